Source: an optimization exercise on an open RTL-to-GDS flow (aim: small area and a short achievable clock period). Production flows keep margins and buffers that such runs may drop.
RTL that was checked went through simulation tests only; none was proved equivalent to the original.
Order is by start time. A run may have started before the one above it ended, and the first run may already hold edits.
The series may have gaps, and a smaller design here may also do less where the tests do not look.
Function not checked in runs 2 to 9, 23, 30 and 32: the RTL went through the layout flow alone.
Power is estimated from default activity; no workload was simulated.

<file path="flow/run.sh">
#!/bin/bash
# synth_recipe.tcl (not shown) runs the flow's synth.tcl, then flattens the netlist and writes it again
# the make line also repeats each setting of config.mk as NAME=value (left out here)
make -C /OpenROAD-flow-scripts/flow DESIGN_CONFIG=/design/flow/config.mk WORK_HOME=/design/flow/orfs CLKGATE_MAP_FILE= SYNTH_SCRIPT=/design/flow/synth_recipe.tcl finish
</file>
<file path="flow/config.mk">
export PLATFORM = sky130hd
export DESIGN_NAME = mac
export DESIGN_NICKNAME = mac
export VERILOG_FILES = /design/flow/design.v
export SDC_FILE = /design/flow/constraint.sdc
export NUM_CORES = 4
export LEC_CHECK = 0
export CAP_MARGIN = 20
export CORE_MARGIN = 2
export CORE_UTILIZATION = 40
export SLEW_MARGIN = 20
</file>
<file path="flow/constraint.sdc">
create_clock -name core_clock -period 18.0 [get_ports {clk}]
set_input_delay 3.6000 -clock core_clock [delete_from_list [all_inputs] [get_ports {clk}]]
set_output_delay 3.6000 -clock core_clock [all_outputs]
set_load 0.01 [all_outputs]
</file>
<file path="flow/design.v">
module vm16bit(a,b,z);
  input [15:0] a,b;
  output [31:0] z;
  wire [63:0] s;
  wire c1,c2,c3;
  wire [15:0] s1;
  wire [15:0]sp;
  vm8bit v1(a[7:0],b[7:0],s[15:0]);
  vm8bit v2(a[7:0],b[15:8],s[31:16]);
  vm8bit v3(a[15:8],b[7:0],s[47:32]);
  vm8bit v4(a[15:8],b[15:8],s[63:48]);
  rca16 a1(s[31:16], s[47:32], 1'b0, s1[15:0], c1);
  rca16 a2(s1[15:0], {8'd0,s[15:8]} ,1'b0, sp[15:0],c2);
  rca16 a3(s[63:48], {6'd0,(c1&c2),(c1^c2),sp[15:8]}, 1'b0, z[31:16],c3);
  assign z[7:0]=s[7:0];
  assign z[15:8]=sp[7:0];
endmodule
module vm8bit(a,b,z);
  input [7:0] a,b;
  output [15:0] z;
  wire [31:0] s;
  wire c1,c2,c3;
  wire [7:0] s1;
  wire [7:0]sp;
  vm4bit v1(a[3:0],b[3:0],s[7:0]);
  vm4bit v2(a[3:0],b[7:4],s[15:8]);
  vm4bit v3(a[7:4],b[3:0],s[23:16]);
  vm4bit v4(a[7:4],b[7:4],s[31:24]);
  rca8 a1(s[15:8], s[23:16], 1'b0, s1[7:0], c1);
  rca8 a2(s1[7:0], {1'b0,1'b0,1'b0,1'b0,s[7:4]} ,1'b0, sp[7:0],c2);
  rca8 a3(s[31:24], {2'b00,(c1&c2),(c1^c2),sp[7:4]}, 1'b0, z[15:8],c3);
  assign z[3:0]=s[3:0];
  assign z[7:4]=sp[3:0];
endmodule
module vm4bit(a,b,z);
  input [3:0] a,b;
  output [7:0] z;
  wire [15:0] s;
  wire c1,c2,c3;
  wire [3:0] s1;
  wire [3:0]sp;
  vm2bit v1(a[1:0],b[1:0],s[3:0]);
  vm2bit v2(a[1:0],b[3:2],s[7:4]);
  vm2bit v3(a[3:2],b[1:0],s[11:8]);
  vm2bit v4(a[3:2],b[3:2],s[15:12]);
  rca4 a1(s[11:8],s[7:4],1'b0,s1[3:0],c1);
  rca4 a2(s1[3:0],{1'b0,1'b0,s[3],s[2]},1'b0,sp[3:0],c2);
  rca4 a3(s[15:12],{(c1&c2),(c1^c2),sp[3:2]},1'b0,z[7:4],c3);
  assign z[1:0]=s[1:0];
  assign z[3:2]=sp[1:0];
endmodule
module vm2bit(a,b,z);
  input [1:0] a,b;
  output [3:0] z;
  reg p[1:0][1:0];
  wire [1:0] s,c;
  integer i,j;
  always @(a,b) begin
    for(i=0;i<2;i=i+1) 
      for(j=0;j<2;j=j+1)
        p[j][i] = a[j] & b[i];end 
  ha h1(p[0][1],p[1][0],s[0],c[0]);
  ha h2(c[0],p[1][1],s[1],c[1]);
  assign z[0]=p[0][0];
  assign z[1]=s[0];
  assign z[2]=s[1];
  assign z[3]=c[1];
endmodule 
module rca16(a,b,cin,s,cout);
  input [15:0] a,b;
  input cin;
  output [15:0] s;
  output cout;
  wire c1;
rca8 a1(a[7:0],b[7:0],cin,s[7:0],c1);
rca8 a2(a[15:8],b[15:8],c1,s[15:8],cout);
endmodule 
module rca8(a,b,cin,s,cout);
  input [7:0] a,b;
  input cin;
  output [7:0] s;
  output cout;
  wire c1;
  rca4 a1(a[3:0],b[3:0],cin,s[3:0],c1);
  rca4 a2(a[7:4],b[7:4],c1,s[7:4],cout);
endmodule 
module rca4(a,b,cin,s,cout);
  input [3:0] a,b;
  input cin;
  output [3:0] s;
  output cout;
  wire c1,c2,c3;
  fa f1(a[0],b[0],cin,s[0],c1);
  fa f2(a[1],b[1],c1,s[1],c2);
  fa f3(a[2],b[2],c2,s[2],c3);
  fa f4(a[3],b[3],c3,s[3],cout);
endmodule 
module fa(input a,b,cin,output sum,carry);
  assign sum = a ^ b ^ cin;
  assign carry = (a & b) | (b & cin) | (cin & a);
endmodule 
module ha(input a,b,output sum,carry);
  assign sum = a ^ b;
  assign carry = a & b;
endmodule
module pipo(input[31:0]rin,input clk,rst,output reg [31:0]rout);
always@(posedge clk )
 begin
  if(rst) rout<=31'd0;
  else rout<=rin;
 end
endmodule
module mac(input clk,rst,input [15:0] x,y,output [31:0]acc);
wire[31:0] w1,x1;
reg [15:0] in1,in2;
always@(posedge clk)
begin
in1<=x;in2<=y;
 if(rst)begin in1<=16'd0;in2<=16'd0;end
end
vm16bit v01(in1,in2,w1);
assign acc=w1+x1;
pipo p1(acc,clk,rst,x1);
endmodule
</file>
==> impl_results.md, run 1 <==
* Distinct cell type count after synthesis at 49
* Top post-synthesis cells by count: inv_1 (316), ha_1 (308), and2_1 (259), fa_1 (188), dfxtp_1 (64)
* WHS at between 0.5 and 0.6 ns
* Initial Util at between 40% and 50%
* Final nets at roughly 2100
* Dpl ws at ~0.21 ns
* Final Power at between 1 and 1.5 mW
* Bufs on Longest Clock Path at 2
* N_diodes at 0
* Worst Hold Class: reg2reg
* Yosys warnings at 5
* # DRC at 0
* Largest net degree at the start of global routing at 72
* Layout cells sized above 1 at under 10%
* Layout Area Growth over Synthesis at 11.4%
* Crit path kind: reg2out
* GRT Resource Usage Total at between 10% and 20%
* Ports at 66
* Crit-path max cell delay at about 0.52 ns
* Biggest area consumer among synthesized cells: ha_1
* Synth area leaders: ha_1 (27%), fa_1 (27%), and2_1 (11%), dfxtp_1 (9.1%), inv_1 (8.4%)
* Antenna violations before repair at 0
* CP Max Fanout at 15
* Vias in the first global route at approximately 11000
* Clk slew on worst S/H paths at about 0.06 ns
* First-pass GRT wire length at around 52000 µm
* Critical Path End Type: primary output
* Synthesized flop and latch total at 64
* Final ANT Viol Nets at 0
* Worst Path Required at about 14 ns
* Dpl hpwl at approximately 26000 µm
* Final period util at 96.9%
* CP dominant cell by count: fa_1
* DR iter-0 viols at 344
* Worst IR Drop VDD at around 120 µV
* Slew Limit Fails at 0
* Core Region at about 35000 µm²
* Via Count at slightly below 10000
* Routed len/inst at between 15 and 20 µm
* Delay-heaviest family, CP: adder cells
* Avg Inst Size Synth at between 9 and 10 µm²
* Syn Inst Count at ~1500
* # H-tree levels at 3
* EDFF count, synth at 0
* Row cnt at ~70
* Final Hold Viols at 0
* Buf/Inv on CP at 10
* CTS tree: done
* Total wire length at 31000 µm
* Top FF cell, synth: dfxtp_1
* Final setup violation count at 0
* Grt total ovfl at 0
* Rel. slew slack at a little under half
* Most frequent cell after synthesis: inv_1
* Clock latency on the worst-skew pair at 0.36 ns
* Final worst slack at 0.552 ns
* Clock buffer count from CTS at 9
* CP max-delay cell: fa_1
* Max Freq at approximately 0.057 GHz
* Final Instance Count excl. Fillers at 2032
* Status: finished clean
* Mapped Area at 14100 µm²
* LEAKAGE at ~8.5 nW
* Placed Cells at 2014
* Pwr per Cell Area at 90.3 nW/µm²
* Worst Path Arrival at roughly 14 ns
* Worst setup SP type: flop
* Final setup skew at between 0.007 and 0.008 ns
* Vias per cell at 4.83
* Synth top area share at 27.3%
* Tightest Pin Transition at 0.817 ns
* Max_cap viols at 0
* Synth async-reset ratio at 0%
* Die width at 192 µm
* Clock net sink count at 64
* Crit path time final at roughly 17 ns
* RD Place Congestion at around 0.85
* Sequential area share after synthesis at a little under a tenth
* Final Instance Area at 15700 µm²
* Root Buffer: clkbuf_16
* Fin util at roughly 45%
* DIE AREA at about 37000 µm²
* Setup TNS Final at 0 ns
* TritonRoute pass-1 iters at 5
* PortBufs at 65
* Fillers at between 3000 and 4000
* Die height at between 150 and 200 µm
* Placed inst area at 15300 µm²
==> metal layers <==
metal | up-vias | GRT usage [%] | part of all wire (%)
li1 | 4872 | - | -
met2 | 125 | 31.4 | 48
met4 | 0 | 4.35 | 1.2
met5 | - | 0 | 0
met1 | 4795 | 24.3 | 48
met3 | 23 | 2.03 | 2.7
==> worst reg2reg max path: cells and delay by family (launching register included) <==
family          cells  cell delay, ns
simple gates        2            0.42
mux                 1            0.32
fa+ha+maj          35           11.02
compound gates      3            0.80
flops               1            0.31
buf+inv            10            0.81
==> cell usage in the layout (no fill, tap or decap), drive strengths merged, types with 24 or more instances in the layout <==
| master | n |
|---|---|
| ha | 308 |
| buf | 28 |
| clkdlybuf4s50 | 60 |
| dfxtp | 64 |
| nand2 | 24 |
| nor2b | 57 |
| a21oi | 32 |
| xnor2 | 47 |
| fa | 188 |
| and2 | 259 |
| inv | 316 |
==> final cells by class <==
cell class	count	area, µm²	share of cell area (%)
multi-input cells	1089	11500	73.2
flip-flops and latches	64	1280	8.15
inverters	316	1190	7.54
repair buffers	92	851	5.41
well taps	455	569	3.62
clock buffers	11	253	1.61
clock inverters	5	78.8	0.501
==> where the power goes <==
part           total (mW)  switching (mW)  internal, mW
registers           0.189          0.0164         0.172
logic                1.03           0.563         0.464
clock network       0.205          0.0762         0.129
==> repair_timing <==
item	CTS	global route
hold buffers	0	0
setup endpoints to repair	2	6
gates resized for setup	3	21
pin swaps	0	3
buffers inserted	0	2
==> worst paths after layout <==
check / depth (start not counted) / end / slack [ns] / start
setup / recovery: 51 / acc[31] / 0.55 / in2[0]
hold / removal: 2 / p1.rout[0] / 0.58 / p1.rout[0]
setup reg to reg: 51 / p1.rout[31] / 4.24 / in2[0]
hold reg to reg: 2 / p1.rout[0] / 0.58 / p1.rout[0]
==> kinds of logic (layout without fill, tap and decap cells) <==
group	Yosys count	after routing	share of synthesized area (%)
adders and majority gates	496	496	54.0
and+or+nand+nor	415	415	17.7
buffers and inverters	368	424	9.84
AOI/OAI and AO/OA	113	113	5.23
DFF	64	64	9.08
xor gates and xnor gates	58	58	3.60
muxes	7	7	0.559
==> state kept, by name, summed over array words and instances (netlist names) <==
signal / cells
p1.rout: 32
in2: 16
in1: 16
==> run 2: changes to the inputs <==
==> flow/design.v (replaced) <==
module mac(input clk, input rst, input [15:0] x, input [15:0] y, output [31:0] acc);
reg r0_0;
reg r0_1;
reg r1_0;
reg r1_1;
reg r2_0;
reg r2_1;
reg r3_0;
reg r3_1;
reg r4_0;
reg r4_1;
reg r5_0;
reg r5_1;
reg r6_0;
reg r6_1;
reg r7_0;
reg r7_1;
reg r8_0;
reg r8_1;
reg r9_0;
reg r9_1;
reg r10_0;
reg r10_1;
reg r11_0;
reg r11_1;
reg r12_0;
reg r12_1;
reg r13_0;
reg r13_1;
reg r14_0;
reg r14_1;
reg r15_0;
reg r15_1;
reg r16_0;
reg r16_1;
reg r17_0;
reg r17_1;
reg r18_0;
reg r18_1;
reg r19_0;
reg r19_1;
reg r20_0;
reg r20_1;
reg r21_0;
reg r21_1;
reg r22_0;
reg r22_1;
reg r23_0;
reg r23_1;
reg r24_0;
reg r24_1;
reg r25_0;
reg r25_1;
reg r26_0;
reg r26_1;
reg r27_0;
reg r27_1;
reg r28_0;
reg r28_1;
reg r29_0;
reg r29_1;
reg r30_0;
reg r30_1;
reg r31_0;
wire p1;
wire p2;
wire p3;
wire p4;
wire p5;
wire p6;
wire p7;
wire p8;
wire p9;
wire p10;
wire p11;
wire p12;
wire p13;
wire p14;
wire p15;
wire p16;
wire p17;
wire p18;
wire p19;
wire p20;
wire p21;
wire p22;
wire p23;
wire p24;
wire p25;
wire p26;
wire p27;
wire p28;
wire p29;
wire p30;
wire p31;
wire p32;
wire p33;
wire p34;
wire p35;
wire p36;
wire p37;
wire p38;
wire p39;
wire p40;
wire p41;
wire p42;
wire p43;
wire p44;
wire p45;
wire p46;
wire p47;
wire p48;
wire p49;
wire p50;
wire p51;
wire p52;
wire p53;
wire p54;
wire p55;
wire p56;
wire p57;
wire p58;
wire p59;
wire p60;
wire p61;
wire p62;
wire p63;
wire p64;
wire p65;
wire p66;
wire p67;
wire p68;
wire p69;
wire p70;
wire p71;
wire p72;
wire p73;
wire p74;
wire p75;
wire p76;
wire p77;
wire p78;
wire p79;
wire p80;
wire p81;
wire p82;
wire p83;
wire p84;
wire p85;
wire p86;
wire p87;
wire p88;
wire p89;
wire p90;
wire p91;
wire p92;
wire p93;
wire p94;
wire p95;
wire p96;
wire p97;
wire p98;
wire p99;
wire p100;
wire p101;
wire p102;
wire p103;
wire p104;
wire p105;
wire p106;
wire p107;
wire p108;
wire p109;
wire p110;
wire p111;
wire p112;
wire p113;
wire p114;
wire p115;
wire p116;
wire p117;
wire p118;
wire p119;
wire p120;
wire p121;
wire p122;
wire p123;
wire p124;
wire p125;
wire p126;
wire p127;
wire p128;
wire p129;
wire p130;
wire p131;
wire p132;
wire p133;
wire p134;
wire p135;
wire p136;
wire p137;
wire p138;
wire p139;
wire p140;
wire p141;
wire p142;
wire p143;
wire p144;
wire p145;
wire p146;
wire p147;
wire p148;
wire p149;
wire p150;
wire p151;
wire p152;
wire p153;
wire p154;
wire p155;
wire p156;
wire p157;
wire p158;
wire p159;
wire p160;
wire p161;
wire p162;
wire p163;
wire p164;
wire p165;
wire p166;
wire p167;
wire p168;
wire p169;
wire p170;
wire p171;
wire p172;
wire p173;
wire p174;
wire p175;
wire p176;
wire p177;
wire p178;
wire p179;
wire p180;
wire p181;
wire p182;
wire p183;
wire p184;
wire p185;
wire p186;
wire p187;
wire p188;
wire p189;
wire p190;
wire p191;
wire p192;
wire p193;
wire p194;
wire p195;
wire p196;
wire p197;
wire p198;
wire p199;
wire p200;
wire p201;
wire p202;
wire p203;
wire p204;
wire p205;
wire p206;
wire p207;
wire p208;
wire p209;
wire p210;
wire p211;
wire p212;
wire p213;
wire p214;
wire p215;
wire p216;
wire p217;
wire p218;
wire p219;
wire p220;
wire p221;
wire p222;
wire p223;
wire p224;
wire p225;
wire p226;
wire p227;
wire p228;
wire p229;
wire p230;
wire p231;
wire p232;
wire p233;
wire p234;
wire p235;
wire p236;
wire p237;
wire p238;
wire p239;
wire p240;
wire p241;
wire p242;
wire p243;
wire p244;
wire p245;
wire p246;
wire p247;
wire p248;
wire p249;
wire p250;
wire p251;
wire p252;
wire p253;
wire p254;
wire p255;
wire p256;
wire s257;
wire c258;
wire s259;
wire c260;
wire s261;
wire c262;
wire s263;
wire c264;
wire s265;
wire c266;
wire s267;
wire c268;
wire s269;
wire c270;
wire s271;
wire c272;
wire s273;
wire c274;
wire s275;
wire c276;
wire s277;
wire c278;
wire s279;
wire c280;
wire s281;
wire c282;
wire s283;
wire c284;
wire s285;
wire c286;
wire s287;
wire c288;
wire s289;
wire c290;
wire s291;
wire c292;
wire s293;
wire c294;
wire s295;
wire c296;
wire s297;
wire c298;
wire s299;
wire c300;
wire s301;
wire c302;
wire s303;
wire c304;
wire s305;
wire c306;
wire s307;
wire c308;
wire s309;
wire c310;
wire s311;
wire c312;
wire s313;
wire c314;
wire s315;
wire c316;
wire s317;
wire c318;
wire s319;
wire c320;
wire s321;
wire c322;
wire s323;
wire c324;
wire s325;
wire c326;
wire s327;
wire c328;
wire s329;
wire c330;
wire s331;
wire c332;
wire s333;
wire c334;
wire s335;
wire c336;
wire s337;
wire c338;
wire s339;
wire c340;
wire s341;
wire c342;
wire s343;
wire c344;
wire s345;
wire c346;
wire s347;
wire c348;
wire s349;
wire c350;
wire s351;
wire c352;
wire s353;
wire c354;
wire s355;
wire c356;
wire s357;
wire c358;
wire s359;
wire c360;
wire s361;
wire c362;
wire s363;
wire c364;
wire s365;
wire c366;
wire s367;
wire c368;
wire s369;
wire c370;
wire s371;
wire c372;
wire s373;
wire c374;
wire s375;
wire c376;
wire s377;
wire c378;
wire s379;
wire c380;
wire s381;
wire c382;
wire s383;
wire c384;
wire s385;
wire c386;
wire s387;
wire c388;
wire s389;
wire c390;
wire s391;
wire c392;
wire s393;
wire c394;
wire s395;
wire c396;
wire s397;
wire c398;
wire s399;
wire c400;
wire s401;
wire c402;
wire s403;
wire c404;
wire s405;
wire c406;
wire s407;
wire c408;
wire s409;
wire c410;
wire s411;
wire c412;
wire s413;
wire c414;
wire s415;
wire c416;
wire s417;
wire c418;
wire s419;
wire c420;
wire s421;
wire c422;
wire s423;
wire c424;
wire s425;
wire c426;
wire s427;
wire c428;
wire s429;
wire c430;
wire s431;
wire c432;
wire s433;
wire c434;
wire s435;
wire c436;
wire s437;
wire c438;
wire s439;
wire c440;
wire s441;
wire c442;
wire s443;
wire c444;
wire s445;
wire c446;
wire s447;
wire c448;
wire s449;
wire c450;
wire s451;
wire c452;
wire s453;
wire c454;
wire s455;
wire c456;
wire s457;
wire c458;
wire s459;
wire c460;
wire s461;
wire c462;
wire s463;
wire c464;
wire s465;
wire c466;
wire s467;
wire c468;
wire s469;
wire c470;
wire s471;
wire c472;
wire s473;
wire c474;
wire s475;
wire c476;
wire s477;
wire c478;
wire s479;
wire c480;
wire s481;
wire c482;
wire s483;
wire c484;
wire s485;
wire c486;
wire s487;
wire c488;
wire s489;
wire c490;
wire s491;
wire c492;
wire s493;
wire c494;
wire s495;
wire c496;
wire s497;
wire c498;
wire s499;
wire c500;
wire s501;
wire c502;
wire s503;
wire c504;
wire s505;
wire c506;
wire s507;
wire c508;
wire s509;
wire c510;
wire s511;
wire c512;
wire s513;
wire c514;
wire s515;
wire c516;
wire s517;
wire c518;
wire s519;
wire c520;
wire s521;
wire c522;
wire s523;
wire c524;
wire s525;
wire c526;
wire s527;
wire c528;
wire s529;
wire c530;
wire s531;
wire c532;
wire s533;
wire c534;
wire s535;
wire c536;
wire s537;
wire c538;
wire s539;
wire c540;
wire s541;
wire c542;
wire s543;
wire c544;
wire s545;
wire c546;
wire s547;
wire c548;
wire s549;
wire c550;
wire s551;
wire c552;
wire s553;
wire c554;
wire s555;
wire c556;
wire s557;
wire c558;
wire s559;
wire c560;
wire s561;
wire c562;
wire s563;
wire c564;
wire s565;
wire c566;
wire s567;
wire c568;
wire s569;
wire c570;
wire s571;
wire c572;
wire s573;
wire c574;
wire s575;
wire c576;
wire s577;
wire c578;
wire s579;
wire c580;
wire s581;
wire c582;
wire s583;
wire c584;
wire s585;
wire c586;
wire s587;
wire c588;
wire s589;
wire c590;
wire s591;
wire c592;
wire s593;
wire c594;
wire s595;
wire c596;
wire s597;
wire c598;
wire s599;
wire c600;
wire s601;
wire c602;
wire s603;
wire c604;
wire s605;
wire c606;
wire s607;
wire c608;
wire s609;
wire c610;
wire s611;
wire c612;
wire s613;
wire c614;
wire s615;
wire c616;
wire s617;
wire c618;
wire s619;
wire c620;
wire s621;
wire c622;
wire s623;
wire c624;
wire s625;
wire c626;
wire s627;
wire c628;
wire s629;
wire c630;
wire s631;
wire c632;
wire s633;
wire c634;
wire s635;
wire c636;
wire s637;
wire c638;
wire s639;
wire c640;
wire s641;
wire c642;
wire s643;
wire c644;
wire s645;
wire c646;
wire s647;
wire c648;
wire s649;
wire c650;
wire s651;
wire c652;
wire s653;
wire c654;
wire s655;
wire c656;
wire s657;
wire c658;
wire s659;
wire c660;
wire s661;
wire c662;
wire s663;
wire c664;
wire s665;
wire c666;
wire s667;
wire c668;
wire s669;
wire c670;
wire s671;
wire c672;
wire s673;
wire c674;
wire s675;
wire c676;
wire s677;
wire c678;
wire s679;
wire c680;
wire s681;
wire c682;
wire s683;
wire c684;
wire s685;
wire c686;
wire s687;
wire c688;
wire s689;
wire c690;
wire s691;
wire c692;
wire s693;
wire c694;
wire s695;
wire c696;
wire s697;
wire c698;
wire s699;
wire c700;
wire s701;
wire c702;
wire s703;
wire c704;
wire s705;
wire c706;
wire s707;
wire c708;
wire s709;
wire c710;
wire s711;
wire c712;
wire s713;
wire c714;
wire s715;
wire c716;
wire s717;
wire c718;
wire s719;
wire c720;
wire s721;
wire c722;
wire s723;
wire c724;
wire s725;
wire c726;
wire s727;
wire c728;
wire s729;
wire c730;
wire s731;
wire c732;
wire s733;
wire c734;
wire s735;
wire c736;
wire s737;
wire c738;
wire s739;
wire c740;
wire s741;
wire c742;
wire s743;
wire c744;
wire s745;
wire c746;
wire s747;
wire c748;
wire s749;
wire c750;
wire s751;
wire c752;
wire s753;
wire c754;
wire s755;
wire c756;
wire s757;
wire c758;
wire s759;
wire c760;
wire s761;
wire c762;
wire s763;
wire c764;
wire s765;
wire c766;
wire s767;
wire c768;
wire s769;
wire c770;
wire s771;
wire c772;
wire s773;
wire c774;
wire s775;
wire c776;
wire s777;
wire c778;
wire s779;
wire c780;
wire s781;
wire c782;
wire s783;
wire c784;
wire s785;
wire c786;
wire s787;
wire c788;
wire s789;
wire c790;
wire s791;
wire c792;
wire s793;
wire c794;
wire s795;
wire c796;
wire s797;
wire c798;
wire x799;
wire x800;
assign p1 = ~(x[0] & y[0]);
assign p2 = ~(x[0] & y[1]);
assign p3 = ~(x[0] & y[2]);
assign p4 = ~(x[0] & y[3]);
assign p5 = ~(x[0] & y[4]);
assign p6 = ~(x[0] & y[5]);
assign p7 = ~(x[0] & y[6]);
assign p8 = ~(x[0] & y[7]);
assign p9 = ~(x[0] & y[8]);
assign p10 = ~(x[0] & y[9]);
assign p11 = ~(x[0] & y[10]);
assign p12 = ~(x[0] & y[11]);
assign p13 = ~(x[0] & y[12]);
assign p14 = ~(x[0] & y[13]);
assign p15 = ~(x[0] & y[14]);
assign p16 = ~(x[0] & y[15]);
assign p17 = ~(x[1] & y[0]);
assign p18 = ~(x[1] & y[1]);
assign p19 = ~(x[1] & y[2]);
assign p20 = ~(x[1] & y[3]);
assign p21 = ~(x[1] & y[4]);
assign p22 = ~(x[1] & y[5]);
assign p23 = ~(x[1] & y[6]);
assign p24 = ~(x[1] & y[7]);
assign p25 = ~(x[1] & y[8]);
assign p26 = ~(x[1] & y[9]);
assign p27 = ~(x[1] & y[10]);
assign p28 = ~(x[1] & y[11]);
assign p29 = ~(x[1] & y[12]);
assign p30 = ~(x[1] & y[13]);
assign p31 = ~(x[1] & y[14]);
assign p32 = ~(x[1] & y[15]);
assign p33 = ~(x[2] & y[0]);
assign p34 = ~(x[2] & y[1]);
assign p35 = ~(x[2] & y[2]);
assign p36 = ~(x[2] & y[3]);
assign p37 = ~(x[2] & y[4]);
assign p38 = ~(x[2] & y[5]);
assign p39 = ~(x[2] & y[6]);
assign p40 = ~(x[2] & y[7]);
assign p41 = ~(x[2] & y[8]);
assign p42 = ~(x[2] & y[9]);
assign p43 = ~(x[2] & y[10]);
assign p44 = ~(x[2] & y[11]);
assign p45 = ~(x[2] & y[12]);
assign p46 = ~(x[2] & y[13]);
assign p47 = ~(x[2] & y[14]);
assign p48 = ~(x[2] & y[15]);
assign p49 = ~(x[3] & y[0]);
assign p50 = ~(x[3] & y[1]);
assign p51 = ~(x[3] & y[2]);
assign p52 = ~(x[3] & y[3]);
assign p53 = ~(x[3] & y[4]);
assign p54 = ~(x[3] & y[5]);
assign p55 = ~(x[3] & y[6]);
assign p56 = ~(x[3] & y[7]);
assign p57 = ~(x[3] & y[8]);
assign p58 = ~(x[3] & y[9]);
assign p59 = ~(x[3] & y[10]);
assign p60 = ~(x[3] & y[11]);
assign p61 = ~(x[3] & y[12]);
assign p62 = ~(x[3] & y[13]);
assign p63 = ~(x[3] & y[14]);
assign p64 = ~(x[3] & y[15]);
assign p65 = ~(x[4] & y[0]);
assign p66 = ~(x[4] & y[1]);
assign p67 = ~(x[4] & y[2]);
assign p68 = ~(x[4] & y[3]);
assign p69 = ~(x[4] & y[4]);
assign p70 = ~(x[4] & y[5]);
assign p71 = ~(x[4] & y[6]);
assign p72 = ~(x[4] & y[7]);
assign p73 = ~(x[4] & y[8]);
assign p74 = ~(x[4] & y[9]);
assign p75 = ~(x[4] & y[10]);
assign p76 = ~(x[4] & y[11]);
assign p77 = ~(x[4] & y[12]);
assign p78 = ~(x[4] & y[13]);
assign p79 = ~(x[4] & y[14]);
assign p80 = ~(x[4] & y[15]);
assign p81 = ~(x[5] & y[0]);
assign p82 = ~(x[5] & y[1]);
assign p83 = ~(x[5] & y[2]);
assign p84 = ~(x[5] & y[3]);
assign p85 = ~(x[5] & y[4]);
assign p86 = ~(x[5] & y[5]);
assign p87 = ~(x[5] & y[6]);
assign p88 = ~(x[5] & y[7]);
assign p89 = ~(x[5] & y[8]);
assign p90 = ~(x[5] & y[9]);
assign p91 = ~(x[5] & y[10]);
assign p92 = ~(x[5] & y[11]);
assign p93 = ~(x[5] & y[12]);
assign p94 = ~(x[5] & y[13]);
assign p95 = ~(x[5] & y[14]);
assign p96 = ~(x[5] & y[15]);
assign p97 = ~(x[6] & y[0]);
assign p98 = ~(x[6] & y[1]);
assign p99 = ~(x[6] & y[2]);
assign p100 = ~(x[6] & y[3]);
assign p101 = ~(x[6] & y[4]);
assign p102 = ~(x[6] & y[5]);
assign p103 = ~(x[6] & y[6]);
assign p104 = ~(x[6] & y[7]);
assign p105 = ~(x[6] & y[8]);
assign p106 = ~(x[6] & y[9]);
assign p107 = ~(x[6] & y[10]);
assign p108 = ~(x[6] & y[11]);
assign p109 = ~(x[6] & y[12]);
assign p110 = ~(x[6] & y[13]);
assign p111 = ~(x[6] & y[14]);
assign p112 = ~(x[6] & y[15]);
assign p113 = ~(x[7] & y[0]);
assign p114 = ~(x[7] & y[1]);
assign p115 = ~(x[7] & y[2]);
assign p116 = ~(x[7] & y[3]);
assign p117 = ~(x[7] & y[4]);
assign p118 = ~(x[7] & y[5]);
assign p119 = ~(x[7] & y[6]);
assign p120 = ~(x[7] & y[7]);
assign p121 = ~(x[7] & y[8]);
assign p122 = ~(x[7] & y[9]);
assign p123 = ~(x[7] & y[10]);
assign p124 = ~(x[7] & y[11]);
assign p125 = ~(x[7] & y[12]);
assign p126 = ~(x[7] & y[13]);
assign p127 = ~(x[7] & y[14]);
assign p128 = ~(x[7] & y[15]);
assign p129 = ~(x[8] & y[0]);
assign p130 = ~(x[8] & y[1]);
assign p131 = ~(x[8] & y[2]);
assign p132 = ~(x[8] & y[3]);
assign p133 = ~(x[8] & y[4]);
assign p134 = ~(x[8] & y[5]);
assign p135 = ~(x[8] & y[6]);
assign p136 = ~(x[8] & y[7]);
assign p137 = ~(x[8] & y[8]);
assign p138 = ~(x[8] & y[9]);
assign p139 = ~(x[8] & y[10]);
assign p140 = ~(x[8] & y[11]);
assign p141 = ~(x[8] & y[12]);
assign p142 = ~(x[8] & y[13]);
assign p143 = ~(x[8] & y[14]);
assign p144 = ~(x[8] & y[15]);
assign p145 = ~(x[9] & y[0]);
assign p146 = ~(x[9] & y[1]);
assign p147 = ~(x[9] & y[2]);
assign p148 = ~(x[9] & y[3]);
assign p149 = ~(x[9] & y[4]);
assign p150 = ~(x[9] & y[5]);
assign p151 = ~(x[9] & y[6]);
assign p152 = ~(x[9] & y[7]);
assign p153 = ~(x[9] & y[8]);
assign p154 = ~(x[9] & y[9]);
assign p155 = ~(x[9] & y[10]);
assign p156 = ~(x[9] & y[11]);
assign p157 = ~(x[9] & y[12]);
assign p158 = ~(x[9] & y[13]);
assign p159 = ~(x[9] & y[14]);
assign p160 = ~(x[9] & y[15]);
assign p161 = ~(x[10] & y[0]);
assign p162 = ~(x[10] & y[1]);
assign p163 = ~(x[10] & y[2]);
assign p164 = ~(x[10] & y[3]);
assign p165 = ~(x[10] & y[4]);
assign p166 = ~(x[10] & y[5]);
assign p167 = ~(x[10] & y[6]);
assign p168 = ~(x[10] & y[7]);
assign p169 = ~(x[10] & y[8]);
assign p170 = ~(x[10] & y[9]);
assign p171 = ~(x[10] & y[10]);
assign p172 = ~(x[10] & y[11]);
assign p173 = ~(x[10] & y[12]);
assign p174 = ~(x[10] & y[13]);
assign p175 = ~(x[10] & y[14]);
assign p176 = ~(x[10] & y[15]);
assign p177 = ~(x[11] & y[0]);
assign p178 = ~(x[11] & y[1]);
assign p179 = ~(x[11] & y[2]);
assign p180 = ~(x[11] & y[3]);
assign p181 = ~(x[11] & y[4]);
assign p182 = ~(x[11] & y[5]);
assign p183 = ~(x[11] & y[6]);
assign p184 = ~(x[11] & y[7]);
assign p185 = ~(x[11] & y[8]);
assign p186 = ~(x[11] & y[9]);
assign p187 = ~(x[11] & y[10]);
assign p188 = ~(x[11] & y[11]);
assign p189 = ~(x[11] & y[12]);
assign p190 = ~(x[11] & y[13]);
assign p191 = ~(x[11] & y[14]);
assign p192 = ~(x[11] & y[15]);
assign p193 = ~(x[12] & y[0]);
assign p194 = ~(x[12] & y[1]);
assign p195 = ~(x[12] & y[2]);
assign p196 = ~(x[12] & y[3]);
assign p197 = ~(x[12] & y[4]);
assign p198 = ~(x[12] & y[5]);
assign p199 = ~(x[12] & y[6]);
assign p200 = ~(x[12] & y[7]);
assign p201 = ~(x[12] & y[8]);
assign p202 = ~(x[12] & y[9]);
assign p203 = ~(x[12] & y[10]);
assign p204 = ~(x[12] & y[11]);
assign p205 = ~(x[12] & y[12]);
assign p206 = ~(x[12] & y[13]);
assign p207 = ~(x[12] & y[14]);
assign p208 = ~(x[12] & y[15]);
assign p209 = ~(x[13] & y[0]);
assign p210 = ~(x[13] & y[1]);
assign p211 = ~(x[13] & y[2]);
assign p212 = ~(x[13] & y[3]);
assign p213 = ~(x[13] & y[4]);
assign p214 = ~(x[13] & y[5]);
assign p215 = ~(x[13] & y[6]);
assign p216 = ~(x[13] & y[7]);
assign p217 = ~(x[13] & y[8]);
assign p218 = ~(x[13] & y[9]);
assign p219 = ~(x[13] & y[10]);
assign p220 = ~(x[13] & y[11]);
assign p221 = ~(x[13] & y[12]);
assign p222 = ~(x[13] & y[13]);
assign p223 = ~(x[13] & y[14]);
assign p224 = ~(x[13] & y[15]);
assign p225 = ~(x[14] & y[0]);
assign p226 = ~(x[14] & y[1]);
assign p227 = ~(x[14] & y[2]);
assign p228 = ~(x[14] & y[3]);
assign p229 = ~(x[14] & y[4]);
assign p230 = ~(x[14] & y[5]);
assign p231 = ~(x[14] & y[6]);
assign p232 = ~(x[14] & y[7]);
assign p233 = ~(x[14] & y[8]);
assign p234 = ~(x[14] & y[9]);
assign p235 = ~(x[14] & y[10]);
assign p236 = ~(x[14] & y[11]);
assign p237 = ~(x[14] & y[12]);
assign p238 = ~(x[14] & y[13]);
assign p239 = ~(x[14] & y[14]);
assign p240 = ~(x[14] & y[15]);
assign p241 = ~(x[15] & y[0]);
assign p242 = ~(x[15] & y[1]);
assign p243 = ~(x[15] & y[2]);
assign p244 = ~(x[15] & y[3]);
assign p245 = ~(x[15] & y[4]);
assign p246 = ~(x[15] & y[5]);
assign p247 = ~(x[15] & y[6]);
assign p248 = ~(x[15] & y[7]);
assign p249 = ~(x[15] & y[8]);
assign p250 = ~(x[15] & y[9]);
assign p251 = ~(x[15] & y[10]);
assign p252 = ~(x[15] & y[11]);
assign p253 = ~(x[15] & y[12]);
assign p254 = ~(x[15] & y[13]);
assign p255 = ~(x[15] & y[14]);
assign p256 = ~(x[15] & y[15]);
han us257 (r0_0, r0_1, s257, c258);
fa us259 (r1_0, r1_1, c258, s259, c260);
han us261 (s259, p17, s261, c262);
fa us263 (r2_0, r2_1, c260, s263, c264);
fa us265 (s263, p18, p3, s265, c266);
han us267 (p33, c262, s267, c268);
fa us269 (r3_0, r3_1, c264, s269, c270);
fa us271 (s269, p19, p34, s271, c272);
fa us273 (p4, p49, c266, s273, c274);
han us275 (s271, c268, s275, c276);
fa us277 (r4_0, r4_1, c270, s277, c278);
fa us279 (s277, p20, p35, s279, c280);
fa us281 (p5, p50, p65, s281, c282);
fa us283 (c272, s279, s281, s283, c284);
han us285 (c276, c274, s285, c286);
fa us287 (r5_0, r5_1, c278, s287, c288);
fa us289 (s287, p21, p36, s289, c290);
fa us291 (p51, p6, p66, s291, c292);
fa us293 (p81, c280, c282, s293, c294);
fa us295 (s289, s291, c284, s295, c296);
han us297 (s293, c286, s297, c298);
fa us299 (r6_0, r6_1, c288, s299, c300);
fa us301 (s299, p22, p37, s301, c302);
fa us303 (p52, p67, p7, s303, c304);
fa us305 (p82, p97, c290, s305, c306);
fa us307 (c292, s301, s303, s307, c308);
fa us309 (c294, s305, s307, s309, c310);
han us311 (c296, c298, s311, c312);
fa us313 (r7_0, r7_1, c300, s313, c314);
fa us315 (s313, p113, p23, s315, c316);
fa us317 (p38, p53, p68, s317, c318);
fa us319 (p8, p83, p98, s319, c320);
fa us321 (c302, c304, s315, s321, c322);
fa us323 (s317, s319, c306, s323, c324);
fa us325 (c308, s321, s323, s325, c326);
han us327 (c310, c312, s327, c328);
fa us329 (r8_0, r8_1, c314, s329, c330);
fa us331 (s329, p114, p129, s331, c332);
fa us333 (p24, p39, p54, s333, c334);
fa us335 (p69, p84, p9, s335, c336);
fa us337 (p99, c316, c318, s337, c338);
fa us339 (c320, s331, s333, s339, c340);
fa us341 (s335, c322, s337, s341, c342);
fa us343 (s339, c324, s341, s343, c344);
han us345 (c326, s343, s345, c346);
fa us347 (r9_0, r9_1, c330, s347, c348);
fa us349 (p10, p100, p115, s349, c350);
fa us351 (p130, p145, p25, s351, c352);
fa us353 (p40, p55, p70, s353, c354);
fa us355 (p85, s347, c332, s355, c356);
fa us357 (c334, c336, s349, s357, c358);
fa us359 (s351, s353, c338, s359, c360);
fa us361 (c340, s355, s357, s361, c362);
fa us363 (c342, s359, s361, s363, c364);
han us365 (c344, s363, s365, c366);
fa us367 (r10_0, r10_1, p101, s367, c368);
fa us369 (p11, p116, p131, s369, c370);
fa us371 (p146, p161, p26, s371, c372);
fa us373 (p41, p56, p71, s373, c374);
fa us375 (p86, c348, c350, s375, c376);
fa us377 (c352, c354, s367, s377, c378);
fa us379 (s369, s371, s373, s379, c380);
fa us381 (c356, c358, s375, s381, c382);
fa us383 (s377, s379, c360, s383, c384);
fa us385 (c362, s381, s383, s385, c386);
han us387 (c364, c366, s387, c388);
fa us389 (r11_0, r11_1, p102, s389, c390);
fa us391 (p117, p12, p132, s391, c392);
fa us393 (p147, p162, p177, s393, c394);
fa us395 (p27, p42, p57, s395, c396);
fa us397 (p72, p87, c368, s397, c398);
fa us399 (c370, c372, c374, s399, c400);
fa us401 (s389, s391, s393, s401, c402);
fa us403 (s395, c376, c378, s403, c404);
fa us405 (c380, s397, s399, s405, c406);
fa us407 (s401, c382, s403, s407, c408);
fa us409 (s405, c384, s407, s409, c410);
han us411 (c386, s409, s411, c412);
fa us413 (r12_0, r12_1, p103, s413, c414);
fa us415 (p118, p13, p133, s415, c416);
fa us417 (p148, p163, p178, s417, c418);
fa us419 (p193, p28, p43, s419, c420);
fa us421 (p58, p73, p88, s421, c422);
fa us423 (c390, c392, c394, s423, c424);
fa us425 (c396, s413, s415, s425, c426);
fa us427 (s417, s419, s421, s427, c428);
fa us429 (c398, c400, c402, s429, c430);
fa us431 (s423, s425, s427, s431, c432);
fa us433 (c404, c406, s429, s433, c434);
fa us435 (s431, c408, s433, s435, c436);
han us437 (c410, s435, s437, c438);
fa us439 (r13_0, r13_1, p104, s439, c440);
fa us441 (p119, p134, p14, s441, c442);
fa us443 (p149, p164, p179, s443, c444);
fa us445 (p194, p209, p29, s445, c446);
fa us447 (p44, p59, p74, s447, c448);
fa us449 (p89, c414, c416, s449, c450);
fa us451 (c418, c420, c422, s451, c452);
fa us453 (s439, s441, s443, s453, c454);
fa us455 (s445, s447, c424, s455, c456);
fa us457 (c426, c428, s449, s457, c458);
fa us459 (s451, s453, c430, s459, c460);
fa us461 (s455, c432, s457, s461, c462);
fa us463 (c434, s459, s461, s463, c464);
han us465 (c436, s463, s465, c466);
fa us467 (r14_0, r14_1, p105, s467, c468);
fa us469 (p120, p135, p15, s469, c470);
fa us471 (p150, p165, p180, s471, c472);
fa us473 (p195, p210, p225, s473, c474);
fa us475 (p30, p45, p60, s475, c476);
fa us477 (p75, p90, c440, s477, c478);
fa us479 (c442, c444, c446, s479, c480);
fa us481 (c448, s467, s469, s481, c482);
fa us483 (s471, s473, s475, s483, c484);
fa us485 (c450, c452, c454, s485, c486);
fa us487 (s477, s479, s481, s487, c488);
fa us489 (s483, c456, c458, s489, c490);
fa us491 (s485, s487, c460, s491, c492);
fa us493 (c462, s489, s491, s493, c494);
han us495 (c464, c466, s495, c496);
fa us497 (r15_0, r15_1, p106, s497, c498);
fa us499 (p121, p136, p151, s499, c500);
fa us501 (p16, p166, p181, s501, c502);
fa us503 (p196, p211, p226, s503, c504);
fa us505 (p241, p31, p46, s505, c506);
fa us507 (p61, p76, p91, s507, c508);
fa us509 (c468, c470, c472, s509, c510);
fa us511 (c474, c476, s497, s511, c512);
fa us513 (s499, s501, s503, s513, c514);
fa us515 (s505, s507, c478, s515, c516);
fa us517 (c480, c482, c484, s517, c518);
fa us519 (s509, s511, s513, s519, c520);
fa us521 (c486, s515, c488, s521, c522);
fa us523 (s517, s519, c490, s523, c524);
fa us525 (s521, c492, s523, s525, c526);
han us527 (c494, s525, s527, c528);
fa us529 (r16_0, r16_1, p107, s529, c530);
fa us531 (p122, p137, p152, s531, c532);
fa us533 (p167, p182, p197, s533, c534);
fa us535 (p212, p227, p242, s535, c536);
fa us537 (p32, p47, p62, s537, c538);
fa us539 (p77, p92, c498, s539, c540);
fa us541 (c500, c502, c504, s541, c542);
fa us543 (c506, c508, s529, s543, c544);
fa us545 (s531, s533, s535, s545, c546);
fa us547 (s537, c510, c512, s547, c548);
fa us549 (c514, s539, s541, s549, c550);
fa us551 (s543, s545, c516, s551, c552);
fa us553 (c518, c520, s547, s553, c554);
fa us555 (s549, s551, c522, s555, c556);
fa us557 (s553, c524, s555, s557, c558);
han us559 (c526, s557, s559, c560);
fa us561 (r17_0, r17_1, p108, s561, c562);
fa us563 (p123, p138, p153, s563, c564);
fa us565 (p168, p183, p198, s565, c566);
fa us567 (p213, p228, p243, s567, c568);
fa us569 (p48, p63, p78, s569, c570);
fa us571 (p93, c530, c532, s571, c572);
fa us573 (c534, c536, c538, s573, c574);
fa us575 (s561, s563, s565, s575, c576);
fa us577 (s567, s569, c540, s577, c578);
fa us579 (c542, c544, c546, s579, c580);
fa us581 (s571, s573, s575, s581, c582);
fa us583 (c548, c550, s577, s583, c584);
fa us585 (s579, s581, c552, s585, c586);
fa us587 (c554, s583, s585, s587, c588);
fa us589 (c556, s587, c558, s589, c590);
fa us591 (r18_0, r18_1, p109, s591, c592);
fa us593 (p124, p139, p154, s593, c594);
fa us595 (p169, p184, p199, s595, c596);
fa us597 (p214, p229, p244, s597, c598);
fa us599 (p64, p79, p94, s599, c600);
fa us601 (c562, c564, c566, s601, c602);
fa us603 (c568, c570, s591, s603, c604);
fa us605 (s593, s595, s597, s605, c606);
fa us607 (s599, c572, c574, s607, c608);
fa us609 (c576, s601, s603, s609, c610);
fa us611 (s605, c578, c580, s611, c612);
fa us613 (s607, c582, s609, s613, c614);
fa us615 (c584, s611, s613, s615, c616);
fa us617 (c586, s615, c588, s617, c618);
fa us619 (r19_0, r19_1, p110, s619, c620);
fa us621 (p125, p140, p155, s621, c622);
fa us623 (p170, p185, p200, s623, c624);
fa us625 (p215, p230, p245, s625, c626);
fa us627 (p80, p95, c592, s627, c628);
fa us629 (c594, c596, c598, s629, c630);
fa us631 (c600, s619, s621, s631, c632);
fa us633 (s623, s625, c602, s633, c634);
fa us635 (c604, c606, s627, s635, c636);
fa us637 (s629, s631, c608, s637, c638);
fa us639 (s633, c610, s635, s639, c640);
fa us641 (c612, s637, c614, s641, c642);
fa us643 (s639, c616, s641, s643, c644);
fa us645 (r20_0, r20_1, p111, s645, c646);
fa us647 (p126, p141, p156, s647, c648);
fa us649 (p171, p186, p201, s649, c650);
fa us651 (p216, p231, p246, s651, c652);
fa us653 (p96, c620, c622, s653, c654);
fa us655 (c624, c626, s645, s655, c656);
fa us657 (s647, s649, s651, s657, c658);
fa us659 (c628, c630, c632, s659, c660);
fa us661 (s653, s655, s657, s661, c662);
fa us663 (c634, c636, s659, s663, c664);
fa us665 (s661, c638, c640, s665, c666);
fa us667 (s663, c642, s665, s667, c668);
fa us669 (r21_0, r21_1, p112, s669, c670);
fa us671 (p127, p142, p157, s671, c672);
fa us673 (p172, p187, p202, s673, c674);
fa us675 (p217, p232, p247, s675, c676);
fa us677 (c646, c648, c650, s677, c678);
fa us679 (c652, s669, s671, s679, c680);
fa us681 (s673, s675, c654, s681, c682);
fa us683 (c656, c658, s677, s683, c684);
fa us685 (s679, c660, s681, s685, c686);
fa us687 (c662, s683, c664, s687, c688);
fa us689 (s685, c666, s687, s689, c690);
fa us691 (r22_0, r22_1, p128, s691, c692);
fa us693 (p143, p158, p173, s693, c694);
fa us695 (p188, p203, p218, s695, c696);
fa us697 (p233, p248, c670, s697, c698);
fa us699 (c672, c674, c676, s699, c700);
fa us701 (s691, s693, s695, s701, c702);
fa us703 (c678, c680, s697, s703, c704);
fa us705 (s699, s701, c682, s705, c706);
fa us707 (c684, s703, c686, s707, c708);
fa us709 (s705, c688, s707, s709, c710);
fa us711 (r23_0, r23_1, p144, s711, c712);
fa us713 (p159, p174, p189, s713, c714);
fa us715 (p204, p219, p234, s715, c716);
fa us717 (p249, c692, c694, s717, c718);
fa us719 (c696, s711, s713, s719, c720);
fa us721 (s715, c698, c700, s721, c722);
fa us723 (c702, s717, s719, s723, c724);
fa us725 (c704, s721, s723, s725, c726);
fa us727 (c706, s725, c708, s727, c728);
fa us729 (r24_0, r24_1, p160, s729, c730);
fa us731 (p175, p190, p205, s731, c732);
fa us733 (p220, p235, p250, s733, c734);
fa us735 (c712, c714, c716, s735, c736);
fa us737 (s729, s731, s733, s737, c738);
fa us739 (c718, c720, s735, s739, c740);
fa us741 (s737, c722, c724, s741, c742);
fa us743 (s739, c726, s741, s743, c744);
fa us745 (r25_0, r25_1, p176, s745, c746);
fa us747 (p191, p206, p221, s747, c748);
fa us749 (p236, p251, c730, s749, c750);
fa us751 (c732, c734, s745, s751, c752);
fa us753 (s747, c736, c738, s753, c754);
fa us755 (s749, s751, c740, s755, c756);
fa us757 (s753, c742, s755, s757, c758);
fa us759 (r26_0, r26_1, p192, s759, c760);
fa us761 (p207, p222, p237, s761, c762);
fa us763 (p252, c746, c748, s763, c764);
fa us765 (s759, s761, c750, s765, c766);
fa us767 (c752, s763, c754, s767, c768);
fa us769 (s765, c756, s767, s769, c770);
fa us771 (r27_0, r27_1, p208, s771, c772);
fa us773 (p223, p238, p253, s773, c774);
fa us775 (c760, c762, s771, s775, c776);
fa us777 (s773, c764, s775, s777, c778);
fa us779 (c766, s777, c768, s779, c780);
fa us781 (r28_0, r28_1, p224, s781, c782);
fa us783 (p239, p254, c772, s783, c784);
fa us785 (c774, s781, c776, s785, c786);
fa us787 (s783, c778, s785, s787, c788);
fa us789 (r29_0, r29_1, p240, s789, c790);
fa us791 (p255, c782, s789, s791, c792);
fa us793 (c784, s791, c786, s793, c794);
fa us795 (r30_0, r30_1, p256, s795, c796);
fa us797 (c790, s795, c792, s797, c798);
assign x799 = ~(r31_0 ^ c796);
assign x800 = ~(x799 ^ c798);
always @(posedge clk) begin
  r0_0 <= rst | s257;
  r0_1 <= rst | p1;
  r1_0 <= rst | p2;
  r1_1 <= rst | s261;
  r2_0 <= rst | s265;
  r2_1 <= rst | s267;
  r3_0 <= rst | s275;
  r3_1 <= rst | s273;
  r4_0 <= rst | s283;
  r4_1 <= rst | s285;
  r5_0 <= rst | s295;
  r5_1 <= rst | s297;
  r6_0 <= rst | s309;
  r6_1 <= rst | s311;
  r7_0 <= rst | s325;
  r7_1 <= rst | s327;
  r8_0 <= rst | c328;
  r8_1 <= rst | s345;
  r9_0 <= rst | c346;
  r9_1 <= rst | s365;
  r10_0 <= rst | s385;
  r10_1 <= rst | s387;
  r11_0 <= rst | c388;
  r11_1 <= rst | s411;
  r12_0 <= rst | c412;
  r12_1 <= rst | s437;
  r13_0 <= rst | c438;
  r13_1 <= rst | s465;
  r14_0 <= rst | s493;
  r14_1 <= rst | s495;
  r15_0 <= rst | c496;
  r15_1 <= rst | s527;
  r16_0 <= rst | c528;
  r16_1 <= rst | s559;
  r17_0 <= rst | c560;
  r17_1 <= rst | s589;
  r18_0 <= rst | s617;
  r18_1 <= rst | c590;
  r19_0 <= rst | s643;
  r19_1 <= rst | c618;
  r20_0 <= rst | c644;
  r20_1 <= rst | s667;
  r21_0 <= rst | c668;
  r21_1 <= rst | s689;
  r22_0 <= rst | c690;
  r22_1 <= rst | s709;
  r23_0 <= rst | c710;
  r23_1 <= rst | s727;
  r24_0 <= rst | s743;
  r24_1 <= rst | c728;
  r25_0 <= rst | c744;
  r25_1 <= rst | s757;
  r26_0 <= rst | c758;
  r26_1 <= rst | s769;
  r27_0 <= rst | c770;
  r27_1 <= rst | s779;
  r28_0 <= rst | s787;
  r28_1 <= rst | c780;
  r29_0 <= rst | c788;
  r29_1 <= rst | s793;
  r30_0 <= rst | s797;
  r30_1 <= rst | c794;
  r31_0 <= rst | x800;
end
wire [31:0] sa = {r31_0, r30_0, r29_0, r28_0, r27_0, r26_0, r25_0, r24_0, r23_0, r22_0, r21_0, r20_0, r19_0, r18_0, r17_0, r16_0, r15_0, r14_0, r13_0, r12_0, r11_0, r10_0, r9_0, r8_0, r7_0, r6_0, r5_0, r4_0, r3_0, r2_0, r1_0, r0_0};
wire [31:0] sb = {1'b1, r30_1, r29_1, r28_1, r27_1, r26_1, r25_1, r24_1, r23_1, r22_1, r21_1, r20_1, r19_1, r18_1, r17_1, r16_1, r15_1, r14_1, r13_1, r12_1, r11_1, r10_1, r9_1, r8_1, r7_1, r6_1, r5_1, r4_1, r3_1, r2_1, r1_1, r0_1};
assign acc = ~(sa + sb + 32'd1);
endmodule
module fa(input a, input b, input c, output s, output co);
assign s = a ^ b ^ c;
assign co = (a & b) | (a & c) | (b & c);
endmodule
module ha(input a, input b, output s, output co);
assign s = a ^ b;
assign co = a & b;
endmodule
module han(input a, input b, output s, output co);
assign s = ~(a ^ b);
assign co = a | b;
endmodule
--- a/flow/config.mk
+++ b/flow/config.mk
@@ -11 +11,3 @@
 export SLEW_MARGIN = 20
+export SYNTH_HIERARCHICAL = 1
+export SYNTH_MINIMUM_KEEP_SIZE = 0
==> run 2 against run 1 <==
  * Via count shrank 26%
  * Total power grew 60%
  * Sequential cell count shrank 1
  * Wire length shrank 12%
  * Die area shrank 27%
  * Largest cell class unchanged
  * Still clean on timing, DRC and antenna
  * Register-to-register slack gained 6.9 ns
  * Synthesized cell count shrank 32%
==> impl_results.md, run 2 <==
* Crit path kind: in2reg
* Post-synthesis compound-gate area fraction at 7.04% (+1.8 points)
* Dpl ws at 9.59 ns (+9.38 ns)
* RD Place Congestion at 0.893 (+5.1%)
* Max_cap viols at 0 (unchanged)
* Top FF cell, synth: dfxtp_1
* Max Freq at 0.124 GHz (+120%)
* Setup TNS Final at 0 ns (unchanged)
* N_diodes at 0 (unchanged)
* Most frequent cell after synthesis: nand2_1
* WHS at 0.525 ns (-0.0556 ns)
* Hold path endpoint: r31_0
* Row cnt at 58 (-15%)
* Status: finished clean
* Final worst slack at 9.93 ns (+9.38 ns)
* Via Count at 7290 (-26%)
* Ports at 66 (unchanged)
* Bufs on Longest Clock Path at 2 (unchanged)
* LEAKAGE at 4.26 nW (-50%)
* Total wire length at 27200 µm (-12%)
* Worst flop-to-flop path endpoint: r14_1
* Synth Area in Simple Gates at 16.2% (-1.5 points)
* Top post-synthesis cells by count: nand2_1 (273), fa_1 (255), inv_1 (82), clkbuf_1 (69), dfxtp_1 (63)
* Met3 WL at 1510 µm (+81%)
* Tightest Pin Transition at 0.983 ns (+0.166 ns)
* Post-Synth Adder-Cell Area at 56.3% (+2.3 points)
* RSZ-0062 raised after global routing: false
* Placed inst area at 11000 µm² (-28%)
* Mux cell area share after synthesis at 0% (-0.56 points)
* Placed Cells at 1360 (-32%)
* Flop-to-flop setup slack at 11.10 ns (+6.86 ns)
* Distinct cell type count after synthesis at 53 (+8.2%)
* Final nets at 1379 (-34%)
* Vias in the first global route at 8379 (-20%)
* Largest family of logic cells by synthesized area: adder cells
* Synth area leaders: fa_1 (50%), dfxtp_1 (12%), nand2_1 (10%), ha_1 (6.0%), or2_2 (3.7%)
* Synthesized flop and latch total at 63 (-1.6%)
* Final setup skew at 0.0108 ns (+0.00337 ns)
* Biggest area consumer among synthesized cells: fa_1
* Critical Path End Type: flop
* Final Power at 2.27 mW (+60%)
* Slew Limit Fails at 0 (unchanged)
* Crit path time final at 8.07 ns (-9.38 ns)
* Layout cells sized above 1 at 9.37% (+4.6 points)
* Grt total ovfl at 0 (unchanged)
* Clk slew on worst S/H paths at 0.05 ns (about the same)
* Clock latency on the worst-skew pair at 0.34 ns (-0.02 ns)
* Avg Inst Size Synth at 9.88 µm² (+6.5%)
* Routed len/inst at 19.8 µm (+30%)
* EDFF count, synth at 0 (unchanged)
* Syn Inst Count at 1029 (-32%)
* Yosys warnings at 7 (+2)
* Root Buffer: clkbuf_16
* Beginning of the worst hold path: r31_0
* Dpl hpwl at 21200 µm (-18%)
* Mapped Area at 10200 µm² (-28%)
* Clock net sink count at 63 (-1.6%)
* Post CTS Setup Buffer Count at 0 (unchanged)
* Worst R2R Path Depth at 23 (-55%)
* Final ANT Viol Nets at 0 (unchanged)
* Final Hold Viols at 0 (unchanged)
* Layout Area Growth over Synthesis at 12.1%
* Most frequent cells in the layout: nand2_1 (273), fa_1 (255), inv_1 (82), clkdlybuf4s50_1 (65), dfxtp_1 (63)
* Vias per cell at 5.30 (+9.7%)
* PortBufs at 65 (unchanged)
* DR top layer: met4
* Rel. slew slack at 34.2% (-11 points)
* Pwr per Cell Area at 199 nW/µm² (+120%)
* Commonest non-fill, non-tap cell in the layout: nand2_1
* Final period util at 44.8% (-52 points)
* Worst setup SP type: primary input
* # H-tree levels at 3 (unchanged)
* Met2 wire length at 14100 µm (-6.0%)
* First-pass GRT wire length at 45000 µm (-14%)
* CP Max Fanout at 16 (+1)
* Core Region at 25000 µm² (-28%)
* Worst Path Required at 18.22 ns (+3.82 ns)
* DR iter-0 viols at 399 (+16%)
* # resized after CTS at 0 (-3)
* Xor and xnor area share after synthesis at 2.41% (-1.2 points)
* Die height at 163 µm (-15%)
* GRT Resource Usage Total at 22.4% (+4.3 points)
* TritonRoute pass-1 iters at 4 (-1)
* Largest net degree at the start of global routing at 63 (-13%)
* Initial Util at 40.6% (-0.16 points)
* Die width at 163 µm (-15%)
* CTS tree: done
* Worst r2r src: r0_0
* Synth async-reset ratio at 0% (unchanged)
* Post-CTS Hold Fix Bufs at 0 (unchanged)
* Clock buffer count from CTS at 9 (unchanged)
* Fin util at 45.5% (+0.096 points)
* Worst Hold Class: reg2reg
* Antenna violations before repair at 0 (unchanged)
* Hold path cells at 2 (unchanged)
* Final Instance Count excl. Fillers at 1376 (-32%)
* Worst IR Drop VDD at 104 µV (-15%)
* Final Instance Area at 11400 µm² (-28%)
* Sequential area share after synthesis at 12.4% (+3.3 points)
* DIE AREA at 26700 µm² (-27%)
* # DRC at 0 (unchanged)
* Worst Path Arrival at 8.29 ns (-5.56 ns)
* Final setup violation count at 0 (unchanged)
* Synth top area share at 50.2% (+23 points)
* Met1 WL at 10500 µm (-29%)
-- run 2: cell families after synthesis --
group,after synthesis
AOI/OAI and AO/OA,103
xor gates and xnor gates,28
adders and majority gates,304
buffers and inverters,153
DFF,63
and+or+nand+nor,378
-- run 2: critical path: stages --
cell             delay [ns]
clkdlybuf4s50_1        1.12
nand2_1                0.18
fa_1                   0.53
fa_1                   0.44
fa_1                   0.41
fa_1                   0.44
fa_1                   0.48
fa_1                   0.40
fa_1                   0.42
or2_2                  0.27
-- run 2: routing by layer --
metal,global-route usage (%),vias to the layer above
met2,39.9,269
met1,26.8,3766
met3,4.04,68
met4,9.05,0
li1,-,3187
met5,0,-
-- run 2: worst max-delay path by stage --
stage          start     to  slack, ns  cells past startpoint
6_report        x[8]  r17_1       9.93                     10
5_1_grt         x[8]  r17_1       9.74                     10
4_1_cts         x[8]  r17_1       9.94                     10
3_5_place_dp    x[8]  r17_1       9.59                     10
3_3_place_gp    x[8]  r17_1       9.63                     10
2_1_floorplan   x[9]  r17_1      10.42                     11
-- run 2: per-module statistics from Yosys (local to each module, per instance) --
module / flops+latches / copies in the design
fa: 0 / 254
mac: 63 / 1
han: 0 / 17
-- run 2: area by class of cell --
cell class | count | area (µm²)
fillers | 2409 | 13600
clock inverters | 5 | 128
inverters | 82 | 308
well taps | 330 | 413
flip-flops and latches | 63 | 1260
clock buffers | 11 | 253
repair buffers | 72 | 703
multi-input cells | 813 | 8330
-- run 2: power by group --
part	switching, mW	internal, mW	total (mW)
clock network	0.0658	0.157	0.223
logic	0.901	0.897	1.80
registers	0.0457	0.201	0.247
total	1.01	1.26	2.27
==> run 3: changes to the inputs <==
--- a/flow/config.mk
+++ b/flow/config.mk
@@ -11,3 +11 @@
 export SLEW_MARGIN = 20
-export SYNTH_HIERARCHICAL = 1
-export SYNTH_MINIMUM_KEEP_SIZE = 0
==> run 3 against run 2 <==
  * Via count grew 6.7%
  * Sequential cell count is the same
  * Clock skew decreased by 0.0016 ns
  * Synthesized cell count increased by 16%
  * Cell count up 18%
  * Synthesized area grew 10%
  * Utilization shrank 0.23 points
  * Die area is 9.9% higher
  * Still clean
  * Global-route usage decreased by 0.24 points
  * Fmax about the same
==> impl_results.md, run 3 <==
* PortBufs at 65 (unchanged)
* RSZ-0062 raised after global routing: false
* Hold path cells at 3 (+1)
* CTS tree: done
* Pwr per Cell Area at 178 nW/µm² (-10%)
* Rel. slew slack at 36.0% (+1.8 points)
* Post CTS Setup Buffer Count at 0 (unchanged)
* Max_cap viols at 0 (unchanged)
* Mapped Area at 11200 µm² (+10%)
* Slew Limit Fails at 0 (unchanged)
* RD Place Congestion at 0.854 (-4.3%)
* CP Max Fanout at 16 (unchanged)
* Synth top area share at 45.4% (-4.8 points)
* Worst setup SP type: primary input
* Antenna violations before repair at 0 (unchanged)
* Setup TNS Final at 0 ns (unchanged)
* Final Hold Viols at 0 (unchanged)
* Top FF cell, synth: dfxtp_1
* Final Power at 2.24 mW (-1.3%)
* Worst R2R Path Depth at 21 (-8.7%)
* Final nets at 1571 (+14%)
* Worst IR Drop VDD at 71.4 µV (-32%)
* Vias in the first global route at 8708 (+3.9%)
* Total wire length at 29800 µm (+9.6%)
* Via Count at 7781 (+6.7%)
* Clk slew on worst S/H paths at 0.06 ns (about the same)
* Dpl hpwl at 22800 µm (+7.4%)
* Avg Inst Size Synth at 9.35 µm² (-5.3%)
* Crit path time final at 8.08 ns (+0.00731 ns)
* N_diodes at 0 (unchanged)
* WHS at 0.575 ns (+0.0499 ns)
* Hold path endpoint: r0_0
* Tightest Pin Transition at 0.957 ns (-0.0267 ns)
* Final period util at 44.9% (about the same)
* Worst flop-to-flop path endpoint: r10_1
* Final setup violation count at 0 (unchanged)
* DR iter-0 viols at 390 (-2.3%)
* Die height at 171 µm (+4.9%)
* # DRC at 0 (unchanged)
* Setup crit start: x[11]
* Worst r2r src: r0_0
* Clock buffer count from CTS at 9 (unchanged)
* Vias per cell at 4.81 (-9.3%)
* Most frequent cell after synthesis: inv_1
* Row cnt at 61 (+5.2%)
* Status: finished clean
* Bufs on Longest Clock Path at 2 (unchanged)
* Core Region at 27700 µm² (+11%)
* Final ANT Viol Nets at 0 (unchanged)
* Final Instance Count excl. Fillers at 1619 (+18%)
* Syn Inst Count at 1198 (+16%)
* Initial Util at 40.4% (-0.17 points)
* Flop-to-flop setup slack at 11.42 ns (+0.32 ns)
* GRT Resource Usage Total at 22.2% (-0.24 points)
* Crit path kind: in2reg
* Max Freq at 0.124 GHz (about the same)
* Sequential area share after synthesis at 11.3% (-1.1 points)
* Synthesized flop and latch total at 63 (unchanged)
* Distinct cell type count after synthesis at 40 (-25%)
* Commonest non-fill, non-tap cell in the layout: inv_1
* TritonRoute pass-1 iters at 5 (+1)
* Most frequent cells in the layout: inv_1 (275), fa_1 (254), and2_1 (200), nand2_1 (80), clkdlybuf4s50_1 (65)
* Worst Path Required at 18.23 ns (about the same)
* Root Buffer: clkbuf_16
* Clock latency on the worst-skew pair at 0.34 ns (about the same)
* Ports at 66 (unchanged)
* Die width at 171 µm (+4.9%)
* # resized after CTS at 0 (unchanged)
* Layout cells sized above 1 at 4.75% (-4.6 points)
* Yosys warnings at 1 (-6)
* DIE AREA at 29400 µm² (+9.9%)
* Critical Path End Type: flop
* Worst Hold Class: reg2reg
* Largest net degree at the start of global routing at 63 (unchanged)
* Routed len/inst at 18.4 µm (-6.9%)
* Synth area leaders: fa_1 (45%), dfxtp_1 (11%), and2_1 (11%), inv_1 (9.2%), ha_1 (5.3%)
* Worst Path Arrival at 8.31 ns (+0.02 ns)
* Placed Cells at 1603 (+18%)
* First-pass GRT wire length at 48600 µm (+8.0%)
* Final setup skew at 0.00925 ns (-0.00156 ns)
* EDFF count, synth at 0 (unchanged)
* # H-tree levels at 3 (unchanged)
* Clock net sink count at 63 (unchanged)
* Post-CTS Hold Fix Bufs at 0 (unchanged)
* Final Instance Area at 12500 µm² (+10%)
* LEAKAGE at 6.08 nW (+43%)
* Biggest area consumer among synthesized cells: fa_1
* Beginning of the worst hold path: r0_1
* Top post-synthesis cells by count: inv_1 (275), fa_1 (254), and2_1 (200), nand2_1 (80), dfxtp_1 (63)
* Synth async-reset ratio at 0% (unchanged)
* Placed inst area at 12200 µm² (+11%)
* Grt total ovfl at 0 (unchanged)
* Layout Area Growth over Synthesis at 12.0%
-- run 3: cell types whose count changed after synthesis, moves of 25 or more --
cell and change:
or2_2 -25, and2_1 +200, nand2b_1 +26, nand2_1 -193, clkbuf_1 -27, inv_1 +193
-- run 3: power by group --
part / internal, mW / leakage (nW) / switching [mW]
Clock: 0.139 / 0.168 / 0.0690
Sequential: 0.201 / 0.523 / 0.0319
Combinational: 0.843 / 5.39 / 0.954
-- run 3: cell families after synthesis --
| logic type | share of synthesized area (%) |
|---|---|
| multiplexers | 0.190 |
| AND/OR/NAND/NOR | 19.6 |
| buffers and inverters | 10.6 |
| adder cells (fa/ha/maj) | 50.6 |
| XOR/XNOR | 2.27 |
| flip-flops | 11.3 |
| AO/OA/AOI/OAI | 5.37 |
-- run 3: metrics by stage --
step	util [%]	setup WS [ns]
2_1_floorplan	-	10.68
3_3_place_gp	44.0	9.60
3_5_place_dp	44.0	9.59
4_1_cts	45.3	9.94
5_1_grt	45.3	9.81
6_report	45.3	9.92
-- run 3: layer usage --
layer / track usage (%) / share of wire, % / vias to the layer above
met3: 2.76 / 4.8 / 31
met5: 0 / 0 / -
met4: 5.20 / 1.4 / 0
met1: 31.6 / 47 / 3987
li1: - / - / 3571
met2: 36.3 / 47 / 192
-- run 3: layout make-up --
type,count,area [µm²]
fill,2740,15200
timing repair buffer,69,681
sequential,63,1260
clock buffer,10,239
clock inverter,6,108
inverter,275,1030
tap,378,473
multi-input combinational,818,8750
-- run 3: critical path: stages --
cell and delay, ns:
clkdlybuf4s50_1 0.91, and2_1 0.44, fa_1 0.46, fa_1 0.47
fa_1 0.46, fa_1 0.42, fa_1 0.40, fa_1 0.39
inv_1 0.07, fa_1 0.40, or2_2 0.27
-- run 3: worst max path at each step --
stage / end / slack [ns]
detailed placement: r17_1 / 9.59
global route: r17_1 / 9.81
finish: r17_1 / 9.92
floorplan: r17_1 / 10.68
global placement: r17_1 / 9.60
CTS: r17_1 / 9.94
==> run 4: changes to the inputs <==
==> flow/flow/run.sh (new file) <==
#!/bin/bash
# Standard ORFS layout with timing repair aimed below the clock period,
# port buffers of a small cell, and a clock tree without dummy loads.
set -euo pipefail
cat >> config.mk <<'EOC'
export SETUP_SLACK_MARGIN = 10
export BUFFER_PORTS_ARGS = -buffer_cell sky130_fd_sc_hd__buf_2
export CTS_ARGS = -sink_clustering_enable -repair_clock_nets -dont_use_dummy_load
EOC
bash standard.sh > standard.log 2>&1
==> flow/standard.sh (new file) <==
#!/bin/bash
# synth_recipe.tcl (not shown) runs the flow's synth.tcl, then flattens the netlist and writes it again
# the make line also repeats each setting of config.mk as NAME=value (left out here)
make -C /OpenROAD-flow-scripts/flow DESIGN_CONFIG=/design/flow/config.mk WORK_HOME=/design/flow/orfs CLKGATE_MAP_FILE= SYNTH_SCRIPT=/design/flow/synth_recipe.tcl "${@:-finish}"
--- a/flow/config.mk
+++ b/flow/config.mk
@@ -11 +11,6 @@
 export SLEW_MARGIN = 20
+export SYNTH_HIERARCHICAL = 1
+export SYNTH_MINIMUM_KEEP_SIZE = 0
+export SETUP_SLACK_MARGIN = 10
+export BUFFER_PORTS_ARGS = -buffer_cell sky130_fd_sc_hd__buf_2
+export CTS_ARGS = -sink_clustering_enable -repair_clock_nets -dont_use_dummy_load
removed: flow/run.sh
==> run 4 against run 3 <==
  * Clock skew increased by 0.013 ns
  * First-iteration DRC count decreased by 6.4%
  * Synthesized area decreased by 9.3%
  * Setup slack improved by 0.78 ns
  * Clock-buffer cell count decreased by 1
  * Utilization decreased by 1.9 points
  * Sequential cell count unchanged
  * Die area decreased by 9.0%
  * Sequential share of layout area increased by 1.6 points
  * Total power decreased by 6.1%
  * Cell area decreased by 13%
  * Critical endpoint unchanged
==> impl_results.md, run 4 <==
* Grt total ovfl at 0 (unchanged)
* First-pass GRT wire length at 44500 µm (-8.5%)
* Worst Hold Class: reg2reg
* TritonRoute pass-1 iters at 5 (unchanged)
* Pwr per Cell Area at 194 nW/µm² (+8.5%)
* CP dominant cell by count: fa_1
* Beginning of the worst hold path: r31_0
* Row cnt at 58 (-4.9%)
* Final worst slack at 10.70 ns (+0.782 ns)
* Fin util at 43.4% (-1.9 points)
* CP cell instances: buf_2 > nand2_1 > fa_1 > fa_1 > fa_1 > fa_1 > fa_1 > fa_1 > fa_1 > or2_2
* DR top layer: met4
* Synthesized flop and latch total at 63 (unchanged)
* Final ANT Viol Nets at 0 (unchanged)
* Core Region at 25000 µm² (-9.6%)
* Dpl hpwl at 21200 µm (-7.1%)
* Top post-synthesis cells by count: nand2_1 (273), fa_1 (255), inv_1 (82), clkbuf_1 (69), dfxtp_1 (63)
* Commonest non-fill, non-tap cell in the layout: nand2_1
* Initial Util at 40.6% (+0.17 points)
* Layout Area Growth over Synthesis at 6.86%
* Slew Limit Fails at 0 (unchanged)
* Setup TNS Final at 0 ns (unchanged)
* Biggest area consumer among synthesized cells: fa_1
* Tightest Pin Transition at 0.955 ns (-0.00117 ns)
* PortBufs at 65 (unchanged)
* Vias in the first global route at 8295 (-4.7%)
* Layout cells sized above 1 at 14.4% (+9.7 points)
* Crit path time final at 7.30 ns (-0.782 ns)
* Combinational share of power at 81.4% (+1.1 points)
* RSZ-0062 raised after global routing: false
* Hold path endpoint: r31_0
* Die width at 163 µm (-4.6%)
* Avg Inst Size Synth at 9.88 µm² (+5.6%)
* Final nets at 1372 (-13%)
* Routed len/inst at 19.7 µm (+7.1%)
* LEAKAGE at 4.17 nW (-31%)
* Int Pwr at 1.10 mW (-7.0%)
* Root Buffer: clkbuf_16
* Most frequent cells in the layout: nand2_1 (273), fa_1 (255), inv_1 (82), buf_2 (65), dfxtp_1 (63)
* Delay-heaviest family, CP: adder cells
* Post CTS Setup Buffer Count at 0 (unchanged)
* Top FF cell, synth: dfxtp_1
* GRT Resource Usage Total at 22.0% (-0.15 points)
* Antenna violations before repair at 0 (unchanged)
* Final setup skew at 0.0221 ns (+0.0129 ns)
* Synth top area share at 50.2% (+4.8 points)
* Ports at 66 (unchanged)
* Buf/Inv on CP at 1 (-1)
* Critical Path End Type: flop
* Worst R2R Path Depth at 23 (+9.5%)
* Die height at 163 µm (-4.6%)
* Met3 WL at 1440 µm (unchanged)
* Total wire length at 26900 µm (-9.9%)
* Flop-to-flop setup slack at 10.99 ns (-0.43 ns)
* Clk slew on worst S/H paths at 0.05 ns (about the same)
* Crit path kind: in2reg
* Met2 wire length at 14100 µm (+1.2%)
* Clock latency on the worst-skew pair at 0.34 ns (about the same)
* Via Count at 7215 (-7.3%)
* Yosys warnings at 7 (+6)
* Status: finished clean
* Hold path cells at 2 (-1)
* Clock buffer count from CTS at 9 (unchanged)
* Final Power at 2.10 mW (-6.1%)
* Mapped Area at 10200 µm² (-9.3%)
* RD Place Congestion at 0.882 (+3.2%)
* CP max-delay cell: fa_1
* Post-CTS Hold Fix Bufs at 0 (unchanged)
* Synth async-reset ratio at 0% (unchanged)
* Worst IR Drop VDD at 126 µV (+77%)
* Sequential area share after synthesis at 12.4% (+1.1 points)
* Worst r2r src: r0_0
* DIE AREA at 26700 µm² (-9.0%)
* Worst Path Arrival at 7.50 ns (-0.81 ns)
* Clock net sink count at 63 (unchanged)
* Most frequent cell after synthesis: nand2_1
* Rel. slew slack at 36.3% (+0.28 points)
* Worst Path Required at 18.21 ns (-0.02 ns)
* Dpl ws at 10.39 ns (+0.800 ns)
* Worst setup SP type: primary input
* CP Max Fanout at 16 (unchanged)
* Vias per cell at 5.30 (+10%)
* Bufs on Longest Clock Path at 2 (unchanged)
* EDFF count, synth at 0 (unchanged)
* Final Instance Area at 10900 µm² (-13%)
* # resized after CTS at 0 (unchanged)
* Final period util at 40.5% (-4.3 points)
* Placed inst area at 10600 µm² (-13%)
* P_sw at 1.00 mW (-5.1%)
* Worst flop-to-flop path endpoint: r14_1
* Largest net degree at the start of global routing at 63 (unchanged)
* # DRC at 0 (unchanged)
* Final Hold Viols at 0 (unchanged)
* Sequential share of power at 11.7% (+1.3 points)
* Max_cap viols at 0 (unchanged)
* Crit-path max cell delay at 0.53 ns (-0.38 ns)
* Distinct cell type count after synthesis at 53 (+33%)
* CTS tree: done
* DR iter-0 viols at 365 (-6.4%)
* Synth area leaders: fa_1 (50%), dfxtp_1 (12%), nand2_1 (10%), ha_1 (6.0%), or2_2 (3.7%)
* Clock share of power at 6.9% (-2.4 points)
* Final setup violation count at 0 (unchanged)
* N_diodes at 0 (unchanged)
* # H-tree levels at 3 (unchanged)
* Sw frac at 47.7% (+0.51 points)
* Met1 WL at 10400 µm (-26%)
* Syn Inst Count at 1029 (-14%)
* Max Freq at 0.137 GHz (+11%)
-- run 4: cells by family after synthesis --
family / Yosys count / share of synthesized area, %
fa+ha+maj: 304 / 56.3
xor+xnor: 28 / 2.41
simple gates: 378 / 16.2
flops: 63 / 12.4
buf+inv: 153 / 5.65
compound gates: 103 / 7.04
-- run 4: final cells by class --
class | count | area, µm²
fill | 2436 | 14200
clock buffer | 9 | 225
timing repair buffer | 65 | 325
multi-input combinational | 813 | 8330
tap | 330 | 413
inverter | 82 | 308
sequential | 63 | 1260
-- run 4: power groups by stage --
stage | clock network (mW) | registers [mW] | logic, mW
floorplan | 0 | 0.236 | 1.26
detailed placement | 0 | 0.251 | 1.72
CTS | 0.149 | 0.249 | 1.74
global placement | 0 | 0.252 | 1.71
finish | 0.144 | 0.247 | 1.71
global route | 0.154 | 0.255 | 2.00
-- run 4: modules after synthesis (local to each module, per instance) --
module,cell area [µm²],copies in the design,cells,flops+latches
mac,4610,1,690,63
han,27.5,17,5,0
fa,20.0,254,1,0
-- run 4: per-stage QoR --
step,cells,hold slack (ns)
detailed placement,1353,0.518
finish,1362,0.522
CTS,1362,0.531
global placement,1353,0.504
floorplan,1029,0.490
global route,1362,0.573
-- run 4: per-layer routing --
metal | vias to the layer above | global-route usage [%]
li1 | 3170 | -
met4 | 0 | 7.88
met2 | 238 | 40.3
met5 | - | 0
met1 | 3748 | 25.9
met3 | 59 | 3.81
-- run 4: worst max-delay path by stage --
| stage | from | endpoint | depth (start not counted) |
|---|---|---|---|
| 2_1_floorplan | x[9] | r17_1 | 11 |
| 3_3_place_gp | y[6] | r16_1 | 12 |
| 3_5_place_dp | x[2] | r17_1 | 10 |
| 4_1_cts | x[2] | r17_1 | 10 |
| 5_1_grt | y[10] | r14_1 | 14 |
| 6_report | x[2] | r17_1 | 10 |
-- run 4: worst min-delay path: stages, from the launching register on --
cell,delay (ns)
dfxtp_1,0.36
xnor2_1,0.08
nand2b_1,0.05
==> run 5: changes to the inputs <==
--- a/flow/flow/run.sh
+++ b/flow/flow/run.sh
@@ -5,3 +5,3 @@
 cat >> config.mk <<'EOC'
-export SETUP_SLACK_MARGIN = 10
+export SETUP_SLACK_MARGIN = 11
 export BUFFER_PORTS_ARGS = -buffer_cell sky130_fd_sc_hd__buf_2
--- a/flow/config.mk
+++ b/flow/config.mk
@@ -13,3 +13,3 @@
 export SYNTH_MINIMUM_KEEP_SIZE = 0
-export SETUP_SLACK_MARGIN = 10
+export SETUP_SLACK_MARGIN = 11
 export BUFFER_PORTS_ARGS = -buffer_cell sky130_fd_sc_hd__buf_2
==> run 5 against run 4 <==
  * Synthesized area did not move
  * Global-route usage is 0.30 points higher
  * Clock skew fell by 0.0053 ns
  * Cell count stayed put
  * Critical path depth unchanged
  * Wire length grew 2.0%
  * Register-to-register slack gained 0.29 ns
  * Setup slack better by 0.36 ns
  * Non-clock buffer count is the same
  * Clock-buffer cell count is the same
  * Die area unchanged
  * First-iteration DRC count is 1.4% higher
  * Critical endpoint unchanged
  * Largest cell class unchanged
  * Largest power group unchanged
  * Highest routed layer unchanged
==> impl_results.md, run 5 <==
* Top FF cell, synth: dfxtp_1
* Clock buffer count from CTS at 9 (unchanged)
* Fin util at 44.9% (+1.5 points)
* Die width at 163 µm (unchanged)
* # DRC at 0 (unchanged)
* Vias in the first global route at 8149 (-1.8%)
* RSZ-0062 raised after global routing: true
* Buf/Inv on CP at 1 (unchanged)
* Vias per cell at 5.29 (about the same)
* Rel. slew slack at 38.5% (+2.2 points)
* Post CTS Setup Buffer Count at 0 (unchanged)
* LEAKAGE at 4.26 nW (+2.1%)
* Setup TNS Final at 0 ns (unchanged)
* Row cnt at 58 (unchanged)
* Synth area leaders: fa_1 (50%), dfxtp_1 (12%), nand2_1 (10%), ha_1 (6.0%), or2_2 (3.7%)
* Synthesized flop and latch total at 63 (unchanged)
* RD Place Congestion at 0.846 (-4.1%)
* Most frequent cells in the layout: nand2_1 (270), fa_1 (212), inv_1 (82), dfxtp_1 (63), or2_2 (57)
* Clk slew on worst S/H paths at 0.06 ns (about the same)
* Worst Path Required at 18.20 ns (about the same)
* Fillers at 2396 (-1.6%)
* Worst Path Arrival at 7.14 ns (-0.36 ns)
* Largest net degree at the start of global routing at 63 (unchanged)
* Via Count at 7211 (-0.055%)
* Critical Path End Type: flop
* Layout cells sized above 1 at 19.0% (+4.6 points)
* Slew Limit Fails at 0 (unchanged)
* Max_cap viols at 0 (unchanged)
* Grt total ovfl at 0 (unchanged)
* Synth top area share at 50.2% (unchanged)
* Biggest area consumer among synthesized cells: fa_1
* Crit path kind: in2reg
* Layout Area Growth over Synthesis at 10.6%
* CP cell instances: buf_8 > nand2_1 > fa_1 > fa_1 > fa_2 > fa_2 > fa_1 > fa_2 > fa_2 > or2_2
* Commonest non-fill, non-tap cell in the layout: nand2_1
* Final setup skew at 0.0168 ns (-0.00533 ns)
* Tightest Pin Transition at 0.922 ns (-0.0333 ns)
* Antenna violations before repair at 0 (unchanged)
* Sequential area share after synthesis at 12.4% (unchanged)
* Delay-heaviest family, CP: adder cells
* N_diodes at 0 (unchanged)
* Dpl hpwl at 21200 µm (about the same)
* Pwr per Cell Area at 191 nW/µm² (-1.4%)
* Avg Inst Size Synth at 9.88 µm² (unchanged)
* Initial Util at 40.6% (unchanged)
* Placed Cells at 1353 (unchanged)
* Distinct cell type count after synthesis at 53 (unchanged)
* Bufs on Longest Clock Path at 2 (unchanged)
* GRT Resource Usage Total at 22.3% (+0.30 points)
* Crit path time final at 6.94 ns (-0.358 ns)
* Final Hold Viols at 0 (unchanged)
* Worst setup SP type: primary input
* Core Region at 25000 µm² (unchanged)
* EDFF count, synth at 0 (unchanged)
* Status: finished clean
* Final ANT Viol Nets at 0 (unchanged)
* CP dominant cell by count: fa_2
* Die height at 163 µm (unchanged)
* Yosys warnings at 7 (unchanged)
* DR iter-0 viols at 370 (+1.4%)
* Worst IR Drop VDD at 90.8 µV (-28%)
* First-pass GRT wire length at 44800 µm (+0.64%)
* Final nets at 1372 (unchanged)
* Final Instance Count excl. Fillers at 1362 (unchanged)
* CP max-delay cell: fa_1
* Root Buffer: clkbuf_16
* Worst Hold Class: reg2reg
* Routed len/inst at 20.1 µm (+2.0%)
* Ports at 66 (unchanged)
* TritonRoute pass-1 iters at 4 (-1)
* DIE AREA at 26700 µm² (unchanged)
* Max Freq at 0.144 GHz (+5.2%)
* Synth async-reset ratio at 0% (unchanged)
* Crit-path max cell delay at 0.57 ns (+0.04 ns)
* Total wire length at 27400 µm (+2.0%)
* Most frequent cell after synthesis: nand2_1
* Syn Inst Count at 1029 (unchanged)
* Clock net sink count at 63 (unchanged)
* Final setup violation count at 0 (unchanged)
* Clock latency on the worst-skew pair at 0.34 ns (about the same)
* PortBufs at 65 (unchanged)
* Top post-synthesis cells by count: nand2_1 (273), fa_1 (255), inv_1 (82), clkbuf_1 (69), dfxtp_1 (63)
* Final period util at 38.5% (-2.0 points)
* CTS tree: done
* # H-tree levels at 3 (unchanged)
* CP Max Fanout at 16 (unchanged)
* Mapped Area at 10200 µm² (unchanged)
run 5: metrics by stage:
stage | total power, mW | hold WS [ns] | setup WS (ns) | cell area [µm²]
final | 2.15 | 0.534 | 11.06 | 11200
after global routing | 2.45 | 0.565 | 11.00 | 11200
after CTS | 2.18 | 0.538 | 11.00 | 11100
after detailed placement | 2.02 | 0.524 | 10.48 | 10800
after floorplan | 1.55 | 0.490 | 10.81 | 10800
after global placement | 2.00 | 0.515 | 10.51 | 10800
run 5: layer usage:
| metal | global-route usage [%] | vias up | wire (µm) |
|---|---|---|---|
| li1 | - | 3176 | - |
| met1 | 27.0 | 3722 | 10800 |
| met2 | 40.1 | 248 | 14400 |
| met3 | 2.92 | 65 | 1270 |
| met4 | 9.37 | 0 | 929 |
| met5 | 0 | - | 0 |
run 5: worst min-delay path: cells and delay by family (launching register included):
| kind | cells | cell delay [ns] |
|---|---|---|
| AND/OR/NAND/NOR | 1 | 0.06 |
| XOR/XNOR | 1 | 0.08 |
| flip-flops | 1 | 0.36 |
run 5: cell type report:
class                           instances  area, µm²  share of cell area [%]
Clock buffer                            9        225                    2.00
Multi-Input combinational cell        813       8470                    75.4
Sequential cell                        63       1260                    11.2
Tap cell                              330        413                    3.67
Timing Repair Buffer                   65        559                    4.98
Inverter                               82        308                    2.74
run 5: logic make-up (layout without fill, tap and decap cells):
logic type,after synthesis,after routing,synth area share (%)
AO/OA/AOI/OAI,103,103,7.04
XOR/XNOR,28,28,2.41
adder cells (fa/ha/maj),304,304,56.3
buffers and inverters,153,156,5.65
flip-flops,63,63,12.4
AND/OR/NAND/NOR,378,378,16.2
run 5: path summary, 6_finish.rpt:
kind	slack, ns	from	to	cells past startpoint
setup / recovery	11.06	y[7]	r17_1	10
hold / removal	0.53	r31_0	r31_0	2
setup reg to reg	11.28	r0_0	r12_1	20
hold reg to reg	0.53	r31_0	r31_0	2
run 5: report_power, final:
part	switching [mW]	internal (mW)	total, mW
Clock	0.0554	0.0871	0.142
Sequential	0.0507	0.201	0.252
Combinational	0.904	0.846	1.75
Total	1.01	1.13	2.15
run 5: per-module statistics from Yosys, one instance, submodules excluded:
module | area [µm²] | flops+latches | cells inside
mac | 4610 | 63 | 690
fa | 20.0 | 0 | 1
han | 27.5 | 0 | 5
run 5: repair_timing:
action | 4_1_cts | 5_1_grt
hold endpoints to repair | 0 | 0
hold buffers | 0 | 0
resized for setup | 38 | 44
endpoints found under the setup margin | 11 | 12
pin swaps | 0 | 2
==> run 6: changes to the inputs <==
--- a/flow/design.v
+++ b/flow/design.v
@@ -2,13 +2,7 @@
 reg r0_0;
-reg r0_1;
 reg r1_0;
-reg r1_1;
 reg r2_0;
-reg r2_1;
 reg r3_0;
-reg r3_1;
 reg r4_0;
-reg r4_1;
 reg r5_0;
-reg r5_1;
 reg r6_0;
@@ -64,2 +58,3 @@
 reg r31_0;
+reg rci;
 wire p1;
@@ -862,4 +857,8 @@
 wire c798;
-wire x799;
-wire x800;
+wire s799;
+wire c800;
+wire s801;
+wire c802;
+wire x803;
+wire x804;
 assign p1 = ~(x[0] & y[0]);
@@ -1120,343 +1119,448 @@
 assign p256 = ~(x[15] & y[15]);
-han us257 (r0_0, r0_1, s257, c258);
-fa us259 (r1_0, r1_1, c258, s259, c260);
-han us261 (s259, p17, s261, c262);
-fa us263 (r2_0, r2_1, c260, s263, c264);
-fa us265 (s263, p18, p3, s265, c266);
-han us267 (p33, c262, s267, c268);
-fa us269 (r3_0, r3_1, c264, s269, c270);
-fa us271 (s269, p19, p34, s271, c272);
-fa us273 (p4, p49, c266, s273, c274);
-han us275 (s271, c268, s275, c276);
-fa us277 (r4_0, r4_1, c270, s277, c278);
-fa us279 (s277, p20, p35, s279, c280);
-fa us281 (p5, p50, p65, s281, c282);
-fa us283 (c272, s279, s281, s283, c284);
-han us285 (c276, c274, s285, c286);
-fa us287 (r5_0, r5_1, c278, s287, c288);
-fa us289 (s287, p21, p36, s289, c290);
-fa us291 (p51, p6, p66, s291, c292);
-fa us293 (p81, c280, c282, s293, c294);
-fa us295 (s289, s291, c284, s295, c296);
-han us297 (s293, c286, s297, c298);
-fa us299 (r6_0, r6_1, c288, s299, c300);
-fa us301 (s299, p22, p37, s301, c302);
-fa us303 (p52, p67, p7, s303, c304);
-fa us305 (p82, p97, c290, s305, c306);
-fa us307 (c292, s301, s303, s307, c308);
-fa us309 (c294, s305, s307, s309, c310);
-han us311 (c296, c298, s311, c312);
-fa us313 (r7_0, r7_1, c300, s313, c314);
-fa us315 (s313, p113, p23, s315, c316);
-fa us317 (p38, p53, p68, s317, c318);
-fa us319 (p8, p83, p98, s319, c320);
-fa us321 (c302, c304, s315, s321, c322);
-fa us323 (s317, s319, c306, s323, c324);
-fa us325 (c308, s321, s323, s325, c326);
-han us327 (c310, c312, s327, c328);
-fa us329 (r8_0, r8_1, c314, s329, c330);
-fa us331 (s329, p114, p129, s331, c332);
-fa us333 (p24, p39, p54, s333, c334);
-fa us335 (p69, p84, p9, s335, c336);
-fa us337 (p99, c316, c318, s337, c338);
-fa us339 (c320, s331, s333, s339, c340);
-fa us341 (s335, c322, s337, s341, c342);
-fa us343 (s339, c324, s341, s343, c344);
-han us345 (c326, s343, s345, c346);
-fa us347 (r9_0, r9_1, c330, s347, c348);
-fa us349 (p10, p100, p115, s349, c350);
-fa us351 (p130, p145, p25, s351, c352);
-fa us353 (p40, p55, p70, s353, c354);
-fa us355 (p85, s347, c332, s355, c356);
-fa us357 (c334, c336, s349, s357, c358);
-fa us359 (s351, s353, c338, s359, c360);
-fa us361 (c340, s355, s357, s361, c362);
-fa us363 (c342, s359, s361, s363, c364);
-han us365 (c344, s363, s365, c366);
-fa us367 (r10_0, r10_1, p101, s367, c368);
-fa us369 (p11, p116, p131, s369, c370);
-fa us371 (p146, p161, p26, s371, c372);
-fa us373 (p41, p56, p71, s373, c374);
-fa us375 (p86, c348, c350, s375, c376);
-fa us377 (c352, c354, s367, s377, c378);
-fa us379 (s369, s371, s373, s379, c380);
-fa us381 (c356, c358, s375, s381, c382);
-fa us383 (s377, s379, c360, s383, c384);
-fa us385 (c362, s381, s383, s385, c386);
-han us387 (c364, c366, s387, c388);
-fa us389 (r11_0, r11_1, p102, s389, c390);
-fa us391 (p117, p12, p132, s391, c392);
-fa us393 (p147, p162, p177, s393, c394);
-fa us395 (p27, p42, p57, s395, c396);
-fa us397 (p72, p87, c368, s397, c398);
-fa us399 (c370, c372, c374, s399, c400);
-fa us401 (s389, s391, s393, s401, c402);
-fa us403 (s395, c376, c378, s403, c404);
-fa us405 (c380, s397, s399, s405, c406);
-fa us407 (s401, c382, s403, s407, c408);
-fa us409 (s405, c384, s407, s409, c410);
-han us411 (c386, s409, s411, c412);
-fa us413 (r12_0, r12_1, p103, s413, c414);
-fa us415 (p118, p13, p133, s415, c416);
-fa us417 (p148, p163, p178, s417, c418);
-fa us419 (p193, p28, p43, s419, c420);
-fa us421 (p58, p73, p88, s421, c422);
-fa us423 (c390, c392, c394, s423, c424);
-fa us425 (c396, s413, s415, s425, c426);
-fa us427 (s417, s419, s421, s427, c428);
-fa us429 (c398, c400, c402, s429, c430);
-fa us431 (s423, s425, s427, s431, c432);
-fa us433 (c404, c406, s429, s433, c434);
-fa us435 (s431, c408, s433, s435, c436);
-han us437 (c410, s435, s437, c438);
-fa us439 (r13_0, r13_1, p104, s439, c440);
-fa us441 (p119, p134, p14, s441, c442);
-fa us443 (p149, p164, p179, s443, c444);
-fa us445 (p194, p209, p29, s445, c446);
-fa us447 (p44, p59, p74, s447, c448);
-fa us449 (p89, c414, c416, s449, c450);
-fa us451 (c418, c420, c422, s451, c452);
-fa us453 (s439, s441, s443, s453, c454);
-fa us455 (s445, s447, c424, s455, c456);
-fa us457 (c426, c428, s449, s457, c458);
-fa us459 (s451, s453, c430, s459, c460);
-fa us461 (s455, c432, s457, s461, c462);
-fa us463 (c434, s459, s461, s463, c464);
-han us465 (c436, s463, s465, c466);
-fa us467 (r14_0, r14_1, p105, s467, c468);
-fa us469 (p120, p135, p15, s469, c470);
-fa us471 (p150, p165, p180, s471, c472);
-fa us473 (p195, p210, p225, s473, c474);
-fa us475 (p30, p45, p60, s475, c476);
-fa us477 (p75, p90, c440, s477, c478);
-fa us479 (c442, c444, c446, s479, c480);
-fa us481 (c448, s467, s469, s481, c482);
-fa us483 (s471, s473, s475, s483, c484);
-fa us485 (c450, c452, c454, s485, c486);
-fa us487 (s477, s479, s481, s487, c488);
-fa us489 (s483, c456, c458, s489, c490);
-fa us491 (s485, s487, c460, s491, c492);
-fa us493 (c462, s489, s491, s493, c494);
-han us495 (c464, c466, s495, c496);
-fa us497 (r15_0, r15_1, p106, s497, c498);
-fa us499 (p121, p136, p151, s499, c500);
-fa us501 (p16, p166, p181, s501, c502);
-fa us503 (p196, p211, p226, s503, c504);
-fa us505 (p241, p31, p46, s505, c506);
-fa us507 (p61, p76, p91, s507, c508);
-fa us509 (c468, c470, c472, s509, c510);
-fa us511 (c474, c476, s497, s511, c512);
-fa us513 (s499, s501, s503, s513, c514);
-fa us515 (s505, s507, c478, s515, c516);
-fa us517 (c480, c482, c484, s517, c518);
-fa us519 (s509, s511, s513, s519, c520);
-fa us521 (c486, s515, c488, s521, c522);
-fa us523 (s517, s519, c490, s523, c524);
-fa us525 (s521, c492, s523, s525, c526);
-han us527 (c494, s525, s527, c528);
-fa us529 (r16_0, r16_1, p107, s529, c530);
-fa us531 (p122, p137, p152, s531, c532);
-fa us533 (p167, p182, p197, s533, c534);
-fa us535 (p212, p227, p242, s535, c536);
-fa us537 (p32, p47, p62, s537, c538);
-fa us539 (p77, p92, c498, s539, c540);
-fa us541 (c500, c502, c504, s541, c542);
-fa us543 (c506, c508, s529, s543, c544);
-fa us545 (s531, s533, s535, s545, c546);
-fa us547 (s537, c510, c512, s547, c548);
-fa us549 (c514, s539, s541, s549, c550);
-fa us551 (s543, s545, c516, s551, c552);
-fa us553 (c518, c520, s547, s553, c554);
-fa us555 (s549, s551, c522, s555, c556);
-fa us557 (s553, c524, s555, s557, c558);
-han us559 (c526, s557, s559, c560);
-fa us561 (r17_0, r17_1, p108, s561, c562);
-fa us563 (p123, p138, p153, s563, c564);
-fa us565 (p168, p183, p198, s565, c566);
-fa us567 (p213, p228, p243, s567, c568);
-fa us569 (p48, p63, p78, s569, c570);
-fa us571 (p93, c530, c532, s571, c572);
-fa us573 (c534, c536, c538, s573, c574);
-fa us575 (s561, s563, s565, s575, c576);
-fa us577 (s567, s569, c540, s577, c578);
-fa us579 (c542, c544, c546, s579, c580);
-fa us581 (s571, s573, s575, s581, c582);
-fa us583 (c548, c550, s577, s583, c584);
-fa us585 (s579, s581, c552, s585, c586);
-fa us587 (c554, s583, s585, s587, c588);
-fa us589 (c556, s587, c558, s589, c590);
-fa us591 (r18_0, r18_1, p109, s591, c592);
-fa us593 (p124, p139, p154, s593, c594);
-fa us595 (p169, p184, p199, s595, c596);
-fa us597 (p214, p229, p244, s597, c598);
-fa us599 (p64, p79, p94, s599, c600);
-fa us601 (c562, c564, c566, s601, c602);
-fa us603 (c568, c570, s591, s603, c604);
-fa us605 (s593, s595, s597, s605, c606);
-fa us607 (s599, c572, c574, s607, c608);
-fa us609 (c576, s601, s603, s609, c610);
-fa us611 (s605, c578, c580, s611, c612);
-fa us613 (s607, c582, s609, s613, c614);
-fa us615 (c584, s611, s613, s615, c616);
-fa us617 (c586, s615, c588, s617, c618);
-fa us619 (r19_0, r19_1, p110, s619, c620);
-fa us621 (p125, p140, p155, s621, c622);
-fa us623 (p170, p185, p200, s623, c624);
-fa us625 (p215, p230, p245, s625, c626);
-fa us627 (p80, p95, c592, s627, c628);
-fa us629 (c594, c596, c598, s629, c630);
-fa us631 (c600, s619, s621, s631, c632);
-fa us633 (s623, s625, c602, s633, c634);
-fa us635 (c604, c606, s627, s635, c636);
-fa us637 (s629, s631, c608, s637, c638);
-fa us639 (s633, c610, s635, s639, c640);
-fa us641 (c612, s637, c614, s641, c642);
-fa us643 (s639, c616, s641, s643, c644);
-fa us645 (r20_0, r20_1, p111, s645, c646);
-fa us647 (p126, p141, p156, s647, c648);
-fa us649 (p171, p186, p201, s649, c650);
-fa us651 (p216, p231, p246, s651, c652);
-fa us653 (p96, c620, c622, s653, c654);
-fa us655 (c624, c626, s645, s655, c656);
-fa us657 (s647, s649, s651, s657, c658);
-fa us659 (c628, c630, c632, s659, c660);
-fa us661 (s653, s655, s657, s661, c662);
-fa us663 (c634, c636, s659, s663, c664);
-fa us665 (s661, c638, c640, s665, c666);
-fa us667 (s663, c642, s665, s667, c668);
-fa us669 (r21_0, r21_1, p112, s669, c670);
-fa us671 (p127, p142, p157, s671, c672);
-fa us673 (p172, p187, p202, s673, c674);
-fa us675 (p217, p232, p247, s675, c676);
-fa us677 (c646, c648, c650, s677, c678);
-fa us679 (c652, s669, s671, s679, c680);
-fa us681 (s673, s675, c654, s681, c682);
-fa us683 (c656, c658, s677, s683, c684);
-fa us685 (s679, c660, s681, s685, c686);
-fa us687 (c662, s683, c664, s687, c688);
-fa us689 (s685, c666, s687, s689, c690);
-fa us691 (r22_0, r22_1, p128, s691, c692);
-fa us693 (p143, p158, p173, s693, c694);
-fa us695 (p188, p203, p218, s695, c696);
-fa us697 (p233, p248, c670, s697, c698);
-fa us699 (c672, c674, c676, s699, c700);
-fa us701 (s691, s693, s695, s701, c702);
-fa us703 (c678, c680, s697, s703, c704);
-fa us705 (s699, s701, c682, s705, c706);
-fa us707 (c684, s703, c686, s707, c708);
-fa us709 (s705, c688, s707, s709, c710);
-fa us711 (r23_0, r23_1, p144, s711, c712);
-fa us713 (p159, p174, p189, s713, c714);
-fa us715 (p204, p219, p234, s715, c716);
-fa us717 (p249, c692, c694, s717, c718);
-fa us719 (c696, s711, s713, s719, c720);
-fa us721 (s715, c698, c700, s721, c722);
-fa us723 (c702, s717, s719, s723, c724);
-fa us725 (c704, s721, s723, s725, c726);
-fa us727 (c706, s725, c708, s727, c728);
-fa us729 (r24_0, r24_1, p160, s729, c730);
-fa us731 (p175, p190, p205, s731, c732);
-fa us733 (p220, p235, p250, s733, c734);
-fa us735 (c712, c714, c716, s735, c736);
-fa us737 (s729, s731, s733, s737, c738);
-fa us739 (c718, c720, s735, s739, c740);
-fa us741 (s737, c722, c724, s741, c742);
-fa us743 (s739, c726, s741, s743, c744);
-fa us745 (r25_0, r25_1, p176, s745, c746);
-fa us747 (p191, p206, p221, s747, c748);
-fa us749 (p236, p251, c730, s749, c750);
-fa us751 (c732, c734, s745, s751, c752);
-fa us753 (s747, c736, c738, s753, c754);
-fa us755 (s749, s751, c740, s755, c756);
-fa us757 (s753, c742, s755, s757, c758);
-fa us759 (r26_0, r26_1, p192, s759, c760);
-fa us761 (p207, p222, p237, s761, c762);
-fa us763 (p252, c746, c748, s763, c764);
-fa us765 (s759, s761, c750, s765, c766);
-fa us767 (c752, s763, c754, s767, c768);
-fa us769 (s765, c756, s767, s769, c770);
-fa us771 (r27_0, r27_1, p208, s771, c772);
-fa us773 (p223, p238, p253, s773, c774);
-fa us775 (c760, c762, s771, s775, c776);
-fa us777 (s773, c764, s775, s777, c778);
-fa us779 (c766, s777, c768, s779, c780);
-fa us781 (r28_0, r28_1, p224, s781, c782);
-fa us783 (p239, p254, c772, s783, c784);
-fa us785 (c774, s781, c776, s785, c786);
-fa us787 (s783, c778, s785, s787, c788);
-fa us789 (r29_0, r29_1, p240, s789, c790);
-fa us791 (p255, c782, s789, s791, c792);
-fa us793 (c784, s791, c786, s793, c794);
-fa us795 (r30_0, r30_1, p256, s795, c796);
-fa us797 (c790, s795, c792, s797, c798);
-assign x799 = ~(r31_0 ^ c796);
-assign x800 = ~(x799 ^ c798);
+fa us257 (r0_0, p1, 1'b1, s257, c258);
+fa us259 (r1_0, p17, p2, s259, c260);
+fa us261 (c258, s259, 1'b1, s261, c262);
+fa us263 (r2_0, p18, p3, s263, c264);
+fa us265 (p33, c260, s263, s265, c266);
+fa us267 (c262, s265, 1'b1, s267, c268);
+fa us269 (r3_0, p19, p34, s269, c270);
+fa us271 (p4, p49, c264, s271, c272);
+fa us273 (s269, c266, s271, s273, c274);
+fa us275 (c268, s273, 1'b1, s275, c276);
+fa us277 (r4_0, p20, p35, s277, c278);
+fa us279 (p5, p50, p65, s279, c280);
+fa us281 (c270, s277, s279, s281, c282);
+fa us283 (c272, s281, c274, s283, c284);
+fa us285 (c276, s283, 1'b1, s285, c286);
+fa us287 (r5_0, p21, p36, s287, c288);
+fa us289 (p51, p6, p66, s289, c290);
+fa us291 (p81, c278, c280, s291, c292);
+fa us293 (s287, s289, c282, s293, c294);
+fa us295 (s291, s293, c284, s295, c296);
+fa us297 (c286, s295, 1'b1, s297, c298);
+fa us299 (r6_0, r6_1, rci, s299, c300);
+fa us301 (r11_0, r11_1, 1'b1, s301, c302);
+fa us303 (r12_0, r12_1, p103, s303, c304);
+fa us305 (p118, p13, 1'b1, s305, c306);
+fa us307 (r13_0, r13_1, p104, s307, c308);
+fa us309 (p119, p134, p14, s309, c310);
+fa us311 (p149, p164, 1'b1, s311, c312);
+fa us313 (r14_0, r14_1, p105, s313, c314);
+fa us315 (p120, p135, p15, s315, c316);
+fa us317 (p150, p165, p180, s317, c318);
+fa us319 (p195, p210, 1'b1, s319, c320);
+fa us321 (r15_0, r15_1, p106, s321, c322);
+fa us323 (p121, p136, p151, s323, c324);
+fa us325 (p16, p166, p181, s325, c326);
+fa us327 (p196, p211, p226, s327, c328);
+fa us329 (p241, p31, 1'b1, s329, c330);
+fa us331 (r16_0, r16_1, p107, s331, c332);
+fa us333 (p122, p137, p152, s333, c334);
+fa us335 (p167, p182, p197, s335, c336);
+fa us337 (p212, p227, p242, s337, c338);
+fa us339 (p32, p47, 1'b1, s339, c340);
+fa us341 (r17_0, r17_1, p108, s341, c342);
+fa us343 (p123, p138, p153, s343, c344);
+fa us345 (p168, p183, p198, s345, c346);
+fa us347 (p213, p228, p243, s347, c348);
+fa us349 (r18_0, r18_1, p109, s349, c350);
+fa us351 (p124, p139, p154, s351, c352);
+fa us353 (p169, p184, p199, s353, c354);
+fa us355 (r19_0, r19_1, p110, s355, c356);
+fa us357 (p125, p140, p155, s357, c358);
+fa us359 (r20_0, r20_1, p111, s359, c360);
+fa us361 (s299, p22, p37, s361, c362);
+fa us363 (p52, p67, p7, s363, c364);
+fa us365 (r7_0, r7_1, c300, s365, c366);
+fa us367 (p113, p23, p38, s367, c368);
+fa us369 (r8_0, r8_1, p114, s369, c370);
+fa us371 (p129, p24, p39, s371, c372);
+fa us373 (r9_0, r9_1, p10, s373, c374);
+fa us375 (p100, p115, p130, s375, c376);
+fa us377 (p145, p25, 1'b1, s377, c378);
+fa us379 (r10_0, r10_1, p101, s379, c380);
+fa us381 (p11, p116, p131, s381, c382);
+fa us383 (p146, p161, p26, s383, c384);
+fa us385 (p41, p56, 1'b1, s385, c386);
+fa us387 (s301, p102, p117, s387, c388);
+fa us389 (p12, p132, p147, s389, c390);
+fa us391 (p162, p177, p27, s391, c392);
+fa us393 (p42, p57, p72, s393, c394);
+fa us395 (c302, p133, p148, s395, c396);
+fa us397 (p163, p178, p193, s397, c398);
+fa us399 (p28, p43, p58, s399, c400);
+fa us401 (p73, p88, s303, s401, c402);
+fa us403 (p179, p194, p209, s403, c404);
+fa us405 (p29, p44, p59, s405, c406);
+fa us407 (p74, p89, c304, s407, c408);
+fa us409 (c306, s307, s309, s409, c410);
+fa us411 (p225, p30, p45, s411, c412);
+fa us413 (p60, p75, p90, s413, c414);
+fa us415 (c308, c310, c312, s415, c416);
+fa us417 (s313, s315, s317, s417, c418);
+fa us419 (p46, p61, p76, s419, c420);
+fa us421 (p91, c314, c316, s421, c422);
+fa us423 (c318, c320, s321, s423, c424);
+fa us425 (s323, s325, s327, s425, c426);
+fa us427 (p62, p77, p92, s427, c428);
+fa us429 (c322, c324, c326, s429, c430);
+fa us431 (c328, c330, s331, s431, c432);
+fa us433 (s333, s335, s337, s433, c434);
+fa us435 (p48, p63, p78, s435, c436);
+fa us437 (p93, c332, c334, s437, c438);
+fa us439 (c336, c338, c340, s439, c440);
+fa us441 (s341, s343, s345, s441, c442);
+fa us443 (p214, p229, p244, s443, c444);
+fa us445 (p64, p79, p94, s445, c446);
+fa us447 (c342, c344, c346, s447, c448);
+fa us449 (c348, s349, s351, s449, c450);
+fa us451 (p170, p185, p200, s451, c452);
+fa us453 (p215, p230, p245, s453, c454);
+fa us455 (p80, p95, c350, s455, c456);
+fa us457 (c352, c354, s355, s457, c458);
+fa us459 (p126, p141, p156, s459, c460);
+fa us461 (p171, p186, p201, s461, c462);
+fa us463 (p216, p231, p246, s463, c464);
+fa us465 (p96, c356, c358, s465, c466);
+fa us467 (r21_0, r21_1, p112, s467, c468);
+fa us469 (p127, p142, p157, s469, c470);
+fa us471 (p172, p187, p202, s471, c472);
+fa us473 (p217, p232, p247, s473, c474);
+fa us475 (r22_0, r22_1, p128, s475, c476);
+fa us477 (p143, p158, p173, s477, c478);
+fa us479 (p188, p203, p218, s479, c480);
+fa us481 (r23_0, r23_1, p144, s481, c482);
+fa us483 (p159, p174, p189, s483, c484);
+fa us485 (r24_0, r24_1, p160, s485, c486);
+fa us487 (p82, p97, c288, s487, c488);
+fa us489 (c290, s361, 1'b1, s489, c490);
+fa us491 (s365, p53, p68, s491, c492);
+fa us493 (p8, p83, p98, s493, c494);
+fa us495 (c362, c364, 1'b1, s495, c496);
+fa us497 (c366, p54, p69, s497, c498);
+fa us499 (p84, p9, p99, s499, c500);
+fa us501 (c368, s369, s371, s501, c502);
+fa us503 (p40, p55, p70, s503, c504);
+fa us505 (p85, c370, c372, s505, c506);
+fa us507 (s373, s375, s377, s507, c508);
+fa us509 (p71, p86, c374, s509, c510);
+fa us511 (c376, c378, s379, s511, c512);
+fa us513 (s381, s383, s385, s513, c514);
+fa us515 (p87, c380, c382, s515, c516);
+fa us517 (c384, c386, s387, s517, c518);
+fa us519 (s389, s391, s393, s519, c520);
+fa us521 (c388, c390, c392, s521, c522);
+fa us523 (c394, s305, s395, s523, c524);
+fa us525 (s397, s399, s401, s525, c526);
+fa us527 (c396, c398, c400, s527, c528);
+fa us529 (s311, s403, s405, s529, c530);
+fa us531 (c402, s407, s409, s531, c532);
+fa us533 (c404, c406, s319, s533, c534);
+fa us535 (s411, s413, c408, s535, c536);
+fa us537 (c410, s415, s417, s537, c538);
+fa us539 (c412, c414, s329, s539, c540);
+fa us541 (s419, c416, c418, s541, c542);
+fa us543 (s421, s423, s425, s543, c544);
+fa us545 (c420, s339, s427, s545, c546);
+fa us547 (c422, c424, c426, s547, c548);
+fa us549 (s429, s431, s433, s549, c550);
+fa us551 (c428, s347, s435, s551, c552);
+fa us553 (c430, c432, c434, s553, c554);
+fa us555 (s437, s439, s441, s555, c556);
+fa us557 (c436, s353, s443, s557, c558);
+fa us559 (s445, c438, c440, s559, c560);
+fa us561 (c442, s447, s449, s561, c562);
+fa us563 (c444, c446, s357, s563, c564);
+fa us565 (s451, s453, c448, s565, c566);
+fa us567 (c450, s455, s457, s567, c568);
+fa us569 (c452, c454, s359, s569, c570);
+fa us571 (s459, s461, s463, s571, c572);
+fa us573 (c456, c458, s465, s573, c574);
+fa us575 (c360, c460, c462, s575, c576);
+fa us577 (c464, s467, s469, s577, c578);
+fa us579 (s471, s473, c466, s579, c580);
+fa us581 (p233, p248, c468, s581, c582);
+fa us583 (c470, c472, c474, s583, c584);
+fa us585 (s475, s477, s479, s585, c586);
+fa us587 (p204, p219, p234, s587, c588);
+fa us589 (p249, c476, c478, s589, c590);
+fa us591 (c480, s481, s483, s591, c592);
+fa us593 (p175, p190, p205, s593, c594);
+fa us595 (p220, p235, p250, s595, c596);
+fa us597 (c482, c484, s485, s597, c598);
+fa us599 (r25_0, r25_1, p176, s599, c600);
+fa us601 (p191, p206, p221, s601, c602);
+fa us603 (p236, p251, c486, s603, c604);
+fa us605 (r26_0, r26_1, p192, s605, c606);
+fa us607 (p207, p222, p237, s607, c608);
+fa us609 (r27_0, r27_1, p208, s609, c610);
+fa us611 (s363, c292, s487, s611, c612);
+fa us613 (s367, s491, s493, s613, c614);
+fa us615 (c488, c490, 1'b1, s615, c616);
+fa us617 (c492, c494, s497, s617, c618);
+fa us619 (s499, c496, s501, s619, c620);
+fa us621 (c498, c500, s503, s621, c622);
+fa us623 (c502, s505, s507, s623, c624);
+fa us625 (c504, c506, c508, s625, c626);
+fa us627 (s509, s511, s513, s627, c628);
+fa us629 (c510, c512, c514, s629, c630);
+fa us631 (s515, s517, s519, s631, c632);
+fa us633 (c516, c518, c520, s633, c634);
+fa us635 (s521, s523, s525, s635, c636);
+fa us637 (c522, c524, s527, s637, c638);
+fa us639 (s529, c526, s531, s639, c640);
+fa us641 (c528, c530, s533, s641, c642);
+fa us643 (s535, c532, s537, s643, c644);
+fa us645 (c534, s539, c536, s645, c646);
+fa us647 (c538, s541, s543, s647, c648);
+fa us649 (c540, s545, c542, s649, c650);
+fa us651 (c544, s547, s549, s651, c652);
+fa us653 (c546, s551, c548, s653, c654);
+fa us655 (c550, s553, s555, s655, c656);
+fa us657 (c552, s557, c554, s657, c658);
+fa us659 (s559, c556, s561, s659, c660);
+fa us661 (c558, s563, c560, s661, c662);
+fa us663 (s565, c562, s567, s663, c664);
+fa us665 (c564, s569, s571, s665, c666);
+fa us667 (c566, c568, s573, s667, c668);
+fa us669 (c570, c572, s575, s669, c670);
+fa us671 (s577, c574, s579, s671, c672);
+fa us673 (c576, c578, s581, s673, c674);
+fa us675 (s583, s585, c580, s675, c676);
+fa us677 (s587, c582, c584, s677, c678);
+fa us679 (c586, s589, s591, s679, c680);
+fa us681 (c588, s593, s595, s681, c682);
+fa us683 (c590, c592, s597, s683, c684);
+fa us685 (c594, c596, s599, s685, c686);
+fa us687 (s601, c598, s603, s687, c688);
+fa us689 (p252, c600, c602, s689, c690);
+fa us691 (s605, s607, c604, s691, c692);
+fa us693 (p223, p238, p253, s693, c694);
+fa us695 (c606, c608, s609, s695, c696);
+fa us697 (r28_0, r28_1, p224, s697, c698);
+fa us699 (p239, p254, c610, s699, c700);
+fa us701 (r29_0, r29_1, p240, s701, c702);
+fa us703 (s489, c294, 1'b1, s703, c704);
+fa us705 (s495, s613, c612, s705, c706);
+fa us707 (c614, s617, c616, s707, c708);
+fa us709 (c618, s621, c620, s709, c710);
+fa us711 (c622, c624, s625, s711, c712);
+fa us713 (c626, c628, s629, s713, c714);
+fa us715 (c630, c632, s633, s715, c716);
+fa us717 (c634, s637, c636, s717, c718);
+fa us719 (c638, s641, c640, s719, c720);
+fa us721 (c642, s645, c644, s721, c722);
+fa us723 (c646, s649, c648, s723, c724);
+fa us725 (c650, s653, c652, s725, c726);
+fa us727 (c654, s657, c656, s727, c728);
+fa us729 (c658, s661, c660, s729, c730);
+fa us731 (s665, c662, c664, s731, c732);
+fa us733 (c666, s669, c668, s733, c734);
+fa us735 (c670, s673, c672, s735, c736);
+fa us737 (c674, s677, s679, s737, c738);
+fa us739 (s681, c678, c680, s739, c740);
+fa us741 (c682, s685, c684, s741, c742);
+fa us743 (c686, s689, c688, s743, c744);
+fa us745 (s693, c690, s695, s745, c746);
+fa us747 (c694, s697, c696, s747, c748);
+fa us749 (p255, c698, s701, s749, c750);
+fa us751 (r30_0, r30_1, p256, s751, c752);
+fa us753 (s611, s703, 1'b1, s753, c754);
+fa us755 (s615, c704, s705, s755, c756);
+fa us757 (s619, c706, s707, s757, c758);
+fa us759 (s623, c708, s709, s759, c760);
+fa us761 (s627, c710, s711, s761, c762);
+fa us763 (s631, c712, s713, s763, c764);
+fa us765 (c714, s715, s635, s765, c766);
+fa us767 (c716, s639, s717, s767, c768);
+fa us769 (s643, c718, s719, s769, c770);
+fa us771 (s647, c720, s721, s771, c772);
+fa us773 (s651, c722, s723, s773, c774);
+fa us775 (s655, c724, s725, s775, c776);
+fa us777 (s659, c726, s727, s777, c778);
+fa us779 (s663, c728, s729, s779, c780);
+fa us781 (s667, c730, s731, s781, c782);
+fa us783 (s671, c732, s733, s783, c784);
+fa us785 (s675, c734, s735, s785, c786);
+fa us787 (c676, s737, c736, s787, c788);
+fa us789 (s683, c738, s739, s789, c790);
+fa us791 (s687, c740, s741, s791, c792);
+fa us793 (s691, c742, s743, s793, c794);
+fa us795 (c692, s745, c744, s795, c796);
+fa us797 (s699, c746, s747, s797, c798);
+fa us799 (c700, s749, c748, s799, c800);
+fa us801 (c702, s751, c750, s801, c802);
+assign x803 = ~(r31_0 ^ c752);
+assign x804 = ~(x803 ^ c802);
 always @(posedge clk) begin
   r0_0 <= rst | s257;
-  r0_1 <= rst | p1;
-  r1_0 <= rst | p2;
-  r1_1 <= rst | s261;
-  r2_0 <= rst | s265;
-  r2_1 <= rst | s267;
+  r1_0 <= rst | s261;
+  r2_0 <= rst | s267;
   r3_0 <= rst | s275;
-  r3_1 <= rst | s273;
-  r4_0 <= rst | s283;
-  r4_1 <= rst | s285;
-  r5_0 <= rst | s295;
-  r5_1 <= rst | s297;
-  r6_0 <= rst | s309;
-  r6_1 <= rst | s311;
-  r7_0 <= rst | s325;
-  r7_1 <= rst | s327;
-  r8_0 <= rst | c328;
-  r8_1 <= rst | s345;
-  r9_0 <= rst | c346;
-  r9_1 <= rst | s365;
-  r10_0 <= rst | s385;
-  r10_1 <= rst | s387;
-  r11_0 <= rst | c388;
-  r11_1 <= rst | s411;
-  r12_0 <= rst | c412;
-  r12_1 <= rst | s437;
-  r13_0 <= rst | c438;
-  r13_1 <= rst | s465;
-  r14_0 <= rst | s493;
-  r14_1 <= rst | s495;
-  r15_0 <= rst | c496;
-  r15_1 <= rst | s527;
-  r16_0 <= rst | c528;
-  r16_1 <= rst | s559;
-  r17_0 <= rst | c560;
-  r17_1 <= rst | s589;
-  r18_0 <= rst | s617;
-  r18_1 <= rst | c590;
-  r19_0 <= rst | s643;
-  r19_1 <= rst | c618;
-  r20_0 <= rst | c644;
-  r20_1 <= rst | s667;
-  r21_0 <= rst | c668;
-  r21_1 <= rst | s689;
-  r22_0 <= rst | c690;
-  r22_1 <= rst | s709;
-  r23_0 <= rst | c710;
-  r23_1 <= rst | s727;
-  r24_0 <= rst | s743;
-  r24_1 <= rst | c728;
-  r25_0 <= rst | c744;
-  r25_1 <= rst | s757;
-  r26_0 <= rst | c758;
-  r26_1 <= rst | s769;
-  r27_0 <= rst | c770;
-  r27_1 <= rst | s779;
-  r28_0 <= rst | s787;
-  r28_1 <= rst | c780;
-  r29_0 <= rst | c788;
-  r29_1 <= rst | s793;
-  r30_0 <= rst | s797;
-  r30_1 <= rst | c794;
-  r31_0 <= rst | x800;
+  r4_0 <= rst | s285;
+  r5_0 <= rst | s297;
+  r6_0 <= rst | c296;
+  r6_1 <= rst | s753;
+  r7_0 <= rst | c754;
+  r7_1 <= rst | s755;
+  r8_0 <= rst | c756;
+  r8_1 <= rst | s757;
+  r9_0 <= rst | c758;
+  r9_1 <= rst | s759;
+  r10_0 <= rst | c760;
+  r10_1 <= rst | s761;
+  r11_0 <= rst | c762;
+  r11_1 <= rst | s763;
+  r12_0 <= rst | c764;
+  r12_1 <= rst | s765;
+  r13_0 <= rst | c766;
+  r13_1 <= rst | s767;
+  r14_0 <= rst | c768;
+  r14_1 <= rst | s769;
+  r15_0 <= rst | c770;
+  r15_1 <= rst | s771;
+  r16_0 <= rst | c772;
+  r16_1 <= rst | s773;
+  r17_0 <= rst | c774;
+  r17_1 <= rst | s775;
+  r18_0 <= rst | c776;
+  r18_1 <= rst | s777;
+  r19_0 <= rst | c778;
+  r19_1 <= rst | s779;
+  r20_0 <= rst | c780;
+  r20_1 <= rst | s781;
+  r21_0 <= rst | c782;
+  r21_1 <= rst | s783;
+  r22_0 <= rst | c784;
+  r22_1 <= rst | s785;
+  r23_0 <= rst | c786;
+  r23_1 <= rst | s787;
+  r24_0 <= rst | s789;
+  r24_1 <= rst | c788;
+  r25_0 <= rst | c790;
+  r25_1 <= rst | s791;
+  r26_0 <= rst | c792;
+  r26_1 <= rst | s793;
+  r27_0 <= rst | c794;
+  r27_1 <= rst | s795;
+  r28_0 <= rst | s797;
+  r28_1 <= rst | c796;
+  r29_0 <= rst | c798;
+  r29_1 <= rst | s799;
+  r30_0 <= rst | s801;
+  r30_1 <= rst | c800;
+  r31_0 <= rst | x804;
+  rci <= rst | c298;
 end
-wire [31:0] sa = {r31_0, r30_0, r29_0, r28_0, r27_0, r26_0, r25_0, r24_0, r23_0, r22_0, r21_0, r20_0, r19_0, r18_0, r17_0, r16_0, r15_0, r14_0, r13_0, r12_0, r11_0, r10_0, r9_0, r8_0, r7_0, r6_0, r5_0, r4_0, r3_0, r2_0, r1_0, r0_0};
-wire [31:0] sb = {1'b1, r30_1, r29_1, r28_1, r27_1, r26_1, r25_1, r24_1, r23_1, r22_1, r21_1, r20_1, r19_1, r18_1, r17_1, r16_1, r15_1, r14_1, r13_1, r12_1, r11_1, r10_1, r9_1, r8_1, r7_1, r6_1, r5_1, r4_1, r3_1, r2_1, r1_1, r0_1};
-assign acc = ~(sa + sb + 32'd1);
+assign acc[0] = ~r0_0;
+assign acc[1] = ~r1_0;
+assign acc[2] = ~r2_0;
+assign acc[3] = ~r3_0;
+assign acc[4] = ~r4_0;
+assign acc[5] = ~r5_0;
+wire [25:0] ra = {r31_0, r30_0, r29_0, r28_0, r27_0, r26_0, r25_0, r24_0, r23_0, r22_0, r21_0, r20_0, r19_0, r18_0, r17_0, r16_0, r15_0, r14_0, r13_0, r12_0, r11_0, r10_0, r9_0, r8_0, r7_0, r6_0};
+wire [25:0] rb = {1'b1, r30_1, r29_1, r28_1, r27_1, r26_1, r25_1, r24_1, r23_1, r22_1, r21_1, r20_1, r19_1, r18_1, r17_1, r16_1, r15_1, r14_1, r13_1, r12_1, r11_1, r10_1, r9_1, r8_1, r7_1, r6_1};
+addn u_add (ra, rb, rci, acc[31:6]);
+endmodule
+module addn(input [25:0] a, input [25:0] b, input ci, output [25:0] s);
+wire [25:0] g, p, c;
+pgen u_pg (a, b, g, p);
+pfx u_pfx (g, p, ci, c);
+assign s = ~(p ^ c);
+endmodule
+module pgen(input [25:0] a, input [25:0] b, output [25:0] g, output [25:0] p);
+assign g = a & b;
+assign p = a ^ b;
+endmodule
+module pfx(input [25:0] g, input [25:0] p, input ci, output [25:0] c);
+wire gc0 = g[0] | (p[0] & ci);
+wire G1 = g[1] | (p[1] & gc0);
+wire G2 = g[3] | (p[3] & g[2]);
+wire P2 = p[3] & p[2];
+wire G3 = g[5] | (p[5] & g[4]);
+wire P3 = p[5] & p[4];
+wire G4 = g[7] | (p[7] & g[6]);
+wire P4 = p[7] & p[6];
+wire G5 = g[9] | (p[9] & g[8]);
+wire P5 = p[9] & p[8];
+wire G6 = g[11] | (p[11] & g[10]);
+wire P6 = p[11] & p[10];
+wire G7 = g[13] | (p[13] & g[12]);
+wire P7 = p[13] & p[12];
+wire G8 = g[15] | (p[15] & g[14]);
+wire P8 = p[15] & p[14];
+wire G9 = g[17] | (p[17] & g[16]);
+wire P9 = p[17] & p[16];
+wire G10 = g[19] | (p[19] & g[18]);
+wire P10 = p[19] & p[18];
+wire G11 = g[21] | (p[21] & g[20]);
+wire P11 = p[21] & p[20];
+wire G12 = g[23] | (p[23] & g[22]);
+wire P12 = p[23] & p[22];
+wire G13 = g[25] | (p[25] & g[24]);
+wire P13 = p[25] & p[24];
+wire G14 = G2 | (P2 & G1);
+wire G15 = G4 | (P4 & G3);
+wire P15 = P4 & P3;
+wire G16 = G6 | (P6 & G5);
+wire P16 = P6 & P5;
+wire G17 = G8 | (P8 & G7);
+wire P17 = P8 & P7;
+wire G18 = G10 | (P10 & G9);
+wire P18 = P10 & P9;
+wire G19 = G12 | (P12 & G11);
+wire P19 = P12 & P11;
+wire G20 = G15 | (P15 & G14);
+wire G21 = G17 | (P17 & G16);
+wire P21 = P17 & P16;
+wire G22 = G19 | (P19 & G18);
+wire P22 = P19 & P18;
+wire G23 = G21 | (P21 & G20);
+wire G24 = G22 | (P22 & G23);
+wire G25 = G16 | (P16 & G20);
+wire G26 = G18 | (P18 & G23);
+wire G27 = G3 | (P3 & G14);
+wire G28 = G5 | (P5 & G20);
+wire G29 = G7 | (P7 & G25);
+wire G30 = G9 | (P9 & G23);
+wire G31 = G11 | (P11 & G26);
+wire G32 = G13 | (P13 & G24);
+wire G33 = g[2] | (p[2] & G1);
+wire G34 = g[4] | (p[4] & G14);
+wire G35 = g[6] | (p[6] & G27);
+wire G36 = g[8] | (p[8] & G20);
+wire G37 = g[10] | (p[10] & G28);
+wire G38 = g[12] | (p[12] & G25);
+wire G39 = g[14] | (p[14] & G29);
+wire G40 = g[16] | (p[16] & G23);
+wire G41 = g[18] | (p[18] & G30);
+wire G42 = g[20] | (p[20] & G26);
+wire G43 = g[22] | (p[22] & G31);
+wire G44 = g[24] | (p[24] & G24);
+assign c[0] = ci;
+assign c[1] = gc0;
+assign c[2] = G1;
+assign c[3] = G33;
+assign c[4] = G14;
+assign c[5] = G34;
+assign c[6] = G27;
+assign c[7] = G35;
+assign c[8] = G20;
+assign c[9] = G36;
+assign c[10] = G28;
+assign c[11] = G37;
+assign c[12] = G25;
+assign c[13] = G38;
+assign c[14] = G29;
+assign c[15] = G39;
+assign c[16] = G23;
+assign c[17] = G40;
+assign c[18] = G30;
+assign c[19] = G41;
+assign c[20] = G26;
+assign c[21] = G42;
+assign c[22] = G31;
+assign c[23] = G43;
+assign c[24] = G24;
+assign c[25] = G44;
 endmodule
@@ -1466,9 +1570 @@
 endmodule
-module ha(input a, input b, output s, output co);
-assign s = a ^ b;
-assign co = a & b;
-endmodule
-module han(input a, input b, output s, output co);
-assign s = ~(a ^ b);
-assign co = a | b;
-endmodule
==> flow/flow/run.sh (replaced) <==
#!/bin/bash
# Layout: the standard ORFS flow (standard.sh, standard synthesis), with
#  - timing repair aimed at a setup slack of SETUP_MARGIN ns, so the resizer
#    works on the real critical paths even though the clock period is loose,
#  - port buffers of a small cell (every port still gets its own buffer),
#  - a clock tree without dummy balancing loads.
# Each tool's output goes to standard.log here and ORFS's own logs in orfs/logs.
set -euo pipefail
M=$(cat flow/margin)
cat >> config.mk <<EOC
export SETUP_SLACK_MARGIN = $M
export BUFFER_PORTS_ARGS = -buffer_cell sky130_fd_sc_hd__buf_2
export CTS_ARGS = -sink_clustering_enable -repair_clock_nets -dont_use_dummy_load
EOC
bash standard.sh > standard.log 2>&1
==> flow/flow/margin (new file) <==
11
==> run 6 against run 5 <==
  * Still clean on timing, DRC and antenna
  * Sequential power shrank 4%
  * Cell area shrank 9.8%
  * Sequential share of layout area grew 0.23 points
  * Non-clock buffer count is the same
  * Die area shrank 5.1%
  * Clock skew shrank 0.0020 ns
  * Via count shrank 16%
  * Register-to-register slack gained 3.1 ns
  * Synthesized area shrank 5.2%
  * Clock power is essentially flat
  * Critical path type unchanged
==> impl_results.md, run 6 <==
* Status: finished clean
* Commonest non-fill, non-tap cell in the layout: nand2_1
* Worst setup SP type: primary input
* Post CTS Setup Buffer Count at 0 (unchanged)
* CP cell instances: buf_2 > nand2_1 > fa_1 > fa_1 > fa_1 > fa_1 > fa_1 > fa_1 > or2_2
* Core Region at 23500 µm² (-6.0%)
* Mapped Area at 9640 µm² (-5.2%)
* Setup TNS Final at 0 ns (unchanged)
* Final Hold Viols at 0 (unchanged)
* Worst r2r src: r11_0
* Via Count at 6088 (-16%)
* CTS tree: done
* Final setup violation count at 0 (unchanged)
* Rel. slew slack at 38.9% (+0.35 points)
* Fillers at 2346 (-2.1%)
* Synthesized flop and latch total at 58 (-7.9%)
* Final period util at 38.3% (-0.20 points)
* CP Max Fanout at 16 (unchanged)
* Pwr per Cell Area at 192 nW/µm² (+0.84%)
* Layout cells sized above 1 at 14.7% (-4.3 points)
* Synth top area share at 56.7% (+6.5 points)
* Max_cap viols at 0 (unchanged)
* Beginning of the worst hold path: r31_0
* Syn Inst Count at 876 (-15%)
* Placed Cells at 1183 (-13%)
* Most frequent cells in the layout: nand2_1 (266), fa_1 (264), dfxtp_1 (58), buf_2 (54), or2_2 (38)
* Clk slew on worst S/H paths at 0.05 ns (about the same)
* Distinct cell type count after synthesis at 40 (-25%)
* Top post-synthesis cells by count: fa_1 (273), nand2_1 (266), dfxtp_1 (58), or2_2 (38), buf_4 (35)
* RSZ-0062 raised after global routing: true
* # DRC at 0 (unchanged)
* Hold path endpoint: r31_0
* Antenna violations before repair at 1 (+1)
* Routed len/inst at 19.4 µm (-3.3%)
* Slew Limit Fails at 0 (unchanged)
* Final setup skew at 0.0148 ns (-0.00203 ns)
* CP max-delay cell: fa_1
* Die height at 159 µm (-2.6%)
* Crit path time final at 6.90 ns (-0.0355 ns)
* Top FF cell, synth: dfxtp_1
* Total wire length at 23200 µm (-15%)
* Bufs on Longest Clock Path at 2 (unchanged)
* Max Freq at 0.145 GHz (+0.51%)
* Ports at 66 (unchanged)
* Vias in the first global route at 6740 (-17%)
* LEAKAGE at 3.63 nW (-15%)
* Clock net sink count at 58 (-7.9%)
* Clock buffer count from CTS at 9 (unchanged)
* Die width at 159 µm (-2.6%)
* Grt total ovfl at 0 (unchanged)
* Layout Area Growth over Synthesis at 5.18%
* Largest net degree at the start of global routing at 59 (-6.3%)
* Worst Hold Class: reg2reg
* EDFF count, synth at 0 (unchanged)
* Crit-path max cell delay at 0.55 ns (-0.02 ns)
* Hold path cells at 2 (unchanged)
* Worst Path Arrival at 7.13 ns (about the same)
* Worst Path Required at 18.22 ns (+0.02 ns)
* Root Buffer: clkbuf_16
* # H-tree levels at 3 (unchanged)
* DR iter-0 viols at 344 (-7.0%)
* Synth area leaders: fa_1 (57%), dfxtp_1 (12%), nand2_1 (10%), ha_1 (3.4%), buf_4 (2.7%)
* PortBufs at 65 (unchanged)
* First-pass GRT wire length at 38400 µm (-14%)
* N_diodes at 0 (unchanged)
* TritonRoute pass-1 iters at 5 (+1)
* RD Place Congestion at 0.812 (-4.0%)
* Tightest Pin Transition at 0.917 ns (-0.00531 ns)
* Worst IR Drop VDD at 104 µV (+14%)
* Critical Path End Type: flop
* Flop-to-flop setup slack at 14.39 ns (+3.11 ns)
* Avg Inst Size Synth at 11.0 µm² (+11%)
* Final nets at 1208 (-12%)
* Vias per cell at 5.11 (-3.5%)
* DIE AREA at 25300 µm² (-5.1%)
* Sequential area share after synthesis at 12.0% (-0.36 points)
* Worst R2R Path Depth at 7 (-65%)
* Final ANT Viol Nets at 0 (unchanged)
* Synth async-reset ratio at 0% (unchanged)
* Dpl hpwl at 18400 µm (-13%)
* Initial Util at 40.9% (+0.34 points)
* Most frequent cell after synthesis: fa_1
* CP dominant cell by count: fa_1
* Clock latency on the worst-skew pair at 0.34 ns (about the same)
* Crit path kind: in2reg
* Biggest area consumer among synthesized cells: fa_1
* Row cnt at 56 (-3.4%)
* Yosys warnings at 7 (unchanged)
* Final Instance Count excl. Fillers at 1192 (-12%)
* Worst flop-to-flop path endpoint: r12_1
* GRT Resource Usage Total at 19.8% (-2.5 points)
run 6: changes by cell type after synthesis, sizes merged, moves of 7 or more:
cell    change
fa         +18
clkbuf     -34
o21ai      -20
xnor2       +7
nor2       -10
buf        +59
a21oi      -14
inv        -74
ha         -23
nand2       -7
xor2        -9
run 6: worst max-delay path: cells and delay by family:
family                     cells  cell delay (ns)
adders and majority gates      6             2.76
and+or+nand+nor                2             0.41
buffers and inverters          1             0.34
run 6: logic make-up (layout without fill, tap and decap cells):
| kind of cell | Yosys count | in the layout | synth area share (%) |
|---|---|---|---|
| simple gates | 343 | 343 | 15.7 |
| fa+ha+maj | 299 | 299 | 60.1 |
| compound gates | 44 | 44 | 3.31 |
| buf+inv | 104 | 82 | 6.25 |
| flops | 58 | 58 | 12.0 |
| other cells | 1 | 20 | 0.0389 |
| xor+xnor | 27 | 27 | 2.60 |
run 6: worst max path at each step:
stage          startpoint  endpoint  slack [ns]  depth (start not counted)
6_report             y[8]     r20_1       11.10                          9
3_5_place_dp         x[6]     r18_1       10.65                          9
3_3_place_gp         x[6]     r17_1       10.68                          9
2_1_floorplan       x[11]     r17_1       10.99                         10
4_1_cts              x[6]     r18_1       11.02                          9
5_1_grt             x[11]     r18_1       11.00                          9
run 6: timing repair:
action,4_1_cts,5_1_grt
endpoints found under the hold margin,0,0
hold buffers,0,0
gates resized for setup,0,12
endpoints found under the setup margin,0,11
run 6: layout make-up:
type	count	area [µm²]	share of cell area, %
clock buffers	9	225	2.22
inverters	8	30.0	0.296
multi-input cells	733	7970	78.6
flip-flops and latches	58	1160	11.5
well taps	319	399	3.94
repair buffers	65	353	3.48
run 6: metal layers:
| layer | vias up | share of wire, % | wire [µm] | global-route usage, % |
|---|---|---|---|---|
| met5 | - | 0.047 | 11 | 0 |
| met4 | 2 | 2.5 | 572 | 5.95 |
| met3 | 32 | 5.1 | 1190 | 3.41 |
| met2 | 179 | 48 | 11200 | 31.7 |
| met1 | 3266 | 44 | 10200 | 27.9 |
| li1 | 2609 | - | - | - |
run 6: per-stage QoR:
step                total power [mW]  hold WS [ns]  area (µm²)  setup slack [ns]  util [%]
floorplan                       1.47         0.605        9860             10.99         -
global placement                1.80         0.624        9880             10.68      42.0
detailed placement              1.82         0.641        9880             10.65      42.0
CTS                             1.99         0.649       10100             11.02      42.9
global route                    2.24         0.698       10100             11.00      43.1
finish                          1.95         0.642       10100             11.10      43.1
run 6: Yosys stat by module, one instance, submodules excluded:
| module | cells inside | flip-flops and latches | area (µm²) |
|---|---|---|---|
| pgen | 26 | 0 | 325 |
| addn | 26 | 0 | 228 |
| mac | 450 | 58 | 2910 |
| fa | 1 | 0 | 20.0 |
| pfx | 101 | 0 | 708 |
run 6: report_power, final:
part / switching (mW) / internal (mW) / total (mW)
registers: 0.0473 / 0.195 / 0.243
clock network: 0.0579 / 0.0873 / 0.145
logic: 0.787 / 0.776 / 1.56
total: 0.892 / 1.06 / 1.95
==> run 7: changes to the inputs <==
--- a/flow/design.v
+++ b/flow/design.v
@@ -1465,102 +1465,3 @@
 module addn(input [25:0] a, input [25:0] b, input ci, output [25:0] s);
-wire [25:0] g, p, c;
-pgen u_pg (a, b, g, p);
-pfx u_pfx (g, p, ci, c);
-assign s = ~(p ^ c);
-endmodule
-module pgen(input [25:0] a, input [25:0] b, output [25:0] g, output [25:0] p);
-assign g = a & b;
-assign p = a ^ b;
-endmodule
-module pfx(input [25:0] g, input [25:0] p, input ci, output [25:0] c);
-wire gc0 = g[0] | (p[0] & ci);
-wire G1 = g[1] | (p[1] & gc0);
-wire G2 = g[3] | (p[3] & g[2]);
-wire P2 = p[3] & p[2];
-wire G3 = g[5] | (p[5] & g[4]);
-wire P3 = p[5] & p[4];
-wire G4 = g[7] | (p[7] & g[6]);
-wire P4 = p[7] & p[6];
-wire G5 = g[9] | (p[9] & g[8]);
-wire P5 = p[9] & p[8];
-wire G6 = g[11] | (p[11] & g[10]);
-wire P6 = p[11] & p[10];
-wire G7 = g[13] | (p[13] & g[12]);
-wire P7 = p[13] & p[12];
-wire G8 = g[15] | (p[15] & g[14]);
-wire P8 = p[15] & p[14];
-wire G9 = g[17] | (p[17] & g[16]);
-wire P9 = p[17] & p[16];
-wire G10 = g[19] | (p[19] & g[18]);
-wire P10 = p[19] & p[18];
-wire G11 = g[21] | (p[21] & g[20]);
-wire P11 = p[21] & p[20];
-wire G12 = g[23] | (p[23] & g[22]);
-wire P12 = p[23] & p[22];
-wire G13 = g[25] | (p[25] & g[24]);
-wire P13 = p[25] & p[24];
-wire G14 = G2 | (P2 & G1);
-wire G15 = G4 | (P4 & G3);
-wire P15 = P4 & P3;
-wire G16 = G6 | (P6 & G5);
-wire P16 = P6 & P5;
-wire G17 = G8 | (P8 & G7);
-wire P17 = P8 & P7;
-wire G18 = G10 | (P10 & G9);
-wire P18 = P10 & P9;
-wire G19 = G12 | (P12 & G11);
-wire P19 = P12 & P11;
-wire G20 = G15 | (P15 & G14);
-wire G21 = G17 | (P17 & G16);
-wire P21 = P17 & P16;
-wire G22 = G19 | (P19 & G18);
-wire P22 = P19 & P18;
-wire G23 = G21 | (P21 & G20);
-wire G24 = G22 | (P22 & G23);
-wire G25 = G16 | (P16 & G20);
-wire G26 = G18 | (P18 & G23);
-wire G27 = G3 | (P3 & G14);
-wire G28 = G5 | (P5 & G20);
-wire G29 = G7 | (P7 & G25);
-wire G30 = G9 | (P9 & G23);
-wire G31 = G11 | (P11 & G26);
-wire G32 = G13 | (P13 & G24);
-wire G33 = g[2] | (p[2] & G1);
-wire G34 = g[4] | (p[4] & G14);
-wire G35 = g[6] | (p[6] & G27);
-wire G36 = g[8] | (p[8] & G20);
-wire G37 = g[10] | (p[10] & G28);
-wire G38 = g[12] | (p[12] & G25);
-wire G39 = g[14] | (p[14] & G29);
-wire G40 = g[16] | (p[16] & G23);
-wire G41 = g[18] | (p[18] & G30);
-wire G42 = g[20] | (p[20] & G26);
-wire G43 = g[22] | (p[22] & G31);
-wire G44 = g[24] | (p[24] & G24);
-assign c[0] = ci;
-assign c[1] = gc0;
-assign c[2] = G1;
-assign c[3] = G33;
-assign c[4] = G14;
-assign c[5] = G34;
-assign c[6] = G27;
-assign c[7] = G35;
-assign c[8] = G20;
-assign c[9] = G36;
-assign c[10] = G28;
-assign c[11] = G37;
-assign c[12] = G25;
-assign c[13] = G38;
-assign c[14] = G29;
-assign c[15] = G39;
-assign c[16] = G23;
-assign c[17] = G40;
-assign c[18] = G30;
-assign c[19] = G41;
-assign c[20] = G26;
-assign c[21] = G42;
-assign c[22] = G31;
-assign c[23] = G43;
-assign c[24] = G24;
-assign c[25] = G44;
+assign s = ~(a + b + ci);
 endmodule
==> run 7 against run 6 <==
  * Still clean
  * Global-route usage up 1.2 points
  * Worst hold slack gained 0.0077 ns
  * Utilization rose by 0.45 points
  * Clock power hardly changed
  * Critical endpoint is now r17_1
  * Highest routed layer is now met4
==> impl_results.md, run 7 <==
* Distinct cell type count after synthesis at 55 (+38%)
* Worst IR Drop VDD at 94.8 µV (-8.4%)
* Final Hold Viols at 0 (unchanged)
* Synth async-reset ratio at 0% (unchanged)
* Layout Area Growth over Synthesis at 7.75%
* TritonRoute pass-1 iters at 5 (unchanged)
* Crit path kind: in2reg
* Tightest Pin Transition at 0.888 ns (-0.0287 ns)
* Biggest area consumer among synthesized cells: fa_1
* Final setup violation count at 0 (unchanged)
* Die width at 160 µm (+0.48%)
* CTS tree: done
* Most frequent cells in the layout: nand2_1 (272), fa_1 (264), dfxtp_1 (58), buf_2 (45), or2_2 (37)
* # H-tree levels at 3 (unchanged)
* Final nets at 1264 (+4.6%)
* Setup TNS Final at 0 ns (unchanged)
* # DRC at 0 (unchanged)
* Yosys warnings at 7 (unchanged)
* RD Place Congestion at 0.842 (+3.8%)
* Via Count at 6519 (+7.1%)
* Largest net degree at the start of global routing at 59 (unchanged)
* Fillers at 2358 (+0.51%)
* Most frequent cell after synthesis: fa_1
* Root Buffer: clkbuf_16
* Synthesized flop and latch total at 58 (unchanged)
* Worst r2r src: r17_1
* CP Max Fanout at 16 (unchanged)
* Placed inst area at 10100 µm² (+2.6%)
* Clock buffer count from CTS at 9 (unchanged)
* Worst Path Arrival at 7.14 ns (about the same)
* Clock net sink count at 58 (unchanged)
* Vias in the first global route at 7388 (+9.6%)
* Hold path endpoint: r0_0
* Worst R2R Path Depth at 7 (unchanged)
* Worst flop-to-flop path endpoint: r19_1
* Slew Limit Fails at 0 (unchanged)
* Placed Cells at 1238 (+4.6%)
* Clk slew on worst S/H paths at 0.05 ns (about the same)
* Die height at 160 µm (+0.48%)
* RSZ-0062 raised after global routing: false
* DIE AREA at 25600 µm² (+0.96%)
* CP max-delay cell: fa_1
* Synth top area share at 56.6% (-0.14 points)
* Avg Inst Size Synth at 10.7 µm² (-2.6%)
* Crit path time final at 6.92 ns (+0.0179 ns)
* Top post-synthesis cells by count: fa_1 (275), nand2_1 (272), dfxtp_1 (58), or2_2 (37)
* Final setup skew at 0.0146 ns (-0.000196 ns)
* Worst setup SP type: primary input
* Post-CTS Hold Fix Bufs at 0 (unchanged)
* Mapped Area at 9730 µm² (+0.99%)
* Vias per cell at 5.20 (+1.9%)
* Flop-to-flop setup slack at 14.39 ns (about the same)
* Ports at 66 (unchanged)
* Sequential area share after synthesis at 11.9% (-0.12 points)
* GRT Resource Usage Total at 21.1% (+1.2 points)
* First-pass GRT wire length at 40900 µm (+6.5%)
* Antenna violations before repair at 0 (-1)
* Grt total ovfl at 0 (unchanged)
* Core Region at 24100 µm² (+2.4%)
* Top FF cell, synth: dfxtp_1
* Max Freq at 0.145 GHz (-0.26%)
* Final Instance Count excl. Fillers at 1253 (+5.1%)
* Beginning of the worst hold path: r0_0
* Max_cap viols at 0 (unchanged)
* Final ANT Viol Nets at 0 (unchanged)
* Final Instance Area at 10500 µm² (+3.5%)
* Hold path cells at 2 (unchanged)
* Dpl hpwl at 19400 µm (+5.9%)
* Commonest non-fill, non-tap cell in the layout: nand2_1
* Worst Hold Class: reg2reg
* CP cell instances: buf_2 > nand2_1 > fa_1 > fa_1 > fa_2 > fa_2 > fa_1 > fa_1 > or2_2
* Clock latency on the worst-skew pair at 0.34 ns (about the same)
* Area of the multi-input gates at 8240 µm² (+3.4%)
* Pwr per Cell Area at 192 nW/µm² (-0.29%)
* LEAKAGE at 3.74 nW (+3.0%)
* Initial Util at 40.4% (-0.56 points)
* EDFF count, synth at 0 (unchanged)
* Critical Path End Type: flop
* Setup crit start: x[14]
* Final Power at 2.01 mW (+3.2%)
* DR iter-0 viols at 417 (+21%)
* N_diodes at 0 (unchanged)
* PortBufs at 65 (unchanged)
* CP dominant cell by count: fa_1
* Final period util at 38.4% (+0.099 points)
* Worst Path Required at 18.22 ns (about the same)
* Crit-path max cell delay at 0.54 ns (about the same)
* Rel. slew slack at 40.8% (+1.9 points)
* Synth area leaders: fa_1 (57%), dfxtp_1 (12%), nand2_1 (10%), ha_1 (3.1%), or2_2 (2.4%)
* Row cnt at 57 (+1.8%)
* Bufs on Longest Clock Path at 2 (unchanged)
* Layout cells sized above 1 at 15.0% (+0.30 points)
* Syn Inst Count at 908 (+3.7%)
* Routed len/inst at 19.9 µm (+2.4%)
* Total wire length at 24900 µm (+7.6%)
* Status: finished clean
* Reg area at 1160 µm² (unchanged)
run 7: report_power, final:
group	switching (mW)	leakage, nW	total, mW	internal, mW
clock network	0.0580	0.111	0.145	0.0872
registers	0.0509	0.483	0.246	0.195
logic	0.832	3.14	1.62	0.789
run 7: critical path: cells and delay by family:
kind,cells,cell delay (ns)
fa+ha+maj,6,2.75
simple gates,2,0.42
buf+inv,1,0.36
run 7: how the worst max path moves through the flow:
stage / depth (start not counted) / slack [ns] / endpoint
after global placement: 9 / 10.72 / r17_1
final: 9 / 11.08 / r17_1
after CTS: 9 / 11.00 / r17_1
after detailed placement: 9 / 10.66 / r17_1
after floorplan: 10 / 10.99 / r17_1
after global routing: 9 / 11.00 / r5_0
run 7: metal layers:
metal | vias to the layer above | GRT usage (%) | wire, µm
met2 | 211 | 35.7 | 12500
met1 | 3440 | 28.0 | 10500
met5 | - | 0 | 0
met3 | 45 | 3.09 | 1170
li1 | 2823 | - | -
met4 | 0 | 6.88 | 754
run 7: logic make-up after synthesis:
group,after synthesis,share of synthesized area [%]
AOI/OAI and AO/OA,70,4.99
xor gates and xnor gates,22,2.12
adders and majority gates,299,59.7
buffers and inverters,88,4.62
DFF,58,11.9
muxes,1,0.103
other,1,0.0385
and+or+nand+nor,369,16.5
run 7: layout make-up:
type / count / share of cell area, %
multi-input cells: 781 / 78.5
inverters: 10 / 0.358
clock buffers: 9 / 2.15
flip-flops and latches: 58 / 11.1
well taps: 324 / 3.87
repair buffers: 71 / 4.01
run 7: stage by stage:
stage	hold WS, ns	setup WS [ns]	util [%]
2_1_floorplan	0.605	10.99	-
3_3_place_gp	0.635	10.72	42.1
3_5_place_dp	0.634	10.66	42.1
4_1_cts	0.659	11.00	43.2
5_1_grt	0.675	11.00	43.5
6_report	0.650	11.08	43.5
run 7: per-module statistics from Yosys (local to each module, per instance):
module / flops+latches / times used / cells
fa: 0 / 273 / 1
addn: 0 / 1 / 185
mac: 58 / 1 / 450
run 7: repair_timing:
| item | in CTS | in global routing |
|---|---|---|
| gates resized for setup | 3 | 22 |
| pin swaps | 2 | 4 |
| endpoints found under the setup margin | 4 | 13 |
| buffers inserted | 3 | 3 |
==> run 8: changes to the inputs <==
--- a/flow/design.v
+++ b/flow/design.v
@@ -1465,3 +1465,128 @@
 module addn(input [25:0] a, input [25:0] b, input ci, output [25:0] s);
-assign s = ~(a + b + ci);
+wire [25:0] g, p, c;
+pgen u_pg (a, b, g, p);
+pfx u_pfx (g, p, ci, c);
+assign s = ~(p ^ c);
+endmodule
+module pgen(input [25:0] a, input [25:0] b, output [25:0] g, output [25:0] p);
+assign g = a & b;
+assign p = a ^ b;
+endmodule
+module pfx(input [25:0] g, input [25:0] p, input ci, output [25:0] c);
+wire gc0 = g[0] | (p[0] & ci);
+wire G1 = g[1] | (p[1] & gc0);
+wire G2 = g[3] | (p[3] & g[2]);
+wire P2 = p[3] & p[2];
+wire G3 = g[5] | (p[5] & g[4]);
+wire P3 = p[5] & p[4];
+wire G4 = g[7] | (p[7] & g[6]);
+wire P4 = p[7] & p[6];
+wire G5 = g[9] | (p[9] & g[8]);
+wire P5 = p[9] & p[8];
+wire G6 = g[11] | (p[11] & g[10]);
+wire P6 = p[11] & p[10];
+wire G7 = g[13] | (p[13] & g[12]);
+wire P7 = p[13] & p[12];
+wire G8 = g[15] | (p[15] & g[14]);
+wire P8 = p[15] & p[14];
+wire G9 = g[17] | (p[17] & g[16]);
+wire P9 = p[17] & p[16];
+wire G10 = g[19] | (p[19] & g[18]);
+wire P10 = p[19] & p[18];
+wire G11 = g[21] | (p[21] & g[20]);
+wire P11 = p[21] & p[20];
+wire G12 = g[23] | (p[23] & g[22]);
+wire P12 = p[23] & p[22];
+wire G13 = g[25] | (p[25] & g[24]);
+wire P13 = p[25] & p[24];
+wire G14 = g[2] | (p[2] & G1);
+wire G15 = G2 | (P2 & G1);
+wire G16 = g[6] | (p[6] & G3);
+wire P16 = p[6] & P3;
+wire G17 = G4 | (P4 & G3);
+wire P17 = P4 & P3;
+wire G18 = g[10] | (p[10] & G5);
+wire P18 = p[10] & P5;
+wire G19 = G6 | (P6 & G5);
+wire P19 = P6 & P5;
+wire G20 = g[14] | (p[14] & G7);
+wire P20 = p[14] & P7;
+wire G21 = G8 | (P8 & G7);
+wire P21 = P8 & P7;
+wire G22 = g[18] | (p[18] & G9);
+wire P22 = p[18] & P9;
+wire G23 = G10 | (P10 & G9);
+wire P23 = P10 & P9;
+wire G24 = g[22] | (p[22] & G11);
+wire P24 = p[22] & P11;
+wire G25 = G12 | (P12 & G11);
+wire P25 = P12 & P11;
+wire G26 = g[4] | (p[4] & G15);
+wire G27 = G3 | (P3 & G15);
+wire G28 = G16 | (P16 & G15);
+wire G29 = G17 | (P17 & G15);
+wire G30 = g[12] | (p[12] & G19);
+wire P30 = p[12] & P19;
+wire G31 = G7 | (P7 & G19);
+wire P31 = P7 & P19;
+wire G32 = G20 | (P20 & G19);
+wire P32 = P20 & P19;
+wire G33 = G21 | (P21 & G19);
+wire P33 = P21 & P19;
+wire G34 = g[20] | (p[20] & G23);
+wire P34 = p[20] & P23;
+wire G35 = G11 | (P11 & G23);
+wire P35 = P11 & P23;
+wire G36 = G24 | (P24 & G23);
+wire P36 = P24 & P23;
+wire G37 = G25 | (P25 & G23);
+wire P37 = P25 & P23;
+wire G38 = g[8] | (p[8] & G29);
+wire G39 = G5 | (P5 & G29);
+wire G40 = G18 | (P18 & G29);
+wire G41 = G19 | (P19 & G29);
+wire G42 = G30 | (P30 & G29);
+wire G43 = G31 | (P31 & G29);
+wire G44 = G32 | (P32 & G29);
+wire G45 = G33 | (P33 & G29);
+wire G46 = g[24] | (p[24] & G37);
+wire P46 = p[24] & P37;
+wire G47 = G13 | (P13 & G37);
+wire P47 = P13 & P37;
+wire G48 = g[16] | (p[16] & G45);
+wire G49 = G9 | (P9 & G45);
+wire G50 = G22 | (P22 & G45);
+wire G51 = G23 | (P23 & G45);
+wire G52 = G34 | (P34 & G45);
+wire G53 = G35 | (P35 & G45);
+wire G54 = G36 | (P36 & G45);
+wire G55 = G37 | (P37 & G45);
+wire G56 = G46 | (P46 & G45);
+wire G57 = G47 | (P47 & G45);
+assign c[0] = ci;
+assign c[1] = gc0;
+assign c[2] = G1;
+assign c[3] = G14;
+assign c[4] = G15;
+assign c[5] = G26;
+assign c[6] = G27;
+assign c[7] = G28;
+assign c[8] = G29;
+assign c[9] = G38;
+assign c[10] = G39;
+assign c[11] = G40;
+assign c[12] = G41;
+assign c[13] = G42;
+assign c[14] = G43;
+assign c[15] = G44;
+assign c[16] = G45;
+assign c[17] = G48;
+assign c[18] = G49;
+assign c[19] = G50;
+assign c[20] = G51;
+assign c[21] = G52;
+assign c[22] = G53;
+assign c[23] = G54;
+assign c[24] = G55;
+assign c[25] = G56;
 endmodule
==> run 8 against run 7 <==
  * Critical path depth unchanged
  * Clock skew decreased by 0.0039 ns
  * Synthesized cell count decreased by 4.7%
  * Critical path type is now reg2out
==> impl_results.md, run 8 <==
* Status: finished clean
* Most frequent cells in the layout: fa_1 (264), nand2_1 (261), buf_2 (58), dfxtp_1 (58), or2_2 (37)
* Critical Path End Type: primary output
* RD Place Congestion at 0.832 (-1.2%)
* Sequential area share after synthesis at 12.2% (+0.23 points)
* Syn Inst Count at 865 (-4.7%)
* Placed inst area at 9790 µm² (-3.5%)
* Root Buffer: clkbuf_16
* Setup TNS Final at 0 ns (unchanged)
* Largest net degree at the start of global routing at 59 (unchanged)
* Final setup violation count at 0 (unchanged)
* Synth async-reset ratio at 0% (unchanged)
* Bufs on Longest Clock Path at 2 (unchanged)
* Commonest non-fill, non-tap cell in the layout: fa_1
* # DRC at 0 (unchanged)
* CP Max Fanout at 4 (-12)
* Worst Hold Class: reg2reg
* Most frequent cell after synthesis: fa_1
* Core Region at 23500 µm² (-2.6%)
* Delay-heaviest family, CP: compound AO/OA/AOI/OAI gates
* Biggest area consumer among synthesized cells: fa_1
* LEAKAGE at 3.60 nW (-3.7%)
* Slew Limit Fails at 0 (unchanged)
* EDFF count, synth at 0 (unchanged)
* Antenna violations before repair at 0 (unchanged)
* Post-CTS Hold Fix Bufs at 0 (unchanged)
* Dpl hpwl at 18500 µm (-4.8%)
* Worst IR Drop VDD at 104 µV (+9.8%)
* Vias per cell at 5.14 (-1.2%)
* First-pass GRT wire length at 38200 µm (-6.5%)
* RSZ-0062 raised after global routing: false
* Buf/Inv on CP at 1 (unchanged)
* TritonRoute pass-1 iters at 6 (+1)
* Layout cells sized above 1 at 14.4% (-0.58 points)
* Crit path time final at 6.94 ns (+0.0216 ns)
* Distinct cell type count after synthesis at 36 (-35%)
* Initial Util at 40.7% (+0.31 points)
* Via Count at 6073 (-6.8%)
* Final Instance Count excl. Fillers at 1181 (-5.7%)
* Final nets at 1197 (-5.3%)
* Tightest Pin Transition at 0.883 ns (-0.00557 ns)
* Clock latency on the worst-skew pair at 0.34 ns (about the same)
* Top post-synthesis cells by count: fa_1 (273), nand2_1 (261), dfxtp_1 (58), or2_2 (37), buf_4 (35)
* Synth top area share at 57.2% (+0.67 points)
* CP cell instances: ha_1 > nand4_1 > or2_1 > a211oi_1 > nor4_1 > o21ai_1 > o31a_1 > xnor2_1 > buf_2
* DR iter-0 viols at 426 (+2.2%)
* Placed Cells at 1172 (-5.3%)
* WHS at 0.648 ns (-0.00210 ns)
* Final period util at 38.6% (+0.12 points)
* Routed len/inst at 19.6 µm (-1.4%)
* # H-tree levels at 3 (unchanged)
* Layout Area Growth over Synthesis at 5.12%
* Top FF cell, synth: dfxtp_1
* Dpl ws at 10.69 ns (+0.0255 ns)
* Pwr per Cell Area at 191 nW/µm² (-0.45%)
* Crit-path max cell delay at 0.70 ns (+0.16 ns)
* Clock buffer count from CTS at 9 (unchanged)
* Total wire length at 23200 µm (-7.0%)
* Final ANT Viol Nets at 0 (unchanged)
* Ports at 66 (unchanged)
* Mapped Area at 9550 µm² (-1.9%)
* CP max-delay cell: a211oi_1
* Yosys warnings at 7 (unchanged)
* Die height at 159 µm (-0.93%)
* GRT Resource Usage Total at 20.7% (-0.32 points)
* Worst setup SP type: flop
* Avg Inst Size Synth at 11.0 µm² (+3.0%)
* Grt total ovfl at 0 (unchanged)
* Die width at 159 µm (-0.93%)
* Final setup skew at 0.0107 ns (-0.00391 ns)
* Vias in the first global route at 6799 (-8.0%)
* Max_cap viols at 0 (unchanged)
* Final Hold Viols at 0 (unchanged)
* Worst Path Required at 14.40 ns (-3.82 ns)
* Clk slew on worst S/H paths at 0.05 ns (about the same)
* CTS tree: done
* N_diodes at 0 (unchanged)
* Synth area leaders: fa_1 (57%), dfxtp_1 (12%), nand2_1 (10%), ha_1 (3.4%), buf_4 (2.8%)
* Crit path kind: reg2out
* Worst Path Arrival at 3.34 ns (-3.80 ns)
* Synthesized flop and latch total at 58 (unchanged)
* Row cnt at 56 (-1.8%)
* Final worst slack at 11.06 ns (-0.0216 ns)
* Max Freq at 0.144 GHz (-0.31%)
* PortBufs at 65 (unchanged)
* Rel. slew slack at 41.2% (+0.37 points)
* Final Power at 1.92 mW (-4.7%)
* Final Instance Area at 10000 µm² (-4.3%)
* DIE AREA at 25100 µm² (-1.8%)
* Fin util at 42.8% (-0.74 points)
* Clock net sink count at 58 (unchanged)
==> run 8: cell types whose count changed after synthesis, moves of 5 or more <==
cell / change
xnor2_1: +14
buf_4: +25
o211ai_1: -5
a21oi_1: -10
nand3_1: -7
a21o_1: +10
o21ai_0: -7
nor2_1: -9
xor2_1: -9
nand2_1: -11
==> run 8: final timing paths <==
| check | startpoint | to | slack, ns | cells past startpoint |
|---|---|---|---|---|
| worst min register to register | r31_0 | r31_0 | 0.65 | 2 |
| worst max-delay path | r18_0 | acc[31] | 11.06 | 9 |
| worst min-delay path | r31_0 | r31_0 | 0.65 | 2 |
| worst max register to register | r11_0 | r13_1 | 14.38 | 7 |
==> run 8: layout make-up <==
type	count	area [µm²]
Clock buffer	9	225
Fill cell	2269	13400
Inverter	8	30.0
Multi-Input combinational cell	722	7880
Sequential cell	58	1160
Tap cell	319	399
Timing Repair Buffer	65	343
==> run 8: timing repair <==
item                                    4_1_cts  5_1_grt
buffers inserted                              0        0
gates resized for setup                       0        7
endpoints found under the setup margin        0        6
==> run 8: power breakdown <==
part           internal, mW  total (mW)  switching (mW)
Sequential            0.195       0.240          0.0451
Combinational         0.769        1.53           0.766
Clock                0.0870       0.142          0.0554
==> run 8: cells by family (layout without fill, tap and decap cells) <==
logic type                 after synthesis  in the layout  share of synthesized area (%)
AOI/OAI and AO/OA                       46             46                           3.42
buffers and inverters                  104             82                           6.30
other                                    1             20                         0.0393
DFF                                     58             58                           12.2
xor gates and xnor gates                27             27                           2.62
and+or+nand+nor                        330            330                           14.8
adders and majority gates              299            299                           60.6
==> run 8: layer usage <==
layer / global-route usage (%) / routed length, µm / vias to the layer above
met2: 33.5 / 11300 / 195
li1: - / - / 2576
met1: 29.5 / 10400 / 3278
met3: 3.29 / 1110 / 24
met5: 0 / 0 / -
met4: 5.28 / 365 / 0
==> run 8: worst reg2reg max path, delay by kind of cell (launching register included) <==
kind	cells	cell delay [ns]
and+or+nand+nor	1	0.21
DFF	1	0.33
adders and majority gates	6	2.96
==> run 8: Yosys stat by module, one instance, submodules excluded <==
module	cells	flops+latches	area, µm²
mac	450	58	2910
fa	1	0	20.0
addn	26	0	228
pfx	90	0	619
pgen	26	0	325
==> run 9: changes to the inputs <==
==> flow/flow/margin (replaced) <==
11.5
--- a/flow/config.mk
+++ b/flow/config.mk
@@ -13,3 +13,3 @@
 export SYNTH_MINIMUM_KEEP_SIZE = 0
-export SETUP_SLACK_MARGIN = 11
+export SETUP_SLACK_MARGIN = 11.5
 export BUFFER_PORTS_ARGS = -buffer_cell sky130_fd_sc_hd__buf_2
==> run 9 against run 8 <==
  * Largest power group unchanged
  * Utilization increased by 6.3 points
  * Wire length increased by 11%
  * Clock skew increased by 0.0042 ns
  * Setup slack improved by 0.25 ns
==> impl_results.md, run 9 <==
* Row cnt at 56 (unchanged)
* Worst path depth at 9 (unchanged)
* Pwr per Cell Area at 183 nW/µm² (-4.1%)
* N_diodes at 0 (unchanged)
* RSZ-0062 raised after global routing: true
* LEAKAGE at 4.18 nW (+16%)
* Placed inst area at 9950 µm² (+1.6%)
* Avg Inst Size Synth at 11.0 µm² (unchanged)
* Die height at 159 µm (unchanged)
* TritonRoute pass-1 iters at 5 (-1)
* Distinct cell type count after synthesis at 36 (unchanged)
* CP dominant cell by count: fa_2
* GRT Resource Usage Total at 22.0% (+1.3 points)
* Max Freq at 0.149 GHz (+3.8%)
* Crit path time final at 6.69 ns (-0.251 ns)
* Yosys warnings at 7 (unchanged)
* Worst setup SP type: primary input
* Vias in the first global route at 7262 (+6.8%)
* Max_cap viols at 0 (unchanged)
* RD Place Congestion at 0.814 (-2.2%)
* Synthesized flop and latch total at 58 (unchanged)
* Top post-synthesis cells by count: fa_1 (273), nand2_1 (261), dfxtp_1 (58), or2_2 (37), buf_4 (35)
* Clock latency on the worst-skew pair at 0.35 ns (about the same)
* Layout cells sized above 1 at 33.3% (+19 points)
* EDFF count, synth at 0 (unchanged)
* Clk slew on worst S/H paths at 0.06 ns (about the same)
* Rel. slew slack at 39.0% (-2.1 points)
* Sequential area share after synthesis at 12.2% (unchanged)
* Die width at 159 µm (unchanged)
* Final ANT Viol Nets at 0 (unchanged)
* Worst Path Required at 18.22 ns (+3.82 ns)
* Ports at 66 (unchanged)
* Bufs on Longest Clock Path at 2 (unchanged)
* Mapped Area at 9550 µm² (unchanged)
* Commonest non-fill, non-tap cell in the layout: nand2_1
* Tightest Pin Transition at 0.914 ns (+0.0317 ns)
* Grt total ovfl at 0 (unchanged)
* Most frequent cells in the layout: nand2_1 (232), fa_1 (186), fa_2 (87), buf_4 (58), dfxtp_1 (57)
* Clock buffer count from CTS at 9 (unchanged)
* Hold path cells at 2 (unchanged)
* Clock net sink count at 58 (unchanged)
* Most frequent cell after synthesis: fa_1
* Synth async-reset ratio at 0% (unchanged)
* First-pass GRT wire length at 40500 µm (+6.1%)
* Via Count at 6417 (+5.7%)
* Worst IR Drop VDD at 117 µV (+13%)
* Total wire length at 25700 µm (+11%)
* Critical Path End Type: flop
* Antenna violations before repair at 0 (unchanged)
* Vias per cell at 5.13 (-0.17%)
* Final nets at 1266 (+5.8%)
* Synth area leaders: fa_1 (57%), dfxtp_1 (12%), nand2_1 (10%), ha_1 (3.4%), buf_4 (2.8%)
* PortBufs at 65 (unchanged)
* CTS tree: done
* Worst Path Arrival at 6.91 ns (+3.57 ns)
* Routed len/inst at 20.6 µm (+4.9%)
* CP Max Fanout at 8 (+4)
* Biggest area consumer among synthesized cells: fa_1
* Core Region at 23500 µm² (unchanged)
* Dpl hpwl at 18600 µm (+0.40%)
* Syn Inst Count at 865 (unchanged)
* CP cell instances: buf_12 > nand2_1 > fa_2 > fa_1 > fa_2 > fa_2 > fa_2 > fa_2 > or2_2
* Status: finished clean
* # H-tree levels at 3 (unchanged)
* CP max-delay cell: fa_1
* Delay-heaviest family, CP: adder cells
* Final Hold Viols at 0 (unchanged)
* Setup TNS Final at 0 ns (unchanged)
* Final period util at 37.2% (-1.4 points)
* Worst Hold Class: reg2reg
* Final setup skew at 0.0149 ns (+0.00424 ns)
* Final Instance Area at 11500 µm² (+15%)
* Top FF cell, synth: dfxtp_1
* Buf/Inv on CP at 1 (unchanged)
* # DRC at 0 (unchanged)
* Synth top area share at 57.2% (unchanged)
* Crit-path max cell delay at 0.59 ns (-0.11 ns)
* Crit path kind: in2reg
* DR iter-0 viols at 462 (+8.5%)
* DIE AREA at 25100 µm² (unchanged)
* Root Buffer: clkbuf_16
* Initial Util at 40.7% (unchanged)
* Largest net degree at the start of global routing at 59 (unchanged)
* Layout Area Growth over Synthesis at 20.7%
* Worst R2R Path Depth at 7 (unchanged)
* Slew Limit Fails at 0 (unchanged)
* Final setup violation count at 0 (unchanged)
[run 9: final timing paths]
kind              start    end  slack, ns
setup / recovery  x[11]  r18_1      11.31
hold / removal    r31_0  r31_0       0.64
setup reg to reg  r17_1  r18_1      14.39
hold reg to reg   r31_0  r31_0       0.64
[run 9: where the power goes]
part | switching (mW) | internal, mW
Sequential | 0.0473 | 0.195
Combinational | 0.832 | 0.890
Clock | 0.0589 | 0.0873
Total | 0.938 | 1.17
[run 9: repair_timing]
| item | in CTS | in global routing |
|---|---|---|
| pin swaps | 27 | 41 |
| buffers inserted | 44 | 24 |
| hold buffers | 0 | 0 |
| gates cloned | 0 | 1 |
| gates resized for setup | 157 | 55 |
| setup endpoints to repair | 33 | 32 |
[run 9: metrics by stage]
step           instances  setup slack, ns  total power [mW]  hold WS [ns]  util [%]
6_report            1250            11.31              2.11         0.643      49.1
5_1_grt             1250            11.27              2.39         0.674      49.1
4_1_cts             1225            11.36              2.09         0.649      47.3
3_5_place_dp        1172            10.68              1.86         0.638      42.4
3_3_place_gp        1172            10.75              1.84         0.638      42.4
2_1_floorplan        884            11.02              1.50         0.619         -
[run 9: cell type report]
cell class	instances	area, µm²
well taps	319	399
repair buffers	134	1420
clock buffers	9	225
fillers	2083	12000
inverters	8	30.0
multi-input cells	722	8290
flip-flops and latches	58	1160
[run 9: kinds of logic after synthesis]
kind of cell	after synthesis	synth area share, %
flops	58	12.2
other cells	1	0.0393
fa+ha+maj	299	60.6
compound gates	46	3.42
simple gates	330	14.8
xor+xnor	27	2.62
buf+inv	104	6.30
[run 9: metal layers]
metal | global-route usage, % | wire length (µm) | vias up
met3 | 4.14 | 1970 | 30
met4 | 6.52 | 398 | 0
met5 | 0 | 0 | -
li1 | - | - | 2717
met2 | 36.1 | 12700 | 263
met1 | 30.1 | 10600 | 3407
[run 9: modules after synthesis, one instance, submodules excluded]
module  cells  times used  cell area, µm²
pgen       26           1             325
addn       26           1             228
mac       450           1            2910
fa          1         273            20.0
pfx        90           1             619
[run 9: tightest hold or removal path, stage by stage, from the launching register on]
cell	delay [ns]
dfxtp_1	0.35
xnor3_1	0.20
nand2b_1	0.05
==> run 10: changes to the inputs <==
--- a/flow/design.v
+++ b/flow/design.v
@@ -863,265 +863,324 @@
 wire x804;
-assign p1 = ~(x[0] & y[0]);
-assign p2 = ~(x[0] & y[1]);
-assign p3 = ~(x[0] & y[2]);
-assign p4 = ~(x[0] & y[3]);
-assign p5 = ~(x[0] & y[4]);
-assign p6 = ~(x[0] & y[5]);
-assign p7 = ~(x[0] & y[6]);
-assign p8 = ~(x[0] & y[7]);
-assign p9 = ~(x[0] & y[8]);
-assign p10 = ~(x[0] & y[9]);
-assign p11 = ~(x[0] & y[10]);
-assign p12 = ~(x[0] & y[11]);
-assign p13 = ~(x[0] & y[12]);
-assign p14 = ~(x[0] & y[13]);
-assign p15 = ~(x[0] & y[14]);
-assign p16 = ~(x[0] & y[15]);
-assign p17 = ~(x[1] & y[0]);
-assign p18 = ~(x[1] & y[1]);
-assign p19 = ~(x[1] & y[2]);
-assign p20 = ~(x[1] & y[3]);
-assign p21 = ~(x[1] & y[4]);
-assign p22 = ~(x[1] & y[5]);
-assign p23 = ~(x[1] & y[6]);
-assign p24 = ~(x[1] & y[7]);
-assign p25 = ~(x[1] & y[8]);
-assign p26 = ~(x[1] & y[9]);
-assign p27 = ~(x[1] & y[10]);
-assign p28 = ~(x[1] & y[11]);
-assign p29 = ~(x[1] & y[12]);
-assign p30 = ~(x[1] & y[13]);
-assign p31 = ~(x[1] & y[14]);
-assign p32 = ~(x[1] & y[15]);
-assign p33 = ~(x[2] & y[0]);
-assign p34 = ~(x[2] & y[1]);
-assign p35 = ~(x[2] & y[2]);
-assign p36 = ~(x[2] & y[3]);
-assign p37 = ~(x[2] & y[4]);
-assign p38 = ~(x[2] & y[5]);
-assign p39 = ~(x[2] & y[6]);
-assign p40 = ~(x[2] & y[7]);
-assign p41 = ~(x[2] & y[8]);
-assign p42 = ~(x[2] & y[9]);
-assign p43 = ~(x[2] & y[10]);
-assign p44 = ~(x[2] & y[11]);
-assign p45 = ~(x[2] & y[12]);
-assign p46 = ~(x[2] & y[13]);
-assign p47 = ~(x[2] & y[14]);
-assign p48 = ~(x[2] & y[15]);
-assign p49 = ~(x[3] & y[0]);
-assign p50 = ~(x[3] & y[1]);
-assign p51 = ~(x[3] & y[2]);
-assign p52 = ~(x[3] & y[3]);
-assign p53 = ~(x[3] & y[4]);
-assign p54 = ~(x[3] & y[5]);
-assign p55 = ~(x[3] & y[6]);
-assign p56 = ~(x[3] & y[7]);
-assign p57 = ~(x[3] & y[8]);
-assign p58 = ~(x[3] & y[9]);
-assign p59 = ~(x[3] & y[10]);
-assign p60 = ~(x[3] & y[11]);
-assign p61 = ~(x[3] & y[12]);
-assign p62 = ~(x[3] & y[13]);
-assign p63 = ~(x[3] & y[14]);
-assign p64 = ~(x[3] & y[15]);
-assign p65 = ~(x[4] & y[0]);
-assign p66 = ~(x[4] & y[1]);
-assign p67 = ~(x[4] & y[2]);
-assign p68 = ~(x[4] & y[3]);
-assign p69 = ~(x[4] & y[4]);
-assign p70 = ~(x[4] & y[5]);
-assign p71 = ~(x[4] & y[6]);
-assign p72 = ~(x[4] & y[7]);
-assign p73 = ~(x[4] & y[8]);
-assign p74 = ~(x[4] & y[9]);
-assign p75 = ~(x[4] & y[10]);
-assign p76 = ~(x[4] & y[11]);
-assign p77 = ~(x[4] & y[12]);
-assign p78 = ~(x[4] & y[13]);
-assign p79 = ~(x[4] & y[14]);
-assign p80 = ~(x[4] & y[15]);
-assign p81 = ~(x[5] & y[0]);
-assign p82 = ~(x[5] & y[1]);
-assign p83 = ~(x[5] & y[2]);
-assign p84 = ~(x[5] & y[3]);
-assign p85 = ~(x[5] & y[4]);
-assign p86 = ~(x[5] & y[5]);
-assign p87 = ~(x[5] & y[6]);
-assign p88 = ~(x[5] & y[7]);
-assign p89 = ~(x[5] & y[8]);
-assign p90 = ~(x[5] & y[9]);
-assign p91 = ~(x[5] & y[10]);
-assign p92 = ~(x[5] & y[11]);
-assign p93 = ~(x[5] & y[12]);
-assign p94 = ~(x[5] & y[13]);
-assign p95 = ~(x[5] & y[14]);
-assign p96 = ~(x[5] & y[15]);
-assign p97 = ~(x[6] & y[0]);
-assign p98 = ~(x[6] & y[1]);
-assign p99 = ~(x[6] & y[2]);
-assign p100 = ~(x[6] & y[3]);
-assign p101 = ~(x[6] & y[4]);
-assign p102 = ~(x[6] & y[5]);
-assign p103 = ~(x[6] & y[6]);
-assign p104 = ~(x[6] & y[7]);
-assign p105 = ~(x[6] & y[8]);
-assign p106 = ~(x[6] & y[9]);
-assign p107 = ~(x[6] & y[10]);
-assign p108 = ~(x[6] & y[11]);
-assign p109 = ~(x[6] & y[12]);
-assign p110 = ~(x[6] & y[13]);
-assign p111 = ~(x[6] & y[14]);
-assign p112 = ~(x[6] & y[15]);
-assign p113 = ~(x[7] & y[0]);
-assign p114 = ~(x[7] & y[1]);
-assign p115 = ~(x[7] & y[2]);
-assign p116 = ~(x[7] & y[3]);
-assign p117 = ~(x[7] & y[4]);
-assign p118 = ~(x[7] & y[5]);
-assign p119 = ~(x[7] & y[6]);
-assign p120 = ~(x[7] & y[7]);
-assign p121 = ~(x[7] & y[8]);
-assign p122 = ~(x[7] & y[9]);
-assign p123 = ~(x[7] & y[10]);
-assign p124 = ~(x[7] & y[11]);
-assign p125 = ~(x[7] & y[12]);
-assign p126 = ~(x[7] & y[13]);
-assign p127 = ~(x[7] & y[14]);
-assign p128 = ~(x[7] & y[15]);
-assign p129 = ~(x[8] & y[0]);
-assign p130 = ~(x[8] & y[1]);
-assign p131 = ~(x[8] & y[2]);
-assign p132 = ~(x[8] & y[3]);
-assign p133 = ~(x[8] & y[4]);
-assign p134 = ~(x[8] & y[5]);
-assign p135 = ~(x[8] & y[6]);
-assign p136 = ~(x[8] & y[7]);
-assign p137 = ~(x[8] & y[8]);
-assign p138 = ~(x[8] & y[9]);
-assign p139 = ~(x[8] & y[10]);
-assign p140 = ~(x[8] & y[11]);
-assign p141 = ~(x[8] & y[12]);
-assign p142 = ~(x[8] & y[13]);
-assign p143 = ~(x[8] & y[14]);
-assign p144 = ~(x[8] & y[15]);
-assign p145 = ~(x[9] & y[0]);
-assign p146 = ~(x[9] & y[1]);
-assign p147 = ~(x[9] & y[2]);
-assign p148 = ~(x[9] & y[3]);
-assign p149 = ~(x[9] & y[4]);
-assign p150 = ~(x[9] & y[5]);
-assign p151 = ~(x[9] & y[6]);
-assign p152 = ~(x[9] & y[7]);
-assign p153 = ~(x[9] & y[8]);
-assign p154 = ~(x[9] & y[9]);
-assign p155 = ~(x[9] & y[10]);
-assign p156 = ~(x[9] & y[11]);
-assign p157 = ~(x[9] & y[12]);
-assign p158 = ~(x[9] & y[13]);
-assign p159 = ~(x[9] & y[14]);
-assign p160 = ~(x[9] & y[15]);
-assign p161 = ~(x[10] & y[0]);
-assign p162 = ~(x[10] & y[1]);
-assign p163 = ~(x[10] & y[2]);
-assign p164 = ~(x[10] & y[3]);
-assign p165 = ~(x[10] & y[4]);
-assign p166 = ~(x[10] & y[5]);
-assign p167 = ~(x[10] & y[6]);
-assign p168 = ~(x[10] & y[7]);
-assign p169 = ~(x[10] & y[8]);
-assign p170 = ~(x[10] & y[9]);
-assign p171 = ~(x[10] & y[10]);
-assign p172 = ~(x[10] & y[11]);
-assign p173 = ~(x[10] & y[12]);
-assign p174 = ~(x[10] & y[13]);
-assign p175 = ~(x[10] & y[14]);
-assign p176 = ~(x[10] & y[15]);
-assign p177 = ~(x[11] & y[0]);
-assign p178 = ~(x[11] & y[1]);
-assign p179 = ~(x[11] & y[2]);
-assign p180 = ~(x[11] & y[3]);
-assign p181 = ~(x[11] & y[4]);
-assign p182 = ~(x[11] & y[5]);
-assign p183 = ~(x[11] & y[6]);
-assign p184 = ~(x[11] & y[7]);
-assign p185 = ~(x[11] & y[8]);
-assign p186 = ~(x[11] & y[9]);
-assign p187 = ~(x[11] & y[10]);
-assign p188 = ~(x[11] & y[11]);
-assign p189 = ~(x[11] & y[12]);
-assign p190 = ~(x[11] & y[13]);
-assign p191 = ~(x[11] & y[14]);
-assign p192 = ~(x[11] & y[15]);
-assign p193 = ~(x[12] & y[0]);
-assign p194 = ~(x[12] & y[1]);
-assign p195 = ~(x[12] & y[2]);
-assign p196 = ~(x[12] & y[3]);
-assign p197 = ~(x[12] & y[4]);
-assign p198 = ~(x[12] & y[5]);
-assign p199 = ~(x[12] & y[6]);
-assign p200 = ~(x[12] & y[7]);
-assign p201 = ~(x[12] & y[8]);
-assign p202 = ~(x[12] & y[9]);
-assign p203 = ~(x[12] & y[10]);
-assign p204 = ~(x[12] & y[11]);
-assign p205 = ~(x[12] & y[12]);
-assign p206 = ~(x[12] & y[13]);
-assign p207 = ~(x[12] & y[14]);
-assign p208 = ~(x[12] & y[15]);
-assign p209 = ~(x[13] & y[0]);
-assign p210 = ~(x[13] & y[1]);
-assign p211 = ~(x[13] & y[2]);
-assign p212 = ~(x[13] & y[3]);
-assign p213 = ~(x[13] & y[4]);
-assign p214 = ~(x[13] & y[5]);
-assign p215 = ~(x[13] & y[6]);
-assign p216 = ~(x[13] & y[7]);
-assign p217 = ~(x[13] & y[8]);
-assign p218 = ~(x[13] & y[9]);
-assign p219 = ~(x[13] & y[10]);
-assign p220 = ~(x[13] & y[11]);
-assign p221 = ~(x[13] & y[12]);
-assign p222 = ~(x[13] & y[13]);
-assign p223 = ~(x[13] & y[14]);
-assign p224 = ~(x[13] & y[15]);
-assign p225 = ~(x[14] & y[0]);
-assign p226 = ~(x[14] & y[1]);
-assign p227 = ~(x[14] & y[2]);
-assign p228 = ~(x[14] & y[3]);
-assign p229 = ~(x[14] & y[4]);
-assign p230 = ~(x[14] & y[5]);
-assign p231 = ~(x[14] & y[6]);
-assign p232 = ~(x[14] & y[7]);
-assign p233 = ~(x[14] & y[8]);
-assign p234 = ~(x[14] & y[9]);
-assign p235 = ~(x[14] & y[10]);
-assign p236 = ~(x[14] & y[11]);
-assign p237 = ~(x[14] & y[12]);
-assign p238 = ~(x[14] & y[13]);
-assign p239 = ~(x[14] & y[14]);
-assign p240 = ~(x[14] & y[15]);
-assign p241 = ~(x[15] & y[0]);
-assign p242 = ~(x[15] & y[1]);
-assign p243 = ~(x[15] & y[2]);
-assign p244 = ~(x[15] & y[3]);
-assign p245 = ~(x[15] & y[4]);
-assign p246 = ~(x[15] & y[5]);
-assign p247 = ~(x[15] & y[6]);
-assign p248 = ~(x[15] & y[7]);
-assign p249 = ~(x[15] & y[8]);
-assign p250 = ~(x[15] & y[9]);
-assign p251 = ~(x[15] & y[10]);
-assign p252 = ~(x[15] & y[11]);
-assign p253 = ~(x[15] & y[12]);
-assign p254 = ~(x[15] & y[13]);
-assign p255 = ~(x[15] & y[14]);
-assign p256 = ~(x[15] & y[15]);
-fa us257 (r0_0, p1, 1'b1, s257, c258);
-fa us259 (r1_0, p17, p2, s259, c260);
+wire [15:0] xg = x;
+wire r0_0_f = ~r0_0;
+wire r1_0_f = ~r1_0;
+wire r2_0_f = ~r2_0;
+wire r3_0_f = ~r3_0;
+wire r4_0_f = ~r4_0;
+wire r5_0_f = ~r5_0;
+wire r6_0_f = ~r6_0;
+wire r6_1_f = ~r6_1;
+wire r7_0_f = ~r7_0;
+wire r7_1_f = ~r7_1;
+wire r8_0_f = ~r8_0;
+wire r8_1_f = ~r8_1;
+wire r9_0_f = ~r9_0;
+wire r9_1_f = ~r9_1;
+wire r10_0_f = ~r10_0;
+wire r10_1_f = ~r10_1;
+wire r11_0_f = ~r11_0;
+wire r11_1_f = ~r11_1;
+wire r12_0_f = ~r12_0;
+wire r12_1_f = ~r12_1;
+wire r13_0_f = ~r13_0;
+wire r13_1_f = ~r13_1;
+wire r14_0_f = ~r14_0;
+wire r14_1_f = ~r14_1;
+wire r15_0_f = ~r15_0;
+wire r15_1_f = ~r15_1;
+wire r16_0_f = ~r16_0;
+wire r16_1_f = ~r16_1;
+wire r17_0_f = ~r17_0;
+wire r17_1_f = ~r17_1;
+wire r18_0_f = ~r18_0;
+wire r18_1_f = ~r18_1;
+wire r19_0_f = ~r19_0;
+wire r19_1_f = ~r19_1;
+wire r20_0_f = ~r20_0;
+wire r20_1_f = ~r20_1;
+wire r21_0_f = ~r21_0;
+wire r21_1_f = ~r21_1;
+wire r22_0_f = ~r22_0;
+wire r22_1_f = ~r22_1;
+wire r23_0_f = ~r23_0;
+wire r23_1_f = ~r23_1;
+wire r24_0_f = ~r24_0;
+wire r24_1_f = ~r24_1;
+wire r25_0_f = ~r25_0;
+wire r25_1_f = ~r25_1;
+wire r26_0_f = ~r26_0;
+wire r26_1_f = ~r26_1;
+wire r27_0_f = ~r27_0;
+wire r27_1_f = ~r27_1;
+wire r28_0_f = ~r28_0;
+wire r28_1_f = ~r28_1;
+wire r29_0_f = ~r29_0;
+wire r29_1_f = ~r29_1;
+wire r30_0_f = ~r30_0;
+wire r30_1_f = ~r30_1;
+wire r31_0_f = ~r31_0;
+wire rci_f = ~rci;
+assign p1 = ~(xg[0] & y[0]);
+assign p2 = ~(xg[0] & y[1]);
+assign p3 = ~(xg[0] & y[2]);
+assign p4 = ~(xg[0] & y[3]);
+assign p5 = ~(xg[0] & y[4]);
+assign p6 = ~(xg[0] & y[5]);
+assign p7 = ~(xg[0] & y[6]);
+assign p8 = ~(xg[0] & y[7]);
+assign p9 = ~(xg[0] & y[8]);
+assign p10 = ~(xg[0] & y[9]);
+assign p11 = ~(xg[0] & y[10]);
+assign p12 = ~(xg[0] & y[11]);
+assign p13 = ~(xg[0] & y[12]);
+assign p14 = ~(xg[0] & y[13]);
+assign p15 = ~(xg[0] & y[14]);
+assign p16 = ~(xg[0] & y[15]);
+assign p17 = ~(xg[1] & y[0]);
+assign p18 = ~(xg[1] & y[1]);
+assign p19 = ~(xg[1] & y[2]);
+assign p20 = ~(xg[1] & y[3]);
+assign p21 = ~(xg[1] & y[4]);
+assign p22 = ~(xg[1] & y[5]);
+assign p23 = ~(xg[1] & y[6]);
+assign p24 = ~(xg[1] & y[7]);
+assign p25 = ~(xg[1] & y[8]);
+assign p26 = ~(xg[1] & y[9]);
+assign p27 = ~(xg[1] & y[10]);
+assign p28 = ~(xg[1] & y[11]);
+assign p29 = ~(xg[1] & y[12]);
+assign p30 = ~(xg[1] & y[13]);
+assign p31 = ~(xg[1] & y[14]);
+assign p32 = ~(xg[1] & y[15]);
+assign p33 = ~(xg[2] & y[0]);
+assign p34 = ~(xg[2] & y[1]);
+assign p35 = ~(xg[2] & y[2]);
+assign p36 = ~(xg[2] & y[3]);
+assign p37 = ~(xg[2] & y[4]);
+assign p38 = ~(xg[2] & y[5]);
+assign p39 = ~(xg[2] & y[6]);
+assign p40 = ~(xg[2] & y[7]);
+assign p41 = ~(xg[2] & y[8]);
+assign p42 = ~(xg[2] & y[9]);
+assign p43 = ~(xg[2] & y[10]);
+assign p44 = ~(xg[2] & y[11]);
+assign p45 = ~(xg[2] & y[12]);
+assign p46 = ~(xg[2] & y[13]);
+assign p47 = ~(xg[2] & y[14]);
+assign p48 = ~(xg[2] & y[15]);
+assign p49 = ~(xg[3] & y[0]);
+assign p50 = ~(xg[3] & y[1]);
+assign p51 = ~(xg[3] & y[2]);
+assign p52 = ~(xg[3] & y[3]);
+assign p53 = ~(xg[3] & y[4]);
+assign p54 = ~(xg[3] & y[5]);
+assign p55 = ~(xg[3] & y[6]);
+assign p56 = ~(xg[3] & y[7]);
+assign p57 = ~(xg[3] & y[8]);
+assign p58 = ~(xg[3] & y[9]);
+assign p59 = ~(xg[3] & y[10]);
+assign p60 = ~(xg[3] & y[11]);
+assign p61 = ~(xg[3] & y[12]);
+assign p62 = ~(xg[3] & y[13]);
+assign p63 = ~(xg[3] & y[14]);
+assign p64 = ~(xg[3] & y[15]);
+assign p65 = ~(xg[4] & y[0]);
+assign p66 = ~(xg[4] & y[1]);
+assign p67 = ~(xg[4] & y[2]);
+assign p68 = ~(xg[4] & y[3]);
+assign p69 = ~(xg[4] & y[4]);
+assign p70 = ~(xg[4] & y[5]);
+assign p71 = ~(xg[4] & y[6]);
+assign p72 = ~(xg[4] & y[7]);
+assign p73 = ~(xg[4] & y[8]);
+assign p74 = ~(xg[4] & y[9]);
+assign p75 = ~(xg[4] & y[10]);
+assign p76 = ~(xg[4] & y[11]);
+assign p77 = ~(xg[4] & y[12]);
+assign p78 = ~(xg[4] & y[13]);
+assign p79 = ~(xg[4] & y[14]);
+assign p80 = ~(xg[4] & y[15]);
+assign p81 = ~(xg[5] & y[0]);
+assign p82 = ~(xg[5] & y[1]);
+assign p83 = ~(xg[5] & y[2]);
+assign p84 = ~(xg[5] & y[3]);
+assign p85 = ~(xg[5] & y[4]);
+assign p86 = ~(xg[5] & y[5]);
+assign p87 = ~(xg[5] & y[6]);
+assign p88 = ~(xg[5] & y[7]);
+assign p89 = ~(xg[5] & y[8]);
+assign p90 = ~(xg[5] & y[9]);
+assign p91 = ~(xg[5] & y[10]);
+assign p92 = ~(xg[5] & y[11]);
+assign p93 = ~(xg[5] & y[12]);
+assign p94 = ~(xg[5] & y[13]);
+assign p95 = ~(xg[5] & y[14]);
+assign p96 = ~(xg[5] & y[15]);
+assign p97 = ~(xg[6] & y[0]);
+assign p98 = ~(xg[6] & y[1]);
+assign p99 = ~(xg[6] & y[2]);
+assign p100 = ~(xg[6] & y[3]);
+assign p101 = ~(xg[6] & y[4]);
+assign p102 = ~(xg[6] & y[5]);
+assign p103 = ~(xg[6] & y[6]);
+assign p104 = ~(xg[6] & y[7]);
+assign p105 = ~(xg[6] & y[8]);
+assign p106 = ~(xg[6] & y[9]);
+assign p107 = ~(xg[6] & y[10]);
+assign p108 = ~(xg[6] & y[11]);
+assign p109 = ~(xg[6] & y[12]);
+assign p110 = ~(xg[6] & y[13]);
+assign p111 = ~(xg[6] & y[14]);
+assign p112 = ~(xg[6] & y[15]);
+assign p113 = ~(xg[7] & y[0]);
+assign p114 = ~(xg[7] & y[1]);
+assign p115 = ~(xg[7] & y[2]);
+assign p116 = ~(xg[7] & y[3]);
+assign p117 = ~(xg[7] & y[4]);
+assign p118 = ~(xg[7] & y[5]);
+assign p119 = ~(xg[7] & y[6]);
+assign p120 = ~(xg[7] & y[7]);
+assign p121 = ~(xg[7] & y[8]);
+assign p122 = ~(xg[7] & y[9]);
+assign p123 = ~(xg[7] & y[10]);
+assign p124 = ~(xg[7] & y[11]);
+assign p125 = ~(xg[7] & y[12]);
+assign p126 = ~(xg[7] & y[13]);
+assign p127 = ~(xg[7] & y[14]);
+assign p128 = ~(xg[7] & y[15]);
+assign p129 = ~(xg[8] & y[0]);
+assign p130 = ~(xg[8] & y[1]);
+assign p131 = ~(xg[8] & y[2]);
+assign p132 = ~(xg[8] & y[3]);
+assign p133 = ~(xg[8] & y[4]);
+assign p134 = ~(xg[8] & y[5]);
+assign p135 = ~(xg[8] & y[6]);
+assign p136 = ~(xg[8] & y[7]);
+assign p137 = ~(xg[8] & y[8]);
+assign p138 = ~(xg[8] & y[9]);
+assign p139 = ~(xg[8] & y[10]);
+assign p140 = ~(xg[8] & y[11]);
+assign p141 = ~(xg[8] & y[12]);
+assign p142 = ~(xg[8] & y[13]);
+assign p143 = ~(xg[8] & y[14]);
+assign p144 = ~(xg[8] & y[15]);
+assign p145 = ~(xg[9] & y[0]);
+assign p146 = ~(xg[9] & y[1]);
+assign p147 = ~(xg[9] & y[2]);
+assign p148 = ~(xg[9] & y[3]);
+assign p149 = ~(xg[9] & y[4]);
+assign p150 = ~(xg[9] & y[5]);
+assign p151 = ~(xg[9] & y[6]);
+assign p152 = ~(xg[9] & y[7]);
+assign p153 = ~(xg[9] & y[8]);
+assign p154 = ~(xg[9] & y[9]);
+assign p155 = ~(xg[9] & y[10]);
+assign p156 = ~(xg[9] & y[11]);
+assign p157 = ~(xg[9] & y[12]);
+assign p158 = ~(xg[9] & y[13]);
+assign p159 = ~(xg[9] & y[14]);
+assign p160 = ~(xg[9] & y[15]);
+assign p161 = ~(xg[10] & y[0]);
+assign p162 = ~(xg[10] & y[1]);
+assign p163 = ~(xg[10] & y[2]);
+assign p164 = ~(xg[10] & y[3]);
+assign p165 = ~(xg[10] & y[4]);
+assign p166 = ~(xg[10] & y[5]);
+assign p167 = ~(xg[10] & y[6]);
+assign p168 = ~(xg[10] & y[7]);
+assign p169 = ~(xg[10] & y[8]);
+assign p170 = ~(xg[10] & y[9]);
+assign p171 = ~(xg[10] & y[10]);
+assign p172 = ~(xg[10] & y[11]);
+assign p173 = ~(xg[10] & y[12]);
+assign p174 = ~(xg[10] & y[13]);
+assign p175 = ~(xg[10] & y[14]);
+assign p176 = ~(xg[10] & y[15]);
+assign p177 = ~(xg[11] & y[0]);
+assign p178 = ~(xg[11] & y[1]);
+assign p179 = ~(xg[11] & y[2]);
+assign p180 = ~(xg[11] & y[3]);
+assign p181 = ~(xg[11] & y[4]);
+assign p182 = ~(xg[11] & y[5]);
+assign p183 = ~(xg[11] & y[6]);
+assign p184 = ~(xg[11] & y[7]);
+assign p185 = ~(xg[11] & y[8]);
+assign p186 = ~(xg[11] & y[9]);
+assign p187 = ~(xg[11] & y[10]);
+assign p188 = ~(xg[11] & y[11]);
+assign p189 = ~(xg[11] & y[12]);
+assign p190 = ~(xg[11] & y[13]);
+assign p191 = ~(xg[11] & y[14]);
+assign p192 = ~(xg[11] & y[15]);
+assign p193 = ~(xg[12] & y[0]);
+assign p194 = ~(xg[12] & y[1]);
+assign p195 = ~(xg[12] & y[2]);
+assign p196 = ~(xg[12] & y[3]);
+assign p197 = ~(xg[12] & y[4]);
+assign p198 = ~(xg[12] & y[5]);
+assign p199 = ~(xg[12] & y[6]);
+assign p200 = ~(xg[12] & y[7]);
+assign p201 = ~(xg[12] & y[8]);
+assign p202 = ~(xg[12] & y[9]);
+assign p203 = ~(xg[12] & y[10]);
+assign p204 = ~(xg[12] & y[11]);
+assign p205 = ~(xg[12] & y[12]);
+assign p206 = ~(xg[12] & y[13]);
+assign p207 = ~(xg[12] & y[14]);
+assign p208 = ~(xg[12] & y[15]);
+assign p209 = ~(xg[13] & y[0]);
+assign p210 = ~(xg[13] & y[1]);
+assign p211 = ~(xg[13] & y[2]);
+assign p212 = ~(xg[13] & y[3]);
+assign p213 = ~(xg[13] & y[4]);
+assign p214 = ~(xg[13] & y[5]);
+assign p215 = ~(xg[13] & y[6]);
+assign p216 = ~(xg[13] & y[7]);
+assign p217 = ~(xg[13] & y[8]);
+assign p218 = ~(xg[13] & y[9]);
+assign p219 = ~(xg[13] & y[10]);
+assign p220 = ~(xg[13] & y[11]);
+assign p221 = ~(xg[13] & y[12]);
+assign p222 = ~(xg[13] & y[13]);
+assign p223 = ~(xg[13] & y[14]);
+assign p224 = ~(xg[13] & y[15]);
+assign p225 = ~(xg[14] & y[0]);
+assign p226 = ~(xg[14] & y[1]);
+assign p227 = ~(xg[14] & y[2]);
+assign p228 = ~(xg[14] & y[3]);
+assign p229 = ~(xg[14] & y[4]);
+assign p230 = ~(xg[14] & y[5]);
+assign p231 = ~(xg[14] & y[6]);
+assign p232 = ~(xg[14] & y[7]);
+assign p233 = ~(xg[14] & y[8]);
+assign p234 = ~(xg[14] & y[9]);
+assign p235 = ~(xg[14] & y[10]);
+assign p236 = ~(xg[14] & y[11]);
+assign p237 = ~(xg[14] & y[12]);
+assign p238 = ~(xg[14] & y[13]);
+assign p239 = ~(xg[14] & y[14]);
+assign p240 = ~(xg[14] & y[15]);
+assign p241 = ~(xg[15] & y[0]);
+assign p242 = ~(xg[15] & y[1]);
+assign p243 = ~(xg[15] & y[2]);
+assign p244 = ~(xg[15] & y[3]);
+assign p245 = ~(xg[15] & y[4]);
+assign p246 = ~(xg[15] & y[5]);
+assign p247 = ~(xg[15] & y[6]);
+assign p248 = ~(xg[15] & y[7]);
+assign p249 = ~(xg[15] & y[8]);
+assign p250 = ~(xg[15] & y[9]);
+assign p251 = ~(xg[15] & y[10]);
+assign p252 = ~(xg[15] & y[11]);
+assign p253 = ~(xg[15] & y[12]);
+assign p254 = ~(xg[15] & y[13]);
+assign p255 = ~(xg[15] & y[14]);
+assign p256 = ~(xg[15] & y[15]);
+fa us257 (r0_0_f, p1, 1'b1, s257, c258);
+fa us259 (r1_0_f, p17, p2, s259, c260);
 fa us261 (c258, s259, 1'b1, s261, c262);
-fa us263 (r2_0, p18, p3, s263, c264);
+fa us263 (r2_0_f, p18, p3, s263, c264);
 fa us265 (p33, c260, s263, s265, c266);
 fa us267 (c262, s265, 1'b1, s267, c268);
-fa us269 (r3_0, p19, p34, s269, c270);
+fa us269 (r3_0_f, p19, p34, s269, c270);
 fa us271 (p4, p49, c264, s271, c272);
@@ -1129,3 +1188,3 @@
 fa us275 (c268, s273, 1'b1, s275, c276);
-fa us277 (r4_0, p20, p35, s277, c278);
+fa us277 (r4_0_f, p20, p35, s277, c278);
 fa us279 (p5, p50, p65, s279, c280);
@@ -1134,3 +1193,3 @@
 fa us285 (c276, s283, 1'b1, s285, c286);
-fa us287 (r5_0, p21, p36, s287, c288);
+fa us287 (r5_0_f, p21, p36, s287, c288);
 fa us289 (p51, p6, p66, s289, c290);
@@ -1140,10 +1199,10 @@
 fa us297 (c286, s295, 1'b1, s297, c298);
-fa us299 (r6_0, r6_1, rci, s299, c300);
-fa us301 (r11_0, r11_1, 1'b1, s301, c302);
-fa us303 (r12_0, r12_1, p103, s303, c304);
+fa us299 (r6_0_f, r6_1_f, rci_f, s299, c300);
+fa us301 (r11_0_f, r11_1_f, 1'b1, s301, c302);
+fa us303 (r12_0_f, r12_1_f, p103, s303, c304);
 fa us305 (p118, p13, 1'b1, s305, c306);
-fa us307 (r13_0, r13_1, p104, s307, c308);
+fa us307 (r13_0_f, r13_1_f, p104, s307, c308);
 fa us309 (p119, p134, p14, s309, c310);
 fa us311 (p149, p164, 1'b1, s311, c312);
-fa us313 (r14_0, r14_1, p105, s313, c314);
+fa us313 (r14_0_f, r14_1_f, p105, s313, c314);
 fa us315 (p120, p135, p15, s315, c316);
@@ -1151,3 +1210,3 @@
 fa us319 (p195, p210, 1'b1, s319, c320);
-fa us321 (r15_0, r15_1, p106, s321, c322);
+fa us321 (r15_0_f, r15_1_f, p106, s321, c322);
 fa us323 (p121, p136, p151, s323, c324);
@@ -1156,3 +1215,3 @@
 fa us329 (p241, p31, 1'b1, s329, c330);
-fa us331 (r16_0, r16_1, p107, s331, c332);
+fa us331 (r16_0_f, r16_1_f, p107, s331, c332);
 fa us333 (p122, p137, p152, s333, c334);
@@ -1161,3 +1220,3 @@
 fa us339 (p32, p47, 1'b1, s339, c340);
-fa us341 (r17_0, r17_1, p108, s341, c342);
+fa us341 (r17_0_f, r17_1_f, p108, s341, c342);
 fa us343 (p123, p138, p153, s343, c344);
@@ -1165,18 +1224,18 @@
 fa us347 (p213, p228, p243, s347, c348);
-fa us349 (r18_0, r18_1, p109, s349, c350);
+fa us349 (r18_0_f, r18_1_f, p109, s349, c350);
 fa us351 (p124, p139, p154, s351, c352);
 fa us353 (p169, p184, p199, s353, c354);
-fa us355 (r19_0, r19_1, p110, s355, c356);
+fa us355 (r19_0_f, r19_1_f, p110, s355, c356);
 fa us357 (p125, p140, p155, s357, c358);
-fa us359 (r20_0, r20_1, p111, s359, c360);
+fa us359 (r20_0_f, r20_1_f, p111, s359, c360);
 fa us361 (s299, p22, p37, s361, c362);
 fa us363 (p52, p67, p7, s363, c364);
-fa us365 (r7_0, r7_1, c300, s365, c366);
+fa us365 (r7_0_f, r7_1_f, c300, s365, c366);
 fa us367 (p113, p23, p38, s367, c368);
-fa us369 (r8_0, r8_1, p114, s369, c370);
+fa us369 (r8_0_f, r8_1_f, p114, s369, c370);
 fa us371 (p129, p24, p39, s371, c372);
-fa us373 (r9_0, r9_1, p10, s373, c374);
+fa us373 (r9_0_f, r9_1_f, p10, s373, c374);
 fa us375 (p100, p115, p130, s375, c376);
 fa us377 (p145, p25, 1'b1, s377, c378);
-fa us379 (r10_0, r10_1, p101, s379, c380);
+fa us379 (r10_0_f, r10_1_f, p101, s379, c380);
 fa us381 (p11, p116, p131, s381, c382);
@@ -1224,3 +1283,3 @@
 fa us465 (p96, c356, c358, s465, c466);
-fa us467 (r21_0, r21_1, p112, s467, c468);
+fa us467 (r21_0_f, r21_1_f, p112, s467, c468);
 fa us469 (p127, p142, p157, s469, c470);
@@ -1228,8 +1287,8 @@
 fa us473 (p217, p232, p247, s473, c474);
-fa us475 (r22_0, r22_1, p128, s475, c476);
+fa us475 (r22_0_f, r22_1_f, p128, s475, c476);
 fa us477 (p143, p158, p173, s477, c478);
 fa us479 (p188, p203, p218, s479, c480);
-fa us481 (r23_0, r23_1, p144, s481, c482);
+fa us481 (r23_0_f, r23_1_f, p144, s481, c482);
 fa us483 (p159, p174, p189, s483, c484);
-fa us485 (r24_0, r24_1, p160, s485, c486);
+fa us485 (r24_0_f, r24_1_f, p160, s485, c486);
 fa us487 (p82, p97, c288, s487, c488);
@@ -1290,8 +1349,8 @@
 fa us597 (c482, c484, s485, s597, c598);
-fa us599 (r25_0, r25_1, p176, s599, c600);
+fa us599 (r25_0_f, r25_1_f, p176, s599, c600);
 fa us601 (p191, p206, p221, s601, c602);
 fa us603 (p236, p251, c486, s603, c604);
-fa us605 (r26_0, r26_1, p192, s605, c606);
+fa us605 (r26_0_f, r26_1_f, p192, s605, c606);
 fa us607 (p207, p222, p237, s607, c608);
-fa us609 (r27_0, r27_1, p208, s609, c610);
+fa us609 (r27_0_f, r27_1_f, p208, s609, c610);
 fa us611 (s363, c292, s487, s611, c612);
@@ -1339,5 +1398,5 @@
 fa us695 (c606, c608, s609, s695, c696);
-fa us697 (r28_0, r28_1, p224, s697, c698);
+fa us697 (r28_0_f, r28_1_f, p224, s697, c698);
 fa us699 (p239, p254, c610, s699, c700);
-fa us701 (r29_0, r29_1, p240, s701, c702);
+fa us701 (r29_0_f, r29_1_f, p240, s701, c702);
 fa us703 (s489, c294, 1'b1, s703, c704);
@@ -1366,3 +1425,3 @@
 fa us749 (p255, c698, s701, s749, c750);
-fa us751 (r30_0, r30_1, p256, s751, c752);
+fa us751 (r30_0_f, r30_1_f, p256, s751, c752);
 fa us753 (s611, s703, 1'b1, s753, c754);
@@ -1392,72 +1451,72 @@
 fa us801 (c702, s751, c750, s801, c802);
-assign x803 = ~(r31_0 ^ c752);
+assign x803 = ~(r31_0_f ^ c752);
 assign x804 = ~(x803 ^ c802);
 always @(posedge clk) begin
-  r0_0 <= rst | s257;
-  r1_0 <= rst | s261;
-  r2_0 <= rst | s267;
-  r3_0 <= rst | s275;
-  r4_0 <= rst | s285;
-  r5_0 <= rst | s297;
-  r6_0 <= rst | c296;
-  r6_1 <= rst | s753;
-  r7_0 <= rst | c754;
-  r7_1 <= rst | s755;
-  r8_0 <= rst | c756;
-  r8_1 <= rst | s757;
-  r9_0 <= rst | c758;
-  r9_1 <= rst | s759;
-  r10_0 <= rst | c760;
-  r10_1 <= rst | s761;
-  r11_0 <= rst | c762;
-  r11_1 <= rst | s763;
-  r12_0 <= rst | c764;
-  r12_1 <= rst | s765;
-  r13_0 <= rst | c766;
-  r13_1 <= rst | s767;
-  r14_0 <= rst | c768;
-  r14_1 <= rst | s769;
-  r15_0 <= rst | c770;
-  r15_1 <= rst | s771;
-  r16_0 <= rst | c772;
-  r16_1 <= rst | s773;
-  r17_0 <= rst | c774;
-  r17_1 <= rst | s775;
-  r18_0 <= rst | c776;
-  r18_1 <= rst | s777;
-  r19_0 <= rst | c778;
-  r19_1 <= rst | s779;
-  r20_0 <= rst | c780;
-  r20_1 <= rst | s781;
-  r21_0 <= rst | c782;
-  r21_1 <= rst | s783;
-  r22_0 <= rst | c784;
-  r22_1 <= rst | s785;
-  r23_0 <= rst | c786;
-  r23_1 <= rst | s787;
-  r24_0 <= rst | s789;
-  r24_1 <= rst | c788;
-  r25_0 <= rst | c790;
-  r25_1 <= rst | s791;
-  r26_0 <= rst | c792;
-  r26_1 <= rst | s793;
-  r27_0 <= rst | c794;
-  r27_1 <= rst | s795;
-  r28_0 <= rst | s797;
-  r28_1 <= rst | c796;
-  r29_0 <= rst | c798;
-  r29_1 <= rst | s799;
-  r30_0 <= rst | s801;
-  r30_1 <= rst | c800;
-  r31_0 <= rst | x804;
-  rci <= rst | c298;
+  r0_0 <= ~(rst | s257);
+  r1_0 <= ~(rst | s261);
+  r2_0 <= ~(rst | s267);
+  r3_0 <= ~(rst | s275);
+  r4_0 <= ~(rst | s285);
+  r5_0 <= ~(rst | s297);
+  r6_0 <= ~(rst | c296);
+  r6_1 <= ~(rst | s753);
+  r7_0 <= ~(rst | c754);
+  r7_1 <= ~(rst | s755);
+  r8_0 <= ~(rst | c756);
+  r8_1 <= ~(rst | s757);
+  r9_0 <= ~(rst | c758);
+  r9_1 <= ~(rst | s759);
+  r10_0 <= ~(rst | c760);
+  r10_1 <= ~(rst | s761);
+  r11_0 <= ~(rst | c762);
+  r11_1 <= ~(rst | s763);
+  r12_0 <= ~(rst | c764);
+  r12_1 <= ~(rst | s765);
+  r13_0 <= ~(rst | c766);
+  r13_1 <= ~(rst | s767);
+  r14_0 <= ~(rst | c768);
+  r14_1 <= ~(rst | s769);
+  r15_0 <= ~(rst | c770);
+  r15_1 <= ~(rst | s771);
+  r16_0 <= ~(rst | c772);
+  r16_1 <= ~(rst | s773);
+  r17_0 <= ~(rst | c774);
+  r17_1 <= ~(rst | s775);
+  r18_0 <= ~(rst | c776);
+  r18_1 <= ~(rst | s777);
+  r19_0 <= ~(rst | c778);
+  r19_1 <= ~(rst | s779);
+  r20_0 <= ~(rst | c780);
+  r20_1 <= ~(rst | s781);
+  r21_0 <= ~(rst | c782);
+  r21_1 <= ~(rst | s783);
+  r22_0 <= ~(rst | c784);
+  r22_1 <= ~(rst | s785);
+  r23_0 <= ~(rst | c786);
+  r23_1 <= ~(rst | s787);
+  r24_0 <= ~(rst | s789);
+  r24_1 <= ~(rst | c788);
+  r25_0 <= ~(rst | c790);
+  r25_1 <= ~(rst | s791);
+  r26_0 <= ~(rst | c792);
+  r26_1 <= ~(rst | s793);
+  r27_0 <= ~(rst | c794);
+  r27_1 <= ~(rst | s795);
+  r28_0 <= ~(rst | s797);
+  r28_1 <= ~(rst | c796);
+  r29_0 <= ~(rst | c798);
+  r29_1 <= ~(rst | s799);
+  r30_0 <= ~(rst | s801);
+  r30_1 <= ~(rst | c800);
+  r31_0 <= ~(rst | x804);
+  rci <= ~(rst | c298);
 end
-assign acc[0] = ~r0_0;
-assign acc[1] = ~r1_0;
-assign acc[2] = ~r2_0;
-assign acc[3] = ~r3_0;
-assign acc[4] = ~r4_0;
-assign acc[5] = ~r5_0;
+assign acc[0] = r0_0;
+assign acc[1] = r1_0;
+assign acc[2] = r2_0;
+assign acc[3] = r3_0;
+assign acc[4] = r4_0;
+assign acc[5] = r5_0;
 wire [25:0] ra = {r31_0, r30_0, r29_0, r28_0, r27_0, r26_0, r25_0, r24_0, r23_0, r22_0, r21_0, r20_0, r19_0, r18_0, r17_0, r16_0, r15_0, r14_0, r13_0, r12_0, r11_0, r10_0, r9_0, r8_0, r7_0, r6_0};
-wire [25:0] rb = {1'b1, r30_1, r29_1, r28_1, r27_1, r26_1, r25_1, r24_1, r23_1, r22_1, r21_1, r20_1, r19_1, r18_1, r17_1, r16_1, r15_1, r14_1, r13_1, r12_1, r11_1, r10_1, r9_1, r8_1, r7_1, r6_1};
+wire [25:0] rb = {1'b0, r30_1, r29_1, r28_1, r27_1, r26_1, r25_1, r24_1, r23_1, r22_1, r21_1, r20_1, r19_1, r18_1, r17_1, r16_1, r15_1, r14_1, r13_1, r12_1, r11_1, r10_1, r9_1, r8_1, r7_1, r6_1};
 addn u_add (ra, rb, rci, acc[31:6]);
@@ -1468,3 +1527,3 @@
 pfx u_pfx (g, p, ci, c);
-assign s = ~(p ^ c);
+assign s = p ^ c;
 endmodule
--- a/flow/flow/run.sh
+++ b/flow/flow/run.sh
@@ -9,2 +9,3 @@
 M=$(cat flow/margin)
+CTS_EXTRA=$(cat flow/cts 2>/dev/null || true)
 cat >> config.mk <<EOC
@@ -12,3 +13,3 @@
 export BUFFER_PORTS_ARGS = -buffer_cell sky130_fd_sc_hd__buf_2
-export CTS_ARGS = -sink_clustering_enable -repair_clock_nets -dont_use_dummy_load
+export CTS_ARGS = -sink_clustering_enable -repair_clock_nets -dont_use_dummy_load $CTS_EXTRA
 EOC
==> flow/flow/cts (new file) <==
-buf_list sky130_fd_sc_hd__clkbuf_4 -root_buf sky130_fd_sc_hd__clkbuf_4 -sink_clustering_size 30
==> flow/flow/margin (replaced) <==
11
--- a/flow/config.mk
+++ b/flow/config.mk
@@ -13,4 +13,4 @@
 export SYNTH_MINIMUM_KEEP_SIZE = 0
-export SETUP_SLACK_MARGIN = 11.5
+export SETUP_SLACK_MARGIN = 11
 export BUFFER_PORTS_ARGS = -buffer_cell sky130_fd_sc_hd__buf_2
-export CTS_ARGS = -sink_clustering_enable -repair_clock_nets -dont_use_dummy_load
+export CTS_ARGS = -sink_clustering_enable -repair_clock_nets -dont_use_dummy_load -buf_list sky130_fd_sc_hd__clkbuf_4 -root_buf sky130_fd_sc_hd__clkbuf_4 -sink_clustering_size 30
==> run 10 against run 9 <==
  * Synthesized area grew 0.88%
  * Cell count is 1.4% lower
  * Worst hold slack worse by 0.0097 ns
  * Critical path depth stayed put
  * Register-to-register slack better by 0.07 ns
  * First-iteration DRC count shrank 22%
  * Sequential power shrank 8.2%
  * Wire length is 11% lower
  * Clock skew increased by 0.014 ns
==> impl_results.md, run 10 <==
* Final Instance Area at 9900 µm² (-14%)
* Setup TNS Final at 0 ns (unchanged)
* Die height at 159 µm (+0.43%)
* Top FF cell, synth: dfxtp_1
* Initial Util at 40.9% (+0.24 points)
* Syn Inst Count at 923 (+6.7%)
* Biggest area consumer among synthesized cells: fa_1
* Synth area leaders: fa_1 (57%), dfxtp_1 (12%), nand2_1 (10%), ha_1 (3.4%), buf_4 (2.6%)
* Grt total ovfl at 0 (unchanged)
* Crit-path max cell delay at 0.60 ns (about the same)
* Worst path depth at 9 (unchanged)
* Final ANT Viol Nets at 0 (unchanged)
* Clk slew on worst S/H paths at 0.10 ns (+0.04 ns)
* Ports at 66 (unchanged)
* Clock buffer count from CTS at 9 (unchanged)
* Total wire length at 23000 µm (-11%)
* Largest net degree at the start of global routing at 59 (unchanged)
* Rel. slew slack at 57.8% (+19 points)
* Area of the multi-input gates at 7720 µm² (-6.8%)
* Sequential area share after synthesis at 12.1% (-0.11 points)
* CP Max Fanout at 16 (+8)
* Post-CTS Hold Fix Bufs at 0 (unchanged)
* Met1 WL at 10100 µm (-5.2%)
* Met2 wire length at 11200 µm (-12%)
* CP max-delay cell: fa_1
* LEAKAGE at 3.95 nW (-5.6%)
* Bufs on Longest Clock Path at 2 (unchanged)
* Post CTS Setup Buffer Count at 0 (-100%)
* Via Count at 6172 (-3.8%)
* Worst Path Arrival at 7.06 ns (+0.15 ns)
* TritonRoute pass-1 iters at 5 (unchanged)
* Worst Path Required at 18.33 ns (+0.11 ns)
* RSZ-0062 raised after global routing: false
* Crit path kind: in2reg
* Synth async-reset ratio at 0% (unchanged)
* DR iter-0 viols at 361 (-22%)
* RD Place Congestion at 0.857 (+5.3%)
* First-pass GRT wire length at 38500 µm (-5.0%)
* Critical Path End Type: flop
* Synthesized flop and latch total at 58 (unchanged)
* Mapped Area at 9630 µm² (+0.88%)
* Max Freq at 0.149 GHz (-0.56%)
* Worst setup SP type: primary input
* Met3 WL at 1060 µm (-46%)
* Die width at 159 µm (+0.43%)
* DIE AREA at 25300 µm² (+0.85%)
* CTS tree: done
* Synth top area share at 56.7% (-0.50 points)
* Row cnt at 56 (unchanged)
* Distinct cell type count after synthesis at 34 (-5.6%)
* Slew Limit Fails at 0 (unchanged)
* CP cell instances: buf_2 > nand2_1 > fa_1 > fa_1 > fa_1 > fa_1 > fa_1 > fa_1 > nor2_1
* Worst R2R Path Depth at 8 (+1)
* # H-tree levels at 3 (unchanged)
* Final nets at 1248 (-1.4%)
* PortBufs at 65 (unchanged)
* Layout cells sized above 1 at 8.76% (-25 points)
* Crit path time final at 6.73 ns (+0.0377 ns)
* Yosys warnings at 7 (unchanged)
* Reg area at 1160 µm² (-0.11%)
* Root Buffer: clkbuf_4
* Final Hold Viols at 0 (unchanged)
* Status: finished clean
* Commonest non-fill, non-tap cell in the layout: fa_1
* Dpl hpwl at 18200 µm (-2.2%)
* WHS at 0.633 ns (-0.00973 ns)
* Vias in the first global route at 7075 (-2.6%)
* Final setup violation count at 0 (unchanged)
* Avg Inst Size Synth at 10.4 µm² (-5.5%)
* Most frequent cells in the layout: fa_1 (273), nand2_1 (261), buf_2 (64), nor2_1 (59), inv_1 (59)
* # DRC at 0 (unchanged)
* Buf/Inv on CP at 1 (unchanged)
* Antenna violations before repair at 2 (+2)
* Worst IR Drop VDD at 99.1 µV (-15%)
* Delay-heaviest family, CP: adder cells
* Tightest Pin Transition at 0.633 ns (-0.281 ns)
* Worst Hold Class: reg2reg
* GRT Resource Usage Total at 19.8% (-2.2 points)
* EDFF count, synth at 0 (unchanged)
* Placed inst area at 9820 µm² (-1.3%)
* Hold path cells at 2 (unchanged)
* Final setup skew at 0.0284 ns (+0.0135 ns)
* Final period util at 37.4% (+0.21 points)
* Routed len/inst at 18.6 µm (-9.6%)
* Pwr per Cell Area at 170 nW/µm² (-7.2%)
* Clock net sink count at 58 (unchanged)
* Vias per cell at 5.01 (-2.5%)
* Clock latency on the worst-skew pair at 0.46 ns (+0.11 ns)
* Fillers at 2334 (+12%)
* Max_cap viols at 0 (unchanged)
* Final Power at 1.68 mW (-20%)
* Layout Area Growth over Synthesis at 2.81%
* Core Region at 23500 µm² (+0.30%)
* DR top layer: met5
* CP dominant cell by count: fa_1
* Most frequent cell after synthesis: fa_1
* Top post-synthesis cells by count: fa_1 (273), nand2_1 (261), inv_1 (59), nor2_1 (59), dfxtp_1 (58)
run 10: cell count changes in the layout (fill, tap and decap cells not counted), sizes merged, moves of 26 or more:
cell   previous run  this run
buf             129        65
inv               8        59
nor2              1        59
or2              58         1
xnor2            26         0
xor2              0        26
run 10: worst paths after layout:
check        startpoint    end  slack (ns)
max                y[9]  r17_1       11.27
min               r31_0  r31_0        0.63
max reg2reg       r11_0  r13_1       14.46
min reg2reg       r31_0  r31_0        0.63
run 10: final cells by class:
type                            count  area share (%)
Inverter                           59            2.24
Sequential cell                    58            11.7
Clock buffer                        9           0.682
Antenna cell                        1          0.0253
Tap cell                          319            4.03
Multi-Input combinational cell    722            78.0
Timing Repair Buffer               65            3.31
run 10: repair_timing:
item                                    CTS  global route
endpoints found under the setup margin    2             2
hold endpoints to repair                  0             0
pin swaps                                 0             0
gates resized for setup                   1             1
run 10: cells by family (layout without fill, tap and decap cells):
kind of cell | Yosys count | in the layout | synth area share, %
AO/OA/AOI/OAI | 46 | 46 | 3.39
buffers and inverters | 161 | 133 | 8.59
flip-flops | 58 | 58 | 12.1
AND/OR/NAND/NOR | 330 | 330 | 13.2
adder cells (fa/ha/maj) | 299 | 299 | 60.1
XOR/XNOR | 27 | 27 | 2.60
other | 2 | 21 | 0.0780
run 10: stage by stage:
stage	cells	utilization (%)	setup WS, ns
floorplan	941	-	11.04
global placement	1223	41.7	10.84
detailed placement	1223	41.7	10.80
CTS	1232	42.0	11.01
global route	1233	42.1	11.09
finish	1233	42.1	11.27
run 10: power breakdown:
| part | internal (mW) | switching, mW |
|---|---|---|
| Sequential | 0.195 | 0.0284 |
| Combinational | 0.644 | 0.745 |
| Clock | 0.0231 | 0.0484 |
| Total | 0.862 | 0.822 |
run 10: tightest hold or removal path, stage by stage, from the launching register on:
cell and delay, ns:
dfxtp_1 0.36, xnor3_1 0.20, nor2_1 0.03
run 10: modules after synthesis, one instance, submodules excluded:
| module | cells inside | flip-flops and latches | cell area [µm²] |
|---|---|---|---|
| addn | 26 | 0 | 228 |
| fa | 1 | 0 | 20.0 |
| mac | 508 | 58 | 2990 |
| pfx | 90 | 0 | 619 |
| pgen | 26 | 0 | 325 |
run 10: layer usage:
metal / vias to the layer above / GRT usage, %
li1: 2669 / -
met1: 3282 / 26.7
met2: 181 / 32.5
met3: 38 / 3.23
met4: 2 / 7.23
met5: - / 0
==> run 11: changes to the inputs <==
==> flow/flow/cts (replaced) <==
-buf_list sky130_fd_sc_hd__clkbuf_8 -root_buf sky130_fd_sc_hd__clkbuf_16 -sink_clustering_size 30
--- a/flow/config.mk
+++ b/flow/config.mk
@@ -9,3 +9,3 @@
 export CORE_MARGIN = 2
-export CORE_UTILIZATION = 40
+export CORE_UTILIZATION = 60
 export SLEW_MARGIN = 20
@@ -15,2 +15,2 @@
 export BUFFER_PORTS_ARGS = -buffer_cell sky130_fd_sc_hd__buf_2
-export CTS_ARGS = -sink_clustering_enable -repair_clock_nets -dont_use_dummy_load -buf_list sky130_fd_sc_hd__clkbuf_4 -root_buf sky130_fd_sc_hd__clkbuf_4 -sink_clustering_size 30
+export CTS_ARGS = -sink_clustering_enable -repair_clock_nets -dont_use_dummy_load -buf_list sky130_fd_sc_hd__clkbuf_8 -root_buf sky130_fd_sc_hd__clkbuf_16 -sink_clustering_size 30
==> run 11 against run 10 <==
  * Sequential share of layout area about the same
  * Utilization increased by 21 points
  * Setup slack got worse by 0.16 ns
  * Synthesized cell count unchanged
  * Non-clock buffer count unchanged
  * Die area decreased by 33%
  * Global-route usage increased by 11 points
  * Clock power increased by 100%
  * Largest cell class unchanged
==> impl_results.md, run 11 <==
* DR iter-0 viols at 365 (+1.1%)
* Crit path time final at 6.89 ns (+0.157 ns)
* Placed Cells at 1120 (-8.4%)
* PortBufs at 65 (unchanged)
* Clock share of power at 8.2% (+4.0 points)
* Synth Area in Simple Gates at 13.2% (unchanged)
* Worst setup SP type: primary input
* Slew Limit Fails at 0 (unchanged)
* Mux cell area share after synthesis at 0% (unchanged)
* CTS tree: done
* Distinct cell type count after synthesis at 34 (unchanged)
* Buf/Inv on CP at 1 (unchanged)
* Yosys warnings at 7 (unchanged)
* Clock latency on the worst-skew pair at 0.35 ns (-0.11 ns)
* LEAKAGE at 4.02 nW (+1.8%)
* Top FF cell, synth: dfxtp_1
* Layout Area Growth over Synthesis at 3.08%
* Grt total ovfl at 0 (unchanged)
* Synth top area share at 56.7% (unchanged)
* Flop-to-flop setup slack at 14.41 ns (-0.05 ns)
* Post-synthesis compound-gate area fraction at 3.39% (unchanged)
* Core Region at 15800 µm² (-33%)
* Ports at 66 (unchanged)
* Clock buffer count from CTS at 9 (unchanged)
* Synthesized flop and latch total at 58 (unchanged)
* Worst r2r src: r6_0
* Dpl ws at 10.77 ns (-0.0295 ns)
* Max Freq at 0.145 GHz (-2.3%)
* Setup TNS Final at 0 ns (unchanged)
* Xor and xnor area share after synthesis at 2.60% (unchanged)
* Synth area leaders: fa_1 (57%), dfxtp_1 (12%), nand2_1 (10%), ha_1 (3.4%), buf_4 (2.6%)
* Crit path kind: in2reg
* Final setup skew at 0.0172 ns (-0.0112 ns)
* Die width at 131 µm (-18%)
* Tightest Pin Transition at 0.677 ns (+0.0440 ns)
* Routed len/inst at 20.9 µm (+12%)
* Post-Synth Adder-Cell Area at 60.1% (unchanged)
* Critical Path End Type: flop
* Dpl hpwl at 18500 µm (+1.7%)
* Worst Path Arrival at 7.09 ns (+0.03 ns)
* Crit-path max cell delay at 0.60 ns (about the same)
* Final Hold Viols at 0 (unchanged)
* Pwr per Cell Area at 180 nW/µm² (+5.9%)
* Sequential area share after synthesis at 12.1% (unchanged)
* P_sw at 0.853 mW (+3.7%)
* CP cell instances: buf_2 > nand2_1 > fa_1 > fa_1 > fa_1 > fa_1 > fa_1 > fa_1 > nor2_1
* Final period util at 38.3% (+0.87 points)
* Int Pwr at 0.936 mW (+8.6%)
* Bufs on Longest Clock Path at 2 (unchanged)
* Largest family of logic cells by synthesized area: adder cells
* Worst R2R Path Depth at 8 (unchanged)
* Antenna violations before repair at 1 (-1)
* EDFF count, synth at 0 (unchanged)
* Final setup violation count at 0 (unchanged)
* Final worst slack at 11.11 ns (-0.157 ns)
* RSZ-0062 raised after global routing: false
* Synth async-reset ratio at 0% (unchanged)
* Sequential share of power at 12.7% (-0.5 points)
* First-pass GRT wire length at 38400 µm (-0.30%)
* Beginning of the worst hold path: r31_0
* Top post-synthesis cells by count: fa_1 (273), nand2_1 (261), inv_1 (59), nor2_1 (59), dfxtp_1 (58)
* Die height at 131 µm (-18%)
* Hold path endpoint: r31_0
* CP max-delay cell: fa_1
* CP dominant cell by count: fa_1
* Total wire length at 23600 µm (+2.8%)
* Sw frac at 47.7% (-1.2 points)
* RD Place Congestion at 0.849 (-0.93%)
* Avg Inst Size Synth at 10.4 µm² (unchanged)
* Most frequent cells in the layout: fa_1 (273), nand2_1 (261), buf_2 (64), nor2_1 (59), inv_1 (59)
* Final Instance Area at 9930 µm² (+0.27%)
* Final Instance Count excl. Fillers at 1129 (-8.4%)
* CP Max Fanout at 16 (unchanged)
* GRT Resource Usage Total at 31.1% (+11 points)
* Worst Path Required at 18.20 ns (-0.13 ns)
* Via Count at 6351 (+2.9%)
* Vias per cell at 5.63 (+12%)
* # DRC at 0 (unchanged)
* Initial Util at 61.1% (+20 points)
* Worst Hold Class: reg2reg
* Final nets at 1248 (unchanged)
* Biggest area consumer among synthesized cells: fa_1
* Max_cap viols at 0 (unchanged)
* Combinational share of power at 79.2% (-3.3 points)
* Worst IR Drop VDD at 115 µV (+16%)
* Layout cells sized above 1 at 8.76% (unchanged)
* Commonest non-fill, non-tap cell in the layout: fa_1
* Worst flop-to-flop path endpoint: r7_1
* Most frequent cell after synthesis: fa_1
* Clock net sink count at 58 (unchanged)
* Clk slew on worst S/H paths at 0.06 ns (-0.04 ns)
* N_diodes at 0 (-1)
* Rel. slew slack at 54.9% (-2.9 points)
* Final ANT Viol Nets at 0 (unchanged)
* Status: finished clean
* Row cnt at 46 (-18%)
* # H-tree levels at 3 (unchanged)
* DIE AREA at 17100 µm² (-33%)
* Syn Inst Count at 923 (unchanged)
* Placed inst area at 9690 µm² (-1.3%)
* Hold path cells at 2 (unchanged)
* TritonRoute pass-1 iters at 4 (-1)
* Post CTS Setup Buffer Count at 0 (unchanged)
* Mapped Area at 9630 µm² (unchanged)
* Largest net degree at the start of global routing at 59 (unchanged)
* Root Buffer: clkbuf_16
* Delay-heaviest family, CP: adder cells
* Vias in the first global route at 7208 (+1.9%)
-- run 11: cell counts after synthesis --
No cell type changed its count.
-- run 11: final cells by class --
class                           instances  area [µm²]
Sequential cell                        58        1160
Clock buffer                            9         225
Tap cell                              216         270
Multi-Input combinational cell        722        7720
Timing Repair Buffer                   65         328
Inverter                               59         221
Fill cell                            1378        5840
-- run 11: what timing repair did --
action | CTS | global route
hold buffers | 0 | 0
resized for setup | 1 | 1
setup endpoints to repair | 1 | 1
-- run 11: power groups by stage --
stage / clock, mW / combinational (mW) / sequential (mW)
after global placement: 0 / 1.38 / 0.227
after CTS: 0.150 / 1.44 / 0.227
after detailed placement: 0 / 1.42 / 0.228
after global routing: 0.154 / 1.65 / 0.231
final: 0.146 / 1.42 / 0.226
after floorplan: 0 / 1.09 / 0.217
-- run 11: cell families after synthesis --
logic type	after synthesis
AND/OR/NAND/NOR	330
adder cells (fa/ha/maj)	299
buffers and inverters	161
flip-flops	58
AO/OA/AOI/OAI	46
XOR/XNOR	27
other	2
-- run 11: worst max-delay path by stage --
stage,startpoint,to,depth (start not counted)
floorplan,x[1],r5_0,10
global placement,y[9],r17_1,9
detailed placement,y[9],r17_1,9
CTS,r19_0,acc[31],9
global route,x[7],r17_1,9
finish,y[9],r17_1,9
-- run 11: routing by layer --
metal	vias up	GRT usage, %	part of all wire, %
li1	2673	-	-
met1	3360	43.4	42
met3	50	5.66	6.8
met5	-	0	0
met2	268	49.6	48
met4	0	11.6	3.2
-- run 11: stage by stage --
step | hold WS, ns | power (mW) | util [%]
final | 0.625 | 1.79 | 63.0
after global routing | 0.679 | 2.03 | 63.0
after CTS | 0.633 | 1.81 | 62.9
after detailed placement | 0.623 | 1.65 | 61.4
after global placement | 0.608 | 1.61 | 61.4
after floorplan | 0.598 | 1.31 | -
-- run 11: per-module statistics from Yosys (local to each module, per instance) --
module | flops+latches | cell area, µm² | times used | cells inside
fa | 0 | 20.0 | 273 | 1
pgen | 0 | 325 | 1 | 26
addn | 0 | 228 | 1 | 26
mac | 58 | 2990 | 1 | 508
pfx | 0 | 619 | 1 | 90
-- run 11: tightest hold or removal path, stage by stage, from the launching register on --
cell and delay (ns):
dfxtp_1 0.35, xnor3_1 0.20, nor2_1 0.04
==> run 12: changes to the inputs <==
--- a/flow/config.mk
+++ b/flow/config.mk
@@ -9,3 +9,3 @@
 export CORE_MARGIN = 2
-export CORE_UTILIZATION = 60
+export CORE_UTILIZATION = 40
 export SLEW_MARGIN = 20
==> run 12 against run 11 <==
  * Synthesized cell count unchanged
  * Cell area increased by 1.2%
  * Non-clock buffer count unchanged
  * Synthesized area unchanged
  * Critical path type unchanged
  * Sequential cell count unchanged
  * Largest power group unchanged
  * Die area increased by 48%
  * Clock skew decreased by 0.0036 ns
  * Fmax increased by 0.63%
  * Utilization decreased by 20 points
==> impl_results.md, run 12 <==
* Status: finished clean
* Worst r2r src: r11_0
* Crit path kind: in2reg
* Crit path time final at 6.84 ns (-0.0433 ns)
* N_diodes at 0 (unchanged)
* Worst setup SP type: primary input
* Dpl hpwl at 18200 µm (-1.7%)
* Setup TNS Final at 0 ns (unchanged)
* Grt total ovfl at 0 (unchanged)
* Worst Path Arrival at 7.04 ns (-0.05 ns)
* Sw frac at 47.3% (-0.41 points)
* Final setup violation count at 0 (unchanged)
* Final setup skew at 0.0136 ns (-0.00358 ns)
* Row cnt at 56 (+22%)
* Clock share of power at 8.2% (about the same)
* Post-Synth Adder-Cell Area at 60.1% (unchanged)
* Most frequent cells in the layout: fa_1 (273), nand2_1 (261), buf_2 (64), nor2_1 (59), inv_1 (59)
* Synth top area share at 56.7% (unchanged)
* Layout cells sized above 1 at 8.65% (-0.11 points)
* Flop-to-flop setup slack at 14.47 ns (+0.06 ns)
* Vias per cell at 5.02 (-11%)
* Synth Area in Simple Gates at 13.2% (unchanged)
* # resized after CTS at 0 (-1)
* Final nets at 1248 (unchanged)
* Core Region at 23500 µm² (+49%)
* Critical Path End Type: flop
* Routed len/inst at 18.7 µm (-11%)
* Clock latency on the worst-skew pair at 0.34 ns (about the same)
* LEAKAGE at 4.01 nW (about the same)
* DR iter-0 viols at 316 (-13%)
* GRT Resource Usage Total at 19.8% (-11 points)
* Final Instance Area at 10100 µm² (+1.2%)
* Largest family of logic cells by synthesized area: adder cells
* Distinct cell type count after synthesis at 34 (unchanged)
* EDFF count, synth at 0 (unchanged)
* Die height at 159 µm (+22%)
* RD Place Congestion at 0.857 (+0.94%)
* Pwr per Cell Area at 174 nW/µm² (-3.2%)
* Area of the multi-input gates at 7720 µm² (about the same)
* Syn Inst Count at 923 (unchanged)
* PortBufs at 65 (unchanged)
* Worst Path Required at 18.20 ns (about the same)
* Sequential area share after synthesis at 12.1% (unchanged)
* Met1 WL at 10100 µm (+2.0%)
* Worst Hold Class: reg2reg
* Commonest non-fill, non-tap cell in the layout: fa_1
* Yosys warnings at 7 (unchanged)
* Xor and xnor area share after synthesis at 2.60% (unchanged)
* Post-CTS Hold Fix Bufs at 0 (unchanged)
* Vias in the first global route at 7102 (-1.5%)
* RSZ-0062 raised after global routing: false
* Bufs on Longest Clock Path at 2 (unchanged)
* Mapped Area at 9630 µm² (unchanged)
* Tightest Pin Transition at 0.761 ns (+0.0843 ns)
* CP Max Fanout at 16 (unchanged)
* Fillers at 2312 (+68%)
* Avg Inst Size Synth at 10.4 µm² (unchanged)
* Top post-synthesis cells by count: fa_1 (273), nand2_1 (261), inv_1 (59), nor2_1 (59), dfxtp_1 (58)
* Synth async-reset ratio at 0% (unchanged)
* Layout Area Growth over Synthesis at 4.35%
* TritonRoute pass-1 iters at 5 (+1)
* First-pass GRT wire length at 38500 µm (+0.30%)
* Combinational share of power at 79.0% (-0.2 points)
* Rel. slew slack at 48.8% (-6.1 points)
* Largest net degree at the start of global routing at 59 (unchanged)
* Met2 wire length at 11100 µm (-2.1%)
* Max Freq at 0.146 GHz (+0.63%)
* DR top layer: met5
* Total wire length at 23000 µm (-2.7%)
* Sequential share of power at 12.8% (about the same)
* DIE AREA at 25300 µm² (+48%)
* Root Buffer: clkbuf_16
* # H-tree levels at 3 (unchanged)
* # DRC at 0 (unchanged)
* Antenna violations before repair at 1 (unchanged)
* Post-synthesis compound-gate area fraction at 3.39% (unchanged)
* Synth area leaders: fa_1 (57%), dfxtp_1 (12%), nand2_1 (10%), ha_1 (3.4%), buf_4 (2.6%)
* Dpl ws at 10.80 ns (+0.0295 ns)
* Most frequent cell after synthesis: fa_1
* Hold path cells at 2 (unchanged)
* Via Count at 6189 (-2.6%)
* Die width at 159 µm (+22%)
* CTS tree: done
* Met3 WL at 1050 µm (-35%)
* Initial Util at 40.9% (-20 points)
* Biggest area consumer among synthesized cells: fa_1
* Worst flop-to-flop path endpoint: r13_1
* Final Hold Viols at 0 (unchanged)
* Clock net sink count at 58 (unchanged)
* Top FF cell, synth: dfxtp_1
* Clock buffer count from CTS at 9 (unchanged)
* Reg area at 1160 µm² (unchanged)
* Max_cap viols at 0 (unchanged)
* Final ANT Viol Nets at 0 (unchanged)
* Slew Limit Fails at 0 (unchanged)
* Post CTS Setup Buffer Count at 0 (unchanged)
* Worst R2R Path Depth at 8 (unchanged)
* Worst IR Drop VDD at 102 µV (-11%)
* Final period util at 38.0% (-0.24 points)
* Placed inst area at 9820 µm² (+1.3%)
* Int Pwr at 0.925 mW (-1.2%)
* Beginning of the worst hold path: r31_0
* Mux cell area share after synthesis at 0% (unchanged)
* Hold path endpoint: r31_0
* Final worst slack at 11.16 ns (+0.0433 ns)
* Clk slew on worst S/H paths at 0.05 ns (about the same)
* Synthesized flop and latch total at 58 (unchanged)
* Ports at 66 (unchanged)
* P_sw at 0.829 mW (-2.8%)
[run 12: critical path, stage by stage]
cell	delay, ns
buf_2	0.34
nand2_1	0.14
fa_1	0.53
fa_1	0.59
fa_1	0.45
fa_1	0.40
fa_1	0.45
fa_1	0.49
nor2_1	0.04
[run 12: worst max-delay path by stage]
stage | startpoint | to | depth (start not counted)
2_1_floorplan | x[1] | r5_0 | 10
6_report | y[9] | r17_1 | 9
5_1_grt | y[8] | r17_1 | 9
4_1_cts | r6_0 | acc[30] | 9
3_5_place_dp | y[9] | r17_1 | 9
3_3_place_gp | y[9] | r17_1 | 9
[run 12: cell families (layout without fill, tap and decap cells)]
family / Yosys count / count (layout)
xor gates and xnor gates: 27 / 27
DFF: 58 / 58
adders and majority gates: 299 / 299
AOI/OAI and AO/OA: 46 / 46
other: 2 / 20
and+or+nand+nor: 330 / 330
buffers and inverters: 161 / 133
[run 12: metal layers]
layer / vias to the layer above / track usage (%)
met5: - / 0
li1: 2670 / -
met1: 3297 / 26.7
met3: 43 / 3.02
met2: 177 / 32.6
met4: 2 / 7.02
[run 12: power by group through the flow]
stage                     sequential, mW  combinational, mW  clock (mW)
after global routing               0.230               1.63       0.151
final                              0.224               1.39       0.144
after CTS                          0.225               1.42       0.147
after detailed placement           0.226               1.41           0
after global placement             0.226               1.40           0
after floorplan                    0.217               1.09           0
[run 12: area by class of cell]
cell class                      count  share of cell area, %
Multi-Input combinational cell    722                   76.8
Sequential cell                    58                   11.6
Tap cell                          319                   3.97
Timing Repair Buffer               65                   3.26
Clock buffer                        9                   2.24
Inverter                           59                   2.20
[run 12: stage by stage]
| stage | util (%) | power, mW | instances | hold slack [ns] |
|---|---|---|---|---|
| final | 42.7 | 1.75 | 1232 | 0.627 |
| after global placement | 41.7 | 1.62 | 1223 | 0.614 |
| after floorplan | - | 1.31 | 941 | 0.598 |
| after detailed placement | 41.7 | 1.64 | 1223 | 0.621 |
| after CTS | 42.7 | 1.80 | 1232 | 0.633 |
| after global routing | 42.7 | 2.02 | 1232 | 0.668 |
[run 12: Yosys stat by module, one instance, submodules excluded]
module / flip-flops and latches / cells inside
pfx: 0 / 90
fa: 0 / 1
mac: 58 / 508
pgen: 0 / 26
addn: 0 / 26
==> run 13: changes to the inputs <==
==> flow/flow/run.sh (replaced) <==
#!/bin/bash
# Layout: the standard ORFS flow (standard.sh, standard synthesis), with
#  - timing repair aimed at a setup slack of flow/margin ns, so the resizer
#    works on the real critical paths even though the clock period is loose,
#  - port buffers placed by flow/ports.tcl (every port gets its own buffer,
#    a stronger one on the inputs, which each drive 16 gates),
#  - a clock tree without dummy balancing loads and with the buffers in flow/cts.
# standard.log here holds make's output; ORFS's own logs are in orfs/logs.
set -euo pipefail
M=$(cat flow/margin)
CTS_EXTRA=$(cat flow/cts 2>/dev/null || true)
cat >> config.mk <<EOC
export SETUP_SLACK_MARGIN = $M
export DONT_BUFFER_PORTS = 1
export PRE_GLOBAL_PLACE_TCL = $PWD/flow/ports.tcl
export CTS_ARGS = -sink_clustering_enable -repair_clock_nets -dont_use_dummy_load $CTS_EXTRA
EOC
bash standard.sh > standard.log 2>&1
==> flow/flow/cts (replaced) <==

==> flow/flow/ports.tcl (new file) <==
# Buffer every input and output port (run before global placement).
puts "Perform port buffering (flow/ports.tcl)..."
buffer_ports -inputs -buffer_cell sky130_fd_sc_hd__buf_4
buffer_ports -outputs -buffer_cell sky130_fd_sc_hd__buf_1
--- a/flow/config.mk
+++ b/flow/config.mk
@@ -14,3 +14,4 @@
 export SETUP_SLACK_MARGIN = 11
-export BUFFER_PORTS_ARGS = -buffer_cell sky130_fd_sc_hd__buf_2
-export CTS_ARGS = -sink_clustering_enable -repair_clock_nets -dont_use_dummy_load -buf_list sky130_fd_sc_hd__clkbuf_8 -root_buf sky130_fd_sc_hd__clkbuf_16 -sink_clustering_size 30
+export DONT_BUFFER_PORTS = 1
+export PRE_GLOBAL_PLACE_TCL = /design/flow/flow/ports.tcl
+export CTS_ARGS = -sink_clustering_enable -repair_clock_nets -dont_use_dummy_load 
==> run 13 against run 12 <==
  * Still clean
  * Sequential power hardly changed
  * Clock power about the same
  * Wire length is 0.97% lower
  * Cell area down 3.3%
  * First-iteration DRC count fell by 1.6%
  * Total power fell by 4.4%
  * Utilization is 1.4 points lower
  * Critical endpoint is now acc[31]
  * Largest power group unchanged
  * Highest routed layer is now met4
==> impl_results.md, run 13 <==
* Clock net sink count at 58 (unchanged)
* Setup TNS Final at 0 ns (unchanged)
* Worst flop-to-flop path endpoint: r12_1
* Top post-synthesis cells by count: fa_1 (273), nand2_1 (261), inv_1 (59), nor2_1 (59), dfxtp_1 (58)
* Final setup skew at 0.0111 ns (-0.00248 ns)
* Clock buffer count from CTS at 9 (unchanged)
* RD Place Congestion at 0.840 (-2.0%)
* Largest net degree at the start of global routing at 59 (unchanged)
* Core Region at 23500 µm² (unchanged)
* Vias per cell at 5.11 (+1.7%)
* Tightest Pin Transition at 0.621 ns (-0.141 ns)
* Worst Path Required at 14.40 ns (-3.80 ns)
* Final ANT Viol Nets at 0 (unchanged)
* LEAKAGE at 3.74 nW (-6.8%)
* Crit path time final at 6.67 ns (-0.174 ns)
* Antenna violations before repair at 0 (-1)
* Worst R2R Path Depth at 8 (unchanged)
* Die height at 159 µm (unchanged)
* RSZ-0062 raised after global routing: false
* Hold path endpoint: r31_0
* TritonRoute pass-1 iters at 5 (unchanged)
* Layout Area Growth over Synthesis at 0.948%
* GRT Resource Usage Total at 19.9% (+0.16 points)
* Clk slew on worst S/H paths at 0.05 ns (about the same)
* CTS tree: done
* Yosys warnings at 7 (unchanged)
* Crit path kind: reg2out
* Vias in the first global route at 6972 (-1.8%)
* Dpl hpwl at 18000 µm (-1.0%)
* # resized after CTS at 0 (unchanged)
* Sequential area share after synthesis at 12.1% (unchanged)
* Pwr per Cell Area at 172 nW/µm² (-1.2%)
* Row cnt at 56 (unchanged)
* Worst setup SP type: flop
* Final Hold Viols at 0 (unchanged)
* Final period util at 37.0% (-0.97 points)
* Synth area leaders: fa_1 (57%), dfxtp_1 (12%), nand2_1 (10%), ha_1 (3.4%), buf_4 (2.6%)
* Root Buffer: clkbuf_16
* Worst IR Drop VDD at 98.7 µV (-3.5%)
* Beginning of the worst hold path: r31_0
* Via Count at 5962 (-3.7%)
* Avg Inst Size Synth at 10.4 µm² (unchanged)
* Synth async-reset ratio at 0% (unchanged)
* Fillers at 2349 (+1.6%)
* CP Max Fanout at 4 (-12)
* Clock latency on the worst-skew pair at 0.35 ns (about the same)
* Rel. slew slack at 58.2% (+9.5 points)
* Layout cells sized above 1 at 1.65% (-7.0 points)
* Distinct cell type count after synthesis at 34 (unchanged)
* Flop-to-flop setup slack at 14.46 ns (about the same)
* Max_cap viols at 0 (unchanged)
* Synthesized flop and latch total at 58 (unchanged)
* Slew Limit Fails at 0 (unchanged)
* DR iter-0 viols at 311 (-1.6%)
* Post-CTS Hold Fix Bufs at 0 (unchanged)
* Ports at 66 (unchanged)
* Most frequent cells in the layout: fa_1 (273), nand2_1 (261), nor2_1 (59), inv_1 (59), dfxtp_1 (58)
* Hold path cells at 2 (unchanged)
* Max Freq at 0.150 GHz (+2.6%)
* Mapped Area at 9630 µm² (unchanged)
* Final setup violation count at 0 (unchanged)
* Grt total ovfl at 0 (unchanged)
* Synth top area share at 56.7% (unchanged)
* N_diodes at 0 (unchanged)
* Top FF cell, synth: dfxtp_1
* DIE AREA at 25300 µm² (unchanged)
* Routed len/inst at 19.5 µm (+4.5%)
* Total wire length at 22800 µm (-0.97%)
* PortBufs at 32 (-51%)
* Worst Hold Class: reg2reg
* Initial Util at 40.9% (unchanged)
* Final nets at 1183 (-5.2%)
* First-pass GRT wire length at 38700 µm (+0.59%)
* Syn Inst Count at 923 (unchanged)
* Critical Path End Type: primary output
* Commonest non-fill, non-tap cell in the layout: fa_1
* Bufs on Longest Clock Path at 2 (unchanged)
* # DRC at 0 (unchanged)
* WHS at 0.639 ns (+0.0118 ns)
* Die width at 159 µm (unchanged)
* Post CTS Setup Buffer Count at 0 (unchanged)
* Most frequent cell after synthesis: fa_1
* EDFF count, synth at 0 (unchanged)
* Status: finished clean
* # H-tree levels at 3 (unchanged)
* Biggest area consumer among synthesized cells: fa_1
* Worst r2r src: r11_0
* Worst Path Arrival at 3.07 ns (-3.97 ns)
==> run 13: cell counts after synthesis <==
No cell type changed its count.
==> run 13: kinds of logic (layout without fill, tap and decap cells) <==
family	count (synthesis)	after routing	share of synthesized area (%)
other	2	20	0.0780
buffers and inverters	161	68	8.59
DFF	58	58	12.1
xor gates and xnor gates	27	27	2.60
adders and majority gates	299	299	60.1
AOI/OAI and AO/OA	46	46	3.39
and+or+nand+nor	330	330	13.2
==> run 13: worst max-delay path by stage <==
stage                     startpoint      end  slack, ns  depth (start not counted)
after floorplan                 x[1]     r5_0      11.04                         10
after global placement          x[7]    r17_1      11.33                          8
after detailed placement        x[1]     r5_0      11.31                          8
after CTS                       r6_1  acc[30]      11.08                          8
after global routing            r8_0  acc[31]      11.20                          8
final                          r20_0  acc[31]      11.33                          8
==> run 13: critical path: stages, from the launching register on <==
cell     delay (ns)
dfxtp_1        0.31
ha_1           0.35
nand4_1        0.19
or2_1          0.22
o22ai_1        0.20
nor4_1         0.62
o21ai_1        0.29
o31a_1         0.30
xor2_1         0.26
==> run 13: metrics by stage <==
step	util, %	power (mW)	std cells	worst slack [ns]	instance area (µm²)
2_1_floorplan	-	1.31	941	11.04	9700
3_3_place_gp	40.3	1.55	1158	11.33	9490
3_5_place_dp	40.3	1.56	1158	11.31	9490
4_1_cts	41.3	1.72	1167	11.08	9720
5_1_grt	41.3	1.95	1167	11.20	9720
6_report	41.3	1.68	1167	11.33	9720
==> run 13: metal layers <==
metal / up-vias / global-route usage (%) / part of all wire, % / routed length, µm
li1: 2542 / - / - / -
met3: 34 / 3.65 / 5.7 / 1290
met4: 0 / 6.98 / 2.4 / 550
met5: - / 0 / 0 / 0
met2: 178 / 33.4 / 50 / 11400
met1: 3208 / 26.1 / 42 / 9540
==> run 13: area by class of cell <==
cell class              instances  area (µm²)  area share [%]
clock buffers                   9         225            2.32
inverters                      59         221            2.28
multi-input cells             722        7720            79.4
flip-flops and latches         58        1160            11.9
well taps                     319         399            4.11
==> run 13: Yosys stat by module (local to each module, per instance) <==
module | flip-flops and latches | cells | cell area [µm²] | copies in the design
mac | 58 | 508 | 2990 | 1
addn | 0 | 26 | 228 | 1
pgen | 0 | 26 | 325 | 1
fa | 0 | 1 | 20.0 | 273
pfx | 0 | 90 | 619 | 1
==> run 13: power breakdown <==
part           internal (mW)  switching [mW]  leakage, nW
registers              0.196          0.0315        0.482
clock network         0.0872          0.0587        0.111
logic                  0.599           0.703         3.15
total                  0.882           0.794         3.74
==> run 14: changes to the inputs <==
==> flow/flow/cts (replaced) <==
-buf_list sky130_fd_sc_hd__clkbuf_4 -root_buf sky130_fd_sc_hd__clkbuf_4 -sink_clustering_size 30
--- a/flow/config.mk
+++ b/flow/config.mk
@@ -16,2 +16,2 @@
 export PRE_GLOBAL_PLACE_TCL = /design/flow/flow/ports.tcl
-export CTS_ARGS = -sink_clustering_enable -repair_clock_nets -dont_use_dummy_load 
+export CTS_ARGS = -sink_clustering_enable -repair_clock_nets -dont_use_dummy_load -buf_list sky130_fd_sc_hd__clkbuf_4 -root_buf sky130_fd_sc_hd__clkbuf_4 -sink_clustering_size 30
==> run 14 against run 13 <==
  * Clock skew is 0.023 ns higher
  * Sequential power barely moved
  * Via count fell by 0.57%
  * Cell area shrank 1.6%
  * Combinational power about the same
  * Clock power decreased by about 50%
  * Largest cell class unchanged
==> impl_results.md, run 14 <==
* Status: finished clean
* Most frequent cells in the layout: fa_1 (273), nand2_1 (261), nor2_1 (59), inv_1 (59), dfxtp_1 (58)
* Top post-synthesis cells by count: fa_1 (273), nand2_1 (261), inv_1 (59), nor2_1 (59), dfxtp_1 (58)
* Most frequent cell after synthesis: fa_1
* Top FF cell, synth: dfxtp_1
* Largest net degree at the start of global routing at 59 (unchanged)
* Commonest non-fill, non-tap cell in the layout: fa_1
* TritonRoute pass-1 iters at 5 (unchanged)
* Final Hold Viols at 0 (unchanged)
* Rel. slew slack at 57.2% (-1.0 points)
* Dpl hpwl at 18000 µm (unchanged)
* Mapped Area at 9630 µm² (unchanged)
* DR iter-0 viols at 351 (+13%)
* Final nets at 1183 (unchanged)
* Synth async-reset ratio at 0% (unchanged)
* Worst Path Arrival at 3.22 ns (+0.15 ns)
* Antenna violations before repair at 1 (+1)
* Bufs on Longest Clock Path at 2 (unchanged)
* Final setup violation count at 0 (unchanged)
* Placed inst area at 9490 µm² (unchanged)
* Routed len/inst at 19.3 µm (-0.78%)
* Setup TNS Final at 0 ns (unchanged)
* Placed Cells at 1158 (unchanged)
* Worst Path Required at 14.40 ns (about the same)
* Die height at 159 µm (unchanged)
* Tightest Pin Transition at 0.636 ns (+0.0149 ns)
* Worst Hold Class: reg2reg
* Hold path cells at 2 (unchanged)
* Sequential area share after synthesis at 12.1% (unchanged)
* Worst R2R Path Depth at 8 (unchanged)
* Worst r2r src: r11_0
* Layout Area Growth over Synthesis at -0.637%
* Pwr per Cell Area at 167 nW/µm² (-3.2%)
* Clock latency on the worst-skew pair at 0.46 ns (+0.11 ns)
* Syn Inst Count at 923 (unchanged)
* Slew Limit Fails at 0 (unchanged)
* Final Instance Area at 9570 µm² (-1.6%)
* Max Freq at 0.147 GHz (-2.2%)
* Vias in the first global route at 6979 (+0.10%)
* LEAKAGE at 3.67 nW (-1.9%)
* Worst setup SP type: flop
* Fillers at 2367 (+0.77%)
* Final Instance Count excl. Fillers at 1169 (+0.17%)
* CTS tree: done
* Synthesized flop and latch total at 58 (unchanged)
* Root Buffer: clkbuf_4
* Worst IR Drop VDD at 96.7 µV (-2.0%)
* Crit path time final at 6.82 ns (+0.151 ns)
* Flop-to-flop setup slack at 14.43 ns (-0.03 ns)
* Clock buffer count from CTS at 9 (unchanged)
* Synth top area share at 56.7% (unchanged)
* Crit path kind: reg2out
* Grt total ovfl at 0 (unchanged)
* DIE AREA at 25300 µm² (unchanged)
* Biggest area consumer among synthesized cells: fa_1
* Final period util at 37.9% (+0.84 points)
* Final ANT Viol Nets at 0 (unchanged)
* RSZ-0062 raised after global routing: false
* Final setup skew at 0.0342 ns (+0.0230 ns)
* # DRC at 0 (unchanged)
* Via Count at 5928 (-0.57%)
* # H-tree levels at 3 (unchanged)
* Worst flop-to-flop path endpoint: r12_1
* First-pass GRT wire length at 38600 µm (-0.36%)
* Clock net sink count at 58 (unchanged)
* RD Place Congestion at 0.840 (unchanged)
* Layout cells sized above 1 at 1.65% (unchanged)
* Avg Inst Size Synth at 10.4 µm² (unchanged)
* Reg area at 1160 µm² (unchanged)
* Synth area leaders: fa_1 (57%), dfxtp_1 (12%), nand2_1 (10%), ha_1 (3.4%), buf_4 (2.6%)
* Total wire length at 22600 µm (-0.61%)
* Ports at 66 (unchanged)
* Beginning of the worst hold path: r31_0
* EDFF count, synth at 0 (unchanged)
* CP Max Fanout at 4 (unchanged)
* Hold path endpoint: r31_0
* Critical Path End Type: primary output
* Area of the multi-input gates at 7720 µm² (unchanged)
* Yosys warnings at 7 (unchanged)
* Vias per cell at 5.07 (-0.74%)
* Distinct cell type count after synthesis at 34 (unchanged)
* Fin util at 40.7% (-0.65 points)
* Clk slew on worst S/H paths at 0.12 ns (+0.07 ns)
* GRT Resource Usage Total at 19.8% (-0.10 points)
* Max_cap viols at 0 (unchanged)
* Core Region at 23500 µm² (unchanged)
* Post CTS Setup Buffer Count at 0 (unchanged)
* Die width at 159 µm (unchanged)
* PortBufs at 32 (unchanged)
* Row cnt at 56 (unchanged)
* Initial Util at 40.9% (unchanged)
==> run 14: cell count changes in the layout (fill, tap and decap cells not counted) <==
cell and change:
clkbuf_4 +9, clkbuf_16 -9, diode_2 +2
==> run 14: power breakdown <==
| group | leakage (nW) | internal [mW] | total (mW) | switching [mW] |
|---|---|---|---|---|
| logic | 3.15 | 0.597 | 1.30 | 0.700 |
| clock network | 0.0414 | 0.0231 | 0.0730 | 0.0499 |
| registers | 0.482 | 0.195 | 0.226 | 0.0314 |
| total | 3.67 | 0.815 | 1.60 | 0.781 |
==> run 14: how the worst max path moves through the flow <==
stage               endpoint   from  cells after the start
global route         acc[31]  r11_0                      8
floorplan               r5_0   x[1]                     10
detailed placement      r5_0   x[1]                      8
global placement       r17_1   x[7]                      8
finish               acc[31]  r11_0                      8
CTS                  acc[31]   r8_0                      8
==> run 14: layout make-up <==
type | count | area share (%)
diodes | 2 | 0.0523
clock buffers | 9 | 0.706
inverters | 59 | 2.31
multi-input cells | 722 | 80.6
flip-flops and latches | 58 | 12.1
well taps | 319 | 4.17
==> run 14: per-layer routing <==
| metal | vias up | GRT usage (%) | part of all wire [%] |
|---|---|---|---|
| li1 | 2541 | - | - |
| met1 | 3193 | 26.0 | 42 |
| met2 | 161 | 33.3 | 50 |
| met3 | 33 | 3.86 | 5.2 |
| met4 | 0 | 6.45 | 2.6 |
| met5 | - | 0 | 0 |
==> run 14: kinds of logic (layout without fill, tap and decap cells) <==
kind of cell             after synthesis  after routing  synth area share, %
AO/OA/AOI/OAI                         46             46                 3.39
flip-flops                            58             58                 12.1
buffers and inverters                161             68                 8.59
AND/OR/NAND/NOR                      330            330                 13.2
adder cells (fa/ha/maj)              299            299                 60.1
XOR/XNOR                              27             27                 2.60
other                                  2             22               0.0780
==> run 14: critical path, stage by stage, from the launching register on <==
cell and delay (ns):
dfxtp_1 0.34, ha_1 0.35, a21oi_1 0.18, o21a_1 0.21, o22ai_1 0.18, nor4_1 0.63
o21ai_1 0.30, o31a_1 0.31, xor2_1 0.25
==> run 14: stage by stage <==
step                      power [mW]  hold slack [ns]  worst slack (ns)
after floorplan                 1.31            0.598             11.04
after global placement          1.55            0.627             11.33
after detailed placement        1.56            0.641             11.31
after CTS                       1.64            0.659             11.07
after global routing            1.87            0.684             11.03
final                           1.60            0.645             11.18
==> run 14: timing repair <==
action | in CTS | in global routing
endpoints found under the setup margin | 2 | 0
hold buffers | 0 | 0
resized for setup | 1 | 0
==> run 14: modules after synthesis, one instance, submodules excluded <==
module	flops+latches	copies in the design	cells inside	area (µm²)
addn	0	1	26	228
fa	0	273	1	20.0
mac	58	1	508	2990
pfx	0	1	90	619
pgen	0	1	26	325
==> run 15: changes to the inputs <==
==> flow/flow/run.sh (replaced) <==
#!/bin/bash
# Layout: the standard ORFS flow (standard.sh, standard synthesis), with
#  - timing repair aimed at a setup slack of SETUP_MARGIN ns, so the resizer
#    works on the real critical paths even though the clock period is loose,
#  - port buffers of a small cell (every port still gets its own buffer),
#  - a clock tree without dummy balancing loads.
# Each tool's output goes to standard.log here and ORFS's own logs in orfs/logs.
set -euo pipefail
M=$(cat flow/margin)
cat >> config.mk <<EOC
export SETUP_SLACK_MARGIN = $M
export BUFFER_PORTS_ARGS = -buffer_cell sky130_fd_sc_hd__buf_2
export CTS_ARGS = -sink_clustering_enable -repair_clock_nets -dont_use_dummy_load
EOC
bash standard.sh > standard.log 2>&1
--- a/flow/config.mk
+++ b/flow/config.mk
@@ -14,4 +14,3 @@
 export SETUP_SLACK_MARGIN = 11
-export DONT_BUFFER_PORTS = 1
-export PRE_GLOBAL_PLACE_TCL = /design/flow/flow/ports.tcl
-export CTS_ARGS = -sink_clustering_enable -repair_clock_nets -dont_use_dummy_load -buf_list sky130_fd_sc_hd__clkbuf_4 -root_buf sky130_fd_sc_hd__clkbuf_4 -sink_clustering_size 30
+export BUFFER_PORTS_ARGS = -buffer_cell sky130_fd_sc_hd__buf_2
+export CTS_ARGS = -sink_clustering_enable -repair_clock_nets -dont_use_dummy_load
removed: flow/flow/cts
removed: flow/flow/ports.tcl
==> run 15 against run 14 <==
  * Utilization rose by 2.0 points
  * Synthesized cell count did not move
  * Critical path type is now in2reg
  * Setup slack got worse by 0.024 ns
==> impl_results.md, run 15 <==
* DIE AREA at 25300 µm² (unchanged)
* Final setup violation count at 0 (unchanged)
* Row cnt at 56 (unchanged)
* RSZ-0062 raised after global routing: false
* Final Hold Viols at 0 (unchanged)
* Initial Util at 40.9% (unchanged)
* Avg Inst Size Synth at 10.4 µm² (unchanged)
* Via Count at 6189 (+4.4%)
* CTS tree: done
* Crit path time final at 6.84 ns (+0.0236 ns)
* Beginning of the worst hold path: r31_0
* Routed len/inst at 18.7 µm (-3.6%)
* # resized after CTS at 0 (-1)
* Root Buffer: clkbuf_16
* LEAKAGE at 4.01 nW (+9.3%)
* RD Place Congestion at 0.857 (+2.0%)
* CP Max Fanout at 16 (+12)
* GRT Resource Usage Total at 19.8% (-0.057 points)
* Distinct cell type count after synthesis at 34 (unchanged)
* Dpl hpwl at 18200 µm (+1.0%)
* Clock net sink count at 58 (unchanged)
* Antenna violations before repair at 1 (unchanged)
* Layout cells sized above 1 at 8.65% (+7.0 points)
* Crit path kind: in2reg
* Biggest area consumer among synthesized cells: fa_1
* Top FF cell, synth: dfxtp_1
* Most frequent cell after synthesis: fa_1
* Worst Path Arrival at 7.04 ns (+3.82 ns)
* # DRC at 0 (unchanged)
* Int Pwr at 0.925 mW (+13%)
* Yosys warnings at 7 (unchanged)
* Clk slew on worst S/H paths at 0.05 ns (-0.07 ns)
* Clock buffer count from CTS at 9 (unchanged)
* Worst IR Drop VDD at 102 µV (+5.8%)
* Total wire length at 23000 µm (+1.6%)
* Final Instance Count excl. Fillers at 1232 (+5.4%)
* Mapped Area at 9630 µm² (unchanged)
* # H-tree levels at 3 (unchanged)
* Grt total ovfl at 0 (unchanged)
* Commonest non-fill, non-tap cell in the layout: fa_1
* Tightest Pin Transition at 0.761 ns (+0.126 ns)
* Reg area at 1160 µm² (unchanged)
* Final nets at 1248 (+5.5%)
* Status: finished clean
* Post CTS Setup Buffer Count at 0 (unchanged)
* Post-CTS Hold Fix Bufs at 0 (unchanged)
* Core Region at 23500 µm² (unchanged)
* Most frequent cells in the layout: fa_1 (273), nand2_1 (261), buf_2 (64), nor2_1 (59), inv_1 (59)
* TritonRoute pass-1 iters at 5 (unchanged)
* First-pass GRT wire length at 38500 µm (-0.23%)
* Worst Path Required at 18.20 ns (+3.80 ns)
* Largest net degree at the start of global routing at 59 (unchanged)
* Clock share of power at 8.2% (+3.6 points)
* Final ANT Viol Nets at 0 (unchanged)
* Critical Path End Type: flop
* Sequential share of power at 12.8% (-1.4 points)
* Worst Hold Class: reg2reg
* Pwr per Cell Area at 174 nW/µm² (+4.6%)
* Sequential area share after synthesis at 12.1% (unchanged)
* Sw frac at 47.3% (-1.7 points)
* Vias in the first global route at 7102 (+1.8%)
* Top post-synthesis cells by count: fa_1 (273), nand2_1 (261), inv_1 (59), nor2_1 (59), dfxtp_1 (58)
* Layout Area Growth over Synthesis at 4.35%
* Final setup skew at 0.0136 ns (-0.0205 ns)
* Synthesized flop and latch total at 58 (unchanged)
* EDFF count, synth at 0 (unchanged)
* PortBufs at 65 (+100%)
* Placed Cells at 1223 (+5.6%)
* Setup crit start: y[9]
* Synth area leaders: fa_1 (57%), dfxtp_1 (12%), nand2_1 (10%), ha_1 (3.4%), buf_4 (2.6%)
* Slew Limit Fails at 0 (unchanged)
* Ports at 66 (unchanged)
* Synth top area share at 56.7% (unchanged)
* Synth async-reset ratio at 0% (unchanged)
* Die width at 159 µm (unchanged)
* Rel. slew slack at 48.8% (-8.5 points)
* Final period util at 38.0% (+0.13 points)
* Max_cap viols at 0 (unchanged)
* Syn Inst Count at 923 (unchanged)
* Die height at 159 µm (unchanged)
* Combinational share of power at 79.0% (-2.3 points)
* DR iter-0 viols at 316 (-10%)
* Clock latency on the worst-skew pair at 0.34 ns (-0.12 ns)
* N_diodes at 0 (-2)
* Bufs on Longest Clock Path at 2 (unchanged)
* Worst setup SP type: primary input
* Setup TNS Final at 0 ns (unchanged)
* Vias per cell at 5.02 (-0.94%)
* P_sw at 0.829 mW (+6.1%)
* Max Freq at 0.146 GHz (-0.35%)
* Worst r2r src: r11_0
* Fillers at 2312 (-2.3%)
* Area of the multi-input gates at 7720 µm² (unchanged)
run 15: changes by cell type in the layout (fill, tap and decap cells not counted), sizes merged:
cell,before,now
diode,2,0
buf,0,65
run 15: power by group through the flow:
stage | Combinational (mW) | Clock (mW) | Sequential [mW]
6_report | 1.39 | 0.144 | 0.224
5_1_grt | 1.63 | 0.151 | 0.230
4_1_cts | 1.42 | 0.147 | 0.225
2_1_floorplan | 1.09 | 0 | 0.217
3_3_place_gp | 1.40 | 0 | 0.226
3_5_place_dp | 1.41 | 0 | 0.226
run 15: per-module statistics from Yosys (local to each module, per instance):
| module | cell area [µm²] | times used |
|---|---|---|
| mac | 2990 | 1 |
| pfx | 619 | 1 |
| pgen | 325 | 1 |
| addn | 228 | 1 |
| fa | 20.0 | 273 |
run 15: final cells by class:
cell class                      count  area share (%)
Multi-Input combinational cell    722            76.8
Sequential cell                    58            11.6
Tap cell                          319            3.97
Timing Repair Buffer               65            3.26
Clock buffer                        9            2.24
Inverter                           59            2.20
run 15: worst paths after layout:
path	end	slack, ns	cells after the start
max reg2reg	r13_1	14.47	8
min	r31_0	0.63	2
min reg2reg	r31_0	0.63	2
max	r17_1	11.16	9
run 15: cells by family (layout without fill, tap and decap cells):
kind of cell | Yosys count | count (layout) | share of synthesized area [%]
compound gates | 46 | 46 | 3.39
buf+inv | 161 | 133 | 8.59
flops | 58 | 58 | 12.1
xor+xnor | 27 | 27 | 2.60
fa+ha+maj | 299 | 299 | 60.1
simple gates | 330 | 330 | 13.2
other cells | 2 | 20 | 0.0780
run 15: metrics by stage:
step	hold slack (ns)	utilization (%)	setup slack [ns]	instance area [µm²]	total power, mW
after floorplan	0.598	-	11.04	9700	1.31
after global placement	0.614	41.7	10.84	9820	1.62
after detailed placement	0.621	41.7	10.80	9820	1.64
after CTS	0.633	42.7	11.11	10000	1.80
after global routing	0.668	42.7	11.03	10100	2.02
final	0.627	42.7	11.16	10100	1.75
run 15: layer usage:
| metal | global-route usage (%) | routed length [µm] |
|---|---|---|
| met1 | 26.7 | 10100 |
| met5 | 0 | 7 |
| met4 | 7.02 | 716 |
| met3 | 3.02 | 1050 |
| met2 | 32.6 | 11100 |
run 15: critical path, stage by stage:
cell     delay [ns]
buf_2          0.34
nand2_1        0.14
fa_1           0.53
fa_1           0.59
fa_1           0.45
fa_1           0.40
fa_1           0.45
fa_1           0.49
nor2_1         0.04
==> run 16: changes to the inputs <==
==> flow/flow/run.sh (replaced) <==
#!/bin/bash
# Layout: the standard ORFS flow (standard.sh, standard synthesis), with
#  - timing repair aimed at a setup slack of flow/margin ns, so the resizer
#    works on the real critical paths even though the clock period is loose,
#  - port buffers placed by flow/ports.tcl (every port gets its own buffer,
#    a stronger one on the inputs, which each drive 16 gates),
#  - a clock tree without dummy balancing loads and with the buffers in flow/cts.
# standard.log here holds make's output; ORFS's own logs are in orfs/logs.
set -euo pipefail
M=$(cat flow/margin)
CTS_EXTRA=$(cat flow/cts 2>/dev/null || true)
cat >> config.mk <<EOC
export SETUP_SLACK_MARGIN = $M
export DONT_BUFFER_PORTS = 1
export PRE_GLOBAL_PLACE_TCL = $PWD/flow/ports.tcl
export CTS_ARGS = -sink_clustering_enable -repair_clock_nets -dont_use_dummy_load $CTS_EXTRA
EOC
bash standard.sh > standard.log 2>&1
==> flow/flow/cts (new file) <==

==> flow/flow/margin (replaced) <==
11.5
==> flow/flow/ports.tcl (new file) <==
# Buffer every input and output port (run before global placement).
puts "Perform port buffering (flow/ports.tcl)..."
buffer_ports -inputs -buffer_cell sky130_fd_sc_hd__buf_4
buffer_ports -outputs -buffer_cell sky130_fd_sc_hd__buf_1
--- a/flow/config.mk
+++ b/flow/config.mk
@@ -13,4 +13,5 @@
 export SYNTH_MINIMUM_KEEP_SIZE = 0
-export SETUP_SLACK_MARGIN = 11
-export BUFFER_PORTS_ARGS = -buffer_cell sky130_fd_sc_hd__buf_2
-export CTS_ARGS = -sink_clustering_enable -repair_clock_nets -dont_use_dummy_load
+export SETUP_SLACK_MARGIN = 11.5
+export DONT_BUFFER_PORTS = 1
+export PRE_GLOBAL_PLACE_TCL = /design/flow/flow/ports.tcl
+export CTS_ARGS = -sink_clustering_enable -repair_clock_nets -dont_use_dummy_load 
==> run 16 against run 15 <==
  * Total power down 1.2%
  * Critical endpoint is now acc[27]
  * Worst hold slack got worse by 0.0027 ns
  * Non-clock buffer count shrank 63
  * Clock skew rose by 0.0012 ns
  * Critical path depth decreased by 1
  * Global-route usage rose by 0.22 points
  * Synthesized cell count unchanged
  * Critical path type is now reg2out
==> impl_results.md, run 16 <==
* Status: finished clean
* TritonRoute pass-1 iters at 5 (unchanged)
* DIE AREA at 25300 µm² (unchanged)
* Max Freq at 0.156 GHz (+7.0%)
* Die width at 159 µm (unchanged)
* CTS tree: done
* Initial Util at 40.9% (unchanged)
* Layout Area Growth over Synthesis at 3.20%
* Synth top area share at 56.7% (unchanged)
* Synth area leaders: fa_1 (57%), dfxtp_1 (12%), nand2_1 (10%), ha_1 (3.4%), buf_4 (2.6%)
* Max_cap viols at 0 (unchanged)
* Vias per cell at 5.16 (+2.7%)
* Final setup skew at 0.0148 ns (+0.00118 ns)
* Via Count at 6030 (-2.6%)
* DR iter-0 viols at 355 (+12%)
* GRT Resource Usage Total at 20.0% (+0.22 points)
* Final Instance Count excl. Fillers at 1169 (-5.1%)
* Area of the multi-input gates at 7920 µm² (+2.6%)
* Top post-synthesis cells by count: fa_1 (273), nand2_1 (261), inv_1 (59), nor2_1 (59), dfxtp_1 (58)
* Sequential area share after synthesis at 12.1% (unchanged)
* Worst Path Arrival at 2.79 ns (-4.25 ns)
* Clock net sink count at 58 (unchanged)
* Avg Inst Size Synth at 10.4 µm² (unchanged)
* EDFF count, synth at 0 (unchanged)
* RSZ-0062 raised after global routing: true
* RD Place Congestion at 0.869 (+1.5%)
* Placed Cells at 1158 (-5.3%)
* CP Max Fanout at 4 (-12)
* Routed len/inst at 19.8 µm (+6.4%)
* Clock latency on the worst-skew pair at 0.35 ns (about the same)
* Total wire length at 23200 µm (+0.96%)
* Slew Limit Fails at 0 (unchanged)
* Row cnt at 56 (unchanged)
* Crit path kind: reg2out
* Largest net degree at the start of global routing at 59 (unchanged)
* Final ANT Viol Nets at 0 (unchanged)
* Layout cells sized above 1 at 9.41% (+0.76 points)
* Root Buffer: clkbuf_16
* Crit path time final at 6.39 ns (-0.448 ns)
* First-pass GRT wire length at 38900 µm (+0.91%)
* Top FF cell, synth: dfxtp_1
* Final Hold Viols at 0 (unchanged)
* Synthesized flop and latch total at 58 (unchanged)
* Reg area at 1160 µm² (unchanged)
* Vias in the first global route at 6921 (-2.5%)
* Core Region at 23500 µm² (unchanged)
* Pwr per Cell Area at 174 nW/µm² (about the same)
* Most frequent cell after synthesis: fa_1
* Syn Inst Count at 923 (unchanged)
* # H-tree levels at 3 (unchanged)
* Ports at 66 (unchanged)
* Antenna violations before repair at 0 (-1)
* Worst Path Required at 14.40 ns (-3.80 ns)
* Clk slew on worst S/H paths at 0.05 ns (about the same)
* Worst setup SP type: flop
* Mapped Area at 9630 µm² (unchanged)
* # DRC at 0 (unchanged)
* Yosys warnings at 7 (unchanged)
* Fillers at 2317 (+0.22%)
* Final setup violation count at 0 (unchanged)
* Bufs on Longest Clock Path at 2 (unchanged)
* Final worst slack at 11.61 ns (+0.448 ns)
* Final nets at 1185 (-5.0%)
* Synth async-reset ratio at 0% (unchanged)
* Most frequent cells in the layout: nand2_1 (254), fa_1 (222), nor2_1 (59), inv_1 (59), dfxtp_1 (58)
* Final period util at 35.5% (-2.5 points)
* Worst IR Drop VDD at 82.9 µV (-19%)
* Setup TNS Final at 0 ns (unchanged)
* Critical Path End Type: primary output
* LEAKAGE at 3.75 nW (-6.5%)
* Worst Hold Class: reg2reg
* Final Power at 1.73 mW (-1.2%)
* PortBufs at 32 (-51%)
* Clock buffer count from CTS at 9 (unchanged)
* Commonest non-fill, non-tap cell in the layout: nand2_1
* Biggest area consumer among synthesized cells: fa_1
* Distinct cell type count after synthesis at 34 (unchanged)
* Dpl ws at 11.33 ns (+0.529 ns)
* N_diodes at 0 (unchanged)
* Grt total ovfl at 0 (unchanged)
* Dpl hpwl at 18400 µm (+1.5%)
* Die height at 159 µm (unchanged)
run 16: cell types whose count changed in the layout (fill, tap and decap cells not counted), sizes merged:
cell / change
buf: -63
run 16: critical path, cell delays in order (launching register included):
cell and delay (ns):
dfxtp_1 0.32, ha_1 0.35, nand4_1 0.23, or2_4 0.34
o22ai_2 0.30, or3_4 0.24, o21a_1 0.24, a21o_1 0.16
xor2_1 0.27
run 16: stage by stage:
stage	util [%]	hold WS, ns	cell area (µm²)
after detailed placement	41.0	0.619	9640
after global routing	42.2	0.675	9940
after floorplan	-	0.598	10200
final	42.2	0.624	9940
after global placement	41.0	0.613	9640
after CTS	42.0	0.627	9890
run 16: layout make-up:
type	count	share of cell area, %
clock buffers	9	2.27
well taps	319	4.02
flip-flops and latches	58	11.7
repair buffers	2	0.151
inverters	59	2.23
multi-input cells	722	79.7
run 16: Yosys stat by module (local to each module, per instance):
module / times used / flip-flops and latches
addn: 1 / 0
fa: 273 / 0
mac: 1 / 58
pfx: 1 / 0
pgen: 1 / 0
run 16: power by group:
part	internal (mW)	total [mW]	leakage, nW	switching [mW]
Sequential	0.195	0.227	0.482	0.0311
Clock	0.0872	0.145	0.111	0.0575
Combinational	0.639	1.36	3.16	0.722
run 16: final timing paths:
path	start	end	slack, ns	depth (start not counted)
min	r31_0	r31_0	0.62	2
max reg2reg	r11_0	r13_1	14.43	8
min reg2reg	r31_0	r31_0	0.62	2
max	r18_0	acc[27]	11.61	8
run 16: kinds of logic (layout without fill, tap and decap cells):
family / Yosys count / in the layout / share of synthesized area [%]
other cells: 2 / 20 / 0.0780
buf+inv: 161 / 70 / 8.59
xor+xnor: 27 / 27 / 2.60
compound gates: 46 / 46 / 3.39
fa+ha+maj: 299 / 299 / 60.1
flops: 58 / 58 / 12.1
simple gates: 330 / 330 / 13.2
run 16: timing repair:
item | CTS | global route
cloned | 0 | 0
pin swaps | 1 | 2
setup endpoints to repair | 7 | 5
buffers inserted | 0 | 2
hold buffers | 0 | 0
gates resized for setup | 4 | 6
run 16: routing by layer:
layer,global-route usage [%],routed length [µm]
met3,3.78,1280
met5,0,0
met4,6.28,618
met2,33.3,11600
met1,26.6,9740
==> run 17: changes to the inputs <==
==> flow/flow/margin (replaced) <==
11.7
--- a/flow/config.mk
+++ b/flow/config.mk
@@ -13,3 +13,3 @@
 export SYNTH_MINIMUM_KEEP_SIZE = 0
-export SETUP_SLACK_MARGIN = 11.5
+export SETUP_SLACK_MARGIN = 11.7
 export DONT_BUFFER_PORTS = 1
==> run 17 against run 16 <==
  * Combinational power grew 4%
  * Critical path depth unchanged
  * Clock power hardly changed
  * Clock skew up 0.0033 ns
  * Critical path type is now in2reg
  * Worst hold slack gained 0.012 ns
  * Global-route usage rose by 0.31 points
  * Largest cell class unchanged
  * Total power rose by 3.5%
  * Still clean
  * Clock-buffer cell count stayed put
  * Setup slack gained 0.096 ns
  * Sequential share of layout area decreased by 0.19 points
  * Cell count rose by 0.34%
  * Die area is the same
==> impl_results.md, run 17 <==
* Clock latency on the worst-skew pair at 0.35 ns (about the same)
* DR iter-0 viols at 399 (+12%)
* Yosys warnings at 7 (unchanged)
* First-pass GRT wire length at 39000 µm (+0.48%)
* Antenna violations before repair at 0 (unchanged)
* Via Count at 5981 (-0.81%)
* Routed len/inst at 20.1 µm (+1.2%)
* Initial Util at 40.9% (unchanged)
* Largest net degree at the start of global routing at 59 (unchanged)
* Final worst slack at 11.70 ns (+0.0960 ns)
* Synth area leaders: fa_1 (57%), dfxtp_1 (12%), nand2_1 (10%), ha_1 (3.4%), buf_4 (2.6%)
* Synth top area share at 56.7% (unchanged)
* Vias per cell at 5.10 (-1.2%)
* Pwr per Cell Area at 176 nW/µm² (+0.95%)
* Crit path kind: in2reg
* Most frequent cell after synthesis: fa_1
* Worst IR Drop VDD at 90.5 µV (+9.1%)
* Clk slew on worst S/H paths at 0.06 ns (about the same)
* Mux cell area share after synthesis at 0% (unchanged)
* Worst Path Arrival at 6.57 ns (+3.78 ns)
* Clock net sink count at 58 (unchanged)
* Dpl hpwl at 18500 µm (+0.59%)
* PortBufs at 32 (unchanged)
* Row cnt at 56 (unchanged)
* Synth async-reset ratio at 0% (unchanged)
* Worst Hold Class: reg2reg
* Sequential share of power at 13.0% (about the same)
* Post-Synth Adder-Cell Area at 60.1% (unchanged)
* Final setup skew at 0.0181 ns (+0.00326 ns)
* Final Power at 1.79 mW (+3.5%)
* Clock buffer count from CTS at 9 (unchanged)
* Combinational share of power at 78.9% (+0.3 points)
* Core Region at 23500 µm² (unchanged)
* Setup TNS Final at 0 ns (unchanged)
* Biggest area consumer among synthesized cells: fa_1
* Slew Limit Fails at 0 (unchanged)
* EDFF count, synth at 0 (unchanged)
* Top FF cell, synth: dfxtp_1
* Grt total ovfl at 0 (unchanged)
* Final period util at 35.0% (-0.53 points)
* Total wire length at 23600 µm (+1.5%)
* Most frequent cells in the layout: nand2_1 (252), fa_1 (196), fa_2 (77), nor2_1 (59), inv_1 (59)
* LEAKAGE at 3.76 nW (+0.30%)
* GRT Resource Usage Total at 20.3% (+0.31 points)
* Post-synthesis compound-gate area fraction at 3.39% (unchanged)
* CP Max Fanout at 16 (+12)
* Tightest Pin Transition at about 0.49 ns
* Die height at 159 µm (unchanged)
* Final nets at 1189 (+0.34%)
* Sw frac at 46.5% (-0.27 points)
* Synthesized flop and latch total at 58 (unchanged)
* Largest family of logic cells by synthesized area: adder cells
* N_diodes at 0 (unchanged)
* Syn Inst Count at 923 (unchanged)
* RSZ-0062 raised after global routing: true
* # DRC at 0 (unchanged)
* Worst setup SP type: primary input
* Top post-synthesis cells by count: fa_1 (273), nand2_1 (261), inv_1 (59), nor2_1 (59), dfxtp_1 (58)
* TritonRoute pass-1 iters at 6 (+1)
* Dpl ws at 11.34 ns (+0.00670 ns)
* Xor and xnor area share after synthesis at 2.60% (unchanged)
* Max_cap viols at 0 (unchanged)
* Sequential area share after synthesis at 12.1% (unchanged)
* Layout cells sized above 1 at 15.2% (+5.8 points)
* Bufs on Longest Clock Path at 2 (unchanged)
* Avg Inst Size Synth at 10.4 µm² (unchanged)
* Final ANT Viol Nets at 0 (unchanged)
* Mapped Area at 9630 µm² (unchanged)
* Synth Area in Simple Gates at 13.2% (unchanged)
* Critical Path End Type: flop
* Layout Area Growth over Synthesis at 5.79%
* CTS tree: done
* Status: finished clean
* Distinct cell type count after synthesis at 34 (unchanged)
* Root Buffer: clkbuf_16
* # H-tree levels at 3 (unchanged)
* Final Hold Viols at 0 (unchanged)
* Clock share of power at 8.1% (-0.3 points)
* DIE AREA at 25300 µm² (unchanged)
* Vias in the first global route at 7000 (+1.1%)
* Die width at 159 µm (unchanged)
* P_sw at 0.834 mW (+2.9%)
* Final setup violation count at 0 (unchanged)
* Ports at 66 (unchanged)
* Int Pwr at 0.959 mW (+4.0%)
* Max Freq at 0.159 GHz (+1.5%)
* Rel. slew slack at about two thirds
* Crit path time final at 6.30 ns (-0.0960 ns)
* RD Place Congestion at 0.836 (-3.8%)
* Worst Path Required at 18.27 ns (+3.87 ns)
* Commonest non-fill, non-tap cell in the layout: nand2_1
[run 17: cell count changes in the layout (fill, tap and decap cells not counted), sizes merged]
cell  before  now
buf        2    6
[run 17: path summary, 6_finish.rpt]
| kind | from | to | slack [ns] | cells past startpoint |
|---|---|---|---|---|
| worst max-delay path | y[11] | r18_1 | 11.70 | 8 |
| worst min register to register | r31_0 | r31_0 | 0.64 | 2 |
| worst max register to register | r11_0 | r13_1 | 14.43 | 8 |
| worst min-delay path | r31_0 | r31_0 | 0.64 | 2 |
[run 17: modules after synthesis, one instance, submodules excluded]
module	copies in the design	area [µm²]
mac	1	2990
pgen	1	325
fa	273	20.0
pfx	1	619
addn	1	228
[run 17: repair_timing]
action / 4_1_cts / 5_1_grt
buffers inserted: 3 / 3
setup endpoints to repair: 12 / 14
pin swaps: 10 / 24
hold buffers: 0 / 0
resized for setup: 24 / 18
[run 17: metrics by stage]
| step | instance area, µm² | hold WS (ns) | util (%) | cells |
|---|---|---|---|---|
| floorplan | 10300 | 0.598 | - | 941 |
| global placement | 9690 | 0.618 | 41.2 | 1158 |
| detailed placement | 9690 | 0.635 | 41.2 | 1158 |
| CTS | 10100 | 0.648 | 42.9 | 1170 |
| global route | 10200 | 0.664 | 43.3 | 1173 |
| finish | 10200 | 0.636 | 43.3 | 1173 |
[run 17: area by class of cell]
cell class / count / area, µm²
repair buffers: 6 / 52.6
well taps: 319 / 399
fillers: 2296 / 13400
clock buffers: 9 / 225
multi-input cells: 722 / 8120
inverters: 59 / 221
flip-flops and latches: 58 / 1170
[run 17: cells by family (layout without fill, tap and decap cells)]
group / Yosys count / after routing
AND/OR/NAND/NOR: 330 / 330
buffers and inverters: 161 / 74
XOR/XNOR: 27 / 27
flip-flops: 58 / 58
AO/OA/AOI/OAI: 46 / 46
other: 2 / 20
adder cells (fa/ha/maj): 299 / 299
[run 17: critical path, stage by stage]
cell     delay, ns
nand2_8       0.04
fa_1          0.48
fa_2          0.59
fa_2          0.46
fa_2          0.35
fa_2          0.54
fa_1          0.41
nor2_1        0.09
[run 17: power by group through the flow]
stage | clock network [mW] | logic, mW | registers (mW)
6_report | 0.145 | 1.41 | 0.233
4_1_cts | 0.149 | 1.45 | 0.231
3_5_place_dp | 0 | 1.42 | 0.228
2_1_floorplan | 0 | 1.16 | 0.217
5_1_grt | 0.155 | 1.66 | 0.239
3_3_place_gp | 0 | 1.38 | 0.229
[run 17: layer usage]
| metal | vias up | routed length (µm) | global-route usage, % |
|---|---|---|---|
| li1 | 2552 | - | - |
| met1 | 3184 | 9510 | 26.2 |
| met2 | 203 | 11700 | 33.6 |
| met3 | 42 | 1520 | 4.40 |
| met4 | 0 | 801 | 7.98 |
| met5 | - | 0 | 0 |
==> run 18: changes to the inputs <==
==> flow/flow/run.sh (replaced) <==
#!/bin/bash
# Layout: the standard ORFS flow (standard.sh, standard synthesis), with
#  - timing repair aimed at a setup slack of flow/margin ns, so the resizer
#    works on the real critical paths even though the clock period is loose
#    (no gate cloning, so each port keeps exactly one buffer),
#  - the standard port buffering (every port gets its own buffer), with the
#    buffer cell in flow/portbuf,
#  - a clock tree without dummy balancing loads, extra CTS options in flow/cts.
# standard.log here holds make's output; ORFS's own logs are in orfs/logs.
set -euo pipefail
M=$(cat flow/margin)
PB=$(cat flow/portbuf)
CTS_EXTRA=$(cat flow/cts 2>/dev/null || true)
cat >> config.mk <<EOC
export SETUP_SLACK_MARGIN = $M
export SKIP_GATE_CLONING = 1
export BUFFER_PORTS_ARGS = -buffer_cell $PB
export CTS_ARGS = -sink_clustering_enable -repair_clock_nets -dont_use_dummy_load $CTS_EXTRA
EOC
bash standard.sh > standard.log 2>&1
==> flow/flow/margin (replaced) <==
11.5
==> flow/flow/portbuf (new file) <==
sky130_fd_sc_hd__buf_2
--- a/flow/config.mk
+++ b/flow/config.mk
@@ -13,5 +13,5 @@
 export SYNTH_MINIMUM_KEEP_SIZE = 0
-export SETUP_SLACK_MARGIN = 11.7
-export DONT_BUFFER_PORTS = 1
-export PRE_GLOBAL_PLACE_TCL = /design/flow/flow/ports.tcl
+export SETUP_SLACK_MARGIN = 11.5
+export SKIP_GATE_CLONING = 1
+export BUFFER_PORTS_ARGS = -buffer_cell sky130_fd_sc_hd__buf_2
 export CTS_ARGS = -sink_clustering_enable -repair_clock_nets -dont_use_dummy_load 
removed: flow/flow/ports.tcl
==> run 18 against run 17 <==
  * Still clean
  * Combinational power increased by 7%
  * Setup slack worse by 0.24 ns
  * Clock-buffer cell count unchanged
  * Global-route usage increased by 0.41 points
==> impl_results.md, run 18 <==
* Synth area leaders: fa_1 (57%), dfxtp_1 (12%), nand2_1 (10%), ha_1 (3.4%), buf_4 (2.6%)
* Delay-heaviest family, CP: adder cells
* Grt total ovfl at 0 (unchanged)
* TritonRoute pass-1 iters at 7 (+1)
* Clock buffer count from CTS at 9 (unchanged)
* Distinct cell type count after synthesis at 34 (unchanged)
* Top post-synthesis cells by count: fa_1 (273), nand2_1 (261), inv_1 (59), nor2_1 (59), dfxtp_1 (58)
* Most frequent cells in the layout: nand2_1 (242), fa_1 (212), fa_2 (61), nor2_1 (59), inv_1 (59)
* Mapped Area at 9630 µm² (unchanged)
* Worst path depth at 9 (+1)
* Crit path kind: in2reg
* LEAKAGE at 4.35 nW (+16%)
* Layout Area Growth over Synthesis at 15.3%
* PortBufs at 65 (+100%)
* Synthesized flop and latch total at 58 (unchanged)
* Worst Path Arrival at 6.74 ns (+0.17 ns)
* Core Region at 23500 µm² (unchanged)
* Biggest area consumer among synthesized cells: fa_1
* Rel. slew slack at 56.6% (-11 points)
* Synth async-reset ratio at 0% (unchanged)
* Layout cells sized above 1 at 21.5% (+6.3 points)
* Clock net sink count at 58 (unchanged)
* Worst setup SP type: primary input
* # H-tree levels at 3 (unchanged)
* CP Max Fanout at 16 (unchanged)
* Worst Path Required at 18.20 ns (-0.07 ns)
* Ports at 66 (unchanged)
* RD Place Congestion at 0.860 (+2.8%)
* Worst flop-to-flop path endpoint: r13_1
* Tightest Pin Transition at 0.651 ns (+0.163 ns)
* Final period util at 36.3% (+1.3 points)
* Routed len/inst at 19.4 µm (-3.2%)
* Critical Path End Type: flop
* Final setup skew at 0.00971 ns (-0.00835 ns)
* Clock latency on the worst-skew pair at 0.35 ns (about the same)
* CP max-delay cell: fa_2
* Worst Hold Class: reg2reg
* GRT Resource Usage Total at 20.7% (+0.41 points)
* Final setup violation count at 0 (unchanged)
* Clk slew on worst S/H paths at 0.04 ns (-0.02 ns)
* DIE AREA at 25300 µm² (unchanged)
* Pwr per Cell Area at 169 nW/µm² (-3.8%)
* Antenna violations before repair at 1 (+1)
* Die width at 159 µm (unchanged)
* Syn Inst Count at 923 (unchanged)
* Root Buffer: clkbuf_16
* # DRC at 0 (unchanged)
* Worst IR Drop VDD at 81.2 µV (-10%)
* Worst Setup EP: r17_1
* Final Hold Viols at 0 (unchanged)
* EDFF count, synth at 0 (unchanged)
* Vias per cell at 5.04 (-1.1%)
* Yosys warnings at 7 (unchanged)
* DR iter-0 viols at 351 (-12%)
* First-pass GRT wire length at 39600 µm (+1.4%)
* Synth top area share at 56.7% (unchanged)
* Dpl hpwl at 18600 µm (+0.54%)
* Setup crit start: x[13]
* Die height at 159 µm (unchanged)
* Initial Util at 40.9% (unchanged)
* Sequential area share after synthesis at 12.1% (unchanged)
* Flop-to-flop setup slack at 14.38 ns (-0.05 ns)
* Vias in the first global route at 7211 (+3.0%)
* WHS at 0.631 ns (-0.00485 ns)
* Final Power at 1.88 mW (+4.9%)
* Worst R2R Path Depth at 8 (unchanged)
* Worst r2r src: r11_0
* CTS tree: done
* RSZ-0062 raised after global routing: true
* Final ANT Viol Nets at 0 (unchanged)
* Crit-path max cell delay at 0.58 ns (about the same)
* Fillers at 2192 (-4.5%)
* Slew Limit Fails at 0 (unchanged)
* Final nets at 1282 (+7.8%)
* Top FF cell, synth: dfxtp_1
* Setup TNS Final at 0 ns (unchanged)
* Total wire length at 24600 µm (+4.5%)
* Via Count at 6391 (+6.9%)
* Row cnt at 56 (unchanged)
* CP cell instances: buf_12 > nand2_2 > fa_1 > fa_2 > fa_2 > fa_2 > fa_1 > fa_1 > nor2_1
* Post-CTS Hold Fix Bufs at 0 (unchanged)
* Bufs on Longest Clock Path at 2 (unchanged)
* Avg Inst Size Synth at 10.4 µm² (unchanged)
* Max Freq at 0.153 GHz (-3.7%)
* Largest net degree at the start of global routing at 59 (unchanged)
* Commonest non-fill, non-tap cell in the layout: nand2_1
* Crit path time final at 6.54 ns (+0.240 ns)
* Buf/Inv on CP at 1 (+1)
* Most frequent cell after synthesis: fa_1
* Max_cap viols at 0 (unchanged)
* Status: finished clean
## run 18: cell count changes in the layout (fill, tap and decap cells not counted), sizes merged
cell | previous run | this run
diode | 0 | 1
buf | 6 | 97
clkbuf | 9 | 11
## run 18: worst min path at each step
stage          start     to  slack [ns]  cells after the start
3_3_place_gp    r0_0   r0_0        0.61                      3
2_1_floorplan   r0_0   r0_0        0.60                      3
5_1_grt        r31_0  r31_0        0.67                      2
4_1_cts         r0_0   r0_0        0.63                      3
6_report        r0_0   r0_0        0.63                      3
3_5_place_dp    r0_0   r0_0        0.62                      3
## run 18: through the flow
stage / setup WS [ns] / utilization [%] / instances / area, µm²
finish: 11.46 / 47.2 / 1267 / 11100
global route: 11.46 / 47.2 / 1266 / 11100
CTS: 11.49 / 46.3 / 1262 / 10900
detailed placement: 10.81 / 42.3 / 1223 / 9970
global placement: 10.89 / 42.3 / 1223 / 9970
floorplan: 11.20 / - / 941 / 10200
## run 18: per-module statistics from Yosys, one instance, submodules excluded
| module | cells | area [µm²] |
|---|---|---|
| mac | 508 | 2990 |
| fa | 1 | 20.0 |
| pgen | 26 | 325 |
| pfx | 90 | 619 |
| addn | 26 | 228 |
## run 18: logic make-up after synthesis
logic type               share of synthesized area, %
flip-flops                                       12.1
other                                          0.0780
buffers and inverters                            8.59
XOR/XNOR                                         2.60
AO/OA/AOI/OAI                                    3.39
adder cells (fa/ha/maj)                          60.1
AND/OR/NAND/NOR                                  13.2
## run 18: tightest hold or removal path, cell delays in order (launching register included)
cell and delay, ns:
dfxtp_1 0.30, inv_1 0.07, fa_1 0.17, nor2_1 0.04
## run 18: power breakdown
group	switching (mW)	internal [mW]	leakage, nW	total [mW]
clock network	0.0583	0.0872	0.111	0.146
registers	0.0318	0.195	0.482	0.227
logic	0.784	0.724	3.76	1.51
## run 18: final cells by class
type	count	area, µm²	area share (%)
multi-input combinational	722	8050	72.5
sequential	58	1160	10.5
timing repair buffer	99	1050	9.43
tap	319	399	3.59
clock buffer	9	225	2.03
inverter	59	221	1.99
antenna	1	2.50	0.0225
## run 18: layer usage
| metal | GRT usage, % | vias up | part of all wire (%) |
|---|---|---|---|
| met2 | 35.2 | 211 | 51 |
| met3 | 4.01 | 49 | 5.1 |
| met4 | 7.60 | 0 | 3.2 |
| met1 | 26.4 | 3384 | 41 |
| met5 | 0 | - | 0 |
| li1 | - | 2747 | - |
## run 18: repair_timing
item                                    in CTS  in global routing
pin swaps                                    7                 12
gates resized for setup                    121                 36
endpoints found under the setup margin      27                 12
buffers inserted                            30                  4
hold endpoints to repair                     0                  0
==> run 19: changes to the inputs <==
==> flow/flow/portbuf (replaced) <==
sky130_fd_sc_hd__buf_1
--- a/flow/config.mk
+++ b/flow/config.mk
@@ -15,3 +15,3 @@
 export SKIP_GATE_CLONING = 1
-export BUFFER_PORTS_ARGS = -buffer_cell sky130_fd_sc_hd__buf_2
+export BUFFER_PORTS_ARGS = -buffer_cell sky130_fd_sc_hd__buf_1
 export CTS_ARGS = -sink_clustering_enable -repair_clock_nets -dont_use_dummy_load 
==> run 19 against run 18 <==
  * Register-to-register slack better by 0.05 ns
  * Critical path depth is 2 higher
  * Global-route usage is 0.15 points higher
  * Fmax is 0.55% lower
  * Cell count is 1.2% higher
  * Synthesized cell count stayed put
  * Clock power hardly changed
  * Sequential share of layout area is 0.18 points higher
  * Setup slack worse by 0.036 ns
  * Worst hold slack better by 0.0017 ns
  * Clock skew is 0.00097 ns higher
  * Non-clock buffer count is 15 higher
==> impl_results.md, run 19 <==
* Status: finished clean
* Die width at 159 µm (unchanged)
* PortBufs at 65 (unchanged)
* Biggest area consumer among synthesized cells: fa_1
* Antenna violations before repair at 2 (+1)
* Worst Path Arrival at 6.78 ns (+0.04 ns)
* Clock share of power at 7.8% (about the same)
* Distinct cell type count after synthesis at 34 (unchanged)
* Grt total ovfl at 0 (unchanged)
* Syn Inst Count at 923 (unchanged)
* CTS tree: done
* EDFF count, synth at 0 (unchanged)
* RSZ-0062 raised after global routing: true
* Sw frac at 46.9% (+0.45 points)
* Core Region at 23500 µm² (unchanged)
* Sequential area share after synthesis at 12.1% (unchanged)
* Rel. slew slack at 55.7% (-0.87 points)
* Total wire length at 25000 µm (+1.5%)
* First-pass GRT wire length at 40100 µm (+1.3%)
* Tightest Pin Transition at 0.664 ns (+0.0131 ns)
* Setup TNS Final at 0 ns (unchanged)
* Layout Area Growth over Synthesis at 13.4%
* Synthesized flop and latch total at 58 (unchanged)
* Clock net sink count at 58 (unchanged)
* Buf/Inv on CP at 3 (+2)
* Top FF cell, synth: dfxtp_1
* Synth top area share at 56.7% (unchanged)
* # DRC at 0 (unchanged)
* Worst Hold Class: reg2reg
* Max_cap viols at 0 (unchanged)
* Clock latency on the worst-skew pair at 0.35 ns (about the same)
* Final ANT Viol Nets at 0 (unchanged)
* Mapped Area at 9630 µm² (unchanged)
* Delay-heaviest family, CP: adder cells
* Int Pwr at 0.980 mW (-2.6%)
* Fin util at 46.4% (-0.78 points)
* Crit path kind: in2reg
* Row cnt at 56 (unchanged)
* Most frequent cell after synthesis: fa_1
* CP Max Fanout at 6 (-10)
* TritonRoute pass-1 iters at 5 (-2)
* P_sw at 0.867 mW (-0.86%)
* Final Hold Viols at 0 (unchanged)
* LEAKAGE at 4.21 nW (-3.3%)
* Largest net degree at the start of global routing at 59 (unchanged)
* Final nets at 1297 (+1.2%)
* Clock buffer count from CTS at 9 (unchanged)
* Critical Path End Type: flop
* Combinational share of power at 80.0% (-0.2 points)
* Via Count at 6488 (+1.5%)
* Most frequent cells in the layout: nand2_1 (250), fa_1 (203), fa_2 (70), nor2_1 (59), inv_1 (59)
* Layout cells sized above 1 at 18.5% (-3.0 points)
* RD Place Congestion at 0.859 (about the same)
* Dpl hpwl at 18700 µm (+0.44%)
* Worst setup SP type: primary input
* GRT Resource Usage Total at 20.8% (+0.15 points)
* Max Freq at 0.152 GHz (-0.55%)
* Final setup violation count at 0 (unchanged)
* Final period util at 36.5% (+0.20 points)
* Initial Util at 40.9% (unchanged)
* Ports at 66 (unchanged)
* Final setup skew at 0.0107 ns (+0.000970 ns)
* Fillers at 2251 (+2.7%)
* Crit-path max cell delay at 0.58 ns (about the same)
* Commonest non-fill, non-tap cell in the layout: nand2_1
* Vias in the first global route at 7271 (+0.83%)
* Post-CTS Hold Fix Bufs at 0 (unchanged)
* Root Buffer: clkbuf_16
* Vias per cell at 5.06 (+0.33%)
* Yosys warnings at 7 (unchanged)
* Pwr per Cell Area at 169 nW/µm² (-0.14%)
* Synth area leaders: fa_1 (57%), dfxtp_1 (12%), nand2_1 (10%), ha_1 (3.4%), buf_4 (2.6%)
* CP cell instances: buf_2 > buf_12 > buf_4 > nand2_1 > fa_2 > fa_2 > fa_1 > fa_2 > fa_1 > fa_2 > nor2_1
* Die height at 159 µm (unchanged)
* Final Instance Count excl. Fillers at 1282 (+1.2%)
* Routed len/inst at 19.5 µm (+0.33%)
* # H-tree levels at 3 (unchanged)
* Avg Inst Size Synth at 10.4 µm² (unchanged)
* Slew Limit Fails at 0 (unchanged)
* Crit path time final at 6.57 ns (+0.0359 ns)
* Clk slew on worst S/H paths at 0.05 ns (about the same)
* Synth async-reset ratio at 0% (unchanged)
* Sequential share of power at 12.2% (about the same)
* Top post-synthesis cells by count: fa_1 (273), nand2_1 (261), inv_1 (59), nor2_1 (59), dfxtp_1 (58)
* CP max-delay cell: fa_2
* Worst IR Drop VDD at 79.1 µV (-2.6%)
* DR iter-0 viols at 414 (+18%)
* Bufs on Longest Clock Path at 2 (unchanged)
* CP dominant cell by count: fa_2
* Placed Cells at 1234 (+0.90%)
* DIE AREA at 25300 µm² (unchanged)
* Worst Path Required at 18.21 ns (about the same)
[run 19: cell counts after synthesis]
Identical to the previous run, type by type.
[run 19: worst register-to-register path, cell delays in order (launching register included)]
cell and delay [ns]:
dfxtp_1 0.33, inv_1 0.06, fa_1 0.52, fa_1 0.59, fa_2 0.45, fa_1 0.42
fa_1 0.46, fa_2 0.58, nor2_1 0.04
[run 19: per-module statistics from Yosys, one instance, submodules excluded]
module,copies in the design,area [µm²],cells
mac,1,2990,508
pfx,1,619,90
pgen,1,325,26
addn,1,228,26
fa,273,20.0,1
[run 19: final timing paths]
kind | start | endpoint | slack, ns | cells after the start
max | y[12] | r14_1 | 11.43 | 11
min | r31_0 | r31_0 | 0.63 | 2
max reg2reg | r11_0 | r13_1 | 14.43 | 8
min reg2reg | r31_0 | r31_0 | 0.63 | 2
[run 19: per-stage QoR]
step	instance area [µm²]	total power, mW	hold WS, ns	setup slack (ns)
2_1_floorplan	10200	1.36	0.598	11.20
3_3_place_gp	9970	1.66	0.612	10.38
3_5_place_dp	9970	1.68	0.627	10.36
4_1_cts	10700	1.86	0.637	11.42
5_1_grt	10900	2.09	0.681	11.34
6_report	10900	1.85	0.633	11.43
[run 19: layout make-up]
class	count	area [µm²]	share of cell area (%)
Multi-Input combinational cell	722	8020	73.4
Tap cell	319	399	3.65
Inverter	59	221	2.03
Timing Repair Buffer	114	893	8.18
Clock buffer	9	225	2.06
Antenna cell	1	2.50	0.0229
Sequential cell	58	1160	10.6
[run 19: repair_timing]
| item | 4_1_cts | 5_1_grt |
|---|---|---|
| buffers inserted | 26 | 12 |
| pin swaps | 11 | 19 |
| gates resized for setup | 133 | 42 |
| endpoints found under the setup margin | 54 | 23 |
[run 19: kinds of logic (layout without fill, tap and decap cells)]
kind of cell	Yosys count	in the layout	synth area share (%)
fa+ha+maj	299	299	60.1
simple gates	330	330	13.2
xor+xnor	27	27	2.60
flops	58	58	12.1
other cells	2	21	0.0780
compound gates	46	46	3.39
buf+inv	161	182	8.59
[run 19: power by group through the flow]
stage / clock [mW] / sequential [mW] / combinational, mW
6_report: 0.145 / 0.225 / 1.48
4_1_cts: 0.149 / 0.224 / 1.49
3_3_place_gp: 0 / 0.226 / 1.44
3_5_place_dp: 0 / 0.226 / 1.46
5_1_grt: 0.153 / 0.231 / 1.71
2_1_floorplan: 0 / 0.217 / 1.14
[run 19: routing by layer]
| layer | up-vias | track usage [%] | routed length [µm] |
|---|---|---|---|
| li1 | 2774 | - | - |
| met1 | 3421 | 27.3 | 10100 |
| met4 | 2 | 7.02 | 716 |
| met3 | 43 | 4.51 | 1780 |
| met2 | 248 | 34.6 | 12400 |
| met5 | - | 0 | 16 |
==> run 20: changes to the inputs <==
==> flow/flow/margin (replaced) <==
11.0
--- a/flow/config.mk
+++ b/flow/config.mk
@@ -13,3 +13,3 @@
 export SYNTH_MINIMUM_KEEP_SIZE = 0
-export SETUP_SLACK_MARGIN = 11.5
+export SETUP_SLACK_MARGIN = 11.0
 export SKIP_GATE_CLONING = 1
==> run 20 against run 19 <==
  * Non-clock buffer count is 42 lower
  * Register-to-register slack improved by 0.02 ns
  * Utilization shrank 3.5 points
  * Largest power group unchanged
  * Critical path depth down 2
  * Synthesized cell count did not move
  * Combinational power is 7% lower
  * Synthesized area is the same
  * Largest cell class unchanged
  * Worst hold slack better by 0.0038 ns
  * Wire length decreased by 5.9%
  * Via count fell by 2.8%
  * Sequential share of layout area up 0.86 points
  * Sequential cell count did not move
  * Still clean on timing, DRC and antenna
==> impl_results.md, run 20 <==
* Status: finished clean
* Most frequent cells in the layout: fa_1 (273), nand2_1 (261), nor2_1 (59), inv_1 (59), dfxtp_1 (58)
* DIE AREA at 25300 µm² (unchanged)
* Synth async-reset ratio at 0% (unchanged)
* Layout cells sized above 1 at 4.89% (-14 points)
* DR iter-0 viols at 372 (-10%)
* Crit path kind: in2reg
* Commonest non-fill, non-tap cell in the layout: fa_1
* Placed inst area at 9790 µm² (-1.8%)
* Post-synthesis compound-gate area fraction at 3.39% (unchanged)
* Tightest Pin Transition at 1.07 ns (+0.402 ns)
* Beginning of the worst hold path: r31_0
* Bufs on Longest Clock Path at 2 (unchanged)
* Worst Path Arrival at 7.11 ns (+0.33 ns)
* TritonRoute pass-1 iters at 4 (-1)
* Final worst slack at 11.10 ns (-0.330 ns)
* Worst IR Drop VDD at 101 µV (+27%)
* Final setup skew at 0.0116 ns (+0.000901 ns)
* Vias per cell at 5.09 (+0.50%)
* Hold path cells at 2 (unchanged)
* CTS tree: done
* CP Max Fanout at 16 (+10)
* Final setup violation count at 0 (unchanged)
* Hold path endpoint: r31_0
* Fillers at 2322 (+3.2%)
* Antenna violations before repair at 1 (-1)
* Pwr per Cell Area at 172 nW/µm² (+1.5%)
* Final Hold Viols at 0 (unchanged)
* Largest net degree at the start of global routing at 59 (unchanged)
* Flop-to-flop setup slack at 14.45 ns (+0.02 ns)
* First-pass GRT wire length at 39400 µm (-1.8%)
* Core Region at 23500 µm² (unchanged)
* Row cnt at 56 (unchanged)
* Biggest area consumer among synthesized cells: fa_1
* Top FF cell, synth: dfxtp_1
* Top post-synthesis cells by count: fa_1 (273), nand2_1 (261), inv_1 (59), nor2_1 (59), dfxtp_1 (58)
* Worst Path Required at 18.20 ns (about the same)
* Sequential area share after synthesis at 12.1% (unchanged)
* Fin util at 42.9% (-3.5 points)
* Worst r2r src: r11_0
* Final Instance Count excl. Fillers at 1240 (-3.3%)
* # H-tree levels at 3 (unchanged)
* Final ANT Viol Nets at 0 (unchanged)
* Worst Hold Class: reg2reg
* Mapped Area at 9630 µm² (unchanged)
* Initial Util at 40.9% (unchanged)
* Max Freq at 0.145 GHz (-4.8%)
* Clock net sink count at 58 (unchanged)
* Post-CTS Hold Fix Bufs at 0 (unchanged)
* Worst flop-to-flop path endpoint: r12_1
* Distinct cell type count after synthesis at 34 (unchanged)
* Routed len/inst at 19.0 µm (-2.8%)
* Avg Inst Size Synth at 10.4 µm² (unchanged)
* Yosys warnings at 7 (unchanged)
* Vias in the first global route at 7208 (-0.87%)
* Grt total ovfl at 0 (unchanged)
* Setup TNS Final at 0 ns (unchanged)
* Worst setup SP type: primary input
* GRT Resource Usage Total at 20.4% (-0.46 points)
* Largest family of logic cells by synthesized area: adder cells
* Die height at 159 µm (unchanged)
* # DRC at 0 (unchanged)
* RD Place Congestion at 0.860 (about the same)
* Syn Inst Count at 923 (unchanged)
* Synthesized flop and latch total at 58 (unchanged)
* Most frequent cell after synthesis: fa_1
* Dpl ws at 10.36 ns (+0.00190 ns)
* Crit path time final at 6.90 ns (+0.330 ns)
* Root Buffer: clkbuf_16
* Max_cap viols at 0 (unchanged)
* EDFF count, synth at 0 (unchanged)
* Slew Limit Fails at 0 (unchanged)
* Clk slew on worst S/H paths at 0.05 ns (about the same)
* RSZ-0062 raised after global routing: false
* Clock buffer count from CTS at 9 (unchanged)
* PortBufs at 65 (unchanged)
* Final period util at 38.4% (+1.8 points)
* LEAKAGE at 3.93 nW (-6.7%)
* Critical Path End Type: flop
* Placed Cells at 1230 (-0.32%)
* Xor and xnor area share after synthesis at 2.60% (unchanged)
* Layout Area Growth over Synthesis at 4.88%
* Die width at 159 µm (unchanged)
* Via Count at 6307 (-2.8%)
* Synth area leaders: fa_1 (57%), dfxtp_1 (12%), nand2_1 (10%), ha_1 (3.4%), buf_4 (2.6%)
* Synth top area share at 56.7% (unchanged)
* Clock latency on the worst-skew pair at 0.34 ns (about the same)
* Rel. slew slack at 29.0% (-27 points)
* Post-Synth Adder-Cell Area at 60.1% (unchanged)
* Synth Area in Simple Gates at 13.2% (unchanged)
* Final Instance Area at 10100 µm² (-7.5%)
* Ports at 66 (unchanged)
* Mux cell area share after synthesis at 0% (unchanged)
* Total wire length at 23500 µm (-5.9%)
* Worst R2R Path Depth at 8 (unchanged)
* Dpl hpwl at 18100 µm (-3.1%)
* Final nets at 1255 (-3.2%)
run 20: repair_timing:
action	4_1_cts	5_1_grt
endpoints found under the setup margin	23	12
setup buffers	0	0
gates resized for setup	39	20
run 20: layer usage:
layer	wire [µm]	track usage, %	share of wire [%]
met4	586	6.40	2.5
met5	0	0	0
met1	9880	27.1	42
met3	1310	4.25	5.6
met2	11700	33.8	50
run 20: layout make-up:
cell class | count | area, µm² | area share, %
inverter | 59 | 221 | 2.19
antenna | 1 | 2.50 | 0.0248
timing repair buffer | 72 | 377 | 3.73
tap | 319 | 399 | 3.95
clock buffer | 9 | 225 | 2.23
sequential | 58 | 1160 | 11.5
multi-input combinational | 722 | 7720 | 76.4
run 20: through the flow:
step / total power [mW] / hold slack [ns]
floorplan: 1.31 / 0.598
global placement: 1.60 / 0.622
detailed placement: 1.61 / 0.633
CTS: 1.77 / 0.642
global route: 2.00 / 0.648
finish: 1.73 / 0.636
run 20: power by group:
part	switching [mW]	total, mW	internal (mW)
Clock	0.0548	0.142	0.0869
Sequential	0.0286	0.224	0.195
Combinational	0.744	1.37	0.624
run 20: modules after synthesis, one instance, submodules excluded:
module | cells inside | flip-flops and latches | times used
mac | 508 | 58 | 1
pfx | 90 | 0 | 1
pgen | 26 | 0 | 1
addn | 26 | 0 | 1
fa | 1 | 0 | 273
run 20: worst max path at each step:
| stage | startpoint | end | slack [ns] | depth (start not counted) |
|---|---|---|---|---|
| after floorplan | x[1] | r5_0 | 11.04 | 10 |
| after global placement | y[8] | r16_1 | 10.39 | 9 |
| after detailed placement | y[8] | r17_1 | 10.36 | 9 |
| after CTS | y[8] | r17_1 | 11.03 | 9 |
| after global routing | y[15] | r18_1 | 11.00 | 9 |
| final | x[9] | r17_1 | 11.10 | 9 |
run 20: worst max-delay path, cell delays in order:
cell and delay [ns]:
clkdlybuf4s18_2 0.46, nand2_1 0.14, fa_1 0.48, fa_1 0.58, fa_1 0.44, fa_1 0.40
fa_1 0.45, fa_1 0.49, nor2_1 0.05
run 20: kinds of logic after synthesis:
kind of cell / after synthesis
AND/OR/NAND/NOR: 330
adder cells (fa/ha/maj): 299
buffers and inverters: 161
flip-flops: 58
AO/OA/AOI/OAI: 46
XOR/XNOR: 27
other: 2
==> run 21: changes to the inputs <==
==> flow/flow/margin (replaced) <==
11.2
--- a/flow/config.mk
+++ b/flow/config.mk
@@ -13,3 +13,3 @@
 export SYNTH_MINIMUM_KEEP_SIZE = 0
-export SETUP_SLACK_MARGIN = 11.0
+export SETUP_SLACK_MARGIN = 11.2
 export SKIP_GATE_CLONING = 1
==> run 21 against run 20 <==
  * Still clean
  * Sequential cell count unchanged
  * Worst hold slack got worse by 0.0093 ns
  * Cell count grew 0.56%
  * Critical path depth increased by 1
  * Utilization grew 0.35 points
  * Register-to-register slack is essentially flat
  * First-iteration DRC count decreased by 3.8%
  * Non-clock buffer count rose by 7
  * Total power rose by 2.4%
  * Fmax increased by 2.5%
  * Sequential power about the same
  * Wire length decreased by 0.29%
==> impl_results.md, run 21 <==
* Commonest non-fill, non-tap cell in the layout: nand2_1
* Worst IR Drop VDD at 79.0 µV (-21%)
* First-pass GRT wire length at 38800 µm (-1.3%)
* GRT Resource Usage Total at 20.1% (-0.30 points)
* Max Freq at 0.148 GHz (+2.5%)
* RD Place Congestion at 0.831 (-3.3%)
* Dpl hpwl at 18300 µm (+0.91%)
* Slew Limit Fails at 0 (unchanged)
* Final setup skew at 0.0127 ns (+0.00109 ns)
* Antenna violations before repair at 1 (unchanged)
* Vias in the first global route at 7144 (-0.89%)
* Largest family of logic cells by synthesized area: adder cells
* Row cnt at 56 (unchanged)
* Worst Path Required at 18.18 ns (-0.02 ns)
* Ports at 66 (unchanged)
* Syn Inst Count at 923 (unchanged)
* Synth top area share at 56.7% (unchanged)
* TritonRoute pass-1 iters at 5 (+1)
* # DRC at 0 (unchanged)
* LEAKAGE at 3.95 nW (+0.53%)
* Layout Area Growth over Synthesis at 5.73%
* DIE AREA at 25300 µm² (unchanged)
* Clock latency on the worst-skew pair at 0.34 ns (about the same)
* Biggest area consumer among synthesized cells: fa_1
* EDFF count, synth at 0 (unchanged)
* Vias per cell at 5.02 (-1.4%)
* Sequential area share after synthesis at 12.1% (unchanged)
* Yosys warnings at 7 (unchanged)
* Setup TNS Final at 0 ns (unchanged)
* Die height at 159 µm (unchanged)
* Synth area leaders: fa_1 (57%), dfxtp_1 (12%), nand2_1 (10%), ha_1 (3.4%), buf_4 (2.6%)
* Post-Synth Adder-Cell Area at 60.1% (unchanged)
* Clk slew on worst S/H paths at 0.04 ns (about the same)
* Final ANT Viol Nets at 0 (unchanged)
* Core Region at 23500 µm² (unchanged)
* Clock net sink count at 58 (unchanged)
* Mapped Area at 9630 µm² (unchanged)
* CTS tree: done
* Final Instance Count excl. Fillers at 1247 (+0.56%)
* Status: finished clean
* Final Hold Viols at 0 (unchanged)
* Via Count at 6256 (-0.81%)
* Synth async-reset ratio at 0% (unchanged)
* Final setup violation count at 0 (unchanged)
* Xor and xnor area share after synthesis at 2.60% (unchanged)
* Synth Area in Simple Gates at 13.2% (unchanged)
* Root Buffer: clkbuf_16
* Placed Cells at 1237 (+0.57%)
* Rel. slew slack at 55.6% (+27 points)
* DR iter-0 viols at 358 (-3.8%)
* Synthesized flop and latch total at 58 (unchanged)
* Most frequent cell after synthesis: fa_1
* Final period util at 37.4% (-0.95 points)
* Fillers at 2315 (-0.30%)
* Distinct cell type count after synthesis at 34 (unchanged)
* PortBufs at 65 (unchanged)
* Worst Hold Class: reg2reg
* Top post-synthesis cells by count: fa_1 (273), nand2_1 (261), inv_1 (59), nor2_1 (59), dfxtp_1 (58)
* Grt total ovfl at 0 (unchanged)
* Initial Util at 40.9% (unchanged)
* Tightest Pin Transition at 0.666 ns (-0.400 ns)
* CP Max Fanout at 16 (unchanged)
* Most frequent cells in the layout: nand2_1 (261), fa_1 (259), nor2_1 (59), inv_1 (59), dfxtp_1 (58)
* Crit path kind: in2reg
* Worst Path Arrival at 6.92 ns (-0.19 ns)
* Final nets at 1262 (+0.56%)
* Routed len/inst at 18.8 µm (-0.84%)
* Total wire length at 23400 µm (-0.29%)
* Die width at 159 µm (unchanged)
* Post-synthesis compound-gate area fraction at 3.39% (unchanged)
* Post CTS Setup Buffer Count at 0 (unchanged)
* Max_cap viols at 0 (unchanged)
* Pwr per Cell Area at 174 nW/µm² (+1.6%)
* Critical Path End Type: flop
* Layout cells sized above 1 at 6.80% (+1.9 points)
* RSZ-0062 raised after global routing: true
* Crit path time final at 6.73 ns (-0.171 ns)
* Mux cell area share after synthesis at 0% (unchanged)
* Top FF cell, synth: dfxtp_1
* Bufs on Longest Clock Path at 2 (unchanged)
* Clock buffer count from CTS at 9 (unchanged)
* Avg Inst Size Synth at 10.4 µm² (unchanged)
* # H-tree levels at 3 (unchanged)
* Worst setup SP type: primary input
* Largest net degree at the start of global routing at 59 (unchanged)
==> run 21: cell counts after synthesis <==
No cell type changed its count.
==> run 21: final timing paths <==
| kind | from | endpoint | slack, ns | cells after the start |
|---|---|---|---|---|
| max | x[7] | r20_1 | 11.27 | 10 |
| min | r0_0 | r0_0 | 0.63 | 3 |
| max reg2reg | r11_0 | r13_1 | 14.45 | 8 |
| min reg2reg | r0_0 | r0_0 | 0.63 | 3 |
==> run 21: repair_timing <==
action,in CTS,in global routing
endpoints found under the hold margin,0,0
setup endpoints to repair,32,17
hold buffers,0,0
resized for setup,48,19
==> run 21: critical path, stage by stage <==
cell and delay (ns):
buf_1 0.06, buf_4 0.26, nand2_1 0.13, fa_2 0.49
fa_1 0.41, fa_1 0.53, fa_1 0.42, fa_1 0.46
fa_1 0.50, nor2_1 0.05
==> run 21: logic make-up (layout without fill, tap and decap cells) <==
family	after synthesis	in the layout
AND/OR/NAND/NOR	330	330
XOR/XNOR	27	27
AO/OA/AOI/OAI	46	46
buffers and inverters	161	147
flip-flops	58	58
adder cells (fa/ha/maj)	299	299
other	2	21
==> run 21: final cells by class <==
cell class / instances / area [µm²] / share of cell area (%)
timing repair buffer: 79 / 417 / 4.09
sequential: 58 / 1160 / 11.4
tap: 319 / 399 / 3.92
antenna: 1 / 2.50 / 0.0246
multi-input combinational: 722 / 7760 / 76.2
inverter: 59 / 221 / 2.17
clock buffer: 9 / 225 / 2.21
==> run 21: per-layer routing <==
metal,wire [µm],track usage (%),part of all wire [%],vias up
met2,11900,34.4,51,194
li1,-,-,-,2707
met1,9850,26.0,42,3321
met4,551,6.45,2.4,0
met5,0,0,0,-
met3,1120,3.62,4.8,34
==> run 21: per-stage QoR <==
step	cell area (µm²)	hold slack (ns)	utilization, %	power [mW]	setup WS [ns]
finish	10200	0.627	43.3	1.78	11.27
global route	10200	0.658	43.3	2.04	11.16
detailed placement	9880	0.624	42.0	1.65	10.44
global placement	9880	0.617	42.0	1.63	10.47
floorplan	9930	0.598	-	1.33	11.18
CTS	10100	0.636	43.1	1.82	11.18
==> run 21: report_power, final <==
| group | total (mW) | switching, mW | leakage (nW) | internal [mW] |
|---|---|---|---|---|
| clock network | 0.146 | 0.0585 | 0.111 | 0.0873 |
| registers | 0.224 | 0.0285 | 0.482 | 0.195 |
| logic | 1.41 | 0.758 | 3.35 | 0.648 |
==> run 21: per-module statistics from Yosys, one instance, submodules excluded <==
module / times used / flops+latches
addn: 1 / 0
fa: 273 / 0
mac: 1 / 58
pfx: 1 / 0
pgen: 1 / 0
==> run 22: changes to the inputs <==
==> flow/flow/margin (replaced) <==
11.3
--- a/flow/config.mk
+++ b/flow/config.mk
@@ -13,3 +13,3 @@
 export SYNTH_MINIMUM_KEEP_SIZE = 0
-export SETUP_SLACK_MARGIN = 11.2
+export SETUP_SLACK_MARGIN = 11.3
 export SKIP_GATE_CLONING = 1
==> run 22 against run 21 <==
  * Clock-buffer cell count is the same
  * Highest routed layer unchanged
  * Critical path depth shrank 1
  * Still clean
  * Wire length grew 2.5%
  * Synthesized cell count unchanged
  * Critical endpoint is now r17_1
==> impl_results.md, run 22 <==
* Status: finished clean
* Final period util at 37.1% (-0.32 points)
* Final Hold Viols at 0 (unchanged)
* Synth top area share at 56.7% (unchanged)
* Most frequent cell after synthesis: fa_1
* CP max-delay cell: fa_1
* Beginning of the worst hold path: r31_0
* Final ANT Viol Nets at 0 (unchanged)
* Final Power at 1.79 mW (+0.54%)
* Worst Setup EP: r17_1
* Setup crit start: x[11]
* Routed len/inst at 19.0 µm (+1.3%)
* LEAKAGE at 4.06 nW (+2.8%)
* Clock buffer count from CTS at 9 (unchanged)
* Synthesized flop and latch total at 58 (unchanged)
* Max_cap viols at 0 (unchanged)
* DIE AREA at 25300 µm² (unchanged)
* Ports at 66 (unchanged)
* Most frequent cells in the layout: nand2_1 (261), fa_1 (250), nor2_1 (59), inv_1 (59), dfxtp_1 (58)
* Root Buffer: clkbuf_16
* DR iter-0 viols at 324 (-9.5%)
* Worst Hold Class: reg2reg
* First-pass GRT wire length at 39400 µm (+1.3%)
* Top FF cell, synth: dfxtp_1
* Layout Area Growth over Synthesis at 8.16%
* Fin util at 44.2% (+0.99 points)
* Distinct cell type count after synthesis at 34 (unchanged)
* Worst IR Drop VDD at 99.9 µV (+26%)
* Critical Path End Type: flop
* Initial Util at 40.9% (unchanged)
* Post-CTS Hold Fix Bufs at 0 (unchanged)
* # H-tree levels at 3 (unchanged)
* EDFF count, synth at 0 (unchanged)
* Synth async-reset ratio at 0% (unchanged)
* CP cell instances: clkbuf_4 > nand2_1 > fa_2 > fa_1 > fa_2 > fa_2 > fa_1 > fa_1 > nor2_1
* Clk slew on worst S/H paths at 0.05 ns (about the same)
* Fillers at 2266 (-2.1%)
* Crit-path max cell delay at 0.58 ns (+0.05 ns)
* Vias in the first global route at 7119 (-0.35%)
* Yosys warnings at 7 (unchanged)
* Worst Path Arrival at 6.88 ns (-0.04 ns)
* Crit path kind: in2reg
* TritonRoute pass-1 iters at 4 (-1)
* Total wire length at 24000 µm (+2.5%)
* Setup TNS Final at 0 ns (unchanged)
* Row cnt at 56 (unchanged)
* Die height at 159 µm (unchanged)
* Final setup violation count at 0 (unchanged)
* Crit path time final at 6.68 ns (-0.0582 ns)
* Grt total ovfl at 0 (unchanged)
* Top post-synthesis cells by count: fa_1 (273), nand2_1 (261), inv_1 (59), nor2_1 (59), dfxtp_1 (58)
* Final setup skew at 0.00743 ns (-0.00524 ns)
* Syn Inst Count at 923 (unchanged)
* Core Region at 23500 µm² (unchanged)
* CP Max Fanout at 16 (unchanged)
* Worst R2R Path Depth at 8 (unchanged)
* Avg Inst Size Synth at 10.4 µm² (unchanged)
* Rel. slew slack at 56.3% (+0.65 points)
* Pwr per Cell Area at 171 nW/µm² (-1.7%)
* # DRC at 0 (unchanged)
* Dpl hpwl at 18400 µm (+0.33%)
* PortBufs at 65 (unchanged)
* Worst flop-to-flop path endpoint: r13_1
* Largest net degree at the start of global routing at 59 (unchanged)
* Die width at 159 µm (unchanged)
* Via Count at 6363 (+1.7%)
* Slew Limit Fails at 0 (unchanged)
* Max Freq at 0.150 GHz (+0.87%)
* Worst r2r src: r11_0
* Worst setup SP type: primary input
* Commonest non-fill, non-tap cell in the layout: nand2_1
* CTS tree: done
* Mapped Area at 9630 µm² (unchanged)
* Worst Path Required at 18.20 ns (+0.02 ns)
* Tightest Pin Transition at 0.656 ns (-0.00970 ns)
* GRT Resource Usage Total at 20.4% (+0.29 points)
* RD Place Congestion at 0.835 (+0.45%)
* Clock net sink count at 58 (unchanged)
* Bufs on Longest Clock Path at 2 (unchanged)
* Antenna violations before repair at 0 (-1)
* RSZ-0062 raised after global routing: true
* Sequential area share after synthesis at 12.1% (unchanged)
* Synth area leaders: fa_1 (57%), dfxtp_1 (12%), nand2_1 (10%), ha_1 (3.4%), buf_4 (2.6%)
* Layout cells sized above 1 at 10.1% (+3.3 points)
* Biggest area consumer among synthesized cells: fa_1
* N_diodes at 0 (-1)
* Flop-to-flop setup slack at 14.44 ns (about the same)
* Clock latency on the worst-skew pair at 0.34 ns (about the same)
* Final nets at 1278 (+1.3%)
* Vias per cell at 5.04 (+0.50%)
[run 22: routing by layer]
metal / share of wire [%] / GRT usage [%] / up-vias
met4: 2.8 / 6.65 / 0
met1: 42 / 26.6 / 3380
li1: - / - / 2734
met3: 4.5 / 3.23 / 47
met5: 0 / 0 / -
met2: 51 / 34.9 / 202
[run 22: worst min-delay path by stage]
stage            end  slack, ns  cells after the start
6_report       r31_0       0.63                      2
5_1_grt         r0_0       0.67                      3
4_1_cts        r31_0       0.64                      2
3_5_place_dp   r31_0       0.63                      2
3_3_place_gp   r31_0       0.61                      2
2_1_floorplan   r0_0       0.60                      3
[run 22: what timing repair did]
item,CTS,global route
setup endpoints to repair,38,16
pin swaps,0,1
gates resized for setup,79,27
buffers inserted,0,21
[run 22: Yosys stat by module (local to each module, per instance)]
| module | cells inside | area [µm²] |
|---|---|---|
| mac | 508 | 2990 |
| pgen | 26 | 325 |
| pfx | 90 | 619 |
| fa | 1 | 20.0 |
| addn | 26 | 228 |
[run 22: kinds of logic (layout without fill, tap and decap cells)]
kind of cell | Yosys count | in the layout | share of synthesized area, %
fa+ha+maj | 299 | 299 | 60.1
other cells | 2 | 20 | 0.0780
xor+xnor | 27 | 27 | 2.60
compound gates | 46 | 46 | 3.39
simple gates | 330 | 330 | 13.2
flops | 58 | 58 | 12.1
buf+inv | 161 | 163 | 8.59
[run 22: worst max-delay path, delay by kind of cell]
family	cells	cell delay (ns)
adder cells (fa/ha/maj)	6	2.82
buffers and inverters	1	0.26
AND/OR/NAND/NOR	2	0.18
[run 22: where the power goes]
group | switching [mW] | internal [mW]
registers | 0.0288 | 0.195
logic | 0.760 | 0.654
clock network | 0.0592 | 0.0873
total | 0.848 | 0.937
[run 22: area by class of cell]
type	instances	area, µm²	area share, %
multi-input cells	722	7800	74.8
inverters	59	221	2.13
well taps	319	399	3.83
clock buffers	9	225	2.16
flip-flops and latches	58	1160	11.1
repair buffers	95	613	5.89
[run 22: stage by stage]
step	hold slack [ns]	setup slack [ns]	instance area, µm²	instances
final	0.630	11.32	10400	1262
after global routing	0.675	11.27	10400	1262
after CTS	0.636	11.25	10200	1241
after detailed placement	0.627	10.41	9860	1232
after global placement	0.614	10.46	9860	1232
after floorplan	0.598	11.19	10000	941
==> run 23: changes to the inputs <==
--- a/flow/design.v
+++ b/flow/design.v
@@ -8,3 +8,3 @@
 reg r6_0;
-reg r6_1;
+wire r6_1 = 1'b0;
 reg r7_0;
@@ -857,8 +857,4 @@
 wire c798;
-wire s799;
-wire c800;
-wire s801;
-wire c802;
-wire x803;
-wire x804;
+wire x799;
+wire x800;
 wire [15:0] xg = x;
@@ -871,3 +867,2 @@
 wire r6_0_f = ~r6_0;
-wire r6_1_f = ~r6_1;
 wire r7_0_f = ~r7_0;
@@ -922,2 +917,3 @@
 wire rci_f = ~rci;
+wire r6_1_f = 1'b1;
 assign p1 = ~(xg[0] & y[0]);
@@ -1200,8 +1196,8 @@
 fa us299 (r6_0_f, r6_1_f, rci_f, s299, c300);
-fa us301 (r11_0_f, r11_1_f, 1'b1, s301, c302);
+fa us301 (r11_0_f, r11_1_f, p102, s301, c302);
 fa us303 (r12_0_f, r12_1_f, p103, s303, c304);
-fa us305 (p118, p13, 1'b1, s305, c306);
+fa us305 (p118, p13, p133, s305, c306);
 fa us307 (r13_0_f, r13_1_f, p104, s307, c308);
 fa us309 (p119, p134, p14, s309, c310);
-fa us311 (p149, p164, 1'b1, s311, c312);
+fa us311 (p149, p164, p179, s311, c312);
 fa us313 (r14_0_f, r14_1_f, p105, s313, c314);
@@ -1209,3 +1205,3 @@
 fa us317 (p150, p165, p180, s317, c318);
-fa us319 (p195, p210, 1'b1, s319, c320);
+fa us319 (p195, p210, p225, s319, c320);
 fa us321 (r15_0_f, r15_1_f, p106, s321, c322);
@@ -1214,3 +1210,3 @@
 fa us327 (p196, p211, p226, s327, c328);
-fa us329 (p241, p31, 1'b1, s329, c330);
+fa us329 (p241, p31, p46, s329, c330);
 fa us331 (r16_0_f, r16_1_f, p107, s331, c332);
@@ -1219,3 +1215,3 @@
 fa us337 (p212, p227, p242, s337, c338);
-fa us339 (p32, p47, 1'b1, s339, c340);
+fa us339 (p32, p47, p62, s339, c340);
 fa us341 (r17_0_f, r17_1_f, p108, s341, c342);
@@ -1238,3 +1234,3 @@
 fa us375 (p100, p115, p130, s375, c376);
-fa us377 (p145, p25, 1'b1, s377, c378);
+fa us377 (p145, p25, p40, s377, c378);
 fa us379 (r10_0_f, r10_1_f, p101, s379, c380);
@@ -1242,27 +1238,27 @@
 fa us383 (p146, p161, p26, s383, c384);
-fa us385 (p41, p56, 1'b1, s385, c386);
-fa us387 (s301, p102, p117, s387, c388);
-fa us389 (p12, p132, p147, s389, c390);
-fa us391 (p162, p177, p27, s391, c392);
-fa us393 (p42, p57, p72, s393, c394);
-fa us395 (c302, p133, p148, s395, c396);
-fa us397 (p163, p178, p193, s397, c398);
-fa us399 (p28, p43, p58, s399, c400);
-fa us401 (p73, p88, s303, s401, c402);
-fa us403 (p179, p194, p209, s403, c404);
-fa us405 (p29, p44, p59, s405, c406);
-fa us407 (p74, p89, c304, s407, c408);
-fa us409 (c306, s307, s309, s409, c410);
-fa us411 (p225, p30, p45, s411, c412);
-fa us413 (p60, p75, p90, s413, c414);
-fa us415 (c308, c310, c312, s415, c416);
-fa us417 (s313, s315, s317, s417, c418);
-fa us419 (p46, p61, p76, s419, c420);
-fa us421 (p91, c314, c316, s421, c422);
-fa us423 (c318, c320, s321, s423, c424);
-fa us425 (s323, s325, s327, s425, c426);
-fa us427 (p62, p77, p92, s427, c428);
-fa us429 (c322, c324, c326, s429, c430);
-fa us431 (c328, c330, s331, s431, c432);
-fa us433 (s333, s335, s337, s433, c434);
+fa us385 (p41, p56, p71, s385, c386);
+fa us387 (p117, p12, p132, s387, c388);
+fa us389 (p147, p162, p177, s389, c390);
+fa us391 (p27, p42, p57, s391, c392);
+fa us393 (p72, p87, s301, s393, c394);
+fa us395 (p148, p163, p178, s395, c396);
+fa us397 (p193, p28, p43, s397, c398);
+fa us399 (p58, p73, p88, s399, c400);
+fa us401 (c302, s303, s305, s401, c402);
+fa us403 (p194, p209, p29, s403, c404);
+fa us405 (p44, p59, p74, s405, c406);
+fa us407 (p89, c304, c306, s407, c408);
+fa us409 (s307, s309, s311, s409, c410);
+fa us411 (p30, p45, p60, s411, c412);
+fa us413 (p75, p90, c308, s413, c414);
+fa us415 (c310, c312, s313, s415, c416);
+fa us417 (s315, s317, s319, s417, c418);
+fa us419 (p61, p76, p91, s419, c420);
+fa us421 (c314, c316, c318, s421, c422);
+fa us423 (c320, s321, s323, s423, c424);
+fa us425 (s325, s327, s329, s425, c426);
+fa us427 (p77, p92, c322, s427, c428);
+fa us429 (c324, c326, c328, s429, c430);
+fa us431 (c330, s331, s333, s431, c432);
+fa us433 (s335, s337, s339, s433, c434);
 fa us435 (p48, p63, p78, s435, c436);
@@ -1294,6 +1290,6 @@
 fa us487 (p82, p97, c288, s487, c488);
-fa us489 (c290, s361, 1'b1, s489, c490);
+fa us489 (c290, s361, s363, s489, c490);
 fa us491 (s365, p53, p68, s491, c492);
 fa us493 (p8, p83, p98, s493, c494);
-fa us495 (c362, c364, 1'b1, s495, c496);
+fa us495 (c362, c364, s367, s495, c496);
 fa us497 (c366, p54, p69, s497, c498);
@@ -1301,27 +1297,27 @@
 fa us501 (c368, s369, s371, s501, c502);
-fa us503 (p40, p55, p70, s503, c504);
-fa us505 (p85, c370, c372, s505, c506);
-fa us507 (s373, s375, s377, s507, c508);
-fa us509 (p71, p86, c374, s509, c510);
-fa us511 (c376, c378, s379, s511, c512);
-fa us513 (s381, s383, s385, s513, c514);
-fa us515 (p87, c380, c382, s515, c516);
-fa us517 (c384, c386, s387, s517, c518);
-fa us519 (s389, s391, s393, s519, c520);
+fa us503 (p55, p70, p85, s503, c504);
+fa us505 (c370, c372, s373, s505, c506);
+fa us507 (s375, s377, 1'b1, s507, c508);
+fa us509 (p86, c374, c376, s509, c510);
+fa us511 (c378, s379, s381, s511, c512);
+fa us513 (s383, s385, 1'b1, s513, c514);
+fa us515 (c380, c382, c384, s515, c516);
+fa us517 (c386, s387, s389, s517, c518);
+fa us519 (s391, s393, 1'b1, s519, c520);
 fa us521 (c388, c390, c392, s521, c522);
-fa us523 (c394, s305, s395, s523, c524);
-fa us525 (s397, s399, s401, s525, c526);
+fa us523 (s395, s397, s399, s523, c524);
+fa us525 (c394, s401, 1'b1, s525, c526);
 fa us527 (c396, c398, c400, s527, c528);
-fa us529 (s311, s403, s405, s529, c530);
-fa us531 (c402, s407, s409, s531, c532);
-fa us533 (c404, c406, s319, s533, c534);
-fa us535 (s411, s413, c408, s535, c536);
-fa us537 (c410, s415, s417, s537, c538);
-fa us539 (c412, c414, s329, s539, c540);
-fa us541 (s419, c416, c418, s541, c542);
-fa us543 (s421, s423, s425, s543, c544);
-fa us545 (c420, s339, s427, s545, c546);
-fa us547 (c422, c424, c426, s547, c548);
-fa us549 (s429, s431, s433, s549, c550);
-fa us551 (c428, s347, s435, s551, c552);
+fa us529 (s403, s405, c402, s529, c530);
+fa us531 (s407, s409, 1'b1, s531, c532);
+fa us533 (c404, c406, s411, s533, c534);
+fa us535 (c408, c410, s413, s535, c536);
+fa us537 (s415, s417, 1'b1, s537, c538);
+fa us539 (c412, s419, c414, s539, c540);
+fa us541 (c416, c418, s421, s541, c542);
+fa us543 (s423, s425, 1'b1, s543, c544);
+fa us545 (c420, c422, c424, s545, c546);
+fa us547 (c426, s427, s429, s547, c548);
+fa us549 (s431, s433, 1'b1, s549, c550);
+fa us551 (s347, s435, c428, s551, c552);
 fa us553 (c430, c432, c434, s553, c554);
@@ -1355,100 +1351,98 @@
 fa us609 (r27_0_f, r27_1_f, p208, s609, c610);
-fa us611 (s363, c292, s487, s611, c612);
-fa us613 (s367, s491, s493, s613, c614);
-fa us615 (c488, c490, 1'b1, s615, c616);
-fa us617 (c492, c494, s497, s617, c618);
-fa us619 (s499, c496, s501, s619, c620);
-fa us621 (c498, c500, s503, s621, c622);
-fa us623 (c502, s505, s507, s623, c624);
-fa us625 (c504, c506, c508, s625, c626);
-fa us627 (s509, s511, s513, s627, c628);
-fa us629 (c510, c512, c514, s629, c630);
-fa us631 (s515, s517, s519, s631, c632);
-fa us633 (c516, c518, c520, s633, c634);
-fa us635 (s521, s523, s525, s635, c636);
-fa us637 (c522, c524, s527, s637, c638);
-fa us639 (s529, c526, s531, s639, c640);
-fa us641 (c528, c530, s533, s641, c642);
-fa us643 (s535, c532, s537, s643, c644);
-fa us645 (c534, s539, c536, s645, c646);
-fa us647 (c538, s541, s543, s647, c648);
-fa us649 (c540, s545, c542, s649, c650);
-fa us651 (c544, s547, s549, s651, c652);
-fa us653 (c546, s551, c548, s653, c654);
-fa us655 (c550, s553, s555, s655, c656);
-fa us657 (c552, s557, c554, s657, c658);
-fa us659 (s559, c556, s561, s659, c660);
-fa us661 (c558, s563, c560, s661, c662);
-fa us663 (s565, c562, s567, s663, c664);
-fa us665 (c564, s569, s571, s665, c666);
-fa us667 (c566, c568, s573, s667, c668);
-fa us669 (c570, c572, s575, s669, c670);
-fa us671 (s577, c574, s579, s671, c672);
-fa us673 (c576, c578, s581, s673, c674);
-fa us675 (s583, s585, c580, s675, c676);
-fa us677 (s587, c582, c584, s677, c678);
-fa us679 (c586, s589, s591, s679, c680);
-fa us681 (c588, s593, s595, s681, c682);
-fa us683 (c590, c592, s597, s683, c684);
-fa us685 (c594, c596, s599, s685, c686);
-fa us687 (s601, c598, s603, s687, c688);
-fa us689 (p252, c600, c602, s689, c690);
-fa us691 (s605, s607, c604, s691, c692);
-fa us693 (p223, p238, p253, s693, c694);
-fa us695 (c606, c608, s609, s695, c696);
-fa us697 (r28_0_f, r28_1_f, p224, s697, c698);
-fa us699 (p239, p254, c610, s699, c700);
-fa us701 (r29_0_f, r29_1_f, p240, s701, c702);
-fa us703 (s489, c294, 1'b1, s703, c704);
-fa us705 (s495, s613, c612, s705, c706);
-fa us707 (c614, s617, c616, s707, c708);
-fa us709 (c618, s621, c620, s709, c710);
-fa us711 (c622, c624, s625, s711, c712);
-fa us713 (c626, c628, s629, s713, c714);
-fa us715 (c630, c632, s633, s715, c716);
-fa us717 (c634, s637, c636, s717, c718);
-fa us719 (c638, s641, c640, s719, c720);
-fa us721 (c642, s645, c644, s721, c722);
-fa us723 (c646, s649, c648, s723, c724);
-fa us725 (c650, s653, c652, s725, c726);
-fa us727 (c654, s657, c656, s727, c728);
-fa us729 (c658, s661, c660, s729, c730);
-fa us731 (s665, c662, c664, s731, c732);
-fa us733 (c666, s669, c668, s733, c734);
-fa us735 (c670, s673, c672, s735, c736);
-fa us737 (c674, s677, s679, s737, c738);
-fa us739 (s681, c678, c680, s739, c740);
-fa us741 (c682, s685, c684, s741, c742);
-fa us743 (c686, s689, c688, s743, c744);
-fa us745 (s693, c690, s695, s745, c746);
-fa us747 (c694, s697, c696, s747, c748);
-fa us749 (p255, c698, s701, s749, c750);
-fa us751 (r30_0_f, r30_1_f, p256, s751, c752);
-fa us753 (s611, s703, 1'b1, s753, c754);
-fa us755 (s615, c704, s705, s755, c756);
-fa us757 (s619, c706, s707, s757, c758);
-fa us759 (s623, c708, s709, s759, c760);
-fa us761 (s627, c710, s711, s761, c762);
-fa us763 (s631, c712, s713, s763, c764);
-fa us765 (c714, s715, s635, s765, c766);
-fa us767 (c716, s639, s717, s767, c768);
-fa us769 (s643, c718, s719, s769, c770);
-fa us771 (s647, c720, s721, s771, c772);
-fa us773 (s651, c722, s723, s773, c774);
-fa us775 (s655, c724, s725, s775, c776);
-fa us777 (s659, c726, s727, s777, c778);
-fa us779 (s663, c728, s729, s779, c780);
-fa us781 (s667, c730, s731, s781, c782);
-fa us783 (s671, c732, s733, s783, c784);
-fa us785 (s675, c734, s735, s785, c786);
-fa us787 (c676, s737, c736, s787, c788);
-fa us789 (s683, c738, s739, s789, c790);
-fa us791 (s687, c740, s741, s791, c792);
-fa us793 (s691, c742, s743, s793, c794);
-fa us795 (c692, s745, c744, s795, c796);
-fa us797 (s699, c746, s747, s797, c798);
-fa us799 (c700, s749, c748, s799, c800);
-fa us801 (c702, s751, c750, s801, c802);
-assign x803 = ~(r31_0_f ^ c752);
-assign x804 = ~(x803 ^ c802);
+fa us611 (c292, s487, s489, s611, c612);
+fa us613 (s491, s493, c488, s613, c614);
+fa us615 (c492, c494, s497, s615, c616);
+fa us617 (s499, c496, s501, s617, c618);
+fa us619 (c498, c500, s503, s619, c620);
+fa us621 (c502, s505, s507, s621, c622);
+fa us623 (c504, c506, c508, s623, c624);
+fa us625 (s509, s511, s513, s625, c626);
+fa us627 (c510, c512, c514, s627, c628);
+fa us629 (s515, s517, s519, s629, c630);
+fa us631 (c516, c518, s521, s631, c632);
+fa us633 (s523, c520, s525, s633, c634);
+fa us635 (c522, c524, s527, s635, c636);
+fa us637 (c526, s529, s531, s637, c638);
+fa us639 (c528, s533, c530, s639, c640);
+fa us641 (c532, s535, s537, s641, c642);
+fa us643 (c534, c536, s539, s643, c644);
+fa us645 (c538, s541, s543, s645, c646);
+fa us647 (c540, c542, c544, s647, c648);
+fa us649 (s545, s547, s549, s649, c650);
+fa us651 (c546, c548, s551, s651, c652);
+fa us653 (c550, s553, s555, s653, c654);
+fa us655 (s557, c552, c554, s655, c656);
+fa us657 (s559, c556, s561, s657, c658);
+fa us659 (c558, s563, c560, s659, c660);
+fa us661 (s565, c562, s567, s661, c662);
+fa us663 (c564, s569, s571, s663, c664);
+fa us665 (c566, c568, s573, s665, c666);
+fa us667 (c570, c572, s575, s667, c668);
+fa us669 (s577, c574, s579, s669, c670);
+fa us671 (c576, c578, s581, s671, c672);
+fa us673 (s583, s585, c580, s673, c674);
+fa us675 (s587, c582, c584, s675, c676);
+fa us677 (c586, s589, s591, s677, c678);
+fa us679 (c588, s593, s595, s679, c680);
+fa us681 (c590, c592, s597, s681, c682);
+fa us683 (c594, c596, s599, s683, c684);
+fa us685 (s601, c598, s603, s685, c686);
+fa us687 (p252, c600, c602, s687, c688);
+fa us689 (s605, s607, c604, s689, c690);
+fa us691 (p223, p238, p253, s691, c692);
+fa us693 (c606, c608, s609, s693, c694);
+fa us695 (r28_0_f, r28_1_f, p224, s695, c696);
+fa us697 (p239, p254, c610, s697, c698);
+fa us699 (r29_0_f, r29_1_f, p240, s699, c700);
+fa us701 (c490, s495, s613, s701, c702);
+fa us703 (s615, c614, s617, s703, c704);
+fa us705 (c616, s619, c618, s705, c706);
+fa us707 (c620, c622, s623, s707, c708);
+fa us709 (c624, c626, s627, s709, c710);
+fa us711 (c628, s631, c630, s711, c712);
+fa us713 (c632, s635, c634, s713, c714);
+fa us715 (c636, s639, c638, s715, c716);
+fa us717 (c640, s643, c642, s717, c718);
+fa us719 (c644, c646, s647, s719, c720);
+fa us721 (c648, s651, c650, s721, c722);
+fa us723 (c652, s655, c654, s723, c724);
+fa us725 (c656, s659, c658, s725, c726);
+fa us727 (s663, c660, c662, s727, c728);
+fa us729 (c664, s667, c666, s729, c730);
+fa us731 (c668, s671, c670, s731, c732);
+fa us733 (c672, s675, s677, s733, c734);
+fa us735 (s679, c676, c678, s735, c736);
+fa us737 (c680, s683, c682, s737, c738);
+fa us739 (c684, s687, c686, s739, c740);
+fa us741 (s691, c688, s693, s741, c742);
+fa us743 (c692, s695, c694, s743, c744);
+fa us745 (p255, c696, s699, s745, c746);
+fa us747 (r30_0_f, r30_1_f, p256, s747, c748);
+fa us749 (c294, s611, c296, s749, c750);
+fa us751 (c612, s701, 1'b1, s751, c752);
+fa us753 (c702, s703, 1'b1, s753, c754);
+fa us755 (s621, c704, s705, s755, c756);
+fa us757 (s625, c706, s707, s757, c758);
+fa us759 (c708, s709, s629, s759, c760);
+fa us761 (c710, s633, s711, s761, c762);
+fa us763 (s637, c712, s713, s763, c764);
+fa us765 (s641, c714, s715, s765, c766);
+fa us767 (s645, c716, s717, s767, c768);
+fa us769 (s649, c718, s719, s769, c770);
+fa us771 (s653, c720, s721, s771, c772);
+fa us773 (s657, c722, s723, s773, c774);
+fa us775 (s661, c724, s725, s775, c776);
+fa us777 (s665, c726, s727, s777, c778);
+fa us779 (s669, c728, s729, s779, c780);
+fa us781 (s673, c730, s731, s781, c782);
+fa us783 (c674, s733, c732, s783, c784);
+fa us785 (s681, c734, s735, s785, c786);
+fa us787 (s685, c736, s737, s787, c788);
+fa us789 (s689, c738, s739, s789, c790);
+fa us791 (c690, s741, c740, s791, c792);
+fa us793 (s697, c742, s743, s793, c794);
+fa us795 (c698, s745, c744, s795, c796);
+fa us797 (c700, s747, c746, s797, c798);
+assign x799 = ~(r31_0_f ^ c748);
+assign x800 = ~(x799 ^ c798);
 always @(posedge clk) begin
@@ -1460,53 +1454,52 @@
   r5_0 <= ~(rst | s297);
-  r6_0 <= ~(rst | c296);
-  r6_1 <= ~(rst | s753);
-  r7_0 <= ~(rst | c754);
-  r7_1 <= ~(rst | s755);
-  r8_0 <= ~(rst | c756);
-  r8_1 <= ~(rst | s757);
-  r9_0 <= ~(rst | c758);
-  r9_1 <= ~(rst | s759);
-  r10_0 <= ~(rst | c760);
-  r10_1 <= ~(rst | s761);
-  r11_0 <= ~(rst | c762);
-  r11_1 <= ~(rst | s763);
-  r12_0 <= ~(rst | c764);
-  r12_1 <= ~(rst | s765);
-  r13_0 <= ~(rst | c766);
-  r13_1 <= ~(rst | s767);
-  r14_0 <= ~(rst | c768);
-  r14_1 <= ~(rst | s769);
-  r15_0 <= ~(rst | c770);
-  r15_1 <= ~(rst | s771);
-  r16_0 <= ~(rst | c772);
-  r16_1 <= ~(rst | s773);
-  r17_0 <= ~(rst | c774);
-  r17_1 <= ~(rst | s775);
-  r18_0 <= ~(rst | c776);
-  r18_1 <= ~(rst | s777);
-  r19_0 <= ~(rst | c778);
-  r19_1 <= ~(rst | s779);
-  r20_0 <= ~(rst | c780);
-  r20_1 <= ~(rst | s781);
-  r21_0 <= ~(rst | c782);
-  r21_1 <= ~(rst | s783);
-  r22_0 <= ~(rst | c784);
-  r22_1 <= ~(rst | s785);
-  r23_0 <= ~(rst | c786);
-  r23_1 <= ~(rst | s787);
-  r24_0 <= ~(rst | s789);
-  r24_1 <= ~(rst | c788);
-  r25_0 <= ~(rst | c790);
-  r25_1 <= ~(rst | s791);
-  r26_0 <= ~(rst | c792);
-  r26_1 <= ~(rst | s793);
-  r27_0 <= ~(rst | c794);
-  r27_1 <= ~(rst | s795);
-  r28_0 <= ~(rst | s797);
-  r28_1 <= ~(rst | c796);
-  r29_0 <= ~(rst | c798);
-  r29_1 <= ~(rst | s799);
-  r30_0 <= ~(rst | s801);
-  r30_1 <= ~(rst | c800);
-  r31_0 <= ~(rst | x804);
+  r6_0 <= ~(rst | s749);
+  r7_0 <= ~(rst | s751);
+  r7_1 <= ~(rst | c750);
+  r8_0 <= ~(rst | c752);
+  r8_1 <= ~(rst | s753);
+  r9_0 <= ~(rst | c754);
+  r9_1 <= ~(rst | s755);
+  r10_0 <= ~(rst | c756);
+  r10_1 <= ~(rst | s757);
+  r11_0 <= ~(rst | c758);
+  r11_1 <= ~(rst | s759);
+  r12_0 <= ~(rst | c760);
+  r12_1 <= ~(rst | s761);
+  r13_0 <= ~(rst | c762);
+  r13_1 <= ~(rst | s763);
+  r14_0 <= ~(rst | c764);
+  r14_1 <= ~(rst | s765);
+  r15_0 <= ~(rst | c766);
+  r15_1 <= ~(rst | s767);
+  r16_0 <= ~(rst | c768);
+  r16_1 <= ~(rst | s769);
+  r17_0 <= ~(rst | c770);
+  r17_1 <= ~(rst | s771);
+  r18_0 <= ~(rst | c772);
+  r18_1 <= ~(rst | s773);
+  r19_0 <= ~(rst | c774);
+  r19_1 <= ~(rst | s775);
+  r20_0 <= ~(rst | c776);
+  r20_1 <= ~(rst | s777);
+  r21_0 <= ~(rst | c778);
+  r21_1 <= ~(rst | s779);
+  r22_0 <= ~(rst | c780);
+  r22_1 <= ~(rst | s781);
+  r23_0 <= ~(rst | c782);
+  r23_1 <= ~(rst | s783);
+  r24_0 <= ~(rst | s785);
+  r24_1 <= ~(rst | c784);
+  r25_0 <= ~(rst | c786);
+  r25_1 <= ~(rst | s787);
+  r26_0 <= ~(rst | c788);
+  r26_1 <= ~(rst | s789);
+  r27_0 <= ~(rst | c790);
+  r27_1 <= ~(rst | s791);
+  r28_0 <= ~(rst | s793);
+  r28_1 <= ~(rst | c792);
+  r29_0 <= ~(rst | c794);
+  r29_1 <= ~(rst | s795);
+  r30_0 <= ~(rst | s797);
+  r30_1 <= ~(rst | c796);
+  r31_0 <= ~(rst | x800);
   rci <= ~(rst | c298);
==> flow/flow/cts (replaced) <==
-buf_list sky130_fd_sc_hd__clkbuf_4 -root_buf sky130_fd_sc_hd__clkbuf_8
==> flow/flow/margin (replaced) <==
11.2
--- a/flow/config.mk
+++ b/flow/config.mk
@@ -13,5 +13,5 @@
 export SYNTH_MINIMUM_KEEP_SIZE = 0
-export SETUP_SLACK_MARGIN = 11.3
+export SETUP_SLACK_MARGIN = 11.2
 export SKIP_GATE_CLONING = 1
 export BUFFER_PORTS_ARGS = -buffer_cell sky130_fd_sc_hd__buf_1
-export CTS_ARGS = -sink_clustering_enable -repair_clock_nets -dont_use_dummy_load 
+export CTS_ARGS = -sink_clustering_enable -repair_clock_nets -dont_use_dummy_load -buf_list sky130_fd_sc_hd__clkbuf_4 -root_buf sky130_fd_sc_hd__clkbuf_8
==> run 23 against run 22 <==
  * Clock skew rose by 0.0064 ns
  * Die area down 0.62%
  * Wire length is 4.6% lower
  * Critical path depth is the same
  * Setup slack worse by 0.062 ns
  * Clock-buffer cell count unchanged
  * Clock power fell by 33%
  * Largest power group unchanged
==> impl_results.md, run 23 <==
* Total wire length at 22900 µm (-4.6%)
* EDFF count, synth at 0 (unchanged)
* Bufs on Longest Clock Path at 2 (unchanged)
* PortBufs at 65 (unchanged)
* Sequential area share after synthesis at 11.9% (-0.13 points)
* Final period util at 37.4% (+0.34 points)
* Rel. slew slack at 57.6% (+1.4 points)
* Top FF cell, synth: dfxtp_1
* Most frequent cell after synthesis: fa_1
* Syn Inst Count at 918 (-0.54%)
* Distinct cell type count after synthesis at 34 (unchanged)
* Final setup skew at 0.0138 ns (+0.00637 ns)
* N_diodes at 0 (unchanged)
* # H-tree levels at 3 (unchanged)
* Vias per cell at 5.01 (-0.64%)
* Layout cells sized above 1 at 8.27% (-1.8 points)
* Root Buffer: clkbuf_8
* Final Instance Area at 10000 µm² (-3.6%)
* CP Max Fanout at 16 (unchanged)
* Pwr per Cell Area at 170 nW/µm² (-0.73%)
* Ports at 66 (unchanged)
* Setup TNS Final at 0 ns (unchanged)
* LEAKAGE at 3.86 nW (-4.8%)
* Clock latency on the worst-skew pair at 0.38 ns (+0.04 ns)
* Buf/Inv on CP at 1 (unchanged)
* Most frequent cells in the layout: nand2_1 (261), fa_1 (247), nor2_1 (58), inv_1 (58), dfxtp_1 (57)
* Crit-path max cell delay at 0.64 ns (+0.06 ns)
* Crit path time final at 6.74 ns (+0.0621 ns)
* Die height at 159 µm (-0.31%)
* Busiest grt layer: met2
* Tightest Pin Transition at 0.635 ns (-0.0206 ns)
* Max Freq at 0.148 GHz (-0.92%)
* Die width at 159 µm (-0.31%)
* Core Region at 23500 µm² (-0.30%)
* Clock net sink count at 57 (-1.7%)
* DR iter-0 viols at 248 (-23%)
* Synth top area share at 56.7% (about the same)
* Worst IR Drop VDD at 85.0 µV (-15%)
* TritonRoute pass-1 iters at 5 (+1)
* Grt total ovfl at 0 (unchanged)
* Worst Hold Class: reg2reg
* Final ANT Viol Nets at 0 (unchanged)
* RD Place Congestion at 0.849 (+1.7%)
* Synthesized flop and latch total at 57 (-1.7%)
* Final Hold Viols at 0 (unchanged)
* Status: finished clean
* Delay-heaviest family, CP: adder cells
* Routed len/inst at 18.5 µm (-2.8%)
* Synth area leaders: fa_1 (57%), dfxtp_1 (12%), nand2_1 (10%), ha_1 (3.4%), buf_4 (2.6%)
* CP max-delay cell: fa_2
* Avg Inst Size Synth at 10.4 µm² (about the same)
* # DRC at 0 (unchanged)
* CTS tree: done
* DIE AREA at 25200 µm² (-0.62%)
* GRT met2 Usage at 34.3% (-0.66 points)
* Placed Cells at 1227 (-0.41%)
* Fin util at 42.8% (-1.5 points)
* Worst Path Arrival at 6.97 ns (+0.09 ns)
* Vias in the first global route at 7085 (-0.48%)
* Final Power at 1.71 mW (-4.3%)
* Crit path kind: in2reg
* Largest net degree at the start of global routing at 58 (-1.7%)
* Yosys warnings at 7 (unchanged)
* Biggest area consumer among synthesized cells: fa_1
* Max_cap viols at 0 (unchanged)
* Synth async-reset ratio at 0% (unchanged)
* Final setup violation count at 0 (unchanged)
* Via Count at 6202 (-2.5%)
* Post-CTS Hold Fix Bufs at 0 (unchanged)
* Worst setup SP type: primary input
* RSZ-0062 raised after global routing: false
* Final nets at 1252 (-2.0%)
* Commonest non-fill, non-tap cell in the layout: nand2_1
* CP cell instances: buf_2 > nand2_1 > fa_1 > fa_2 > fa_2 > fa_2 > fa_1 > fa_1 > nor2_1
* Initial Util at 40.8% (-0.14 points)
* Mapped Area at 9570 µm² (-0.64%)
* Final Instance Count excl. Fillers at 1238 (-1.9%)
* Critical Path End Type: flop
* Placed inst area at 9800 µm² (-0.65%)
* Clk slew on worst S/H paths at 0.07 ns (+0.02 ns)
* Row cnt at 56 (unchanged)
* GRT Resource Usage Total at 20.4% (+0.046 points)
* Layout Area Growth over Synthesis at 4.95%
* First-pass GRT wire length at 38000 µm (-3.6%)
* Worst path depth at 9 (unchanged)
* Hold path cells at 3 (+1)
* Worst R2R Path Depth at 8 (unchanged)
* Worst Path Required at 18.23 ns (+0.03 ns)
* Top post-synthesis cells by count: fa_1 (271), nand2_1 (261), inv_1 (58), nor2_1 (58), dfxtp_1 (57)
* Met1 usage at 26.9% (+0.29 points)
* Clock buffer count from CTS at 9 (unchanged)
* Dpl hpwl at 18000 µm (-1.8%)
* Antenna violations before repair at 1 (+1)
* Slew Limit Fails at 0 (unchanged)
* Met3 usage at 4.16% (+0.93 points)
run 23: report_power, final:
part / total [mW] / switching (mW) / internal, mW
clock network: 0.0980 / 0.0535 / 0.0445
registers: 0.219 / 0.0277 / 0.191
logic: 1.39 / 0.748 / 0.644
run 23: metrics by stage:
step                worst slack, ns  hold slack, ns
floorplan                     11.15           0.598
global placement              10.43           0.618
detailed placement            10.39           0.625
CTS                           11.18           0.637
global route                  11.20           0.667
finish                        11.26           0.631
run 23: path summary, 6_finish.rpt:
check | start | endpoint | slack [ns]
min | r0_0 | r0_0 | 0.63
max reg2reg | r6_0 | r7_0 | 14.47
min reg2reg | r0_0 | r0_0 | 0.63
max | x[3] | r17_1 | 11.26
run 23: kinds of logic after synthesis:
family | synth area share, %
XOR/XNOR | 2.61
flip-flops | 11.9
AO/OA/AOI/OAI | 3.41
adder cells (fa/ha/maj) | 60.1
buffers and inverters | 8.67
AND/OR/NAND/NOR | 13.2
other | 0.0785
run 23: final cells by class:
class | count | area, µm²
inverter | 58 | 218
timing repair buffer | 77 | 414
multi-input combinational | 718 | 7750
sequential | 57 | 1140
fill | 2294 | 13400
clock buffer | 9 | 124
tap | 319 | 399
run 23: what timing repair did:
item,4_1_cts,5_1_grt
gates resized for setup,51,27
endpoints found under the setup margin,34,21
buffers inserted,0,2
run 23: Yosys stat by module (local to each module, per instance):
module	area, µm²	cells inside	times used
mac	2970	505	1
pgen	325	26	1
fa	20.0	1	271
pfx	619	90	1
addn	228	26	1
run 23: worst register-to-register path: stages, from the launching register on:
cell and delay (ns):
dfxtp_1 0.34, inv_1 0.07, fa_1 0.43, fa_1 0.48, fa_1 0.52, fa_1 0.57
fa_1 0.45, fa_1 0.52, nor2_1 0.04
run 23: routing by layer:
layer,vias to the layer above,wire (µm)
met5,-,12
met4,2,399
met3,27,1530
met2,229,11500
met1,3266,9470
li1,2678,-
==> run 24: changes to the inputs <==
==> flow/design.v: back to that of run 10 <==
==> flow/flow/margin (replaced) <==
11.1
--- a/flow/config.mk
+++ b/flow/config.mk
@@ -13,3 +13,3 @@
 export SYNTH_MINIMUM_KEEP_SIZE = 0
-export SETUP_SLACK_MARGIN = 11.2
+export SETUP_SLACK_MARGIN = 11.1
 export SKIP_GATE_CLONING = 1
==> run 24 against run 23 <==
  * Highest routed layer is now met4
  * Die area grew 0.63%
  * Total power shrank 0.58%
  * Register-to-register slack lost 0.03 ns
  * Global-route usage grew 0.087 points
  * Critical endpoint is now r16_1
  * Cell count grew 0.16%
  * Critical path depth shrank 1
  * Worst hold slack lost 0.0073 ns
  * Clock skew shrank 0.0028 ns
==> impl_results.md, run 24 <==
* Top post-synthesis cells by count: fa_1 (273), nand2_1 (261), inv_1 (59), nor2_1 (59), dfxtp_1 (58)
* Final period util at 37.9% (+0.43 points)
* Setup TNS Final at 0 ns (unchanged)
* Worst IR Drop VDD at 72.9 µV (-14%)
* Die height at 159 µm (+0.31%)
* Final ANT Viol Nets at 0 (unchanged)
* Worst setup SP type: primary input
* Grt total ovfl at 0 (unchanged)
* Clock buffer count from CTS at 9 (unchanged)
* Sequential area share after synthesis at 12.1% (+0.13 points)
* Dpl hpwl at 18600 µm (+2.9%)
* RSZ-0062 raised after global routing: false
* Clk slew on worst S/H paths at 0.06 ns (about the same)
* Synth async-reset ratio at 0% (unchanged)
* Placed inst area at 9800 µm² (about the same)
* Crit-path max cell delay at 0.67 ns (+0.03 ns)
* First-pass GRT wire length at 39900 µm (+5.1%)
* CTS tree: done
* TritonRoute pass-1 iters at 4 (-1)
* Commonest non-fill, non-tap cell in the layout: fa_1
* Max_cap viols at 0 (unchanged)
* Crit path kind: in2reg
* Worst Path Required at 18.22 ns (about the same)
* Fillers at 2352 (+2.5%)
* CP Max Fanout at 16 (unchanged)
* Synth top area share at 56.7% (about the same)
* Distinct cell type count after synthesis at 34 (unchanged)
* Worst r2r src: r11_0
* Ports at 66 (unchanged)
* Initial Util at 40.9% (+0.14 points)
* Vias per cell at 5.07 (+1.3%)
* Final Hold Viols at 0 (unchanged)
* Core Region at 23500 µm² (+0.30%)
* Total wire length at 23900 µm (+4.3%)
* Biggest area consumer among synthesized cells: fa_1
* Clock latency on the worst-skew pair at 0.36 ns (-0.02 ns)
* Status: finished clean
* N_diodes at 0 (unchanged)
* Syn Inst Count at 923 (+0.54%)
* Tightest Pin Transition at 0.768 ns (+0.133 ns)
* Post CTS Setup Buffer Count at 0 (unchanged)
* Synth area leaders: fa_1 (57%), dfxtp_1 (12%), nand2_1 (10%), ha_1 (3.4%), buf_4 (2.6%)
* Final Power at 1.70 mW (-0.58%)
* Max Freq at 0.147 GHz (-1.1%)
* Reg area at 1160 µm² (+1.8%)
* Crit path time final at 6.82 ns (+0.0772 ns)
* Beginning of the worst hold path: r0_0
* # H-tree levels at 3 (unchanged)
* Rel. slew slack at 48.8% (-8.8 points)
* Die width at 159 µm (+0.31%)
* DIE AREA at 25300 µm² (+0.63%)
* WHS at 0.624 ns (-0.00726 ns)
* Via Count at 6292 (+1.5%)
* Worst Hold Class: reg2reg
* Buf/Inv on CP at 1 (unchanged)
* Delay-heaviest family, CP: adder cells
* Layout cells sized above 1 at 5.32% (-2.9 points)
* CP max-delay cell: clkdlybuf4s15_1
* Final setup skew at 0.0110 ns (-0.00277 ns)
* Synthesized flop and latch total at 58 (+1.8%)
* Final nets at 1256 (+0.32%)
* Critical Path End Type: flop
* PortBufs at 65 (unchanged)
* Top FF cell, synth: dfxtp_1
* Avg Inst Size Synth at 10.4 µm² (about the same)
* # DRC at 0 (unchanged)
* Yosys warnings at 7 (unchanged)
* Most frequent cells in the layout: fa_1 (272), nand2_1 (261), nor2_1 (59), inv_1 (59), dfxtp_1 (58)
* LEAKAGE at 3.89 nW (+0.65%)
* Layout Area Growth over Synthesis at 3.74%
* Clock net sink count at 58 (+1.8%)
* Vias in the first global route at 7322 (+3.3%)
* Mapped Area at 9630 µm² (+0.64%)
* Most frequent cell after synthesis: fa_1
* Largest net degree at the start of global routing at 59 (+1.7%)
* Row cnt at 56 (unchanged)
* GRT Resource Usage Total at 20.5% (+0.087 points)
* Area of the multi-input gates at 7730 µm² (-0.21%)
* Slew Limit Fails at 0 (unchanged)
* EDFF count, synth at 0 (unchanged)
* Bufs on Longest Clock Path at 2 (unchanged)
* Routed len/inst at 19.3 µm (+4.1%)
* Pwr per Cell Area at 170 nW/µm² (about the same)
* CP cell instances: clkdlybuf4s15_1 > nand2_1 > fa_1 > fa_1 > fa_1 > fa_1 > fa_1 > nor2_1
* Worst Path Arrival at 7.04 ns (+0.07 ns)
* CP dominant cell by count: fa_1
* Antenna violations before repair at 0 (-1)
* RD Place Congestion at 0.808 (-4.8%)
* Root Buffer: clkbuf_8
* Final setup violation count at 0 (unchanged)
* Setup crit start: x[3]
* DR iter-0 viols at 353 (+42%)
* Final Instance Area at 9990 µm² (-0.52%)
==> run 24: cell count changes in the layout (fill, tap and decap cells not counted), sizes merged <==
cell           delta
buf               +6
clkbuf           -11
clkdlybuf4s15     +1
conb              +1
dfxtp             +1
fa                +2
inv               +1
nor2              +1
==> run 24: layer usage <==
| metal | track usage, % | vias up | part of all wire [%] |
|---|---|---|---|
| li1 | - | 2686 | - |
| met1 | 26.8 | 3354 | 42 |
| met2 | 34.1 | 202 | 50 |
| met3 | 3.96 | 50 | 5.0 |
| met4 | 7.60 | 0 | 3.2 |
| met5 | 0 | - | 0 |
==> run 24: per-stage QoR <==
| step | std cells | setup WS (ns) | util [%] |
|---|---|---|---|
| floorplan | 941 | 11.10 | - |
| global placement | 1231 | 10.36 | 41.6 |
| detailed placement | 1231 | 10.37 | 41.6 |
| CTS | 1240 | 11.07 | 42.8 |
| global route | 1240 | 11.10 | 42.4 |
| finish | 1240 | 11.18 | 42.4 |
==> run 24: kinds of logic (layout without fill, tap and decap cells) <==
logic type	Yosys count	count (layout)	share of synthesized area (%)
DFF	58	58	12.1
other	2	20	0.0780
adders and majority gates	299	299	60.1
and+or+nand+nor	330	330	13.2
buffers and inverters	161	141	8.59
xor gates and xnor gates	27	27	2.60
AOI/OAI and AO/OA	46	46	3.39
==> run 24: layout make-up <==
type / instances / area share [%]
repair buffers: 73 / 3.54
inverters: 59 / 2.22
well taps: 319 / 3.99
flip-flops and latches: 58 / 11.6
clock buffers: 9 / 1.24
multi-input cells: 722 / 77.4
==> run 24: worst paths after layout <==
path	to	slack, ns	cells after the start
worst max-delay path	r16_1	11.18	8
worst min-delay path	r0_0	0.62	3
worst max register to register	r13_1	14.44	8
worst min register to register	r0_0	0.62	3
==> run 24: worst min-delay path: cells and delay by family (launching register included) <==
| kind | cells | cell delay (ns) |
|---|---|---|
| flops | 1 | 0.31 |
| buf+inv | 1 | 0.07 |
| simple gates | 1 | 0.04 |
| fa+ha+maj | 1 | 0.16 |
==> run 24: per-module statistics from Yosys, one instance, submodules excluded <==
| module | flip-flops and latches | cell area, µm² | copies in the design | cells inside |
|---|---|---|---|---|
| fa | 0 | 20.0 | 273 | 1 |
| pfx | 0 | 619 | 1 | 90 |
| mac | 58 | 2990 | 1 | 508 |
| pgen | 0 | 325 | 1 | 26 |
| addn | 0 | 228 | 1 | 26 |
==> run 24: timing repair <==
action,in CTS,in global routing
hold buffers,0,0
endpoints found under the setup margin,28,18
gates resized for setup,45,41
==> run 24: report_power, final <==
group	total [mW]	internal [mW]	switching [mW]
clock	0.0954	0.0444	0.0510
sequential	0.224	0.195	0.0290
combinational	1.38	0.629	0.750
==> run 25: changes to the inputs <==
==> flow/flow/margin (replaced) <==
11.2
--- a/flow/config.mk
+++ b/flow/config.mk
@@ -13,3 +13,3 @@
 export SYNTH_MINIMUM_KEEP_SIZE = 0
-export SETUP_SLACK_MARGIN = 11.1
+export SETUP_SLACK_MARGIN = 11.2
 export SKIP_GATE_CLONING = 1
==> run 25 against run 24 <==
  * Cell area increased by 1.1%
  * Global-route usage down 0.41 points
  * Utilization grew 0.46 points
  * Non-clock buffer count rose by 6
  * Via count is 0.76% lower
  * Clock power up 0.9%
  * Setup slack improved by 0.13 ns
  * Total power rose by 1.8%
  * Largest cell class unchanged
==> impl_results.md, run 25 <==
* Clock net sink count at 58 (unchanged)
* Initial Util at 40.9% (unchanged)
* Antenna violations before repair at 1 (+1)
* RD Place Congestion at 0.831 (+2.8%)
* Tightest Pin Transition at 0.654 ns (-0.114 ns)
* Status: finished clean
* DIE AREA at 25300 µm² (unchanged)
* CP Max Fanout at 16 (unchanged)
* Ports at 66 (unchanged)
* Vias in the first global route at 7128 (-2.6%)
* Final period util at 37.1% (-0.75 points)
* Layout Area Growth over Synthesis at 4.87%
* Root Buffer: clkbuf_8
* Top FF cell, synth: dfxtp_1
* Largest net degree at the start of global routing at 59 (unchanged)
* Post CTS Setup Buffer Count at 0 (unchanged)
* Final worst slack at 11.32 ns (+0.135 ns)
* Top post-synthesis cells by count: fa_1 (273), nand2_1 (261), inv_1 (59), nor2_1 (59), dfxtp_1 (58)
* Synthesized flop and latch total at 58 (unchanged)
* DR iter-0 viols at 346 (-2.0%)
* Worst Path Arrival at 6.89 ns (-0.15 ns)
* LEAKAGE at 3.90 nW (+0.38%)
* First-pass GRT wire length at 38800 µm (-2.8%)
* Most frequent cells in the layout: nand2_1 (261), fa_1 (259), nor2_1 (59), inv_1 (59), dfxtp_1 (58)
* Mapped Area at 9630 µm² (unchanged)
* Clk slew on worst S/H paths at 0.06 ns (about the same)
* Via Count at 6244 (-0.76%)
* Critical Path End Type: flop
* Dpl hpwl at 18300 µm (-1.4%)
* Hold path cells at 3 (unchanged)
* Final Instance Count excl. Fillers at 1248 (+0.65%)
* Routed len/inst at 18.7 µm (-2.8%)
* Synth Area in Simple Gates at 13.2% (unchanged)
* Final setup violation count at 0 (unchanged)
* TritonRoute pass-1 iters at 4 (unchanged)
* Pwr per Cell Area at 171 nW/µm² (+0.69%)
* Commonest non-fill, non-tap cell in the layout: nand2_1
* Dpl ws at 10.44 ns (+0.0760 ns)
* Largest family of logic cells by synthesized area: adder cells
* Crit path kind: in2reg
* Xor and xnor area share after synthesis at 2.60% (unchanged)
* Yosys warnings at 7 (unchanged)
* Placed inst area at 9880 µm² (+0.79%)
* Avg Inst Size Synth at 10.4 µm² (unchanged)
* Setup TNS Final at 0 ns (unchanged)
* Post-Synth Adder-Cell Area at 60.1% (unchanged)
* # H-tree levels at 3 (unchanged)
* Clock buffer count from CTS at 9 (unchanged)
* Rel. slew slack at 56.4% (+7.6 points)
* Final Hold Viols at 0 (unchanged)
* Bufs on Longest Clock Path at 2 (unchanged)
* Worst setup SP type: primary input
* PortBufs at 65 (unchanged)
* Placed Cells at 1237 (+0.49%)
* Worst R2R Path Depth at 8 (unchanged)
* Max Freq at 0.150 GHz (+2.0%)
* # DRC at 0 (unchanged)
* Worst IR Drop VDD at 79.9 µV (+9.7%)
* Most frequent cell after synthesis: fa_1
* Layout cells sized above 1 at 6.90% (+1.6 points)
* CTS tree: done
* Sequential area share after synthesis at 12.1% (unchanged)
* Worst Hold Class: reg2reg
* Grt total ovfl at 0 (unchanged)
* Vias per cell at 5.00 (-1.4%)
* Biggest area consumer among synthesized cells: fa_1
* Clock latency on the worst-skew pair at 0.37 ns (about the same)
* Synth async-reset ratio at 0% (unchanged)
* Syn Inst Count at 923 (unchanged)
* Total wire length at 23400 µm (-2.2%)
* Mux cell area share after synthesis at 0% (unchanged)
* Final nets at 1262 (+0.48%)
* RSZ-0062 raised after global routing: false
* GRT Resource Usage Total at 20.1% (-0.41 points)
* Synth top area share at 56.7% (unchanged)
* Synth area leaders: fa_1 (57%), dfxtp_1 (12%), nand2_1 (10%), ha_1 (3.4%), buf_4 (2.6%)
* Slew Limit Fails at 0 (unchanged)
* Post-synthesis compound-gate area fraction at 3.39% (unchanged)
* Row cnt at 56 (unchanged)
* Fillers at 2332 (-0.85%)
* Distinct cell type count after synthesis at 34 (unchanged)
* Die height at 159 µm (unchanged)
* Worst Path Required at 18.21 ns (about the same)
* Final Power at 1.73 mW (+1.8%)
* Final ANT Viol Nets at 0 (unchanged)
* Final Instance Area at 10100 µm² (+1.1%)
* WHS at 0.630 ns (+0.00564 ns)
* Max_cap viols at 0 (unchanged)
* Final setup skew at 0.0207 ns (+0.00962 ns)
* EDFF count, synth at 0 (unchanged)
* Die width at 159 µm (unchanged)
* Fin util at 42.9% (+0.46 points)
* Crit path time final at 6.68 ns (-0.135 ns)
* Core Region at 23500 µm² (unchanged)
* Flop-to-flop setup slack at 14.45 ns (about the same)
[run 25: worst max-delay path, cell delays in order]
cell and delay [ns]:
clkbuf_4 0.26, nand2_1 0.12, fa_1 0.48, fa_1 0.54
fa_1 0.45, fa_1 0.42, fa_1 0.46, fa_1 0.50
nor2_1 0.04
[run 25: routing by layer]
| metal | track usage (%) | up-vias | part of all wire, % |
|---|---|---|---|
| li1 | - | 2706 | - |
| met1 | 26.0 | 3300 | 41 |
| met2 | 34.6 | 200 | 51 |
| met3 | 3.07 | 38 | 5.4 |
| met4 | 6.90 | 0 | 2.5 |
| met5 | 0 | - | 0 |
[run 25: worst paths after layout]
kind	startpoint	to
max reg2reg	r11_0	r13_1
min reg2reg	r0_0	r0_0
min	r0_0	r0_0
max	y[8]	r20_1
[run 25: cell families after synthesis]
logic type / after synthesis
adders and majority gates: 299
other: 2
DFF: 58
AOI/OAI and AO/OA: 46
and+or+nand+nor: 330
buffers and inverters: 161
xor gates and xnor gates: 27
[run 25: where the power goes]
group,internal (mW),switching [mW]
logic,0.649,0.760
clock network,0.0444,0.0519
registers,0.195,0.0286
[run 25: cell type report]
class	instances	area, µm²	area share [%]
Sequential cell	58	1160	11.5
Tap cell	319	399	3.95
Clock buffer	9	124	1.23
Antenna cell	2	5.00	0.0495
Timing Repair Buffer	79	419	4.15
Multi-Input combinational cell	722	7770	76.9
Inverter	59	221	2.19
[run 25: timing repair]
item                       in CTS  in global routing
cloned                          0                  0
hold buffers                    0                  0
setup endpoints to repair      28                 12
gates resized for setup        45                 25
[run 25: per-module statistics from Yosys (local to each module, per instance)]
module,copies in the design,flip-flops and latches,cells inside,area (µm²)
addn,1,0,26,228
fa,273,0,1,20.0
mac,1,58,508,2990
pfx,1,0,90,619
pgen,1,0,26,325
==> run 26: changes to the inputs <==
==> flow/flow/cts (replaced) <==
-buf_list sky130_fd_sc_hd__clkbuf_4 -root_buf sky130_fd_sc_hd__clkbuf_8 -sink_clustering_size 30 -sink_clustering_max_diameter 300
--- a/flow/config.mk
+++ b/flow/config.mk
@@ -16,2 +16,2 @@
 export BUFFER_PORTS_ARGS = -buffer_cell sky130_fd_sc_hd__buf_1
-export CTS_ARGS = -sink_clustering_enable -repair_clock_nets -dont_use_dummy_load -buf_list sky130_fd_sc_hd__clkbuf_4 -root_buf sky130_fd_sc_hd__clkbuf_8
+export CTS_ARGS = -sink_clustering_enable -repair_clock_nets -dont_use_dummy_load -buf_list sky130_fd_sc_hd__clkbuf_4 -root_buf sky130_fd_sc_hd__clkbuf_8 -sink_clustering_size 30 -sink_clustering_max_diameter 300
==> run 26 against run 25 <==
  * Still clean
  * Combinational power is essentially flat
  * Die area unchanged
  * Critical path depth stayed put
  * Critical endpoint unchanged
  * Largest cell class unchanged
  * Largest power group unchanged
==> impl_results.md, run 26 <==
* Row cnt at 56 (unchanged)
* Die height at 159 µm (unchanged)
* Rel. slew slack at 56.4% (unchanged)
* DR iter-0 viols at 346 (unchanged)
* Crit path kind: in2reg
* Worst R2R Path Depth at 8 (unchanged)
* Hold path cells at 3 (unchanged)
* Worst Path Arrival at 6.89 ns (about the same)
* Max Freq at 0.150 GHz (unchanged)
* # DRC at 0 (unchanged)
* # H-tree levels at 3 (unchanged)
* Root Buffer: clkbuf_8
* Clk slew on worst S/H paths at 0.06 ns (about the same)
* Met3 WL at 1260 µm (unchanged)
* Max_cap viols at 0 (unchanged)
* Placed inst area at 9880 µm² (unchanged)
* Die width at 159 µm (unchanged)
* Fin util at 42.9% (unchanged)
* Final Hold Viols at 0 (unchanged)
* Clock buffer count from CTS at 9 (unchanged)
* GRT Resource Usage Total at 20.1% (unchanged)
* Vias in the first global route at 7128 (unchanged)
* CP Max Fanout at 16 (unchanged)
* Synthesized flop and latch total at 58 (unchanged)
* Beginning of the worst hold path: r0_0
* Flop-to-flop setup slack at 14.45 ns (about the same)
* Most frequent cell after synthesis: fa_1
* Met1 WL at 9570 µm (unchanged)
* Worst Path Required at 18.21 ns (about the same)
* Status: finished clean
* Clock latency on the worst-skew pair at 0.37 ns (about the same)
* Final Instance Area at 10100 µm² (unchanged)
* Syn Inst Count at 923 (unchanged)
* Antenna violations before repair at 1 (unchanged)
* Final period util at 37.1% (unchanged)
* Pwr per Cell Area at 171 nW/µm² (unchanged)
* EDFF count, synth at 0 (unchanged)
* DIE AREA at 25300 µm² (unchanged)
* Final ANT Viol Nets at 0 (unchanged)
* Largest net degree at the start of global routing at 59 (unchanged)
* Final setup violation count at 0 (unchanged)
* Fillers at 2332 (unchanged)
* PortBufs at 65 (unchanged)
* First-pass GRT wire length at 38800 µm (unchanged)
* CTS tree: done
* Hold path endpoint: r0_0
* WHS at 0.630 ns (unchanged)
* Worst IR Drop VDD at 79.9 µV (unchanged)
* Post CTS Setup Buffer Count at 0 (unchanged)
* Mapped Area at 9630 µm² (unchanged)
* Core Region at 23500 µm² (unchanged)
* Crit path time final at 6.68 ns (unchanged)
* Synth top area share at 56.7% (unchanged)
* Dpl hpwl at 18300 µm (unchanged)
* Layout cells sized above 1 at 6.90% (unchanged)
* Avg Inst Size Synth at 10.4 µm² (unchanged)
* Most frequent cells in the layout: nand2_1 (261), fa_1 (259), nor2_1 (59), inv_1 (59), dfxtp_1 (58)
* Synth area leaders: fa_1 (57%), dfxtp_1 (12%), nand2_1 (10%), ha_1 (3.4%), buf_4 (2.6%)
* Setup TNS Final at 0 ns (unchanged)
* Clock net sink count at 58 (unchanged)
* Biggest area consumer among synthesized cells: fa_1
* Final setup skew at 0.0207 ns (unchanged)
* Total wire length at 23400 µm (unchanged)
* Synth async-reset ratio at 0% (unchanged)
* RD Place Congestion at 0.831 (unchanged)
* Slew Limit Fails at 0 (unchanged)
* Worst flop-to-flop path endpoint: r13_1
* Placed Cells at 1237 (unchanged)
* Top post-synthesis cells by count: fa_1 (273), nand2_1 (261), inv_1 (59), nor2_1 (59), dfxtp_1 (58)
* Tightest Pin Transition at 0.654 ns (unchanged)
* Met2 wire length at 11900 µm (unchanged)
* TritonRoute pass-1 iters at 4 (unchanged)
* Routed len/inst at 18.7 µm (unchanged)
* Layout Area Growth over Synthesis at 4.87% (unchanged)
* Post-CTS Hold Fix Bufs at 0 (unchanged)
* RSZ-0062 raised after global routing: false
* Top FF cell, synth: dfxtp_1
* Final nets at 1262 (unchanged)
* Worst setup SP type: primary input
* Bufs on Longest Clock Path at 2 (unchanged)
* Critical Path End Type: flop
* Commonest non-fill, non-tap cell in the layout: nand2_1
* Final Instance Count excl. Fillers at 1248 (unchanged)
* Distinct cell type count after synthesis at 34 (unchanged)
* Via Count at 6244 (unchanged)
* Grt total ovfl at 0 (unchanged)
* LEAKAGE at 3.90 nW (unchanged)
* Sequential area share after synthesis at 12.1% (unchanged)
* Worst Hold Class: reg2reg
* Worst r2r src: r11_0
* DR top layer: met4
* Initial Util at 40.9% (unchanged)
* Yosys warnings at 7 (unchanged)
* Ports at 66 (unchanged)
* Vias per cell at 5.00 (unchanged)
==> run 26: cell counts after synthesis <==
No cell type changed its count.
==> run 26: critical path, stage by stage <==
cell and delay (ns):
clkbuf_4 0.26, nand2_1 0.12, fa_1 0.48, fa_1 0.54, fa_1 0.45, fa_1 0.42
fa_1 0.46, fa_1 0.50, nor2_1 0.04
==> run 26: how the worst max path moves through the flow <==
stage,startpoint,to,depth (start not counted)
after floorplan,x[1],r5_0,10
after global placement,x[6],r17_1,9
after detailed placement,x[6],r18_1,9
after CTS,x[9],r16_1,9
after global routing,r18_1,acc[30],9
final,y[8],r20_1,9
==> run 26: kinds of logic (layout without fill, tap and decap cells) <==
kind of cell | count (synthesis) | after routing | synth area share [%]
XOR/XNOR | 27 | 27 | 2.60
AND/OR/NAND/NOR | 330 | 330 | 13.2
other | 2 | 22 | 0.0780
buffers and inverters | 161 | 147 | 8.59
flip-flops | 58 | 58 | 12.1
adder cells (fa/ha/maj) | 299 | 299 | 60.1
AO/OA/AOI/OAI | 46 | 46 | 3.39
==> run 26: power by group <==
group	internal (mW)	switching, mW
logic	0.649	0.760
clock network	0.0444	0.0519
registers	0.195	0.0286
total	0.889	0.841
==> run 26: per-module statistics from Yosys, one instance, submodules excluded <==
| module | cell area [µm²] | flip-flops and latches | cells | copies in the design |
|---|---|---|---|---|
| pfx | 619 | 0 | 90 | 1 |
| fa | 20.0 | 0 | 1 | 273 |
| addn | 228 | 0 | 26 | 1 |
| pgen | 325 | 0 | 26 | 1 |
| mac | 2990 | 58 | 508 | 1 |
==> run 26: stage by stage <==
step,worst slack (ns),total power [mW]
final,11.32,1.73
after CTS,11.20,1.77
after global routing,11.18,2.00
after floorplan,11.18,1.33
after global placement,10.47,1.63
after detailed placement,10.44,1.65
==> run 26: timing repair <==
item                       4_1_cts  5_1_grt
setup endpoints to repair       28       12
resized for setup               45       25
gates cloned                     0        0
==> run 26: per-layer routing <==
metal | global-route usage [%] | vias up
met5 | 0 | -
met4 | 6.90 | 0
met3 | 3.07 | 38
met2 | 34.6 | 200
li1 | - | 2706
met1 | 26.0 | 3300
==> run 26: final cells by class <==
| type | instances | area [µm²] | share of cell area (%) |
|---|---|---|---|
| Tap cell | 319 | 399 | 3.95 |
| Multi-Input combinational cell | 722 | 7770 | 76.9 |
| Timing Repair Buffer | 79 | 419 | 4.15 |
| Antenna cell | 2 | 5.00 | 0.0495 |
| Inverter | 59 | 221 | 2.19 |
| Sequential cell | 58 | 1160 | 11.5 |
| Clock buffer | 9 | 124 | 1.23 |
==> run 27: changes to the inputs <==
==> flow/flow/cts (replaced) <==
-buf_list sky130_fd_sc_hd__clkbuf_4 -root_buf sky130_fd_sc_hd__clkbuf_8
--- a/flow/config.mk
+++ b/flow/config.mk
@@ -9,3 +9,4 @@
 export CORE_MARGIN = 2
-export CORE_UTILIZATION = 40
+export CORE_UTILIZATION = 70
+export PLACE_DENSITY = 0.8
 export SLEW_MARGIN = 20
@@ -16,2 +17,2 @@
 export BUFFER_PORTS_ARGS = -buffer_cell sky130_fd_sc_hd__buf_1
-export CTS_ARGS = -sink_clustering_enable -repair_clock_nets -dont_use_dummy_load -buf_list sky130_fd_sc_hd__clkbuf_4 -root_buf sky130_fd_sc_hd__clkbuf_8 -sink_clustering_size 30 -sink_clustering_max_diameter 300
+export CTS_ARGS = -sink_clustering_enable -repair_clock_nets -dont_use_dummy_load -buf_list sky130_fd_sc_hd__clkbuf_4 -root_buf sky130_fd_sc_hd__clkbuf_8
==> run 27 against run 26 <==
  * Synthesized cell count is the same
  * Clock power shrank 3.2%
  * Via count up 0.85%
  * Non-clock buffer count shrank 8
  * Critical path type unchanged
  * Largest power group unchanged
==> impl_results.md, run 27 <==
* Biggest area consumer among synthesized cells: fa_1
* LEAKAGE at 3.88 nW (-0.64%)
* Synth async-reset ratio at 0% (unchanged)
* Layout Area Growth over Synthesis at 2.14%
* Worst setup SP type: primary input
* Final Hold Viols at 0 (unchanged)
* Dpl hpwl at 17100 µm (-6.7%)
* EDFF count, synth at 0 (unchanged)
* Final Instance Area at 9840 µm² (-2.6%)
* Synth top area share at 56.7% (unchanged)
* Slew Limit Fails at 0 (unchanged)
* Sequential area share after synthesis at 12.1% (unchanged)
* RD Place Congestion at 0.922 (+11%)
* PortBufs at 65 (unchanged)
* Final ANT Viol Nets at 0 (unchanged)
* Commonest non-fill, non-tap cell in the layout: nand2_1
* Clock net sink count at 58 (unchanged)
* CTS tree: done
* Final setup skew at 0.0208 ns (+0.000194 ns)
* Worst Path Arrival at 6.93 ns (+0.04 ns)
* Yosys warnings at 7 (unchanged)
* Total wire length at 21500 µm (-7.9%)
* Clock buffer count from CTS at 9 (unchanged)
* Top FF cell, synth: dfxtp_1
* Layout cells sized above 1 at 6.86% (-0.049 points)
* Die width at 121 µm (-24%)
* Max Freq at 0.149 GHz (-0.51%)
* Max_cap viols at 0 (unchanged)
* Pwr per Cell Area at 174 nW/µm² (+1.8%)
* Synth area leaders: fa_1 (57%), dfxtp_1 (12%), nand2_1 (10%), ha_1 (3.4%), buf_4 (2.6%)
* Vias per cell at 5.75 (+15%)
* Synthesized flop and latch total at 58 (unchanged)
* Top post-synthesis cells by count: fa_1 (273), nand2_1 (261), inv_1 (59), nor2_1 (59), dfxtp_1 (58)
* Distinct cell type count after synthesis at 34 (unchanged)
* Setup TNS Final at 0 ns (unchanged)
* Grt total ovfl at 0 (unchanged)
* Crit path kind: in2reg
* Rel. slew slack at 58.2% (+1.8 points)
* Most frequent cell after synthesis: fa_1
* Final setup violation count at 0 (unchanged)
* Worst IR Drop VDD at 117 µV (+46%)
* Placed Cells at 1086 (-12%)
* CP Max Fanout at 16 (unchanged)
* Crit path time final at 6.71 ns (+0.0340 ns)
* Status: finished clean
* Area of the multi-input gates at 7760 µm² (about the same)
* DR iter-0 viols at 376 (+8.7%)
* Worst Hold Class: reg2reg
* Row cnt at 42 (-25%)
* Reg area at 1160 µm² (unchanged)
* Post CTS Setup Buffer Count at 0 (unchanged)
* Final period util at 37.3% (+0.19 points)
* Largest net degree at the start of global routing at 59 (unchanged)
* Post-CTS Hold Fix Bufs at 0 (unchanged)
* DIE AREA at 14700 µm² (-42%)
* Fillers at 931 (-60%)
* GRT Resource Usage Total at 33.5% (+13 points)
* Critical Path End Type: flop
* Flop-to-flop setup slack at 14.42 ns (-0.03 ns)
* Via Count at 6297 (+0.85%)
* Syn Inst Count at 923 (unchanged)
* Vias in the first global route at 6997 (-1.8%)
* Ports at 66 (unchanged)
* Bufs on Longest Clock Path at 2 (unchanged)
* # DRC at 0 (unchanged)
* Root Buffer: clkbuf_8
* Clock latency on the worst-skew pair at 0.37 ns (about the same)
* RSZ-0062 raised after global routing: false
* Worst Path Required at 18.21 ns (about the same)
* Placed inst area at 9640 µm² (-2.4%)
* Final Instance Count excl. Fillers at 1096 (-12%)
* Routed len/inst at 19.6 µm (+4.8%)
* TritonRoute pass-1 iters at 4 (unchanged)
* Core Region at 13300 µm² (-43%)
* Clk slew on worst S/H paths at 0.05 ns (about the same)
* Tightest Pin Transition at 0.620 ns (-0.0335 ns)
* Mapped Area at 9630 µm² (unchanged)
* Final nets at 1254 (-0.63%)
* Antenna violations before repair at 0 (-1)
* Die height at 121 µm (-24%)
* Most frequent cells in the layout: nand2_1 (261), fa_1 (259), nor2_1 (59), inv_1 (59), dfxtp_1 (58)
* Initial Util at 72.2% (+31 points)
* Avg Inst Size Synth at 10.4 µm² (unchanged)
* First-pass GRT wire length at 36100 µm (-7.0%)
* # H-tree levels at 3 (unchanged)
## run 27: logic make-up (layout without fill, tap and decap cells)
| group | Yosys count | count (layout) | synth area share [%] |
|---|---|---|---|
| AOI/OAI and AO/OA | 46 | 46 | 3.39 |
| adders and majority gates | 299 | 299 | 60.1 |
| buffers and inverters | 161 | 139 | 8.59 |
| DFF | 58 | 58 | 12.1 |
| other | 2 | 21 | 0.0780 |
| and+or+nand+nor | 330 | 330 | 13.2 |
| xor gates and xnor gates | 27 | 27 | 2.60 |
## run 27: metal layers
layer	vias up	global-route usage, %	wire length [µm]
li1	2683	-	-
met4	0	15.5	893
met5	-	0	0
met1	3225	42.6	8120
met3	61	12.0	2220
met2	328	52.2	10300
## run 27: worst paths after layout
kind | start | endpoint | cells past startpoint
hold / removal | r0_0 | r0_0 | 3
setup / recovery | x[11] | r18_1 | 9
setup reg to reg | r11_1 | r12_1 | 8
hold reg to reg | r0_0 | r0_0 | 3
## run 27: power breakdown
part / switching [mW] / internal [mW]
clock: 0.0490 / 0.0442
sequential: 0.0300 / 0.195
combinational: 0.753 / 0.643
## run 27: Yosys stat by module, one instance, submodules excluded
module | flip-flops and latches | copies in the design | cells inside | cell area [µm²]
addn | 0 | 1 | 26 | 228
pgen | 0 | 1 | 26 | 325
fa | 0 | 273 | 1 | 20.0
pfx | 0 | 1 | 90 | 619
mac | 58 | 1 | 508 | 2990
## run 27: critical path, cell delays in order
cell and delay, ns:
buf_2 0.33, nand2_1 0.14, fa_2 0.47, fa_1 0.59, fa_2 0.46, fa_2 0.35, fa_1 0.41, fa_1 0.52
nor2_1 0.04
## run 27: layout make-up
type                       count  area share (%)
sequential                    58            11.8
inverter                      59            2.25
clock buffer                   9            1.26
tap                          176            2.24
multi-input combinational    722            78.9
timing repair buffer          71            3.50
antenna                        1          0.0254
## run 27: stage by stage
step | hold slack (ns) | power, mW | util (%) | setup WS [ns]
2_1_floorplan | 0.598 | 1.33 | - | 11.18
3_3_place_gp | 0.617 | 1.57 | 72.2 | 10.49
3_5_place_dp | 0.620 | 1.62 | 72.2 | 10.48
4_1_cts | 0.633 | 1.73 | 73.8 | 11.17
5_1_grt | 0.687 | 1.96 | 73.7 | 11.21
6_report | 0.628 | 1.71 | 73.7 | 11.29
## run 27: timing repair
item,in CTS,in global routing
resized for setup,41,30
endpoints found under the hold margin,0,0
endpoints found under the setup margin,29,24
==> run 28: changes to the inputs <==
==> flow/flow/cts (replaced) <==
-buf_list sky130_fd_sc_hd__clkbuf_16 -root_buf sky130_fd_sc_hd__clkbuf_16 -sink_clustering_size 60 -sink_clustering_max_diameter 500
--- a/flow/config.mk
+++ b/flow/config.mk
@@ -9,4 +9,3 @@
 export CORE_MARGIN = 2
-export CORE_UTILIZATION = 70
-export PLACE_DENSITY = 0.8
+export CORE_UTILIZATION = 40
 export SLEW_MARGIN = 20
@@ -17,2 +16,2 @@
 export BUFFER_PORTS_ARGS = -buffer_cell sky130_fd_sc_hd__buf_1
-export CTS_ARGS = -sink_clustering_enable -repair_clock_nets -dont_use_dummy_load -buf_list sky130_fd_sc_hd__clkbuf_4 -root_buf sky130_fd_sc_hd__clkbuf_8
+export CTS_ARGS = -sink_clustering_enable -repair_clock_nets -dont_use_dummy_load -buf_list sky130_fd_sc_hd__clkbuf_16 -root_buf sky130_fd_sc_hd__clkbuf_16 -sink_clustering_size 60 -sink_clustering_max_diameter 500
==> run 28 against run 27 <==
  * Non-clock buffer count increased by 8
  * Combinational power about the same
  * Critical path type unchanged
  * Clock-buffer cell count unchanged
  * Sequential cell count unchanged
  * Clock power increased by 57%
  * Cell count increased by 14%
  * Worst hold slack got worse by 0.0013 ns
  * Register-to-register slack improved by 0.03 ns
==> impl_results.md, run 28 <==
* Final setup violation count at 0 (unchanged)
* Syn Inst Count at 923 (unchanged)
* Synth async-reset ratio at 0% (unchanged)
* Root Buffer: clkbuf_16
* Bufs on Longest Clock Path at 2 (unchanged)
* Crit-path max cell delay at 0.53 ns (-0.06 ns)
* RSZ-0062 raised after global routing: true
* Core Region at 23500 µm² (+76%)
* Distinct cell type count after synthesis at 34 (unchanged)
* Final nets at 1262 (+0.64%)
* Max_cap viols at 0 (unchanged)
* Mapped Area at 9630 µm² (unchanged)
* Hold path endpoint: r0_0
* EDFF count, synth at 0 (unchanged)
* Final setup skew at 0.0127 ns (-0.00817 ns)
* Dpl hpwl at 18300 µm (+7.2%)
* Commonest non-fill, non-tap cell in the layout: nand2_1
* Worst flop-to-flop path endpoint: r13_1
* Worst Path Arrival at 6.92 ns (about the same)
* Rel. slew slack at 55.6% (-2.6 points)
* First-pass GRT wire length at 38800 µm (+7.7%)
* Placed Cells at 1237 (+14%)
* Die width at 159 µm (+31%)
* Worst Hold Class: reg2reg
* Biggest area consumer among synthesized cells: fa_1
* CP dominant cell by count: fa_1
* PortBufs at 65 (unchanged)
* TritonRoute pass-1 iters at 5 (+1)
* LEAKAGE at 3.95 nW (+1.8%)
* Sequential area share after synthesis at 12.1% (unchanged)
* Vias in the first global route at 7144 (+2.1%)
* Setup TNS Final at 0 ns (unchanged)
* DR iter-0 viols at 358 (-4.8%)
* Worst Path Required at 18.18 ns (-0.03 ns)
* Hold path cells at 3 (unchanged)
* Area of the multi-input gates at 7760 µm² (about the same)
* Final period util at 37.4% (+0.11 points)
* Post-CTS Hold Fix Bufs at 0 (unchanged)
* Layout cells sized above 1 at 6.80% (-0.059 points)
* Worst setup SP type: primary input
* GRT Resource Usage Total at 20.1% (-13 points)
* Grt total ovfl at 0 (unchanged)
* Worst IR Drop VDD at 79.0 µV (-32%)
* Worst r2r src: r11_0
* Ports at 66 (unchanged)
* Max Freq at 0.148 GHz (-0.29%)
* DIE AREA at 25300 µm² (+72%)
* RD Place Congestion at 0.831 (-9.8%)
* Final Hold Viols at 0 (unchanged)
* Synth area leaders: fa_1 (57%), dfxtp_1 (12%), nand2_1 (10%), ha_1 (3.4%), buf_4 (2.6%)
* CP max-delay cell: fa_1
* Tightest Pin Transition at 0.666 ns (+0.0454 ns)
* Crit path time final at 6.73 ns (+0.0198 ns)
* Die height at 159 µm (+31%)
* Clock net sink count at 58 (unchanged)
* Clock latency on the worst-skew pair at 0.34 ns (-0.03 ns)
* Critical Path End Type: flop
* Final ANT Viol Nets at 0 (unchanged)
* Pwr per Cell Area at 174 nW/µm² (about the same)
* Row cnt at 56 (+33%)
* CP Max Fanout at 16 (unchanged)
* Most frequent cells in the layout: nand2_1 (261), fa_1 (259), nor2_1 (59), inv_1 (59), dfxtp_1 (58)
* Clk slew on worst S/H paths at 0.04 ns (about the same)
* Synthesized flop and latch total at 58 (unchanged)
* Top FF cell, synth: dfxtp_1
* Worst R2R Path Depth at 8 (unchanged)
* Final Instance Count excl. Fillers at 1247 (+14%)
* Reg area at 1160 µm² (unchanged)
* Slew Limit Fails at 0 (unchanged)
* # DRC at 0 (unchanged)
* Largest net degree at the start of global routing at 59 (unchanged)
* Crit path kind: in2reg
* Status: finished clean
* Via Count at 6256 (-0.65%)
* Initial Util at 40.9% (-31 points)
* Post CTS Setup Buffer Count at 0 (unchanged)
* Beginning of the worst hold path: r0_0
* Total wire length at 23400 µm (+9.0%)
* Most frequent cell after synthesis: fa_1
* Fin util at 43.3% (-30 points)
* Yosys warnings at 7 (unchanged)
* Flop-to-flop setup slack at 14.45 ns (+0.03 ns)
* Routed len/inst at 18.8 µm (-4.2%)
* # H-tree levels at 3 (unchanged)
* CTS tree: done
* Vias per cell at 5.02 (-13%)
* Clock buffer count from CTS at 9 (unchanged)
* Top post-synthesis cells by count: fa_1 (273), nand2_1 (261), inv_1 (59), nor2_1 (59), dfxtp_1 (58)
* Fillers at 2315 (+150%)
* Synth top area share at 56.7% (unchanged)
* Antenna violations before repair at 1 (+1)
* CP cell instances: buf_1 > buf_4 > nand2_1 > fa_2 > fa_1 > fa_1 > fa_1 > fa_1 > fa_1 > nor2_1
* Avg Inst Size Synth at 10.4 µm² (unchanged)
* Layout Area Growth over Synthesis at 5.73%
==> run 28: logic make-up (layout without fill, tap and decap cells) <==
| family | Yosys count | count (layout) | synth area share, % |
|---|---|---|---|
| xor+xnor | 27 | 27 | 2.60 |
| simple gates | 330 | 330 | 13.2 |
| other cells | 2 | 21 | 0.0780 |
| buf+inv | 161 | 147 | 8.59 |
| flops | 58 | 58 | 12.1 |
| fa+ha+maj | 299 | 299 | 60.1 |
| compound gates | 46 | 46 | 3.39 |
==> run 28: critical path, delay by kind of cell <==
kind	cells	cell delay, ns
fa+ha+maj	6	2.81
buf+inv	2	0.32
simple gates	2	0.18
==> run 28: worst max path at each step <==
stage	slack, ns	start	cells after the start	end
3_3_place_gp	10.47	x[6]	9	r17_1
2_1_floorplan	11.18	x[1]	10	r5_0
3_5_place_dp	10.44	x[6]	9	r18_1
4_1_cts	11.18	y[9]	9	r18_1
5_1_grt	11.16	y[3]	9	r20_1
6_report	11.27	x[7]	10	r20_1
==> run 28: routing by layer <==
layer,track usage (%),wire length [µm],part of all wire [%]
met2,34.4,11900,51
met1,26.0,9850,42
met5,0,0,0
met3,3.62,1120,4.8
met4,6.45,551,2.4
==> run 28: cell type report <==
class / count / area share, %
multi-input cells: 722 / 76.2
well taps: 319 / 3.92
diodes: 1 / 0.0246
inverters: 59 / 2.17
flip-flops and latches: 58 / 11.4
clock buffers: 9 / 2.21
repair buffers: 79 / 4.09
==> run 28: modules after synthesis (local to each module, per instance) <==
module / cell area, µm² / copies in the design / flip-flops and latches
addn: 228 / 1 / 0
pgen: 325 / 1 / 0
pfx: 619 / 1 / 0
fa: 20.0 / 273 / 0
mac: 2990 / 1 / 58
==> run 28: timing repair <==
action | in CTS | in global routing
cloned | 0 | 0
endpoints found under the hold margin | 0 | 0
gates resized for setup | 48 | 19
endpoints found under the setup margin | 32 | 17
==> run 28: power by group <==
part / switching [mW] / internal (mW) / total, mW
clock: 0.0585 / 0.0873 / 0.146
combinational: 0.758 / 0.648 / 1.41
sequential: 0.0285 / 0.195 / 0.224
total: 0.845 / 0.930 / 1.78
==> run 28: per-stage QoR <==
stage	worst slack [ns]	total power, mW	area, µm²	hold slack [ns]
3_5_place_dp	10.44	1.65	9880	0.624
5_1_grt	11.16	2.04	10200	0.658
6_report	11.27	1.78	10200	0.627
2_1_floorplan	11.18	1.33	9930	0.598
3_3_place_gp	10.47	1.63	9880	0.617
4_1_cts	11.18	1.82	10100	0.636
==> run 29: changes to the inputs <==
==> flow/flow/cts (replaced) <==
-buf_list sky130_fd_sc_hd__clkbuf_8 -root_buf sky130_fd_sc_hd__clkbuf_8 -sink_clustering_size 60 -sink_clustering_max_diameter 500
--- a/flow/config.mk
+++ b/flow/config.mk
@@ -16,2 +16,2 @@
 export BUFFER_PORTS_ARGS = -buffer_cell sky130_fd_sc_hd__buf_1
-export CTS_ARGS = -sink_clustering_enable -repair_clock_nets -dont_use_dummy_load -buf_list sky130_fd_sc_hd__clkbuf_16 -root_buf sky130_fd_sc_hd__clkbuf_16 -sink_clustering_size 60 -sink_clustering_max_diameter 500
+export CTS_ARGS = -sink_clustering_enable -repair_clock_nets -dont_use_dummy_load -buf_list sky130_fd_sc_hd__clkbuf_8 -root_buf sky130_fd_sc_hd__clkbuf_8 -sink_clustering_size 60 -sink_clustering_max_diameter 500
==> run 29 against run 28 <==
  * Critical endpoint unchanged
  * Cell area fell by 0.81%
  * Global-route usage barely moved
  * First-iteration DRC count fell by 3.4%
  * Still clean
==> impl_results.md, run 29 <==
* Final worst slack at 11.32 ns (+0.0538 ns)
* Buf/Inv on CP at 1 (-1)
* Worst Hold Class: reg2reg
* Biggest area consumer among synthesized cells: fa_1
* Syn Inst Count at 923 (unchanged)
* Worst IR Drop VDD at 79.9 µV (+1.1%)
* First-pass GRT wire length at 38800 µm (-0.18%)
* Distinct cell type count after synthesis at 34 (unchanged)
* Row cnt at 56 (unchanged)
* LEAKAGE at 3.90 nW (-1.1%)
* TritonRoute pass-1 iters at 4 (-1)
* Clk slew on worst S/H paths at 0.06 ns (+0.02 ns)
* Fillers at 2332 (+0.73%)
* Crit-path max cell delay at 0.54 ns (about the same)
* WHS at 0.630 ns (+0.00254 ns)
* Post-CTS Hold Fix Bufs at 0 (unchanged)
* DR top layer: met4
* Via Count at 6244 (-0.19%)
* Dpl hpwl at 18300 µm (unchanged)
* Initial Util at 40.9% (unchanged)
* Pwr per Cell Area at 171 nW/µm² (-1.8%)
* Bufs on Longest Clock Path at 2 (unchanged)
* DR iter-0 viols at 346 (-3.4%)
* GRT Resource Usage Total at 20.1% (about the same)
* Crit path time final at 6.68 ns (-0.0538 ns)
* Largest net degree at the start of global routing at 59 (unchanged)
* Most frequent cells in the layout: nand2_1 (261), fa_1 (259), nor2_1 (59), inv_1 (59), dfxtp_1 (58)
* Tightest Pin Transition at 0.654 ns (-0.0119 ns)
* Setup TNS Final at 0 ns (unchanged)
* # resized after CTS at 45 (-6.3%)
* Ports at 66 (unchanged)
* Worst setup SP type: primary input
* Rel. slew slack at 56.4% (+0.79 points)
* Total wire length at 23400 µm (-0.33%)
* Root Buffer: clkbuf_8
* Synth async-reset ratio at 0% (unchanged)
* Core Region at 23500 µm² (unchanged)
* Clock net sink count at 58 (unchanged)
* Clock latency on the worst-skew pair at 0.37 ns (+0.03 ns)
* Met1 WL at 9570 µm (-2.9%)
* Mapped Area at 9630 µm² (unchanged)
* Met3 WL at 1260 µm (+13%)
* RD Place Congestion at 0.831 (unchanged)
* Routed len/inst at 18.7 µm (-0.41%)
* Final setup skew at 0.0207 ns (+0.00798 ns)
* Final setup violation count at 0 (unchanged)
* # H-tree levels at 3 (unchanged)
* Slew Limit Fails at 0 (unchanged)
* Most frequent cell after synthesis: fa_1
* Yosys warnings at 7 (unchanged)
* Post CTS Setup Buffer Count at 0 (unchanged)
* CP dominant cell by count: fa_1
* Delay-heaviest family, CP: adder cells
* Vias per cell at 5.00 (-0.27%)
* Max_cap viols at 0 (unchanged)
* Vias in the first global route at 7128 (-0.22%)
* CTS tree: done
* Synth top area share at 56.7% (unchanged)
* Final ANT Viol Nets at 0 (unchanged)
* CP cell instances: clkbuf_4 > nand2_1 > fa_1 > fa_1 > fa_1 > fa_1 > fa_1 > fa_1 > nor2_1
* DIE AREA at 25300 µm² (unchanged)
* Worst Path Required at 18.21 ns (+0.03 ns)
* Avg Inst Size Synth at 10.4 µm² (unchanged)
* CP Max Fanout at 16 (unchanged)
* Grt total ovfl at 0 (unchanged)
* Final Hold Viols at 0 (unchanged)
* RSZ-0062 raised after global routing: false
* Commonest non-fill, non-tap cell in the layout: nand2_1
* EDFF count, synth at 0 (unchanged)
* Clock buffer count from CTS at 9 (unchanged)
* Status: finished clean
* Worst Path Arrival at 6.89 ns (-0.03 ns)
* Synthesized flop and latch total at 58 (unchanged)
* Die height at 159 µm (unchanged)
* Dpl ws at 10.44 ns (unchanged)
* Layout cells sized above 1 at 6.90% (+0.11 points)
* CP max-delay cell: fa_1
* Final period util at 37.1% (-0.30 points)
* # DRC at 0 (unchanged)
* PortBufs at 65 (unchanged)
* Synth area leaders: fa_1 (57%), dfxtp_1 (12%), nand2_1 (10%), ha_1 (3.4%), buf_4 (2.6%)
* Top post-synthesis cells by count: fa_1 (273), nand2_1 (261), inv_1 (59), nor2_1 (59), dfxtp_1 (58)
* Layout Area Growth over Synthesis at 4.87%
* Crit path kind: in2reg
* Met2 wire length at 11900 µm (+0.18%)
* Antenna violations before repair at 1 (unchanged)
* Critical Path End Type: flop
* Final nets at 1262 (unchanged)
* Die width at 159 µm (unchanged)
* Max Freq at 0.150 GHz (+0.81%)
* Sequential area share after synthesis at 12.1% (unchanged)
* Top FF cell, synth: dfxtp_1
## run 29: worst paths after layout
path	start	slack [ns]	cells past startpoint	endpoint
min reg2reg	r0_0	0.63	3	r0_0
max reg2reg	r11_0	14.45	8	r13_1
max	y[8]	11.32	9	r20_1
min	r0_0	0.63	3	r0_0
## run 29: cells by family after synthesis
group	count (synthesis)	synth area share, %
AO/OA/AOI/OAI	46	3.39
XOR/XNOR	27	2.60
adder cells (fa/ha/maj)	299	60.1
buffers and inverters	161	8.59
flip-flops	58	12.1
other	2	0.0780
AND/OR/NAND/NOR	330	13.2
## run 29: final cells by class
class,count,area (µm²),area share (%)
sequential,58,1160,11.5
antenna,2,5.00,0.0495
clock buffer,9,124,1.23
multi-input combinational,722,7770,76.9
tap,319,399,3.95
timing repair buffer,79,419,4.15
inverter,59,221,2.19
## run 29: stage by stage
stage	utilization (%)	std cells	power (mW)	cell area, µm²
after detailed placement	42.0	1237	1.65	9880
after global placement	42.0	1237	1.63	9880
after floorplan	-	941	1.33	9930
final	42.9	1248	1.73	10100
after CTS	42.7	1246	1.77	10100
after global routing	42.9	1247	2.00	10100
## run 29: modules after synthesis (local to each module, per instance)
module	flip-flops and latches	cells inside	times used	area [µm²]
mac	58	508	1	2990
addn	0	26	1	228
pfx	0	90	1	619
pgen	0	26	1	325
fa	0	1	273	20.0
## run 29: power by group
group          switching (mW)  leakage [nW]  internal [mW]
registers              0.0286         0.482          0.195
clock network          0.0519        0.0647         0.0444
logic                   0.760          3.36          0.649
## run 29: layer usage
metal	vias up	track usage [%]
met2	200	34.6
met5	-	0
li1	2706	-
met3	38	3.07
met4	0	6.90
met1	3300	26.0
## run 29: tightest hold or removal path: cells and delay by family (launching register included)
| kind | cells | cell delay [ns] |
|---|---|---|
| fa+ha+maj | 1 | 0.16 |
| simple gates | 1 | 0.04 |
| buf+inv | 1 | 0.07 |
| flops | 1 | 0.31 |
==> run 30: changes to the inputs <==
==> flow/design.v (replaced) <==
module mac(input clk, input rst, input [15:0] x, input [15:0] y, output [31:0] acc);
reg r0_0;
reg r1_0;
reg r2_0;
reg r3_0;
reg r4_0;
reg r4_1;
reg r5_0;
reg r5_1;
reg r6_0;
reg r6_1;
reg r7_0;
reg r7_1;
reg r8_0;
reg r8_1;
reg r9_0;
reg r9_1;
reg r10_0;
reg r10_1;
reg r11_0;
reg r11_1;
reg r12_0;
reg r12_1;
reg r13_0;
reg r13_1;
reg r14_0;
reg r14_1;
reg r15_0;
reg r15_1;
reg r16_0;
reg r16_1;
reg r17_0;
reg r17_1;
reg r18_0;
reg r18_1;
reg r19_0;
reg r19_1;
reg r20_0;
reg r20_1;
reg r21_0;
reg r21_1;
reg r22_0;
reg r22_1;
reg r23_0;
reg r23_1;
reg r24_0;
reg r24_1;
reg r25_0;
reg r25_1;
reg r26_0;
reg r26_1;
reg r27_0;
reg r27_1;
reg r28_0;
reg r28_1;
reg r29_0;
reg r29_1;
reg r30_0;
reg r30_1;
reg r31_0;
reg rci;
wire p1;
wire p2;
wire p3;
wire p4;
wire p5;
wire p6;
wire p7;
wire p8;
wire p9;
wire p10;
wire p11;
wire p12;
wire p13;
wire p14;
wire p15;
wire p16;
wire p17;
wire p18;
wire p19;
wire p20;
wire p21;
wire p22;
wire p23;
wire p24;
wire p25;
wire p26;
wire p27;
wire p28;
wire p29;
wire p30;
wire p31;
wire p32;
wire p33;
wire p34;
wire p35;
wire p36;
wire p37;
wire p38;
wire p39;
wire p40;
wire p41;
wire p42;
wire p43;
wire p44;
wire p45;
wire p46;
wire p47;
wire p48;
wire p49;
wire p50;
wire p51;
wire p52;
wire p53;
wire p54;
wire p55;
wire p56;
wire p57;
wire p58;
wire p59;
wire p60;
wire p61;
wire p62;
wire p63;
wire p64;
wire p65;
wire p66;
wire p67;
wire p68;
wire p69;
wire p70;
wire p71;
wire p72;
wire p73;
wire p74;
wire p75;
wire p76;
wire p77;
wire p78;
wire p79;
wire p80;
wire p81;
wire p82;
wire p83;
wire p84;
wire p85;
wire p86;
wire p87;
wire p88;
wire p89;
wire p90;
wire p91;
wire p92;
wire p93;
wire p94;
wire p95;
wire p96;
wire p97;
wire p98;
wire p99;
wire p100;
wire p101;
wire p102;
wire p103;
wire p104;
wire p105;
wire p106;
wire p107;
wire p108;
wire p109;
wire p110;
wire p111;
wire p112;
wire p113;
wire p114;
wire p115;
wire p116;
wire p117;
wire p118;
wire p119;
wire p120;
wire p121;
wire p122;
wire p123;
wire p124;
wire p125;
wire p126;
wire p127;
wire p128;
wire p129;
wire p130;
wire p131;
wire p132;
wire p133;
wire p134;
wire p135;
wire p136;
wire p137;
wire p138;
wire p139;
wire p140;
wire p141;
wire p142;
wire p143;
wire p144;
wire p145;
wire p146;
wire p147;
wire p148;
wire p149;
wire p150;
wire p151;
wire p152;
wire p153;
wire p154;
wire p155;
wire p156;
wire p157;
wire p158;
wire p159;
wire p160;
wire s161;
wire c162;
wire s163;
wire c164;
wire s165;
wire c166;
wire s167;
wire c168;
wire s169;
wire c170;
wire s171;
wire c172;
wire s173;
wire c174;
wire s175;
wire c176;
wire s177;
wire c178;
wire s179;
wire c180;
wire s181;
wire c182;
wire s183;
wire c184;
wire s185;
wire c186;
wire s187;
wire c188;
wire s189;
wire c190;
wire s191;
wire c192;
wire s193;
wire c194;
wire s195;
wire c196;
wire s197;
wire c198;
wire s199;
wire c200;
wire s201;
wire c202;
wire s203;
wire c204;
wire s205;
wire c206;
wire s207;
wire c208;
wire s209;
wire c210;
wire s211;
wire c212;
wire s213;
wire c214;
wire s215;
wire c216;
wire s217;
wire c218;
wire s219;
wire c220;
wire s221;
wire c222;
wire s223;
wire c224;
wire s225;
wire c226;
wire s227;
wire c228;
wire s229;
wire c230;
wire s231;
wire c232;
wire s233;
wire c234;
wire s235;
wire c236;
wire s237;
wire c238;
wire s239;
wire c240;
wire s241;
wire c242;
wire s243;
wire c244;
wire s245;
wire c246;
wire s247;
wire c248;
wire s249;
wire c250;
wire s251;
wire c252;
wire s253;
wire c254;
wire s255;
wire c256;
wire s257;
wire c258;
wire s259;
wire c260;
wire s261;
wire c262;
wire s263;
wire c264;
wire s265;
wire c266;
wire s267;
wire c268;
wire s269;
wire c270;
wire s271;
wire c272;
wire s273;
wire c274;
wire s275;
wire c276;
wire s277;
wire c278;
wire s279;
wire c280;
wire s281;
wire c282;
wire s283;
wire c284;
wire s285;
wire c286;
wire s287;
wire c288;
wire s289;
wire c290;
wire s291;
wire c292;
wire s293;
wire c294;
wire s295;
wire c296;
wire s297;
wire c298;
wire s299;
wire c300;
wire s301;
wire c302;
wire s303;
wire c304;
wire s305;
wire c306;
wire s307;
wire c308;
wire s309;
wire c310;
wire s311;
wire c312;
wire s313;
wire c314;
wire s315;
wire c316;
wire s317;
wire c318;
wire s319;
wire c320;
wire s321;
wire c322;
wire s323;
wire c324;
wire s325;
wire c326;
wire s327;
wire c328;
wire s329;
wire c330;
wire s331;
wire c332;
wire s333;
wire c334;
wire s335;
wire c336;
wire s337;
wire c338;
wire s339;
wire c340;
wire s341;
wire c342;
wire s343;
wire c344;
wire s345;
wire c346;
wire s347;
wire c348;
wire s349;
wire c350;
wire s351;
wire c352;
wire s353;
wire c354;
wire s355;
wire c356;
wire s357;
wire c358;
wire s359;
wire c360;
wire s361;
wire c362;
wire s363;
wire c364;
wire s365;
wire c366;
wire s367;
wire c368;
wire s369;
wire c370;
wire s371;
wire c372;
wire s373;
wire c374;
wire s375;
wire c376;
wire s377;
wire c378;
wire s379;
wire c380;
wire s381;
wire c382;
wire s383;
wire c384;
wire s385;
wire c386;
wire s387;
wire c388;
wire s389;
wire c390;
wire s391;
wire c392;
wire s393;
wire c394;
wire s395;
wire c396;
wire s397;
wire c398;
wire s399;
wire c400;
wire s401;
wire c402;
wire s403;
wire c404;
wire s405;
wire c406;
wire s407;
wire c408;
wire s409;
wire c410;
wire s411;
wire c412;
wire s413;
wire c414;
wire s415;
wire c416;
wire s417;
wire c418;
wire s419;
wire c420;
wire s421;
wire c422;
wire s423;
wire c424;
wire s425;
wire c426;
wire s427;
wire c428;
wire s429;
wire c430;
wire s431;
wire c432;
wire s433;
wire c434;
wire s435;
wire c436;
wire s437;
wire c438;
wire s439;
wire c440;
wire s441;
wire c442;
wire s443;
wire c444;
wire s445;
wire c446;
wire s447;
wire c448;
wire s449;
wire c450;
wire s451;
wire c452;
wire s453;
wire c454;
wire s455;
wire c456;
wire s457;
wire c458;
wire s459;
wire c460;
wire s461;
wire c462;
wire s463;
wire c464;
wire s465;
wire c466;
wire s467;
wire c468;
wire s469;
wire c470;
wire s471;
wire c472;
wire s473;
wire c474;
wire s475;
wire c476;
wire s477;
wire c478;
wire s479;
wire c480;
wire s481;
wire c482;
wire s483;
wire c484;
wire s485;
wire c486;
wire s487;
wire c488;
wire s489;
wire c490;
wire s491;
wire c492;
wire s493;
wire c494;
wire s495;
wire c496;
wire s497;
wire c498;
wire s499;
wire c500;
wire s501;
wire c502;
wire s503;
wire c504;
wire s505;
wire c506;
wire s507;
wire c508;
wire s509;
wire c510;
wire s511;
wire c512;
wire s513;
wire c514;
wire s515;
wire c516;
wire s517;
wire c518;
wire s519;
wire c520;
wire s521;
wire c522;
wire s523;
wire c524;
wire s525;
wire c526;
wire s527;
wire c528;
wire s529;
wire c530;
wire s531;
wire c532;
wire s533;
wire c534;
wire s535;
wire c536;
wire s537;
wire c538;
wire s539;
wire c540;
wire s541;
wire c542;
wire x543;
wire x544;
wire x545;
wire x546;
wire x547;
wire x548;
wire [15:0] xg = x;
wire r0_0_f = ~r0_0;
wire r1_0_f = ~r1_0;
wire r2_0_f = ~r2_0;
wire r3_0_f = ~r3_0;
wire r4_0_f = ~r4_0;
wire r4_1_f = ~r4_1;
wire r5_0_f = ~r5_0;
wire r5_1_f = ~r5_1;
wire r6_0_f = ~r6_0;
wire r6_1_f = ~r6_1;
wire r7_0_f = ~r7_0;
wire r7_1_f = ~r7_1;
wire r8_0_f = ~r8_0;
wire r8_1_f = ~r8_1;
wire r9_0_f = ~r9_0;
wire r9_1_f = ~r9_1;
wire r10_0_f = ~r10_0;
wire r10_1_f = ~r10_1;
wire r11_0_f = ~r11_0;
wire r11_1_f = ~r11_1;
wire r12_0_f = ~r12_0;
wire r12_1_f = ~r12_1;
wire r13_0_f = ~r13_0;
wire r13_1_f = ~r13_1;
wire r14_0_f = ~r14_0;
wire r14_1_f = ~r14_1;
wire r15_0_f = ~r15_0;
wire r15_1_f = ~r15_1;
wire r16_0_f = ~r16_0;
wire r16_1_f = ~r16_1;
wire r17_0_f = ~r17_0;
wire r17_1_f = ~r17_1;
wire r18_0_f = ~r18_0;
wire r18_1_f = ~r18_1;
wire r19_0_f = ~r19_0;
wire r19_1_f = ~r19_1;
wire r20_0_f = ~r20_0;
wire r20_1_f = ~r20_1;
wire r21_0_f = ~r21_0;
wire r21_1_f = ~r21_1;
wire r22_0_f = ~r22_0;
wire r22_1_f = ~r22_1;
wire r23_0_f = ~r23_0;
wire r23_1_f = ~r23_1;
wire r24_0_f = ~r24_0;
wire r24_1_f = ~r24_1;
wire r25_0_f = ~r25_0;
wire r25_1_f = ~r25_1;
wire r26_0_f = ~r26_0;
wire r26_1_f = ~r26_1;
wire r27_0_f = ~r27_0;
wire r27_1_f = ~r27_1;
wire r28_0_f = ~r28_0;
wire r28_1_f = ~r28_1;
wire r29_0_f = ~r29_0;
wire r29_1_f = ~r29_1;
wire r30_0_f = ~r30_0;
wire r30_1_f = ~r30_1;
wire r31_0_f = ~r31_0;
wire rci_f = ~rci;
wire [7:0] bone, btwo, bneg;
benc ue0 (y[1], y[0], 1'b0, bone[0], btwo[0]);
assign bneg[0] = y[1];
assign p1 = ~((xg[0] & bone[0]) ^ bneg[0]);
bpp up2 (xg[1], xg[0], bone[0], btwo[0], bneg[0], p2);
bpp up3 (xg[2], xg[1], bone[0], btwo[0], bneg[0], p3);
bpp up4 (xg[3], xg[2], bone[0], btwo[0], bneg[0], p4);
bpp up5 (xg[4], xg[3], bone[0], btwo[0], bneg[0], p5);
bpp up6 (xg[5], xg[4], bone[0], btwo[0], bneg[0], p6);
bpp up7 (xg[6], xg[5], bone[0], btwo[0], bneg[0], p7);
bpp up8 (xg[7], xg[6], bone[0], btwo[0], bneg[0], p8);
bpp up9 (xg[8], xg[7], bone[0], btwo[0], bneg[0], p9);
bpp up10 (xg[9], xg[8], bone[0], btwo[0], bneg[0], p10);
bpp up11 (xg[10], xg[9], bone[0], btwo[0], bneg[0], p11);
bpp up12 (xg[11], xg[10], bone[0], btwo[0], bneg[0], p12);
bpp up13 (xg[12], xg[11], bone[0], btwo[0], bneg[0], p13);
bpp up14 (xg[13], xg[12], bone[0], btwo[0], bneg[0], p14);
bpp up15 (xg[14], xg[13], bone[0], btwo[0], bneg[0], p15);
bpp up16 (xg[15], xg[14], bone[0], btwo[0], bneg[0], p16);
assign p17 = ~((xg[15] & btwo[0]) ^ bneg[0]);
assign p18 = ~bneg[0];
benc ue1 (y[3], y[2], y[1], bone[1], btwo[1]);
assign bneg[1] = y[3];
assign p19 = ~((xg[0] & bone[1]) ^ bneg[1]);
bpp up20 (xg[1], xg[0], bone[1], btwo[1], bneg[1], p20);
bpp up21 (xg[2], xg[1], bone[1], btwo[1], bneg[1], p21);
bpp up22 (xg[3], xg[2], bone[1], btwo[1], bneg[1], p22);
bpp up23 (xg[4], xg[3], bone[1], btwo[1], bneg[1], p23);
bpp up24 (xg[5], xg[4], bone[1], btwo[1], bneg[1], p24);
bpp up25 (xg[6], xg[5], bone[1], btwo[1], bneg[1], p25);
bpp up26 (xg[7], xg[6], bone[1], btwo[1], bneg[1], p26);
bpp up27 (xg[8], xg[7], bone[1], btwo[1], bneg[1], p27);
bpp up28 (xg[9], xg[8], bone[1], btwo[1], bneg[1], p28);
bpp up29 (xg[10], xg[9], bone[1], btwo[1], bneg[1], p29);
bpp up30 (xg[11], xg[10], bone[1], btwo[1], bneg[1], p30);
bpp up31 (xg[12], xg[11], bone[1], btwo[1], bneg[1], p31);
bpp up32 (xg[13], xg[12], bone[1], btwo[1], bneg[1], p32);
bpp up33 (xg[14], xg[13], bone[1], btwo[1], bneg[1], p33);
bpp up34 (xg[15], xg[14], bone[1], btwo[1], bneg[1], p34);
assign p35 = ~((xg[15] & btwo[1]) ^ bneg[1]);
assign p36 = ~bneg[1];
benc ue2 (y[5], y[4], y[3], bone[2], btwo[2]);
assign bneg[2] = y[5];
assign p37 = ~((xg[0] & bone[2]) ^ bneg[2]);
bpp up38 (xg[1], xg[0], bone[2], btwo[2], bneg[2], p38);
bpp up39 (xg[2], xg[1], bone[2], btwo[2], bneg[2], p39);
bpp up40 (xg[3], xg[2], bone[2], btwo[2], bneg[2], p40);
bpp up41 (xg[4], xg[3], bone[2], btwo[2], bneg[2], p41);
bpp up42 (xg[5], xg[4], bone[2], btwo[2], bneg[2], p42);
bpp up43 (xg[6], xg[5], bone[2], btwo[2], bneg[2], p43);
bpp up44 (xg[7], xg[6], bone[2], btwo[2], bneg[2], p44);
bpp up45 (xg[8], xg[7], bone[2], btwo[2], bneg[2], p45);
bpp up46 (xg[9], xg[8], bone[2], btwo[2], bneg[2], p46);
bpp up47 (xg[10], xg[9], bone[2], btwo[2], bneg[2], p47);
bpp up48 (xg[11], xg[10], bone[2], btwo[2], bneg[2], p48);
bpp up49 (xg[12], xg[11], bone[2], btwo[2], bneg[2], p49);
bpp up50 (xg[13], xg[12], bone[2], btwo[2], bneg[2], p50);
bpp up51 (xg[14], xg[13], bone[2], btwo[2], bneg[2], p51);
bpp up52 (xg[15], xg[14], bone[2], btwo[2], bneg[2], p52);
assign p53 = ~((xg[15] & btwo[2]) ^ bneg[2]);
assign p54 = ~bneg[2];
benc ue3 (y[7], y[6], y[5], bone[3], btwo[3]);
assign bneg[3] = y[7];
assign p55 = ~((xg[0] & bone[3]) ^ bneg[3]);
bpp up56 (xg[1], xg[0], bone[3], btwo[3], bneg[3], p56);
bpp up57 (xg[2], xg[1], bone[3], btwo[3], bneg[3], p57);
bpp up58 (xg[3], xg[2], bone[3], btwo[3], bneg[3], p58);
bpp up59 (xg[4], xg[3], bone[3], btwo[3], bneg[3], p59);
bpp up60 (xg[5], xg[4], bone[3], btwo[3], bneg[3], p60);
bpp up61 (xg[6], xg[5], bone[3], btwo[3], bneg[3], p61);
bpp up62 (xg[7], xg[6], bone[3], btwo[3], bneg[3], p62);
bpp up63 (xg[8], xg[7], bone[3], btwo[3], bneg[3], p63);
bpp up64 (xg[9], xg[8], bone[3], btwo[3], bneg[3], p64);
bpp up65 (xg[10], xg[9], bone[3], btwo[3], bneg[3], p65);
bpp up66 (xg[11], xg[10], bone[3], btwo[3], bneg[3], p66);
bpp up67 (xg[12], xg[11], bone[3], btwo[3], bneg[3], p67);
bpp up68 (xg[13], xg[12], bone[3], btwo[3], bneg[3], p68);
bpp up69 (xg[14], xg[13], bone[3], btwo[3], bneg[3], p69);
bpp up70 (xg[15], xg[14], bone[3], btwo[3], bneg[3], p70);
assign p71 = ~((xg[15] & btwo[3]) ^ bneg[3]);
assign p72 = ~bneg[3];
benc ue4 (y[9], y[8], y[7], bone[4], btwo[4]);
assign bneg[4] = y[9];
assign p73 = ~((xg[0] & bone[4]) ^ bneg[4]);
bpp up74 (xg[1], xg[0], bone[4], btwo[4], bneg[4], p74);
bpp up75 (xg[2], xg[1], bone[4], btwo[4], bneg[4], p75);
bpp up76 (xg[3], xg[2], bone[4], btwo[4], bneg[4], p76);
bpp up77 (xg[4], xg[3], bone[4], btwo[4], bneg[4], p77);
bpp up78 (xg[5], xg[4], bone[4], btwo[4], bneg[4], p78);
bpp up79 (xg[6], xg[5], bone[4], btwo[4], bneg[4], p79);
bpp up80 (xg[7], xg[6], bone[4], btwo[4], bneg[4], p80);
bpp up81 (xg[8], xg[7], bone[4], btwo[4], bneg[4], p81);
bpp up82 (xg[9], xg[8], bone[4], btwo[4], bneg[4], p82);
bpp up83 (xg[10], xg[9], bone[4], btwo[4], bneg[4], p83);
bpp up84 (xg[11], xg[10], bone[4], btwo[4], bneg[4], p84);
bpp up85 (xg[12], xg[11], bone[4], btwo[4], bneg[4], p85);
bpp up86 (xg[13], xg[12], bone[4], btwo[4], bneg[4], p86);
bpp up87 (xg[14], xg[13], bone[4], btwo[4], bneg[4], p87);
bpp up88 (xg[15], xg[14], bone[4], btwo[4], bneg[4], p88);
assign p89 = ~((xg[15] & btwo[4]) ^ bneg[4]);
assign p90 = ~bneg[4];
benc ue5 (y[11], y[10], y[9], bone[5], btwo[5]);
assign bneg[5] = y[11];
assign p91 = ~((xg[0] & bone[5]) ^ bneg[5]);
bpp up92 (xg[1], xg[0], bone[5], btwo[5], bneg[5], p92);
bpp up93 (xg[2], xg[1], bone[5], btwo[5], bneg[5], p93);
bpp up94 (xg[3], xg[2], bone[5], btwo[5], bneg[5], p94);
bpp up95 (xg[4], xg[3], bone[5], btwo[5], bneg[5], p95);
bpp up96 (xg[5], xg[4], bone[5], btwo[5], bneg[5], p96);
bpp up97 (xg[6], xg[5], bone[5], btwo[5], bneg[5], p97);
bpp up98 (xg[7], xg[6], bone[5], btwo[5], bneg[5], p98);
bpp up99 (xg[8], xg[7], bone[5], btwo[5], bneg[5], p99);
bpp up100 (xg[9], xg[8], bone[5], btwo[5], bneg[5], p100);
bpp up101 (xg[10], xg[9], bone[5], btwo[5], bneg[5], p101);
bpp up102 (xg[11], xg[10], bone[5], btwo[5], bneg[5], p102);
bpp up103 (xg[12], xg[11], bone[5], btwo[5], bneg[5], p103);
bpp up104 (xg[13], xg[12], bone[5], btwo[5], bneg[5], p104);
bpp up105 (xg[14], xg[13], bone[5], btwo[5], bneg[5], p105);
bpp up106 (xg[15], xg[14], bone[5], btwo[5], bneg[5], p106);
assign p107 = ~((xg[15] & btwo[5]) ^ bneg[5]);
assign p108 = ~bneg[5];
benc ue6 (y[13], y[12], y[11], bone[6], btwo[6]);
assign bneg[6] = y[13];
assign p109 = ~((xg[0] & bone[6]) ^ bneg[6]);
bpp up110 (xg[1], xg[0], bone[6], btwo[6], bneg[6], p110);
bpp up111 (xg[2], xg[1], bone[6], btwo[6], bneg[6], p111);
bpp up112 (xg[3], xg[2], bone[6], btwo[6], bneg[6], p112);
bpp up113 (xg[4], xg[3], bone[6], btwo[6], bneg[6], p113);
bpp up114 (xg[5], xg[4], bone[6], btwo[6], bneg[6], p114);
bpp up115 (xg[6], xg[5], bone[6], btwo[6], bneg[6], p115);
bpp up116 (xg[7], xg[6], bone[6], btwo[6], bneg[6], p116);
bpp up117 (xg[8], xg[7], bone[6], btwo[6], bneg[6], p117);
bpp up118 (xg[9], xg[8], bone[6], btwo[6], bneg[6], p118);
bpp up119 (xg[10], xg[9], bone[6], btwo[6], bneg[6], p119);
bpp up120 (xg[11], xg[10], bone[6], btwo[6], bneg[6], p120);
bpp up121 (xg[12], xg[11], bone[6], btwo[6], bneg[6], p121);
bpp up122 (xg[13], xg[12], bone[6], btwo[6], bneg[6], p122);
bpp up123 (xg[14], xg[13], bone[6], btwo[6], bneg[6], p123);
bpp up124 (xg[15], xg[14], bone[6], btwo[6], bneg[6], p124);
assign p125 = ~((xg[15] & btwo[6]) ^ bneg[6]);
assign p126 = ~bneg[6];
benc ue7 (y[15], y[14], y[13], bone[7], btwo[7]);
assign bneg[7] = y[15];
assign p127 = ~((xg[0] & bone[7]) ^ bneg[7]);
bpp up128 (xg[1], xg[0], bone[7], btwo[7], bneg[7], p128);
bpp up129 (xg[2], xg[1], bone[7], btwo[7], bneg[7], p129);
bpp up130 (xg[3], xg[2], bone[7], btwo[7], bneg[7], p130);
bpp up131 (xg[4], xg[3], bone[7], btwo[7], bneg[7], p131);
bpp up132 (xg[5], xg[4], bone[7], btwo[7], bneg[7], p132);
bpp up133 (xg[6], xg[5], bone[7], btwo[7], bneg[7], p133);
bpp up134 (xg[7], xg[6], bone[7], btwo[7], bneg[7], p134);
bpp up135 (xg[8], xg[7], bone[7], btwo[7], bneg[7], p135);
bpp up136 (xg[9], xg[8], bone[7], btwo[7], bneg[7], p136);
bpp up137 (xg[10], xg[9], bone[7], btwo[7], bneg[7], p137);
bpp up138 (xg[11], xg[10], bone[7], btwo[7], bneg[7], p138);
bpp up139 (xg[12], xg[11], bone[7], btwo[7], bneg[7], p139);
bpp up140 (xg[13], xg[12], bone[7], btwo[7], bneg[7], p140);
bpp up141 (xg[14], xg[13], bone[7], btwo[7], bneg[7], p141);
bpp up142 (xg[15], xg[14], bone[7], btwo[7], bneg[7], p142);
assign p143 = ~((xg[15] & btwo[7]) ^ bneg[7]);
assign p144 = ~bneg[7];
assign p145 = ~(xg[0] & y[15]);
assign p146 = ~(xg[1] & y[15]);
assign p147 = ~(xg[2] & y[15]);
assign p148 = ~(xg[3] & y[15]);
assign p149 = ~(xg[4] & y[15]);
assign p150 = ~(xg[5] & y[15]);
assign p151 = ~(xg[6] & y[15]);
assign p152 = ~(xg[7] & y[15]);
assign p153 = ~(xg[8] & y[15]);
assign p154 = ~(xg[9] & y[15]);
assign p155 = ~(xg[10] & y[15]);
assign p156 = ~(xg[11] & y[15]);
assign p157 = ~(xg[12] & y[15]);
assign p158 = ~(xg[13] & y[15]);
assign p159 = ~(xg[14] & y[15]);
assign p160 = ~(xg[15] & y[15]);
fa us161 (r0_0_f, p18, p1, s161, c162);
fa us163 (r1_0_f, p2, c162, s163, c164);
fa us165 (r2_0_f, p36, p19, s165, c166);
fa us167 (p3, s165, c164, s167, c168);
fa us169 (r3_0_f, p20, p4, s169, c170);
fa us171 (c166, s169, c168, s171, c172);
fa us173 (r12_0_f, r12_1_f, 1'b1, s173, c174);
fa us175 (r13_0_f, r13_1_f, 1'b1, s175, c176);
fa us177 (r14_0_f, r14_1_f, p144, s177, c178);
fa us179 (p111, p127, 1'b1, s179, c180);
fa us181 (r15_0_f, r15_1_f, p112, s181, c182);
fa us183 (p128, p16, 1'b1, s183, c184);
fa us185 (r16_0_f, r16_1_f, p145, s185, c186);
fa us187 (p113, p129, p17, s187, c188);
fa us189 (1'b0, r17_0_f, r17_1_f, s189, c190);
fa us191 (bneg[0], p146, p114, s191, c192);
fa us193 (p130, p34, 1'b1, s193, c194);
fa us195 (1'b0, r18_0_f, r18_1_f, s195, c196);
fa us197 (p147, p115, p131, s197, c198);
fa us199 (p35, p51, 1'b1, s199, c200);
fa us201 (r19_0_f, r19_1_f, bneg[1], s201, c202);
fa us203 (p148, p100, p116, s203, c204);
fa us205 (1'b0, r20_0_f, r20_1_f, s205, c206);
fa us207 (p149, p101, 1'b1, s207, c208);
fa us209 (r21_0_f, r21_1_f, bneg[2], s209, c210);
fa us211 (1'b0, r22_0_f, 1'b1, s211, c212);
fa us213 (r4_0_f, r4_1_f, rci_f, s213, c214);
fa us215 (r6_0_f, r6_1_f, 1'b1, s215, c216);
fa us217 (r7_0_f, r7_1_f, 1'b1, s217, c218);
fa us219 (r8_0_f, r8_1_f, p90, s219, c220);
fa us221 (p25, p41, 1'b1, s221, c222);
fa us223 (r9_0_f, r9_1_f, p10, s223, c224);
fa us225 (p26, p42, 1'b1, s225, c226);
fa us227 (r10_0_f, r10_1_f, p108, s227, c228);
fa us229 (p11, p27, p43, s229, c230);
fa us231 (p59, p75, 1'b1, s231, c232);
fa us233 (r11_0_f, r11_1_f, p12, s233, c234);
fa us235 (p28, p44, p60, s235, c236);
fa us237 (p76, p92, 1'b1, s237, c238);
fa us239 (s173, p126, p109, s239, c240);
fa us241 (p13, p29, p45, s241, c242);
fa us243 (p61, p77, p93, s243, c244);
fa us245 (c174, s175, p110, s245, c246);
fa us247 (p14, p30, p46, s247, c248);
fa us249 (p62, p78, p94, s249, c250);
fa us251 (c176, p15, p31, s251, c252);
fa us253 (p47, p63, p79, s253, c254);
fa us255 (p95, s177, s179, s255, c256);
fa us257 (c178, p32, p48, s257, c258);
fa us259 (p64, p80, p96, s259, c260);
fa us261 (c180, s181, s183, s261, c262);
fa us263 (p33, p49, p65, s263, c264);
fa us265 (p81, p97, s185, s265, c266);
fa us267 (c182, c184, s187, s267, c268);
fa us269 (s189, c186, p50, s269, c270);
fa us271 (p66, p82, p98, s271, c272);
fa us273 (c188, s191, s193, s273, c274);
fa us275 (c190, s195, p67, s275, c276);
fa us277 (p83, p99, c192, s277, c278);
fa us279 (c194, s197, s199, s279, c280);
fa us281 (c196, s201, p132, s281, c282);
fa us283 (p52, p68, p84, s283, c284);
fa us285 (c198, c200, s203, s285, c286);
fa us287 (s205, c202, p117, s287, c288);
fa us289 (p133, p53, p69, s289, c290);
fa us291 (p85, c204, s207, s291, c292);
fa us293 (c206, p150, s209, s293, c294);
fa us295 (p102, p118, p134, s295, c296);
fa us297 (p70, p86, c208, s297, c298);
fa us299 (r22_1_f, s211, p151, s299, c300);
fa us301 (c210, p103, p119, s301, c302);
fa us303 (p135, p71, p87, s303, c304);
fa us305 (r23_0_f, r23_1_f, c212, s305, c306);
fa us307 (bneg[3], p152, p104, s307, c308);
fa us309 (p120, p136, p88, s309, c310);
fa us311 (1'b0, r24_0_f, r24_1_f, s311, c312);
fa us313 (p153, p105, p121, s313, c314);
fa us315 (p137, p89, 1'b1, s315, c316);
fa us317 (r25_0_f, r25_1_f, bneg[4], s317, c318);
fa us319 (p154, p106, p122, s319, c320);
fa us321 (1'b0, r26_0_f, r26_1_f, s321, c322);
fa us323 (p155, p107, 1'b1, s323, c324);
fa us325 (r27_0_f, r27_1_f, bneg[5], s325, c326);
fa us327 (1'b0, r28_0_f, 1'b1, s327, c328);
fa us329 (s213, p54, p21, s329, c330);
fa us331 (r5_0_f, r5_1_f, c214, s331, c332);
fa us333 (p22, p38, 1'b1, s333, c334);
fa us335 (s215, p72, p23, s335, c336);
fa us337 (p39, p55, p7, s337, c338);
fa us339 (c216, s217, p24, s339, c340);
fa us341 (p40, p56, p8, s341, c342);
fa us343 (c218, p57, p73, s343, c344);
fa us345 (p9, s219, s221, s345, c346);
fa us347 (c220, p58, p74, s347, c348);
fa us349 (c222, s223, s225, s349, c350);
fa us351 (p91, s227, c224, s351, c352);
fa us353 (c226, s229, s231, s353, c354);
fa us355 (c228, c230, c232, s355, c356);
fa us357 (s233, s235, s237, s357, c358);
fa us359 (c234, c236, c238, s359, c360);
fa us361 (s239, s241, s243, s361, c362);
fa us363 (c240, c242, c244, s363, c364);
fa us365 (s245, s247, s249, s365, c366);
fa us367 (c246, c248, c250, s367, c368);
fa us369 (s251, s253, s255, s369, c370);
fa us371 (c252, c254, s257, s371, c372);
fa us373 (s259, c256, s261, s373, c374);
fa us375 (c258, c260, s263, s375, c376);
fa us377 (s265, c262, s267, s377, c378);
fa us379 (c264, c266, s269, s379, c380);
fa us381 (s271, c268, s273, s381, c382);
fa us383 (c270, c272, s275, s383, c384);
fa us385 (c274, s277, s279, s385, c386);
fa us387 (c276, s281, s283, s387, c388);
fa us389 (c278, c280, s285, s389, c390);
fa us391 (c282, c284, s287, s391, c392);
fa us393 (s289, c286, s291, s393, c394);
fa us395 (s293, c288, c290, s395, c396);
fa us397 (s295, c292, s297, s397, c398);
fa us399 (s299, c294, c296, s399, c400);
fa us401 (s301, s303, c298, s401, c402);
fa us403 (s305, c300, c302, s403, c404);
fa us405 (c304, s307, s309, s405, c406);
fa us407 (s311, c306, c308, s407, c408);
fa us409 (c310, s313, s315, s409, c410);
fa us411 (c312, s317, p138, s411, c412);
fa us413 (c314, c316, s319, s413, c414);
fa us415 (s321, c318, p123, s415, c416);
fa us417 (p139, c320, s323, s417, c418);
fa us419 (c322, p156, s325, s419, c420);
fa us421 (p124, p140, c324, s421, c422);
fa us423 (r28_1_f, s327, p157, s423, c424);
fa us425 (c326, p125, p141, s425, c426);
fa us427 (r29_0_f, r29_1_f, c328, s427, c428);
fa us429 (bneg[6], p158, p142, s429, c430);
fa us431 (1'b0, r30_0_f, r30_1_f, s431, c432);
fa us433 (p159, p143, 1'b1, s433, c434);
fa us435 (p37, p5, 1'b1, s435, c436);
fa us437 (s331, p6, c330, s437, c438);
fa us439 (c332, c334, s335, s439, c440);
fa us441 (c336, c338, s339, s441, c442);
fa us443 (c340, c342, s343, s443, c444);
fa us445 (c344, s347, c346, s445, c446);
fa us447 (c348, c350, s351, s447, c448);
fa us449 (c352, c354, s355, s449, c450);
fa us451 (c356, c358, s359, s451, c452);
fa us453 (c360, c362, s363, s453, c454);
fa us455 (c364, c366, s367, s455, c456);
fa us457 (c368, s371, c370, s457, c458);
fa us459 (c372, s375, c374, s459, c460);
fa us461 (c376, s379, c378, s461, c462);
fa us463 (c380, s383, c382, s463, c464);
fa us465 (c384, s387, c386, s465, c466);
fa us467 (c388, s391, c390, s467, c468);
fa us469 (c392, s395, c394, s469, c470);
fa us471 (c396, s399, c398, s471, c472);
fa us473 (c400, s403, s405, s473, c474);
fa us475 (c404, c406, s407, s475, c476);
fa us477 (s411, c408, c410, s477, c478);
fa us479 (c412, s415, c414, s479, c480);
fa us481 (s419, c416, c418, s481, c482);
fa us483 (s423, c420, s425, s483, c484);
fa us485 (s427, c424, c426, s485, c486);
fa us487 (s431, c428, c430, s487, c488);
fa us489 (c170, s329, 1'b1, s489, c490);
fa us491 (c436, s333, s437, s491, c492);
fa us493 (s337, c438, s439, s493, c494);
fa us495 (s341, c440, s441, s495, c496);
fa us497 (c442, s345, s443, s497, c498);
fa us499 (c444, s349, s445, s499, c500);
fa us501 (s353, c446, s447, s501, c502);
fa us503 (s357, c448, s449, s503, c504);
fa us505 (s361, c450, s451, s505, c506);
fa us507 (s365, c452, s453, s507, c508);
fa us509 (c454, s455, s369, s509, c510);
fa us511 (c456, s373, s457, s511, c512);
fa us513 (s377, c458, s459, s513, c514);
fa us515 (s381, c460, s461, s515, c516);
fa us517 (s385, c462, s463, s517, c518);
fa us519 (s389, c464, s465, s519, c520);
fa us521 (s393, c466, s467, s521, c522);
fa us523 (s397, c468, s469, s523, c524);
fa us525 (s401, c470, s471, s525, c526);
fa us527 (c402, s473, c472, s527, c528);
fa us529 (s409, c474, s475, s529, c530);
fa us531 (s413, c476, s477, s531, c532);
fa us533 (s417, c478, s479, s533, c534);
fa us535 (s421, c480, s481, s535, c536);
fa us537 (c422, s483, c482, s537, c538);
fa us539 (s429, c484, s485, s539, c540);
fa us541 (s433, c486, s487, s541, c542);
assign x543 = ~(r31_0_f ^ c432);
assign x544 = ~(x543 ^ bneg[7]);
assign x545 = ~(p160 ^ x544);
assign x546 = ~(x545 ^ c434);
assign x547 = ~(x546 ^ c488);
assign x548 = ~(x547 ^ c542);
always @(posedge clk) begin
  r0_0 <= ~(rst | s161);
  r1_0 <= ~(rst | s163);
  r2_0 <= ~(rst | s167);
  r3_0 <= ~(rst | s171);
  r4_0 <= ~(rst | s435);
  r4_1 <= ~(rst | s489);
  r5_0 <= ~(rst | c490);
  r5_1 <= ~(rst | s491);
  r6_0 <= ~(rst | c492);
  r6_1 <= ~(rst | s493);
  r7_0 <= ~(rst | c494);
  r7_1 <= ~(rst | s495);
  r8_0 <= ~(rst | c496);
  r8_1 <= ~(rst | s497);
  r9_0 <= ~(rst | c498);
  r9_1 <= ~(rst | s499);
  r10_0 <= ~(rst | c500);
  r10_1 <= ~(rst | s501);
  r11_0 <= ~(rst | c502);
  r11_1 <= ~(rst | s503);
  r12_0 <= ~(rst | c504);
  r12_1 <= ~(rst | s505);
  r13_0 <= ~(rst | c506);
  r13_1 <= ~(rst | s507);
  r14_0 <= ~(rst | c508);
  r14_1 <= ~(rst | s509);
  r15_0 <= ~(rst | c510);
  r15_1 <= ~(rst | s511);
  r16_0 <= ~(rst | c512);
  r16_1 <= ~(rst | s513);
  r17_0 <= ~(rst | c514);
  r17_1 <= ~(rst | s515);
  r18_0 <= ~(rst | c516);
  r18_1 <= ~(rst | s517);
  r19_0 <= ~(rst | c518);
  r19_1 <= ~(rst | s519);
  r20_0 <= ~(rst | c520);
  r20_1 <= ~(rst | s521);
  r21_0 <= ~(rst | c522);
  r21_1 <= ~(rst | s523);
  r22_0 <= ~(rst | c524);
  r22_1 <= ~(rst | s525);
  r23_0 <= ~(rst | c526);
  r23_1 <= ~(rst | s527);
  r24_0 <= ~(rst | s529);
  r24_1 <= ~(rst | c528);
  r25_0 <= ~(rst | c530);
  r25_1 <= ~(rst | s531);
  r26_0 <= ~(rst | c532);
  r26_1 <= ~(rst | s533);
  r27_0 <= ~(rst | c534);
  r27_1 <= ~(rst | s535);
  r28_0 <= ~(rst | c536);
  r28_1 <= ~(rst | s537);
  r29_0 <= ~(rst | s539);
  r29_1 <= ~(rst | c538);
  r30_0 <= ~(rst | c540);
  r30_1 <= ~(rst | s541);
  r31_0 <= ~(rst | x548);
  rci <= ~(rst | c172);
end
assign acc[0] = r0_0;
assign acc[1] = r1_0;
assign acc[2] = r2_0;
assign acc[3] = r3_0;
wire [27:0] ra = {r31_0, r30_0, r29_0, r28_0, r27_0, r26_0, r25_0, r24_0, r23_0, r22_0, r21_0, r20_0, r19_0, r18_0, r17_0, r16_0, r15_0, r14_0, r13_0, r12_0, r11_0, r10_0, r9_0, r8_0, r7_0, r6_0, r5_0, r4_0};
wire [27:0] rb = {1'b0, r30_1, r29_1, r28_1, r27_1, r26_1, r25_1, r24_1, r23_1, r22_1, r21_1, r20_1, r19_1, r18_1, r17_1, r16_1, r15_1, r14_1, r13_1, r12_1, r11_1, r10_1, r9_1, r8_1, r7_1, r6_1, r5_1, r4_1};
addn u_add (ra, rb, rci, acc[31:4]);
endmodule
module addn(input [27:0] a, input [27:0] b, input ci, output [27:0] s);
wire [27:0] g, p, c;
pgen u_pg (a, b, g, p);
pfx u_pfx (g, p, ci, c);
assign s = p ^ c;
endmodule
module pgen(input [27:0] a, input [27:0] b, output [27:0] g, output [27:0] p);
assign g = a & b;
assign p = a ^ b;
endmodule
module pfx(input [27:0] g, input [27:0] p, input ci, output [27:0] c);
wire gc0 = g[0] | (p[0] & ci);
wire G1 = g[1] | (p[1] & gc0);
wire G2 = g[3] | (p[3] & g[2]);
wire P2 = p[3] & p[2];
wire G3 = g[5] | (p[5] & g[4]);
wire P3 = p[5] & p[4];
wire G4 = g[7] | (p[7] & g[6]);
wire P4 = p[7] & p[6];
wire G5 = g[9] | (p[9] & g[8]);
wire P5 = p[9] & p[8];
wire G6 = g[11] | (p[11] & g[10]);
wire P6 = p[11] & p[10];
wire G7 = g[13] | (p[13] & g[12]);
wire P7 = p[13] & p[12];
wire G8 = g[15] | (p[15] & g[14]);
wire P8 = p[15] & p[14];
wire G9 = g[17] | (p[17] & g[16]);
wire P9 = p[17] & p[16];
wire G10 = g[19] | (p[19] & g[18]);
wire P10 = p[19] & p[18];
wire G11 = g[21] | (p[21] & g[20]);
wire P11 = p[21] & p[20];
wire G12 = g[23] | (p[23] & g[22]);
wire P12 = p[23] & p[22];
wire G13 = g[25] | (p[25] & g[24]);
wire P13 = p[25] & p[24];
wire G14 = g[27] | (p[27] & g[26]);
wire P14 = p[27] & p[26];
wire G15 = g[2] | (p[2] & G1);
wire G16 = G2 | (P2 & G1);
wire G17 = g[6] | (p[6] & G3);
wire P17 = p[6] & P3;
wire G18 = G4 | (P4 & G3);
wire P18 = P4 & P3;
wire G19 = g[10] | (p[10] & G5);
wire P19 = p[10] & P5;
wire G20 = G6 | (P6 & G5);
wire P20 = P6 & P5;
wire G21 = g[14] | (p[14] & G7);
wire P21 = p[14] & P7;
wire G22 = G8 | (P8 & G7);
wire P22 = P8 & P7;
wire G23 = g[18] | (p[18] & G9);
wire P23 = p[18] & P9;
wire G24 = G10 | (P10 & G9);
wire P24 = P10 & P9;
wire G25 = g[22] | (p[22] & G11);
wire P25 = p[22] & P11;
wire G26 = G12 | (P12 & G11);
wire P26 = P12 & P11;
wire G27 = g[26] | (p[26] & G13);
wire P27 = p[26] & P13;
wire G28 = G14 | (P14 & G13);
wire P28 = P14 & P13;
wire G29 = g[4] | (p[4] & G16);
wire G30 = G3 | (P3 & G16);
wire G31 = G17 | (P17 & G16);
wire G32 = G18 | (P18 & G16);
wire G33 = g[12] | (p[12] & G20);
wire P33 = p[12] & P20;
wire G34 = G7 | (P7 & G20);
wire P34 = P7 & P20;
wire G35 = G21 | (P21 & G20);
wire P35 = P21 & P20;
wire G36 = G22 | (P22 & G20);
wire P36 = P22 & P20;
wire G37 = g[20] | (p[20] & G24);
wire P37 = p[20] & P24;
wire G38 = G11 | (P11 & G24);
wire P38 = P11 & P24;
wire G39 = G25 | (P25 & G24);
wire P39 = P25 & P24;
wire G40 = G26 | (P26 & G24);
wire P40 = P26 & P24;
wire G41 = g[8] | (p[8] & G32);
wire G42 = G5 | (P5 & G32);
wire G43 = G19 | (P19 & G32);
wire G44 = G20 | (P20 & G32);
wire G45 = G33 | (P33 & G32);
wire G46 = G34 | (P34 & G32);
wire G47 = G35 | (P35 & G32);
wire G48 = G36 | (P36 & G32);
wire G49 = g[24] | (p[24] & G40);
wire P49 = p[24] & P40;
wire G50 = G13 | (P13 & G40);
wire P50 = P13 & P40;
wire G51 = G27 | (P27 & G40);
wire P51 = P27 & P40;
wire G52 = G28 | (P28 & G40);
wire P52 = P28 & P40;
wire G53 = g[16] | (p[16] & G48);
wire G54 = G9 | (P9 & G48);
wire G55 = G23 | (P23 & G48);
wire G56 = G24 | (P24 & G48);
wire G57 = G37 | (P37 & G48);
wire G58 = G38 | (P38 & G48);
wire G59 = G39 | (P39 & G48);
wire G60 = G40 | (P40 & G48);
wire G61 = G49 | (P49 & G48);
wire G62 = G50 | (P50 & G48);
wire G63 = G51 | (P51 & G48);
wire G64 = G52 | (P52 & G48);
assign c[0] = ci;
assign c[1] = gc0;
assign c[2] = G1;
assign c[3] = G15;
assign c[4] = G16;
assign c[5] = G29;
assign c[6] = G30;
assign c[7] = G31;
assign c[8] = G32;
assign c[9] = G41;
assign c[10] = G42;
assign c[11] = G43;
assign c[12] = G44;
assign c[13] = G45;
assign c[14] = G46;
assign c[15] = G47;
assign c[16] = G48;
assign c[17] = G53;
assign c[18] = G54;
assign c[19] = G55;
assign c[20] = G56;
assign c[21] = G57;
assign c[22] = G58;
assign c[23] = G59;
assign c[24] = G60;
assign c[25] = G61;
assign c[26] = G62;
assign c[27] = G63;
endmodule
module benc(input y2, input y1, input y0, output one, output two);
assign one = y1 ^ y0;
assign two = (y2 & ~y1 & ~y0) | (~y2 & y1 & y0);
endmodule
module bpp(input x1, input x0, input one, input two, input neg, output pn);
assign pn = ~(((x1 & one) | (x0 & two)) ^ neg);
endmodule
module fa(input a, input b, input c, output s, output co);
assign s = a ^ b ^ c;
assign co = (a & b) | (a & c) | (b & c);
endmodule
==> flow/flow/cts (replaced) <==
-buf_list sky130_fd_sc_hd__clkbuf_4 -root_buf sky130_fd_sc_hd__clkbuf_8
--- a/flow/config.mk
+++ b/flow/config.mk
@@ -16,2 +16,2 @@
 export BUFFER_PORTS_ARGS = -buffer_cell sky130_fd_sc_hd__buf_1
-export CTS_ARGS = -sink_clustering_enable -repair_clock_nets -dont_use_dummy_load -buf_list sky130_fd_sc_hd__clkbuf_8 -root_buf sky130_fd_sc_hd__clkbuf_8 -sink_clustering_size 60 -sink_clustering_max_diameter 500
+export CTS_ARGS = -sink_clustering_enable -repair_clock_nets -dont_use_dummy_load -buf_list sky130_fd_sc_hd__clkbuf_4 -root_buf sky130_fd_sc_hd__clkbuf_8
==> run 30 against run 29 <==
  * Still clean on timing, DRC and antenna
  * Register-to-register slack improved by 0.42 ns
  * First-iteration DRC count increased by 11%
  * Cell count is 5.0% higher
  * Total power up 12%
  * Wire length increased by 8.0%
  * Setup slack lost 0.032 ns
  * Critical endpoint is now acc[29]
==> impl_results.md, run 30 <==
* Status: finished clean
* Pwr per Cell Area at 171 nW/µm² (-0.38%)
* Setup TNS Final at 0 ns (unchanged)
* Final setup skew at 0.0172 ns (-0.00347 ns)
* EDFF count, synth at 0 (unchanged)
* Mapped Area at 9990 µm² (+3.7%)
* Tightest Pin Transition at 0.654 ns (-0.000302 ns)
* LEAKAGE at 4.47 nW (+14%)
* Clock share of power at 5.1% (-0.5 points)
* Largest net degree at the start of global routing at 61 (+3.4%)
* RSZ-0062 raised after global routing: true
* Clock net sink count at 60 (+3.4%)
* First-pass GRT wire length at 41800 µm (+7.9%)
* Top post-synthesis cells by count: fa_1 (191), xor2_1 (157), a22oi_2 (120), inv_1 (70), nor2_1 (61)
* Clock buffer count from CTS at 9 (unchanged)
* TritonRoute pass-1 iters at 5 (+1)
* Final nets at 1242 (-1.6%)
* Final Instance Count excl. Fillers at 1311 (+5.0%)
* Top FF cell, synth: dfxtp_1
* Synth top area share at 38.3% (-18 points)
* Final Hold Viols at 0 (unchanged)
* Root Buffer: clkbuf_8
* Commonest non-fill, non-tap cell in the layout: fa_1
* Layout cells sized above 1 at 24.4% (+18 points)
* Met1 usage at 28.9% (+2.9 points)
* Final period util at 37.3% (+0.18 points)
* Most frequent cell after synthesis: fa_1
* Worst setup SP type: flop
* Antenna violations before repair at 0 (-1)
* Worst IR Drop VDD at 99.4 µV (+24%)
* Area of the multi-input gates at 8590 µm² (+11%)
* Combinational share of power at 82.7% (+1.2 points)
* Via Count at 6741 (+8.0%)
* Reg area at 1200 µm² (+3.4%)
* Bufs on Longest Clock Path at 2 (unchanged)
* Final ANT Viol Nets at 0 (unchanged)
* Distinct cell type count after synthesis at 41 (+21%)
* CP max-delay cell: ha_1
* Sequential share of power at 12.3% (-0.6 points)
* Clock latency on the worst-skew pair at 0.37 ns (about the same)
* DR iter-0 viols at 384 (+11%)
* Yosys warnings at 7 (unchanged)
* Synth area leaders: fa_1 (38%), a22oi_2 (15%), xor2_1 (14%), dfxtp_1 (12%), ha_1 (3.5%)
* Biggest area consumer among synthesized cells: fa_1
* Total wire length at 25200 µm (+8.0%)
* Rel. slew slack at 56.4% (about the same)
* Most frequent cells in the layout: fa_1 (179), xor2_1 (149), a22oi_2 (120), inv_1 (70), nor2_1 (61)
* Int Pwr at 0.996 mW (+12%)
* Max_cap viols at 0 (unchanged)
* Clk slew on worst S/H paths at 0.07 ns (about the same)
* Synth async-reset ratio at 0% (unchanged)
* Met3 usage at 2.76% (-0.32 points)
* Grt total ovfl at 0 (unchanged)
* Avg Inst Size Synth at 11.5 µm² (+10%)
* P_sw at 0.947 mW (+13%)
* Worst Path Required at 14.40 ns (-3.81 ns)
* Ports at 66 (unchanged)
* Busiest grt layer: met2
* CP dominant cell by count: a21o_1
* CTS tree: done
* Vias in the first global route at 7385 (+3.6%)
* Initial Util at 41.0% (about the same)
* Crit-path max cell delay at 0.35 ns (-0.19 ns)
* Syn Inst Count at 870 (-5.7%)
* Sw frac at 48.7% (+0.11 points)
* DIE AREA at 26300 µm² (+3.6%)
* Die height at 162 µm (+1.8%)
* Routed len/inst at 19.3 µm (+2.8%)
* Die width at 162 µm (+1.8%)
* Crit path kind: reg2out
* RD Place Congestion at 0.801 (-3.6%)
* GRT Resource Usage Total at 20.8% (+0.73 points)
* Worst Hold Class: reg2reg
* Vias per cell at 5.14 (+2.8%)
* Worst Path Arrival at 3.11 ns (-3.78 ns)
* GRT met2 Usage at 34.1% (-0.56 points)
* Critical Path End Type: primary output
* Layout Area Growth over Synthesis at 14.1%
* Final setup violation count at 0 (unchanged)
* N_diodes at 0 (-2)
* Crit path time final at 6.71 ns (+0.0318 ns)
* # H-tree levels at 3 (unchanged)
* Placed Cells at 1270 (+2.7%)
* Max Freq at 0.149 GHz (-0.47%)
* Fillers at 2320 (-0.51%)
* Synthesized flop and latch total at 60 (+3.4%)
* # DRC at 0 (unchanged)
* Final Power at 1.94 mW (+12%)
* Sequential area share after synthesis at 12.0% (-0.030 points)
* CP cell instances: ha_1 > a21o_1 > a21o_1 > a221o_1 > a21oi_4 > buf_12 > o31ai_4 > buf_4 > buf_4 > a31o_1 > a21o_1 > xor2_1 > clkbuf_2
* Row cnt at 57 (+1.8%)
* Slew Limit Fails at 0 (unchanged)
* PortBufs at 65 (unchanged)
* CP Max Fanout at 5 (-11)
* Core Region at 24400 µm² (+3.6%)
* Dpl hpwl at 18600 µm (+1.5%)
==> run 30: cell types whose count changed after synthesis, sizes merged, moves of 3 or more <==
cell,before,now
xor2,26,157
fa,273,191
inv,59,71
nand2,261,44
buf,70,39
clkbuf,32,4
nor2b,0,3
o22ai,1,8
xnor2,0,20
a22oi,0,120
nand2b,2,9
==> run 30: repair_timing <==
item / 4_1_cts / 5_1_grt
pin swaps: 13 / 1
endpoints found under the setup margin: 42 / 19
setup buffers: 29 / 3
gates resized for setup: 17 / 14
hold buffers: 0 / 0
==> run 30: kinds of logic after synthesis <==
kind of cell             synth area share (%)
buffers and inverters                    5.66
other                                  0.0752
XOR/XNOR                                 15.6
adder cells (fa/ha/maj)                  41.8
AO/OA/AOI/OAI                            19.3
flip-flops                               12.0
AND/OR/NAND/NOR                          5.52
==> run 30: final timing paths <==
kind	start	end	slack (ns)	cells past startpoint
setup / recovery	r13_0	acc[29]	11.29	13
hold / removal	r0_0	r0_0	0.64	3
setup reg to reg	r21_0	r21_1	14.87	7
hold reg to reg	r0_0	r0_0	0.64	3
==> run 30: per-layer routing <==
layer | vias to the layer above | wire, µm
met1 | 3491 | 11400
met3 | 28 | 1130
met5 | - | 0
li1 | 3055 | -
met2 | 167 | 12300
met4 | 0 | 438
==> run 30: layout make-up <==
type,instances,share of cell area (%)
Clock buffer,9,1.09
Tap cell,324,3.56
Sequential cell,60,10.5
Inverter,71,2.34
Timing Repair Buffer,120,7.10
Multi-Input combinational cell,727,75.4
==> run 30: power by group through the flow <==
stage	Clock [mW]	Combinational, mW	Sequential (mW)
finish	0.0986	1.61	0.238
global route	0.108	1.88	0.246
CTS	0.103	1.64	0.239
detailed placement	0	1.61	0.241
global placement	0	1.58	0.241
floorplan	0	1.26	0.231
==> run 30: through the flow <==
stage | util [%] | setup slack, ns | cell area (µm²) | hold WS, ns
after floorplan | - | 11.10 | 10300 | 0.593
after global placement | 44.5 | 10.02 | 10900 | 0.625
after detailed placement | 44.5 | 10.02 | 10900 | 0.627
after CTS | 46.4 | 11.14 | 11300 | 0.639
after global routing | 46.7 | 11.15 | 11400 | 0.673
final | 46.7 | 11.29 | 11400 | 0.643
==> run 30: critical path, delay by kind of cell, from the launching register on <==
kind | cells | cell delay, ns
fa+ha+maj | 1 | 0.35
flops | 1 | 0.32
buf+inv | 4 | 0.61
xor+xnor | 1 | 0.15
compound gates | 7 | 1.30
==> run 30: per-module statistics from Yosys, one instance, submodules excluded <==
| module | copies in the design | flip-flops and latches |
|---|---|---|
| benc | 8 | 0 |
| pfx | 1 | 0 |
| fa | 191 | 0 |
| pgen | 1 | 0 |
| mac | 1 | 60 |
| bpp | 120 | 0 |
| addn | 1 | 0 |
==> run 31: changes to the inputs <==
==> flow/design.v: back to that of run 10 <==
==> flow/flow/cts (replaced) <==
-buf_list sky130_fd_sc_hd__clkbuf_8 -root_buf sky130_fd_sc_hd__clkbuf_8 -sink_clustering_size 30 -sink_clustering_max_diameter 500 -sink_buffer_max_cap_derate 1.0 -sink_clustering_levels 1
--- a/flow/config.mk
+++ b/flow/config.mk
@@ -16,2 +16,2 @@
 export BUFFER_PORTS_ARGS = -buffer_cell sky130_fd_sc_hd__buf_1
-export CTS_ARGS = -sink_clustering_enable -repair_clock_nets -dont_use_dummy_load -buf_list sky130_fd_sc_hd__clkbuf_4 -root_buf sky130_fd_sc_hd__clkbuf_8
+export CTS_ARGS = -sink_clustering_enable -repair_clock_nets -dont_use_dummy_load -buf_list sky130_fd_sc_hd__clkbuf_8 -root_buf sky130_fd_sc_hd__clkbuf_8 -sink_clustering_size 30 -sink_clustering_max_diameter 500 -sink_buffer_max_cap_derate 1.0 -sink_clustering_levels 1
==> run 31 against run 30 <==
  * Largest power group unchanged
  * Cell area decreased by 11%
  * Fmax increased by 0.48%
  * Clock skew increased by 0.0035 ns
  * Still clean
  * Die area decreased by 3.5%
  * Largest cell class unchanged
  * Via count decreased by 7.4%
  * Critical path type is now in2reg
  * Global-route usage decreased by 0.73 points
  * Combinational power decreased by 12%
  * Cell count decreased by 4.8%
  * Sequential power decreased by 6%
==> impl_results.md, run 31 <==
* Status: finished clean
* Antenna violations before repair at 1 (+1)
* Worst Path Arrival at 6.89 ns (+3.78 ns)
* Dpl hpwl at 18300 µm (-1.5%)
* Most frequent cells in the layout: nand2_1 (261), fa_1 (259), nor2_1 (59), inv_1 (59), dfxtp_1 (58)
* Final setup skew at 0.0207 ns (+0.00347 ns)
* Synth async-reset ratio at 0% (unchanged)
* Crit path time final at 6.68 ns (-0.0318 ns)
* Top post-synthesis cells by count: fa_1 (273), nand2_1 (261), inv_1 (59), nor2_1 (59), dfxtp_1 (58)
* CP cell instances: clkbuf_4 > nand2_1 > fa_1 > fa_1 > fa_1 > fa_1 > fa_1 > fa_1 > nor2_1
* Hold path endpoint: r0_0
* Placed inst area at 9880 µm² (-9.0%)
* Layout Area Growth over Synthesis at 4.87%
* TritonRoute pass-1 iters at 4 (-1)
* Final Instance Count excl. Fillers at 1248 (-4.8%)
* Sequential area share after synthesis at 12.1% (+0.030 points)
* Row cnt at 56 (-1.8%)
* Worst IR Drop VDD at 79.9 µV (-20%)
* Worst flop-to-flop path endpoint: r13_1
* Root Buffer: clkbuf_8
* Via Count at 6244 (-7.4%)
* Routed len/inst at 18.7 µm (-2.8%)
* Mapped Area at 9630 µm² (-3.6%)
* Worst Hold Class: reg2reg
* Vias per cell at 5.00 (-2.7%)
* Final nets at 1262 (+1.6%)
* Die width at 159 µm (-1.8%)
* Beginning of the worst hold path: r0_0
* Initial Util at 40.9% (about the same)
* Biggest area consumer among synthesized cells: fa_1
* EDFF count, synth at 0 (unchanged)
* Max_cap viols at 0 (unchanged)
* Clock latency on the worst-skew pair at 0.37 ns (about the same)
* Synth area leaders: fa_1 (57%), dfxtp_1 (12%), nand2_1 (10%), ha_1 (3.4%), buf_4 (2.6%)
* Most frequent cell after synthesis: fa_1
* Crit path kind: in2reg
* Synthesized flop and latch total at 58 (-3.3%)
* Die height at 159 µm (-1.8%)
* Vias in the first global route at 7128 (-3.5%)
* Layout cells sized above 1 at 6.90% (-18 points)
* Core Region at 23500 µm² (-3.5%)
* Top FF cell, synth: dfxtp_1
* Final Instance Area at 10100 µm² (-11%)
* Yosys warnings at 7 (unchanged)
* Commonest non-fill, non-tap cell in the layout: nand2_1
* CP Max Fanout at 16 (+11)
* Max Freq at 0.150 GHz (+0.48%)
* Ports at 66 (unchanged)
* Hold path cells at 3 (unchanged)
* Distinct cell type count after synthesis at 34 (-17%)
* RSZ-0062 raised after global routing: false
* Final ANT Viol Nets at 0 (unchanged)
* Fin util at 42.9% (-3.8 points)
* Syn Inst Count at 923 (+6.1%)
* DR iter-0 viols at 346 (-9.9%)
* RD Place Congestion at 0.831 (+3.7%)
* Grt total ovfl at 0 (unchanged)
* Pwr per Cell Area at 171 nW/µm² (+0.38%)
* Bufs on Longest Clock Path at 2 (unchanged)
* First-pass GRT wire length at 38800 µm (-7.3%)
* Final Hold Viols at 0 (unchanged)
* Total wire length at 23400 µm (-7.4%)
* Final Power at 1.73 mW (-11%)
* Slew Limit Fails at 0 (unchanged)
* Clk slew on worst S/H paths at 0.06 ns (about the same)
* # DRC at 0 (unchanged)
* Post-CTS Hold Fix Bufs at 0 (unchanged)
* PortBufs at 65 (unchanged)
* LEAKAGE at 3.90 nW (-13%)
* Worst setup SP type: primary input
* Placed Cells at 1237 (-2.6%)
* Avg Inst Size Synth at 10.4 µm² (-9.1%)
* Clock net sink count at 58 (-3.3%)
* Rel. slew slack at 56.4% (about the same)
* Worst r2r src: r11_0
* Critical Path End Type: flop
* Final setup violation count at 0 (unchanged)
* CP max-delay cell: fa_1
* GRT Resource Usage Total at 20.1% (-0.73 points)
* Clock buffer count from CTS at 9 (unchanged)
* Delay-heaviest family, CP: adder cells
* Crit-path max cell delay at 0.54 ns (+0.19 ns)
* DIE AREA at 25300 µm² (-3.5%)
* Final period util at 37.1% (-0.18 points)
* Worst Path Required at 18.21 ns (+3.81 ns)
* Buf/Inv on CP at 1 (-3)
* CP dominant cell by count: fa_1
* Tightest Pin Transition at 0.654 ns (+0.000302 ns)
* Worst R2R Path Depth at 8 (+1)
* Flop-to-flop setup slack at 14.45 ns (-0.42 ns)
* Fillers at 2332 (+0.52%)
* CTS tree: done
* # H-tree levels at 3 (unchanged)
* Largest net degree at the start of global routing at 59 (-3.3%)
* Synth top area share at 56.7% (+18 points)
* Setup TNS Final at 0 ns (unchanged)
## run 31: cell types whose count changed after synthesis, moves of 11 or more
cell	delta
fa_1	+82
a22oi_2	-120
xnor2_1	-19
xor2_1	-131
nand2_1	+217
inv_1	-11
buf_2	+30
clkbuf_2	+32
## run 31: metrics by stage
step	worst slack (ns)	hold WS, ns
after floorplan	11.18	0.598
after global placement	10.47	0.617
after detailed placement	10.44	0.624
after CTS	11.20	0.639
after global routing	11.18	0.661
final	11.32	0.630
## run 31: kinds of logic after synthesis
logic type	share of synthesized area, %
flip-flops	12.1
AND/OR/NAND/NOR	13.2
AO/OA/AOI/OAI	3.39
XOR/XNOR	2.60
adder cells (fa/ha/maj)	60.1
buffers and inverters	8.59
other	0.0780
## run 31: layout make-up
| class | count | area, µm² | share of cell area, % |
|---|---|---|---|
| Antenna cell | 2 | 5.00 | 0.0495 |
| Sequential cell | 58 | 1160 | 11.5 |
| Timing Repair Buffer | 79 | 419 | 4.15 |
| Clock buffer | 9 | 124 | 1.23 |
| Multi-Input combinational cell | 722 | 7770 | 76.9 |
| Tap cell | 319 | 399 | 3.95 |
| Inverter | 59 | 221 | 2.19 |
## run 31: worst max path at each step
stage,start,endpoint,cells past startpoint
after floorplan,x[1],r5_0,10
after global placement,x[6],r17_1,9
after detailed placement,x[6],r18_1,9
after CTS,x[9],r16_1,9
after global routing,r18_1,acc[30],9
final,y[8],r20_1,9
## run 31: per-module statistics from Yosys (local to each module, per instance)
module | cells | flops+latches
pgen | 26 | 0
pfx | 90 | 0
mac | 508 | 58
fa | 1 | 0
addn | 26 | 0
## run 31: layer usage
| metal | part of all wire [%] | GRT usage (%) | vias to the layer above |
|---|---|---|---|
| met4 | 2.5 | 6.90 | 0 |
| met5 | 0 | 0 | - |
| met1 | 41 | 26.0 | 3300 |
| met3 | 5.4 | 3.07 | 38 |
| met2 | 51 | 34.6 | 200 |
| li1 | - | - | 2706 |
## run 31: power breakdown
group / internal, mW / switching (mW)
sequential: 0.195 / 0.0286
combinational: 0.649 / 0.760
clock: 0.0444 / 0.0519
total: 0.889 / 0.841
## run 31: what timing repair did
item                       4_1_cts  5_1_grt
setup endpoints to repair       28       12
buffers inserted                 0        0
gates resized for setup         45       25
## run 31: worst register-to-register path: stages, from the launching register on
cell and delay, ns:
dfxtp_1 0.35, inv_1 0.07, fa_1 0.52, fa_1 0.46, fa_1 0.46, fa_1 0.57, fa_1 0.44, fa_1 0.50
nor2_1 0.04
==> run 32: changes to the inputs <==
==> flow/design.v: back to that of run 23 <==
==> flow/flow/cts (replaced) <==
-buf_list sky130_fd_sc_hd__clkbuf_4 -root_buf sky130_fd_sc_hd__clkbuf_8
--- a/flow/config.mk
+++ b/flow/config.mk
@@ -10,2 +10,3 @@
 export CORE_UTILIZATION = 40
+export PLACE_DENSITY = 0.75
 export SLEW_MARGIN = 20
@@ -16,2 +17,2 @@
 export BUFFER_PORTS_ARGS = -buffer_cell sky130_fd_sc_hd__buf_1
-export CTS_ARGS = -sink_clustering_enable -repair_clock_nets -dont_use_dummy_load -buf_list sky130_fd_sc_hd__clkbuf_8 -root_buf sky130_fd_sc_hd__clkbuf_8 -sink_clustering_size 30 -sink_clustering_max_diameter 500 -sink_buffer_max_cap_derate 1.0 -sink_clustering_levels 1
+export CTS_ARGS = -sink_clustering_enable -repair_clock_nets -dont_use_dummy_load -buf_list sky130_fd_sc_hd__clkbuf_4 -root_buf sky130_fd_sc_hd__clkbuf_8
==> run 32 against run 31 <==
  * Still clean
  * Total power is 0.50% lower
  * Cell area is 0.89% lower
  * Worst hold slack better by 0.0057 ns
  * Clock power is 2.5% lower
  * Clock skew is 0.0099 ns lower
  * First-iteration DRC count is 58% higher
  * Sequential power is 2% lower
  * Sequential share of layout area is 0.097 points lower
  * Critical endpoint is now r17_1
  * Largest power group unchanged
==> impl_results.md, run 32 <==
* Status: finished clean
* Largest net degree at the start of global routing at 58 (-1.7%)
* Buf/Inv on CP at 1 (unchanged)
* Tightest Pin Transition at 0.665 ns (+0.0109 ns)
* Final setup skew at 0.0108 ns (-0.00985 ns)
* Grt total ovfl at 0 (unchanged)
* TritonRoute pass-1 iters at 5 (+1)
* Avg Inst Size Synth at 10.4 µm² (about the same)
* Worst Hold Class: reg2reg
* Worst R2R Path Depth at 8 (unchanged)
* Max Freq at 0.148 GHz (-1.1%)
* Layout Area Growth over Synthesis at 4.60%
* PortBufs at 65 (unchanged)
* Final ANT Viol Nets at 0 (unchanged)
* Synth area leaders: fa_1 (57%), dfxtp_1 (12%), nand2_1 (10%), ha_1 (3.4%), buf_4 (2.6%)
* # H-tree levels at 3 (unchanged)
* Bufs on Longest Clock Path at 2 (unchanged)
* Distinct cell type count after synthesis at 34 (unchanged)
* Dpl hpwl at 17700 µm (-3.6%)
* Syn Inst Count at 918 (-0.54%)
* CP max-delay cell: fa_1
* Core Region at 23500 µm² (-0.30%)
* Clock latency on the worst-skew pair at 0.36 ns (about the same)
* CP cell instances: buf_2 > nand2_1 > fa_1 > fa_1 > fa_2 > fa_2 > fa_1 > fa_1 > nor2_1
* Most frequent cells in the layout: nand2_1 (261), fa_1 (248), nor2_1 (58), inv_1 (58), dfxtp_1 (57)
* Reg area at 1140 µm² (-1.7%)
* Hold path cells at 2 (-1)
* Worst IR Drop VDD at 89.8 µV (+12%)
* Commonest non-fill, non-tap cell in the layout: nand2_1
* Total wire length at 22400 µm (-4.2%)
* Vias per cell at 5.18 (+3.5%)
* DR iter-0 viols at 547 (+58%)
* Root Buffer: clkbuf_8
* Yosys warnings at 7 (unchanged)
* N_diodes at 0 (-2)
* Worst flop-to-flop path endpoint: r8_1
* Sequential area share after synthesis at 11.9% (-0.13 points)
* Crit path time final at 6.75 ns (+0.0744 ns)
* Placed inst area at 9780 µm² (-0.95%)
* Clk slew on worst S/H paths at 0.06 ns (about the same)
* Final nets at 1248 (-1.1%)
* Synth async-reset ratio at 0% (unchanged)
* Slew Limit Fails at 0 (unchanged)
* CTS tree: done
* First-pass GRT wire length at 37100 µm (-4.2%)
* CP Max Fanout at 16 (unchanged)
* Crit path kind: in2reg
* Final period util at 37.5% (+0.41 points)
* Synth top area share at 56.7% (about the same)
* Most frequent cell after synthesis: fa_1
* Pwr per Cell Area at 172 nW/µm² (+0.40%)
* Worst Path Arrival at 6.97 ns (+0.08 ns)
* GRT Resource Usage Total at 19.7% (-0.44 points)
* LEAKAGE at 3.85 nW (-1.3%)
* Via Count at 6388 (+2.3%)
* Post-CTS Hold Fix Bufs at 0 (unchanged)
* Biggest area consumer among synthesized cells: fa_1
* Die height at 159 µm (-0.31%)
* Delay-heaviest family, CP: adder cells
* Area of the multi-input gates at 7730 µm² (-0.50%)
* Layout cells sized above 1 at 7.87% (+0.96 points)
* Antenna violations before repair at 0 (-1)
* Worst r2r src: rci
* Flop-to-flop setup slack at 14.43 ns (-0.02 ns)
* Final Instance Area at 10000 µm² (-0.89%)
* EDFF count, synth at 0 (unchanged)
* Rel. slew slack at 55.7% (-0.73 points)
* Synthesized flop and latch total at 57 (-1.7%)
* Worst Path Required at 18.22 ns (about the same)
* Critical Path End Type: flop
* # DRC at 0 (unchanged)
* DIE AREA at 25200 µm² (-0.62%)
* Final setup violation count at 0 (unchanged)
* Final Hold Viols at 0 (unchanged)
* Top post-synthesis cells by count: fa_1 (271), nand2_1 (261), inv_1 (58), nor2_1 (58), dfxtp_1 (57)
* Top FF cell, synth: dfxtp_1
* Mapped Area at 9570 µm² (-0.64%)
* Setup TNS Final at 0 ns (unchanged)
* Ports at 66 (unchanged)
* RSZ-0062 raised after global routing: false
* Clock buffer count from CTS at 9 (unchanged)
* Beginning of the worst hold path: r31_0
* CP dominant cell by count: fa_1
* Row cnt at 56 (unchanged)
* Die width at 159 µm (-0.31%)
* Crit-path max cell delay at 0.61 ns (+0.07 ns)
* RD Place Congestion at 0.901 (+8.3%)
* Initial Util at 40.8% (-0.14 points)
* Clock net sink count at 57 (-1.7%)
* Max_cap viols at 0 (unchanged)
* Worst setup SP type: primary input
* Hold path endpoint: r31_0
* Fillers at 2181 (-6.5%)
* Routed len/inst at 18.1 µm (-3.1%)
* Vias in the first global route at 7188 (+0.84%)
==> run 32: changes by cell type after synthesis <==
cell	before	now
nor2_1	59	58
dfxtp_1	58	57
inv_1	59	58
fa_1	273	271
buf_2	35	34
buf_6	2	3
==> run 32: power by group <==
| group | switching [mW] | total, mW | internal (mW) |
|---|---|---|---|
| Combinational | 0.761 | 1.41 | 0.646 |
| Clock | 0.0495 | 0.0939 | 0.0444 |
| Sequential | 0.0281 | 0.220 | 0.191 |
==> run 32: tightest hold or removal path, delay by kind of cell, from the launching register on <==
kind          cells  cell delay, ns
simple gates      1            0.04
flops             1            0.35
xor+xnor          1            0.21
==> run 32: how the worst max path moves through the flow <==
stage / start / end / slack, ns / cells past startpoint
final: y[2] / r17_1 / 11.25 / 9
after global routing: x[3] / r17_1 / 11.20 / 9
after CTS: x[4] / r17_1 / 11.19 / 8
after detailed placement: y[6] / r17_1 / 10.43 / 9
after global placement: x[6] / r16_1 / 10.43 / 9
after floorplan: x[14] / r16_1 / 11.15 / 10
==> run 32: per-module statistics from Yosys (local to each module, per instance) <==
module  cells inside  area [µm²]  flops+latches
fa                 1        20.0              0
pgen              26         325              0
addn              26         228              0
pfx               90         619              0
mac              505        2970             57
==> run 32: area by class of cell <==
cell class / count / share of cell area [%]
Sequential cell: 57 / 11.4
Tap cell: 319 / 3.99
Multi-Input combinational cell: 718 / 77.2
Clock buffer: 9 / 1.24
Timing Repair Buffer: 73 / 3.96
Inverter: 58 / 2.17
==> run 32: kinds of logic (layout without fill, tap and decap cells) <==
group / after synthesis / count (layout) / synth area share [%]
and+or+nand+nor: 329 / 329 / 13.2
adders and majority gates: 297 / 297 / 60.1
buffers and inverters: 160 / 140 / 8.67
DFF: 57 / 57 / 11.9
AOI/OAI and AO/OA: 46 / 46 / 3.41
xor gates and xnor gates: 27 / 27 / 2.61
other: 2 / 19 / 0.0785
==> run 32: timing repair <==
item                       CTS  global route
gates resized for setup     47            25
pin swaps                    0             0
buffers inserted             0             0
gates cloned                 0             0
setup endpoints to repair   32            18
==> run 32: layer usage <==
layer / vias up / routed length [µm] / GRT usage, %
met3: 49 / 2020 / 5.14
met4: 0 / 669 / 6.74
li1: 2671 / - / -
met2: 336 / 10900 / 32.4
met1: 3332 / 8780 / 25.2
met5: - / 0 / 0
==> run 32: stage by stage <==
stage	setup WS [ns]	hold slack [ns]	total power, mW	std cells	utilization, %
2_1_floorplan	11.15	0.598	1.32	935	-
3_3_place_gp	10.43	0.612	1.59	1225	41.7
3_5_place_dp	10.43	0.626	1.64	1225	41.7
4_1_cts	11.19	0.638	1.74	1234	42.4
5_1_grt	11.20	0.651	1.98	1234	42.6
6_report	11.25	0.635	1.72	1234	42.6
==> run 33: changes to the inputs <==
==> flow/design.v: back to that of run 10 <==
==> flow/flow/margin (replaced) <==
11.25
--- a/flow/config.mk
+++ b/flow/config.mk
@@ -14,3 +14,3 @@
 export SYNTH_MINIMUM_KEEP_SIZE = 0
-export SETUP_SLACK_MARGIN = 11.2
+export SETUP_SLACK_MARGIN = 11.25
 export SKIP_GATE_CLONING = 1
==> run 33 against run 32 <==
  * Clock skew is 0.0015 ns higher
  * Sequential cell count is 1 higher
  * Setup slack better by 0.059 ns
  * Clock power is 2% higher
  * Critical path type unchanged
  * Largest power group unchanged
==> impl_results.md, run 33 <==
* Post-CTS Hold Fix Bufs at 0 (unchanged)
* Initial Util at 40.9% (+0.14 points)
* RSZ-0062 raised after global routing: true
* EDFF count, synth at 0 (unchanged)
* P_sw at 0.845 mW (+0.82%)
* Final setup skew at 0.0123 ns (+0.00148 ns)
* Sequential share of power at 12.9% (about the same)
* Slew Limit Fails at 0 (unchanged)
* DIE AREA at 25300 µm² (+0.63%)
* Root Buffer: clkbuf_8
* Clk slew on worst S/H paths at 0.06 ns (about the same)
* RD Place Congestion at 0.870 (-3.4%)
* # H-tree levels at 3 (unchanged)
* Die height at 159 µm (+0.31%)
* Critical Path End Type: flop
* Routed len/inst at 18.9 µm (+4.3%)
* Core Region at 23500 µm² (+0.30%)
* Most frequent cell after synthesis: fa_1
* Top FF cell, synth: dfxtp_1
* Clock latency on the worst-skew pair at 0.38 ns (+0.02 ns)
* Commonest non-fill, non-tap cell in the layout: nand2_1
* Worst IR Drop VDD at 96.6 µV (+7.6%)
* Fin util at 42.8% (+0.15 points)
* LEAKAGE at 3.89 nW (+0.89%)
* Avg Inst Size Synth at 10.4 µm² (about the same)
* Synth async-reset ratio at 0% (unchanged)
* Final setup violation count at 0 (unchanged)
* Worst Hold Class: reg2reg
* Final ANT Viol Nets at 0 (unchanged)
* Rel. slew slack at 56.9% (+1.2 points)
* Yosys warnings at 7 (unchanged)
* Top post-synthesis cells by count: fa_1 (273), nand2_1 (261), inv_1 (59), nor2_1 (59), dfxtp_1 (58)
* Max Freq at 0.149 GHz (+0.89%)
* CTS tree: done
* Grt total ovfl at 0 (unchanged)
* # DRC at 0 (unchanged)
* Mapped Area at 9630 µm² (+0.64%)
* GRT Resource Usage Total at 19.9% (+0.27 points)
* TritonRoute pass-1 iters at 7 (+2)
* Combinational share of power at 81.6% (-0.2 points)
* PortBufs at 65 (unchanged)
* Int Pwr at 0.891 mW (+0.98%)
* Most frequent cells in the layout: nand2_1 (261), fa_1 (253), nor2_1 (59), inv_1 (59), dfxtp_1 (58)
* Worst Path Arrival at 6.93 ns (-0.04 ns)
* CP Max Fanout at 16 (unchanged)
* Tightest Pin Transition at 0.647 ns (-0.0179 ns)
* Worst setup SP type: primary input
* Dpl hpwl at 18200 µm (+3.2%)
* Bufs on Longest Clock Path at 2 (unchanged)
* Layout Area Growth over Synthesis at 4.62% (about the same)
* Synth area leaders: fa_1 (57%), dfxtp_1 (12%), nand2_1 (10%), ha_1 (3.4%), buf_4 (2.6%)
* Crit path kind: in2reg
* Synth top area share at 56.7% (about the same)
* Biggest area consumer among synthesized cells: fa_1
* Vias per cell at 5.26 (+1.7%)
* Crit path time final at 6.70 ns (-0.0595 ns)
* Via Count at 6517 (+2.0%)
* Largest net degree at the start of global routing at 59 (+1.7%)
* First-pass GRT wire length at 38700 µm (+4.3%)
* Final Hold Viols at 0 (unchanged)
* Status: finished clean
* Total wire length at 23400 µm (+4.6%)
* Final period util at 37.2% (-0.33 points)
* Setup TNS Final at 0 ns (unchanged)
* Synthesized flop and latch total at 58 (+1.8%)
* Clock share of power at 5.5% (about the same)
* Die width at 159 µm (+0.31%)
* Pwr per Cell Area at 172 nW/µm² (+0.24%)
* DR iter-0 viols at 502 (-8.2%)
* Sequential area share after synthesis at 12.1% (+0.13 points)
* N_diodes at 0 (unchanged)
* Syn Inst Count at 923 (+0.54%)
* Row cnt at 56 (unchanged)
* Antenna violations before repair at 0 (unchanged)
* Clock buffer count from CTS at 9 (unchanged)
* Clock net sink count at 58 (+1.8%)
* Final nets at 1254 (+0.48%)
* Post CTS Setup Buffer Count at 0 (unchanged)
* Sw frac at 48.7% (about the same)
* Max_cap viols at 0 (unchanged)
* Layout cells sized above 1 at 7.51% (-0.36 points)
* Vias in the first global route at 7525 (+4.7%)
* Worst Path Required at 18.24 ns (+0.02 ns)
* Distinct cell type count after synthesis at 34 (unchanged)
* Ports at 66 (unchanged)
==> run 33: cell type report <==
class / instances / area (µm²)
multi-input combinational: 722 / 7780
sequential: 58 / 1160
timing repair buffer: 71 / 392
clock buffer: 9 / 124
fill: 2251 / 13500
tap: 319 / 399
inverter: 59 / 221
==> run 33: critical path, stage by stage <==
cell and delay (ns):
clkbuf_4 0.28, nand2_1 0.15, fa_2 0.51, fa_1 0.58
fa_2 0.45, fa_2 0.35, fa_1 0.46, fa_1 0.50
nor2_1 0.04
==> run 33: kinds of logic (layout without fill, tap and decap cells) <==
logic type	after synthesis	after routing	share of synthesized area [%]
flops	58	58	12.1
fa+ha+maj	299	299	60.1
xor+xnor	27	27	2.60
other cells	2	20	0.0780
compound gates	46	46	3.39
simple gates	330	330	13.2
buf+inv	161	139	8.59
==> run 33: power groups by stage <==
stage	Sequential [mW]	Clock [mW]	Combinational, mW
3_5_place_dp	0.226	0	1.42
6_report	0.224	0.0954	1.42
4_1_cts	0.224	0.0989	1.44
3_3_place_gp	0.226	0	1.37
5_1_grt	0.230	0.102	1.65
2_1_floorplan	0.217	0	1.12
==> run 33: worst paths after layout <==
path | slack (ns) | startpoint | end | depth (start not counted)
hold / removal | 0.63 | r31_0 | r31_0 | 2
hold reg to reg | 0.63 | r31_0 | r31_0 | 2
setup / recovery | 11.30 | y[6] | r17_1 | 9
setup reg to reg | 14.37 | r11_0 | r12_1 | 8
==> run 33: repair_timing <==
item,in CTS,in global routing
endpoints found under the setup margin,33,20
cloned,0,0
resized for setup,73,24
pin swaps,0,1
==> run 33: through the flow <==
| stage | hold slack (ns) | setup slack (ns) | total power, mW | instance area (µm²) | cells |
|---|---|---|---|---|---|
| CTS | 0.645 | 11.25 | 1.76 | 10000 | 1238 |
| floorplan | 0.598 | 11.18 | 1.33 | 9980 | 941 |
| detailed placement | 0.634 | 10.37 | 1.65 | 9830 | 1229 |
| global placement | 0.613 | 10.44 | 1.60 | 9830 | 1229 |
| global route | 0.692 | 11.20 | 1.98 | 10100 | 1238 |
| finish | 0.632 | 11.30 | 1.74 | 10100 | 1238 |
==> run 33: layer usage <==
metal	track usage (%)	vias up	part of all wire (%)
li1	-	2681	-
met4	10.5	0	5.0
met5	0	-	0
met2	32.9	354	49
met1	24.5	3388	37
met3	4.58	94	8.5
==> run 33: per-module statistics from Yosys, one instance, submodules excluded <==
module  copies in the design  cells  flip-flops and latches
addn                       1     26                       0
pgen                       1     26                       0
pfx                        1     90                       0
mac                        1    508                      58
fa                       273      1                       0
==> run 34: changes to the inputs <==
==> flow/flow/margin (replaced) <==
11.2
--- a/flow/config.mk
+++ b/flow/config.mk
@@ -14,3 +14,3 @@
 export SYNTH_MINIMUM_KEEP_SIZE = 0
-export SETUP_SLACK_MARGIN = 11.25
+export SETUP_SLACK_MARGIN = 11.2
 export SKIP_GATE_CLONING = 1
==> run 34 against run 33 <==
  * Combinational power barely moved
  * Utilization fell by 0.24 points
  * Critical endpoint is now r16_1
  * Cell area fell by 0.56%
  * Largest power group unchanged
  * Critical path depth did not move
  * Still clean on timing, DRC and antenna
  * Fmax fell by 0.21%
  * Die area did not move
  * Total power fell by 0.48%
  * Sequential cell count did not move
  * Clock-buffer cell count did not move
  * First-iteration DRC count rose by 7.4%
  * Clock skew rose by 0.0036 ns
  * Wire length fell by 2.9%
==> impl_results.md, run 34 <==
* Layout cells sized above 1 at 6.86% (-0.65 points)
* Avg Inst Size Synth at 10.4 µm² (unchanged)
* Area of the multi-input gates at 7760 µm² (-0.29%)
* Top FF cell, synth: dfxtp_1
* Most frequent cells in the layout: nand2_1 (261), fa_1 (259), nor2_1 (59), inv_1 (59), dfxtp_1 (58)
* Worst Path Required at 18.23 ns (about the same)
* Dpl hpwl at 17900 µm (-2.0%)
* PortBufs at 65 (unchanged)
* Post CTS Setup Buffer Count at 0 (unchanged)
* Most frequent cell after synthesis: fa_1
* Via Count at 6480 (-0.57%)
* Bufs on Longest Clock Path at 2 (unchanged)
* Worst setup SP type: primary input
* Crit path time final at 6.71 ns (+0.0139 ns)
* CP Max Fanout at 16 (unchanged)
* # DRC at 0 (unchanged)
* Synth top area share at 56.7% (unchanged)
* DR iter-0 viols at 539 (+7.4%)
* CTS tree: done
* Clk slew on worst S/H paths at 0.07 ns (about the same)
* Slew Limit Fails at 0 (unchanged)
* Worst IR Drop VDD at 93.6 µV (-3.1%)
* Final Instance Count excl. Fillers at 1238 (unchanged)
* LEAKAGE at 3.88 nW (-0.13%)
* Distinct cell type count after synthesis at 34 (unchanged)
* Placed Cells at 1229 (unchanged)
* CP max-delay cell: fa_1
* Final nets at 1254 (unchanged)
* Setup TNS Final at 0 ns (unchanged)
* Final period util at 37.3% (+0.077 points)
* Synthesized flop and latch total at 58 (unchanged)
* Vias in the first global route at 7298 (-3.0%)
* Pwr per Cell Area at 172 nW/µm² (about the same)
* GRT Resource Usage Total at 19.3% (-0.63 points)
* DIE AREA at 25300 µm² (unchanged)
* Max_cap viols at 0 (unchanged)
* CP dominant cell by count: fa_1
* Mapped Area at 9630 µm² (unchanged)
* Ports at 66 (unchanged)
* EDFF count, synth at 0 (unchanged)
* Commonest non-fill, non-tap cell in the layout: nand2_1
* Die width at 159 µm (unchanged)
* Tightest Pin Transition at 0.656 ns (+0.00907 ns)
* Largest net degree at the start of global routing at 59 (unchanged)
* RD Place Congestion at 0.873 (+0.30%)
* Root Buffer: clkbuf_8
* Critical Path End Type: flop
* First-pass GRT wire length at 38000 µm (-2.0%)
* Worst Hold Class: reg2reg
* RSZ-0062 raised after global routing: false
* Grt total ovfl at 0 (unchanged)
* Total wire length at 22700 µm (-2.9%)
* Final setup violation count at 0 (unchanged)
* N_diodes at 0 (unchanged)
* Core Region at 23500 µm² (unchanged)
* Antenna violations before repair at 1 (+1)
* Synth area leaders: fa_1 (57%), dfxtp_1 (12%), nand2_1 (10%), ha_1 (3.4%), buf_4 (2.6%)
* Rel. slew slack at 56.3% (-0.60 points)
* Final setup skew at 0.0159 ns (+0.00365 ns)
* Layout Area Growth over Synthesis at 4.04%
* Post-CTS Hold Fix Bufs at 0 (unchanged)
* Initial Util at 40.9% (unchanged)
* CP cell instances: buf_2 > nand2_1 > fa_1 > fa_1 > fa_1 > fa_2 > fa_1 > fa_1 > nor2_1
* Synth async-reset ratio at 0% (unchanged)
* Vias per cell at 5.23 (-0.57%)
* Routed len/inst at 18.4 µm (-2.9%)
* Clock net sink count at 58 (unchanged)
* Sequential area share after synthesis at 12.1% (unchanged)
* Crit-path max cell delay at 0.58 ns (about the same)
* Final Hold Viols at 0 (unchanged)
* Worst Path Arrival at 6.94 ns (about the same)
* Die height at 159 µm (unchanged)
* Row cnt at 56 (unchanged)
* Reg area at 1160 µm² (unchanged)
* # H-tree levels at 3 (unchanged)
* WHS at 0.628 ns (-0.00446 ns)
* Final Instance Area at 10000 µm² (-0.56%)
* Clock buffer count from CTS at 9 (unchanged)
* Crit path kind: in2reg
* Final ANT Viol Nets at 0 (unchanged)
* Biggest area consumer among synthesized cells: fa_1
* TritonRoute pass-1 iters at 5 (-2)
* Status: finished clean
* Yosys warnings at 7 (unchanged)
* Fillers at 2274 (+1.0%)
* Clock latency on the worst-skew pair at 0.36 ns (-0.02 ns)
* Max Freq at 0.149 GHz (-0.21%)
* Syn Inst Count at 923 (unchanged)
* Top post-synthesis cells by count: fa_1 (273), nand2_1 (261), inv_1 (59), nor2_1 (59), dfxtp_1 (58)
* Final Power at 1.73 mW (-0.48%)
* Placed inst area at 9820 µm² (-0.15%)
run 34: cell counts after synthesis:
No cell type changed its count.
run 34: final timing paths:
kind	end	from	cells after the start	slack, ns
max	r16_1	y[3]	9	11.29
min	r0_0	r0_0	3	0.63
max reg2reg	r12_1	r11_0	8	14.38
min reg2reg	r0_0	r0_0	3	0.63
run 34: per-layer routing:
metal | part of all wire (%) | track usage (%) | up-vias
met5 | 0.062 | 0 | -
met4 | 4.4 | 8.47 | 2
met3 | 8.0 | 4.27 | 74
met2 | 48 | 31.5 | 351
met1 | 39 | 24.9 | 3371
li1 | - | - | 2682
run 34: Yosys stat by module, one instance, submodules excluded:
module / cell area, µm² / flops+latches / times used / cells
addn: 228 / 0 / 1 / 26
fa: 20.0 / 0 / 273 / 1
mac: 2990 / 58 / 1 / 508
pfx: 619 / 0 / 1 / 90
pgen: 325 / 0 / 1 / 26
run 34: area by class of cell:
| class | instances | area share [%] |
|---|---|---|
| clock buffers | 9 | 1.24 |
| well taps | 319 | 3.98 |
| multi-input cells | 722 | 77.4 |
| inverters | 59 | 2.21 |
| repair buffers | 71 | 3.57 |
| flip-flops and latches | 58 | 11.6 |
run 34: cell families (layout without fill, tap and decap cells):
family / Yosys count / in the layout / synth area share [%]
XOR/XNOR: 27 / 27 / 2.60
other: 2 / 20 / 0.0780
buffers and inverters: 161 / 139 / 8.59
adder cells (fa/ha/maj): 299 / 299 / 60.1
flip-flops: 58 / 58 / 12.1
AO/OA/AOI/OAI: 46 / 46 / 3.39
AND/OR/NAND/NOR: 330 / 330 / 13.2
run 34: timing repair:
action | 4_1_cts | 5_1_grt
setup endpoints to repair | 30 | 20
cloned | 0 | 0
resized for setup | 60 | 22
run 34: through the flow:
stage          setup WS, ns  utilization [%]
6_report              11.29             42.6
5_1_grt               11.20             42.6
4_1_cts               11.20             42.5
3_5_place_dp          10.39             41.7
3_3_place_gp          10.46             41.7
2_1_floorplan         11.18                -
run 34: critical path, delay by kind of cell:
kind / cells / cell delay [ns]
adders and majority gates: 6 / 2.82
buffers and inverters: 1 / 0.33
and+or+nand+nor: 2 / 0.18
run 34: report_power, final:
group | total, mW | switching (mW) | internal [mW]
sequential | 0.224 | 0.0287 | 0.195
clock | 0.0946 | 0.0502 | 0.0444
combinational | 1.41 | 0.764 | 0.646

re-timing with driven ports:
In the flow no input, the clock included, has a driving cell. The finished layouts below were timed again as built, in two steps.
Step 1 assumes that a clkbuf_16 drives the clock port and a buf_2 every other input.
Step 2 times the ports against the registers' clock, not the clock port: input delays grow and output delays shrink by t, the midpoint of the rising clock arrivals with the driver on.
a / b / c = no drivers / after step 1 / after step 2; a / b = the first two.
run	t, ns	setup WS [ns]	clock arrival spread, ns	pins driven straight from the clock port
run 1	0.410	0.552 / 0.503 / 0.913	0.007 / 0.007	1
run 2	0.376	9.929 / 9.944 / 9.568	0.011 / 0.011	1
run 3	0.384	9.921 / 9.944 / 9.560	0.009 / 0.010	1
run 4	0.370	10.704 / 10.715 / 10.344	0.022 / 0.023	1
run 5	0.369	11.062 / 11.047 / 10.677	0.017 / 0.017	1
run 6	0.382	11.097 / 11.105 / 10.723	0.015 / 0.014	1
run 7	0.386	11.080 / 11.107 / 10.721	0.016 / 0.016	1
run 8	0.382	11.058 / 11.015 / 10.686	0.011 / 0.011	1
run 9	0.385	11.309 / 11.194 / 10.810	0.016 / 0.015	1
run 10	0.483	11.271 / 11.232 / 10.806	0.030 / 0.030	1
run 11	0.385	11.114 / 11.103 / 10.718	0.017 / 0.018	1
run 12	0.377	11.157 / 11.135 / 10.803	0.014 / 0.013	1
run 13	0.385	11.332 / 11.277 / 10.892	0.012 / 0.012	1
run 14	0.485	11.181 / 11.137 / 10.896	0.034 / 0.034	1
run 15	0.377	11.157 / 11.135 / 10.803	0.014 / 0.013	1
run 16	0.386	11.605 / 11.300 / 10.914	0.015 / 0.015	1
run 17	0.388	11.701 / 11.225 / 10.837	0.019 / 0.018	1
run 18	0.389	11.461 / 11.435 / 11.046	0.010 / 0.010	1
run 19	0.388	11.425 / 11.440 / 11.053	0.015 / 0.015	1
run 20	0.383	11.095 / 11.099 / 10.716	0.012 / 0.012	1
run 21	0.382	11.266 / 11.272 / 10.890	0.013 / 0.013	1
run 22	0.387	11.324 / 11.346 / 10.959	0.009 / 0.008	1
run 23	0.413	11.262 / 11.237 / 10.823	0.016 / 0.017	1
run 24	0.400	11.185 / 11.165 / 10.765	0.011 / 0.011	1
run 25	0.405	11.320 / 11.326 / 10.932	0.022 / 0.022	1
run 26	0.405	11.320 / 11.326 / 10.932	0.022 / 0.022	1
run 27	0.398	11.286 / 11.276 / 10.878	0.021 / 0.021	1
run 28	0.382	11.266 / 11.272 / 10.890	0.013 / 0.013	1
run 29	0.405	11.320 / 11.326 / 10.932	0.022 / 0.022	1
run 30	0.409	11.288 / 11.246 / 10.898	0.020 / 0.021	1
run 31	0.405	11.320 / 11.326 / 10.932	0.022 / 0.022	1
run 32	0.394	11.245 / 11.258 / 10.865	0.011 / 0.011	1
run 33	0.415	11.305 / 11.323 / 10.908	0.013 / 0.012	1
run 34	0.396	11.291 / 11.311 / 10.915	0.016 / 0.016	1
After both steps every run listed still meets setup and hold. For run 17, which loses most, drivers alone change the setup slack by -0.476 ns; drivers and shift together by -0.864 ns.
